What follows belongs to an exercise in optimizing a design on an open flow for small area and a short achievable clock period; a production flow would make more cautious choices.
At most, simulation tests tie the RTL to the original design; equivalence was not proved.
Order is by start time. A run may have started before the one above it ended, and the first run may already hold edits.
Some runs may be left out. An edit can pass the tests and still lose a function that they never use.
Function not checked in runs 2 to 14, 17 to 20, 23 to 31, 41 to 46, 49 and 52 to 54: the RTL went through the layout flow alone.

==> design.v <==
module    mult_cell
  #(parameter N=4,
    parameter M=4)
 (
      input                     clk,
      input                     rstn,
      input                     en,
      input [M+N-1:0]           mult1,
      input [M-1:0]             mult2,
      input [M+N-1:0]           mult1_acci,
      input                     flag      ,
      output reg [M+N-1:0]      mult1_o,
      output reg [M-1:0]        mult2_shift,  
      output reg [N+M-1:0]      mult1_acco,    
      output reg                rdy,
      output reg                flag_r    
  );
   always @(posedge clk or negedge rstn) begin
      if (!rstn) begin
         rdy            <= 'b0 ;
         mult1_o        <= 'b0 ;
         mult1_acco     <= 'b0 ;
         mult2_shift    <= 'b0 ;
         flag_r         <= 'b0 ;
      end
      else if (en) begin
         rdy            <= 1'b1 ;
         mult2_shift    <= mult2 >> 1 ;
         mult1_o        <= mult1 << 1 ;
         flag_r         <= flag        ;
         if (mult2[0]) begin
            mult1_acco  <= mult1_acci + mult1 ;
         end
         else begin
            mult1_acco  <= mult1_acci ;
         end
      end
      else begin
         rdy            <= 'b0 ;
         mult1_o        <= 'b0 ;
         mult1_acco     <= 'b0 ;
         mult2_shift    <= 'b0 ;
         flag_r         <= 'b0 ;
      end
   end  
endmodule
module    mult_man
  #(parameter N=16,
    parameter M=16)
   (
      input                     clk,
      input                     rstn,
      input                     data_rdy ,
      input [N:0]             mult1_signed,
      input [M:0]             mult2_signed,
      output [N+M-1:0]       res            ,
      output [N+M+1:0]         res_signed     ,
      output                    res_rdy ,
      output [N+M:0]          res_final    
    );
   wire [N-1:0]         mult1           ;
   wire [M-1:0]         mult2           ;
   wire [N+M-1:0]       mult1_t [M-1:0] ;
   wire [M-1:0]         mult2_t [M-1:0] ;
   wire [N+M-1:0]       mult1_acc_t [M-1:0] ;
   wire [M-1:0]         flag_t          ;
   wire [M-1:0]         rdy_t ;
   wire                 flag           ;
   assign flag          =  mult1_signed[N]   +  mult2_signed[M]   ;
   assign mult1   =     (mult1_signed[N]==1'b1)?{~(mult1_signed[N-1:0]-1'b1)} : mult1_signed[N-1:0]  ;
   assign mult2   =     (mult2_signed[M]==1'b1)?{~(mult2_signed[M-1:0]-1'b1)} : mult2_signed[M-1:0]  ;
   mult_cell      #(.N(N), .M(M))
   u_mult_step0
     (
      .clk              (clk),
      .rstn             (rstn),
      .en               (data_rdy),
      .mult1            ({{(M){1'b0}}, mult1}),
      .mult2            (mult2),
      .mult1_acci       ({(N+M){1'b0}}),
      .flag             (flag)         ,
      .mult1_acco       (mult1_acc_t[0]),
      .mult2_shift      (mult2_t[0]),
      .mult1_o          (mult1_t[0]),
      .rdy              (rdy_t[0]),
      .flag_r           (flag_t[0]) 
      );
   genvar               i ;
   generate
      for(i=1; i<=M-1; i=i+1) begin: mult_stepx
         mult_cell      #(.N(N), .M(M))
         u_mult_step
         (
          .clk              (clk),
          .rstn             (rstn),
          .en               (rdy_t[i-1]),
          .mult1            (mult1_t[i-1]),
          .mult2            (mult2_t[i-1]),
          .mult1_acci       (mult1_acc_t[i-1]),
          .flag             (flag_t[i-1])      ,
          .mult1_acco       (mult1_acc_t[i]),
          .mult1_o          (mult1_t[i]),
          .mult2_shift      (mult2_t[i]),
          .rdy              (rdy_t[i]),
          .flag_r           (flag_t[i])   
          );
      end  
   endgenerate
   reg   [N+M+1:0]  res_a                           ;
   always @(*) begin
      if(mult1_acc_t[M-1]==0)begin
         res_a       =     'd0            ;
      end
      else if((mult1_acc_t[M-1]!=0)&&(flag_t[M-1]==1))begin
         res_a       =      {1'b1,(~res_final + 1'b1)} ;
      end
      else begin
         res_a       =     'd0            ;
      end
   end
   assign res_rdy       = rdy_t[M-1];
   assign res           = mult1_acc_t[M-1];
   assign res_final  =  {1'b0,res}  ;
   assign res_signed =  (flag_t[M-1]==1) ? res_a : {1'b0,res_final}   ; 
endmodule
==> run.sh <==
#!/bin/bash
# synth_recipe.tcl (not shown) runs the flow's synth.tcl, then flattens the netlist and writes it again
# the make line also repeats each setting of config.mk as NAME=value (left out here)
make -C /OpenROAD-flow-scripts/flow DESIGN_CONFIG=/design/flow/config.mk WORK_HOME=/design/flow/orfs CLKGATE_MAP_FILE= SYNTH_SCRIPT=/design/flow/synth_recipe.tcl finish
==> config.mk <==
export PLATFORM = sky130hd
export DESIGN_NAME = mult_man
export DESIGN_NICKNAME = mult_man
export VERILOG_FILES = /design/flow/design.v
export SDC_FILE = /design/flow/constraint.sdc
export NUM_CORES = 4
export LEC_CHECK = 0
export CAP_MARGIN = 20
export CORE_MARGIN = 2
export CORE_UTILIZATION = 40
export SLEW_MARGIN = 20
==> constraint.sdc <==
create_clock -name core_clock -period 4.5 [get_ports {clk}]
set_input_delay 0.9000 -clock core_clock [delete_from_list [all_inputs] [get_ports {clk}]]
set_output_delay 0.9000 -clock core_clock [all_outputs]
set_load 0.01 [all_outputs]
==> results of run 1 <==
==> path summary, 6_finish.rpt <==
path | end | slack [ps]
min in group core_clock | mult_stepx[2].u_mult_step.rdy$_DFF_PN0_ | 410
max reg2reg | mult_stepx[15].u_mult_step.mult1_acco[30]$_DFF_PN0_ | 1240
max in group asynchronous | mult_stepx[1].u_mult_step.mult1_o[15]$_DFF_PN0_ | 3030
min | mult_stepx[12].u_mult_step.mult1_o[28]$_DFF_PN0_ | 330
max | res_signed[13] | 130
min reg2reg | mult_stepx[2].u_mult_step.rdy$_DFF_PN0_ | 410
==> per-layer routing <==
layer | up-vias | wire length [um]
met2 | 381 | 43900
met4 | 0 | 2530
met5 | - | 0
li1 | 12511 | -
met3 | 157 | 2050
met1 | 12256 | 29400
==> kinds of logic (layout without fill, tap and decap cells) <==
kind of cell               Yosys count  in the layout  share of synthesized area [%]
xor gates and xnor gates           197            197                           4.52
buffers and inverters              209            381                           2.40
DFF                                783            783                           51.3
adders and majority gates          257            257                           8.71
AOI/OAI and AO/OA                  757            757                           13.0
other                                1              1                        0.00982
muxes                              106            106                           2.81
and+or+nand+nor                   1223           1223                           17.2
==> stage by stage <==
| step | cells | instance area (um2) | hold WS, ps |
|---|---|---|---|
| after floorplan | 3533 | 38200 | 352 |
| after global placement | 4813 | 40800 | 422 |
| after detailed placement | 4813 | 40800 | 416 |
| after CTS | 4966 | 43800 | 365 |
| after global routing | 4970 | 43900 | 395 |
| final | 4970 | 43900 | 334 |
==> final cells by class <==
type                    instances  area share [%]
clock inverters                33            1.10
inverters                      47           0.402
repair buffers                182            4.11
flip-flops and latches        783            44.7
clock buffers                 119            5.67
well taps                    1265            3.61
multi-input cells            2541            40.4
==> repair_timing <==
item,4_1_cts,5_1_grt
pin swaps,1,0
gates resized for setup,9,15
setup endpoints to repair,16,16
hold endpoints to repair,0,0
gates cloned,0,1
buffers inserted,1,3
==> flip-flops by register name, indices dropped and copies added (netlist names), 15 cells and up <==
| signal | cells |
|---|---|
| u_mult_step0.mult2_shift | 15 |
| mult_stepx.u_mult_step.mult1_acco | 375 |
| mult_stepx.u_mult_step.rdy | 15 |
| u_mult_step0.mult1_acco | 16 |
| mult_stepx.u_mult_step.mult2_shift | 105 |
| u_mult_step0.mult1_o | 16 |
| mult_stepx.u_mult_step.flag_r | 15 |
| mult_stepx.u_mult_step.mult1_o | 224 |
==> critical path, delay by kind of cell, from the launching register on <==
kind	cells	cell delay, ps
AND/OR/NAND/NOR	5	1850
flip-flops	1	450
buffers and inverters	1	290
AO/OA/AOI/OAI	2	260
==> layout by cell type (no fill, tap or decap), drive strengths merged, types with 9 or more instances in the layout <==
cell type,instances
a2111o,9
a211o,15
a211oi,65
a21o,85
a21oi,155
a31oi,41
and2,494
and3,22
buf,48
bufinv,9
clkbuf,120
clkdlybuf4s50,130
clkinv,15
dfrtp,783
fa,15
ha,242
inv,51
mux2,9
mux2i,97
nand2,214
nand2b,26
nand3,38
nand4,20
nand4b,15
nor2,223
nor2b,47
nor3,50
nor3b,15
o211ai,21
o21a,59
o21ai,167
o21bai,18
o22ai,18
o31ai,29
o41ai,11
or3,20
or4,12
xnor2,127
xor2,70
==> impl_summary.log, run 1 <==
[metrics] final core area utilization: a little under half
[metrics] total congestion overflow: 0
[metrics] Routed WL per cell: roughly 16 um
[metrics] proportion of synthesized chip area in sequential cells: 51.3%
[metrics] first-pass GRT wire length: between 100000 and 150000 um
[metrics] Initial Util: between 40% and 50%
[metrics] clock slew seen by the registers of the worst setup and hold paths: 60 ps
[metrics] I/O pin total: 137
[metrics] FF+latch count, synth: between 700 and 800
[metrics] number of max-cap violations: 0
[metrics] Reg2Reg Launch Point: mult_stepx[14].u_mult_step.mult1_o[16]$_DFF_PN0_
[metrics] root cell of the clock tree: clkbuf_16
[metrics] Synth warnings: 2
[metrics] die outline width: 313 um
[metrics] count of antenna-violating nets left after detailed routing: 0
[metrics] worst-case clock buffer depth: 3
[metrics] most numerous cell types in the synthesized netlist: 783 x dfrtp_1, 494 x and2_1, 242 x ha_1
[metrics] initial antenna violation count: 0
[metrics] die height: ~310 um
[metrics] detailed-routing iteration count for the pre-antenna-repair pass: 5
[metrics] clock tree from TritonCTS: yes
[metrics] area fraction of the dominant cell type after synthesis: 51.3%
[metrics] final setup violation count: 0
[metrics] Filler cells: approximately 8700
[metrics] number of CTS-inserted buffers: 85
[metrics] final antenna diode count: 0
[metrics] endpoint arrival time on the critical path: about 3500 ps
[metrics] primary flip-flop cell chosen by synthesis mapping: dfrtp_1
[metrics] standard cell with the maximum stage delay on the critical path: or4_4
[metrics] die outline area: about 98000 um2
[metrics] fraction of met3 tracks used by global routing: under 10%
[metrics] cells after synthesis: 3533
[metrics] cell area after synthesis: 38200 um2
[metrics] core footprint: between 90000 and 100000 um2
[metrics] busiest grt layer: met2
[metrics] critical path's most frequent cell: or4_4
[metrics] combined area of the multi-input logic cells: ~18000 um2
[metrics] number of standard-cell rows in the floorplan: roughly 110
[metrics] drt drc: 0
[metrics] share of async-settable or async-resettable flops after synthesis: 100%
[metrics] required time at the endpoint of the critical path: 3600 ps
[metrics] min setup slack post-route: approximately 130 ps
[metrics] first element of the critical path: mult_stepx[15].u_mult_step.mult1_acco[4]$_DFF_PN0_
[metrics] Worst Skew: between 20 and 30 ps
[metrics] list of cells traversed by the critical path: or3_4, or4_4, or4_4, or4_4, o21ai_0, nand2_1, o21ai_0, dlygate4sd2_1
[metrics] leading post-synthesis cells by cell area: dfrtp_1 51%, and2_1 8.1%, ha_1 7.9%
[metrics] Post-Syn Nets: about 3800
[metrics] area used by sequential logic in the layout: between 15000 and 20000 um2
[metrics] met2 track demand over resource: 32.4%
[metrics] combined global-route utilization of all metal layers: around 16%
[metrics] deepest level of the CTS H-tree: 3
[metrics] outcome: finished clean
[metrics] via count of the first global-routing pass: around 26000
[metrics] CP Launch Type: flop
[metrics] pre-CTS worst setup slack: roughly 450 ps
[metrics] kind of critical path: reg -> out
[metrics] DRC violation total after the first TritonRoute iteration: approximately 1100
[metrics] RePlAce Congestion: 0.868
[metrics] HPWL after DPL: 59000 um
[metrics] total detailed-routing wirelength: slightly below 80000 um
[metrics] area overhead of the layout relative to synthesis: 14.9%
[metrics] cell accounting for the most synthesized area: dfrtp_1
[metrics] Rel. slew slack: 32.8%
[metrics] Final Hold Viols: 0
[metrics] post-synthesis area per instance: ~11 um2
[metrics] Nets: around 3900
[metrics] number of port buffers: 135
[metrics] worst slew pin tran: about 1000 ps
[metrics] path category of the worst min-delay check: in -> async
[metrics] maximum fanout encountered on the critical timing path: 6
[metrics] met1 track utilization from global routing: between 10% and 20%
[metrics] Clock Sink Count: just under 800
[metrics] number of hold buffers added after CTS: 0
[metrics] pin count of the biggest net entering global routing: 107
[metrics] number of enable-type register cells in the synthesized netlist: 0
[metrics] biggest cell delay along the critical path: 460 ps
[metrics] number of cells on the worst reg-to-reg path: 8
[metrics] Vias: about 25000
[metrics] Max Slew Vio Count: 0
[metrics] final cycle utilization of the critical path: approximately 97%
[metrics] final critical delay including setup and external delays: 4370 ps
[metrics] top achievable clock speed: 0.229 GHz
[metrics] fraction of layout cells with a size suffix above 1: 6.15%
[metrics] most common cell in the synthesized netlist: dfrtp_1
[metrics] distinct cell type count after synthesis: 73
[metrics] Crit. End Element: primary output
[metrics] final total negative setup slack: 0 ps
[metrics] clock insertion delay at the later pin of the skew report: around 650 ps
[metrics] per-cell via count in the routed design: 5.09
Power of run 1 is not shown: the default activity estimate is doubtful for this run.
## Run 2: large edit since run 1, in outline
design.v: 125 -> 905 lines; modules unchanged: 1
  mult_man: edited, 79 -> 859 lines, shown in part
==> module mult_man as of run 2, first 11 of 859 lines <==
module mult_man (
  input clk, input rstn, input data_rdy,
  input [16:0] mult1_signed, input [16:0] mult2_signed,
  output [31:0] res, output [33:0] res_signed, output res_rdy, output [32:0] res_final);
  wire v0 = data_rdy;
  wire [16:0] ain = {mult1_signed[16],mult1_signed[15],mult1_signed[14],mult1_signed[13],mult1_signed[12],mult1_signed[11],mult1_signed[10],mult1_signed[9],mult1_signed[8],mult1_signed[7],mult1_signed[6],mult1_signed[5],mult1_signed[4],mult1_signed[3],mult1_signed[2],mult1_signed[1],mult1_signed[0]};
  wire [16:0] bin = {mult2_signed[16],mult2_signed[15],mult2_signed[14],mult2_signed[13],mult2_signed[12],mult2_signed[11],mult2_signed[10],mult2_signed[9],mult2_signed[8],mult2_signed[7],mult2_signed[6],mult2_signed[5],mult2_signed[4],mult2_signed[3],mult2_signed[2],mult2_signed[1],mult2_signed[0]};
  wire [15:0] amag = ain[16] ? ~(ain[15:0] - 16'd1) : ain[15:0];
  wire [15:0] bmag = bin[16] ? ~(bin[15:0] - 16'd1) : bin[15:0];
  wire neg0 = (ain[16] ^ bin[16]) & (|ain[15:0]) & (|bin[15:0]);
  wire pp_0_0 = amag[0] & bmag[0];
==> run 2 against run 1 <==
  * Now fails the layout checks on negative setup slack
  * Hold slack gained 92 ps
  * First-iteration DRC count shrank 46%
  * Via count shrank 55%
  * Critical endpoint is now rs_q[30]$_DFF_PN0_
  * Clock-buffer cell count shrank 87
  * Non-clock buffer count grew 157
  * Critical path type is now reg -> reg
  * Die area shrank 59%
  * Synthesized cell count shrank 54%
  * Maximum frequency shrank 3.5%
  * Area after synthesis shrank 60%
==> impl_summary.log, run 2 <==
[metrics] primary flip-flop cell chosen by synthesis mapping: dfxtp_1
[metrics] Final Hold Viols: 0
[metrics] FF+latch count, synth: around 220
[metrics] most common cell in the synthesized netlist: inv_1
[metrics] I/O pin total: ~140
[metrics] required time at the endpoint of the critical path: 4910 ps
[metrics] area fraction in compound gates after synthesis: 7.85%
[metrics] min setup slack post-route: -28.5 ps
[metrics] kind of critical path: reg -> reg
[metrics] final cycle utilization of the critical path: 101%
[metrics] most used cells in the layout excluding fill and tap cells: 310 x inv_1, 225 x nor2_1, 202 x buf_4, 195 x fa_1, 153 x dfxtp_1
[metrics] via count of the first global-routing pass: 12090
[metrics] register bank with the most flops: rs_q
[metrics] worst slew pin tran: 1090 ps
[metrics] most numerous cell types in the synthesized netlist: 315 x inv_1, 226 x nor2_1, 196 x fa_1
[metrics] Filler cells: approximately 3400
[metrics] first-pass GRT wire length: roughly 63000 um
[metrics] Worst Skew: between 15 and 20 ps
[metrics] Synth warnings: 1
[metrics] die outline area: approximately 40000 um2
[metrics] leading post-synthesis cells by cell area: fa_1 25%, dfxtp_1 21%, dfrtp_1 11%
[metrics] core footprint: around 38000 um2
[metrics] drt drc: 0
[metrics] final setup violation count: 2
[metrics] share of async-settable or async-resettable flops after synthesis: between 20 and 30%
[metrics] area used by sequential logic in the layout: between 4000 and 5000 um2
[metrics] top achievable clock speed: 0.221 GHz
[metrics] outcome: failed layout checks
[metrics] die outline width: around 200 um
[metrics] number of port buffers: about 140
[metrics] count of antenna-violating nets left after detailed routing: 0
[metrics] cell total after placement: about 2400
[metrics] number of standard-cell rows in the floorplan: between 70 and 80
[metrics] CP Launch Type: flop
[metrics] per-cell via count in the routed design: 4.69
[metrics] combined global-route utilization of all metal layers: between 10% and 20%
[metrics] Nets: 2198
[metrics] clock slew seen by the registers of the worst setup and hold paths: approximately 60 ps
[metrics] Routed WL per cell: ~16 um
[metrics] HPWL after DPL: between 30000 and 40000 um
[metrics] Post-Synth XOR/XNOR Area: ~5.7%
[metrics] leading cell type in the layout, fill and taps excluded: inv_1
[metrics] number of hold buffers added after CTS: 0
[metrics] cells after synthesis: roughly 1600
[metrics] Top Registers: rs_q x33, r_q x31
[metrics] combined area of the multi-input logic cells: roughly 9600 um2
[metrics] cell area after synthesis: between 15000 and 20000 um2
[metrics] final core area utilization: 52.7%
[metrics] area overhead of the layout relative to synthesis: 29.3%
[metrics] Clock Sink Count: between 200 and 250
[metrics] detailed-routing iteration count for the pre-antenna-repair pass: 5
[metrics] RePlAce Congestion: slightly below 0.9
[metrics] pin count of the biggest net entering global routing: 36
[metrics] flip-flop count of the largest register after layout: 33
[metrics] cell accounting for the most synthesized area: fa_1
[metrics] final cell count without fillers: roughly 2400
[metrics] Post-Syn Nets: about 1900
[metrics] area fraction of the dominant cell type after synthesis: about a quarter
[metrics] maximum fanout encountered on the critical timing path: 6
[metrics] DRC violation total after the first TritonRoute iteration: about 580
[metrics] Max Slew Vio Count: 0
[metrics] pre-CTS worst setup slack: -179 ps
[metrics] post-synthesis adder-cell area fraction: between 20 and 30%
[metrics] first element of the critical path: p1_col5_2$_DFF_P_
[metrics] violated layout checks: negative setup slack
[metrics] portion of netlist area occupied by mux cells: less than 1%
[metrics] number of max-cap violations: 0
[metrics] number of enable-type register cells in the synthesized netlist: 0
[metrics] proportion of synthesized chip area in sequential cells: approximately 31%
[metrics] Rel. slew slack: around a quarter
[metrics] final critical delay including setup and external delays: between 4000 and 5000 ps
-- run 2: cell count changes in the layout (fill, tap and decap cells not counted), sizes merged, moves of 134 or more --
cell / change
buf: +157
dfxtp: +158
inv: +265
dfrtp: -717
fa: +181
and2: -470
o21ai: -134
ha: -193
-- run 2: metal layers --
| layer | track usage, % | wire, um |
|---|---|---|
| met1 | 26.1 | 17400 |
| met2 | 33.1 | 18400 |
| met3 | 3.53 | 2490 |
| met4 | 6.34 | 1100 |
| met5 | 0 | 0 |
-- run 2: area by class of cell --
type / count / share of cell area (%)
Clock buffer: 32 / 3.42
Tap cell: 511 / 3.21
Sequential cell: 224 / 24.2
Antenna cell: 1 / 0.0126
Inverter: 316 / 5.96
Timing Repair Buffer: 339 / 14.6
Clock inverter: 12 / 0.559
Multi-Input combinational cell: 1011 / 48.0
-- run 2: critical path, cell delays in order, from the launching register on --
cell	delay [ps]
dfxtp_2	320
fa_1	480
fa_1	490
inv_1	50
fa_1	470
inv_1	60
ha_4	290
o211a_1	170
a21bo_4	270
a21oi_4	140
nor4_1	80
o211a_1	220
or2_4	250
or3_4	430
nor3_4	190
a41oi_2	160
mux2_4	320
-- run 2: stage by stage --
step	instance area (um2)	TNS (ps)	hold WS, ps
floorplan	15500	0	425
global placement	18500	-1510	448
detailed placement	18500	-2410	451
CTS	19600	-75.5	431
global route	19900	-1780	485
finish	19900	-39.0	426
-- run 2: timing repair --
item / CTS / global route
setup buffers: 8 / 6
hold endpoints to repair: 0 / 0
gates resized for setup: 40 / 64
endpoints found under the setup margin: 15 / 15
pin swaps: 18 / 17
-- run 2: path summary, 6_finish.rpt --
kind,endpoint,slack [ps],cells past startpoint
min reg2reg,rs_q[0]$_DFF_PN0_,460,2
max reg2reg,rs_q[30]$_DFF_PN0_,-30,16
min,r_q[13]$_DFF_PN0_,430,1
max in group asynchronous,rs_q[31]$_DFF_PN0_,3190,2
min in group core_clock,rs_q[0]$_DFF_PN0_,460,2
max,rs_q[30]$_DFF_PN0_,-30,16
Power of run 2 is not shown: default switching activity piles up to over one toggle a cycle in this logic, so the estimate is an artifact.
--- run 3: outline of the changes from run 2 ---
design.v: 905 -> 1046 lines; modules unchanged: 1
  mult_man: edited, 859 -> 1000 lines, shown in part
==> module mult_man as of run 3, first 11 of 1000 lines <==
module mult_man (
  input clk, input rstn, input data_rdy,
  input [16:0] mult1_signed, input [16:0] mult2_signed,
  output [31:0] res, output [33:0] res_signed, output res_rdy, output [32:0] res_final);
  wire v0 = data_rdy;
  wire [16:0] ain = {mult1_signed[16],mult1_signed[15],mult1_signed[14],mult1_signed[13],mult1_signed[12],mult1_signed[11],mult1_signed[10],mult1_signed[9],mult1_signed[8],mult1_signed[7],mult1_signed[6],mult1_signed[5],mult1_signed[4],mult1_signed[3],mult1_signed[2],mult1_signed[1],mult1_signed[0]};
  wire [16:0] bin = {mult2_signed[16],mult2_signed[15],mult2_signed[14],mult2_signed[13],mult2_signed[12],mult2_signed[11],mult2_signed[10],mult2_signed[9],mult2_signed[8],mult2_signed[7],mult2_signed[6],mult2_signed[5],mult2_signed[4],mult2_signed[3],mult2_signed[2],mult2_signed[1],mult2_signed[0]};
  wire [15:0] amag = ain[16] ? ~(ain[15:0] - 16'd1) : ain[15:0];
  wire [15:0] bmag = bin[16] ? ~(bin[15:0] - 16'd1) : bin[15:0];
  wire neg0 = (ain[16] ^ bin[16]) & (|ain[15:0]) & (|bin[15:0]);
  wire pp_0_0 = amag[0] & bmag[0];
==> run 3 against run 2 <==
  * The run now finishes clean
  * Area after synthesis up 12%
  * Clock skew up 2.2 ps
  * Highest routed layer unchanged
  * First-iteration DRC count up 17%
  * Non-clock buffer count down 109
  * Critical path depth down 2
  * Die area up 11%
  * Utilization down 3.3 points
  * Via count down 2.6%
  * Clock-buffer cell count up 23
  * Maximum frequency up 4.0%
  * Routed wire length up 0.88%
==> impl_summary.log, run 3 <==
[metrics] outcome: finished clean
[metrics] hold worst-path end: p2_col29_1$_DFF_P_
[metrics] core footprint: between 40000 and 50000 um2
[metrics] FF+latch count, synth: between 300 and 400
[metrics] final core area utilization: between 40% and 50%
[metrics] number of CTS-inserted buffers: 38
[metrics] Vias: ~11000
[metrics] Post-Syn Nets: ~1800
[metrics] area overhead of the layout relative to synthesis: 21.4%
[metrics] final cycle utilization of the critical path: between 90% and 100%
[metrics] met2 track demand over resource: 29.5%
[metrics] via count of the first global-routing pass: 11653
[metrics] DRC violation total after the first TritonRoute iteration: around 680
[metrics] Max Slew Vio Count: 0
[metrics] drt drc: 0
[metrics] post-synthesis area per instance: 11.1 um2
[metrics] Register-to-Register Setup Slack: ~150 ps
[metrics] list of cells traversed by the critical path: fa_1, ha_1, nand2_1, or3_1, o22ai_1, and3_1, o32ai_1, nor4_1, buf_4, or4bb_4, buf_4, nor3_4, a21oi_2, mux2_1
[metrics] Initial Util: 40.7%
[metrics] Reg2Reg Launch Point: p2_col8_0$_DFF_P_
[metrics] primary flip-flop cell chosen by synthesis mapping: dfxtp_1
[metrics] biggest cell delay along the critical path: around 500 ps
[metrics] number of port buffers: between 100 and 150
[metrics] cells after synthesis: around 1600
[metrics] fraction of met3 tracks used by global routing: under 10%
[metrics] total detailed-routing wirelength: around 40000 um
[metrics] Synth warnings: 1
[metrics] most common cell in the synthesized netlist: dfxtp_1
[metrics] required time at the endpoint of the critical path: roughly 4900 ps
[metrics] cell area after synthesis: between 15000 and 20000 um2
[metrics] critical path's most frequent cell: buf_4
[metrics] path category of the worst min-delay check: reg -> reg
[metrics] initial antenna violation count: 0
[metrics] worst-case clock buffer depth: 3
[metrics] Worst Skew: 20.3 ps
[metrics] register bank with the most flops: rs_q
[metrics] CP Launch Type: flop
[metrics] worst path buffer plus inverter count: 2
[metrics] leading cell type in the layout, fill and taps excluded: dfxtp_1
[metrics] detailed-routing iteration count for the pre-antenna-repair pass: 5
[metrics] I/O pin total: roughly 140
[metrics] Clock Sink Count: roughly 370
[metrics] maximum fanout encountered on the critical timing path: 6
[metrics] root cell of the clock tree: clkbuf_16
[metrics] first-pass GRT wire length: about 63000 um
[metrics] area used by sequential logic in the layout: roughly 7600 um2
[metrics] cell accounting for the most synthesized area: dfxtp_1
[metrics] number of max-cap violations: 0
[metrics] die height: 211 um
[metrics] HPWL after DPL: ~31000 um
[metrics] Routed WL per cell: between 15 and 20 um
[metrics] standard cell with the maximum stage delay on the critical path: or4bb_4
[metrics] final critical delay including setup and external delays: ~4400 ps
[metrics] pin count of the biggest net entering global routing: 68
[metrics] combined global-route utilization of all metal layers: a little under a fifth
[metrics] clock slew seen by the registers of the worst setup and hold paths: about 60 ps
[metrics] final setup violation count: 0
[metrics] total congestion overflow: 0
[metrics] number of hold buffers added after CTS: 0
[metrics] Rel. slew slack: approximately 30%
[metrics] r2r endpoint: rs_q[29]$_DFF_PN0_
[metrics] cell class contributing the biggest share of worst-path delay: simple AND/OR/NAND/NOR gates
[metrics] worst-case hold slack: ~330 ps
[metrics] Nets: 2034
[metrics] Final Hold Viols: 0
[metrics] count of antenna-violating nets left after detailed routing: 0
[metrics] Filler cells: just under 4000
[metrics] number of enable-type register cells in the synthesized netlist: 0
[metrics] die outline area: 44700 um2
[metrics] flip-flop count of the largest register after layout: 33
[metrics] Crit. End Element: flop
-- run 3: per-stage QoR --
step / instance area (um2) / TNS (ps) / worst slack (ps) / cells
floorplan: 17200 / 0 / 36.7 / 1554
global placement: 19400 / -859 / -204 / 2239
detailed placement: 19400 / -870 / -170 / 2239
CTS: 20700 / 0 / 8.46 / 2312
global route: 20900 / -18.8 / -17.8 / 2316
finish: 20900 / 0 / 147 / 2316
-- run 3: what timing repair did --
action,4_1_cts,5_1_grt
cloned,0,0
setup buffers,8,4
gates resized for setup,7,28
pin swaps,3,12
setup endpoints to repair,9,13
-- run 3: worst register-to-register path, delay by kind of cell, from the launching register on --
| kind | cells | cell delay, ps |
|---|---|---|
| buf+inv | 2 | 340 |
| mux | 1 | 310 |
| fa+ha+maj | 2 | 910 |
| flops | 1 | 320 |
| compound gates | 3 | 450 |
| simple gates | 6 | 1920 |
-- run 3: layout make-up --
type	count	area share (%)
Clock buffer	55	5.11
Timing Repair Buffer	230	9.88
Inverter	145	2.61
Multi-Input combinational cell	972	41.8
Tap cell	539	3.23
Clock inverter	10	0.785
Sequential cell	365	36.6
-- run 3: how the worst max path moves through the flow --
stage	from	endpoint	slack [ps]	cells past startpoint
final	p2_col8_0$_DFF_P_	rs_q[29]$_DFF_PN0_	150	14
after global routing	p2_col5_0$_DFF_P_	rs_q[31]$_DFF_PN0_	-20	18
after CTS	p2_col5_0$_DFF_P_	rs_q[28]$_DFF_PN0_	8	15
after detailed placement	p2_col5_0$_DFF_P_	rs_q[31]$_DFF_PN0_	-170	18
after global placement	p2_col5_0$_DFF_P_	rs_q[30]$_DFF_PN0_	-200	17
after floorplan	p2_col5_0$_DFF_P_	rs_q[28]$_DFF_PN0_	40	14
-- run 3: routing by layer --
layer	routed length (um)	vias up
li1	-	5282
met1	18400	5504
met2	18200	323
met3	2090	63
met4	1050	0
met5	0	-
-- run 3: cell families after synthesis --
family                     count (synthesis)  share of synthesized area (%)
AOI/OAI and AO/OA                        156                           6.00
xor gates and xnor gates                 100                           5.09
adders and majority gates                245                           26.4
buffers and inverters                    217                           5.76
DFF                                      365                           44.4
muxes                                      5                          0.335
other                                      1                         0.0218
and+or+nand+nor                          465                           12.0
Power of run 3 is not shown: the default activity estimate is doubtful for this run.
==> run 4: too many edits to list; what changed since run 3 <==
design.v: 1046 -> 896 lines; modules unchanged: 1
  mult_man: edited, 1000 -> 850 lines, shown in part
==> module mult_man, changes in run 4, first 10 of 952 lines <==
@@ -4,6 +4,41 @@
   output [31:0] res, output [33:0] res_signed, output res_rdy, output [32:0] res_final);
   wire v0 = data_rdy;
-  wire [16:0] ain = {mult1_signed[16],mult1_signed[15],mult1_signed[14],mult1_signed[13],mult1_signed[12],mult1_signed[11],mult1_signed[10],mult1_signed[9],mult1_signed[8],mult1_signed[7],mult1_signed[6],mult1_signed[5],mult1_signed[4],mult1_signed[3],mult1_signed[2],mult1_signed[1],mult1_signed[0]};
-  wire [16:0] bin = {mult2_signed[16],mult2_signed[15],mult2_signed[14],mult2_signed[13],mult2_signed[12],mult2_signed[11],mult2_signed[10],mult2_signed[9],mult2_signed[8],mult2_signed[7],mult2_signed[6],mult2_signed[5],mult2_signed[4],mult2_signed[3],mult2_signed[2],mult2_signed[1],mult2_signed[0]};
+  reg p1_a_0; always @(posedge clk) p1_a_0 <= mult1_signed[0];
+  reg p1_a_1; always @(posedge clk) p1_a_1 <= mult1_signed[1];
+  reg p1_a_2; always @(posedge clk) p1_a_2 <= mult1_signed[2];
+  reg p1_a_3; always @(posedge clk) p1_a_3 <= mult1_signed[3];
+  reg p1_a_4; always @(posedge clk) p1_a_4 <= mult1_signed[4];
==> run 4 against run 3 <==
  * Register-to-register slack improved by 20 ps
  * Utilization down 1.2 points
  * Hold slack better by 24 ps
  * Routed wire length down 7.5%
  * Sequential share of layout area down 11 points
  * Worst setup slack improved by 24 ps
  * Final cell count down 1.3%
  * Via count fell by 0.80%
  * Die area decreased by 11%
  * Critical path type unchanged
==> impl_summary.log, run 4 <==
[metrics] outcome: finished clean
[metrics] met2 routed WL: about 16000 um
[metrics] worst-case clock buffer depth: 3
[metrics] clock insertion delay at the later pin of the skew report: 550 ps
[metrics] drt drc: 0
[metrics] number of cells on the worst reg-to-reg path: 17
[metrics] via count of the first global-routing pass: roughly 11000
[metrics] pin count of the biggest net entering global routing: 43
[metrics] share of async-settable or async-resettable flops after synthesis: 31.2%
[metrics] endpoint arrival time on the critical path: about 4800 ps
[metrics] most numerous cell types in the synthesized netlist: 280 x inv_1, 259 x nor2_1, 196 x fa_1
[metrics] busiest grt layer: met2
[metrics] RePlAce Congestion: between 0.8 and 0.9
[metrics] core footprint: 37600 um2
[metrics] Hold Crit Depth: 0
[metrics] number of hold buffers added after CTS: 0
[metrics] per-cell via count in the routed design: 4.85
[metrics] Max Slew Vio Count: 0
[metrics] total detailed-routing wirelength: 36800 um
[metrics] placement-stage cell area: approximately 17000 um2
[metrics] area fraction of the dominant cell type after synthesis: around a quarter
[metrics] number of standard-cell rows in the floorplan: slightly above 70
[metrics] die outline width: 199 um
[metrics] wl on met1: 16300 um
[metrics] number of CTS-inserted buffers: 25
[metrics] path category of the worst min-delay check: reg -> reg
[metrics] area overhead of the layout relative to synthesis: 19.0%
[metrics] standard cell with the maximum stage delay on the critical path: a211oi_1
[metrics] CP Launch Type: flop
[metrics] root cell of the clock tree: clkbuf_16
[metrics] post-synthesis area per instance: 9.39 um2
[metrics] maximum fanout encountered on the critical timing path: 7
[metrics] Vias: 11083
[metrics] detailed-routing iteration count for the pre-antenna-repair pass: 6
[metrics] Crit. End Element: flop
[metrics] number of max-cap violations: 0
[metrics] Nets: 2038
[metrics] Register-to-Register Setup Slack: approximately 170 ps
[metrics] Reg2Reg Launch Point: p2_col7_0$_DFF_P_
[metrics] clock tree from TritonCTS: yes
[metrics] Rel. slew slack: 41.7%
[metrics] count of antenna-violating nets left after detailed routing: 0
[metrics] Worst Skew: ~17 ps
[metrics] cell accounting for the most synthesized area: fa_1
[metrics] most used cells in the layout excluding fill and tap cells: 280 x inv_1, 258 x nor2_1, 196 x fa_1, 148 x dfxtp_1, 134 x clkdlybuf4s50_1
[metrics] fraction of met3 tracks used by global routing: between 2 and 3%
[metrics] cells after synthesis: roughly 1600
[metrics] met1 track utilization from global routing: between 20% and 30%
[metrics] clock slew seen by the registers of the worst setup and hold paths: about 60 ps
[metrics] final cycle utilization of the critical path: between 90% and 100%
[metrics] Clock Sink Count: approximately 220
[metrics] DRC violation total after the first TritonRoute iteration: about 800
[metrics] kind of critical path: reg -> reg
[metrics] worst-case hold slack: 350 ps
[metrics] final core area utilization: between 40% and 50%
[metrics] biggest cell delay along the critical path: 590 ps
[metrics] leading cell type in the layout, fill and taps excluded: inv_1
[metrics] primary flip-flop cell chosen by synthesis mapping: dfxtp_1
[metrics] Final Hold Viols: 0
[metrics] final critical delay including setup and external delays: 4330 ps
[metrics] met3 routed WL: between 2000 and 3000 um
[metrics] first-pass GRT wire length: between 50000 and 60000 um
[metrics] cell area after synthesis: around 15000 um2
[metrics] Post-Syn Nets: 1905
[metrics] uppermost signal routing layer after detailed routing: met4
[metrics] most common cell in the synthesized netlist: inv_1
[metrics] die height: ~200 um
[metrics] FF+latch count, synth: between 200 and 250
[metrics] cell class contributing the biggest share of worst-path delay: adder cells
[metrics] total congestion overflow: 0
[metrics] worst path buffer plus inverter count: 4
==> run 4: changes by cell type after synthesis, moves of 7 or more <==
cell	delta
inv_1	+135
xor2_1	-7
nand3_1	+10
nand2_1	-58
dfxtp_1	-150
nand2b_1	+16
or2_2	+19
clkbuf_1	+17
nor2_1	+54
a211oi_1	+7
xnor2_1	-12
==> run 4: worst max path at each step <==
| stage | from | endpoint | slack (ps) | cells after the start |
|---|---|---|---|---|
| finish | p2_col7_0$_DFF_P_ | rs_q[27]$_DFF_PN0_ | 170 | 17 |
| global route | p2_col7_0$_DFF_P_ | rs_q[27]$_DFF_PN0_ | -40 | 17 |
| CTS | p2_col6_0$_DFF_P_ | rs_q[29]$_DFF_PN0_ | 100 | 15 |
| detailed placement | p2_col4_0$_DFF_P_ | rs_q[31]$_DFF_PN0_ | -9 | 15 |
| global placement | p2_col4_0$_DFF_P_ | rs_q[31]$_DFF_PN0_ | 50 | 15 |
| floorplan | p2_col5_0$_DFF_P_ | rs_q[31]$_DFF_PN0_ | 440 | 16 |
==> run 4: metrics by stage <==
step	instances	TNS, ps
finish	2286	0
global route	2286	-107
CTS	2283	0
detailed placement	2237	-9.47
global placement	2237	0
floorplan	1623	0
==> run 4: logic make-up (layout without fill, tap and decap cells) <==
kind of cell / after synthesis / in the layout / synth area share, %
buffers and inverters: 374 / 526 / 10.4
multiplexers: 8 / 8 / 0.542
adder cells (fa/ha/maj): 245 / 245 / 29.8
flip-flops: 215 / 215 / 30.5
AO/OA/AOI/OAI: 179 / 179 / 8.19
AND/OR/NAND/NOR: 519 / 519 / 15.8
other: 1 / 1 / 0.0246
XOR/XNOR: 82 / 82 / 4.76
==> run 4: area by class of cell <==
type / instances / area, um2 / area share, %
Timing Repair Buffer: 199 / 1830 / 10.1
Inverter: 281 / 1050 / 5.82
Clock buffer: 32 / 662 / 3.65
Tap cell: 511 / 639 / 3.53
Clock inverter: 14 / 160 / 0.884
Multi-Input combinational cell: 1034 / 9140 / 50.4
Sequential cell: 215 / 4640 / 25.6
==> run 4: what timing repair did <==
item | in CTS | in global routing
buffers inserted | 0 | 3
gates resized for setup | 1 | 30
pin swaps | 0 | 4
setup endpoints to repair | 1 | 12
Power of run 4 is left out: the tool's default activity adds up to more than one toggle a clock period on the data nets, which glitch-free logic cannot reach.
==> run 5: too many edits to list; what changed since run 4 <==
design.v: 896 -> 973 lines; modules unchanged: 1
  mult_man: edited, 850 -> 927 lines, shown in part
==> module mult_man as of run 5, first 6 of 927 lines <==
module mult_man (
  input clk, input rstn, input data_rdy,
  input [16:0] mult1_signed, input [16:0] mult2_signed,
  output [31:0] res, output [33:0] res_signed, output res_rdy, output [32:0] res_final);
  wire v0 = data_rdy;
  wire [16:0] ain = {mult1_signed[16],mult1_signed[15],mult1_signed[14],mult1_signed[13],mult1_signed[12],mult1_signed[11],mult1_signed[10],mult1_signed[9],mult1_signed[8],mult1_signed[7],mult1_signed[6],mult1_signed[5],mult1_signed[4],mult1_signed[3],mult1_signed[2],mult1_signed[1],mult1_signed[0]};
--- a/config.mk
+++ b/config.mk
@@ -6,6 +6,8 @@
 export NUM_CORES = 4
 export LEC_CHECK = 0
+export ABC_CLOCK_PERIOD_IN_PS = 2000
 export CAP_MARGIN = 20
 export CORE_MARGIN = 2
 export CORE_UTILIZATION = 40
+export SETUP_SLACK_MARGIN = 2.5
 export SLEW_MARGIN = 20
==> run 5 against run 4 <==
  * Still clean on timing, DRC and antenna
  * Worst setup slack gained 550 ps
  * Die area increased by 7.3%
  * Sequential share of layout area up 5.3 points
  * Critical endpoint is now p3_p_30$_DFF_P_
  * Highest routed layer unchanged
==> impl_summary.log, run 5 <==
[metrics] outcome: finished clean
[metrics] most numerous cell types in the synthesized netlist: 307 x inv_1, 224 x dfxtp_1, 212 x and2_1
[metrics] combined global-route utilization of all metal layers: about 18%
[metrics] worst path buffer plus inverter count: 2
[metrics] fraction of layout cells with a size suffix above 1: approximately a quarter
[metrics] Filler cells: 3685
[metrics] clock insertion delay at the later pin of the skew report: 520 ps
[metrics] RePlAce Congestion: 0.811
[metrics] drt drc: 0
[metrics] first-pass GRT wire length: 60300 um
[metrics] critical path's most frequent cell: fa_1
[metrics] per-cell via count in the routed design: around 4.7
[metrics] path category of the worst min-delay check: in -> async
[metrics] FF+latch count, synth: roughly 290
[metrics] root cell of the clock tree: clkbuf_16
[metrics] die height: 206 um
[metrics] number of CTS-inserted buffers: 35
[metrics] worst slew pin tran: about 740 ps
[metrics] deepest level of the CTS H-tree: 2
[metrics] path length in cells of the critical path: 13
[metrics] list of cells traversed by the critical path: inv_2, fa_1, fa_1, fa_1, inv_2, ha_4, a21oi_2, nor2b_1, a211o_1, a221o_1, o31a_1, a41oi_2, xnor2_1
[metrics] number of max-cap violations: 0
[metrics] Register-to-Register Setup Slack: approximately 720 ps
[metrics] distinct cell type count after synthesis: 61
[metrics] pin count of the biggest net entering global routing: 66
[metrics] number of standard-cell rows in the floorplan: 74
[metrics] cell accounting for the most synthesized area: dfxtp_1
[metrics] Initial Util: between 40% and 50%
[metrics] first element of the critical path: p2_col11_0$_DFF_P_
[metrics] initial antenna violation count: 0
[metrics] Max Slew Vio Count: 0
[metrics] Crit. End Element: flop
[metrics] endpoint arrival time on the critical path: between 4000 and 5000 ps
[metrics] required time at the endpoint of the critical path: between 4000 and 5000 ps
[metrics] number of enable-type register cells in the synthesized netlist: 0
[metrics] Post-Syn Nets: ~1900
[metrics] final setup violation count: 0
[metrics] post-synthesis area per instance: just over 10 um2
[metrics] die outline width: 206 um
[metrics] detailed-routing iteration count for the pre-antenna-repair pass: 4
[metrics] flip-flop count of the largest register after layout: 33
[metrics] count of antenna-violating nets left after detailed routing: 0
[metrics] clock tree from TritonCTS: yes
[metrics] combined area of the multi-input logic cells: 9430 um2
[metrics] most common cell in the synthesized netlist: inv_1
[metrics] area fraction of the dominant cell type after synthesis: 27.4%
[metrics] final critical delay including setup and external delays: between 3000 and 4000 ps
[metrics] standard cell with the maximum stage delay on the critical path: fa_1
[metrics] core footprint: slightly above 40000 um2
[metrics] cell area after synthesis: 16400 um2
[metrics] die outline area: ~43000 um2
[metrics] Clock Sink Count: between 200 and 300
[metrics] maximum fanout encountered on the critical timing path: 5
[metrics] Final Hold Viols: 0
[metrics] total congestion overflow: 0
[metrics] most used cells in the layout excluding fill and tap cells: 294 x inv_1, 197 x and2_1, 182 x dfxtp_1, 180 x fa_1, 132 x nand2_1
[metrics] Reg2Reg Launch Point: p2_col11_0$_DFF_P_
[metrics] area used by sequential logic in the layout: approximately 6300 um2
[metrics] leading cell type in the layout, fill and taps excluded: inv_1
[metrics] cell class contributing the biggest share of worst-path delay: adder cells
[metrics] Nets: about 2000
[metrics] I/O pin total: 137
[metrics] total detailed-routing wirelength: about 38000 um
[metrics] leading post-synthesis cells by cell area: dfxtp_1 27%, fa_1 24%, dfrtp_1 10%
[metrics] r2r endpoint: p3_p_30$_DFF_P_
[metrics] primary flip-flop cell chosen by synthesis mapping: dfxtp_1
[metrics] area overhead of the layout relative to synthesis: 24.5%
[metrics] register bank with the most flops: rs_q
[metrics] DRC violation total after the first TritonRoute iteration: ~560
[metrics] clock slew seen by the registers of the worst setup and hold paths: about 60 ps
[metrics] Routed WL per cell: about 16 um
-- run 5: cell count changes in the layout (fill, tap and decap cells not counted), moves of 41 or more --
cell,change
nor2_1,-240
nand2_1,+42
xor2_1,-41
and2_1,+175
clkdlybuf4s50_1,-110
buf_2,+98
-- run 5: logic make-up (layout without fill, tap and decap cells) --
kind of cell,after synthesis,after routing,share of synthesized area (%)
fa+ha+maj,244,244,27.6
flops,292,292,37.8
buf+inv,393,592,9.94
compound gates,149,149,5.99
xor+xnor,79,79,4.23
mux,2,2,0.130
other cells,1,1,0.0229
simple gates,433,433,14.3
-- run 5: timing repair --
| action | 4_1_cts | 5_1_grt |
|---|---|---|
| gates cloned | 0 | 0 |
| buffers inserted | 64 | 22 |
| pin swaps | 66 | 55 |
| setup endpoints to repair | 215 | 87 |
| gates resized for setup | 536 | 81 |
-- run 5: final cells by class --
cell class	count	share of cell area (%)
flip-flops and latches	292	30.8
clock buffers	45	4.68
clock inverters	16	0.970
inverters	307	5.65
well taps	532	3.27
repair buffers	224	8.32
multi-input cells	908	46.3
-- run 5: layer usage --
metal	global-route usage [%]	vias to the layer above	wire length [um]	part of all wire (%)
met1	24.4	5341	17000	45
met2	30.0	345	17300	46
met5	0	-	0	0
li1	-	5125	-	-
met3	3.44	80	2510	6.6
met4	5.48	0	947	2.5
-- run 5: stage by stage --
step / instance area [um2] / instances / worst slack (ps) / util (%) / hold slack [ps]
floorplan: 16900 / 1593 / 857 / - / 310
global placement: 18400 / 2177 / 678 / 45.2 / 312
detailed placement: 18400 / 2177 / 604 / 45.2 / 316
CTS: 19900 / 2302 / 730 / 49.0 / 309
global route: 20400 / 2324 / 626 / 50.2 / 325
finish: 20400 / 2324 / 717 / 50.2 / 314
Power of run 5 is left out for the same reason.
==> run 6: too many edits to list; what changed since run 5 <==
design.v: 973 -> 895 lines; modules unchanged: 1
  mult_man: edited, 927 -> 849 lines, not shown
--- a/config.mk
+++ b/config.mk
@@ -6,8 +6,8 @@
 export NUM_CORES = 4
 export LEC_CHECK = 0
-export ABC_CLOCK_PERIOD_IN_PS = 2000
+export ABC_CLOCK_PERIOD_IN_PS = 2500
 export CAP_MARGIN = 20
 export CORE_MARGIN = 2
 export CORE_UTILIZATION = 40
-export SETUP_SLACK_MARGIN = 2.5
+export SETUP_SLACK_MARGIN = 2.0
 export SLEW_MARGIN = 20
==> run 6 against run 5 <==
  * The layout now fails its checks (negative setup slack)
  * Utilization grew 3.8 points
  * Critical path type unchanged
  * Area after synthesis shrank 7.1%
  * Critical path depth grew 3
  * Routed wire length shrank 0.65%
  * Non-clock buffer count grew 90
  * Global-route usage grew 1.1 points
==> impl_summary.log, run 6 <==
[metrics] endpoint arrival time on the critical path: between 5000 and 6000 ps
[metrics] Crit. End Element: flop
[metrics] leading cell type in the layout, fill and taps excluded: inv_1
[metrics] final antenna diode count: 0
[metrics] total detailed-routing wirelength: about 38000 um
[metrics] initial antenna violation count: 0
[metrics] final cycle utilization of the critical path: 103%
[metrics] cells after synthesis: around 1600
[metrics] primary flip-flop cell chosen by synthesis mapping: dfxtp_1
[metrics] cell total after placement: about 2200
[metrics] cell accounting for the most synthesized area: fa_1
[metrics] register bank with the most flops: rs_q
[metrics] HPWL after DPL: 26800 um
[metrics] flip-flop count of the largest register after layout: 33
[metrics] die height: 199 um
[metrics] biggest cell delay along the critical path: 600 ps
[metrics] top achievable clock speed: 0.216 GHz
[metrics] CP Launch Type: flop
[metrics] min setup slack post-route: -132 ps
[metrics] fraction of layout cells with a size suffix above 1: between 20% and 30%
[metrics] worst slew pin tran: a little over 900 ps
[metrics] count of antenna-violating nets left after detailed routing: 0
[metrics] violated layout checks: negative setup slack
[metrics] combined global-route utilization of all metal layers: between 10% and 20%
[metrics] FF+latch count, synth: 214
[metrics] clock slew seen by the registers of the worst setup and hold paths: 60 ps
[metrics] design area: 20300 um2
[metrics] area fraction of the dominant cell type after synthesis: between 20% and 30%
[metrics] outcome: failed layout checks
[metrics] final core area utilization: about 54%
[metrics] most common cell in the synthesized netlist: inv_1
[metrics] required time at the endpoint of the critical path: about 4900 ps
[metrics] path category of the worst min-delay check: reg -> reg
[metrics] Max Slew Vio Count: 0
[metrics] maximum fanout encountered on the critical timing path: 4
[metrics] placement-stage cell area: between 15000 and 20000 um2
[metrics] distinct cell type count after synthesis: 80
[metrics] worst-case hold slack: around 350 ps
[metrics] final critical delay including setup and external delays: between 4000 and 5000 ps
[metrics] pre-CTS worst setup slack: -193 ps
[metrics] Post-Syn Nets: 1838
[metrics] Vias: around 11000
[metrics] cell area after synthesis: roughly 15000 um2
[metrics] via count of the first global-routing pass: around 12000
[metrics] die outline area: 39600 um2
[metrics] cell class contributing the biggest share of worst-path delay: simple AND/OR/NAND/NOR gates
[metrics] number of standard-cell rows in the floorplan: between 70 and 80
[metrics] worst path buffer plus inverter count: 3
[metrics] clock tree from TritonCTS: yes
[metrics] Synth warnings: 1
[metrics] DRC violation total after the first TritonRoute iteration: 478
[metrics] most numerous cell types in the synthesized netlist: 280 x inv_1, 226 x and2_1, 196 x fa_1
[metrics] Worst Skew: around 28 ps
[metrics] Nets: approximately 2100
[metrics] die outline width: 199 um
[metrics] deepest level of the CTS H-tree: 1
[metrics] most used cells in the layout excluding fill and tap cells: 251 x inv_1, 199 x and2_1, 176 x fa_1, 134 x clkdlybuf4s50_1
[metrics] standard cell with the maximum stage delay on the critical path: or4b_4
[metrics] I/O pin total: roughly 140
[metrics] number of max-cap violations: 0
[metrics] number of CTS-inserted buffers: 24
[metrics] final setup violation count: 10
[metrics] kind of critical path: reg -> reg
[metrics] area overhead of the layout relative to synthesis: 33.4%
[metrics] number of hold buffers added after CTS: 0
[metrics] core footprint: approximately 38000 um2
[metrics] Rel. slew slack: a little under two fifths
[metrics] Top Registers: rs_q x33, r_q x31
[metrics] RePlAce Congestion: ~0.83
[metrics] list of cells traversed by the critical path: inv_2, fa_2, inv_2, fa_1, ha_4, o211ai_4, a21oi_4, nor2_4, mux4_2, nor3_4, or4b_4, or4b_4, buf_6, o41ai_4, xor2_1, nor2_1
[metrics] final cell count without fillers: roughly 2300
==> run 6: changes by cell type after synthesis, moves of 14 or more <==
cell | previous run | this run
and2_1 | 212 | 226
dfxtp_1 | 224 | 147
inv_1 | 307 | 280
nand2_1 | 140 | 95
nor2_1 | 19 | 70
xnor2_1 | 68 | 48
xor2_1 | 11 | 25
==> run 6: cells by family (layout without fill, tap and decap cells) <==
kind of cell / count (synthesis) / in the layout / share of synthesized area, %
AND/OR/NAND/NOR: 480 / 480 / 17.2
XOR/XNOR: 73 / 73 / 4.20
other: 1 / 1 / 0.0247
multiplexers: 4 / 4 / 0.378
buffers and inverters: 373 / 638 / 10.2
adder cells (fa/ha/maj): 244 / 244 / 29.8
AO/OA/AOI/OAI: 168 / 168 / 7.92
flip-flops: 214 / 214 / 30.4
==> run 6: final cells by class <==
| class | count | area, um2 |
|---|---|---|
| clock buffers | 34 | 753 |
| clock inverters | 10 | 71.3 |
| fillers | 3309 | 17300 |
| inverters | 280 | 1050 |
| multi-input cells | 970 | 10100 |
| flip-flops and latches | 214 | 4730 |
| well taps | 511 | 639 |
| repair buffers | 314 | 2960 |
==> run 6: repair_timing <==
| item | 4_1_cts | 5_1_grt |
|---|---|---|
| pin swaps | 65 | 86 |
| buffers inserted | 60 | 26 |
| gates resized for setup | 168 | 132 |
| endpoints found under the setup margin | 96 | 78 |
==> run 6: worst paths after layout <==
check	slack, ps	start	cells after the start	endpoint
min	350	v1$_DFF_PN0_	0	v2$_DFF_PN0_
max	-130	p2_col5_2$_DFF_P_	16	rs_q[26]$_DFF_PN0_
max reg2reg	-130	p2_col5_2$_DFF_P_	16	rs_q[26]$_DFF_PN0_
min in group asynchronous	420	rstn	1	r_q[2]$_DFF_PN0_
min reg2reg	350	v1$_DFF_PN0_	0	v2$_DFF_PN0_
max in group asynchronous	3210	rstn	2	r_q[14]$_DFF_PN0_
==> run 6: routing by layer <==
layer	up-vias	share of wire [%]	track usage, %	wire (um)
li1	5241	-	-	-
met1	5470	44	25.2	16600
met2	316	47	32.9	17800
met3	75	5.5	3.14	2060
met4	0	2.8	6.33	1050
met5	-	0	0	0
Power of run 6 is left out for the same reason.
## Run 7: large edit since run 6, in outline
design.v: 895 -> 939 lines; modules unchanged: 1
  mult_man: edited, 849 -> 893 lines, shown in part
==> module mult_man as of run 7, first 6 of 893 lines <==
module mult_man (
  input clk, input rstn, input data_rdy,
  input [16:0] mult1_signed, input [16:0] mult2_signed,
  output [31:0] res, output [33:0] res_signed, output res_rdy, output [32:0] res_final);
  wire v0 = data_rdy;
  wire [16:0] ain = {mult1_signed[16],mult1_signed[15],mult1_signed[14],mult1_signed[13],mult1_signed[12],mult1_signed[11],mult1_signed[10],mult1_signed[9],mult1_signed[8],mult1_signed[7],mult1_signed[6],mult1_signed[5],mult1_signed[4],mult1_signed[3],mult1_signed[2],mult1_signed[1],mult1_signed[0]};
--- a/config.mk
+++ b/config.mk
@@ -6,8 +6,8 @@
 export NUM_CORES = 4
 export LEC_CHECK = 0
-export ABC_CLOCK_PERIOD_IN_PS = 2500
+export ABC_CLOCK_PERIOD_IN_PS = 3000
 export CAP_MARGIN = 20
 export CORE_MARGIN = 2
 export CORE_UTILIZATION = 40
-export SETUP_SLACK_MARGIN = 2.0
+export SETUP_SLACK_MARGIN = 1.5
 export SLEW_MARGIN = 20
==> run 7 against run 6 <==
  * The layout still fails its checks (negative setup slack)
  * Global-route usage up 0.052 points
  * Critical endpoint unchanged
  * Final cell count up 5.9%
  * Non-clock buffer count up 10
==> impl_summary.log, run 7 <==
[metrics] post-synthesis adder-cell area fraction: approximately 28%
[metrics] Routed WL per cell: roughly 16 um
[metrics] Crit. End Element: flop
[metrics] Final Hold Viols: 0
[metrics] die height: just over 200 um
[metrics] maximum fanout encountered on the critical timing path: 5
[metrics] total congestion overflow: 0
[metrics] Initial Util: between 40% and 50%
[metrics] main combinational cell family by area after synthesis: adder cells
[metrics] final critical delay including setup and external delays: 4870 ps
[metrics] FF+latch count, synth: 258
[metrics] combined area of the multi-input logic cells: 10300 um2
[metrics] total detailed-routing wirelength: between 30000 and 40000 um
[metrics] most numerous cell types in the synthesized netlist: 314 x inv_1, 196 x fa_1, 191 x dfxtp_1
[metrics] most used cells in the layout excluding fill and tap cells: 299 x inv_1, 195 x fa_1, 182 x dfxtp_1, 167 x and2_1, 147 x nand2_1
[metrics] most common cell in the synthesized netlist: inv_1
[metrics] area fraction in compound gates after synthesis: roughly 7.7%
[metrics] outcome: failed layout checks
[metrics] die outline width: about 200 um
[metrics] final setup violation count: 18
[metrics] area used by sequential logic in the layout: ~5500 um2
[metrics] worst slew pin tran: 951 ps
[metrics] endpoint arrival time on the critical path: between 5000 and 6000 ps
[metrics] number of cells on the worst reg-to-reg path: 16
[metrics] Post-Synth XOR/XNOR Area: about 3.5%
[metrics] core footprint: roughly 40000 um2
[metrics] CP Launch Type: flop
[metrics] RePlAce Congestion: 0.827
[metrics] area overhead of the layout relative to synthesis: 33.2%
[metrics] number of CTS-inserted buffers: 28
[metrics] die outline area: 42100 um2
[metrics] cell accounting for the most synthesized area: fa_1
[metrics] distinct cell type count after synthesis: 79
[metrics] initial antenna violation count: 0
[metrics] pin count of the biggest net entering global routing: 68
[metrics] leading post-synthesis cells by cell area: fa_1 24%, dfxtp_1 24%, dfrtp_1 10%
[metrics] portion of netlist area occupied by mux cells: 0.487%
[metrics] Vias: 11649
[metrics] Worst Skew: 29.1 ps
[metrics] register bank with the most flops: rs_q
[metrics] number of enable-type register cells in the synthesized netlist: 0
[metrics] HPWL after DPL: roughly 29000 um
[metrics] clock insertion delay at the later pin of the skew report: roughly 570 ps
[metrics] kind of critical path: reg -> reg
[metrics] Max Slew Vio Count: 0
[metrics] post-synthesis area per instance: around 9.7 um2
[metrics] final core area utilization: a little over half
[metrics] per-cell via count in the routed design: 4.71
[metrics] min setup slack post-route: -373 ps
[metrics] detailed-routing iteration count for the pre-antenna-repair pass: 5
[metrics] cells after synthesis: approximately 1700
[metrics] Post-Syn Nets: approximately 1900
[metrics] count of buffers added by post-CTS timing repair for setup: 28
[metrics] primary flip-flop cell chosen by synthesis mapping: dfxtp_1
[metrics] number of standard-cell rows in the floorplan: between 70 and 80
[metrics] number of port buffers: between 100 and 150
[metrics] share of async-settable or async-resettable flops after synthesis: between 20 and 30%
[metrics] Rel. slew slack: a little over a third
[metrics] combined global-route utilization of all metal layers: between 10% and 20%
[metrics] Clock Sink Count: 258
[metrics] DRC violation total after the first TritonRoute iteration: 469
[metrics] share of synthesized cell area in and, or, nand and nor gates: 16.2%
[metrics] leading cell type in the layout, fill and taps excluded: inv_1
[metrics] clock tree from TritonCTS: yes
[metrics] flip-flop count of the largest register after layout: 33
[metrics] top achievable clock speed: approximately 0.21 GHz
[metrics] violated layout checks: negative setup slack
[metrics] worst-case clock buffer depth: 3
[metrics] final antenna diode count: 0
[metrics] Nets: around 2200
[metrics] deepest level of the CTS H-tree: 1
[run 7: routing by layer]
| layer | global-route usage, % | share of wire (%) | vias to the layer above |
|---|---|---|---|
| met3 | 2.96 | 5.2 | 54 |
| met5 | 0 | 0 | - |
| met4 | 5.60 | 2.1 | 0 |
| met1 | 25.5 | 45 | 5713 |
| li1 | - | - | 5601 |
| met2 | 33.2 | 48 | 281 |
[run 7: cell type report]
type | instances | share of cell area (%)
clock buffers | 38 | 3.81
clock inverters | 12 | 0.847
inverters | 314 | 5.47
multi-input cells | 1000 | 47.6
flip-flops and latches | 258 | 25.6
well taps | 525 | 3.05
repair buffers | 324 | 13.7
[run 7: cells by family (layout without fill, tap and decap cells)]
family,after synthesis,count (layout)
adders and majority gates,244,244
DFF,258,258
AOI/OAI and AO/OA,177,177
buffers and inverters,402,688
other,1,1
muxes,7,7
and+or+nand+nor,506,506
xor gates and xnor gates,65,65
[run 7: per-stage QoR]
| step | area [um2] | std cells | TNS, ps | worst slack (ps) |
|---|---|---|---|---|
| after floorplan | 16600 | 1660 | -477 | -218 |
| after global placement | 19200 | 2376 | -2520 | -339 |
| after detailed placement | 19200 | 2376 | -3660 | -434 |
| after CTS | 21100 | 2454 | -2240 | -316 |
| after global routing | 21600 | 2471 | -7000 | -536 |
| final | 21600 | 2471 | -3290 | -373 |
[run 7: path summary, 6_finish.rpt]
kind	start	end	slack [ps]
worst max-delay path	p2_col12_0$_DFF_P_	rs_q[26]$_DFF_PN0_	-370
worst min-delay path	v1$_DFF_PN0_	v2$_DFF_PN0_	350
worst max register to register	p2_col12_0$_DFF_P_	rs_q[26]$_DFF_PN0_	-370
worst min register to register	v1$_DFF_PN0_	v2$_DFF_PN0_	350
max in group asynchronous	rstn	rs_q[15]$_DFF_PN0_	3480
min in group asynchronous	rstn	r_q[11]$_DFF_PN0_	510
[run 7: critical path, stage by stage, from the launching register on]
cell and delay (ps):
dfxtp_2 330, inv_2 40, fa_1 550, fa_1 440, fa_1 520, inv_2 50
ha_4 280, buf_6 100, nand4_4 170, buf_4 200, a2111oi_4 310, o211a_1 230
nor3_2 70, or4_4 500, or4_4 460, o21a_1 200, mux2_4 300
Power of run 7 is left out for the same reason.
==> run 8, diff against run 7 <==
--- a/design.v
+++ b/design.v
@@ -924,11 +924,82 @@
   wire s419 = p2_col29_0 ^ p2_col29_1 ^ c364;
   wire c420 = (p2_col29_0 & p2_col29_1) | (p2_col29_0 & c364) | (p2_col29_1 & c364);
-  wire [31:0] cx = {1'b0,p2_col30_0,c418,c416,c414,c412,c410,c408,c406,c404,c402,c400,c398,c396,c394,c392,c390,c388,c386,c384,c382,c380,c378,c376,c374,c372,c370,c368,c366,p2_col2_2,p2_col1_0,p2_col0_0};
-  wire [31:0] cy = {1'b0,c420,s419,s417,s415,s413,s411,s409,s407,s405,s403,s401,s399,s397,s395,s393,s391,s389,s387,s385,s383,s381,s379,s377,s375,s373,s371,s369,s367,s365,p2_col1_1,1'b0};
+  reg p3_col0_0; always @(posedge clk) p3_col0_0 <= p2_col0_0;
+  reg p3_col1_0; always @(posedge clk) p3_col1_0 <= p2_col1_0;
+  reg p3_col1_1; always @(posedge clk) p3_col1_1 <= p2_col1_1;
+  reg p3_col2_0; always @(posedge clk) p3_col2_0 <= p2_col2_2;
+  reg p3_col2_1; always @(posedge clk) p3_col2_1 <= s365;
+  reg p3_col3_0; always @(posedge clk) p3_col3_0 <= c366;
+  reg p3_col3_1; always @(posedge clk) p3_col3_1 <= s367;
+  reg p3_col4_0; always @(posedge clk) p3_col4_0 <= c368;
+  reg p3_col4_1; always @(posedge clk) p3_col4_1 <= s369;
+  reg p3_col5_0; always @(posedge clk) p3_col5_0 <= c370;
+  reg p3_col5_1; always @(posedge clk) p3_col5_1 <= s371;
+  reg p3_col6_0; always @(posedge clk) p3_col6_0 <= c372;
+  reg p3_col6_1; always @(posedge clk) p3_col6_1 <= s373;
+  reg p3_col7_0; always @(posedge clk) p3_col7_0 <= c374;
+  reg p3_col7_1; always @(posedge clk) p3_col7_1 <= s375;
+  reg p3_col8_0; always @(posedge clk) p3_col8_0 <= c376;
+  reg p3_col8_1; always @(posedge clk) p3_col8_1 <= s377;
+  reg p3_col9_0; always @(posedge clk) p3_col9_0 <= c378;
+  reg p3_col9_1; always @(posedge clk) p3_col9_1 <= s379;
+  reg p3_col10_0; always @(posedge clk) p3_col10_0 <= c380;
+  reg p3_col10_1; always @(posedge clk) p3_col10_1 <= s381;
+  reg p3_col11_0; always @(posedge clk) p3_col11_0 <= c382;
+  reg p3_col11_1; always @(posedge clk) p3_col11_1 <= s383;
+  reg p3_col12_0; always @(posedge clk) p3_col12_0 <= c384;
+  reg p3_col12_1; always @(posedge clk) p3_col12_1 <= s385;
+  reg p3_col13_0; always @(posedge clk) p3_col13_0 <= c386;
+  reg p3_col13_1; always @(posedge clk) p3_col13_1 <= s387;
+  reg p3_col14_0; always @(posedge clk) p3_col14_0 <= c388;
+  reg p3_col14_1; always @(posedge clk) p3_col14_1 <= s389;
+  reg p3_col15_0; always @(posedge clk) p3_col15_0 <= c390;
+  reg p3_col15_1; always @(posedge clk) p3_col15_1 <= s391;
+  reg p3_col16_0; always @(posedge clk) p3_col16_0 <= c392;
+  reg p3_col16_1; always @(posedge clk) p3_col16_1 <= s393;
+  reg p3_col17_0; always @(posedge clk) p3_col17_0 <= c394;
+  reg p3_col17_1; always @(posedge clk) p3_col17_1 <= s395;
+  reg p3_col18_0; always @(posedge clk) p3_col18_0 <= c396;
+  reg p3_col18_1; always @(posedge clk) p3_col18_1 <= s397;
+  reg p3_col19_0; always @(posedge clk) p3_col19_0 <= c398;
+  reg p3_col19_1; always @(posedge clk) p3_col19_1 <= s399;
+  reg p3_col20_0; always @(posedge clk) p3_col20_0 <= c400;
+  reg p3_col20_1; always @(posedge clk) p3_col20_1 <= s401;
+  reg p3_col21_0; always @(posedge clk) p3_col21_0 <= c402;
+  reg p3_col21_1; always @(posedge clk) p3_col21_1 <= s403;
+  reg p3_col22_0; always @(posedge clk) p3_col22_0 <= c404;
+  reg p3_col22_1; always @(posedge clk) p3_col22_1 <= s405;
+  reg p3_col23_0; always @(posedge clk) p3_col23_0 <= c406;
+  reg p3_col23_1; always @(posedge clk) p3_col23_1 <= s407;
+  reg p3_col24_0; always @(posedge clk) p3_col24_0 <= c408;
+  reg p3_col24_1; always @(posedge clk) p3_col24_1 <= s409;
+  reg p3_col25_0; always @(posedge clk) p3_col25_0 <= c410;
+  reg p3_col25_1; always @(posedge clk) p3_col25_1 <= s411;
+  reg p3_col26_0; always @(posedge clk) p3_col26_0 <= c412;
+  reg p3_col26_1; always @(posedge clk) p3_col26_1 <= s413;
+  reg p3_col27_0; always @(posedge clk) p3_col27_0 <= c414;
+  reg p3_col27_1; always @(posedge clk) p3_col27_1 <= s415;
+  reg p3_col28_0; always @(posedge clk) p3_col28_0 <= c416;
+  reg p3_col28_1; always @(posedge clk) p3_col28_1 <= s417;
+  reg p3_col29_0; always @(posedge clk) p3_col29_0 <= c418;
+  reg p3_col29_1; always @(posedge clk) p3_col29_1 <= s419;
+  reg p3_col30_0; always @(posedge clk) p3_col30_0 <= p2_col30_0;
+  reg p3_col30_1; always @(posedge clk) p3_col30_1 <= c420;
+  reg p3_n_0; always @(posedge clk) p3_n_0 <= p2_n_0;
+  reg v3; always @(posedge clk or negedge rstn) if (!rstn) v3 <= 1'b0; else v3 <= v2;
+  wire [31:0] cx = {1'b0,p3_col30_0,p3_col29_0,p3_col28_0,p3_col27_0,p3_col26_0,p3_col25_0,p3_col24_0,p3_col23_0,p3_col22_0,p3_col21_0,p3_col20_0,p3_col19_0,p3_col18_0,p3_col17_0,p3_col16_0,p3_col15_0,p3_col14_0,p3_col13_0,p3_col12_0,p3_col11_0,p3_col10_0,p3_col9_0,p3_col8_0,p3_col7_0,p3_col6_0,p3_col5_0,p3_col4_0,p3_col3_0,p3_col2_0,p3_col1_0,p3_col0_0};
+  wire [31:0] cy = {1'b0,p3_col30_1,p3_col29_1,p3_col28_1,p3_col27_1,p3_col26_1,p3_col25_1,p3_col24_1,p3_col23_1,p3_col22_1,p3_col21_1,p3_col20_1,p3_col19_1,p3_col18_1,p3_col17_1,p3_col16_1,p3_col15_1,p3_col14_1,p3_col13_1,p3_col12_1,p3_col11_1,p3_col10_1,p3_col9_1,p3_col8_1,p3_col7_1,p3_col6_1,p3_col5_1,p3_col4_1,p3_col3_1,p3_col2_1,p3_col1_1,1'b0};
   wire [31:0] prod = cx + cy;
   wire [31:0] pf = {prod[31],prod[30],prod[29],prod[28],prod[27],prod[26],prod[25],prod[24],prod[23],prod[22],prod[21],prod[20],prod[19],prod[18],prod[17],prod[16],prod[15],prod[14],prod[13],prod[12],prod[11],prod[10],prod[9],prod[8],prod[7],prod[6],prod[5],prod[4],prod[3],prod[2],prod[1],prod[0]};
-  wire nf = p2_n_0;
-  wire vf = v2;
-  wire [33:0] sgn = nf ? (34'd0 - {2'b00, pf}) : {2'b00, pf};
+  wire nf = p3_n_0;
+  wire vf = v3;
+  wire [31:0] zt = cx ^ cy;
+  wire [31:0] zo = {cx[30:0] | cy[30:0], 1'b0};
+  wire [31:0] ze = ~(zt ^ zo);
+  wire [31:0] nzp;
+  assign nzp[0] = 1'b0;
+  genvar gi; generate for (gi = 1; gi < 32; gi = gi + 1) begin : g_nz
+    assign nzp[gi] = ~&ze[gi-1:0];
+  end endgenerate
+  wire [33:0] sgn = {nf, nf, pf ^ ({32{nf}} & nzp)};
   reg [31:0] r_q; reg [33:0] rs_q; reg rdy_q;
   always @(posedge clk or negedge rstn)
--- a/config.mk
+++ b/config.mk
@@ -6,8 +6,7 @@
 export NUM_CORES = 4
 export LEC_CHECK = 0
-export ABC_CLOCK_PERIOD_IN_PS = 3000
+export ABC_CLOCK_PERIOD_IN_PS = 2000
 export CAP_MARGIN = 20
 export CORE_MARGIN = 2
 export CORE_UTILIZATION = 40
-export SETUP_SLACK_MARGIN = 1.5
 export SLEW_MARGIN = 20
==> run 8 against run 7 <==
  * Now clean on timing, DRC and antenna
  * Die area up 10%
  * Utilization is 7.2 points lower
  * Clock skew fell by 5.4 ps
  * Sequential cell count grew 63
  * Register-to-register slack better by 1700 ps
  * Sequential share of layout area rose by 7.1 points
  * Final cell count shrank 0.53%
  * Hold slack got worse by 37 ps
  * Routed wire length is 1.7% lower
==> impl_summary.log, run 8 <==
[metrics] FF+latch count, synth: around 320
[metrics] Rel. slew slack: a little under two fifths
[metrics] detailed-routing iteration count for the pre-antenna-repair pass: 5
[metrics] Routed WL per cell: between 15 and 20 um
[metrics] Hold Crit Depth: 0
[metrics] final total negative setup slack: 0 ps
[metrics] combined global-route utilization of all metal layers: between 10% and 20%
[metrics] fraction of layout cells with a size suffix above 1: 4.82%
[metrics] total detailed-routing wirelength: roughly 39000 um
[metrics] Resized Gates After CTS: 0
[metrics] leading post-synthesis cells by cell area: dfxtp_1 28%, fa_1 22%, dfrtp_1 9.5%
[metrics] Final Hold Viols: 0
[metrics] Nets: approximately 2100
[metrics] number of max-cap violations: 0
[metrics] die height: 215 um
[metrics] Clock Sink Count: 321
[metrics] DRC violation total after the first TritonRoute iteration: slightly below 600
[metrics] number of standard-cell rows in the floorplan: 77
[metrics] clock slew seen by the registers of the worst setup and hold paths: around 60 ps
[metrics] drt drc: 0
[metrics] die outline width: ~220 um
[metrics] register bank with the most flops: rs_q
[metrics] core footprint: 44100 um2
[metrics] final antenna diode count: 0
[metrics] die outline area: roughly 46000 um2
[metrics] area fraction in compound gates after synthesis: 5.08%
[metrics] I/O pin total: ~140
[metrics] busiest grt layer: met2
[metrics] maximum fanout encountered on the critical timing path: 5
[metrics] CP Launch Type: flop
[metrics] number of port buffers: 135
[metrics] root cell of the clock tree: clkbuf_16
[metrics] number of CTS-inserted buffers: 36
[metrics] cell accounting for the most synthesized area: dfxtp_1
[metrics] most numerous cell types in the synthesized netlist: 341 x inv_1, 253 x dfxtp_1, 196 x fa_1
[metrics] first-pass GRT wire length: 63700 um
[metrics] per-cell via count in the routed design: 4.58
[metrics] Top Registers: rs_q x33, r_q x31
[metrics] clock insertion delay at the later pin of the skew report: 540 ps
[metrics] number of cells on the worst reg-to-reg path: 10
[metrics] area fraction of the dominant cell type after synthesis: ~28%
[metrics] endpoint arrival time on the critical path: roughly 3600 ps
[metrics] number of enable-type register cells in the synthesized netlist: 0
[metrics] Worst Skew: around 24 ps
[metrics] top achievable clock speed: around 0.31 GHz
[metrics] required time at the endpoint of the critical path: 4910 ps
[metrics] flip-flop count of the largest register after layout: 33
[metrics] RePlAce Congestion: 0.804
[metrics] final setup violation count: 0
[metrics] number of hold buffers added after CTS: 0
[metrics] path category of the worst min-delay check: reg -> reg
[metrics] count of antenna-violating nets left after detailed routing: 0
[metrics] pin count of the biggest net entering global routing: 37
[metrics] main combinational cell family by area after synthesis: adder cells
[metrics] Synth warnings: 1
[metrics] r2r endpoint: rs_q[25]$_DFF_PN0_
[metrics] kind of critical path: reg -> reg
[metrics] count of buffers added by post-CTS timing repair for setup: 0
[metrics] most common cell in the synthesized netlist: inv_1
[metrics] met1 track utilization from global routing: between 20% and 30%
[metrics] Vias: between 10000 and 15000
[metrics] proportion of synthesized chip area in sequential cells: between 30 and 40%
[metrics] Initial Util: around two fifths
[metrics] leading cell type in the layout, fill and taps excluded: inv_1
[metrics] Post-Synth XOR/XNOR Area: around 5.3%
[metrics] cell area after synthesis: about 18000 um2
[metrics] met2 track demand over resource: about 28%
[metrics] outcome: finished clean
[metrics] Filler cells: between 4000 and 5000
[metrics] HPWL after DPL: about 28000 um
[metrics] Post-Syn Nets: between 2000 and 2500
==> run 8: worst max-delay path: stages, from the launching register on <==
cell and delay [ps]:
dfxtp_1 330, inv_1 80, ha_1 320, xnor2_1 200, nor4b_4 460, nand3_1 260, nor4b_2 540, nand2_1 190
o41ai_1 440, xor2_1 170, nor2_1 60
==> run 8: final cells by class <==
class / count / area (um2) / area share, %
Clock buffer: 53 / 1100 / 5.30
Clock inverter: 11 / 174 / 0.840
Inverter: 341 / 1280 / 6.18
Multi-Input combinational cell: 999 / 9260 / 44.7
Sequential cell: 321 / 6770 / 32.7
Tap cell: 592 / 741 / 3.58
Timing Repair Buffer: 141 / 1390 / 6.72
==> run 8: kinds of logic (layout without fill, tap and decap cells) <==
kind of cell / Yosys count / in the layout
buf+inv: 438 / 546
mux: 8 / 8
xor+xnor: 104 / 104
fa+ha+maj: 272 / 272
simple gates: 472 / 472
compound gates: 142 / 142
other cells: 1 / 1
flops: 321 / 321
==> run 8: how the worst max path moves through the flow <==
stage	from	end	slack (ps)	depth (start not counted)
2_1_floorplan	p3_col2_0$_DFF_P_	rs_q[23]$_DFF_PN0_	1800	10
3_3_place_gp	mult1_signed[0]	p1_am_14$_DFF_P_	1290	9
3_5_place_dp	mult1_signed[1]	p1_am_14$_DFF_P_	1240	9
4_1_cts	p3_col2_0$_DFF_P_	rs_q[25]$_DFF_PN0_	1350	10
5_1_grt	p3_col2_0$_DFF_P_	rs_q[25]$_DFF_PN0_	1170	10
6_report	p3_col2_0$_DFF_P_	rs_q[25]$_DFF_PN0_	1320	10
==> run 8: layer usage <==
layer | vias to the layer above | routed length, um
met4 | 0 | 1130
met1 | 5466 | 18000
met3 | 72 | 2040
met2 | 315 | 17600
li1 | 5405 | -
met5 | - | 0
==> run 8: stage by stage <==
stage               instance area (um2)  util (%)  cells  hold WS, ps  worst slack, ps
finish                            20700      46.9   2458          312             1320
global route                      20700      46.9   2458          309             1170
CTS                               20700      46.9   2458          306             1350
detailed placement                19400      44.0   2394          312             1240
global placement                  19400      44.0   2394          309             1290
floorplan                         17800         -   1758          310             1800
Power of run 8 is not shown: the default activity estimate is doubtful for this run.
==> run 9, diff against run 8 <==
--- a/design.v
+++ b/design.v
@@ -990,14 +990,45 @@
   wire [31:0] cy = {1'b0,p3_col30_1,p3_col29_1,p3_col28_1,p3_col27_1,p3_col26_1,p3_col25_1,p3_col24_1,p3_col23_1,p3_col22_1,p3_col21_1,p3_col20_1,p3_col19_1,p3_col18_1,p3_col17_1,p3_col16_1,p3_col15_1,p3_col14_1,p3_col13_1,p3_col12_1,p3_col11_1,p3_col10_1,p3_col9_1,p3_col8_1,p3_col7_1,p3_col6_1,p3_col5_1,p3_col4_1,p3_col3_1,p3_col2_1,p3_col1_1,1'b0};
   wire [31:0] prod = cx + cy;
-  wire [31:0] pf = {prod[31],prod[30],prod[29],prod[28],prod[27],prod[26],prod[25],prod[24],prod[23],prod[22],prod[21],prod[20],prod[19],prod[18],prod[17],prod[16],prod[15],prod[14],prod[13],prod[12],prod[11],prod[10],prod[9],prod[8],prod[7],prod[6],prod[5],prod[4],prod[3],prod[2],prod[1],prod[0]};
-  wire nf = p3_n_0;
-  wire vf = v3;
-  wire [31:0] zt = cx ^ cy;
-  wire [31:0] zo = {cx[30:0] | cy[30:0], 1'b0};
-  wire [31:0] ze = ~(zt ^ zo);
+  reg p4_p_0; always @(posedge clk) p4_p_0 <= prod[0];
+  reg p4_p_1; always @(posedge clk) p4_p_1 <= prod[1];
+  reg p4_p_2; always @(posedge clk) p4_p_2 <= prod[2];
+  reg p4_p_3; always @(posedge clk) p4_p_3 <= prod[3];
+  reg p4_p_4; always @(posedge clk) p4_p_4 <= prod[4];
+  reg p4_p_5; always @(posedge clk) p4_p_5 <= prod[5];
+  reg p4_p_6; always @(posedge clk) p4_p_6 <= prod[6];
+  reg p4_p_7; always @(posedge clk) p4_p_7 <= prod[7];
+  reg p4_p_8; always @(posedge clk) p4_p_8 <= prod[8];
+  reg p4_p_9; always @(posedge clk) p4_p_9 <= prod[9];
+  reg p4_p_10; always @(posedge clk) p4_p_10 <= prod[10];
+  reg p4_p_11; always @(posedge clk) p4_p_11 <= prod[11];
+  reg p4_p_12; always @(posedge clk) p4_p_12 <= prod[12];
+  reg p4_p_13; always @(posedge clk) p4_p_13 <= prod[13];
+  reg p4_p_14; always @(posedge clk) p4_p_14 <= prod[14];
+  reg p4_p_15; always @(posedge clk) p4_p_15 <= prod[15];
+  reg p4_p_16; always @(posedge clk) p4_p_16 <= prod[16];
+  reg p4_p_17; always @(posedge clk) p4_p_17 <= prod[17];
+  reg p4_p_18; always @(posedge clk) p4_p_18 <= prod[18];
+  reg p4_p_19; always @(posedge clk) p4_p_19 <= prod[19];
+  reg p4_p_20; always @(posedge clk) p4_p_20 <= prod[20];
+  reg p4_p_21; always @(posedge clk) p4_p_21 <= prod[21];
+  reg p4_p_22; always @(posedge clk) p4_p_22 <= prod[22];
+  reg p4_p_23; always @(posedge clk) p4_p_23 <= prod[23];
+  reg p4_p_24; always @(posedge clk) p4_p_24 <= prod[24];
+  reg p4_p_25; always @(posedge clk) p4_p_25 <= prod[25];
+  reg p4_p_26; always @(posedge clk) p4_p_26 <= prod[26];
+  reg p4_p_27; always @(posedge clk) p4_p_27 <= prod[27];
+  reg p4_p_28; always @(posedge clk) p4_p_28 <= prod[28];
+  reg p4_p_29; always @(posedge clk) p4_p_29 <= prod[29];
+  reg p4_p_30; always @(posedge clk) p4_p_30 <= prod[30];
+  reg p4_p_31; always @(posedge clk) p4_p_31 <= prod[31];
+  reg p4_n_0; always @(posedge clk) p4_n_0 <= p3_n_0;
+  reg v4; always @(posedge clk or negedge rstn) if (!rstn) v4 <= 1'b0; else v4 <= v3;
+  wire [31:0] pf = {p4_p_31,p4_p_30,p4_p_29,p4_p_28,p4_p_27,p4_p_26,p4_p_25,p4_p_24,p4_p_23,p4_p_22,p4_p_21,p4_p_20,p4_p_19,p4_p_18,p4_p_17,p4_p_16,p4_p_15,p4_p_14,p4_p_13,p4_p_12,p4_p_11,p4_p_10,p4_p_9,p4_p_8,p4_p_7,p4_p_6,p4_p_5,p4_p_4,p4_p_3,p4_p_2,p4_p_1,p4_p_0};
+  wire nf = p4_n_0;
+  wire vf = v4;
   wire [31:0] nzp;
   assign nzp[0] = 1'b0;
   genvar gi; generate for (gi = 1; gi < 32; gi = gi + 1) begin : g_nz
-    assign nzp[gi] = ~&ze[gi-1:0];
+    assign nzp[gi] = |pf[gi-1:0];
   end endgenerate
   wire [33:0] sgn = {nf, nf, pf ^ ({32{nf}} & nzp)};
==> run 9 against run 8 <==
  * Area after synthesis shrank 1.7%
  * Clock-buffer cell count up 6
  * First-iteration DRC count rose by 3.1%
  * Highest routed layer unchanged
==> impl_summary.log, run 9 <==
[metrics] outcome: finished clean
[metrics] fraction of layout cells with a size suffix above 1: around 4.2%
[metrics] deepest level of the CTS H-tree: 2
[metrics] standard cell with the maximum stage delay on the critical path: a2111oi_0
[metrics] met2 routed WL: approximately 16000 um
[metrics] Final Hold Viols: 0
[metrics] worst-case clock buffer depth: 3
[metrics] RePlAce Congestion: between 0.8 and 0.9
[metrics] number of cells on the worst reg-to-reg path: 7
[metrics] Reg2Reg Launch Point: p3_col12_0$_DFF_P_
[metrics] pre-CTS worst setup slack: around 1500 ps
[metrics] register bank with the most flops: rs_q
[metrics] final total negative setup slack: 0 ps
[metrics] count of buffers added by post-CTS timing repair for setup: 0
[metrics] final cell count without fillers: about 2400
[metrics] top achievable clock speed: 0.353 GHz
[metrics] met3 routed WL: between 2000 and 2500 um
[metrics] initial antenna violation count: 1
[metrics] number of enable-type register cells in the synthesized netlist: 0
[metrics] min setup slack post-route: ~1700 ps
[metrics] count of antenna-violating nets left after detailed routing: 0
[metrics] Top Registers: rs_q x33, r_q x31
[metrics] detailed-routing iteration count for the pre-antenna-repair pass: 5
[metrics] CP Launch Type: flop
[metrics] Routed WL per cell: 15.3 um
[metrics] flip-flop count of the largest register after layout: 33
[metrics] Hold Crit Depth: 0
[metrics] HPWL after DPL: roughly 26000 um
[metrics] Register-to-Register Setup Slack: 1660 ps
[metrics] most common cell in the synthesized netlist: inv_1
[metrics] number of max-cap violations: 0
[metrics] area fraction of the dominant cell type after synthesis: between 30% and 40%
[metrics] critical path's most frequent cell: a21oi_1
[metrics] share of async-settable or async-resettable flops after synthesis: about a fifth
[metrics] wl on met1: between 15000 and 20000 um
[metrics] final antenna diode count: 0
[metrics] final core area utilization: a little under half
[metrics] cell accounting for the most synthesized area: dfxtp_1
[metrics] most numerous cell types in the synthesized netlist: 312 x inv_1, 286 x dfxtp_1, 198 x nand2_1
[metrics] r2r endpoint: p4_p_22$_DFF_P_
[metrics] worst-case hold slack: between 300 and 400 ps
[metrics] die outline area: 45600 um2
[metrics] clock tree from TritonCTS: yes
[metrics] first-pass GRT wire length: 59900 um
[metrics] cell area after synthesis: 17500 um2
[metrics] most used cells in the layout excluding fill and tap cells: 312 x inv_1, 285 x dfxtp_1, 198 x nand2_1, 196 x fa_1, 149 x and2_1
[metrics] maximum fanout encountered on the critical timing path: 9
[metrics] primary flip-flop cell chosen by synthesis mapping: dfxtp_1
[metrics] proportion of synthesized chip area in sequential cells: 42.5%
[metrics] total congestion overflow: 0
[metrics] distinct cell type count after synthesis: between 50 and 60
[metrics] hold worst-path end: p2_n_0$_DFF_P_
[metrics] root cell of the clock tree: clkbuf_16
[metrics] Max Slew Vio Count: 0
[metrics] placement-stage cell area: approximately 19000 um2
[metrics] clock insertion delay at the later pin of the skew report: 540 ps
[metrics] worst hold path startpoint: p1_n_0$_DFF_P_
[metrics] path category of the worst min-delay check: reg -> reg
[metrics] Synth warnings: 1
[metrics] die outline width: 213 um
[metrics] combined global-route utilization of all metal layers: about 17%
[metrics] number of standard-cell rows in the floorplan: 76
[metrics] Resized Gates After CTS: 0
[metrics] number of port buffers: around 140
[metrics] final setup violation count: 0
[metrics] Crit. End Element: flop
[metrics] pin count of the biggest net entering global routing: 45
[metrics] cells after synthesis: between 1500 and 2000
[metrics] leading post-synthesis cells by cell area: dfxtp_1 33%, fa_1 22%, dfrtp_1 9.8%
[metrics] final critical delay including setup and external delays: 2840 ps
[metrics] Post-Syn Nets: roughly 2000
-- run 9: cell count changes in the layout (fill, tap and decap cells not counted), moves of 25 or more --
| cell | previous run | this run |
|---|---|---|
| nor2_1 | 50 | 17 |
| dfxtp_1 | 253 | 285 |
| inv_1 | 341 | 312 |
| nand2_1 | 170 | 198 |
| ha_1 | 76 | 49 |
| xor2_1 | 51 | 26 |
-- run 9: worst max path at each step --
stage | start | endpoint | slack, ps | cells past startpoint
2_1_floorplan | mult2_signed[9] | p1_bm_14$_DFF_P_ | 2050 | 6
3_3_place_gp | mult2_signed[9] | p1_bm_14$_DFF_P_ | 1500 | 7
3_5_place_dp | mult2_signed[8] | p1_bm_14$_DFF_P_ | 1520 | 7
4_1_cts | p3_col12_0$_DFF_P_ | p4_p_22$_DFF_P_ | 1580 | 7
5_1_grt | p3_col12_0$_DFF_P_ | p4_p_22$_DFF_P_ | 1370 | 7
6_report | p3_col12_0$_DFF_P_ | p4_p_22$_DFF_P_ | 1660 | 7
-- run 9: worst max-delay path, delay by kind of cell (launching register included) --
kind,cells,cell delay (ps)
simple gates,1,140
compound gates,4,1680
xor+xnor,1,160
flops,1,310
fa+ha+maj,1,440
-- run 9: final cells by class --
cell class / count / area, um2
clock buffer: 59 / 1190
clock inverter: 9 / 73.8
fill: 4020 / 22700
inverter: 312 / 1170
multi-input combinational: 915 / 8460
sequential: 355 / 7450
tap: 585 / 732
timing repair buffer: 137 / 1360
-- run 9: cells by family after synthesis --
| group | Yosys count | share of synthesized area (%) |
|---|---|---|
| flip-flops | 355 | 42.5 |
| other | 1 | 0.0214 |
| AND/OR/NAND/NOR | 442 | 12.7 |
| adder cells (fa/ha/maj) | 245 | 25.9 |
| XOR/XNOR | 80 | 3.99 |
| buffers and inverters | 399 | 9.33 |
| AO/OA/AOI/OAI | 147 | 5.58 |
-- run 9: layer usage --
metal / track usage, % / vias up
met1: 22.6 / 5343
met5: 0 / -
li1: - / 5186
met3: 3.66 / 85
met2: 27.1 / 341
met4: 5.10 / 0
Power of run 9 is not shown: the default activity estimate is doubtful for this run.
==> run 10, diff against run 9 <==
==> design.v: back to that of run 8 <==
--- a/config.mk
+++ b/config.mk
@@ -10,3 +10,4 @@
 export CORE_MARGIN = 2
 export CORE_UTILIZATION = 40
+export SETUP_SLACK_MARGIN = 2.4
 export SLEW_MARGIN = 20
==> run 10 against run 9 <==
  * Synthesized cell count grew 5.3%
  * First-iteration DRC count grew 3.2%
  * Design area grew 11%
  * Largest cell class unchanged
  * Still clean on timing, DRC and antenna
  * Critical endpoint is now rs_q[23]$_DFF_PN0_
  * Die area grew 1.7%
  * Clock skew is essentially flat
  * Utilization grew 4.0 points
==> impl_summary.log, run 10 <==
[metrics] outcome: finished clean
[metrics] via count of the first global-routing pass: about 13000
[metrics] leading post-synthesis cells by cell area: dfxtp_1 28%, fa_1 22%, dfrtp_1 9.5%
[metrics] top achievable clock speed: ~0.37 GHz
[metrics] number of standard-cell rows in the floorplan: 77
[metrics] DRC violation total after the first TritonRoute iteration: approximately 620
[metrics] final critical delay including setup and external delays: ~2700 ps
[metrics] most common cell in the synthesized netlist: inv_1
[metrics] Crit. End Element: flop
[metrics] Filler cells: between 3000 and 4000
[metrics] Rel. slew slack: around 51%
[metrics] root cell of the clock tree: clkbuf_16
[metrics] initial antenna violation count: 0
[metrics] met2 routed WL: 18500 um
[metrics] deepest level of the CTS H-tree: 2
[metrics] area fraction of the dominant cell type after synthesis: 28.4%
[metrics] count of antenna-violating nets left after detailed routing: 0
[metrics] share of async-settable or async-resettable flops after synthesis: between 20% and 30%
[metrics] cells after synthesis: around 1800
[metrics] number of port buffers: ~140
[metrics] leading cell type in the layout, fill and taps excluded: inv_1
[metrics] number of enable-type register cells in the synthesized netlist: 0
[metrics] Nets: ~2300
[metrics] wl on met1: 18800 um
[metrics] worst-case clock buffer depth: 3
[metrics] final cell count without fillers: ~2600
[metrics] register bank with the most flops: rs_q
[metrics] maximum fanout encountered on the critical timing path: 6
[metrics] design area: 22600 um2
[metrics] fraction of layout cells with a size suffix above 1: 22.7%
[metrics] Initial Util: 40.4%
[metrics] Max Slew Vio Count: 0
[metrics] Synth warnings: 1
[metrics] final total negative setup slack: 0 ps
[metrics] core footprint: 44100 um2
[metrics] flip-flop count of the largest register after layout: 33
[metrics] most numerous cell types in the synthesized netlist: 341 x inv_1, 253 x dfxtp_1, 196 x fa_1
[metrics] count of buffers added by post-CTS timing repair for setup: 81
[metrics] placement-stage cell area: ~20000 um2
[metrics] Clock Sink Count: 321
[metrics] combined global-route utilization of all metal layers: 17.8%
[metrics] final cycle utilization of the critical path: roughly 60%
[metrics] Routed WL per cell: 15.8 um
[metrics] HPWL after DPL: between 20000 and 30000 um
[metrics] total congestion overflow: 0
[metrics] first-pass GRT wire length: ~66000 um
[metrics] per-cell via count in the routed design: ~4.6
[metrics] cell total after placement: about 2400
[metrics] Vias: between 10000 and 15000
[metrics] die height: roughly 220 um
[metrics] area overhead of the layout relative to synthesis: 26.9%
[metrics] proportion of synthesized chip area in sequential cells: a little under two fifths
[metrics] number of max-cap violations: 0
[metrics] met3 routed WL: slightly below 2000 um
[metrics] Post-Syn Nets: approximately 2100
[metrics] min setup slack post-route: around 1800 ps
[metrics] FF+latch count, synth: about 320
[metrics] uppermost signal routing layer after detailed routing: met4
[metrics] final antenna diode count: 0
[metrics] clock insertion delay at the later pin of the skew report: ~540 ps
[metrics] path category of the worst min-delay check: reg -> reg
[metrics] number of hold buffers added after CTS: 0
[metrics] post-synthesis area per instance: ~10 um2
[metrics] pre-CTS worst setup slack: approximately 1300 ps
[metrics] cell area after synthesis: between 15000 and 20000 um2
[metrics] distinct cell type count after synthesis: 65
[metrics] pin count of the biggest net entering global routing: 37
[metrics] most used cells in the layout excluding fill and tap cells: 329 x inv_1, 209 x dfxtp_1, 194 x fa_1, 167 x and2_1, 161 x nand2_1
[metrics] clock slew seen by the registers of the worst setup and hold paths: 60 ps
[metrics] setup repair after global routing missed its margin: yes
[metrics] Top Registers: rs_q x33, r_q x31
[metrics] drt drc: 0
[metrics] kind of critical path: reg -> reg
[metrics] required time at the endpoint of the critical path: roughly 4900 ps
[metrics] detailed-routing iteration count for the pre-antenna-repair pass: 4
[metrics] endpoint arrival time on the critical path: ~3100 ps
[metrics] cell accounting for the most synthesized area: dfxtp_1
[metrics] number of CTS-inserted buffers: 36
[metrics] clock tree from TritonCTS: yes
[metrics] die outline area: roughly 46000 um2
[metrics] Final Hold Viols: 0
[metrics] worst slew pin tran: roughly 740 ps
[metrics] CP Launch Type: flop
[metrics] die outline width: 215 um
[metrics] total detailed-routing wirelength: between 40000 and 50000 um
[metrics] final setup violation count: 0
[metrics] Resized Gates After CTS: 438
[metrics] primary flip-flop cell chosen by synthesis mapping: dfxtp_1
[metrics] Worst Skew: around 21 ps
[metrics] I/O pin total: 137
[metrics] RePlAce Congestion: between 0.8 and 0.9
==> run 10: worst max-delay path, cell delays in order, from the launching register on <==
cell and delay (ps):
dfxtp_1 360, inv_1 90, ha_4 280, xnor2_1 170, nor3_2 260, nand4_4 200, or2_4 280, or4b_4 580
o21ai_2 170, xor2_1 150, nor2_1 50
==> run 10: per-layer routing <==
| layer | track usage, % | vias to the layer above |
|---|---|---|
| met1 | 24.1 | 5702 |
| met3 | 3.09 | 87 |
| met5 | 0 | - |
| met2 | 28.9 | 282 |
| met4 | 6.41 | 0 |
| li1 | - | 5600 |
==> run 10: kinds of logic (layout without fill, tap and decap cells) <==
logic type	Yosys count	count (layout)	share of synthesized area, %
fa+ha+maj	272	272	27.3
buf+inv	438	651	10.2
flops	321	321	37.9
mux	8	8	0.449
xor+xnor	104	104	5.34
compound gates	142	142	5.08
other cells	1	1	0.0210
simple gates	472	472	13.7
==> run 10: layout make-up <==
class	instances	area, um2	area share (%)
sequential	321	6860	30.3
clock inverter	14	215	0.950
multi-input combinational	999	10400	46.1
timing repair buffer	246	2040	9.00
inverter	341	1310	5.77
clock buffer	50	1040	4.61
tap	592	741	3.27
==> run 10: final timing paths <==
check / start / end / slack [ps] / cells after the start
setup / recovery: p3_col7_0$_DFF_P_ / rs_q[23]$_DFF_PN0_ / 1800 / 10
hold / removal: p2_col30_0$_DFF_P_ / p3_col30_0$_DFF_P_ / 320 / 0
setup reg to reg: p3_col7_0$_DFF_P_ / rs_q[23]$_DFF_PN0_ / 1800 / 10
hold reg to reg: p2_col30_0$_DFF_P_ / p3_col30_0$_DFF_P_ / 320 / 0
max in group asynchronous: rstn / rs_q[29]$_DFF_PN0_ / 3180 / 2
min in group asynchronous: rstn / r_q[3]$_DFF_PN0_ / 410 / 1
==> run 10: metrics by stage <==
stage                     util, %  hold slack (ps)
after global routing         51.3              331
after CTS                    50.5              323
final                        51.3              324
after global placement       45.0              311
after detailed placement     45.0              312
after floorplan                 -              310
Power of run 10 is not shown: the default activity estimate is doubtful for this run.
==> run 11: too many edits to list; what changed since run 10 <==
design.v: 1010 -> 793 lines; modules unchanged: 0
  mult_cell: edited, 46 -> 4 lines
  mult_ha: new, 4 lines
  mult_man: edited, 964 -> 785 lines, shown in part
==> module mult_cell as of run 11 <==
module mult_cell (input a, input b, input ci, output s, output co);
   assign s  = a ^ b ^ ci;
   assign co = (a & b) | (a & ci) | (b & ci);
endmodule
==> module mult_ha as of run 11 <==
module mult_ha (input a, input b, output s, output co);
   assign s  = a ^ b;
   assign co = a & b;
endmodule
==> module mult_man as of run 11, first 6 of 785 lines <==
module mult_man (
  input clk, input rstn, input data_rdy,
  input [16:0] mult1_signed, input [16:0] mult2_signed,
  output [31:0] res, output [33:0] res_signed, output res_rdy, output [32:0] res_final);
  wire v0 = data_rdy;
  wire [16:0] ain = {mult1_signed[16],mult1_signed[15],mult1_signed[14],mult1_signed[13],mult1_signed[12],mult1_signed[11],mult1_signed[10],mult1_signed[9],mult1_signed[8],mult1_signed[7],mult1_signed[6],mult1_signed[5],mult1_signed[4],mult1_signed[3],mult1_signed[2],mult1_signed[1],mult1_signed[0]};
--- a/config.mk
+++ b/config.mk
@@ -10,4 +10,4 @@
 export CORE_MARGIN = 2
 export CORE_UTILIZATION = 40
-export SETUP_SLACK_MARGIN = 2.4
 export SLEW_MARGIN = 20
+export SYNTH_HIERARCHICAL = 1
==> run 11 against run 10 <==
  * Area after synthesis shrank 5.9%
  * Clock skew is 3.6 ps higher
  * Synthesized cell count down 22%
==> impl_summary.log, run 11 <==
[metrics] outcome: finished clean
[metrics] list of cells traversed by the critical path: or4_1, or3_1, or4_4, or3_4, o41ai_4, xnor2_1, and2_1
[metrics] Max Slew Vio Count: 0
[metrics] area overhead of the layout relative to synthesis: 16.4%
[metrics] post-synthesis adder-cell area fraction: approximately 27%
[metrics] area fraction in compound gates after synthesis: 5.70%
[metrics] clock insertion delay at the later pin of the skew report: roughly 540 ps
[metrics] total congestion overflow: 0
[metrics] Post-Syn Nets: 1647
[metrics] most numerous cell types in the synthesized netlist: 321 x and2_1, 286 x dfxtp_1, 196 x fa_1
[metrics] final core area utilization: roughly 47%
[metrics] clock slew seen by the registers of the worst setup and hold paths: about 60 ps
[metrics] Top Registers: rs_q x33, r_q x31
[metrics] fraction of layout cells with a size suffix above 1: ~4.7%
[metrics] cells after synthesis: roughly 1400
[metrics] FF+latch count, synth: about 360
[metrics] die outline width: between 200 and 250 um
[metrics] first-pass GRT wire length: between 50000 and 60000 um
[metrics] number of max-cap violations: 0
[metrics] Vias: roughly 9700
[metrics] deepest level of the CTS H-tree: 2
[metrics] setup repair after global routing missed its margin: no
[metrics] Final Hold Viols: 0
[metrics] cell area after synthesis: ~17000 um2
[metrics] die height: around 210 um
[metrics] main combinational cell family by area after synthesis: adder cells
[metrics] total detailed-routing wirelength: 35200 um
[metrics] drt drc: 0
[metrics] busiest grt layer: met2
[metrics] Post-Synth XOR/XNOR Area: roughly 4.5%
[metrics] number of standard-cell rows in the floorplan: 75
[metrics] most used cells in the layout excluding fill and tap cells: 321 x and2_1, 285 x dfxtp_1, 196 x fa_1, 134 x clkdlybuf4s50_1, 72 x xnor2_1
[metrics] I/O pin total: around 140
[metrics] CP Launch Type: flop
[metrics] Crit. End Element: flop
[metrics] clock tree from TritonCTS: yes
[metrics] final total negative setup slack: 0 ps
[metrics] worst slew pin tran: 837 ps
[metrics] RePlAce Congestion: 0.784
[metrics] worst-case hold slack: around 320 ps
[metrics] initial antenna violation count: 0
[metrics] number of CTS-inserted buffers: 37
[metrics] pre-CTS worst setup slack: 1410 ps
[metrics] number of port buffers: approximately 140
[metrics] die outline area: ~44000 um2
[metrics] portion of netlist area occupied by mux cells: 0%
[metrics] path category of the worst min-delay check: reg -> reg
[metrics] root cell of the clock tree: clkbuf_16
[metrics] primary flip-flop cell chosen by synthesis mapping: dfxtp_1
[metrics] leading cell type in the layout, fill and taps excluded: and2_1
[metrics] biggest cell delay along the critical path: around 660 ps
[metrics] pin count of the biggest net entering global routing: 70
[metrics] fraction of met3 tracks used by global routing: under 10%
[metrics] maximum fanout encountered on the critical timing path: 7
[metrics] endpoint arrival time on the critical path: between 3000 and 4000 ps
[metrics] Resized Gates After CTS: 0
[metrics] distinct cell type count after synthesis: 59
[metrics] per-cell via count in the routed design: between 4 and 5
[metrics] number of hold buffers added after CTS: 0
[metrics] Nets: between 1500 and 2000
[metrics] Routed WL per cell: roughly 17 um
[metrics] most common cell in the synthesized netlist: and2_1
[metrics] final setup violation count: 0
[metrics] Worst Skew: 24.4 ps
[metrics] proportion of synthesized chip area in sequential cells: 44.4%
[metrics] worst-case clock buffer depth: 3
[metrics] Initial Util: between 40% and 50%
[metrics] min setup slack post-route: about 1400 ps
[metrics] via count of the first global-routing pass: around 11000
[metrics] required time at the endpoint of the critical path: between 4000 and 5000 ps
[metrics] cell accounting for the most synthesized area: dfxtp_1
[run 11: path summary, 6_finish.rpt]
path / from / endpoint / slack, ps / cells past startpoint
worst max-delay path: p4_p_1$_DFF_P_ / rs_q[30]$_DFF_PN0_ / 1420 / 7
worst min-delay path: p3_col0_0$_DFF_P_ / p4_p_0$_DFF_P_ / 320 / 0
worst max register to register: p4_p_1$_DFF_P_ / rs_q[30]$_DFF_PN0_ / 1420 / 7
worst min register to register: p3_col0_0$_DFF_P_ / p4_p_0$_DFF_P_ / 320 / 0
max in group asynchronous: rstn / r_q[25]$_DFF_PN0_ / 3400 / 2
min in group asynchronous: rstn / r_q[2]$_DFF_PN0_ / 530 / 2
[run 11: per-stage QoR]
| stage | cells | cell area (um2) |
|---|---|---|
| finish | 2015 | 19600 |
| floorplan | 1365 | 16800 |
| CTS | 2014 | 19600 |
| detailed placement | 1950 | 18400 |
| global placement | 1950 | 18400 |
| global route | 2014 | 19600 |
[run 11: routing by layer]
layer | routed length (um) | share of wire (%)
met5 | 0 | 0
met4 | 802 | 2.3
met3 | 1780 | 5.1
met2 | 16400 | 47
met1 | 16200 | 46
[run 11: logic make-up after synthesis]
logic type      count (synthesis)
simple gates                  431
fa+ha+maj                     245
other cells                     1
xor+xnor                       87
compound gates                144
buf+inv                       102
flops                         355
[run 11: per-module statistics from Yosys (local to each module, per instance)]
module | cell area [um2] | flip-flops and latches | times used
mult_cell | 20.0 | 0 | 195
mult_man | 12700 | 355 | 1
mult_ha | 12.5 | 0 | 15
[run 11: layout make-up]
cell class,count,area (um2)
antenna,1,2.50
clock buffer,53,1110
clock inverter,11,86.3
fill,3803,22100
inverter,11,41.3
multi-input combinational,908,8830
sequential,355,7450
tap,539,674
timing repair buffer,137,1360
[run 11: critical path: cells and delay by family (launching register included)]
family	cells	cell delay [ps]
AO/OA/AOI/OAI	1	220
XOR/XNOR	1	90
flip-flops	1	340
AND/OR/NAND/NOR	5	2310
Power of run 11 is not shown: the default activity estimate is doubtful for this run.
==> run 12, diff against run 11 <==
--- a/config.mk
+++ b/config.mk
@@ -6,8 +6,9 @@
 export NUM_CORES = 4
 export LEC_CHECK = 0
-export ABC_CLOCK_PERIOD_IN_PS = 2000
+export ABC_CLOCK_PERIOD_IN_PS = 1500
 export CAP_MARGIN = 20
 export CORE_MARGIN = 2
 export CORE_UTILIZATION = 40
+export SETUP_SLACK_MARGIN = 2.4
 export SLEW_MARGIN = 20
 export SYNTH_HIERARCHICAL = 1
==> run 12 against run 11 <==
  * Hold slack better by 3.5 ps
  * Sequential share of layout area down 1.8 points
  * Final cell count up 3.2%
  * Largest cell class unchanged
==> impl_summary.log, run 12 <==
[metrics] number of max-cap violations: 0
[metrics] final core area utilization: about half
[metrics] total congestion overflow: 0
[metrics] worst-case hold slack: 326 ps
[metrics] combined global-route utilization of all metal layers: 17.4%
[metrics] drt drc: 0
[metrics] I/O pin total: approximately 140
[metrics] per-cell via count in the routed design: slightly below 5
[metrics] cell total after placement: 1950
[metrics] post-synthesis area per instance: ~12 um2
[metrics] pre-CTS worst setup slack: 1430 ps
[metrics] area fraction of the dominant cell type after synthesis: 34.1%
[metrics] number of hold buffers added after CTS: 0
[metrics] cells after synthesis: between 1000 and 1500
[metrics] final setup violation count: 0
[metrics] worst slew pin tran: between 800 and 900 ps
[metrics] die outline area: 43600 um2
[metrics] root cell of the clock tree: clkbuf_16
[metrics] leading cell type in the layout, fill and taps excluded: and2_1
[metrics] RePlAce Congestion: about 0.77
[metrics] Post-Syn Nets: between 1500 and 2000
[metrics] Routed WL per cell: ~18 um
[metrics] Final Hold Viols: 0
[metrics] number of port buffers: between 100 and 150
[metrics] outcome: finished clean
[metrics] maximum fanout encountered on the critical timing path: 5
[metrics] Hold Crit Depth: 0
[metrics] Max Slew Vio Count: 0
[metrics] clock tree from TritonCTS: yes
[metrics] final cycle utilization of the critical path: slightly above 60%
[metrics] min setup slack post-route: roughly 1800 ps
[metrics] most numerous cell types in the synthesized netlist: 321 x and2_1, 286 x dfxtp_1, 196 x fa_1
[metrics] FF+latch count, synth: between 300 and 400
[metrics] area overhead of the layout relative to synthesis: 23.5%
[metrics] die height: ~210 um
[metrics] area used by sequential logic in the layout: between 7000 and 8000 um2
[metrics] distinct cell type count after synthesis: 59
[metrics] via count of the first global-routing pass: approximately 11000
[metrics] number of CTS-inserted buffers: 39
[metrics] DRC violation total after the first TritonRoute iteration: ~370
[metrics] Register-to-Register Setup Slack: between 1500 and 2000 ps
[metrics] design area: between 20000 and 25000 um2
[metrics] first-pass GRT wire length: a little under 60000 um
[metrics] final total negative setup slack: 0 ps
[metrics] required time at the endpoint of the critical path: a little under 5000 ps
[metrics] worst-case clock buffer depth: 3
[metrics] placement-stage cell area: 18500 um2
[metrics] Rel. slew slack: 45.8%
[metrics] endpoint arrival time on the critical path: around 3200 ps
[metrics] cell area after synthesis: around 17000 um2
[metrics] deepest level of the CTS H-tree: 2
[metrics] count of antenna-violating nets left after detailed routing: 0
[metrics] initial antenna violation count: 1
[metrics] Synth warnings: 7
[metrics] total detailed-routing wirelength: around 37000 um
[metrics] Filler cells: between 3000 and 4000
[metrics] clock slew seen by the registers of the worst setup and hold paths: approximately 60 ps
[metrics] Initial Util: 40.3%
[metrics] most common cell in the synthesized netlist: and2_1
[metrics] Crit. End Element: flop
[metrics] Clock Sink Count: 355
[metrics] fraction of layout cells with a size suffix above 1: 17.9%
[metrics] cell accounting for the most synthesized area: dfxtp_1
[metrics] number of enable-type register cells in the synthesized netlist: 0
[metrics] top achievable clock speed: about 0.37 GHz
[metrics] Vias: around 10000
[metrics] Nets: roughly 1800
[metrics] Worst Skew: 21.0 ps
[metrics] kind of critical path: reg -> reg
[metrics] pin count of the biggest net entering global routing: 53
[metrics] clock insertion delay at the later pin of the skew report: 540 ps
## run 12: cell count changes in the layout (fill, tap and decap cells not counted), moves of 15 or more
cell             change
clkdlybuf4s50_1    -107
clkdlybuf4s15_1     +74
buf_4               +48
dfxtp_1             -37
dfxtp_2             +22
dfxtp_4             +15
## run 12: path summary, 6_finish.rpt
| path | endpoint | start |
|---|---|---|
| worst max-delay path | rs_q[30]$_DFF_PN0_ | p4_p_4$_DFF_P_ |
| worst min-delay path | p2_n_0$_DFF_P_ | p1_n_0$_DFF_P_ |
| worst max register to register | rs_q[30]$_DFF_PN0_ | p4_p_4$_DFF_P_ |
| worst min register to register | p2_n_0$_DFF_P_ | p1_n_0$_DFF_P_ |
| max in group asynchronous | r_q[25]$_DFF_PN0_ | rstn |
| min in group asynchronous | r_q[7]$_DFF_PN0_ | rstn |
## run 12: what timing repair did
item / CTS / global route
gates resized for setup: 295 / 93
pin swaps: 46 / 40
setup endpoints to repair: 175 / 85
buffers inserted: 46 / 11
cloned: 0 / 0
## run 12: cell type report
class	instances	share of cell area [%]
Antenna cell	1	0.0121
Clock buffer	57	5.57
Clock inverter	14	0.802
Inverter	11	0.199
Multi-Input combinational cell	908	45.6
Sequential cell	355	36.3
Tap cell	539	3.25
Timing Repair Buffer	194	8.25
## run 12: critical path: stages (launching register included)
cell	delay [ps]
dfxtp_4	350
or4_4	510
or3_4	400
or4_4	450
or3_4	440
o41ai_4	230
xnor2_1	90
and2_1	150
## run 12: kinds of logic (layout without fill, tap and decap cells)
kind of cell / Yosys count / after routing / synth area share [%]
buf+inv: 102 / 276 / 3.08
xor+xnor: 87 / 87 / 4.54
fa+ha+maj: 245 / 245 / 27.0
compound gates: 144 / 144 / 5.70
simple gates: 431 / 431 / 15.3
flops: 355 / 355 / 44.4
other cells: 1 / 2 / 0.0223
## run 12: per-layer routing
metal	share of wire, %	GRT usage [%]	vias up
met5	0.035	0	-
met4	3.1	6.43	2
met3	5.7	3.65	84
met2	47	28.5	292
met1	44	22.7	5009
li1	-	-	4657
## run 12: modules after synthesis, one instance, submodules excluded
module | flops+latches | copies in the design
mult_cell | 0 | 195
mult_ha | 0 | 15
mult_man | 355 | 1
Power of run 12 is not shown: the default activity estimate is doubtful for this run.
==> run 13: too many edits to list; what changed since run 12 <==
design.v: 793 -> 1645 lines; modules unchanged: 2
  mult_or2: new, 3 lines
  mult_and2: new, 3 lines
  mult_ao21: new, 3 lines
  mult_man: edited, 785 -> 1628 lines, shown in part
==> module mult_or2 as of run 13 <==
module mult_or2 (input a, input b, output y);
   assign y = a | b;
endmodule
==> module mult_and2 as of run 13 <==
module mult_and2 (input a, input b, output y);
   assign y = a & b;
endmodule
==> module mult_ao21 as of run 13 <==
module mult_ao21 (input a, input b, input c, output y);
   assign y = a | (b & c);
endmodule
==> module mult_man, changes in run 13, first 4 of 1812 lines <==
@@ -4,9 +4,167 @@
   output [31:0] res, output [33:0] res_signed, output res_rdy, output [32:0] res_final);
   wire v0 = data_rdy;
-  wire [16:0] ain = {mult1_signed[16],mult1_signed[15],mult1_signed[14],mult1_signed[13],mult1_signed[12],mult1_signed[11],mult1_signed[10],mult1_signed[9],mult1_signed[8],mult1_signed[7],mult1_signed[6],mult1_signed[5],mult1_signed[4],mult1_signed[3],mult1_signed[2],mult1_signed[1],mult1_signed[0]};
--- a/config.mk
+++ b/config.mk
@@ -6,5 +6,5 @@
 export NUM_CORES = 4
 export LEC_CHECK = 0
-export ABC_CLOCK_PERIOD_IN_PS = 1500
+export ABC_CLOCK_PERIOD_IN_PS = 2000
 export CAP_MARGIN = 20
 export CORE_MARGIN = 2
==> run 13 against run 12 <==
  * Still clean
  * Non-clock buffer count up 40
  * Maximum frequency up 18%
  * First-iteration DRC count up 43%
  * Sequential cell count down 61
  * Largest cell class unchanged
==> impl_summary.log, run 13 <==
[metrics] first-pass GRT wire length: around 59000 um
[metrics] Reg2Reg Launch Point: p1_am_2$_DFF_P_
[metrics] root cell of the clock tree: clkbuf_16
[metrics] area fraction of the dominant cell type after synthesis: about 27%
[metrics] main combinational cell family by area after synthesis: adder cells
[metrics] list of cells traversed by the critical path: buf_6, and2_4, fa_2, fa_1, fa_2
[metrics] outcome: finished clean
[metrics] Resized Gates After CTS: 369
[metrics] worst-case clock buffer depth: 3
[metrics] detailed-routing iteration count for the pre-antenna-repair pass: 5
[metrics] clock tree from TritonCTS: yes
[metrics] die height: about 210 um
[metrics] Post-Syn Nets: 1743
[metrics] count of buffers added by post-CTS timing repair for setup: 85
[metrics] die outline width: ~210 um
[metrics] deepest level of the CTS H-tree: 2
[metrics] Nets: a little under 2000
[metrics] critical path's most frequent cell: fa_2
[metrics] path category of the worst min-delay check: reg -> reg
[metrics] register bank with the most flops: rs_q
[metrics] Synth warnings: 7
[metrics] final critical delay including setup and external delays: 2310 ps
[metrics] HPWL after DPL: ~24000 um
[metrics] Crit. End Element: flop
[metrics] combined global-route utilization of all metal layers: between 10% and 20%
[metrics] area overhead of the layout relative to synthesis: 26.9%
[metrics] leading cell type in the layout, fill and taps excluded: and2_1
[metrics] number of hold buffers added after CTS: 0
[metrics] pin count of the biggest net entering global routing: 43
[metrics] standard cell with the maximum stage delay on the critical path: fa_1
[metrics] Max Slew Vio Count: 0
[metrics] drt drc: 0
[metrics] worst slew pin tran: between 700 and 800 ps
[metrics] DRC violation total after the first TritonRoute iteration: between 500 and 600
[metrics] count of antenna-violating nets left after detailed routing: 0
[metrics] Top Registers: rs_q x33, r_q x31
[metrics] final setup violation count: 0
[metrics] top achievable clock speed: 0.432 GHz
[metrics] Register-to-Register Setup Slack: ~2200 ps
[metrics] number of standard-cell rows in the floorplan: 74
[metrics] hold worst-path end: p3_c29_0$_DFF_P_
[metrics] leading post-synthesis cells by cell area: dfxtp_1 27%, fa_1 24%, and2_1 13%
[metrics] cell accounting for the most synthesized area: dfxtp_1
[metrics] die outline area: roughly 43000 um2
[metrics] Hold Crit Depth: 0
[metrics] via count of the first global-routing pass: around 11000
[metrics] kind of critical path: reg -> reg
[metrics] cells after synthesis: around 1400
[metrics] clock insertion delay at the later pin of the skew report: around 520 ps
[metrics] FF+latch count, synth: 294
[metrics] I/O pin total: about 140
[metrics] per-cell via count in the routed design: 4.58
[metrics] required time at the endpoint of the critical path: 4900 ps
[metrics] most common cell in the synthesized netlist: and2_1
[metrics] post-synthesis adder-cell area fraction: between 20% and 30%
[metrics] Initial Util: 40.5%
[metrics] Vias: around 10000
[metrics] share of async-settable or async-resettable flops after synthesis: 23.5%
[metrics] number of max-cap violations: 0
[metrics] total detailed-routing wirelength: approximately 37000 um
[metrics] Final Hold Viols: 0
[metrics] share of synthesized cell area in and, or, nand and nor gates: about 21%
[metrics] Routed WL per cell: 16.7 um
[metrics] most used cells in the layout excluding fill and tap cells: 292 x and2_1, 182 x dfxtp_1, 124 x or2_1, 112 x fa_2, 86 x fa_1
[metrics] initial antenna violation count: 1
[metrics] proportion of synthesized chip area in sequential cells: a little under two fifths
[metrics] final total negative setup slack: 0 ps
[metrics] CP Launch Type: flop
[metrics] flip-flop count of the largest register after layout: 33
[metrics] post-synthesis area per instance: between 10 and 15 um2
[metrics] most numerous cell types in the synthesized netlist: 335 x and2_1, 225 x dfxtp_1, 198 x fa_1
-- run 13: changes by cell type after synthesis, sizes merged, moves of 39 or more --
cell   change
a21o      +56
xnor2     -42
a21oi     -39
inv       +67
or2      +137
dfxtp     -61
-- run 13: final cells by class --
class                   count  area (um2)  share of cell area, %
well taps                 532         666                   3.17
clock inverters            16         236                   1.13
clock buffers              45        1020                   4.85
flip-flops and latches    294        6360                   30.3
multi-input cells         994       10100                   48.1
inverters                  78         293                   1.40
diodes                      1        2.50                 0.0119
repair buffers            234        2310                   11.0
-- run 13: cells by family (layout without fill, tap and decap cells) --
family	after synthesis	after routing
xor gates and xnor gates	60	60
muxes	31	31
buffers and inverters	158	373
other	1	2
AOI/OAI and AO/OA	69	69
DFF	294	294
adders and majority gates	263	263
and+or+nand+nor	567	570
-- run 13: worst reg2reg max path, stage by stage (launching register included) --
cell	delay (ps)
dfxtp_4	420
buf_6	160
and2_4	150
fa_2	450
fa_1	590
fa_2	430
-- run 13: worst max path at each step --
stage | from | end | slack, ps | cells after the start
2_1_floorplan | p1_am_14$_DFF_P_ | p2_c14_3$_DFF_P_ | 2320 | 5
3_3_place_gp | mult2_signed[0] | p1_bm_13$_DFF_P_ | 1830 | 7
3_5_place_dp | mult1_signed[0] | p1_am_9$_DFF_P_ | 1820 | 7
4_1_cts | p1_am_11$_DFF_P_ | p2_c21_2$_DFF_P_ | 2220 | 5
5_1_grt | p1_am_2$_DFF_P_ | p2_c14_3$_DFF_P_ | 2170 | 5
6_report | p1_am_2$_DFF_P_ | p2_c14_3$_DFF_P_ | 2190 | 5
-- run 13: stage by stage --
step	utilization, %	cell area (um2)	hold slack, ps	worst slack (ps)	std cells
3_3_place_gp	44.6	18200	310	1830	2032
4_1_cts	50.6	20700	326	2220	2181
5_1_grt	51.4	21000	329	2170	2193
3_5_place_dp	44.6	18200	312	1820	2032
6_report	51.4	21000	325	2190	2194
2_1_floorplan	-	16700	310	2320	1443
-- run 13: per-layer routing --
metal / GRT usage, % / vias up / routed length [um]
met4: 6.35 / 2 / 1300
met5: 0 / - / 19
li1: - / 4754 / -
met2: 27.8 / 339 / 16400
met1: 23.1 / 4858 / 16300
met3: 3.87 / 97 / 2480
Power of run 13 is not shown: the default activity estimate is doubtful for this run.
==> run 14, diff against run 13 <==
--- a/config.mk
+++ b/config.mk
@@ -10,5 +10,4 @@
 export CORE_MARGIN = 2
 export CORE_UTILIZATION = 40
-export SETUP_SLACK_MARGIN = 2.4
 export SLEW_MARGIN = 20
 export SYNTH_HIERARCHICAL = 1
==> run 14 against run 13 <==
  * Utilization down 4.1 points
  * Routed wire length down 12%
  * Largest cell class unchanged
  * Final cell count down 4.5%
  * Highest routed layer is now met4
  * Global-route usage down 1.8 points
  * First-iteration DRC count down 36%
  * Critical path type unchanged
  * Sequential cell count unchanged
==> impl_summary.log, run 14 <==
[metrics] outcome: finished clean
[metrics] number of enable-type register cells in the synthesized netlist: 0
[metrics] share of async-settable or async-resettable flops after synthesis: between 20% and 30%
[metrics] Final Hold Viols: 0
[metrics] kind of critical path: reg -> reg
[metrics] Filler cells: approximately 3700
[metrics] DRC violation total after the first TritonRoute iteration: approximately 340
[metrics] area fraction of the dominant cell type after synthesis: 27.2%
[metrics] Routed WL per cell: ~15 um
[metrics] via count of the first global-routing pass: around 10000
[metrics] final cycle utilization of the critical path: around three fifths
[metrics] first-pass GRT wire length: 53600 um
[metrics] final total negative setup slack: 0 ps
[metrics] count of antenna-violating nets left after detailed routing: 0
[metrics] pin count of the biggest net entering global routing: 70
[metrics] HPWL after DPL: between 20000 and 25000 um
[metrics] Resized Gates After CTS: 0
[metrics] endpoint arrival time on the critical path: 3030 ps
[metrics] die outline width: 207 um
[metrics] most numerous cell types in the synthesized netlist: 335 x and2_1, 225 x dfxtp_1, 198 x fa_1
[metrics] setup repair after global routing missed its margin: no
[metrics] required time at the endpoint of the critical path: 4880 ps
[metrics] number of standard-cell rows in the floorplan: 74
[metrics] CP Launch Type: flop
[metrics] Crit. End Element: flop
[metrics] primary flip-flop cell chosen by synthesis mapping: dfxtp_1
[metrics] final antenna diode count: 0
[metrics] clock insertion delay at the later pin of the skew report: roughly 510 ps
[metrics] Clock Sink Count: around 290
[metrics] worst-case clock buffer depth: 3
[metrics] combined area of the multi-input logic cells: 9570 um2
[metrics] Post-Syn Nets: 1743
[metrics] number of CTS-inserted buffers: 34
[metrics] total detailed-routing wirelength: between 30000 and 40000 um
[metrics] post-synthesis area per instance: 11.5 um2
[metrics] number of port buffers: 135
[metrics] drt drc: 0
[metrics] register bank with the most flops: rs_q
[metrics] top achievable clock speed: between 0.3 and 0.4 GHz
[metrics] I/O pin total: 137
[metrics] final setup violation count: 0
[metrics] per-cell via count in the routed design: about 4.5
[metrics] Vias: 9428
[metrics] fraction of layout cells with a size suffix above 1: under 10%
[metrics] path category of the worst min-delay check: reg -> reg
[metrics] area used by sequential logic in the layout: just over 6000 um2
[metrics] Top Registers: rs_q x33, r_q x31
[metrics] detailed-routing iteration count for the pre-antenna-repair pass: 4
[metrics] RePlAce Congestion: just over 0.8
[metrics] flip-flop count of the largest register after layout: 33
[metrics] final critical delay including setup and external delays: ~2600 ps
[metrics] number of max-cap violations: 0
[metrics] most used cells in the layout excluding fill and tap cells: 335 x and2_1, 225 x dfxtp_1, 198 x fa_1, 139 x or2_1, 134 x clkdlybuf4s50_1
[metrics] root cell of the clock tree: clkbuf_16
[metrics] initial antenna violation count: 0
[metrics] total congestion overflow: 0
[metrics] Rel. slew slack: about 44%
[metrics] combined global-route utilization of all metal layers: between 10% and 20%
[metrics] worst slew pin tran: 834 ps
[metrics] distinct cell type count after synthesis: 20
[metrics] leading cell type in the layout, fill and taps excluded: and2_1
[metrics] die height: roughly 210 um
[metrics] most common cell in the synthesized netlist: and2_1
[metrics] number of hold buffers added after CTS: 0
[metrics] die outline area: 43000 um2
[metrics] clock slew seen by the registers of the worst setup and hold paths: roughly 60 ps
[metrics] clock tree from TritonCTS: yes
[metrics] cell accounting for the most synthesized area: dfxtp_1
[metrics] core footprint: 40800 um2
[metrics] cell area after synthesis: around 17000 um2
[metrics] area overhead of the layout relative to synthesis: 16.8%
[metrics] Initial Util: about two fifths
[metrics] Nets: 1837
[metrics] cells after synthesis: roughly 1400
[metrics] Synth warnings: 7
[metrics] leading post-synthesis cells by cell area: dfxtp_1 27%, fa_1 24%, and2_1 13%
[metrics] deepest level of the CTS H-tree: 2
[metrics] maximum fanout encountered on the critical timing path: 16
[metrics] FF+latch count, synth: 294
[metrics] count of buffers added by post-CTS timing repair for setup: 0
[metrics] Worst Skew: 13.3 ps
[metrics] Max Slew Vio Count: 0
[metrics] proportion of synthesized chip area in sequential cells: between 30% and 40%
## run 14: cell families after synthesis
kind of cell	synth area share, %
DFF	37.7
AOI/OAI and AO/OA	3.13
buffers and inverters	4.47
muxes	2.11
xor gates and xnor gates	3.18
adders and majority gates	28.9
and+or+nand+nor	20.5
other	0.0227
## run 14: per-module statistics from Yosys (local to each module, per instance)
module,copies in the design,cells inside,area (um2)
mult_ao21,69,1,7.51
mult_man,1,979,10700
mult_ha,12,1,12.5
mult_or2,139,1,6.26
mult_cell,198,1,20.0
mult_and2,46,1,6.26
## run 14: cell type report
class                      instances  area share (%)
clock buffer                      49            5.34
sequential                       294            32.2
inverter                          78            1.52
clock inverter                    13           0.848
multi-input combinational        991            49.5
tap                              532            3.44
timing repair buffer             138            7.08
## run 14: critical path, cell delays in order, from the launching register on
cell,delay (ps)
dfxtp_1,760
and2_1,250
fa_1,450
fa_1,610
fa_1,450
## run 14: final timing paths
path	cells after the start	from	slack (ps)	end
worst max-delay path	4	p1_bm_13$_DFF_P_	1860	p2_c14_3$_DFF_P_
worst min-delay path	0	p2_c29_1$_DFF_P_	320	p3_c29_1$_DFF_P_
max in group asynchronous	2	rstn	3370	r_q[25]$_DFF_PN0_
min in group asynchronous	2	rstn	570	r_q[4]$_DFF_PN0_
worst max register to register	4	p1_bm_13$_DFF_P_	1860	p2_c14_3$_DFF_P_
worst min register to register	0	p2_c29_1$_DFF_P_	320	p3_c29_1$_DFF_P_
## run 14: metal layers
layer	vias up	GRT usage [%]	wire length, um
li1	4555	-	-
met1	4614	21.4	15000
met2	208	24.7	14500
met3	51	3.28	1880
met4	0	4.19	668
met5	-	0	0
## run 14: through the flow
step                area, um2  cells  hold WS, ps  setup slack [ps]  util (%)
floorplan               16500   1443          310              2260         -
global route            19300   2095          327              1790      47.3
detailed placement      18100   2033          312              1660      44.4
CTS                     19300   2095          320              1860      47.3
finish                  19300   2095          325              1860      47.3
global placement        18100   2033          312              1680      44.4
Power of run 14 is not shown: the default activity estimate is doubtful for this run.
==> run 15: too many edits to list; what changed since run 14 <==
design.v: 1645 -> 1649 lines; modules unchanged: 5
  mult_man: edited, 1628 -> 1632 lines, shown in part
==> module mult_man, changes in run 15, first 26 of 742 lines <==
@@ -1119,285 +1119,289 @@
   wire pp838 = p3_c30_0 | p3_c30_1;
   wire hh839 = p3_c30_0 ^ p3_c30_1;
-  wire g840;
-  mult_ao21 u841 (.a(gg768), .b(pp769), .c(gg765), .y(g840));
+  wire n840;
+  mult_and2 u841 (.a(p3_c3_0), .b(p3_c2_0), .y(n840));
   wire n842;
-  mult_and2 u843 (.a(pp769), .b(pp766), .y(n842));
+  mult_and2 u843 (.a(pp763), .b(p3_c4_0), .y(n842));
   wire g844;
-  mult_ao21 u845 (.a(gg774), .b(pp775), .c(gg771), .y(g844));
+  mult_ao21 u845 (.a(gg768), .b(pp769), .c(gg765), .y(g844));
   wire n846;
-  mult_and2 u847 (.a(pp775), .b(pp772), .y(n846));
+  mult_and2 u847 (.a(pp769), .b(pp766), .y(n846));
   wire g848;
-  mult_ao21 u849 (.a(gg780), .b(pp781), .c(gg777), .y(g848));
+  mult_ao21 u849 (.a(gg774), .b(pp775), .c(gg771), .y(g848));
   wire n850;
-  mult_and2 u851 (.a(pp781), .b(pp778), .y(n850));
+  mult_and2 u851 (.a(pp775), .b(pp772), .y(n850));
   wire g852;
-  mult_ao21 u853 (.a(gg786), .b(pp787), .c(gg783), .y(g852));
+  mult_ao21 u853 (.a(gg780), .b(pp781), .c(gg777), .y(g852));
   wire n854;
==> run 15 against run 14 <==
  * Still clean on timing, DRC and antenna
  * Global-route usage fell by 0.22 points
  * Clock-buffer cell count fell by 8
  * First-iteration DRC count fell by 17%
  * Via count fell by 0.74%
  * Die area barely moved
  * Worst setup slack improved by 18 ps
  * Non-clock buffer count fell by 1
  * Clock skew rose by 13 ps
  * Routed wire length fell by 0.99%
  * Utilization fell by 0.53 points
  * Critical path depth did not move
==> impl_summary.log, run 15 <==
[metrics] outcome: finished clean
[metrics] area fraction of the dominant cell type after synthesis: between 20% and 30%
[metrics] cell accounting for the most synthesized area: dfxtp_1
[metrics] count of antenna-violating nets left after detailed routing: 0
[metrics] Reg2Reg Launch Point: p1_am_7$_DFF_P_
[metrics] portion of netlist area occupied by mux cells: roughly 2.1%
[metrics] cell area after synthesis: approximately 17000 um2
[metrics] first-pass GRT wire length: approximately 53000 um
[metrics] distinct cell type count after synthesis: 20
[metrics] clock insertion delay at the later pin of the skew report: about 560 ps
[metrics] most used cells in the layout excluding fill and tap cells: 337 x and2_1, 224 x dfxtp_1, 198 x fa_1, 139 x or2_1, 134 x clkdlybuf4s50_1
[metrics] I/O pin total: 137
[metrics] pin count of the biggest net entering global routing: 70
[metrics] hold worst-path end: p4_s_0$_DFF_P_
[metrics] share of async-settable or async-resettable flops after synthesis: 23.5%
[metrics] min setup slack post-route: roughly 1900 ps
[metrics] post-synthesis adder-cell area fraction: 28.9%
[metrics] die outline area: roughly 43000 um2
[metrics] top achievable clock speed: roughly 0.38 GHz
[metrics] number of max-cap violations: 0
[metrics] clock tree from TritonCTS: yes
[metrics] Post-Syn Nets: approximately 1700
[metrics] number of hold buffers added after CTS: 0
[metrics] cells after synthesis: roughly 1400
[metrics] register bank with the most flops: rs_q
[metrics] Synth warnings: 7
[metrics] worst hold path startpoint: p3_c0_0$_DFF_P_
[metrics] leading post-synthesis cells by cell area: dfxtp_1 27%, fa_1 24%, and2_1 13%
[metrics] number of CTS-inserted buffers: 31
[metrics] core footprint: 40800 um2
[metrics] worst slew pin tran: between 800 and 900 ps
[metrics] total congestion overflow: 0
[metrics] flip-flop count of the largest register after layout: 33
[metrics] post-synthesis area per instance: between 10 and 15 um2
[metrics] maximum fanout encountered on the critical timing path: 16
[metrics] cell total after placement: 2034
[metrics] RePlAce Congestion: 0.820
[metrics] initial antenna violation count: 0
[metrics] number of cells on the worst reg-to-reg path: 4
[metrics] primary flip-flop cell chosen by synthesis mapping: dfxtp_1
[metrics] final antenna diode count: 0
[metrics] Resized Gates After CTS: 0
[metrics] combined global-route utilization of all metal layers: roughly 15%
[metrics] number of enable-type register cells in the synthesized netlist: 0
[metrics] share of synthesized cell area in and, or, nand and nor gates: 20.6%
[metrics] path category of the worst min-delay check: reg -> reg
[metrics] detailed-routing iteration count for the pre-antenna-repair pass: 4
[metrics] Post-Synth XOR/XNOR Area: under 10%
[metrics] endpoint arrival time on the critical path: 3040 ps
[metrics] required time at the endpoint of the critical path: just under 5000 ps
[metrics] Final Hold Viols: 0
[metrics] die height: 207 um
[metrics] area fraction in compound gates after synthesis: approximately 3.1%
[metrics] per-cell via count in the routed design: roughly 4.5
[metrics] r2r endpoint: p2_c19_4$_DFF_P_
[metrics] Nets: roughly 1800
[metrics] Max Slew Vio Count: 0
[metrics] Crit. End Element: flop
[metrics] fraction of layout cells with a size suffix above 1: around 5.5%
[metrics] final cell count without fillers: about 2100
[metrics] clock slew seen by the registers of the worst setup and hold paths: approximately 60 ps
[metrics] number of port buffers: around 140
[metrics] die outline width: roughly 210 um
[metrics] via count of the first global-routing pass: 10141
[metrics] DRC violation total after the first TritonRoute iteration: about 280
[metrics] Routed WL per cell: between 15 and 20 um
[metrics] HPWL after DPL: 23200 um
[metrics] Vias: slightly above 9000
[metrics] main combinational cell family by area after synthesis: adder cells
[metrics] drt drc: 0
[metrics] total detailed-routing wirelength: between 30000 and 40000 um
## run 15: changes by cell type after synthesis
cell    previous run  this run
and2_1           335       337
## run 15: layer usage
layer,up-vias,global-route usage (%),part of all wire [%]
li1,4546,-,-
met1,4532,21.0,47
met2,238,24.4,44
met3,42,3.18,6.7
met4,0,4.58,1.6
met5,-,0,0
## run 15: how the worst max path moves through the flow
stage,cells past startpoint,to,slack (ps),startpoint
after global placement,7,p1_bm_11$_DFF_P_,1730,mult2_signed[0]
after floorplan,5,p2_c14_3$_DFF_P_,2260,p1_am_7$_DFF_P_
after detailed placement,7,p1_bm_13$_DFF_P_,1710,mult2_signed[0]
after CTS,4,p2_c14_3$_DFF_P_,1900,p1_am_2$_DFF_P_
after global routing,4,p2_c14_3$_DFF_P_,1790,p1_bm_13$_DFF_P_
final,4,p2_c19_4$_DFF_P_,1870,p1_am_7$_DFF_P_
## run 15: cell families after synthesis
group	after synthesis
compound gates	69
xor+xnor	60
fa+ha+maj	263
buf+inv	158
flops	294
mux	31
other cells	1
simple gates	569
## run 15: final cells by class
type | instances | area, um2
repair buffers | 137 | 1360
well taps | 532 | 666
flip-flops and latches | 294 | 6230
clock inverters | 15 | 97.6
multi-input cells | 993 | 9580
clock buffers | 41 | 875
fillers | 3765 | 21700
inverters | 78 | 293
## run 15: Yosys stat by module (local to each module, per instance)
module | cell area [um2] | times used | flip-flops and latches | cells
mult_and2 | 6.26 | 48 | 0 | 1
mult_ao21 | 7.51 | 69 | 0 | 1
mult_cell | 20.0 | 198 | 0 | 1
mult_ha | 12.5 | 12 | 0 | 1
mult_man | 10700 | 1 | 294 | 979
mult_or2 | 6.26 | 139 | 0 | 1
## run 15: critical path, cell delays in order, from the launching register on
cell,delay (ps)
dfxtp_1,810
and2_1,250
fa_1,450
fa_1,450
fa_1,520
## run 15: stage by stage
stage	util, %	area, um2	hold slack, ps
after floorplan	-	16600	310
final	46.8	19100	325
after CTS	46.8	19100	326
after global placement	44.4	18100	311
after detailed placement	44.4	18100	312
after global routing	46.8	19100	329
Power of run 15 is not shown: the default activity estimate is doubtful for this run.
==> run 16, diff against run 15 <==
--- a/config.mk
+++ b/config.mk
@@ -10,4 +10,5 @@
 export CORE_MARGIN = 2
 export CORE_UTILIZATION = 40
+export SETUP_SLACK_MARGIN = 2.4
 export SLEW_MARGIN = 20
 export SYNTH_HIERARCHICAL = 1
==> run 16 against run 15 <==
  * Non-clock buffer count grew 62
  * First-iteration DRC count grew 9.9%
  * Register-to-register slack gained 360 ps
  * Critical path depth grew 1
  * Sequential share of layout area shrank 0.71 points
  * Via count grew 4.6%
  * Routed wire length grew 8.6%
  * Clock skew shrank 7.3 ps
  * Worst setup slack gained 360 ps
  * Area after synthesis is the same
  * Utilization grew 2.0 points
  * Synthesized cell count is the same
  * Critical endpoint is now p2_c10_2$_DFF_P_
  * Largest cell class unchanged
==> impl_summary.log, run 16 <==
[metrics] outcome: finished clean
[metrics] setup repair after global routing missed its margin: yes
[metrics] core footprint: approximately 41000 um2
[metrics] hold worst-path end: p3_c1_0$_DFF_P_
[metrics] worst slew pin tran: around 740 ps
[metrics] cell total after placement: slightly above 2000
[metrics] Reg2Reg Launch Point: p1_am_0$_DFF_P_
[metrics] clock tree from TritonCTS: yes
[metrics] path category of the worst min-delay check: reg -> reg
[metrics] final cycle utilization of the critical path: 50.4%
[metrics] area fraction of the dominant cell type after synthesis: 27.2%
[metrics] root cell of the clock tree: clkbuf_16
[metrics] Clock Sink Count: roughly 290
[metrics] number of max-cap violations: 0
[metrics] uppermost signal routing layer after detailed routing: met5
[metrics] first-pass GRT wire length: around 56000 um
[metrics] primary flip-flop cell chosen by synthesis mapping: dfxtp_1
[metrics] die outline width: around 210 um
[metrics] pin count of the biggest net entering global routing: between 60 and 70
[metrics] most numerous cell types in the synthesized netlist: 337 x and2_1, 225 x dfxtp_1, 198 x fa_1
[metrics] most used cells in the layout excluding fill and tap cells: 318 x and2_1, 184 x dfxtp_1, 125 x or2_1, 122 x fa_1, 78 x inv_1
[metrics] DRC violation total after the first TritonRoute iteration: a little over 300
[metrics] Synth warnings: 7
[metrics] Crit. End Element: flop
[metrics] initial antenna violation count: 1
[metrics] Final Hold Viols: 0
[metrics] number of port buffers: around 140
[metrics] leading post-synthesis cells by cell area: dfxtp_1 27%, fa_1 24%, and2_1 13%
[metrics] FF+latch count, synth: ~290
[metrics] pre-CTS worst setup slack: 1770 ps
[metrics] fraction of layout cells with a size suffix above 1: 23.9%
[metrics] die height: between 200 and 250 um
[metrics] endpoint arrival time on the critical path: between 2000 and 3000 ps
[metrics] design area: roughly 20000 um2
[metrics] final setup violation count: 0
[metrics] Register-to-Register Setup Slack: roughly 2200 ps
[metrics] distinct cell type count after synthesis: 20
[metrics] required time at the endpoint of the critical path: roughly 4900 ps
[metrics] total congestion overflow: 0
[metrics] Worst Skew: between 15 and 20 ps
[metrics] per-cell via count in the routed design: approximately 4.5
[metrics] cell accounting for the most synthesized area: dfxtp_1
[metrics] final cell count without fillers: about 2200
[metrics] area overhead of the layout relative to synthesis: 20.4%
[metrics] number of standard-cell rows in the floorplan: 74
[metrics] r2r endpoint: p2_c10_2$_DFF_P_
[metrics] proportion of synthesized chip area in sequential cells: a little under two fifths
[metrics] worst-case hold slack: about 320 ps
[metrics] wl on met1: 15900 um
[metrics] met2 routed WL: approximately 16000 um
[metrics] HPWL after DPL: between 20000 and 25000 um
[metrics] biggest cell delay along the critical path: roughly 530 ps
[metrics] final critical delay including setup and external delays: 2270 ps
[metrics] clock insertion delay at the later pin of the skew report: approximately 570 ps
[metrics] number of hold buffers added after CTS: 0
[metrics] final core area utilization: approximately half
[metrics] maximum fanout encountered on the critical timing path: 6
[metrics] Vias: about 10000
[metrics] most common cell in the synthesized netlist: and2_1
[metrics] Nets: 1900
[metrics] Hold Crit Depth: 0
[metrics] worst hold path startpoint: p2_c1_0$_DFF_P_
[metrics] final antenna diode count: 0
[metrics] final total negative setup slack: 0 ps
[metrics] Routed WL per cell: 16.0 um
[metrics] detailed-routing iteration count for the pre-antenna-repair pass: 4
[metrics] top achievable clock speed: approximately 0.44 GHz
[metrics] I/O pin total: around 140
[metrics] cells after synthesis: 1445
[metrics] die outline area: approximately 43000 um2
[metrics] kind of critical path: reg -> reg
run 16: cell counts after synthesis:
Identical to the previous run, type by type.
run 16: final cells by class:
class	count	area, um2
fill	3703	20900
inverter	78	293
multi-input combinational	996	9960
timing repair buffer	199	1580
sequential	294	6360
clock inverter	14	143
tap	532	666
clock buffer	44	928
run 16: cell families (layout without fill, tap and decap cells):
logic type,count (synthesis),in the layout,share of synthesized area [%]
AOI/OAI and AO/OA,69,69,3.13
adders and majority gates,263,263,28.9
other,1,1,0.0227
DFF,294,294,37.6
buffers and inverters,158,335,4.47
and+or+nand+nor,569,572,20.6
muxes,31,31,2.11
xor gates and xnor gates,60,60,3.18
run 16: layer usage:
layer | GRT usage (%) | vias up
li1 | - | 4681
met1 | 22.1 | 4817
met2 | 26.0 | 233
met3 | 2.66 | 54
met4 | 4.88 | 2
met5 | 0 | -
run 16: Yosys stat by module, one instance, submodules excluded:
module     copies in the design  flops+latches
mult_and2                    48              0
mult_ao21                    69              0
mult_cell                   198              0
mult_ha                      12              0
mult_man                      1            294
mult_or2                    139              0
run 16: worst max path at each step:
| stage | from | slack (ps) | cells after the start | end |
|---|---|---|---|---|
| after detailed placement | mult2_signed[0] | 1770 | 7 | p1_bm_15$_DFF_P_ |
| after global placement | mult2_signed[0] | 1810 | 7 | p1_bm_13$_DFF_P_ |
| after floorplan | p1_am_14$_DFF_P_ | 2320 | 5 | p2_c14_3$_DFF_P_ |
| after global routing | p1_am_3$_DFF_P_ | 2180 | 5 | p2_c7_1$_DFF_P_ |
| final | p1_am_0$_DFF_P_ | 2230 | 5 | p2_c10_2$_DFF_P_ |
| after CTS | p1_am_0$_DFF_P_ | 2240 | 5 | p2_c7_1$_DFF_P_ |
run 16: critical path: cells and delay by family (launching register included):
family	cells	cell delay (ps)
adders and majority gates	3	1430
DFF	1	380
and+or+nand+nor	1	160
buffers and inverters	1	150
run 16: what timing repair did:
action / CTS / global route
hold endpoints to repair: 0 / 0
gates resized for setup: 452 / 104
buffers inserted: 47 / 15
gates cloned: 1 / 2
endpoints found under the setup margin: 206 / 141
pin swaps: 49 / 34
Power of run 16 is not shown: the default activity estimate is doubtful for this run.
==> run 17: too many edits to list; what changed since run 16 <==
design.v: 1649 -> 2323 lines; modules unchanged: 0
  mult_cell: edited, 4 -> 4 lines, not shown
  mult_ha: edited, 4 -> 4 lines, not shown
  mult_han: new, 4 lines, not shown
  mult_inv: new, 3 lines
  mult_nand2: new, 3 lines
  mult_nor2: new, 3 lines
  mult_aoi21: new, 3 lines
  mult_oai21: new, 3 lines, not shown
  mult_man: edited, 1632 -> 2296 lines, shown in part
  removed: mult_or2, mult_and2, mult_ao21
==> module mult_inv as of run 17 <==
module mult_inv (input a, output y);
   assign y = ~a;
endmodule
==> module mult_nand2 as of run 17 <==
module mult_nand2 (input a, input b, output y);
   assign y = ~(a & b);
endmodule
==> module mult_nor2 as of run 17 <==
module mult_nor2 (input a, input b, output y);
   assign y = ~(a | b);
endmodule
==> module mult_aoi21 as of run 17 <==
module mult_aoi21 (input a, input b, input c, output y);
   assign y = ~(a | (b & c));
endmodule
==> module mult_man as of run 17, first 10 of 2296 lines <==
module mult_man (
  input clk, input rstn, input data_rdy,
  input [16:0] mult1_signed, input [16:0] mult2_signed,
  output [31:0] res, output [33:0] res_signed, output res_rdy, output [32:0] res_final);
  wire v0 = data_rdy;
  wire w1;
  mult_nor2 u2 (.y(w1), .a(mult1_signed[1]), .b(mult1_signed[0]));
  wire w3;
  mult_nor2 u4 (.y(w3), .a(mult1_signed[3]), .b(mult1_signed[2]));
  wire w5;
==> run 17 against run 16 <==
  * Critical path depth fell by 1
  * Area after synthesis decreased by 9.9%
  * Critical endpoint is now p2_c18_3$_DFF_P_
  * Clock skew up 2.0 ps
  * Maximum frequency grew 0.12%
  * Routed wire length is 4.9% higher
  * Largest cell class unchanged
==> impl_summary.log, run 17 <==
[metrics] outcome: finished clean
[metrics] Top Registers: rs_q x33, r_q x31
[metrics] Rel. slew slack: 46.2%
[metrics] final setup violation count: 0
[metrics] final total negative setup slack: 0 ps
[metrics] pre-CTS worst setup slack: roughly 1800 ps
[metrics] area overhead of the layout relative to synthesis: 34.4%
[metrics] worst slew pin tran: approximately 810 ps
[metrics] Initial Util: between 40% and 50%
[metrics] clock slew seen by the registers of the worst setup and hold paths: around 60 ps
[metrics] final critical delay including setup and external delays: around 2300 ps
[metrics] Worst Skew: between 20 and 25 ps
[metrics] Crit. End Element: flop
[metrics] number of CTS-inserted buffers: 29
[metrics] flip-flop count of the largest register after layout: 33
[metrics] portion of netlist area occupied by mux cells: 0%
[metrics] number of port buffers: between 100 and 150
[metrics] die outline width: 197 um
[metrics] post-synthesis adder-cell area fraction: 27.6%
[metrics] clock insertion delay at the later pin of the skew report: approximately 570 ps
[metrics] top achievable clock speed: ~0.44 GHz
[metrics] Nets: a little over 2000
[metrics] post-synthesis area per instance: between 9 and 10 um2
[metrics] per-cell via count in the routed design: roughly 4.6
[metrics] I/O pin total: approximately 140
[metrics] final antenna diode count: 0
[metrics] count of antenna-violating nets left after detailed routing: 0
[metrics] root cell of the clock tree: clkbuf_16
[metrics] first-pass GRT wire length: ~57000 um
[metrics] cell class contributing the biggest share of worst-path delay: adder cells
[metrics] final core area utilization: 54.6%
[metrics] RePlAce Congestion: 0.840
[metrics] primary flip-flop cell chosen by synthesis mapping: dfxtp_1
[metrics] share of synthesized cell area in and, or, nand and nor gates: 17.3%
[metrics] die outline area: 38900 um2
[metrics] standard cell with the maximum stage delay on the critical path: fa_1
[metrics] final cycle utilization of the critical path: 50.3%
[metrics] number of max-cap violations: 0
[metrics] list of cells traversed by the critical path: nand2_1, fa_2, fa_1, fa_2
[metrics] area fraction of the dominant cell type after synthesis: roughly a quarter
[metrics] via count of the first global-routing pass: approximately 11000
[metrics] critical path's most frequent cell: fa_2
[metrics] required time at the endpoint of the critical path: ~5000 ps
[metrics] Hold Crit Depth: 0
[metrics] drt drc: 0
[metrics] area fraction in compound gates after synthesis: 3.30%
[metrics] maximum fanout encountered on the critical timing path: 8
[metrics] Register-to-Register Setup Slack: 2240 ps
[metrics] total detailed-routing wirelength: 36100 um
[metrics] path length in cells of the critical path: 4
[metrics] cell accounting for the most synthesized area: fa_1
[metrics] Synth warnings: 7
[metrics] clock tree from TritonCTS: yes
[metrics] fraction of layout cells with a size suffix above 1: between 20% and 30%
[metrics] kind of critical path: reg -> reg
[metrics] most common cell in the synthesized netlist: nand2_1
[metrics] leading cell type in the layout, fill and taps excluded: nand2_1
[metrics] distinct cell type count after synthesis: 21
[metrics] biggest cell delay along the critical path: between 500 and 600 ps
[metrics] Clock Sink Count: 260
[metrics] endpoint arrival time on the critical path: 2690 ps
[metrics] detailed-routing iteration count for the pre-antenna-repair pass: 5
[metrics] CP Launch Type: flop
[metrics] worst path buffer plus inverter count: 0
[metrics] proportion of synthesized chip area in sequential cells: approximately 37%
[metrics] Routed WL per cell: ~16 um
[metrics] number of cells on the worst reg-to-reg path: 4
[metrics] worst-case clock buffer depth: 3
[metrics] Max Slew Vio Count: 0
[metrics] Final Hold Viols: 0
[metrics] register bank with the most flops: rs_q
## run 17: Yosys stat by module, one instance, submodules excluded
module,flops+latches,copies in the design,area (um2)
mult_han,0,12,20.0
mult_aoi21,0,39,8.76
mult_nand2,0,365,3.75
mult_oai21,0,30,5.00
mult_cell,0,198,20.0
mult_man,260,1,7820
mult_inv,0,143,3.75
mult_nor2,0,131,3.75
## run 17: stage by stage
stage / area [um2] / hold WS [ps] / instances
after floorplan: 15000 / 310 / 1532
after global placement: 16600 / 315 / 2091
after detailed placement: 16600 / 312 / 2091
after CTS: 19200 / 325 / 2263
after global routing: 20000 / 339 / 2302
final: 20000 / 325 / 2302
## run 17: final cells by class
class / instances / area [um2]
Clock buffer: 38 / 851
Clock inverter: 16 / 159
Fill cell: 3187 / 16600
Inverter: 168 / 638
Multi-Input combinational cell: 1058 / 9130
Sequential cell: 260 / 5710
Tap cell: 468 / 586
Timing Repair Buffer: 294 / 2980
## run 17: timing repair
action / CTS / global route
cloned: 0 / 1
endpoints found under the setup margin: 195 / 123
pin swaps: 43 / 67
setup buffers: 118 / 38
hold buffers: 0 / 0
resized for setup: 396 / 199
## run 17: worst reg2reg max path, cell delays in order, from the launching register on
cell     delay, ps
dfxtp_4        430
nand2_1        140
fa_2           510
fa_1           590
fa_2           480
## run 17: per-layer routing
layer / part of all wire, % / wire [um] / GRT usage, %
met1: 43 / 15500 / 25.0
met2: 45 / 16200 / 29.6
met3: 8.9 / 3220 / 4.03
met4: 3.4 / 1230 / 6.77
met5: 0 / 0 / 0
## run 17: path summary, 6_finish.rpt
kind / startpoint / endpoint
worst min register to register: p1_n_0$_DFF_P_ / p2_n_0$_DFF_P_
worst min-delay path: p1_n_0$_DFF_P_ / p2_n_0$_DFF_P_
min in group asynchronous: rstn / r_q[1]$_DFF_PN0_
worst max register to register: p1_am_6$_DFF_P_ / p2_c18_3$_DFF_P_
worst max-delay path: p1_am_6$_DFF_P_ / p2_c18_3$_DFF_P_
max in group asynchronous: rstn / v3$_DFF_PN0_
Power of run 17 is not shown: the default activity estimate is doubtful for this run.
==> run 18, diff against run 17 <==
--- a/config.mk
+++ b/config.mk
@@ -10,4 +10,5 @@
 export CORE_MARGIN = 2
 export CORE_UTILIZATION = 40
+export CTS_BUF_LIST = sky130_fd_sc_hd__clkbuf_4 sky130_fd_sc_hd__clkbuf_8
 export SETUP_SLACK_MARGIN = 2.4
 export SLEW_MARGIN = 20
==> run 18 against run 17 <==
  * Non-clock buffer count down 4
  * Global-route usage grew 0.20 points
  * Design area fell by 0.65%
  * Critical path depth is the same
  * Critical path type unchanged
  * Largest cell class unchanged
==> impl_summary.log, run 18 <==
[metrics] most used cells in the layout excluding fill and tap cells: 359 x nand2_1, 163 x inv_1, 150 x nor2_1, 141 x dfxtp_1, 104 x fa_1
[metrics] leading post-synthesis cells by cell area: fa_1 27%, dfxtp_1 26%, dfrtp_1 11%
[metrics] proportion of synthesized chip area in sequential cells: between 30% and 40%
[metrics] outcome: finished clean
[metrics] met3 routed WL: about 3600 um
[metrics] most numerous cell types in the synthesized netlist: 402 x nand2_1, 198 x fa_1, 192 x dfxtp_1
[metrics] cells after synthesis: 1532
[metrics] endpoint arrival time on the critical path: 2800 ps
[metrics] drt drc: 0
[metrics] capture point of the worst path: p2_c18_3$_DFF_P_
[metrics] Top Registers: rs_q x33, r_q x31
[metrics] maximum fanout encountered on the critical timing path: 9
[metrics] setup repair after global routing missed its margin: yes
[metrics] Synth warnings: 7
[metrics] final setup violation count: 0
[metrics] most common cell in the synthesized netlist: nand2_1
[metrics] worst slew pin tran: ~800 ps
[metrics] r2r endpoint: p2_c18_3$_DFF_P_
[metrics] path category of the worst min-delay check: reg -> reg
[metrics] post-synthesis area per instance: 9.74 um2
[metrics] uppermost signal routing layer after detailed routing: met4
[metrics] Vias: 10775
[metrics] die outline area: between 30000 and 40000 um2
[metrics] Reg2Reg Launch Point: p1_bm_5$_DFF_P_
[metrics] kind of critical path: reg -> reg
[metrics] detailed-routing iteration count for the pre-antenna-repair pass: 8
[metrics] DRC violation total after the first TritonRoute iteration: 778
[metrics] core footprint: 36700 um2
[metrics] share of async-settable or async-resettable flops after synthesis: roughly a quarter
[metrics] root cell of the clock tree: clkbuf_8
[metrics] die outline width: 197 um
[metrics] Nets: between 2000 and 2500
[metrics] I/O pin total: roughly 140
[metrics] worst-case clock buffer depth: 3
[metrics] clock slew seen by the registers of the worst setup and hold paths: around 60 ps
[metrics] combined global-route utilization of all metal layers: between 10% and 20%
[metrics] distinct cell type count after synthesis: 21
[metrics] Worst Skew: around 26 ps
[metrics] cell area after synthesis: 14900 um2
[metrics] worst hold path startpoint: p1_n_0$_DFF_P_
[metrics] initial antenna violation count: 1
[metrics] Final Hold Viols: 0
[metrics] pin count of the biggest net entering global routing: 69
[metrics] final critical delay including setup and external delays: around 2400 ps
[metrics] clock insertion delay at the later pin of the skew report: 560 ps
[metrics] flip-flop count of the largest register after layout: 33
[metrics] Clock Sink Count: 260
[metrics] number of port buffers: between 100 and 150
[metrics] register bank with the most flops: rs_q
[metrics] HPWL after DPL: 23000 um
[metrics] primary flip-flop cell chosen by synthesis mapping: dfxtp_1
[metrics] first element of the critical path: p1_bm_5$_DFF_P_
[metrics] number of enable-type register cells in the synthesized netlist: 0
[metrics] fraction of layout cells with a size suffix above 1: between 30 and 40%
[metrics] deepest level of the CTS H-tree: 2
[metrics] Register-to-Register Setup Slack: 2100 ps
[metrics] number of standard-cell rows in the floorplan: 70
[metrics] clock tree from TritonCTS: yes
[metrics] number of CTS-inserted buffers: 43
[metrics] number of hold buffers added after CTS: 0
[metrics] area overhead of the layout relative to synthesis: 33.5%
[metrics] via count of the first global-routing pass: 11181
[metrics] first-pass GRT wire length: just under 60000 um
[metrics] count of antenna-violating nets left after detailed routing: 0
[metrics] Max Slew Vio Count: 0
[metrics] CP Launch Type: flop
[metrics] final cycle utilization of the critical path: a little over half
[metrics] total detailed-routing wirelength: roughly 37000 um
[metrics] Routed WL per cell: ~16 um
[metrics] Crit. End Element: flop
[metrics] leading cell type in the layout, fill and taps excluded: nand2_1
[metrics] final total negative setup slack: 0 ps
[metrics] top achievable clock speed: 0.417 GHz
[metrics] die height: a little under 200 um
[metrics] FF+latch count, synth: 260
[metrics] RePlAce Congestion: approximately 0.84
[metrics] required time at the endpoint of the critical path: between 4000 and 5000 ps
[metrics] wl on met1: around 15000 um
[metrics] per-cell via count in the routed design: between 4 and 5
[metrics] Post-Syn Nets: around 1800
[metrics] number of cells on the worst reg-to-reg path: 4
[metrics] Initial Util: 40.6%
[metrics] Rel. slew slack: between 40% and 50%
[metrics] area fraction of the dominant cell type after synthesis: 26.6%
[metrics] number of max-cap violations: 0
[metrics] met2 routed WL: between 15000 and 20000 um
[metrics] cell accounting for the most synthesized area: fa_1
[metrics] total congestion overflow: 0
## run 18: cell types whose count changed in the layout (fill, tap and decap cells not counted), sizes merged
cell,change
clkdlybuf4s15,-34
diode,+1
clkinv,-4
bufinv,+1
buf,+31
inv,-5
clkbuf,+32
## run 18: cell families after synthesis
kind of cell / after synthesis / share of synthesized area, %
compound gates: 69 / 3.30
xor+xnor: 140 / 8.22
fa+ha+maj: 210 / 27.6
buf+inv: 214 / 6.42
flops: 260 / 37.2
other cells: 1 / 0.0251
simple gates: 638 / 17.3
## run 18: area by class of cell
cell class	count	area [um2]
Timing Repair Buffer	290	2780
Antenna cell	1	2.50
Inverter	168	631
Multi-Input combinational cell	1058	9190
Sequential cell	260	5700
Clock inverter	8	121
Tap cell	468	586
Clock buffer	71	908
Fill cell	3217	16800
## run 18: worst min-delay path by stage
stage | endpoint | cells past startpoint
floorplan | p3_h4_0$_DFF_P_ | 0
global placement | p3_h4_0$_DFF_P_ | 0
detailed placement | p2_n_0$_DFF_P_ | 0
CTS | p2_n_0$_DFF_P_ | 0
global route | p3_h4_0$_DFF_P_ | 0
finish | p2_n_0$_DFF_P_ | 0
## run 18: routing by layer
metal  vias up  global-route usage, %
met1      4974                   25.4
met2       569                   29.3
li1       5100                      -
met3       132                   4.30
met5         -                      0
met4         0                   7.52
## run 18: timing repair
item	CTS	global route
gates resized for setup	440	226
pin swaps	28	98
endpoints found under the setup margin	194	125
gates cloned	0	1
buffers inserted	114	38
## run 18: stage by stage
step	utilization, %	worst slack, ps	instances	instance area (um2)	hold WS (ps)
after global placement	45.3	1880	2091	16600	315
after CTS	51.8	2290	2284	19000	331
after detailed placement	45.3	1850	2091	16600	312
after floorplan	-	2370	1532	15000	310
final	54.3	2100	2324	19900	327
after global routing	54.3	2140	2323	19900	338
## run 18: critical path, cell delays in order (launching register included)
cell,delay (ps)
dfxtp_4,450
nand2_1,140
fa_1,630
fa_1,500
fa_1,520
Power of run 18 is not shown: the default activity estimate is doubtful for this run.
==> run 19, diff against run 18 <==
--- a/config.mk
+++ b/config.mk
@@ -10,6 +10,6 @@
 export CORE_MARGIN = 2
 export CORE_UTILIZATION = 40
-export CTS_BUF_LIST = sky130_fd_sc_hd__clkbuf_4 sky130_fd_sc_hd__clkbuf_8
 export SETUP_SLACK_MARGIN = 2.4
 export SLEW_MARGIN = 20
 export SYNTH_HIERARCHICAL = 1
+export TNS_END_PERCENT = 0
==> run 19 against run 18 <==
  * Die area stayed put
  * Critical endpoint is now p2_c14_3$_DFF_P_
  * Sequential share of layout area is 1.9 points higher
  * Non-clock buffer count is 77 lower
  * Still clean on timing, DRC and antenna
  * First-iteration DRC count is 26% lower
==> impl_summary.log, run 19 <==
[metrics] Final Hold Viols: 0
[metrics] per-cell via count in the routed design: 4.61
[metrics] worst path buffer plus inverter count: 1
[metrics] number of standard-cell rows in the floorplan: 70
[metrics] via count of the first global-routing pass: between 10000 and 15000
[metrics] top achievable clock speed: roughly 0.45 GHz
[metrics] Crit. End Element: flop
[metrics] Initial Util: approximately 40%
[metrics] leading cell type in the layout, fill and taps excluded: nand2_1
[metrics] share of async-settable or async-resettable flops after synthesis: 26.2%
[metrics] Routed WL per cell: between 15 and 20 um
[metrics] biggest cell delay along the critical path: roughly 520 ps
[metrics] clock slew seen by the registers of the worst setup and hold paths: ~60 ps
[metrics] worst slew pin tran: just over 800 ps
[metrics] maximum fanout encountered on the critical timing path: 9
[metrics] setup repair after global routing missed its margin: yes
[metrics] final antenna diode count: 0
[metrics] cell total after placement: roughly 2100
[metrics] total detailed-routing wirelength: approximately 34000 um
[metrics] final cycle utilization of the critical path: 49.9%
[metrics] leading post-synthesis cells by cell area: fa_1 27%, dfxtp_1 26%, dfrtp_1 11%
[metrics] drt drc: 0
[metrics] deepest level of the CTS H-tree: 1
[metrics] Post-Syn Nets: around 1800
[metrics] most used cells in the layout excluding fill and tap cells: 397 x nand2_1, 192 x fa_1, 167 x inv_1, 160 x nor2_1, 154 x dfxtp_1
[metrics] post-synthesis area per instance: approximately 10 um2
[metrics] HPWL after DPL: ~23000 um
[metrics] Top Registers: rs_q x33, r_q x31
[metrics] clock tree from TritonCTS: yes
[metrics] primary flip-flop cell chosen by synthesis mapping: dfxtp_1
[metrics] DRC violation total after the first TritonRoute iteration: around 580
[metrics] cell class contributing the biggest share of worst-path delay: adder cells
[metrics] final setup violation count: 0
[metrics] cells after synthesis: around 1500
[metrics] first-pass GRT wire length: 54800 um
[metrics] critical path's most frequent cell: fa_1
[metrics] RePlAce Congestion: 0.823
[metrics] required time at the endpoint of the critical path: between 4000 and 5000 ps
[metrics] distinct cell type count after synthesis: 21
[metrics] number of port buffers: 135
[metrics] final cell count without fillers: approximately 2200
[metrics] fraction of layout cells with a size suffix above 1: a little over an eighth
[metrics] I/O pin total: about 140
[metrics] CP Launch Type: flop
[metrics] count of antenna-violating nets left after detailed routing: 0
[metrics] total congestion overflow: 0
[metrics] Nets: just under 2000
[metrics] core footprint: about 37000 um2
[metrics] register bank with the most flops: rs_q
[metrics] die outline width: about 200 um
[metrics] most common cell in the synthesized netlist: nand2_1
[metrics] standard cell with the maximum stage delay on the critical path: fa_1
[metrics] outcome: finished clean
[metrics] clock insertion delay at the later pin of the skew report: slightly below 600 ps
[metrics] final total negative setup slack: 0 ps
[metrics] most numerous cell types in the synthesized netlist: 402 x nand2_1, 198 x fa_1, 192 x dfxtp_1
[metrics] number of max-cap violations: 0
[metrics] die outline area: about 39000 um2
[metrics] Worst Skew: 30.5 ps
[metrics] initial antenna violation count: 1
[metrics] endpoint arrival time on the critical path: around 2700 ps
[metrics] number of enable-type register cells in the synthesized netlist: 0
[metrics] path category of the worst min-delay check: reg -> reg
[metrics] final critical delay including setup and external delays: ~2200 ps
[metrics] Max Slew Vio Count: 0
[metrics] worst-case clock buffer depth: 3
[metrics] detailed-routing iteration count for the pre-antenna-repair pass: 6
[metrics] Clock Sink Count: 260
[metrics] area overhead of the layout relative to synthesis: 24.6%
[metrics] flip-flop count of the largest register after layout: 33
[metrics] proportion of synthesized chip area in sequential cells: 37.2%
[metrics] number of hold buffers added after CTS: 0
[metrics] cell accounting for the most synthesized area: fa_1
[metrics] kind of critical path: reg -> reg
[metrics] Synth warnings: 7
[metrics] combined global-route utilization of all metal layers: between 10% and 20%
[metrics] Rel. slew slack: 46.0%
[metrics] area fraction of the dominant cell type after synthesis: 26.6%
[metrics] die height: roughly 200 um
[metrics] Vias: a little over 10000
[metrics] cell area after synthesis: approximately 15000 um2
[metrics] root cell of the clock tree: clkbuf_16
[metrics] list of cells traversed by the critical path: buf_6, nand2_1, fa_1, fa_1, fa_1
[metrics] FF+latch count, synth: 260
[metrics] number of CTS-inserted buffers: 30
[metrics] pin count of the biggest net entering global routing: 69
## run 19: cell counts after synthesis
Identical to the previous run, type by type.
## run 19: metal layers
metal / GRT usage, % / vias up / share of wire (%)
met3: 4.29 / 66 / 9.0
met5: 0 / - / 0
met2: 27.4 / 407 / 43
met4: 5.29 / 0 / 2.5
li1: - / 4921 / -
met1: 24.5 / 4862 / 45
## run 19: per-module statistics from Yosys, one instance, submodules excluded, excerpt
module	copies in the design	area, um2
mult_cell	198	20.0
mult_han	12	20.0
mult_nor2	131	3.75
mult_aoi21	39	8.76
mult_inv	143	3.75
mult_man	1	7820
## run 19: layout make-up
cell class / instances / area (um2)
clock buffer: 38 / 843
sequential: 260 / 5670
clock inverter: 18 / 193
fill: 3396 / 18100
inverter: 168 / 631
timing repair buffer: 213 / 2090
multi-input combinational: 1058 / 8570
tap: 468 / 586
## run 19: repair_timing
action	CTS	global route
endpoints found under the setup margin	198	209
pin swaps	4	2
gates resized for setup	139	39
setup buffers	56	19
## run 19: worst paths after layout
| path | startpoint | slack (ps) | to | depth (start not counted) |
|---|---|---|---|---|
| max | p1_am_8$_DFF_P_ | 2250 | p2_c14_3$_DFF_P_ | 5 |
| min | p1_n_0$_DFF_P_ | 330 | p2_n_0$_DFF_P_ | 0 |
| max reg2reg | p1_am_8$_DFF_P_ | 2250 | p2_c14_3$_DFF_P_ | 5 |
| min reg2reg | p1_n_0$_DFF_P_ | 330 | p2_n_0$_DFF_P_ | 0 |
| max in group asynchronous | rstn | 3440 | r_q[27]$_DFF_PN0_ | 2 |
| min in group asynchronous | rstn | 490 | r_q[7]$_DFF_PN0_ | 2 |
## run 19: cells by family after synthesis
kind of cell,count (synthesis),synth area share (%)
compound gates,69,3.30
flops,260,37.2
fa+ha+maj,210,27.6
simple gates,638,17.3
buf+inv,214,6.42
other cells,1,0.0251
xor+xnor,140,8.22
## run 19: per-stage QoR
stage / area [um2] / hold slack, ps / util, % / setup slack (ps)
global route: 18600 / 330 / 50.6 / 2230
detailed placement: 16600 / 312 / 45.3 / 1840
finish: 18600 / 328 / 50.6 / 2250
CTS: 18200 / 328 / 49.7 / 2270
floorplan: 15000 / 310 / - / 2370
global placement: 16600 / 315 / 45.3 / 1870
Power of run 19 is not shown: the default activity estimate is doubtful for this run.
==> run 20, diff against run 19 <==
--- a/config.mk
+++ b/config.mk
@@ -10,6 +10,6 @@
 export CORE_MARGIN = 2
 export CORE_UTILIZATION = 40
-export SETUP_SLACK_MARGIN = 2.4
+export SETUP_SLACK_MARGIN = 2.3
 export SLEW_MARGIN = 20
 export SYNTH_HIERARCHICAL = 1
-export TNS_END_PERCENT = 0
+export TNS_END_PERCENT = 10
==> run 20 against run 19 <==
  * Still clean
  * Final cell count fell by 2.0%
  * Maximum frequency shrank 4.5%
  * Sequential share of layout area rose by 0.69 points
  * Die area unchanged
  * Critical path type is now reg -> out
  * Critical endpoint is now res[7]
  * Highest routed layer unchanged
==> impl_summary.log, run 20 <==
[metrics] share of async-settable or async-resettable flops after synthesis: 26.2%
[metrics] die height: slightly below 200 um
[metrics] met2 track demand over resource: 27.0%
[metrics] setup repair after global routing missed its margin: yes
[metrics] combined global-route utilization of all metal layers: about 17%
[metrics] pin count of the biggest net entering global routing: 37
[metrics] Final Hold Viols: 0
[metrics] worst hold path startpoint: p2_c3_0$_DFF_P_
[metrics] post-synthesis adder-cell area fraction: 27.6%
[metrics] detailed-routing iteration count for the pre-antenna-repair pass: 5
[metrics] fraction of met3 tracks used by global routing: under 10%
[metrics] core footprint: 36700 um2
[metrics] r2r endpoint: p2_c10_2$_DFF_P_
[metrics] cell area after synthesis: about 15000 um2
[metrics] CP Launch Type: flop
[metrics] combined area of the multi-input logic cells: ~8600 um2
[metrics] number of standard-cell rows in the floorplan: 70
[metrics] clock slew seen by the registers of the worst setup and hold paths: 60 ps
[metrics] Worst Skew: roughly 17 ps
[metrics] cell accounting for the most synthesized area: fa_1
[metrics] hold worst-path end: p3_h3_0$_DFF_P_
[metrics] Synth warnings: 7
[metrics] Hold Crit Depth: 0
[metrics] deepest level of the CTS H-tree: 1
[metrics] area overhead of the layout relative to synthesis: 22.2%
[metrics] Filler cells: approximately 3400
[metrics] placement-stage cell area: ~17000 um2
[metrics] Register-to-Register Setup Slack: about 2300 ps
[metrics] biggest cell delay along the critical path: about 550 ps
[metrics] final cell count without fillers: about 2200
[metrics] I/O pin total: roughly 140
[metrics] first-pass GRT wire length: about 54000 um
[metrics] required time at the endpoint of the critical path: ~3600 ps
[metrics] number of port buffers: roughly 140
[metrics] drt drc: 0
[metrics] cells after synthesis: roughly 1500
[metrics] area fraction in compound gates after synthesis: ~3.3%
[metrics] most common cell in the synthesized netlist: nand2_1
[metrics] final setup violation count: 0
[metrics] Rel. slew slack: about half
[metrics] leading cell type in the layout, fill and taps excluded: nand2_1
[metrics] per-cell via count in the routed design: about 4.6
[metrics] standard cell with the maximum stage delay on the critical path: clkdlybuf4s50_1
[metrics] register bank with the most flops: rs_q
[metrics] die outline area: between 30000 and 40000 um2
[metrics] busiest grt layer: met2
[metrics] number of hold buffers added after CTS: 0
[metrics] outcome: finished clean
[metrics] design area: 18200 um2
[metrics] final critical delay including setup and external delays: between 2000 and 2500 ps
[metrics] area fraction of the dominant cell type after synthesis: 26.6%
[metrics] cell class contributing the biggest share of worst-path delay: buffers and inverters
[metrics] flip-flop count of the largest register after layout: 33
[metrics] FF+latch count, synth: 260
[metrics] post-synthesis area per instance: 9.74 um2
[metrics] distinct cell type count after synthesis: 21
[metrics] Crit. End Element: primary output
[metrics] path category of the worst min-delay check: reg -> reg
[metrics] min setup slack post-route: roughly 2100 ps
[metrics] area used by sequential logic in the layout: roughly 5700 um2
[metrics] leading post-synthesis cells by cell area: fa_1 27%, dfxtp_1 26%, dfrtp_1 11%
[metrics] list of cells traversed by the critical path: clkdlybuf4s50_1
[metrics] root cell of the clock tree: clkbuf_16
[metrics] Nets: between 1500 and 2000
[metrics] Max Slew Vio Count: 0
[metrics] count of antenna-violating nets left after detailed routing: 0
[metrics] kind of critical path: reg -> out
[metrics] endpoint arrival time on the critical path: roughly 1500 ps
[metrics] most numerous cell types in the synthesized netlist: 402 x nand2_1, 198 x fa_1, 192 x dfxtp_1
[metrics] Initial Util: 40.6%
[metrics] top achievable clock speed: about 0.43 GHz
==> run 20: cell counts after synthesis <==
No cell type changed its count.
==> run 20: worst max path at each step <==
stage	start	to	slack (ps)
floorplan	p1_am_0$_DFF_P_	p2_c14_3$_DFF_P_	2260
global placement	p3_h1_0$_DFF_P_	rs_q[19]$_DFF_PN0_	1780
detailed placement	p3_h1_0$_DFF_P_	rs_q[19]$_DFF_PN0_	1730
CTS	r_q[4]$_DFF_PN0_	res_final[4]	2070
global route	r_q[2]$_DFF_PN0_	res_final[2]	2090
finish	r_q[7]$_DFF_PN0_	res[7]	2150
==> run 20: area by class of cell <==
class	instances	area share, %
Multi-Input combinational cell	1058	47.4
Clock inverter	11	0.405
Timing Repair Buffer	176	9.87
Clock buffer	37	4.41
Sequential cell	260	31.2
Inverter	168	3.46
Tap cell	468	3.21
==> run 20: per-module statistics from Yosys, one instance, submodules excluded <==
module	times used	flip-flops and latches
mult_han	12	0
mult_man	1	260
mult_aoi21	39	0
mult_inv	143	0
mult_nor2	131	0
mult_cell	198	0
mult_oai21	30	0
mult_nand2	365	0
==> run 20: kinds of logic after synthesis <==
family                     Yosys count
and+or+nand+nor                    638
DFF                                260
buffers and inverters              214
adders and majority gates          210
xor gates and xnor gates           140
AOI/OAI and AO/OA                   69
other                                1
==> run 20: layer usage <==
layer / vias up / share of wire [%]
met1: 4687 / 45
met5: - / 0
met4: 0 / 2.5
li1: 4827 / -
met3: 73 / 9.4
met2: 445 / 43
==> run 20: what timing repair did <==
action,4_1_cts,5_1_grt
gates resized for setup,76,59
cloned,0,1
endpoints found under the setup margin,194,163
pin swaps,4,18
buffers inserted,27,11
==> run 20: per-stage QoR <==
stage                     utilization (%)  hold WS, ps
after floorplan                         -          310
after global placement               45.1          312
after detailed placement             45.1          314
after CTS                            48.8          329
after global routing                 49.7          329
final                                49.7          327
Power of run 20 is not shown: the default activity estimate is doubtful for this run.
## Run 21: large edit since run 20, in outline
design.v: 2323 -> 2125 lines; modules unchanged: 8
  mult_orpn: new, 3 lines, not shown
  mult_andpn: new, 3 lines, not shown
  mult_man: edited, 2296 -> 2092 lines, not shown
removed: run.sh
==> flow/run.sh (new file) <==
#!/bin/bash
# The standard layout (standard.sh), with one change: the port buffers that buffer_ports
# inserts are sky130_fd_sc_hd__buf_1 cells (later resized as needed) instead of the delay cell
# buffer_ports picks by itself. Every input and output port still gets its buffer.
set -euo pipefail
bash standard.sh 'BUFFER_PORTS_ARGS=-buffer_cell sky130_fd_sc_hd__buf_1' finish > standard_flow.log 2>&1
==> standard.sh (new file) <==
#!/bin/bash
# synth_recipe.tcl (not shown) runs the flow's synth.tcl, then flattens the netlist and writes it again
# the make line also repeats each setting of config.mk as NAME=value (left out here)
make -C /OpenROAD-flow-scripts/flow DESIGN_CONFIG=/design/flow/config.mk WORK_HOME=/design/flow/orfs CLKGATE_MAP_FILE= SYNTH_SCRIPT=/design/flow/synth_recipe.tcl "${@:-finish}"
--- a/config.mk
+++ b/config.mk
@@ -10,6 +10,6 @@
 export CORE_MARGIN = 2
 export CORE_UTILIZATION = 40
-export SETUP_SLACK_MARGIN = 2.3
+export SETUP_SLACK_MARGIN = 2.4
 export SLEW_MARGIN = 20
 export SYNTH_HIERARCHICAL = 1
-export TNS_END_PERCENT = 10
+export TNS_END_PERCENT = 0
==> run 21 against run 20 <==
  * Final cell count is 2.3% higher
  * Routed wire length up 11%
  * Clock-buffer cell count increased by 9
  * Area after synthesis rose by 1.9%
  * Synthesized cell count decreased by 5.7%
  * First-iteration DRC count rose by 25%
  * Utilization grew 0.48 points
==> impl_summary.log, run 21 <==
[metrics] outcome: finished clean
[metrics] leading cell type in the layout, fill and taps excluded: nand2_1
[metrics] distinct cell type count after synthesis: 24
[metrics] Post-Syn Nets: ~1700
[metrics] HPWL after DPL: roughly 23000 um
[metrics] flip-flop count of the largest register after layout: 33
[metrics] DRC violation total after the first TritonRoute iteration: 765
[metrics] final total negative setup slack: 0 ps
[metrics] combined global-route utilization of all metal layers: a little under a fifth
[metrics] maximum fanout encountered on the critical timing path: 7
[metrics] leading post-synthesis cells by cell area: fa_1 26%, dfxtp_1 25%, dfrtp_1 11%
[metrics] number of port buffers: between 100 and 150
[metrics] standard cell with the maximum stage delay on the critical path: fa_1
[metrics] share of async-settable or async-resettable flops after synthesis: 26.2%
[metrics] total detailed-routing wirelength: roughly 36000 um
[metrics] primary flip-flop cell chosen by synthesis mapping: dfxtp_1
[metrics] count of buffers added by post-CTS timing repair for setup: 87
[metrics] most used cells in the layout excluding fill and tap cells: 362 x nand2_1, 189 x fa_1, 149 x dfxtp_1, 134 x buf_1, 110 x nor2_1
[metrics] die height: 199 um
[metrics] worst-case hold slack: around 330 ps
[metrics] area overhead of the layout relative to synthesis: 24.0%
[metrics] via count of the first global-routing pass: 10403
[metrics] Filler cells: around 3400
[metrics] Clock Sink Count: 260
[metrics] required time at the endpoint of the critical path: approximately 4900 ps
[metrics] proportion of synthesized chip area in sequential cells: ~36%
[metrics] clock insertion delay at the later pin of the skew report: 580 ps
[metrics] pin count of the biggest net entering global routing: 69
[metrics] worst hold path startpoint: p2_c3_0$_DFF_P_
[metrics] number of CTS-inserted buffers: 29
[metrics] cell accounting for the most synthesized area: fa_1
[metrics] total congestion overflow: 0
[metrics] CP Launch Type: flop
[metrics] final core area utilization: about half
[metrics] Nets: between 1500 and 2000
[metrics] per-cell via count in the routed design: about 4.6
[metrics] core footprint: roughly 38000 um2
[metrics] setup repair after global routing missed its margin: yes
[metrics] area fraction of the dominant cell type after synthesis: 26.1%
[metrics] min setup slack post-route: roughly 2200 ps
[metrics] Rel. slew slack: ~46%
[metrics] Vias: slightly above 10000
[metrics] most common cell in the synthesized netlist: nand2_1
[metrics] deepest level of the CTS H-tree: 1
[metrics] final cycle utilization of the critical path: 50.7%
[metrics] Max Slew Vio Count: 0
[metrics] Routed WL per cell: between 15 and 20 um
[metrics] number of cells on the worst reg-to-reg path: 5
[metrics] count of antenna-violating nets left after detailed routing: 0
[metrics] placement-stage cell area: 16100 um2
[metrics] Hold Crit Depth: 0
[metrics] cell class contributing the biggest share of worst-path delay: adder cells
[metrics] Resized Gates After CTS: 75
[metrics] die outline area: around 40000 um2
[metrics] hold worst-path end: p3_h3_0$_DFF_P_
[metrics] Synth warnings: 7
[metrics] most numerous cell types in the synthesized netlist: 377 x nand2_1, 198 x fa_1, 192 x dfxtp_1
[metrics] number of standard-cell rows in the floorplan: slightly above 70
[metrics] first-pass GRT wire length: between 50000 and 60000 um
[metrics] number of hold buffers added after CTS: 0
[metrics] Register-to-Register Setup Slack: approximately 2200 ps
[metrics] register bank with the most flops: rs_q
[metrics] Top Registers: rs_q x33, r_q x31
[metrics] detailed-routing iteration count for the pre-antenna-repair pass: 5
[metrics] kind of critical path: reg -> reg
[metrics] clock slew seen by the registers of the worst setup and hold paths: about 60 ps
[metrics] Crit. End Element: flop
[metrics] drt drc: 0
[metrics] list of cells traversed by the critical path: buf_6, nand2_1, fa_1, fa_1, fa_1
[metrics] final critical delay including setup and external delays: around 2300 ps
[metrics] top achievable clock speed: between 0.4 and 0.5 GHz
==> run 21: changes by cell type after synthesis, sizes merged, moves of 4 or more <==
cell    change
nand2b     +21
inv        -85
xor2        +7
o21ai       -7
xnor2       -4
nand2      -25
nor2       -53
a21oi       +7
nor2b      +50
==> run 21: kinds of logic after synthesis <==
group	count (synthesis)	synth area share [%]
adder cells (fa/ha/maj)	210	27.1
AO/OA/AOI/OAI	69	3.41
flip-flops	260	36.5
XOR/XNOR	143	8.24
buffers and inverters	129	4.27
other	1	0.0247
AND/OR/NAND/NOR	632	20.5
==> run 21: layout make-up <==
class / count / area, um2 / share of cell area, %
clock buffers: 46 / 912 / 4.84
repair buffers: 264 / 1990 / 10.6
inverters: 83 / 312 / 1.65
well taps: 511 / 639 / 3.39
flip-flops and latches: 260 / 5680 / 30.1
multi-input cells: 1056 / 9200 / 48.8
clock inverters: 8 / 106 / 0.564
==> run 21: per-layer routing <==
metal / vias up / part of all wire [%] / GRT usage [%]
met5: - / 0 / 0
met4: 0 / 3.4 / 5.83
met3: 92 / 11 / 5.21
met2: 534 / 43 / 28.1
met1: 4866 / 43 / 24.5
li1: 4836 / - / -
==> run 21: per-module statistics from Yosys, one instance, submodules excluded, excerpt <==
module,flip-flops and latches,copies in the design,cells,area [um2]
mult_nor2,0,80,1,3.75
mult_andpn,0,50,1,13.8
mult_oai21,0,23,1,5.00
mult_nand2,0,335,1,3.75
mult_han,0,12,3,20.0
mult_aoi21,0,46,1,8.76
mult_orpn,0,31,1,6.26
mult_inv,0,58,1,3.75
mult_man,260,1,587,7810
==> run 21: worst max path at each step <==
stage,startpoint,endpoint,cells after the start
final,p1_bm_15$_DFF_P_,p2_c20_4$_DFF_P_,5
after global routing,p1_bm_15$_DFF_P_,p2_c20_4$_DFF_P_,5
after CTS,p1_am_0$_DFF_P_,p2_c7_1$_DFF_P_,5
after detailed placement,p3_h2_0$_DFF_P_,rs_q[28]$_DFF_PN0_,10
after global placement,p3_h7_0$_DFF_P_,rs_q[24]$_DFF_PN0_,10
after floorplan,p3_h5_0$_DFF_P_,rs_q[28]$_DFF_PN0_,11
Power of run 21 is not shown: the default activity estimate is doubtful for this run.
==> run 22, diff against run 21 <==
==> run.sh (new file) <==
#!/bin/bash
# synth_recipe.tcl (not shown) runs the flow's synth.tcl, then flattens the netlist and writes it again
# the make line also repeats each setting of config.mk as NAME=value (left out here)
make -C /OpenROAD-flow-scripts/flow DESIGN_CONFIG=/design/flow/config.mk WORK_HOME=/design/flow/orfs CLKGATE_MAP_FILE= SYNTH_SCRIPT=/design/flow/synth_recipe.tcl finish
removed: flow/run.sh
removed: standard.sh
==> run 22 against run 21 <==
  * Sequential share of layout area grew 1.5 points
  * Via count decreased by 6.2%
  * Still clean
  * Synthesized cell count unchanged
  * Largest cell class unchanged
==> impl_summary.log, run 22 <==
[metrics] RePlAce Congestion: slightly above 0.8
[metrics] Clock Sink Count: 260
[metrics] fraction of layout cells with a size suffix above 1: between 10% and 20%
[metrics] Nets: around 1800
[metrics] top achievable clock speed: between 0.4 and 0.5 GHz
[metrics] kind of critical path: reg -> out
[metrics] cells after synthesis: 1444
[metrics] cell area after synthesis: 15200 um2
[metrics] Crit. End Element: primary output
[metrics] count of antenna-violating nets left after detailed routing: 0
[metrics] leading cell type in the layout, fill and taps excluded: nand2_1
[metrics] Worst Skew: between 10 and 15 ps
[metrics] die height: just under 200 um
[metrics] number of port buffers: around 140
[metrics] number of max-cap violations: 0
[metrics] HPWL after DPL: 23100 um
[metrics] met2 track demand over resource: roughly 28%
[metrics] root cell of the clock tree: clkbuf_16
[metrics] via count of the first global-routing pass: 10362
[metrics] most numerous cell types in the synthesized netlist: 377 x nand2_1, 198 x fa_1, 192 x dfxtp_1
[metrics] detailed-routing iteration count for the pre-antenna-repair pass: 6
[metrics] DRC violation total after the first TritonRoute iteration: 597
[metrics] area fraction of the dominant cell type after synthesis: 26.1%
[metrics] combined global-route utilization of all metal layers: approximately 17%
[metrics] Resized Gates After CTS: between 100 and 150
[metrics] path category of the worst min-delay check: reg -> reg
[metrics] setup repair after global routing missed its margin: yes
[metrics] most common cell in the synthesized netlist: nand2_1
[metrics] total detailed-routing wirelength: 32500 um
[metrics] leading post-synthesis cells by cell area: fa_1 26%, dfxtp_1 25%, dfrtp_1 11%
[metrics] worst path buffer plus inverter count: 1
[metrics] final total negative setup slack: 0 ps
[metrics] clock slew seen by the registers of the worst setup and hold paths: around 60 ps
[metrics] list of cells traversed by the critical path: clkdlybuf4s50_1
[metrics] Rel. slew slack: between 40 and 50%
[metrics] Routed WL per cell: roughly 15 um
[metrics] cell class contributing the biggest share of worst-path delay: buffers and inverters
[metrics] fraction of met3 tracks used by global routing: 3.39%
[metrics] biggest cell delay along the critical path: 530 ps
[metrics] outcome: finished clean
[metrics] core footprint: ~38000 um2
[metrics] flip-flop count of the largest register after layout: 33
[metrics] endpoint arrival time on the critical path: approximately 1400 ps
[metrics] register bank with the most flops: rs_q
[metrics] die outline area: ~40000 um2
[metrics] number of enable-type register cells in the synthesized netlist: 0
[metrics] most used cells in the layout excluding fill and tap cells: 374 x nand2_1, 198 x fa_1, 153 x dfxtp_1, 112 x nor2_1, 81 x inv_1
[metrics] Max Slew Vio Count: 0
[metrics] final setup violation count: 0
[metrics] number of hold buffers added after CTS: 0
[metrics] primary flip-flop cell chosen by synthesis mapping: dfxtp_1
[metrics] area overhead of the layout relative to synthesis: 18.0%
[metrics] total congestion overflow: 0
[metrics] cell accounting for the most synthesized area: fa_1
[metrics] final critical delay including setup and external delays: ~2300 ps
[metrics] busiest grt layer: met2
[metrics] per-cell via count in the routed design: 4.60
[metrics] Synth warnings: 7
[metrics] share of async-settable or async-resettable flops after synthesis: 26.2%
[metrics] number of standard-cell rows in the floorplan: 71
[metrics] distinct cell type count after synthesis: 24
[metrics] die outline width: between 150 and 200 um
[metrics] FF+latch count, synth: 260
[metrics] proportion of synthesized chip area in sequential cells: 36.5%
[metrics] clock tree from TritonCTS: yes
[metrics] maximum fanout encountered on the critical timing path: 2
[metrics] drt drc: 0
[metrics] first-pass GRT wire length: about 54000 um
[metrics] worst-case clock buffer depth: 3
[metrics] Final Hold Viols: 0
[metrics] pin count of the biggest net entering global routing: 40
==> run 22: cell counts after synthesis <==
No cell type changed its count.
==> run 22: routing by layer <==
metal | vias to the layer above | routed length [um]
li1 | 4588 | -
met1 | 4664 | 14400
met2 | 372 | 14700
met3 | 61 | 2570
met4 | 0 | 720
met5 | - | 0
==> run 22: per-module statistics from Yosys (local to each module, per instance) <==
module / cell area (um2) / times used
mult_man: 7810 / 1
mult_han: 20.0 / 12
mult_nor2: 3.75 / 80
mult_orpn: 6.26 / 31
mult_oai21: 5.00 / 23
mult_andpn: 13.8 / 50
mult_inv: 3.75 / 58
mult_nand2: 3.75 / 335
mult_aoi21: 8.76 / 46
mult_cell: 20.0 / 198
==> run 22: final timing paths <==
path | start | endpoint | cells past startpoint
worst max-delay path | r_q[3]$_DFF_PN0_ | res[3] | 1
worst min-delay path | p2_c3_0$_DFF_P_ | p3_h3_0$_DFF_P_ | 0
worst max register to register | p1_bm_8$_DFF_P_ | p2_c14_3$_DFF_P_ | 4
worst min register to register | p2_c3_0$_DFF_P_ | p3_h3_0$_DFF_P_ | 0
max in group asynchronous | rstn | rs_q[28]$_DFF_PN0_ | 2
min in group asynchronous | rstn | r_q[9]$_DFF_PN0_ | 1
==> run 22: cells by family after synthesis <==
logic type / Yosys count / synth area share, %
and+or+nand+nor: 632 / 20.5
DFF: 260 / 36.5
adders and majority gates: 210 / 27.1
xor gates and xnor gates: 143 / 8.24
buffers and inverters: 129 / 4.27
AOI/OAI and AO/OA: 69 / 3.41
other: 1 / 0.0247
==> run 22: cell type report <==
class,instances,area [um2]
Inverter,83,312
Tap cell,511,639
Clock inverter,11,62.6
Timing Repair Buffer,146,1350
Sequential cell,260,5660
Multi-Input combinational cell,1055,9090
Clock buffer,40,797
Fill cell,3493,19700
==> run 22: through the flow <==
step / hold WS, ps / instance area (um2) / std cells / setup slack (ps) / util (%)
floorplan: 310 / 15300 / 1444 / 2350 / -
global placement: 315 / 16900 / 2046 / 1890 / 45.1
detailed placement: 317 / 16900 / 2046 / 1890 / 45.1
CTS: 334 / 17900 / 2105 / 2180 / 47.5
global route: 345 / 17900 / 2106 / 2140 / 47.7
finish: 329 / 17900 / 2106 / 2210 / 47.7
Power of run 22 is not shown: the default activity estimate is doubtful for this run.
==> run 23: too many edits to list; what changed since run 22 <==
design.v: 2125 -> 2105 lines; modules unchanged: 10
  mult_aoi21b: new, 3 lines
  mult_oai21b: new, 3 lines
  mult_man: edited, 2092 -> 2066 lines, not shown
==> module mult_aoi21b as of run 23 <==
module mult_aoi21b (input a, input b, input c, output y);    
   assign y = ~(~a | (b & c));
endmodule
==> module mult_oai21b as of run 23 <==
module mult_oai21b (input a, input b, input c, output y);    
   assign y = ~(~a & (b | c));
endmodule
==> run 23 against run 22 <==
  * Still clean on timing, DRC and antenna
  * Non-clock buffer count rose by 3
  * Synthesized cell count fell by 0.90%
  * Register-to-register slack got worse by 20 ps
  * Critical endpoint is now p2_c18_3$_DFF_P_
==> impl_summary.log, run 23 <==
[metrics] outcome: finished clean
[metrics] first-pass GRT wire length: 53100 um
[metrics] standard cell with the maximum stage delay on the critical path: fa_1
[metrics] setup repair after global routing missed its margin: yes
[metrics] fraction of layout cells with a size suffix above 1: between 10 and 15%
[metrics] number of port buffers: between 100 and 150
[metrics] Routed WL per cell: approximately 15 um
[metrics] clock tree from TritonCTS: yes
[metrics] Nets: ~1800
[metrics] Clock Sink Count: 260
[metrics] Crit. End Element: flop
[metrics] list of cells traversed by the critical path: nand2_1, fa_1, fa_1, fa_1
[metrics] biggest cell delay along the critical path: 580 ps
[metrics] clock slew seen by the registers of the worst setup and hold paths: approximately 60 ps
[metrics] final critical delay including setup and external delays: between 2000 and 2500 ps
[metrics] number of standard-cell rows in the floorplan: 71
[metrics] final antenna diode count: 0
[metrics] Rel. slew slack: roughly 45%
[metrics] cells after synthesis: 1431
[metrics] maximum fanout encountered on the critical timing path: 16
[metrics] Max Slew Vio Count: 0
[metrics] primary flip-flop cell chosen by synthesis mapping: dfxtp_1
[metrics] distinct cell type count after synthesis: 26
[metrics] register bank with the most flops: rs_q
[metrics] required time at the endpoint of the critical path: roughly 4900 ps
[metrics] core footprint: 37500 um2
[metrics] first element of the critical path: p1_am_6$_DFF_P_
[metrics] detailed-routing iteration count for the pre-antenna-repair pass: 5
[metrics] top achievable clock speed: 0.434 GHz
[metrics] Vias: between 9000 and 10000
[metrics] path category of the worst min-delay check: reg -> reg
[metrics] HPWL after DPL: between 20000 and 25000 um
[metrics] number of CTS-inserted buffers: 29
[metrics] flip-flop count of the largest register after layout: 33
[metrics] die outline width: 199 um
[metrics] number of max-cap violations: 0
[metrics] area overhead of the layout relative to synthesis: 19.1%
[metrics] count of antenna-violating nets left after detailed routing: 0
[metrics] clock insertion delay at the later pin of the skew report: between 500 and 600 ps
[metrics] final total negative setup slack: 0 ps
[metrics] min setup slack post-route: 2200 ps
[metrics] Reg2Reg Launch Point: p1_am_6$_DFF_P_
[metrics] via count of the first global-routing pass: approximately 10000
[metrics] leading post-synthesis cells by cell area: fa_1 26%, dfxtp_1 25%, dfrtp_1 11%
[metrics] root cell of the clock tree: clkbuf_16
[metrics] final core area utilization: around half
[metrics] Top Registers: rs_q x33, r_q x31
[metrics] cell area after synthesis: about 15000 um2
[metrics] I/O pin total: 137
[metrics] Synth warnings: 7
[metrics] RePlAce Congestion: ~0.82
[metrics] pre-CTS worst setup slack: 1860 ps
[metrics] Post-Syn Nets: approximately 1700
[metrics] pin count of the biggest net entering global routing: 69
[metrics] total congestion overflow: 0
[metrics] drt drc: 0
[metrics] most used cells in the layout excluding fill and tap cells: 373 x nand2_1, 198 x fa_1, 153 x dfxtp_1, 112 x nor2_1, 81 x dlygate4sd2_1
[metrics] DRC violation total after the first TritonRoute iteration: roughly 500
[metrics] final cycle utilization of the critical path: about half
[metrics] kind of critical path: reg -> reg
[metrics] worst-case clock buffer depth: 3
[metrics] leading cell type in the layout, fill and taps excluded: nand2_1
[metrics] area fraction of the dominant cell type after synthesis: a little over a quarter
[metrics] critical path's most frequent cell: fa_1
[metrics] combined global-route utilization of all metal layers: 17.0%
[metrics] die height: 199 um
[metrics] worst slew pin tran: 823 ps
[metrics] share of async-settable or async-resettable flops after synthesis: between 20% and 30%
[metrics] CP Launch Type: flop
[metrics] worst hold path startpoint: p2_c4_0$_DFF_P_
[metrics] die outline area: between 30000 and 40000 um2
run 23: changes by cell type in the layout (fill, tap and decap cells not counted), sizes merged, moves of 4 or more:
cell	change
a21boi	+11
a21oi	-11
clkdlybuf4s50	-9
clkinv	-4
dlygate4sd2	+9
inv	-12
run 23: cell type report:
class                      instances  share of cell area (%)
timing repair buffer             149                    7.55
tap                              511                    3.54
inverter                          70                    1.45
multi-input combinational       1056                    50.6
clock buffer                      43                    4.87
clock inverter                     9                   0.616
sequential                       260                    31.3
run 23: what timing repair did:
item,4_1_cts,5_1_grt
buffers inserted,9,3
gates resized for setup,119,14
pin swaps,2,2
gates cloned,0,1
setup endpoints to repair,199,213
hold buffers,0,0
run 23: final timing paths:
check / to / slack, ps / cells after the start
setup / recovery: p2_c18_3$_DFF_P_ / 2200 / 4
hold / removal: p3_h4_0$_DFF_P_ / 330 / 0
setup reg to reg: p2_c18_3$_DFF_P_ / 2200 / 4
hold reg to reg: p3_h4_0$_DFF_P_ / 330 / 0
max in group asynchronous: rs_q[28]$_DFF_PN0_ / 3420 / 2
min in group asynchronous: r_q[11]$_DFF_PN0_ / 530 / 2
run 23: modules after synthesis, one instance, submodules excluded, a selection:
module,cells inside,flops+latches,cell area [um2],copies in the design
mult_nand2,1,0,3.75,335
mult_han,3,0,20.0,12
mult_aoi21,1,0,8.76,35
mult_oai21b,1,0,7.51,2
mult_man,587,260,7810,1
mult_nor2,1,0,3.75,80
mult_cell,1,0,20.0,198
run 23: per-stage QoR:
step	std cells	hold WS [ps]
floorplan	1431	310
global placement	2033	314
detailed placement	2033	315
CTS	2094	329
global route	2098	336
finish	2098	327
run 23: logic make-up after synthesis:
family | count (synthesis) | synth area share, %
DFF | 260 | 36.5
AOI/OAI and AO/OA | 69 | 3.63
adders and majority gates | 210 | 27.1
and+or+nand+nor | 632 | 20.5
other | 1 | 0.0247
buffers and inverters | 116 | 3.95
xor gates and xnor gates | 143 | 8.25
run 23: metal layers:
metal	GRT usage [%]	up-vias	part of all wire, %
li1	-	4570	-
met1	23.3	4645	45
met2	27.2	354	45
met3	3.15	75	7.7
met4	5.39	0	2.9
met5	0	-	0
Power of run 23 is not shown: the default activity estimate is doubtful for this run.
==> run 24, diff against run 23 <==
--- a/config.mk
+++ b/config.mk
@@ -10,4 +10,6 @@
 export CORE_MARGIN = 2
 export CORE_UTILIZATION = 40
+export CTS_CLUSTER_DIAMETER = 60
+export CTS_CLUSTER_SIZE = 30
 export SETUP_SLACK_MARGIN = 2.4
 export SLEW_MARGIN = 20
==> run 24 against run 23 <==
  * Die area unchanged
  * Clock skew rose by 12 ps
  * Utilization shrank 0.65 points
  * Still clean
  * Critical endpoint unchanged
  * Design area fell by 1.4%
  * Critical path type unchanged
  * Sequential share of layout area increased by 0.42 points
  * Worst setup slack got worse by 20 ps
  * Global-route usage shrank 0.16 points
  * Sequential cell count is the same
  * Hold slack improved by 10 ps
  * First-iteration DRC count rose by 0.20%
  * Non-clock buffer count down 2
==> impl_summary.log, run 24 <==
[metrics] total congestion overflow: 0
[metrics] pin count of the biggest net entering global routing: a little under 70
[metrics] met2 routed WL: approximately 14000 um
[metrics] most common cell in the synthesized netlist: nand2_1
[metrics] final core area utilization: between 40% and 50%
[metrics] critical path's most frequent cell: fa_1
[metrics] CP Launch Type: flop
[metrics] share of synthesized cell area in and, or, nand and nor gates: 20.5%
[metrics] final critical delay including setup and external delays: 2320 ps
[metrics] path category of the worst min-delay check: reg -> reg
[metrics] list of cells traversed by the critical path: nand2_1, fa_1, fa_1, fa_1
[metrics] design area: 17800 um2
[metrics] share of async-settable or async-resettable flops after synthesis: 26.2%
[metrics] outcome: finished clean
[metrics] flip-flop count of the largest register after layout: 33
[metrics] top achievable clock speed: about 0.43 GHz
[metrics] Clock Sink Count: between 200 and 300
[metrics] detailed-routing iteration count for the pre-antenna-repair pass: 5
[metrics] count of antenna-violating nets left after detailed routing: 0
[metrics] primary flip-flop cell chosen by synthesis mapping: dfxtp_1
[metrics] uppermost signal routing layer after detailed routing: met4
[metrics] fraction of layout cells with a size suffix above 1: 12.9%
[metrics] post-synthesis adder-cell area fraction: 27.1%
[metrics] number of hold buffers added after CTS: 0
[metrics] number of standard-cell rows in the floorplan: 71
[metrics] die outline width: approximately 200 um
[metrics] Post-Syn Nets: ~1700
[metrics] number of enable-type register cells in the synthesized netlist: 0
[metrics] distinct cell type count after synthesis: 26
[metrics] via count of the first global-routing pass: between 10000 and 15000
[metrics] clock insertion delay at the later pin of the skew report: ~530 ps
[metrics] register bank with the most flops: rs_q
[metrics] main combinational cell family by area after synthesis: adder cells
[metrics] Synth warnings: 7
[metrics] wl on met1: 14400 um
[metrics] die outline area: about 40000 um2
[metrics] I/O pin total: between 100 and 150
[metrics] HPWL after DPL: between 20000 and 25000 um
[metrics] drt drc: 0
[metrics] number of max-cap violations: 0
[metrics] core footprint: ~37000 um2
[metrics] DRC violation total after the first TritonRoute iteration: between 400 and 500
[metrics] placement-stage cell area: approximately 17000 um2
[metrics] worst slew pin tran: a little over 800 ps
[metrics] most numerous cell types in the synthesized netlist: 377 x nand2_1, 198 x fa_1, 192 x dfxtp_1
[metrics] portion of netlist area occupied by mux cells: 0%
[metrics] biggest cell delay along the critical path: slightly below 600 ps
[metrics] maximum fanout encountered on the critical timing path: 16
[metrics] Nets: 1803
[metrics] most used cells in the layout excluding fill and tap cells: 374 x nand2_1, 198 x fa_1, 154 x dfxtp_1, 112 x nor2_1, 77 x clkdlybuf4s50_1
[metrics] root cell of the clock tree: clkbuf_16
[metrics] Vias: just under 10000
[metrics] endpoint arrival time on the critical path: ~2700 ps
[metrics] leading cell type in the layout, fill and taps excluded: nand2_1
[metrics] Routed WL per cell: around 16 um
[metrics] worst-case clock buffer depth: 3
[metrics] per-cell via count in the routed design: 4.62
[metrics] standard cell with the maximum stage delay on the critical path: fa_1
[metrics] post-synthesis area per instance: 10.6 um2
[metrics] area fraction of the dominant cell type after synthesis: between 20% and 30%
[metrics] FF+latch count, synth: 260
[metrics] combined global-route utilization of all metal layers: 16.8%
[metrics] leading post-synthesis cells by cell area: fa_1 26%, dfxtp_1 25%, dfrtp_1 11%
[metrics] area overhead of the layout relative to synthesis: 17.5%
[metrics] initial antenna violation count: 0
[metrics] area fraction in compound gates after synthesis: about 3.6%
[metrics] proportion of synthesized chip area in sequential cells: between 30% and 40%
[metrics] first-pass GRT wire length: about 53000 um
[metrics] Rel. slew slack: around 45%
[metrics] cells after synthesis: 1431
[metrics] Top Registers: rs_q x33, r_q x31
run 24: cell counts after synthesis:
Identical to the previous run, type by type.
run 24: worst max-delay path, delay by kind of cell, from the launching register on:
kind	cells	cell delay, ps
adder cells (fa/ha/maj)	3	1550
flip-flops	1	510
AND/OR/NAND/NOR	1	140
run 24: path summary, 6_finish.rpt:
path	start	to	slack, ps	depth (start not counted)
max in group asynchronous	rstn	rs_q[0]$_DFF_PN0_	3410	2
min in group asynchronous	rstn	r_q[11]$_DFF_PN0_	550	2
min reg2reg	p2_c2_0$_DFF_P_	p3_h2_0$_DFF_P_	340	0
max	p1_am_6$_DFF_P_	p2_c18_3$_DFF_P_	2180	4
max reg2reg	p1_am_6$_DFF_P_	p2_c18_3$_DFF_P_	2180	4
min	p2_c2_0$_DFF_P_	p3_h2_0$_DFF_P_	340	0
run 24: repair_timing:
action | in CTS | in global routing
endpoints found under the setup margin | 199 | 217
gates resized for setup | 91 | 13
setup buffers | 10 | 0
hold endpoints to repair | 0 | 0
cloned | 0 | 1
pin swaps | 3 | 1
run 24: layout make-up:
| type | count | area [um2] |
|---|---|---|
| fillers | 3517 | 19700 |
| inverters | 70 | 263 |
| clock buffers | 22 | 529 |
| well taps | 511 | 639 |
| multi-input cells | 1056 | 9140 |
| repair buffers | 147 | 1380 |
| clock inverters | 15 | 221 |
| flip-flops and latches | 260 | 5660 |
run 24: per-layer routing:
metal	GRT usage, %	vias to the layer above
li1	-	4544
met1	23.2	4645
met2	26.6	356
met3	3.17	77
met4	5.78	0
met5	0	-
run 24: per-module statistics from Yosys, one instance, submodules excluded, excerpt:
module       copies in the design  flops+latches  cell area [um2]  cells inside
mult_han                       12              0             20.0             3
mult_orpn                      31              0             6.26             1
mult_aoi21                     35              0             8.76             1
mult_inv                       45              0             3.75             1
mult_oai21                     21              0             5.00             1
mult_man                        1            260             7810           587
mult_oai21b                     2              0             7.51             1
run 24: per-stage QoR:
stage / hold WS, ps / worst slack (ps) / cells
finish: 337 / 2180 / 2081
CTS: 341 / 2180 / 2080
global route: 346 / 2140 / 2081
global placement: 314 / 1890 / 2033
floorplan: 310 / 2350 / 1431
detailed placement: 315 / 1860 / 2033
Power of run 24 is not shown: the default activity estimate is doubtful for this run.
==> run 25, diff against run 24 <==
--- a/config.mk
+++ b/config.mk
@@ -10,7 +10,5 @@
 export CORE_MARGIN = 2
 export CORE_UTILIZATION = 40
-export CTS_CLUSTER_DIAMETER = 60
-export CTS_CLUSTER_SIZE = 30
-export SETUP_SLACK_MARGIN = 2.4
+export SETUP_SLACK_MARGIN = 2.2
 export SLEW_MARGIN = 20
 export SYNTH_HIERARCHICAL = 1
==> run 25 against run 24 <==
  * Still clean
  * Register-to-register slack worse by 40 ps
  * First-iteration DRC count fell by 2.0%
  * Routed wire length is 1.4% lower
  * Area after synthesis unchanged
  * Maximum frequency fell by 1.8%
  * Global-route usage shrank 0.15 points
  * Via count about the same
  * Critical path depth is the same
  * Design area increased by 1.2%
  * Worst setup slack lost 42 ps
  * Highest routed layer unchanged
==> impl_summary.log, run 25 <==
[metrics] outcome: finished clean
[metrics] leading post-synthesis cells by cell area: fa_1 26%, dfxtp_1 25%, dfrtp_1 11%
[metrics] clock slew seen by the registers of the worst setup and hold paths: approximately 60 ps
[metrics] final total negative setup slack: 0 ps
[metrics] number of CTS-inserted buffers: 29
[metrics] multi-input logic portion of the cell area: approximately half
[metrics] Final Hold Viols: 0
[metrics] Vias: 9630
[metrics] Filler cells: 3471
[metrics] HPWL after DPL: around 23000 um
[metrics] count of clock buffers in the final design: 37
[metrics] clock tree cell share of total cell area: 5.48%
[metrics] hold worst-path end: p2_n_0$_DFF_P_
[metrics] Worst Skew: roughly 12 ps
[metrics] kind of critical path: reg -> reg
[metrics] Nets: around 1800
[metrics] worst slew pin tran: 847 ps
[metrics] Clock Sink Count: 260
[metrics] area used by sequential logic in the layout: 5600 um2
[metrics] setup repair after global routing missed its margin: yes
[metrics] total detailed-routing wirelength: roughly 32000 um
[metrics] worst hold path startpoint: p1_n_0$_DFF_P_
[metrics] area fraction of the dominant cell type after synthesis: 26.1%
[metrics] number of max-cap violations: 0
[metrics] number of tap cells added at floorplan: ~500
[metrics] number of enable-type register cells in the synthesized netlist: 0
[metrics] most common cell in the synthesized netlist: nand2_1
[metrics] register bank with the most flops: rs_q
[metrics] area overhead of the layout relative to synthesis: 19.0%
[metrics] final critical delay including setup and external delays: around 2400 ps
[metrics] pin count of the biggest net entering global routing: 69
[metrics] per-cell via count in the routed design: 4.60
[metrics] combined area of the multi-input logic cells: 9100 um2
[metrics] I/O pin total: about 140
[metrics] number of hold buffers added after CTS: 0
[metrics] Hold Crit Depth: 0
[metrics] combined global-route utilization of all metal layers: around 17%
[metrics] deepest level of the CTS H-tree: 1
[metrics] Top Registers: rs_q x33, r_q x31
[metrics] path category of the worst min-delay check: reg -> reg
[metrics] clock tree from TritonCTS: yes
[metrics] non-clock inverter total of the final layout: 70
[metrics] cell accounting for the most synthesized area: fa_1
[metrics] number of port buffers: approximately 140
[metrics] initial antenna violation count: 1
[metrics] worst-case clock buffer depth: 3
[metrics] final setup violation count: 0
[metrics] top achievable clock speed: approximately 0.42 GHz
[metrics] first element of the critical path: p1_bm_12$_DFF_P_
[metrics] Post-Syn Nets: between 1500 and 2000
[metrics] required time at the endpoint of the critical path: slightly below 5000 ps
[metrics] busiest grt layer: met2
[metrics] number of combinational gates with multiple inputs: approximately 1100
[metrics] Max Slew Vio Count: 0
[metrics] Initial Util: about 40%
[metrics] DRC violation total after the first TritonRoute iteration: between 400 and 500
[metrics] Routed WL per cell: ~15 um
[metrics] post-synthesis area per instance: 10.6 um2
[metrics] top cell category: multi-input combinational cells
[metrics] flip-flop count of the largest register after layout: 33
[metrics] FF+latch count, synth: 260
[metrics] endpoint arrival time on the critical path: 2780 ps
[metrics] fraction of area in registers: ~31%
[metrics] final core area utilization: 48.2%
[metrics] most used cells in the layout excluding fill and tap cells: 374 x nand2_1, 198 x fa_1, 159 x dfxtp_1, 132 x clkdlybuf4s50_1, 113 x nor2_1
[metrics] core footprint: approximately 37000 um2
[metrics] most numerous cell types in the synthesized netlist: 377 x nand2_1, 198 x fa_1, 192 x dfxtp_1
[metrics] capture point of the worst path: p2_c21_1$_DFF_P_
[metrics] CP Launch Type: flop
[metrics] proportion of synthesized chip area in sequential cells: about 37%
[metrics] share of async-settable or async-resettable flops after synthesis: about a quarter
run 25: cell counts after synthesis:
No cell type changed its count.
run 25: critical path, cell delays in order (launching register included):
cell	delay, ps
dfxtp_2	580
nand2_1	180
fa_1	560
fa_1	480
fa_1	440
run 25: per-module statistics from Yosys (local to each module, per instance):
| module | cells inside | flops+latches | times used | area [um2] |
|---|---|---|---|---|
| mult_oai21 | 1 | 0 | 21 | 5.00 |
| mult_man | 587 | 260 | 1 | 7810 |
| mult_aoi21 | 1 | 0 | 35 | 8.76 |
| mult_inv | 1 | 0 | 45 | 3.75 |
| mult_andpn | 1 | 0 | 50 | 13.8 |
| mult_cell | 1 | 0 | 198 | 20.0 |
| mult_oai21b | 1 | 0 | 2 | 7.51 |
| mult_nor2 | 1 | 0 | 80 | 3.75 |
| mult_orpn | 1 | 0 | 31 | 6.26 |
| mult_aoi21b | 1 | 0 | 11 | 11.3 |
| mult_nand2 | 1 | 0 | 335 | 3.75 |
| mult_han | 3 | 0 | 12 | 20.0 |
run 25: stage by stage:
step / hold WS, ps / setup slack [ps] / cells / area (um2)
final: 328 / 2140 / 2095 / 18100
after global routing: 334 / 2080 / 2095 / 18100
after CTS: 327 / 2110 / 2095 / 18000
after detailed placement: 312 / 1750 / 2033 / 16900
after global placement: 312 / 1780 / 2033 / 16900
after floorplan: 310 / 2210 / 1431 / 15200
run 25: cell families (layout without fill, tap and decap cells):
| logic type | after synthesis | count (layout) | synth area share [%] |
|---|---|---|---|
| AO/OA/AOI/OAI | 69 | 69 | 3.63 |
| adder cells (fa/ha/maj) | 210 | 210 | 27.1 |
| buffers and inverters | 116 | 269 | 3.95 |
| XOR/XNOR | 143 | 143 | 8.25 |
| flip-flops | 260 | 260 | 36.5 |
| other | 1 | 1 | 0.0247 |
| AND/OR/NAND/NOR | 632 | 632 | 20.5 |
run 25: metal layers:
metal | vias up | part of all wire (%)
li1 | 4565 | -
met1 | 4651 | 44
met2 | 377 | 45
met3 | 37 | 9.5
met4 | 0 | 1.6
met5 | - | 0
run 25: timing repair:
item	in CTS	in global routing
setup endpoints to repair	193	178
pin swaps	3	0
hold endpoints to repair	0	0
resized for setup	36	17
buffers inserted	9	0
Power of run 25 is not shown: the default activity estimate is doubtful for this run.
==> run 26, diff against run 25 <==
--- a/config.mk
+++ b/config.mk
@@ -9,6 +9,7 @@
 export CAP_MARGIN = 20
 export CORE_MARGIN = 2
-export CORE_UTILIZATION = 40
-export SETUP_SLACK_MARGIN = 2.2
+export CORE_UTILIZATION = 60
+export PLACE_DENSITY = 0.75
+export SETUP_SLACK_MARGIN = 2.4
 export SLEW_MARGIN = 20
 export SYNTH_HIERARCHICAL = 1
==> run 26 against run 25 <==
  * Synthesized cell count is the same
  * Still clean
  * Routed wire length shrank 3.1%
  * Register-to-register slack gained 20 ps
  * Critical path type unchanged
  * Design area shrank 1.6%
  * Clock-buffer cell count shrank 2
  * Clock skew shrank 3.9 ps
==> impl_summary.log, run 26 <==
[metrics] leading post-synthesis cells by cell area: fa_1 26%, dfxtp_1 25%, dfrtp_1 11%
[metrics] flip-flop count of the largest register after layout: 33
[metrics] number of max-cap violations: 0
[metrics] number of hold buffers added after CTS: 0
[metrics] combined global-route utilization of all metal layers: a little under a quarter
[metrics] required time at the endpoint of the critical path: 4910 ps
[metrics] proportion of synthesized chip area in sequential cells: 36.5%
[metrics] Routed WL per cell: roughly 16 um
[metrics] most used cells in the layout excluding fill and tap cells: 374 x nand2_1, 198 x fa_1, 155 x dfxtp_1, 113 x nor2_1, 84 x clkdlybuf4s50_1
[metrics] top achievable clock speed: 0.427 GHz
[metrics] final cycle utilization of the critical path: a little over half
[metrics] register bank with the most flops: rs_q
[metrics] HPWL after DPL: about 21000 um
[metrics] distinct cell type count after synthesis: 26
[metrics] Nets: roughly 1800
[metrics] post-synthesis area per instance: ~11 um2
[metrics] share of async-settable or async-resettable flops after synthesis: a little over a quarter
[metrics] biggest cell delay along the critical path: 600 ps
[metrics] final setup violation count: 0
[metrics] worst-case hold slack: 327 ps
[metrics] primary flip-flop cell chosen by synthesis mapping: dfxtp_1
[metrics] final antenna diode count: 0
[metrics] placement-stage cell area: between 15000 and 20000 um2
[metrics] number of enable-type register cells in the synthesized netlist: 0
[metrics] RePlAce Congestion: ~0.84
[metrics] pre-CTS worst setup slack: 1900 ps
[metrics] leading cell type in the layout, fill and taps excluded: nand2_1
[metrics] Crit. End Element: flop
[metrics] Rel. slew slack: between 30% and 40%
[metrics] path category of the worst min-delay check: reg -> reg
[metrics] Top Registers: rs_q x33, r_q x31
[metrics] Vias: between 9000 and 10000
[metrics] FF+latch count, synth: 260
[metrics] final core area utilization: 71.0%
[metrics] first-pass GRT wire length: about 50000 um
[metrics] area fraction of the dominant cell type after synthesis: between 20% and 30%
[metrics] detailed-routing iteration count for the pre-antenna-repair pass: 5
[metrics] list of cells traversed by the critical path: nand2_1, fa_1, fa_1, fa_1
[metrics] most common cell in the synthesized netlist: nand2_1
[metrics] area overhead of the layout relative to synthesis: 17.1%
[metrics] die outline area: about 27000 um2
[metrics] final critical delay including setup and external delays: about 2300 ps
[metrics] design area: approximately 18000 um2
[metrics] worst path buffer plus inverter count: 0
[metrics] cells after synthesis: 1431
[metrics] drt drc: 0
[metrics] DRC violation total after the first TritonRoute iteration: between 700 and 800
[metrics] Final Hold Viols: 0
[metrics] Synth warnings: 7
[metrics] most numerous cell types in the synthesized netlist: 377 x nand2_1, 198 x fa_1, 192 x dfxtp_1
[metrics] fraction of layout cells with a size suffix above 1: between 10% and 20%
[metrics] cell area after synthesis: 15200 um2
[metrics] clock tree from TritonCTS: yes
[metrics] cell accounting for the most synthesized area: fa_1
[metrics] maximum fanout encountered on the critical timing path: 16
[metrics] initial antenna violation count: 0
[metrics] number of CTS-inserted buffers: 27
[metrics] clock insertion delay at the later pin of the skew report: around 530 ps
[metrics] Post-Syn Nets: roughly 1700
[metrics] per-cell via count in the routed design: between 5 and 6
[metrics] worst slew pin tran: about 1000 ps
[metrics] critical path's most frequent cell: fa_1
[metrics] CP Launch Type: flop
[metrics] root cell of the clock tree: clkbuf_16
[metrics] count of antenna-violating nets left after detailed routing: 0
[metrics] core footprint: between 20000 and 30000 um2
[metrics] deepest level of the CTS H-tree: 1
[metrics] outcome: finished clean
[metrics] die height: between 150 and 200 um
[metrics] kind of critical path: reg -> reg
[metrics] endpoint arrival time on the critical path: approximately 2800 ps
run 26: cell count changes in the layout (fill, tap and decap cells not counted), moves of 5 or more:
cell,delta
dfxtp_4,+17
clkbuf_1,+5
dfxtp_2,-13
clkdlybuf4s50_1,-48
dlygate4sd2_1,+48
run 26: cell type report:
type	instances	area [um2]
multi-input combinational	1056	9140
fill	1845	7260
sequential	260	5650
timing repair buffer	144	1400
clock buffer	35	726
tap	330	413
inverter	70	263
clock inverter	14	180
run 26: what timing repair did:
action                     in CTS  in global routing
setup endpoints to repair     196                212
gates resized for setup        75                 18
buffers inserted                6                  1
pin swaps                       2                  2
cloned                          0                  1
run 26: modules after synthesis (local to each module, per instance):
module	flip-flops and latches	cell area (um2)
mult_inv	0	3.75
mult_nand2	0	3.75
mult_aoi21	0	8.76
mult_andpn	0	13.8
mult_han	0	20.0
mult_man	260	7810
mult_nor2	0	3.75
mult_cell	0	20.0
mult_orpn	0	6.26
mult_aoi21b	0	11.3
mult_oai21b	0	7.51
mult_oai21	0	5.00
run 26: logic make-up after synthesis:
| kind of cell | Yosys count | share of synthesized area [%] |
|---|---|---|
| XOR/XNOR | 143 | 8.25 |
| buffers and inverters | 116 | 3.95 |
| flip-flops | 260 | 36.5 |
| AND/OR/NAND/NOR | 632 | 20.5 |
| other | 1 | 0.0247 |
| AO/OA/AOI/OAI | 69 | 3.63 |
| adder cells (fa/ha/maj) | 210 | 27.1 |
run 26: per-layer routing:
layer	global-route usage (%)	share of wire, %
met5	0	0
met4	7.04	2.5
met3	4.90	8.6
met2	39.9	47
met1	31.9	42
run 26: path summary, 6_finish.rpt:
kind	startpoint	to	slack (ps)	cells past startpoint
hold / removal	p2_c3_0$_DFF_P_	p3_h3_0$_DFF_P_	330	0
setup / recovery	p1_am_11$_DFF_P_	p2_c21_2$_DFF_P_	2160	4
max in group asynchronous	rstn	r_q[30]$_DFF_PN0_	3230	2
setup reg to reg	p1_am_11$_DFF_P_	p2_c21_2$_DFF_P_	2160	4
hold reg to reg	p2_c3_0$_DFF_P_	p3_h3_0$_DFF_P_	330	0
min in group asynchronous	rstn	rs_q[11]$_DFF_PN0_	380	1
Power of run 26 is not shown: the default activity estimate is doubtful for this run.
==> run 27, diff against run 26 <==
--- a/config.mk
+++ b/config.mk
@@ -9,6 +9,6 @@
 export CAP_MARGIN = 20
 export CORE_MARGIN = 2
-export CORE_UTILIZATION = 60
-export PLACE_DENSITY = 0.75
+export CORE_UTILIZATION = 40
+export GPL_TIMING_DRIVEN = 1
 export SETUP_SLACK_MARGIN = 2.4
 export SLEW_MARGIN = 20
==> run 27 against run 26 <==
  * Still clean on timing, DRC and antenna
  * Non-clock buffer count increased by 5
  * Final cell count rose by 9.9%
  * Clock-buffer cell count is 8 higher
  * Sequential share of layout area shrank 0.47 points
  * First-iteration DRC count is 33% lower
  * Clock skew rose by 6.3 ps
  * Synthesized cell count is the same
  * Utilization decreased by 23 points
  * Sequential cell count stayed put
  * Via count fell by 1.6%
  * Maximum frequency is 1.7% higher
==> impl_summary.log, run 27 <==
[metrics] outcome: finished clean
[metrics] final critical delay including setup and external delays: roughly 2300 ps
[metrics] count of antenna-violating nets left after detailed routing: 0
[metrics] I/O pin total: around 140
[metrics] clock insertion delay at the later pin of the skew report: 540 ps
[metrics] met2 routed WL: about 15000 um
[metrics] Final Hold Viols: 0
[metrics] worst slew pin tran: 823 ps
[metrics] number of hold buffers added after CTS: 0
[metrics] cell accounting for the most synthesized area: fa_1
[metrics] register bank with the most flops: rs_q
[metrics] initial antenna violation count: 0
[metrics] FF+latch count, synth: 260
[metrics] die height: between 150 and 200 um
[metrics] fraction of met3 tracks used by global routing: about 3.2%
[metrics] final setup violation count: 0
[metrics] via count of the first global-routing pass: roughly 10000
[metrics] Clock Sink Count: 260
[metrics] final core area utilization: roughly half
[metrics] distinct cell type count after synthesis: 26
[metrics] biggest cell delay along the critical path: roughly 580 ps
[metrics] setup repair after global routing missed its margin: yes
[metrics] Register-to-Register Setup Slack: between 2000 and 2500 ps
[metrics] HPWL after DPL: around 23000 um
[metrics] total detailed-routing wirelength: between 30000 and 40000 um
[metrics] list of cells traversed by the critical path: nand2_1, fa_1, fa_1, fa_1
[metrics] combined global-route utilization of all metal layers: between 10% and 20%
[metrics] worst path buffer plus inverter count: 0
[metrics] endpoint arrival time on the critical path: between 2000 and 3000 ps
[metrics] core footprint: about 37000 um2
[metrics] number of standard-cell rows in the floorplan: 71
[metrics] worst-case clock buffer depth: 3
[metrics] path length in cells of the critical path: 4
[metrics] CP Launch Type: flop
[metrics] flip-flop count of the largest register after layout: 33
[metrics] Nets: approximately 1800
[metrics] deepest level of the CTS H-tree: 1
[metrics] primary flip-flop cell chosen by synthesis mapping: dfxtp_1
[metrics] root cell of the clock tree: clkbuf_16
[metrics] die outline width: approximately 200 um
[metrics] r2r endpoint: p2_c18_3$_DFF_P_
[metrics] Resized Gates After CTS: about 120
[metrics] most common cell in the synthesized netlist: nand2_1
[metrics] pre-CTS worst setup slack: 1860 ps
[metrics] die outline area: between 30000 and 40000 um2
[metrics] design area: roughly 18000 um2
[metrics] number of max-cap violations: 0
[metrics] Routed WL per cell: 15.5 um
[metrics] final antenna diode count: 0
[metrics] busiest grt layer: met2
[metrics] met3 routed WL: roughly 2500 um
[metrics] clock tree from TritonCTS: yes
[metrics] final total negative setup slack: 0 ps
[metrics] Post-Syn Nets: 1678
[metrics] placement-stage cell area: about 17000 um2
[metrics] top achievable clock speed: approximately 0.43 GHz
[metrics] required time at the endpoint of the critical path: just under 5000 ps
[metrics] share of async-settable or async-resettable flops after synthesis: about a quarter
[metrics] Synth warnings: 7
[metrics] RePlAce Congestion: ~0.8
[metrics] Rel. slew slack: 45.1%
[metrics] kind of critical path: reg -> reg
[metrics] proportion of synthesized chip area in sequential cells: 36.5%
[metrics] met2 track demand over resource: 27.2%
[metrics] cells after synthesis: 1431
[metrics] final cycle utilization of the critical path: around half
[metrics] uppermost signal routing layer after detailed routing: met4
[metrics] DRC violation total after the first TritonRoute iteration: around 500
[metrics] maximum fanout encountered on the critical timing path: 16
[metrics] number of port buffers: between 100 and 150
[metrics] drt drc: 0
==> run 27: changes by cell type in the layout (fill, tap and decap cells not counted), sizes merged <==
cell	delta
buf	+5
clkdlybuf4s50	-32
clkbuf	+8
bufinv	-2
clkinv	-4
dlygate4sd2	+32
clkinvlp	+1
==> run 27: final cells by class <==
cell class / instances / area (um2)
inverters: 70 / 263
multi-input cells: 1056 / 9160
clock inverters: 9 / 111
flip-flops and latches: 260 / 5660
repair buffers: 149 / 1370
fillers: 3518 / 19400
well taps: 511 / 639
clock buffers: 43 / 880
==> run 27: cell families (layout without fill, tap and decap cells) <==
| family | Yosys count | count (layout) | share of synthesized area (%) |
|---|---|---|---|
| buffers and inverters | 116 | 271 | 3.95 |
| other | 1 | 1 | 0.0247 |
| adder cells (fa/ha/maj) | 210 | 210 | 27.1 |
| AND/OR/NAND/NOR | 632 | 633 | 20.5 |
| AO/OA/AOI/OAI | 69 | 69 | 3.63 |
| XOR/XNOR | 143 | 143 | 8.25 |
| flip-flops | 260 | 260 | 36.5 |
==> run 27: worst min-delay path by stage <==
| stage | slack [ps] | end | startpoint | cells after the start |
|---|---|---|---|---|
| global route | 340 | p3_h2_0$_DFF_P_ | p2_c2_0$_DFF_P_ | 0 |
| global placement | 310 | p2_n_0$_DFF_P_ | p1_n_0$_DFF_P_ | 0 |
| CTS | 330 | p2_n_0$_DFF_P_ | p1_n_0$_DFF_P_ | 0 |
| detailed placement | 320 | p2_n_0$_DFF_P_ | p1_n_0$_DFF_P_ | 0 |
| floorplan | 310 | p3_h4_0$_DFF_P_ | p2_c4_0$_DFF_P_ | 0 |
| finish | 330 | p3_h4_0$_DFF_P_ | p2_c4_0$_DFF_P_ | 0 |
==> run 27: per-module statistics from Yosys (local to each module, per instance), a selection <==
module,cell area [um2],cells,copies in the design
mult_cell,20.0,1,198
mult_han,20.0,3,12
mult_andpn,13.8,1,50
mult_aoi21b,11.3,1,11
mult_aoi21,8.76,1,35
mult_oai21b,7.51,1,2
mult_orpn,6.26,1,31
mult_oai21,5.00,1,21
mult_inv,3.75,1,45
mult_nor2,3.75,1,80
Power of run 27 is not shown: the default activity estimate is doubtful for this run.
==> run 28, diff against run 27 <==
==> flow/run.sh (new file) <==
#!/bin/bash
# The standard layout (standard.sh), with one change: the port buffers that buffer_ports
# inserts are sky130_fd_sc_hd__buf_2 cells (later resized as needed) instead of the delay cell
# buffer_ports picks by itself. Every input and output port still gets its buffer.
set -euo pipefail
bash standard.sh 'BUFFER_PORTS_ARGS=-buffer_cell sky130_fd_sc_hd__buf_2' finish > standard_flow.log 2>&1
==> standard.sh (new file) <==
#!/bin/bash
# synth_recipe.tcl (not shown) runs the flow's synth.tcl, then flattens the netlist and writes it again
# the make line also repeats each setting of config.mk as NAME=value (left out here)
make -C /OpenROAD-flow-scripts/flow DESIGN_CONFIG=/design/flow/config.mk WORK_HOME=/design/flow/orfs CLKGATE_MAP_FILE= SYNTH_SCRIPT=/design/flow/synth_recipe.tcl "${@:-finish}"
--- a/config.mk
+++ b/config.mk
@@ -10,5 +10,4 @@
 export CORE_MARGIN = 2
 export CORE_UTILIZATION = 40
-export GPL_TIMING_DRIVEN = 1
 export SETUP_SLACK_MARGIN = 2.4
 export SLEW_MARGIN = 20
removed: run.sh
==> run 28 against run 27 <==
  * Global-route usage increased by 1.5 points
  * Sequential share of layout area decreased by 1.4 points
  * Final cell count increased by 5.1%
  * Critical endpoint is now p2_c16_4$_DFF_P_
  * Register-to-register slack improved by 80 ps
  * Design area increased by 4.9%
  * Clock-buffer cell count decreased by 8
  * Maximum frequency increased by 3.8%
  * Synthesized cell count unchanged
  * Utilization increased by 2.4 points
  * Die area unchanged
  * Routed wire length increased by 9.3%
  * Still clean on timing, DRC and antenna
==> impl_summary.log, run 28 <==
[metrics] biggest cell delay along the critical path: ~570 ps
[metrics] fraction of layout cells with a size suffix above 1: 29.1%
[metrics] count of antenna-violating nets left after detailed routing: 0
[metrics] number of cells on the worst reg-to-reg path: 6
[metrics] pin count of the biggest net entering global routing: 46
[metrics] drt drc: 0
[metrics] kind of critical path: reg -> reg
[metrics] die height: 199 um
[metrics] placement-stage cell area: ~16000 um2
[metrics] leading post-synthesis cells by cell area: fa_1 26%, dfxtp_1 25%, dfrtp_1 11%
[metrics] cell total after placement: slightly above 2000
[metrics] Top Registers: rs_q x33, r_q x31
[metrics] RePlAce Congestion: 0.828
[metrics] primary flip-flop cell chosen by synthesis mapping: dfxtp_1
[metrics] number of max-cap violations: 0
[metrics] portion of netlist area occupied by mux cells: 0%
[metrics] most numerous cell types in the synthesized netlist: 377 x nand2_1, 198 x fa_1, 192 x dfxtp_1
[metrics] core footprint: about 37000 um2
[metrics] DRC violation total after the first TritonRoute iteration: around 770
[metrics] leading cell type in the layout, fill and taps excluded: nand2_1
[metrics] cell area after synthesis: 15200 um2
[metrics] Initial Util: between 40% and 50%
[metrics] flip-flop count of the largest register after layout: 33
[metrics] Routed WL per cell: ~16 um
[metrics] initial antenna violation count: 0
[metrics] hold worst-path end: p3_n_0$_DFF_P_
[metrics] worst-case hold slack: 325 ps
[metrics] final cell count without fillers: roughly 2200
[metrics] root cell of the clock tree: clkbuf_16
[metrics] Crit. End Element: flop
[metrics] final setup violation count: 0
[metrics] number of port buffers: about 140
[metrics] endpoint arrival time on the critical path: 2630 ps
[metrics] final critical delay including setup and external delays: 2220 ps
[metrics] Reg2Reg Launch Point: p1_bm_4$_DFF_P_
[metrics] FF+latch count, synth: 260
[metrics] register bank with the most flops: rs_q
[metrics] Nets: 1920
[metrics] detailed-routing iteration count for the pre-antenna-repair pass: 5
[metrics] cells after synthesis: approximately 1400
[metrics] total detailed-routing wirelength: 35500 um
[metrics] Post-Synth XOR/XNOR Area: 8.25%
[metrics] clock slew seen by the registers of the worst setup and hold paths: ~60 ps
[metrics] final cycle utilization of the critical path: just under 50%
[metrics] die outline area: approximately 40000 um2
[metrics] per-cell via count in the routed design: 4.66
[metrics] first-pass GRT wire length: 56600 um
[metrics] outcome: finished clean
[metrics] list of cells traversed by the critical path: buf_4, buf_4, nand2_1, fa_1, fa_1, fa_1
[metrics] clock insertion delay at the later pin of the skew report: ~530 ps
[metrics] Hold Crit Depth: 0
[metrics] proportion of synthesized chip area in sequential cells: between 30% and 40%
[metrics] area overhead of the layout relative to synthesis: 25.0%
[metrics] I/O pin total: about 140
[metrics] share of async-settable or async-resettable flops after synthesis: a little over a quarter
[metrics] Rel. slew slack: between 30% and 40%
[metrics] worst hold path startpoint: p2_n_0$_DFF_P_
[metrics] deepest level of the CTS H-tree: 1
[metrics] HPWL after DPL: 23000 um
[metrics] Vias: about 10000
[metrics] required time at the endpoint of the critical path: approximately 4900 ps
[metrics] worst-case clock buffer depth: 3
[metrics] die outline width: between 150 and 200 um
[metrics] number of CTS-inserted buffers: 27
[metrics] most used cells in the layout excluding fill and tap cells: 366 x nand2_1, 177 x fa_1, 152 x dfxtp_1, 135 x buf_2, 111 x nor2_1
[metrics] Worst Skew: ~9.0 ps
[metrics] Max Slew Vio Count: 0
[metrics] number of standard-cell rows in the floorplan: approximately 70
[metrics] design area: ~19000 um2
[metrics] via count of the first global-routing pass: between 10000 and 15000
[metrics] Clock Sink Count: 260
[run 28: routing by layer]
metal  vias to the layer above  share of wire (%)  global-route usage, %
li1                       4794                  -                      -
met4                         0                3.0                   5.67
met1                      4912                 43                   25.7
met5                         -                  0                      0
met2                       484                 44                   28.6
met3                        84                9.5                   4.07
[run 28: worst register-to-register path, stage by stage, from the launching register on]
cell and delay [ps]:
dfxtp_4 370, buf_4 140, buf_4 130, nand2_1 70
fa_1 400, fa_1 570, fa_1 410
[run 28: worst max-delay path by stage]
stage	depth (start not counted)	slack (ps)	from	to
after global placement	9	2020	p3_h1_0$_DFF_P_	rs_q[24]$_DFF_PN0_
after floorplan	11	2350	p3_h5_0$_DFF_P_	rs_q[28]$_DFF_PN0_
after detailed placement	10	1950	p3_h2_0$_DFF_P_	rs_q[28]$_DFF_PN0_
after CTS	5	2320	p1_am_1$_DFF_P_	p2_c10_2$_DFF_P_
after global routing	10	2220	p3_h10_0$_DFF_P_	rs_q[25]$_DFF_PN0_
final	6	2280	p1_bm_4$_DFF_P_	p2_c16_4$_DFF_P_
[run 28: per-module statistics from Yosys, one instance, submodules excluded]
module,times used,flops+latches
mult_han,12,0
mult_nor2,80,0
mult_oai21b,2,0
mult_cell,198,0
mult_man,1,260
mult_nand2,335,0
mult_aoi21,35,0
mult_andpn,50,0
mult_inv,45,0
mult_aoi21b,11,0
mult_oai21,21,0
mult_orpn,31,0
[run 28: cell families after synthesis]
family,Yosys count
buf+inv,116
flops,260
fa+ha+maj,210
other cells,1
compound gates,69
xor+xnor,143
simple gates,632
[run 28: area by class of cell]
| type | instances | area [um2] |
|---|---|---|
| fill | 3344 | 18500 |
| clock inverter | 14 | 184 |
| multi-input combinational | 1056 | 9250 |
| inverter | 70 | 263 |
| tap | 511 | 639 |
| timing repair buffer | 258 | 2170 |
| sequential | 260 | 5680 |
| clock buffer | 35 | 787 |
[run 28: timing repair]
action                     CTS  global route
setup endpoints to repair   97            86
buffers inserted           110            10
cloned                       1             0
pin swaps                   21            11
resized for setup           95            19
Power of run 28 is not shown: the default activity estimate is doubtful for this run.
==> run 29, diff against run 28 <==
==> flow/run.sh (replaced) <==
#!/bin/bash
# The standard layout (standard.sh), with one change: the port buffers that buffer_ports
# inserts are sky130_fd_sc_hd__buf_4 cells (later resized as needed) instead of the delay cell
# buffer_ports picks by itself. Every input and output port still gets its buffer.
set -euo pipefail
bash standard.sh 'BUFFER_PORTS_ARGS=-buffer_cell sky130_fd_sc_hd__buf_4' finish > standard_flow.log 2>&1
==> run 29 against run 28 <==
  * Still clean on timing, DRC and antenna
  * Sequential share of layout area fell by 0.15 points
  * Non-clock buffer count fell by 24
  * Sequential cell count did not move
  * Routed wire length fell by 1.9%
  * Die area did not move
  * Clock-buffer cell count rose by 6
==> impl_summary.log, run 29 <==
[metrics] outcome: finished clean
[metrics] final setup violation count: 0
[metrics] final core area utilization: ~51%
[metrics] Filler cells: roughly 3400
[metrics] cell total after placement: a little over 2000
[metrics] clock insertion delay at the later pin of the skew report: 550 ps
[metrics] worst-case clock buffer depth: 3
[metrics] first-pass GRT wire length: approximately 57000 um
[metrics] cells after synthesis: around 1400
[metrics] Clock Sink Count: 260
[metrics] number of cells on the worst reg-to-reg path: 4
[metrics] cell class contributing the biggest share of worst-path delay: adder cells
[metrics] CP Launch Type: flop
[metrics] worst path buffer plus inverter count: 0
[metrics] proportion of synthesized chip area in sequential cells: 36.5%
[metrics] Final Hold Viols: 0
[metrics] clock tree from TritonCTS: yes
[metrics] Routed WL per cell: about 16 um
[metrics] Register-to-Register Setup Slack: approximately 2300 ps
[metrics] number of enable-type register cells in the synthesized netlist: 0
[metrics] area fraction of the dominant cell type after synthesis: 26.1%
[metrics] core footprint: 37500 um2
[metrics] RePlAce Congestion: roughly 0.83
[metrics] number of max-cap violations: 0
[metrics] number of standard-cell rows in the floorplan: 71
[metrics] Post-Syn Nets: 1678
[metrics] count of antenna-violating nets left after detailed routing: 0
[metrics] Reg2Reg Launch Point: p1_am_8$_DFF_P_
[metrics] met2 routed WL: about 15000 um
[metrics] Hold Crit Depth: 0
[metrics] per-cell via count in the routed design: between 4 and 5
[metrics] total congestion overflow: 0
[metrics] worst hold path startpoint: p2_n_0$_DFF_P_
[metrics] flip-flop count of the largest register after layout: 33
[metrics] leading cell type in the layout, fill and taps excluded: nand2_1
[metrics] I/O pin total: 137
[metrics] final cycle utilization of the critical path: 49.6%
[metrics] worst slew pin tran: between 800 and 900 ps
[metrics] share of async-settable or async-resettable flops after synthesis: between 20% and 30%
[metrics] combined global-route utilization of all metal layers: around 18%
[metrics] final cell count without fillers: approximately 2200
[metrics] die height: between 150 and 200 um
[metrics] total detailed-routing wirelength: between 30000 and 40000 um
[metrics] number of port buffers: around 140
[metrics] DRC violation total after the first TritonRoute iteration: about 620
[metrics] top achievable clock speed: 0.448 GHz
[metrics] clock slew seen by the registers of the worst setup and hold paths: 60 ps
[metrics] setup repair after global routing missed its margin: yes
[metrics] biggest cell delay along the critical path: ~580 ps
[metrics] fraction of layout cells with a size suffix above 1: 28.5%
[metrics] post-synthesis area per instance: 10.6 um2
[metrics] Worst Skew: 17.9 ps
[metrics] initial antenna violation count: 0
[metrics] maximum fanout encountered on the critical timing path: 12
[metrics] Nets: approximately 1900
[metrics] area overhead of the layout relative to synthesis: 25.8%
[metrics] Max Slew Vio Count: 0
[metrics] hold worst-path end: p3_n_0$_DFF_P_
[metrics] endpoint arrival time on the critical path: 2650 ps
[metrics] detailed-routing iteration count for the pre-antenna-repair pass: 7
[metrics] final antenna diode count: 0
[metrics] cell area after synthesis: between 15000 and 20000 um2
[metrics] final critical delay including setup and external delays: roughly 2200 ps
[metrics] number of hold buffers added after CTS: 0
[metrics] required time at the endpoint of the critical path: between 4000 and 5000 ps
[metrics] drt drc: 0
[metrics] distinct cell type count after synthesis: 26
[metrics] FF+latch count, synth: 260
[metrics] kind of critical path: reg -> reg
[metrics] most numerous cell types in the synthesized netlist: 377 x nand2_1, 198 x fa_1, 192 x dfxtp_1
[metrics] r2r endpoint: p2_c18_3$_DFF_P_
run 29: cell counts after synthesis:
No cell type changed its count.
run 29: metal layers:
layer | up-vias | GRT usage (%)
met5 | - | 0
met4 | 0 | 6.85
met1 | 4828 | 25.2
li1 | 4744 | -
met3 | 83 | 3.71
met2 | 445 | 28.7
run 29: worst max path at each step:
stage                     start                 end  slack, ps  cells after the start
2_1_floorplan   p3_h5_0$_DFF_P_  rs_q[28]$_DFF_PN0_       2350                     11
3_3_place_gp    p3_g1_0$_DFF_P_  rs_q[24]$_DFF_PN0_       1980                     10
3_5_place_dp    p3_h2_0$_DFF_P_  rs_q[28]$_DFF_PN0_       1940                     10
4_1_cts        p1_bm_13$_DFF_P_    p2_c25_1$_DFF_P_       2320                      5
5_1_grt        p3_h10_0$_DFF_P_  rs_q[25]$_DFF_PN0_       2240                     10
6_report        p1_am_8$_DFF_P_    p2_c18_3$_DFF_P_       2270                      4
run 29: area by class of cell:
type / count / area, um2 / share of cell area (%)
clock inverters: 13 / 129 / 0.675
flip-flops and latches: 260 / 5680 / 29.8
inverters: 70 / 263 / 1.38
well taps: 511 / 639 / 3.35
multi-input cells: 1055 / 9260 / 48.5
clock buffers: 41 / 851 / 4.46
repair buffers: 234 / 2260 / 11.8
run 29: stage by stage:
step,area (um2),setup WS [ps]
6_report,19100,2270
5_1_grt,19100,2240
4_1_cts,19000,2320
3_5_place_dp,16600,1940
3_3_place_gp,16600,1980
2_1_floorplan,15300,2350
run 29: logic make-up (layout without fill, tap and decap cells):
group | after synthesis | in the layout | share of synthesized area [%]
AO/OA/AOI/OAI | 69 | 69 | 3.63
XOR/XNOR | 143 | 143 | 8.25
adder cells (fa/ha/maj) | 210 | 210 | 27.1
buffers and inverters | 116 | 358 | 3.95
flip-flops | 260 | 260 | 36.5
other | 1 | 1 | 0.0247
AND/OR/NAND/NOR | 632 | 632 | 20.5
run 29: repair_timing:
item                                    4_1_cts  5_1_grt
buffers inserted                             99        0
endpoints found under the setup margin       97       83
resized for setup                            88       25
pin swaps                                    16        6
Power of run 29 is not shown: the default activity estimate is doubtful for this run.
==> run 30, diff against run 29 <==
==> flow/run.sh (replaced) <==
#!/bin/bash
# The standard layout (standard.sh), with one change: the port buffers that buffer_ports
# inserts are sky130_fd_sc_hd__buf_2 cells (later resized as needed) instead of the delay cell
# buffer_ports picks by itself. Every input and output port still gets its buffer.
set -euo pipefail
bash standard.sh 'BUFFER_PORTS_ARGS=-buffer_cell sky130_fd_sc_hd__buf_2' finish > standard_flow.log 2>&1
--- a/config.mk
+++ b/config.mk
@@ -10,5 +10,5 @@
 export CORE_MARGIN = 2
 export CORE_UTILIZATION = 40
-export SETUP_SLACK_MARGIN = 2.4
+export SETUP_SLACK_MARGIN = 2.3
 export SLEW_MARGIN = 20
 export SYNTH_HIERARCHICAL = 1
==> run 30 against run 29 <==
  * Final cell count decreased by 3.7%
  * Clock skew decreased by 2.5 ps
  * Sequential share of layout area increased by 2.4 points
  * First-iteration DRC count decreased by 8.8%
  * Synthesized cell count unchanged
  * Maximum frequency decreased by 0.62%
  * Register-to-register slack about the same
  * Highest routed layer unchanged
==> impl_summary.log, run 30 <==
[metrics] number of cells on the worst reg-to-reg path: 4
[metrics] hold worst-path end: p3_h4_0$_DFF_P_
[metrics] core footprint: about 37000 um2
[metrics] Reg2Reg Launch Point: p1_bm_14$_DFF_P_
[metrics] die outline area: about 40000 um2
[metrics] final critical delay including setup and external delays: roughly 2200 ps
[metrics] Clock Sink Count: between 200 and 300
[metrics] number of hold buffers added after CTS: 0
[metrics] most used cells in the layout excluding fill and tap cells: 373 x nand2_1, 197 x fa_1, 157 x dfxtp_1, 135 x buf_2, 112 x nor2_1
[metrics] pre-CTS worst setup slack: 1710 ps
[metrics] Post-Syn Nets: approximately 1700
[metrics] flip-flop count of the largest register after layout: 33
[metrics] drt drc: 0
[metrics] kind of critical path: reg -> reg
[metrics] Top Registers: rs_q x33, r_q x31
[metrics] via count of the first global-routing pass: roughly 10000
[metrics] HPWL after DPL: 23600 um
[metrics] Hold Crit Depth: 0
[metrics] maximum fanout encountered on the critical timing path: 16
[metrics] path category of the worst min-delay check: reg -> reg
[metrics] clock slew seen by the registers of the worst setup and hold paths: approximately 70 ps
[metrics] r2r endpoint: p2_c14_3$_DFF_P_
[metrics] final total negative setup slack: 0 ps
[metrics] number of enable-type register cells in the synthesized netlist: 0
[metrics] I/O pin total: 137
[metrics] endpoint arrival time on the critical path: between 2000 and 3000 ps
[metrics] design area: around 18000 um2
[metrics] leading post-synthesis cells by cell area: fa_1 26%, dfxtp_1 25%, dfrtp_1 11%
[metrics] area overhead of the layout relative to synthesis: 16.1%
[metrics] count of antenna-violating nets left after detailed routing: 0
[metrics] Initial Util: roughly two fifths
[metrics] number of port buffers: ~140
[metrics] clock insertion delay at the later pin of the skew report: roughly 550 ps
[metrics] cell accounting for the most synthesized area: fa_1
[metrics] Nets: between 1500 and 2000
[metrics] final setup violation count: 0
[metrics] CP Launch Type: flop
[metrics] deepest level of the CTS H-tree: 1
[metrics] FF+latch count, synth: 260
[metrics] cells after synthesis: ~1400
[metrics] pin count of the biggest net entering global routing: 40
[metrics] final antenna diode count: 0
[metrics] number of max-cap violations: 0
[metrics] Register-to-Register Setup Slack: 2250 ps
[metrics] primary flip-flop cell chosen by synthesis mapping: dfxtp_1
[metrics] final core area utilization: a little under half
[metrics] fraction of layout cells with a size suffix above 1: 22.3%
[metrics] setup repair after global routing missed its margin: yes
[metrics] initial antenna violation count: 0
[metrics] total congestion overflow: 0
[metrics] first-pass GRT wire length: around 53000 um
[metrics] worst-case hold slack: ~330 ps
[metrics] worst slew pin tran: between 800 and 900 ps
[metrics] top achievable clock speed: around 0.45 GHz
[metrics] Routed WL per cell: approximately 15 um
[metrics] register bank with the most flops: rs_q
[metrics] die outline width: ~200 um
[metrics] Vias: approximately 9700
[metrics] worst hold path startpoint: p2_c4_0$_DFF_P_
[metrics] most numerous cell types in the synthesized netlist: 377 x nand2_1, 198 x fa_1, 192 x dfxtp_1
[metrics] most common cell in the synthesized netlist: nand2_1
[metrics] DRC violation total after the first TritonRoute iteration: between 500 and 600
[metrics] area used by sequential logic in the layout: between 5000 and 6000 um2
[metrics] share of async-settable or async-resettable flops after synthesis: 26.2%
[metrics] combined area of the multi-input logic cells: between 9000 and 10000 um2
[metrics] Rel. slew slack: between 40% and 50%
[metrics] Worst Skew: 15.4 ps
[metrics] root cell of the clock tree: clkbuf_16
[metrics] RePlAce Congestion: 0.830
[metrics] clock tree from TritonCTS: yes
[metrics] outcome: finished clean
run 30: cell counts after synthesis:
No cell type changed its count.
run 30: worst max-delay path, cell delays in order (launching register included):
cell,delay [ps]
dfxtp_4,500
nand2_1,130
fa_1,600
fa_1,450
fa_1,450
run 30: Yosys stat by module, one instance, submodules excluded, excerpt:
module / flip-flops and latches / cells / area, um2
mult_nor2: 0 / 1 / 3.75
mult_aoi21b: 0 / 1 / 11.3
mult_cell: 0 / 1 / 20.0
mult_oai21: 0 / 1 / 5.00
mult_orpn: 0 / 1 / 6.26
mult_aoi21: 0 / 1 / 8.76
run 30: cell families (layout without fill, tap and decap cells):
logic type	Yosys count	in the layout	share of synthesized area [%]
AND/OR/NAND/NOR	632	632	20.5
other	1	1	0.0247
adder cells (fa/ha/maj)	210	210	27.1
buffers and inverters	116	277	3.95
flip-flops	260	260	36.5
AO/OA/AOI/OAI	69	69	3.63
XOR/XNOR	143	143	8.25
run 30: layout make-up:
cell class	count	area share [%]
repair buffers	155	5.06
flip-flops and latches	260	32.1
multi-input cells	1055	51.7
clock inverters	20	1.51
inverters	70	1.49
well taps	511	3.63
clock buffers	32	4.48
run 30: routing by layer:
layer	global-route usage [%]	routed length, um	vias up	part of all wire (%)
met2	26.4	14000	391	43
met4	4.28	680	0	2.1
met1	23.6	14600	4642	45
met3	3.56	2930	55	9.1
met5	0	0	-	0
li1	-	-	4593	-
run 30: what timing repair did:
action	in CTS	in global routing
resized for setup	77	3
setup buffers	18	0
setup endpoints to repair	102	52
pin swaps	3	0
hold endpoints to repair	0	0
run 30: worst max-delay path by stage:
stage	from	endpoint	slack, ps	cells after the start
floorplan	p3_h4_0$_DFF_P_	rs_q[28]$_DFF_PN0_	2230	11
global placement	p3_h4_0$_DFF_P_	rs_q[30]$_DFF_PN0_	1740	11
detailed placement	p3_h4_0$_DFF_P_	rs_q[30]$_DFF_PN0_	1710	11
CTS	p1_bm_11$_DFF_P_	p2_c13_2$_DFF_P_	2280	4
global route	p3_h6_0$_DFF_P_	rs_q[18]$_DFF_PN0_	2130	12
finish	p1_bm_14$_DFF_P_	p2_c14_3$_DFF_P_	2250	4
Power of run 30 is not shown: the default activity estimate is doubtful for this run.
--- run 31: outline of the changes from run 30 ---
design.v: 2105 -> 2204 lines; modules unchanged: 12
  mult_buf: new, 3 lines
  mult_man: edited, 2066 -> 2162 lines, shown in part
==> module mult_buf as of run 31 <==
module mult_buf (input a, output y);
   assign y = a;
endmodule
==> module mult_man, changes in run 31, first 14 of 3408 lines <==
@@ -163,4 +163,68 @@
   wire m158 = mult2_signed[15] ^ (mult2_signed[16] & w140);
   wire neg0 = (mult1_signed[16] ^ mult2_signed[16]) & w63 & w142;
+  wire d159;
+  mult_buf u160 (.a(mult1_signed[0]), .y(d159));
+  wire d161;
+  mult_buf u162 (.a(m65), .y(d161));
+  wire d163;
+  mult_buf u164 (.a(m66), .y(d163));
+  wire d165;
+  mult_buf u166 (.a(m67), .y(d165));
+  wire d167;
+  mult_buf u168 (.a(m68), .y(d167));
+  wire d169;
removed: flow/run.sh
removed: standard.sh
==> run.sh (new file) <==
#!/bin/bash
# synth_recipe.tcl (not shown) runs the flow's synth.tcl, then flattens the netlist and writes it again
# the make line also repeats each setting of config.mk as NAME=value (left out here)
make -C /OpenROAD-flow-scripts/flow DESIGN_CONFIG=/design/flow/config.mk WORK_HOME=/design/flow/orfs CLKGATE_MAP_FILE= SYNTH_SCRIPT=/design/flow/synth_recipe.tcl finish
--- a/config.mk
+++ b/config.mk
@@ -10,5 +10,5 @@
 export CORE_MARGIN = 2
 export CORE_UTILIZATION = 40
-export SETUP_SLACK_MARGIN = 2.3
+export SETUP_SLACK_MARGIN = 2.4
 export SLEW_MARGIN = 20
 export SYNTH_HIERARCHICAL = 1
==> run 31 against run 30 <==
  * Sequential cell count increased by 32
  * Synthesized cell count increased by 4.5%
  * Critical path depth unchanged
  * Clock-buffer cell count increased by 9
  * Via count decreased by 0.89%
==> impl_summary.log, run 31 <==
[metrics] core footprint: 39600 um2
[metrics] cell class contributing the biggest share of worst-path delay: adder cells
[metrics] fraction of layout cells with a size suffix above 1: 16.5%
[metrics] die outline area: 41800 um2
[metrics] cells after synthesis: ~1500
[metrics] required time at the endpoint of the critical path: just under 5000 ps
[metrics] clock insertion delay at the later pin of the skew report: 560 ps
[metrics] DRC violation total after the first TritonRoute iteration: 462
[metrics] cell area after synthesis: roughly 16000 um2
[metrics] total congestion overflow: 0
[metrics] number of CTS-inserted buffers: 30
[metrics] Post-Syn Nets: about 1700
[metrics] per-cell via count in the routed design: approximately 4.5
[metrics] Reg2Reg Launch Point: p1_am_9$_DFF_P_
[metrics] die outline width: between 200 and 250 um
[metrics] worst-case clock buffer depth: 3
[metrics] standard cell with the maximum stage delay on the critical path: fa_1
[metrics] Max Slew Vio Count: 0
[metrics] FF+latch count, synth: approximately 300
[metrics] drt drc: 0
[metrics] top achievable clock speed: roughly 0.46 GHz
[metrics] Synth warnings: 7
[metrics] kind of critical path: reg -> reg
[metrics] leading cell type in the layout, fill and taps excluded: nand2_1
[metrics] path category of the worst min-delay check: reg -> reg
[metrics] Vias: 9595
[metrics] min setup slack post-route: between 2000 and 2500 ps
[metrics] Filler cells: approximately 3700
[metrics] most common cell in the synthesized netlist: nand2_1
[metrics] Routed WL per cell: approximately 15 um
[metrics] Worst Skew: about 11 ps
[metrics] r2r endpoint: p2_c14_3$_DFF_P_
[metrics] RePlAce Congestion: 0.876
[metrics] placement-stage cell area: between 15000 and 20000 um2
[metrics] Rel. slew slack: a little under three fifths
[metrics] root cell of the clock tree: clkbuf_16
[metrics] leading post-synthesis cells by cell area: dfxtp_1 28%, fa_1 25%, dfrtp_1 11%
[metrics] outcome: finished clean
[metrics] Initial Util: around two fifths
[metrics] I/O pin total: around 140
[metrics] most used cells in the layout excluding fill and tap cells: 372 x nand2_1, 195 x fa_1, 151 x dfxtp_1, 109 x nor2_1, 71 x xor2_1
[metrics] maximum fanout encountered on the critical timing path: 8
[metrics] final critical delay including setup and external delays: 2170 ps
[metrics] initial antenna violation count: 0
[metrics] final cell count without fillers: ~2200
[metrics] clock slew seen by the registers of the worst setup and hold paths: ~60 ps
[metrics] portion of netlist area occupied by mux cells: 0%
[metrics] area fraction of the dominant cell type after synthesis: 27.9%
[metrics] area overhead of the layout relative to synthesis: 17.9%
[metrics] first-pass GRT wire length: ~53000 um
[metrics] critical path's most frequent cell: fa_1
[metrics] distinct cell type count after synthesis: 26
[metrics] cell total after placement: roughly 2100
[metrics] final antenna diode count: 0
[metrics] pin count of the biggest net entering global routing: 38
[metrics] endpoint arrival time on the critical path: 2600 ps
[metrics] most numerous cell types in the synthesized netlist: 377 x nand2_1, 224 x dfxtp_1, 198 x fa_1
[metrics] number of cells on the worst reg-to-reg path: 4
[metrics] count of antenna-violating nets left after detailed routing: 0
[metrics] list of cells traversed by the critical path: nand2_1, fa_1, fa_1, fa_1
[metrics] number of hold buffers added after CTS: 0
[metrics] detailed-routing iteration count for the pre-antenna-repair pass: 7
[metrics] capture point of the worst path: p2_c14_3$_DFF_P_
[metrics] cell accounting for the most synthesized area: dfxtp_1
[metrics] number of standard-cell rows in the floorplan: between 70 and 80
[metrics] final cycle utilization of the critical path: 48.3%
[metrics] combined global-route utilization of all metal layers: ~16%
[metrics] register bank with the most flops: rs_q
[metrics] Nets: approximately 1900
[metrics] Post-Synth XOR/XNOR Area: between 7 and 8%
[metrics] Clock Sink Count: 292
==> run 31: cell types whose count changed after synthesis, sizes merged <==
cell	previous run	this run
dfxtp	192	224
buf	43	75
==> run 31: worst min path at each step <==
stage,to,depth (start not counted),start
6_report,p3_h3_0$_DFF_P_,0,p2_c3_0$_DFF_P_
5_1_grt,p3_n_0$_DFF_P_,0,p2_n_0$_DFF_P_
4_1_cts,p3_h2_0$_DFF_P_,0,p2_c2_0$_DFF_P_
3_5_place_dp,p3_h3_0$_DFF_P_,0,p2_c3_0$_DFF_P_
3_3_place_gp,p3_h3_0$_DFF_P_,0,p2_c3_0$_DFF_P_
2_1_floorplan,p3_h4_0$_DFF_P_,0,p2_c4_0$_DFF_P_
==> run 31: kinds of logic after synthesis <==
group | Yosys count
buf+inv | 148
fa+ha+maj | 210
other cells | 1
xor+xnor | 143
compound gates | 69
simple gates | 632
flops | 292
==> run 31: per-layer routing <==
metal  up-vias  wire length (um)  GRT usage (%)
met1      4595             15600           22.8
met2       278             13800           24.6
met4         0               510           4.22
met5         -                 0              0
met3        39              2080           2.90
li1       4683                 -              -
==> run 31: what timing repair did <==
action / in CTS / in global routing
resized for setup: 254 / 12
hold endpoints to repair: 0 / 0
buffers inserted: 13 / 6
pin swaps: 8 / 5
endpoints found under the setup margin: 213 / 198
==> run 31: final cells by class <==
cell class                 count  area [um2]  area share (%)
tap                          525         657            3.47
clock inverter                14         158           0.833
inverter                      70         263            1.39
multi-input combinational   1055        9180            48.5
sequential                   292        6360            33.6
timing repair buffer         157        1450            7.64
clock buffer                  41         863            4.56
==> run 31: Yosys stat by module (local to each module, per instance), excerpt <==
module	cell area (um2)	cells inside
mult_man	8450	619
mult_han	20.0	3
mult_andpn	13.8	1
mult_aoi21b	11.3	1
mult_aoi21	8.76	1
mult_buf	7.51	1
mult_oai21b	7.51	1
mult_orpn	6.26	1
mult_oai21	5.00	1
mult_nand2	3.75	1
mult_nor2	3.75	1
==> run 31: stage by stage <==
stage | util [%] | hold slack (ps)
after global placement | 44.3 | 314
after floorplan | - | 310
after global routing | 47.8 | 335
after detailed placement | 44.3 | 315
final | 47.8 | 331
after CTS | 47.5 | 332
Power of run 31 is not shown: the default activity estimate is doubtful for this run.
## Run 32: large edit since run 31, in outline
design.v: 2204 -> 2108 lines; modules unchanged: 13
  mult_man: edited, 2162 -> 2066 lines, shown in part
==> module mult_man as of run 32, first 6 of 2066 lines <==
module mult_man (
  input clk, input rstn, input data_rdy,
  input [16:0] mult1_signed, input [16:0] mult2_signed,
  output [31:0] res, output [33:0] res_signed, output res_rdy, output [32:0] res_final);
  wire v0 = data_rdy;
  wire w1;
removed: run.sh
==> flow/run.sh (new file) <==
#!/bin/bash
# The standard layout (standard.sh), with one change: the port buffers that buffer_ports
# inserts are sky130_fd_sc_hd__buf_2 cells (later resized as needed) instead of the delay cell
# buffer_ports picks by itself. Every input and output port still gets its buffer.
set -euo pipefail
bash standard.sh 'BUFFER_PORTS_ARGS=-buffer_cell sky130_fd_sc_hd__buf_2' finish > standard_flow.log 2>&1
==> standard.sh (new file) <==
#!/bin/bash
# synth_recipe.tcl (not shown) runs the flow's synth.tcl, then flattens the netlist and writes it again
# the make line also repeats each setting of config.mk as NAME=value (left out here)
make -C /OpenROAD-flow-scripts/flow DESIGN_CONFIG=/design/flow/config.mk WORK_HOME=/design/flow/orfs CLKGATE_MAP_FILE= SYNTH_SCRIPT=/design/flow/synth_recipe.tcl "${@:-finish}"
--- a/config.mk
+++ b/config.mk
@@ -10,5 +10,5 @@
 export CORE_MARGIN = 2
 export CORE_UTILIZATION = 40
-export SETUP_SLACK_MARGIN = 2.4
+export SETUP_SLACK_MARGIN = 2.3
 export SLEW_MARGIN = 20
 export SYNTH_HIERARCHICAL = 1
==> run 32 against run 31 <==
  * First-iteration DRC count up 22%
  * Maximum frequency down 3.3%
  * Global-route usage up 0.93 points
  * Routed wire length up 0.90%
  * Critical endpoint unchanged
  * Largest cell class unchanged
==> impl_summary.log, run 32 <==
[metrics] leading cell type in the layout, fill and taps excluded: nand2_1
[metrics] most used cells in the layout excluding fill and tap cells: 373 x nand2_1, 197 x fa_1, 157 x dfxtp_1, 135 x buf_2, 112 x nor2_1
[metrics] detailed-routing iteration count for the pre-antenna-repair pass: 5
[metrics] final cycle utilization of the critical path: approximately 50%
[metrics] combined area of the multi-input logic cells: roughly 9100 um2
[metrics] I/O pin total: approximately 140
[metrics] final setup violation count: 0
[metrics] cell accounting for the most synthesized area: fa_1
[metrics] first-pass GRT wire length: 52600 um
[metrics] non-clock inverter total of the final layout: 70
[metrics] Synth warnings: 7
[metrics] number of enable-type register cells in the synthesized netlist: 0
[metrics] combined global-route utilization of all metal layers: between 10% and 20%
[metrics] final critical delay including setup and external delays: between 2000 and 2500 ps
[metrics] Clock Sink Count: 260
[metrics] Vias: roughly 9700
[metrics] number of non-clock buffers in the layout: roughly 160
[metrics] endpoint arrival time on the critical path: 2680 ps
[metrics] Crit. End Element: flop
[metrics] multi-input logic portion of the cell area: between 50% and 60%
[metrics] distinct cell type count after synthesis: 26
[metrics] final antenna diode count: 0
[metrics] pin count of the biggest net entering global routing: 40
[metrics] Routed WL per cell: 15.3 um
[metrics] root cell of the clock tree: clkbuf_16
[metrics] via count of the first global-routing pass: slightly above 10000
[metrics] register bank with the most flops: rs_q
[metrics] area overhead of the layout relative to synthesis: 16.1%
[metrics] Max Slew Vio Count: 0
[metrics] count of flip-flops and latches: 260
[metrics] per-cell via count in the routed design: 4.60
[metrics] Nets: roughly 1800
[metrics] maximum fanout encountered on the critical timing path: 16
[metrics] area used by sequential logic in the layout: around 5700 um2
[metrics] clock tree from TritonCTS: yes
[metrics] clock tree cell share of total cell area: 5.99%
[metrics] post-synthesis area per instance: ~11 um2
[metrics] cells after synthesis: 1431
[metrics] number of CTS-inserted buffers: 28
[metrics] top achievable clock speed: between 0.4 and 0.5 GHz
[metrics] die outline width: 199 um
[metrics] outcome: finished clean
[metrics] Top Registers: rs_q x33, r_q x31
[metrics] DRC violation total after the first TritonRoute iteration: ~560
[metrics] total detailed-routing wirelength: ~32000 um
[metrics] most numerous cell types in the synthesized netlist: 377 x nand2_1, 198 x fa_1, 192 x dfxtp_1
[metrics] drt drc: 0
[metrics] cell area after synthesis: 15200 um2
[metrics] clock insertion delay at the later pin of the skew report: 550 ps
[metrics] HPWL after DPL: ~24000 um
[metrics] fraction of area in registers: roughly 32%
[metrics] number of standard-cell rows in the floorplan: 71
[metrics] required time at the endpoint of the critical path: ~5000 ps
[metrics] most common cell in the synthesized netlist: nand2_1
[metrics] core footprint: ~37000 um2
[metrics] worst slew pin tran: about 810 ps
[metrics] Rel. slew slack: a little under half
[metrics] setup repair after global routing missed its margin: yes
[metrics] CP Launch Type: flop
[metrics] RePlAce Congestion: between 0.8 and 0.9
[metrics] count of antenna-violating nets left after detailed routing: 0
[metrics] path category of the worst min-delay check: reg -> reg
[metrics] die outline area: around 40000 um2
[metrics] Initial Util: about 40%
[metrics] total congestion overflow: 0
[metrics] flip-flop count of the largest register after layout: 33
[metrics] initial antenna violation count: 0
[metrics] leading post-synthesis cells by cell area: fa_1 26%, dfxtp_1 25%, dfrtp_1 11%
[metrics] clock slew seen by the registers of the worst setup and hold paths: 70 ps
[metrics] Post-Syn Nets: around 1700
[metrics] number of combinational gates with multiple inputs: between 1000 and 1500
[metrics] Worst Skew: between 15 and 20 ps
[metrics] share of async-settable or async-resettable flops after synthesis: about a quarter
[metrics] number of tap cells added at floorplan: 511
[metrics] count of clock buffers in the final design: 32
[metrics] top cell category: multi-input combinational cells
[metrics] FF+latch count, synth: 260
[metrics] area fraction of the dominant cell type after synthesis: between 20% and 30%
[metrics] number of max-cap violations: 0
[metrics] primary flip-flop cell chosen by synthesis mapping: dfxtp_1
[metrics] worst-case clock buffer depth: 3
[metrics] deepest level of the CTS H-tree: 1
[metrics] fraction of layout cells with a size suffix above 1: about 22%
[metrics] Final Hold Viols: 0
[metrics] kind of critical path: reg -> reg
[metrics] die height: 199 um
[metrics] number of port buffers: around 140
[metrics] proportion of synthesized chip area in sequential cells: 36.5%
[metrics] non-clk buf share: between 5 and 6%
[metrics] final total negative setup slack: 0 ps
[metrics] Filler cells: between 3000 and 4000
[run 32: cell types whose count changed after synthesis, sizes merged]
cell and change:
dfxtp -32, buf -32
[run 32: repair_timing]
action,in CTS,in global routing
pin swaps,3,0
endpoints found under the setup margin,102,52
gates cloned,0,0
setup buffers,18,0
gates resized for setup,77,3
hold buffers,0,0
[run 32: layer usage]
layer  GRT usage (%)  share of wire, %  vias up
met4            4.28               2.1        0
met1            23.6                45     4642
li1                -                 -     4593
met5               0                 0        -
met2            26.4                43      391
met3            3.56               9.1       55
[run 32: worst paths after layout]
kind                                   from                 end  slack (ps)  depth (start not counted)
max in group asynchronous              rstn        v3$_DFF_PN0_        3160                          2
min reg2reg                 p2_c4_0$_DFF_P_     p3_h4_0$_DFF_P_         330                          0
min in group asynchronous              rstn  rs_q[11]$_DFF_PN0_         440                          1
max reg2reg                p1_bm_14$_DFF_P_    p2_c14_3$_DFF_P_        2250                          4
min                         p2_c4_0$_DFF_P_     p3_h4_0$_DFF_P_         330                          0
max                        p1_bm_14$_DFF_P_    p2_c14_3$_DFF_P_        2250                          4
[run 32: through the flow]
| step | area, um2 | cells | utilization, % | hold slack [ps] | setup slack (ps) |
|---|---|---|---|---|---|
| after global routing | 17600 | 2103 | 47.0 | 331 | 2130 |
| after CTS | 17600 | 2103 | 47.0 | 328 | 2280 |
| final | 17600 | 2103 | 47.0 | 328 | 2250 |
| after global placement | 16200 | 2033 | 43.2 | 312 | 1740 |
| after floorplan | 15200 | 1431 | - | 310 | 2230 |
| after detailed placement | 16200 | 2033 | 43.2 | 312 | 1710 |
[run 32: worst max-delay path: stages (launching register included)]
cell     delay, ps
dfxtp_4        500
nand2_1        130
fa_1           600
fa_1           450
fa_1           450
[run 32: kinds of logic after synthesis]
group / after synthesis / share of synthesized area [%]
and+or+nand+nor: 632 / 20.5
xor gates and xnor gates: 143 / 8.25
DFF: 260 / 36.5
adders and majority gates: 210 / 27.1
other: 1 / 0.0247
buffers and inverters: 116 / 3.95
AOI/OAI and AO/OA: 69 / 3.63
Power of run 32 is not shown: the default activity estimate is doubtful for this run.
==> run 33, diff against run 32 <==
--- a/design.v
+++ b/design.v
@@ -7,8 +7,4 @@
    assign co = a & b;
 endmodule
-module mult_han (input a, input b, output s, output co);              
-   assign s  = a ^ b;
-   assign co = ~(a | b);
-endmodule
 module mult_buf (input a, output y);
    assign y = a;
@@ -1167,19 +1163,25 @@
   reg v2; always @(posedge clk or negedge rstn) if (!rstn) v2 <= 1'b0; else v2 <= v1;
   wire s1142, c1143;
-  mult_han u1144 (.a(p2_c11_0), .b(p2_c11_1), .s(s1142), .co(c1143));
+  assign s1142 = p2_c11_0 ^ p2_c11_1;
+  mult_nor2 u1144 (.a(p2_c11_0), .b(p2_c11_1), .y(c1143));
   wire s1145, c1146;
-  mult_han u1147 (.a(p2_c12_0), .b(p2_c12_1), .s(s1145), .co(c1146));
+  assign s1145 = p2_c12_0 ^ p2_c12_1;
+  mult_nor2 u1147 (.a(p2_c12_0), .b(p2_c12_1), .y(c1146));
   wire s1148, c1149;
-  mult_han u1150 (.a(p2_c13_0), .b(p2_c13_1), .s(s1148), .co(c1149));
+  assign s1148 = p2_c13_0 ^ p2_c13_1;
+  mult_nor2 u1150 (.a(p2_c13_0), .b(p2_c13_1), .y(c1149));
   wire s1151, c1152;
-  mult_han u1153 (.a(p2_c14_0), .b(p2_c14_1), .s(s1151), .co(c1152));
+  assign s1151 = p2_c14_0 ^ p2_c14_1;
+  mult_nor2 u1153 (.a(p2_c14_0), .b(p2_c14_1), .y(c1152));
   wire s1154, c1155;
   mult_cell u1156 (.a(p2_c15_0), .b(p2_c15_1), .ci(p2_c15_2), .s(s1154), .co(c1155));
   wire s1157, c1158;
-  mult_han u1159 (.a(p2_c15_3), .b(p2_c15_4), .s(s1157), .co(c1158));
+  assign s1157 = p2_c15_3 ^ p2_c15_4;
+  mult_nor2 u1159 (.a(p2_c15_3), .b(p2_c15_4), .y(c1158));
   wire s1160, c1161;
   mult_cell u1162 (.a(p2_c16_0), .b(p2_c16_1), .ci(p2_c16_2), .s(s1160), .co(c1161));
   wire s1163, c1164;
-  mult_han u1165 (.a(p2_c16_3), .b(p2_c16_4), .s(s1163), .co(c1164));
+  assign s1163 = p2_c16_3 ^ p2_c16_4;
+  mult_nor2 u1165 (.a(p2_c16_3), .b(p2_c16_4), .y(c1164));
   wire s1166, c1167;
   mult_cell u1168 (.a(p2_c17_0), .b(p2_c17_1), .ci(p2_c17_2), .s(s1166), .co(c1167));
@@ -1193,9 +1195,12 @@
   mult_cell u1180 (.a(p2_c20_0), .b(p2_c20_1), .ci(p2_c20_2), .s(s1178), .co(c1179));
   wire s1181, c1182;
-  mult_han u1183 (.a(p2_c8_0), .b(p2_c8_1), .s(s1181), .co(c1182));
+  assign s1181 = p2_c8_0 ^ p2_c8_1;
+  mult_nor2 u1183 (.a(p2_c8_0), .b(p2_c8_1), .y(c1182));
   wire s1184, c1185;
-  mult_han u1186 (.a(p2_c9_0), .b(p2_c9_1), .s(s1184), .co(c1185));
+  assign s1184 = p2_c9_0 ^ p2_c9_1;
+  mult_nor2 u1186 (.a(p2_c9_0), .b(p2_c9_1), .y(c1185));
   wire s1187, c1188;
-  mult_han u1189 (.a(p2_c10_0), .b(p2_c10_1), .s(s1187), .co(c1188));
+  assign s1187 = p2_c10_0 ^ p2_c10_1;
+  mult_nor2 u1189 (.a(p2_c10_0), .b(p2_c10_1), .y(c1188));
   wire s1190, c1191;
   mult_cell u1192 (.a(p2_c11_2), .b(p2_c11_3), .ci(p2_c11_4), .s(s1190), .co(c1191));
@@ -1237,9 +1242,12 @@
   mult_cell u1241 (.a(p2_c24_0), .b(p2_c24_1), .ci(p2_c24_2), .s(s1239), .co(c1240));
   wire s1242, c1243;
-  mult_han u1244 (.a(p2_c5_0), .b(p2_c5_1), .s(s1242), .co(c1243));
+  assign s1242 = p2_c5_0 ^ p2_c5_1;
+  mult_nor2 u1244 (.a(p2_c5_0), .b(p2_c5_1), .y(c1243));
   wire s1245, c1246;
-  mult_han u1247 (.a(p2_c6_0), .b(p2_c6_1), .s(s1245), .co(c1246));
+  assign s1245 = p2_c6_0 ^ p2_c6_1;
+  mult_nor2 u1247 (.a(p2_c6_0), .b(p2_c6_1), .y(c1246));
   wire s1248, c1249;
-  mult_han u1250 (.a(p2_c7_0), .b(p2_c7_1), .s(s1248), .co(c1249));
+  assign s1248 = p2_c7_0 ^ p2_c7_1;
+  mult_nor2 u1250 (.a(p2_c7_0), .b(p2_c7_1), .y(c1249));
   wire i1251;
   mult_inv u1252 (.a(s1181), .y(i1251));
--- a/config.mk
+++ b/config.mk
@@ -6,4 +6,5 @@
 export NUM_CORES = 4
 export LEC_CHECK = 0
+export ABC_AREA = 1
 export ABC_CLOCK_PERIOD_IN_PS = 2000
 export CAP_MARGIN = 20
==> run 33 against run 32 <==
  * Final cell count increased by 17%
  * Hold slack worse by 1.4 ps
  * Via count increased by 16%
  * Utilization is 1.5 points higher
  * Largest cell class unchanged
  * First-iteration DRC count rose by 20%
  * Sequential share of layout area decreased by 1.8 points
  * Clock skew barely moved
  * Critical path depth unchanged
  * Sequential cell count did not move
  * Clock-buffer cell count grew 5
  * Critical path type unchanged
  * Synthesized cell count rose by 21%
  * Routed wire length rose by 12%
==> impl_summary.log, run 33 <==
[metrics] setup repair after global routing missed its margin: yes
[metrics] total congestion overflow: 0
[metrics] via count of the first global-routing pass: about 11000
[metrics] count of antenna-violating nets left after detailed routing: 0
[metrics] Rel. slew slack: roughly 33%
[metrics] worst slew pin tran: around 1000 ps
[metrics] Clock Sink Count: 260
[metrics] Worst Skew: approximately 15 ps
[metrics] most used cells in the layout excluding fill and tap cells: 535 x nand2_1, 225 x inv_1, 171 x fa_1, 156 x nor2_1, 155 x dfxtp_1
[metrics] core footprint: approximately 38000 um2
[metrics] post-synthesis area per instance: approximately 9 um2
[metrics] final critical delay including setup and external delays: between 2000 and 2500 ps
[metrics] number of enable-type register cells in the synthesized netlist: 0
[metrics] Initial Util: 40.3%
[metrics] clock slew seen by the registers of the worst setup and hold paths: roughly 60 ps
[metrics] CP Launch Type: flop
[metrics] HPWL after DPL: around 26000 um
[metrics] most numerous cell types in the synthesized netlist: 542 x nand2_1, 226 x inv_1, 198 x fa_1
[metrics] share of async-settable or async-resettable flops after synthesis: a little over a quarter
[metrics] deepest level of the CTS H-tree: 1
[metrics] path length in cells of the critical path: 4
[metrics] combined global-route utilization of all metal layers: about 17%
[metrics] leading post-synthesis cells by cell area: fa_1 26%, dfxtp_1 25%, nand2_1 13%
[metrics] proportion of synthesized chip area in sequential cells: a little over a third
[metrics] die height: ~200 um
[metrics] DRC violation total after the first TritonRoute iteration: about 680
[metrics] most common cell in the synthesized netlist: nand2_1
[metrics] first-pass GRT wire length: ~57000 um
[metrics] Max Slew Vio Count: 0
[metrics] fraction of layout cells with a size suffix above 1: about a quarter
[metrics] met2 routed WL: about 15000 um
[metrics] per-cell via count in the routed design: approximately 4.6
[metrics] number of CTS-inserted buffers: 28
[metrics] primary flip-flop cell chosen by synthesis mapping: dfxtp_1
[metrics] number of cells on the worst reg-to-reg path: 4
[metrics] worst path buffer plus inverter count: 0
[metrics] clock insertion delay at the later pin of the skew report: 560 ps
[metrics] detailed-routing iteration count for the pre-antenna-repair pass: 5
[metrics] hold worst-path end: p3_h0_0$_DFF_P_
[metrics] Final Hold Viols: 0
[metrics] endpoint arrival time on the critical path: 2700 ps
[metrics] clock tree from TritonCTS: yes
[metrics] cells after synthesis: around 1700
[metrics] first element of the critical path: p1_bm_7$_DFF_P_
[metrics] wl on met1: 16300 um
[metrics] pin count of the biggest net entering global routing: 44
[metrics] maximum fanout encountered on the critical timing path: 13
[metrics] Nets: between 2000 and 2500
[metrics] die outline area: 40400 um2
[metrics] register bank with the most flops: rs_q
[metrics] number of hold buffers added after CTS: 0
[metrics] path category of the worst min-delay check: reg -> reg
[metrics] leading cell type in the layout, fill and taps excluded: nand2_1
[metrics] Crit. End Element: flop
[metrics] root cell of the clock tree: clkbuf_16
[metrics] met3 routed WL: between 3000 and 4000 um
[metrics] area overhead of the layout relative to synthesis: 20.4%
[metrics] list of cells traversed by the critical path: nand2_1, fa_1, fa_1, fa_1
[metrics] Synth warnings: 7
[metrics] worst-case clock buffer depth: 3
[metrics] Routed WL per cell: approximately 15 um
[metrics] top achievable clock speed: between 0.4 and 0.5 GHz
[metrics] drt drc: 0
[metrics] final total negative setup slack: 0 ps
[metrics] Hold Crit Depth: 0
[metrics] FF+latch count, synth: 260
[metrics] required time at the endpoint of the critical path: approximately 4900 ps
[metrics] cell accounting for the most synthesized area: fa_1
[metrics] Vias: about 11000
[metrics] r2r endpoint: p2_c14_3$_DFF_P_
[metrics] outcome: finished clean
## run 33: cell count changes after synthesis, sizes merged, moves of 21 or more
cell / before / now
a21oi: 35 / 75
and2: 26 / 0
nor2: 118 / 222
xnor2: 69 / 45
inv: 70 / 227
nand2: 377 / 542
xor2: 74 / 53
nand2b: 44 / 0
nor2b: 50 / 0
nand3: 0 / 30
## run 33: routing by layer
| metal | global-route usage, % | up-vias |
|---|---|---|
| met3 | 4.27 | 73 |
| met1 | 24.0 | 5244 |
| met2 | 26.7 | 454 |
| li1 | - | 5479 |
| met5 | 0 | - |
| met4 | 5.40 | 0 |
## run 33: area by class of cell
type / count / area (um2) / area share [%]
clock buffer: 37 / 850 / 4.55
sequential: 260 / 5670 / 30.4
clock inverter: 15 / 185 / 0.991
multi-input combinational: 1192 / 8900 / 47.7
inverter: 227 / 860 / 4.60
tap: 518 / 648 / 3.47
timing repair buffer: 212 / 1560 / 8.35
## run 33: repair_timing
item,4_1_cts,5_1_grt
pin swaps,3,9
setup endpoints to repair,101,62
buffers inserted,15,60
resized for setup,64,80
hold endpoints to repair,0,0
cloned,0,0
## run 33: per-module statistics from Yosys, one instance, submodules excluded, a selection
module / copies in the design / cell area [um2]
mult_aoi21b: 11 / 12.5
mult_nor2: 92 / 3.75
mult_inv: 45 / 3.75
mult_oai21: 21 / 5.00
mult_andpn: 50 / 10.0
mult_man: 1 / 8470
## run 33: stage by stage
step                cells  setup WS (ps)  hold slack (ps)  area (um2)  util [%]
floorplan            1727           2230              310       15500         -
global route         2461           2210              343       18700      48.6
detailed placement   2334           1710              313       16500      42.9
global placement     2334           1820              312       16500      42.9
CTS                  2401           2260              326       17800      46.3
finish               2461           2230              327       18700      48.6
## run 33: cell families after synthesis
logic type	Yosys count	share of synthesized area, %
flops	260	35.7
xor+xnor	98	5.53
simple gates	796	20.8
other cells	1	0.0242
compound gates	99	4.35
fa+ha+maj	198	25.5
buf+inv	275	7.98
Power of run 33 is not shown: the default activity estimate is doubtful for this run.
==> run 34, diff against run 33 <==
--- a/config.mk
+++ b/config.mk
@@ -6,5 +6,4 @@
 export NUM_CORES = 4
 export LEC_CHECK = 0
-export ABC_AREA = 1
 export ABC_CLOCK_PERIOD_IN_PS = 2000
 export CAP_MARGIN = 20
==> run 34 against run 33 <==
  * Still clean on timing, DRC and antenna
  * Register-to-register slack barely moved
  * Non-clock buffer count is 26 lower
  * Utilization shrank 0.79 points
  * Global-route usage fell by 0.51 points
  * Critical path depth stayed put
  * Sequential cell count unchanged
  * Highest routed layer unchanged
==> impl_summary.log, run 34 <==
[metrics] share of async-settable or async-resettable flops after synthesis: a little over a quarter
[metrics] Reg2Reg Launch Point: p1_bm_5$_DFF_P_
[metrics] CP Launch Type: flop
[metrics] number of max-cap violations: 0
[metrics] setup repair after global routing missed its margin: yes
[metrics] via count of the first global-routing pass: ~10000
[metrics] clock insertion delay at the later pin of the skew report: 550 ps
[metrics] Synth warnings: 7
[metrics] worst slew pin tran: roughly 920 ps
[metrics] area overhead of the layout relative to synthesis: 18.4%
[metrics] combined global-route utilization of all metal layers: roughly 17%
[metrics] I/O pin total: 137
[metrics] path category of the worst min-delay check: reg -> reg
[metrics] wl on met1: 14600 um
[metrics] Crit. End Element: flop
[metrics] outcome: finished clean
[metrics] Rel. slew slack: between 30% and 40%
[metrics] Routed WL per cell: between 15 and 20 um
[metrics] distinct cell type count after synthesis: 25
[metrics] biggest cell delay along the critical path: roughly 550 ps
[metrics] standard cell with the maximum stage delay on the critical path: fa_1
[metrics] Clock Sink Count: 260
[metrics] number of enable-type register cells in the synthesized netlist: 0
[metrics] maximum fanout encountered on the critical timing path: 16
[metrics] cell area after synthesis: ~15000 um2
[metrics] Nets: 1824
[metrics] clock slew seen by the registers of the worst setup and hold paths: 70 ps
[metrics] first element of the critical path: p1_bm_5$_DFF_P_
[metrics] fraction of layout cells with a size suffix above 1: between 20 and 25%
[metrics] primary flip-flop cell chosen by synthesis mapping: dfxtp_1
[metrics] proportion of synthesized chip area in sequential cells: about 37%
[metrics] required time at the endpoint of the critical path: around 4900 ps
[metrics] final antenna diode count: 0
[metrics] final total negative setup slack: 0 ps
[metrics] Max Slew Vio Count: 0
[metrics] pin count of the biggest net entering global routing: 46
[metrics] core footprint: 37400 um2
[metrics] first-pass GRT wire length: approximately 52000 um
[metrics] list of cells traversed by the critical path: nand2_1, fa_1, fa_1, fa_1
[metrics] detailed-routing iteration count for the pre-antenna-repair pass: 5
[metrics] Vias: between 9000 and 10000
[metrics] Top Registers: rs_q x33, r_q x31
[metrics] post-synthesis area per instance: around 11 um2
[metrics] Worst Skew: 25.8 ps
[metrics] register bank with the most flops: rs_q
[metrics] root cell of the clock tree: clkbuf_16
[metrics] Final Hold Viols: 0
[metrics] total congestion overflow: 0
[metrics] worst path buffer plus inverter count: 0
[metrics] worst-case clock buffer depth: 3
[metrics] RePlAce Congestion: ~0.85
[metrics] uppermost signal routing layer after detailed routing: met4
[metrics] final critical delay including setup and external delays: around 2300 ps
[metrics] final setup violation count: 0
[metrics] most used cells in the layout excluding fill and tap cells: 373 x nand2_1, 192 x fa_1, 150 x dfxtp_1, 135 x buf_2, 122 x nor2_1
[metrics] die outline width: between 150 and 200 um
[metrics] per-cell via count in the routed design: between 4 and 5
[metrics] met3 routed WL: between 3000 and 4000 um
[metrics] initial antenna violation count: 0
[metrics] die outline area: 39300 um2
[metrics] kind of critical path: reg -> reg
[metrics] number of CTS-inserted buffers: 28
[metrics] worst hold path startpoint: p2_n_0$_DFF_P_
[metrics] top achievable clock speed: around 0.44 GHz
[metrics] HPWL after DPL: around 23000 um
[metrics] cell class contributing the biggest share of worst-path delay: adder cells
[metrics] most numerous cell types in the synthesized netlist: 377 x nand2_1, 198 x fa_1, 192 x dfxtp_1
[metrics] area fraction of the dominant cell type after synthesis: approximately a quarter
[metrics] leading post-synthesis cells by cell area: fa_1 26%, dfxtp_1 25%, dfrtp_1 11%
[metrics] flip-flop count of the largest register after layout: 33
[metrics] clock tree from TritonCTS: yes
-- run 34: cells by family (layout without fill, tap and decap cells) --
family          after synthesis  after routing  synth area share, %
other cells                   1              1               0.0249
xor+xnor                    155            155                 9.00
simple gates                644            644                 20.9
fa+ha+maj                   198            198                 26.3
compound gates               69             69                 3.65
buf+inv                      92            284                 3.38
flops                       260            260                 36.8
-- run 34: area by class of cell --
type	count	area, um2
fillers	3454	19500
multi-input cells	1067	9190
flip-flops and latches	260	5670
repair buffers	186	1230
clock buffers	42	867
well taps	511	639
inverters	46	173
clock inverters	10	87.6
-- run 34: worst reg2reg max path, delay by kind of cell, from the launching register on --
family | cells | cell delay [ps]
fa+ha+maj | 3 | 1470
flops | 1 | 510
simple gates | 1 | 140
-- run 34: repair_timing --
action,CTS,global route
gates resized for setup,72,51
endpoints found under the setup margin,101,59
pin swaps,3,10
hold endpoints to repair,0,0
setup buffers,9,40
hold buffers,0,0
-- run 34: path summary, 6_finish.rpt --
path,cells after the start,endpoint
setup / recovery,4,p2_c14_3$_DFF_P_
hold reg to reg,0,p3_n_0$_DFF_P_
setup reg to reg,4,p2_c14_3$_DFF_P_
max in group asynchronous,2,r_q[31]$_DFF_PN0_
hold / removal,0,p3_n_0$_DFF_P_
min in group asynchronous,1,r_q[10]$_DFF_PN0_
-- run 34: Yosys stat by module (local to each module, per instance), a selection --
module / flip-flops and latches / area [um2]
mult_man: 260 / 7920
mult_cell: 0 / 20.0
mult_aoi21: 0 / 8.76
mult_oai21: 0 / 5.00
mult_nand2: 0 / 3.75
mult_nor2: 0 / 3.75
-- run 34: routing by layer --
layer | up-vias | global-route usage [%]
met5 | - | 0
met4 | 0 | 4.48
met3 | 68 | 4.48
met2 | 416 | 26.2
met1 | 4694 | 23.1
li1 | 4621 | -
-- run 34: per-stage QoR --
step                      hold WS (ps)  cell area, um2  instances
after global routing               328           17900       2122
after floorplan                    310           15100       1419
after detailed placement           312           16100       2021
after global placement             311           16100       2021
final                              324           17900       2122
after CTS                          326           17300       2082
Power of run 34 is not shown: the default activity estimate is doubtful for this run.
==> run 35, diff against run 34 <==
--- a/config.mk
+++ b/config.mk
@@ -6,5 +6,4 @@
 export NUM_CORES = 4
 export LEC_CHECK = 0
-export ABC_CLOCK_PERIOD_IN_PS = 2000
 export CAP_MARGIN = 20
 export CORE_MARGIN = 2
==> run 35 against run 34 <==
  * Clock-buffer cell count is the same
  * Maximum frequency stayed put
  * Non-clock buffer count is the same
  * Die area unchanged
  * Clock skew stayed put
  * Utilization is the same
  * Final cell count is the same
  * Worst setup slack did not move
  * Hold slack did not move
  * Via count stayed put
  * Routed wire length unchanged
  * Critical endpoint unchanged
==> impl_summary.log, run 35 <==
[metrics] cell accounting for the most synthesized area: fa_1
[metrics] list of cells traversed by the critical path: nand2_1, fa_1, fa_1, fa_1
[metrics] Hold Crit Depth: 0
[metrics] met3 routed WL: ~3300 um
[metrics] total congestion overflow: 0
[metrics] clock insertion delay at the later pin of the skew report: around 550 ps
[metrics] min setup slack post-route: between 2000 and 2500 ps
[metrics] cell class contributing the biggest share of worst-path delay: adder cells
[metrics] via count of the first global-routing pass: ~10000
[metrics] final antenna diode count: 0
[metrics] pre-CTS worst setup slack: 1770 ps
[metrics] cells after synthesis: ~1400
[metrics] most numerous cell types in the synthesized netlist: 377 x nand2_1, 198 x fa_1, 192 x dfxtp_1
[metrics] met2 routed WL: between 10000 and 15000 um
[metrics] Rel. slew slack: 38.5%
[metrics] HPWL after DPL: between 20000 and 25000 um
[metrics] uppermost signal routing layer after detailed routing: met4
[metrics] drt drc: 0
[metrics] met2 track demand over resource: between 20% and 30%
[metrics] path category of the worst min-delay check: reg -> reg
[metrics] register bank with the most flops: rs_q
[metrics] die height: 198 um
[metrics] root cell of the clock tree: clkbuf_16
[metrics] most used cells in the layout excluding fill and tap cells: 373 x nand2_1, 192 x fa_1, 150 x dfxtp_1, 135 x buf_2, 122 x nor2_1
[metrics] DRC violation total after the first TritonRoute iteration: approximately 600
[metrics] biggest cell delay along the critical path: 550 ps
[metrics] cell area after synthesis: ~15000 um2
[metrics] path length in cells of the critical path: 4
[metrics] Register-to-Register Setup Slack: 2250 ps
[metrics] standard cell with the maximum stage delay on the critical path: fa_1
[metrics] number of cells on the worst reg-to-reg path: 4
[metrics] share of async-settable or async-resettable flops after synthesis: 26.2%
[metrics] final cycle utilization of the critical path: around half
[metrics] per-cell via count in the routed design: between 4 and 5
[metrics] CP Launch Type: flop
[metrics] worst-case clock buffer depth: 3
[metrics] met1 track utilization from global routing: between 20% and 30%
[metrics] placement-stage cell area: about 16000 um2
[metrics] clock slew seen by the registers of the worst setup and hold paths: approximately 70 ps
[metrics] Post-Syn Nets: roughly 1700
[metrics] I/O pin total: 137
[metrics] clock tree from TritonCTS: yes
[metrics] die outline area: 39300 um2
[metrics] total detailed-routing wirelength: ~33000 um
[metrics] post-synthesis area per instance: around 11 um2
[metrics] outcome: finished clean
[metrics] Routed WL per cell: approximately 16 um
[metrics] number of max-cap violations: 0
[metrics] required time at the endpoint of the critical path: ~4900 ps
[metrics] critical path's most frequent cell: fa_1
[metrics] wl on met1: around 15000 um
[metrics] initial antenna violation count: 0
[metrics] flip-flop count of the largest register after layout: 33
[metrics] area fraction in compound gates after synthesis: 3.65%
[metrics] top achievable clock speed: between 0.4 and 0.5 GHz
[metrics] Post-Synth XOR/XNOR Area: around 9.0%
[metrics] share of synthesized cell area in and, or, nand and nor gates: 20.9%
[metrics] area fraction of the dominant cell type after synthesis: a little over a quarter
[metrics] Worst Skew: approximately 26 ps
[metrics] most common cell in the synthesized netlist: nand2_1
[metrics] number of port buffers: approximately 140
[metrics] busiest grt layer: met2
[metrics] combined global-route utilization of all metal layers: 16.8%
[metrics] Synth warnings: 7
[metrics] Nets: around 1800
[metrics] number of enable-type register cells in the synthesized netlist: 0
[metrics] Vias: between 9000 and 10000
[metrics] first-pass GRT wire length: about 52000 um
[metrics] pin count of the biggest net entering global routing: 46
[metrics] leading cell type in the layout, fill and taps excluded: nand2_1
[metrics] cell total after placement: between 2000 and 2500
## run 35: cell counts in the layout (fill, tap and decap cells not counted)
Identical to the previous run, type by type.
## run 35: cell families after synthesis
kind of cell             after synthesis
AO/OA/AOI/OAI                         69
adder cells (fa/ha/maj)              198
AND/OR/NAND/NOR                      644
other                                  1
XOR/XNOR                             155
flip-flops                           260
buffers and inverters                 92
## run 35: per-module statistics from Yosys, one instance, submodules excluded
module       cells inside  flip-flops and latches  copies in the design  cell area (um2)
mult_andpn              1                       0                    50             13.8
mult_aoi21              1                       0                    35             8.76
mult_aoi21b             1                       0                    11             11.3
mult_cell               1                       0                   198             20.0
mult_inv                1                       0                    45             3.75
mult_man              599                     260                     1             7920
mult_nand2              1                       0                   335             3.75
mult_nor2               1                       0                    92             3.75
mult_oai21              1                       0                    21             5.00
mult_oai21b             1                       0                     2             7.51
mult_orpn               1                       0                    31             6.26
## run 35: final timing paths
path | startpoint | endpoint
worst max register to register | p1_bm_5$_DFF_P_ | p2_c14_3$_DFF_P_
worst min register to register | p2_n_0$_DFF_P_ | p3_n_0$_DFF_P_
min in group asynchronous | rstn | r_q[10]$_DFF_PN0_
worst min-delay path | p2_n_0$_DFF_P_ | p3_n_0$_DFF_P_
max in group asynchronous | rstn | r_q[31]$_DFF_PN0_
worst max-delay path | p1_bm_5$_DFF_P_ | p2_c14_3$_DFF_P_
## run 35: timing repair
item,CTS,global route
hold buffers,0,0
pin swaps,3,10
endpoints found under the setup margin,101,59
setup buffers,9,40
gates resized for setup,72,51
## run 35: area by class of cell
type | count | area, um2
Sequential cell | 260 | 5670
Timing Repair Buffer | 186 | 1230
Inverter | 46 | 173
Tap cell | 511 | 639
Multi-Input combinational cell | 1067 | 9190
Clock inverter | 10 | 87.6
Fill cell | 3454 | 19500
Clock buffer | 42 | 867
## run 35: worst reg2reg max path, cell delays in order, from the launching register on
cell     delay (ps)
dfxtp_4         510
nand2_1         140
fa_1            510
fa_1            550
fa_1            410
Power of run 35 is not shown: the default activity estimate is doubtful for this run.
==> run 36, diff against run 35 <==
==> flow/run.sh (replaced) <==
#!/bin/bash
# The standard layout (standard.sh) with two changes:
# - the port buffers that buffer_ports inserts are sky130_fd_sc_hd__buf_2 cells (resized later as
#   needed) instead of the delay cell buffer_ports picks by itself; every port still gets one;
# - ABC maps the design's small gate modules for a 1 fF load instead of 5 fF, so that it does
#   not pick x2/x4 drive strengths for single gates (the resizer upsizes where timing needs it).
set -euo pipefail
bash standard.sh 'BUFFER_PORTS_ARGS=-buffer_cell sky130_fd_sc_hd__buf_2' ABC_LOAD_IN_FF=1 finish > standard_flow.log 2>&1
--- a/config.mk
+++ b/config.mk
@@ -6,4 +6,5 @@
 export NUM_CORES = 4
 export LEC_CHECK = 0
+export ABC_CLOCK_PERIOD_IN_PS = 2000
 export CAP_MARGIN = 20
 export CORE_MARGIN = 2
==> run 36 against run 35 <==
  * Area after synthesis decreased by 3.6%
  * Final cell count decreased by 0.19%
  * Design area decreased by 0.25%
  * Utilization increased by 2.2 points
  * Maximum frequency decreased by 0.62%
==> impl_summary.log, run 36 <==
[metrics] biggest cell delay along the critical path: 480 ps
[metrics] die outline width: around 200 um
[metrics] die outline area: 37900 um2
[metrics] Nets: between 1500 and 2000
[metrics] final cycle utilization of the critical path: about half
[metrics] final setup violation count: 0
[metrics] met1 track utilization from global routing: 23.8%
[metrics] worst hold path startpoint: p2_c0_0$_DFF_P_
[metrics] initial antenna violation count: 0
[metrics] maximum fanout encountered on the critical timing path: 9
[metrics] CP Launch Type: flop
[metrics] count of antenna-violating nets left after detailed routing: 0
[metrics] per-cell via count in the routed design: ~4.7
[metrics] Register-to-Register Setup Slack: ~2200 ps
[metrics] total detailed-routing wirelength: between 30000 and 40000 um
[metrics] FF+latch count, synth: 260
[metrics] cells after synthesis: 1419
[metrics] clock tree from TritonCTS: yes
[metrics] distinct cell type count after synthesis: 24
[metrics] outcome: finished clean
[metrics] total congestion overflow: 0
[metrics] die height: a little under 200 um
[metrics] HPWL after DPL: 22100 um
[metrics] pin count of the biggest net entering global routing: 37
[metrics] fraction of layout cells with a size suffix above 1: between 20% and 30%
[metrics] core footprint: around 36000 um2
[metrics] number of standard-cell rows in the floorplan: 69
[metrics] final critical delay including setup and external delays: around 2300 ps
[metrics] area fraction of the dominant cell type after synthesis: between 20% and 30%
[metrics] number of CTS-inserted buffers: 28
[metrics] via count of the first global-routing pass: between 9000 and 10000
[metrics] area overhead of the layout relative to synthesis: 22.6%
[metrics] wl on met1: 14700 um
[metrics] standard cell with the maximum stage delay on the critical path: fa_1
[metrics] number of enable-type register cells in the synthesized netlist: 0
[metrics] Synth warnings: 7
[metrics] Reg2Reg Launch Point: p1_bm_10$_DFF_P_
[metrics] Initial Util: 40.8%
[metrics] kind of critical path: reg -> reg
[metrics] critical path's most frequent cell: fa_1
[metrics] Vias: 9946
[metrics] endpoint arrival time on the critical path: between 2000 and 3000 ps
[metrics] top achievable clock speed: approximately 0.44 GHz
[metrics] most numerous cell types in the synthesized netlist: 377 x nand2_1, 198 x fa_1, 192 x dfxtp_1
[metrics] RePlAce Congestion: 0.831
[metrics] proportion of synthesized chip area in sequential cells: 38.1%
[metrics] primary flip-flop cell chosen by synthesis mapping: dfxtp_1
[metrics] path length in cells of the critical path: 5
[metrics] post-synthesis area per instance: approximately 10 um2
[metrics] cell area after synthesis: between 10000 and 15000 um2
[metrics] combined global-route utilization of all metal layers: about 17%
[metrics] final total negative setup slack: 0 ps
[metrics] DRC violation total after the first TritonRoute iteration: ~660
[metrics] Crit. End Element: flop
[metrics] Rel. slew slack: a little over a third
[metrics] worst-case clock buffer depth: 3
[metrics] hold worst-path end: p3_h0_0$_DFF_P_
[metrics] number of cells on the worst reg-to-reg path: 5
[metrics] met2 track demand over resource: between 20% and 30%
[metrics] share of async-settable or async-resettable flops after synthesis: between 20% and 30%
[metrics] first element of the critical path: p1_bm_10$_DFF_P_
[metrics] cell class contributing the biggest share of worst-path delay: adder cells
[metrics] Routed WL per cell: between 15 and 20 um
[metrics] root cell of the clock tree: clkbuf_16
[metrics] capture point of the worst path: p2_c16_4$_DFF_P_
[metrics] most used cells in the layout excluding fill and tap cells: 376 x nand2_1, 191 x fa_1, 152 x dfxtp_1, 135 x buf_2, 125 x nor2_1
[metrics] setup repair after global routing missed its margin: yes
[metrics] Clock Sink Count: 260
[metrics] number of max-cap violations: 0
[metrics] most common cell in the synthesized netlist: nand2_1
[metrics] busiest grt layer: met2
[run 36: cell count changes after synthesis, moves of 11 or more]
cell | before | now
a21boi_1 | 0 | 11
a21boi_2 | 11 | 0
a21oi_1 | 0 | 35
a21oi_2 | 35 | 0
and2_0 | 0 | 26
and2_1 | 26 | 0
nor2b_1 | 0 | 54
nor2b_4 | 50 | 0
[run 36: modules after synthesis, one instance, submodules excluded]
module | area (um2) | flip-flops and latches | cells | times used
mult_oai21b | 7.51 | 0 | 1 | 2
mult_nand2 | 3.75 | 0 | 1 | 335
mult_nor2 | 3.75 | 0 | 1 | 92
mult_aoi21 | 5.00 | 0 | 1 | 35
mult_oai21 | 5.00 | 0 | 1 | 21
mult_andpn | 6.26 | 0 | 1 | 50
mult_aoi21b | 7.51 | 0 | 1 | 11
mult_orpn | 6.26 | 0 | 1 | 31
mult_man | 7920 | 260 | 599 | 1
mult_cell | 20.0 | 0 | 1 | 198
mult_inv | 3.75 | 0 | 1 | 45
[run 36: timing repair]
item	4_1_cts	5_1_grt
setup buffers	4	91
resized for setup	67	65
pin swaps	3	5
endpoints found under the setup margin	102	73
[run 36: layout make-up]
class	instances	area, um2	share of cell area, %
clock buffer	36	802	4.50
clock inverter	16	206	1.16
inverter	46	173	0.969
multi-input combinational	1067	8610	48.3
sequential	260	5680	31.8
tap	461	577	3.24
timing repair buffer	232	1770	9.94
[run 36: kinds of logic (layout without fill, tap and decap cells)]
group,after synthesis,after routing,synth area share (%)
adders and majority gates,198,198,27.3
xor gates and xnor gates,155,155,9.39
buffers and inverters,92,330,3.48
AOI/OAI and AO/OA,69,69,2.60
DFF,260,260,38.1
other,1,1,0.0258
and+or+nand+nor,644,644,19.1
[run 36: through the flow]
step | cells | hold slack, ps | util (%) | instance area, um2
2_1_floorplan | 1419 | 310 | - | 14600
3_3_place_gp | 1970 | 311 | 43.4 | 15500
3_5_place_dp | 1971 | 312 | 43.5 | 15500
4_1_cts | 2027 | 328 | 46.8 | 16700
5_1_grt | 2118 | 330 | 50.0 | 17800
6_report | 2118 | 327 | 50.0 | 17800
Power of run 36 is not shown: the default activity estimate is doubtful for this run.
==> run 37, diff against run 36 <==
--- a/config.mk
+++ b/config.mk
@@ -6,9 +6,8 @@
 export NUM_CORES = 4
 export LEC_CHECK = 0
-export ABC_CLOCK_PERIOD_IN_PS = 2000
 export CAP_MARGIN = 20
 export CORE_MARGIN = 2
 export CORE_UTILIZATION = 40
-export SETUP_SLACK_MARGIN = 2.3
+export SETUP_SLACK_MARGIN = 2.15
 export SLEW_MARGIN = 20
 export SYNTH_HIERARCHICAL = 1
==> run 37 against run 36 <==
  * First-iteration DRC count decreased by 15%
  * Synthesized cell count unchanged
  * Die area unchanged
  * Critical endpoint is now p2_c20_4$_DFF_P_
  * Clock skew is 7.9 ps lower
  * Sequential cell count is the same
  * Worst setup slack got worse by 59 ps
  * Non-clock buffer count fell by 90
  * Still clean
  * Area after synthesis is the same
  * Clock-buffer cell count rose by 7
==> impl_summary.log, run 37 <==
[metrics] worst-case clock buffer depth: 3
[metrics] core footprint: between 30000 and 40000 um2
[metrics] worst-case hold slack: around 330 ps
[metrics] non-clk buf share: approximately 4.5%
[metrics] drt drc: 0
[metrics] top achievable clock speed: ~0.43 GHz
[metrics] Initial Util: a little over 40%
[metrics] deepest level of the CTS H-tree: 1
[metrics] final cell count without fillers: 2026
[metrics] via count of the first global-routing pass: between 9000 and 10000
[metrics] number of tap cells added at floorplan: 461
[metrics] r2r endpoint: p2_c20_4$_DFF_P_
[metrics] number of port buffers: approximately 140
[metrics] clock tree cell share of total cell area: 5.69%
[metrics] proportion of synthesized chip area in sequential cells: a little under two fifths
[metrics] clock tree from TritonCTS: yes
[metrics] number of max-cap violations: 0
[metrics] Nets: ~1800
[metrics] Crit. End Element: flop
[metrics] cell accounting for the most synthesized area: fa_1
[metrics] standard cell with the maximum stage delay on the critical path: dfxtp_2
[metrics] kind of critical path: reg -> reg
[metrics] outcome: finished clean
[metrics] top cell category: multi-input combinational cells
[metrics] cells after synthesis: roughly 1400
[metrics] combined area of the multi-input logic cells: about 8500 um2
[metrics] combined global-route utilization of all metal layers: 16.5%
[metrics] final core area utilization: a little under half
[metrics] final antenna diode count: 0
[metrics] DRC violation total after the first TritonRoute iteration: roughly 560
[metrics] Worst Skew: approximately 16 ps
[metrics] pre-CTS worst setup slack: about 1600 ps
[metrics] leading post-synthesis cells by cell area: fa_1 27%, dfxtp_1 26%, dfrtp_1 12%
[metrics] biggest cell delay along the critical path: 610 ps
[metrics] Rel. slew slack: roughly a third
[metrics] clock insertion delay at the later pin of the skew report: ~540 ps
[metrics] number of cells on the worst reg-to-reg path: 4
[metrics] primary flip-flop cell chosen by synthesis mapping: dfxtp_1
[metrics] register bank with the most flops: rs_q
[metrics] pin count of the biggest net entering global routing: 41
[metrics] min setup slack post-route: roughly 2200 ps
[metrics] required time at the endpoint of the critical path: between 4000 and 5000 ps
[metrics] flip-flop count of the largest register after layout: 33
[metrics] Register-to-Register Setup Slack: approximately 2200 ps
[metrics] Routed WL per cell: about 15 um
[metrics] area used by sequential logic in the layout: ~5700 um2
[metrics] Final Hold Viols: 0
[metrics] initial antenna violation count: 0
[metrics] distinct cell type count after synthesis: 24
[metrics] post-synthesis area per instance: 10.2 um2
[metrics] Post-Syn Nets: ~1700
[metrics] Filler cells: about 3300
[metrics] multi-input logic portion of the cell area: around half
[metrics] maximum fanout encountered on the critical timing path: 16
[metrics] Reg2Reg Launch Point: p1_am_14$_DFF_P_
[metrics] share of async-settable or async-resettable flops after synthesis: around a quarter
[metrics] cell area after synthesis: 14500 um2
[metrics] count of clock buffers in the final design: 43
[metrics] first element of the critical path: p1_am_14$_DFF_P_
[metrics] list of cells traversed by the critical path: nand2_1, fa_1, fa_1, fa_1
[metrics] die height: about 200 um
[metrics] Top Registers: rs_q x33, r_q x31
[metrics] fraction of area in registers: about a third
[metrics] final total negative setup slack: 0 ps
[metrics] final cycle utilization of the critical path: between 50% and 60%
[metrics] die outline area: around 38000 um2
[metrics] detailed-routing iteration count for the pre-antenna-repair pass: 5
[metrics] first-pass GRT wire length: approximately 51000 um
[metrics] number of CTS-inserted buffers: 28
[metrics] area fraction of the dominant cell type after synthesis: a little over a quarter
[metrics] worst slew pin tran: 1000 ps
run 37: changes by cell type in the layout (fill, tap and decap cells not counted), moves of 3 or more:
cell | previous run | this run
buf_4 | 56 | 6
buf_12 | 23 | 1
buf_6 | 16 | 0
dfxtp_1 | 152 | 159
fa_1 | 191 | 198
fa_2 | 7 | 0
clkbuf_1 | 2 | 7
clkinv_2 | 5 | 1
dfxtp_4 | 32 | 28
dfxtp_2 | 8 | 5
nor2_4 | 4 | 1
nor2b_1 | 50 | 53
run 37: cells by family (layout without fill, tap and decap cells):
logic type / Yosys count / after routing / synth area share, %
AND/OR/NAND/NOR: 644 / 644 / 19.1
flip-flops: 260 / 260 / 38.1
XOR/XNOR: 155 / 155 / 9.39
other: 1 / 1 / 0.0258
buffers and inverters: 92 / 238 / 3.48
AO/OA/AOI/OAI: 69 / 69 / 2.60
adder cells (fa/ha/maj): 198 / 198 / 27.3
run 37: worst max-delay path, delay by kind of cell, from the launching register on:
kind                       cells  cell delay (ps)
adders and majority gates      3             1420
DFF                            1              610
and+or+nand+nor                1              150
run 37: per-layer routing:
metal	GRT usage (%)	wire (um)	vias up
li1	-	-	4530
met3	4.41	2840	56
met4	4.25	591	0
met2	25.7	13300	383
met5	0	0	-
met1	23.0	14200	4478
run 37: repair_timing:
item	CTS	global route
endpoints found under the setup margin	96	53
pin swaps	2	2
setup buffers	4	1
resized for setup	42	31
hold buffers	0	0
run 37: how the worst min path moves through the flow:
| stage | from | endpoint | slack, ps | cells after the start |
|---|---|---|---|---|
| floorplan | p1_n_0$_DFF_P_ | p2_n_0$_DFF_P_ | 310 | 0 |
| global placement | p2_n_0$_DFF_P_ | p3_n_0$_DFF_P_ | 310 | 0 |
| detailed placement | p2_c2_0$_DFF_P_ | p3_h2_0$_DFF_P_ | 310 | 0 |
| CTS | p2_c2_0$_DFF_P_ | p3_h2_0$_DFF_P_ | 330 | 0 |
| global route | p2_c2_0$_DFF_P_ | p3_h2_0$_DFF_P_ | 330 | 0 |
| finish | p2_c2_0$_DFF_P_ | p3_h2_0$_DFF_P_ | 330 | 0 |
Power of run 37 is not shown: the default activity estimate is doubtful for this run.
==> run 38, diff against run 37 <==
--- a/config.mk
+++ b/config.mk
@@ -9,5 +9,5 @@
 export CORE_MARGIN = 2
 export CORE_UTILIZATION = 40
-export SETUP_SLACK_MARGIN = 2.15
+export SETUP_SLACK_MARGIN = 2.25
 export SLEW_MARGIN = 20
 export SYNTH_HIERARCHICAL = 1
==> run 38 against run 37 <==
  * Critical endpoint is now p2_c14_3$_DFF_P_
  * Die area did not move
  * Sequential cell count did not move
  * First-iteration DRC count fell by 3.2%
  * Critical path type unchanged
  * Sequential share of layout area fell by 1.1 points
  * Clock-buffer cell count fell by 7
  * Via count rose by 2.3%
  * Highest routed layer unchanged
  * Final cell count rose by 2.3%
==> impl_summary.log, run 38 <==
[metrics] initial antenna violation count: 0
[metrics] capture point of the worst path: p2_c14_3$_DFF_P_
[metrics] outcome: finished clean
[metrics] Top Registers: rs_q x33, r_q x31
[metrics] cell class contributing the biggest share of worst-path delay: adder cells
[metrics] clock slew seen by the registers of the worst setup and hold paths: 60 ps
[metrics] Clock Sink Count: 260
[metrics] pin count of the biggest net entering global routing: 37
[metrics] clock insertion delay at the later pin of the skew report: about 560 ps
[metrics] register bank with the most flops: rs_q
[metrics] per-cell via count in the routed design: ~4.7
[metrics] area overhead of the layout relative to synthesis: 18.6%
[metrics] Routed WL per cell: around 15 um
[metrics] endpoint arrival time on the critical path: approximately 2700 ps
[metrics] Final Hold Viols: 0
[metrics] proportion of synthesized chip area in sequential cells: about two fifths
[metrics] critical path's most frequent cell: fa_1
[metrics] worst slew pin tran: about 960 ps
[metrics] detailed-routing iteration count for the pre-antenna-repair pass: 5
[metrics] RePlAce Congestion: approximately 0.83
[metrics] number of port buffers: 135
[metrics] number of standard-cell rows in the floorplan: between 60 and 70
[metrics] share of async-settable or async-resettable flops after synthesis: 26.2%
[metrics] die height: 195 um
[metrics] core footprint: around 36000 um2
[metrics] standard cell with the maximum stage delay on the critical path: fa_1
[metrics] Post-Syn Nets: approximately 1700
[metrics] deepest level of the CTS H-tree: 1
[metrics] worst hold path startpoint: p2_c0_0$_DFF_P_
[metrics] FF+latch count, synth: 260
[metrics] min setup slack post-route: around 2200 ps
[metrics] first element of the critical path: p1_bm_14$_DFF_P_
[metrics] number of CTS-inserted buffers: 28
[metrics] total detailed-routing wirelength: 31500 um
[metrics] final cycle utilization of the critical path: between 50% and 60%
[metrics] die outline width: approximately 200 um
[metrics] number of cells on the worst reg-to-reg path: 4
[metrics] final core area utilization: between 40% and 50%
[metrics] HPWL after DPL: about 22000 um
[metrics] top achievable clock speed: around 0.44 GHz
[metrics] primary flip-flop cell chosen by synthesis mapping: dfxtp_1
[metrics] Initial Util: approximately two fifths
[metrics] Max Slew Vio Count: 0
[metrics] cell area after synthesis: around 15000 um2
[metrics] final total negative setup slack: 0 ps
[metrics] drt drc: 0
[metrics] first-pass GRT wire length: 50700 um
[metrics] Register-to-Register Setup Slack: approximately 2200 ps
[metrics] CP Launch Type: flop
[metrics] via count of the first global-routing pass: approximately 10000
[metrics] root cell of the clock tree: clkbuf_16
[metrics] Rel. slew slack: roughly 36%
[metrics] clock tree from TritonCTS: yes
[metrics] biggest cell delay along the critical path: 590 ps
[metrics] cell accounting for the most synthesized area: fa_1
[metrics] distinct cell type count after synthesis: 24
[metrics] Worst Skew: between 20 and 30 ps
[metrics] count of antenna-violating nets left after detailed routing: 0
[metrics] worst path buffer plus inverter count: 0
[metrics] setup repair after global routing missed its margin: yes
[metrics] post-synthesis area per instance: between 10 and 15 um2
[metrics] most common cell in the synthesized netlist: nand2_1
[metrics] path category of the worst min-delay check: reg -> reg
[metrics] number of enable-type register cells in the synthesized netlist: 0
[metrics] area fraction of the dominant cell type after synthesis: 27.3%
[metrics] maximum fanout encountered on the critical timing path: 16
[metrics] Reg2Reg Launch Point: p1_bm_14$_DFF_P_
[metrics] Nets: ~1800
[metrics] Crit. End Element: flop
[metrics] list of cells traversed by the critical path: nand2_1, fa_1, fa_1, fa_1
[metrics] most used cells in the layout excluding fill and tap cells: 376 x nand2_1, 194 x fa_1, 153 x dfxtp_1, 135 x buf_2, 125 x nor2_1
==> run 38: changes by cell type in the layout (fill, tap and decap cells not counted), sizes merged <==
cell / change
inv: +1
clkinv: +4
bufinv: +2
clkbuf: -7
buf: +45
clkinvlp: +2
==> run 38: timing repair <==
action	in CTS	in global routing
setup endpoints to repair	95	44
gates resized for setup	66	37
buffers inserted	4	46
pin swaps	3	4
==> run 38: through the flow <==
stage               instances  hold slack, ps  cell area (um2)
floorplan                1419             310            14600
global placement         1970             311            15500
detailed placement       1971             312            15500
CTS                      2027             328            16700
global route             2073             330            17200
finish                   2073             327            17200
==> run 38: final cells by class <==
type | count | area (um2)
Clock inverter | 16 | 206
Inverter | 46 | 173
Multi-Input combinational cell | 1067 | 8590
Fill cell | 3325 | 18400
Timing Repair Buffer | 187 | 1230
Sequential cell | 260 | 5670
Clock buffer | 36 | 802
Tap cell | 461 | 577
==> run 38: kinds of logic after synthesis <==
family                   count (synthesis)  synth area share [%]
adder cells (fa/ha/maj)                198                  27.3
other                                    1                0.0258
XOR/XNOR                               155                  9.39
AND/OR/NAND/NOR                        644                  19.1
flip-flops                             260                  38.1
AO/OA/AOI/OAI                           69                  2.60
buffers and inverters                   92                  3.48
==> run 38: modules after synthesis, one instance, submodules excluded <==
module | flops+latches | copies in the design | cell area, um2 | cells
mult_aoi21b | 0 | 11 | 7.51 | 1
mult_orpn | 0 | 31 | 6.26 | 1
mult_andpn | 0 | 50 | 6.26 | 1
mult_nor2 | 0 | 92 | 3.75 | 1
mult_oai21 | 0 | 21 | 5.00 | 1
mult_aoi21 | 0 | 35 | 5.00 | 1
mult_inv | 0 | 45 | 3.75 | 1
mult_man | 260 | 1 | 7920 | 599
mult_oai21b | 0 | 2 | 7.51 | 1
mult_nand2 | 0 | 335 | 3.75 | 1
mult_cell | 0 | 198 | 20.0 | 1
==> run 38: routing by layer <==
metal | track usage [%] | vias up | share of wire (%) | wire length [um]
met5 | 0 | - | 0 | 0
met4 | 3.96 | 0 | 1.8 | 570
met3 | 3.96 | 44 | 9.1 | 2870
met2 | 25.4 | 417 | 44 | 13800
met1 | 23.8 | 4580 | 45 | 14300
li1 | - | 4621 | - | -
Power of run 38 is not shown: the default activity estimate is doubtful for this run.
==> run 39, diff against run 38 <==
--- a/config.mk
+++ b/config.mk
@@ -9,5 +9,5 @@
 export CORE_MARGIN = 2
 export CORE_UTILIZATION = 40
-export SETUP_SLACK_MARGIN = 2.25
+export SETUP_SLACK_MARGIN = 2.2
 export SLEW_MARGIN = 20
 export SYNTH_HIERARCHICAL = 1
==> run 39 against run 38 <==
  * Largest cell class unchanged
  * Synthesized cell count stayed put
  * Design area is 2.5% lower
  * Global-route usage is 0.15 points higher
  * Routed wire length is 1.9% lower
  * Highest routed layer unchanged
  * Clock-buffer cell count is 3 higher
  * Area after synthesis stayed put
  * Worst setup slack better by 20 ps
==> impl_summary.log, run 39 <==
[metrics] outcome: finished clean
[metrics] met1 track utilization from global routing: between 20% and 30%
[metrics] clock slew seen by the registers of the worst setup and hold paths: 60 ps
[metrics] combined global-route utilization of all metal layers: between 10% and 20%
[metrics] Filler cells: 3283
[metrics] Max Slew Vio Count: 0
[metrics] number of max-cap violations: 0
[metrics] endpoint arrival time on the critical path: 2670 ps
[metrics] drt drc: 0
[metrics] kind of critical path: reg -> reg
[metrics] I/O pin total: around 140
[metrics] die outline area: 37900 um2
[metrics] Final Hold Viols: 0
[metrics] area overhead of the layout relative to synthesis: 15.6%
[metrics] CP Launch Type: flop
[metrics] first-pass GRT wire length: roughly 50000 um
[metrics] final antenna diode count: 0
[metrics] cells after synthesis: about 1400
[metrics] proportion of synthesized chip area in sequential cells: 38.1%
[metrics] fraction of layout cells with a size suffix above 1: between 10% and 20%
[metrics] core footprint: roughly 36000 um2
[metrics] total congestion overflow: 0
[metrics] register bank with the most flops: rs_q
[metrics] RePlAce Congestion: 0.835
[metrics] FF+latch count, synth: 260
[metrics] area fraction of the dominant cell type after synthesis: between 20 and 30%
[metrics] final total negative setup slack: 0 ps
[metrics] Top Registers: rs_q x33, r_q x31
[metrics] final cell count without fillers: between 2000 and 2500
[metrics] final cycle utilization of the critical path: between 40% and 50%
[metrics] final critical delay including setup and external delays: about 2200 ps
[metrics] maximum fanout encountered on the critical timing path: 16
[metrics] die height: between 150 and 200 um
[metrics] path category of the worst min-delay check: reg -> reg
[metrics] met2 track demand over resource: 25.8%
[metrics] DRC violation total after the first TritonRoute iteration: 545
[metrics] Initial Util: 40.8%
[metrics] HPWL after DPL: roughly 23000 um
[metrics] final setup violation count: 0
[metrics] number of enable-type register cells in the synthesized netlist: 0
[metrics] cell accounting for the most synthesized area: fa_1
[metrics] pin count of the biggest net entering global routing: 40
[metrics] number of CTS-inserted buffers: 29
[metrics] most used cells in the layout excluding fill and tap cells: 375 x nand2_1, 198 x fa_1, 158 x dfxtp_1, 135 x buf_2, 125 x nor2_1
[metrics] Vias: 9483
[metrics] flip-flop count of the largest register after layout: 33
[metrics] cell area after synthesis: approximately 15000 um2
[metrics] clock insertion delay at the later pin of the skew report: roughly 550 ps
[metrics] deepest level of the CTS H-tree: 1
[metrics] Register-to-Register Setup Slack: ~2300 ps
[metrics] clock tree from TritonCTS: yes
[metrics] primary flip-flop cell chosen by synthesis mapping: dfxtp_1
[metrics] cell total after placement: 1971
[metrics] number of port buffers: about 140
[metrics] distinct cell type count after synthesis: 24
[metrics] Nets: ~1800
[metrics] most numerous cell types in the synthesized netlist: 377 x nand2_1, 198 x fa_1, 192 x dfxtp_1
[metrics] Worst Skew: about 16 ps
[metrics] Routed WL per cell: 15.2 um
[metrics] required time at the endpoint of the critical path: 4930 ps
[metrics] worst slew pin tran: about 970 ps
[metrics] total detailed-routing wirelength: around 31000 um
[metrics] share of async-settable or async-resettable flops after synthesis: 26.2%
[metrics] post-synthesis area per instance: 10.2 um2
[metrics] fraction of met3 tracks used by global routing: 4.42%
[metrics] pre-CTS worst setup slack: about 1700 ps
[metrics] number of hold buffers added after CTS: 0
[metrics] Clock Sink Count: 260
[metrics] Crit. End Element: flop
[metrics] Synth warnings: 7
[metrics] min setup slack post-route: 2260 ps
[metrics] top achievable clock speed: roughly 0.45 GHz
[metrics] per-cell via count in the routed design: approximately 4.7
[metrics] leading cell type in the layout, fill and taps excluded: nand2_1
[metrics] most common cell in the synthesized netlist: nand2_1
[metrics] busiest grt layer: met2
[metrics] Post-Syn Nets: around 1700
[metrics] root cell of the clock tree: clkbuf_16
[metrics] setup repair after global routing missed its margin: yes
[metrics] worst-case clock buffer depth: 3
[metrics] via count of the first global-routing pass: 9994
[metrics] leading post-synthesis cells by cell area: fa_1 27%, dfxtp_1 26%, dfrtp_1 12%
[metrics] Rel. slew slack: between 30% and 40%
[metrics] count of antenna-violating nets left after detailed routing: 0
[metrics] number of standard-cell rows in the floorplan: approximately 70
[metrics] detailed-routing iteration count for the pre-antenna-repair pass: 5
[metrics] die outline width: between 150 and 200 um
[metrics] initial antenna violation count: 0
## run 39: cell count changes in the layout (fill, tap and decap cells not counted), sizes merged
cell      previous run  this run
nor2               130       131
clkbuf              36        39
clkinvlp             4         1
clkinv               6         4
inv                 48        51
buf                187       147
## run 39: cell type report
cell class | count | area (um2) | area share [%]
clock buffers | 39 | 836 | 4.97
clock inverters | 14 | 193 | 1.15
inverters | 46 | 173 | 1.03
multi-input cells | 1068 | 8560 | 50.9
flip-flops and latches | 260 | 5660 | 33.7
well taps | 461 | 577 | 3.43
repair buffers | 147 | 803 | 4.78
## run 39: cell families (layout without fill, tap and decap cells)
logic type,after synthesis,count (layout),share of synthesized area (%)
xor+xnor,155,155,9.39
fa+ha+maj,198,198,27.3
buf+inv,92,246,3.48
simple gates,644,645,19.1
flops,260,260,38.1
other cells,1,1,0.0258
compound gates,69,69,2.60
## run 39: layer usage
metal,share of wire [%],wire (um)
met4,1.7,523
met2,43,13400
met5,0,0
met1,46,14200
met3,9.1,2820
## run 39: what timing repair did
action | in CTS | in global routing
setup endpoints to repair | 96 | 71
gates resized for setup | 39 | 43
setup buffers | 1 | 9
cloned | 0 | 1
pin swaps | 1 | 3
## run 39: worst paths after layout
kind | to | from | cells after the start
min reg2reg | p3_n_0$_DFF_P_ | p2_n_0$_DFF_P_ | 0
max reg2reg | p2_c14_3$_DFF_P_ | p1_bm_13$_DFF_P_ | 4
max in group asynchronous | r_q[28]$_DFF_PN0_ | rstn | 2
max | p2_c14_3$_DFF_P_ | p1_bm_13$_DFF_P_ | 4
min | p3_n_0$_DFF_P_ | p2_n_0$_DFF_P_ | 0
min in group asynchronous | r_q[11]$_DFF_PN0_ | rstn | 1
## run 39: metrics by stage
stage	instance area, um2	hold slack (ps)	utilization [%]
finish	16800	325	47.1
floorplan	14500	310	-
detailed placement	15500	312	43.4
global route	16800	331	47.1
CTS	16600	326	46.5
global placement	15500	314	43.4
## run 39: worst max-delay path, cell delays in order (launching register included)
cell     delay [ps]
dfxtp_4         490
nand2_1         120
fa_1            470
fa_1            570
fa_1            490
Power of run 39 is not shown: the default activity estimate is doubtful for this run.
==> run 40, diff against run 39 <==
--- a/config.mk
+++ b/config.mk
@@ -9,4 +9,6 @@
 export CORE_MARGIN = 2
 export CORE_UTILIZATION = 40
+export CTS_BUF_LIST = sky130_fd_sc_hd__clkbuf_4 sky130_fd_sc_hd__clkbuf_8
+export CTS_CLUSTER_SIZE = 30
 export SETUP_SLACK_MARGIN = 2.2
 export SLEW_MARGIN = 20
==> run 40 against run 39 <==
  * Largest cell class unchanged
  * Final cell count rose by 1.2%
  * Hold slack got worse by 1.0 ps
  * Clock skew rose by 5.6 ps
  * Non-clock buffer count fell by 2
  * Still clean on timing, DRC and antenna
  * Synthesized cell count did not move
  * Worst setup slack barely moved
==> impl_summary.log, run 40 <==
[metrics] outcome: finished clean
[metrics] cell accounting for the most synthesized area: fa_1
[metrics] via count of the first global-routing pass: roughly 10000
[metrics] final setup violation count: 0
[metrics] final core area utilization: a little under half
[metrics] final cycle utilization of the critical path: about 50%
[metrics] worst slew pin tran: ~970 ps
[metrics] count of buffers added by post-CTS timing repair for setup: 3
[metrics] count of antenna-violating nets left after detailed routing: 0
[metrics] primary flip-flop cell chosen by synthesis mapping: dfxtp_1
[metrics] setup repair after global routing missed its margin: yes
[metrics] number of hold buffers added after CTS: 0
[metrics] Reg2Reg Launch Point: p1_am_0$_DFF_P_
[metrics] DRC violation total after the first TritonRoute iteration: approximately 570
[metrics] kind of critical path: reg -> reg
[metrics] I/O pin total: approximately 140
[metrics] HPWL after DPL: between 20000 and 25000 um
[metrics] Final Hold Viols: 0
[metrics] required time at the endpoint of the critical path: 4940 ps
[metrics] total congestion overflow: 0
[metrics] hold worst-path end: p3_h3_0$_DFF_P_
[metrics] drt drc: 0
[metrics] Max Slew Vio Count: 0
[metrics] deepest level of the CTS H-tree: 2
[metrics] clock slew seen by the registers of the worst setup and hold paths: about 60 ps
[metrics] cell area after synthesis: 14500 um2
[metrics] cells after synthesis: between 1000 and 1500
[metrics] total detailed-routing wirelength: ~31000 um
[metrics] leading post-synthesis cells by cell area: fa_1 27%, dfxtp_1 26%, dfrtp_1 12%
[metrics] Register-to-Register Setup Slack: about 2300 ps
[metrics] Top Registers: rs_q x33, r_q x31
[metrics] share of async-settable or async-resettable flops after synthesis: between 20% and 30%
[metrics] number of max-cap violations: 0
[metrics] Routed WL per cell: between 15 and 20 um
[metrics] endpoint arrival time on the critical path: between 2000 and 3000 ps
[metrics] first-pass GRT wire length: 51600 um
[metrics] combined global-route utilization of all metal layers: approximately 17%
[metrics] FF+latch count, synth: between 200 and 300
[metrics] Nets: between 1500 and 2000
[metrics] RePlAce Congestion: roughly 0.84
[metrics] most common cell in the synthesized netlist: nand2_1
[metrics] Clock Sink Count: 260
[metrics] distinct cell type count after synthesis: 24
[metrics] number of cells on the worst reg-to-reg path: 4
[metrics] register bank with the most flops: rs_q
[metrics] clock tree from TritonCTS: yes
[metrics] most numerous cell types in the synthesized netlist: 377 x nand2_1, 198 x fa_1, 192 x dfxtp_1
[metrics] Synth warnings: 7
[metrics] worst hold path startpoint: p2_c3_0$_DFF_P_
[metrics] number of CTS-inserted buffers: between 40 and 50
[metrics] Rel. slew slack: a little over a third
[metrics] Vias: between 9000 and 10000
[metrics] clock insertion delay at the later pin of the skew report: between 500 and 600 ps
[metrics] list of cells traversed by the critical path: nand2_1, fa_1, fa_1, fa_1
[metrics] top achievable clock speed: between 0.4 and 0.5 GHz
[metrics] area overhead of the layout relative to synthesis: 15.7%
[metrics] worst-case hold slack: about 320 ps
[metrics] fraction of layout cells with a size suffix above 1: approximately 17%
[metrics] die height: between 150 and 200 um
[metrics] r2r endpoint: p2_c14_3$_DFF_P_
[metrics] path category of the worst min-delay check: reg -> reg
[metrics] per-cell via count in the routed design: 4.64
[metrics] maximum fanout encountered on the critical timing path: 16
[metrics] leading cell type in the layout, fill and taps excluded: nand2_1
[metrics] Filler cells: 3306
[metrics] final critical delay including setup and external delays: around 2200 ps
[metrics] detailed-routing iteration count for the pre-antenna-repair pass: 6
[metrics] number of standard-cell rows in the floorplan: 69
[metrics] Post-Syn Nets: about 1700
[metrics] Worst Skew: 22.0 ps
[metrics] most used cells in the layout excluding fill and tap cells: 376 x nand2_1, 198 x fa_1, 157 x dfxtp_1, 135 x buf_2, 126 x nor2_1
## run 40: cell count changes in the layout (fill, tap and decap cells not counted), sizes merged
cell      previous run  this run
inv                 51        46
nor2               131       130
bufinv               4         6
clkinv               4         6
clkbuf              39        66
clkinvlp             1         3
buf                147       145
## run 40: final cells by class
type                    count  area (um2)  area share, %
repair buffers            145         776           4.61
clock buffers              66         840           4.99
flip-flops and latches    260        5660           33.7
clock inverters            15         236           1.41
multi-input cells        1067        8550           50.9
inverters                  46         173           1.03
well taps                 461         577           3.43
## run 40: per-stage QoR
step / setup slack [ps] / std cells / instance area [um2]
after global placement: 1760 / 1971 / 15500
after global routing: 2160 / 2060 / 16800
after detailed placement: 1690 / 1971 / 15500
after floorplan: 2250 / 1419 / 14500
final: 2260 / 2060 / 16800
after CTS: 2140 / 2055 / 16700
## run 40: logic make-up after synthesis
| family | after synthesis | synth area share (%) |
|---|---|---|
| buffers and inverters | 92 | 3.48 |
| adders and majority gates | 198 | 27.3 |
| other | 1 | 0.0258 |
| and+or+nand+nor | 644 | 19.1 |
| AOI/OAI and AO/OA | 69 | 2.60 |
| xor gates and xnor gates | 155 | 9.39 |
| DFF | 260 | 38.1 |
## run 40: critical path: cells and delay by family, from the launching register on
kind,cells,cell delay (ps)
AND/OR/NAND/NOR,1,120
flip-flops,1,490
adder cells (fa/ha/maj),3,1510
## run 40: worst max path at each step
stage | from | endpoint | slack, ps | depth (start not counted)
CTS | p1_bm_12$_DFF_P_ | p2_c18_3$_DFF_P_ | 2140 | 4
global route | p3_h9_0$_DFF_P_ | rs_q[24]$_DFF_PN0_ | 2160 | 10
finish | p1_am_0$_DFF_P_ | p2_c14_3$_DFF_P_ | 2260 | 4
global placement | p3_h4_0$_DFF_P_ | rs_q[28]$_DFF_PN0_ | 1760 | 11
detailed placement | p3_h4_0$_DFF_P_ | rs_q[18]$_DFF_PN0_ | 1690 | 10
floorplan | p3_h4_0$_DFF_P_ | rs_q[28]$_DFF_PN0_ | 2250 | 11
## run 40: layer usage
layer  GRT usage [%]  share of wire, %  vias up
met5               0                 0        -
met4            5.53               2.5        0
met3            4.79               8.8       73
met2            25.9                43      381
met1            23.3                46     4534
li1                -                 -     4580
Power of run 40 is not shown: the default activity estimate is doubtful for this run.
==> run 41, diff against run 40 <==
--- a/design.v
+++ b/design.v
@@ -1691,203 +1691,203 @@
   wire w1650;
   mult_nand2 u1651 (.y(w1650), .a(w1580), .b(w1564));
-  wire i1652;
-  mult_inv u1653 (.a(w1562), .y(i1652));
+  wire w1652;
+  mult_oai21 u1653 (.y(w1652), .a(w1582), .b(w1584), .c(i1642));
   wire w1654;
-  mult_oai21 u1655 (.y(w1654), .a(w1582), .b(w1584), .c(i1652));
-  wire w1656;
-  mult_andpn u1657 (.y(w1656), .a(w1564), .b(w1584));
-  wire i1658;
-  mult_inv u1659 (.a(w1600), .y(i1658));
+  mult_andpn u1655 (.y(w1654), .a(w1564), .b(w1584));
+  wire i1656;
+  mult_inv u1657 (.a(w1600), .y(i1656));
+  wire w1658;
+  mult_aoi21 u1659 (.y(w1658), .a(p3_g24_0), .b(p3_h24_0), .c(i1656));
   wire w1660;
-  mult_aoi21 u1661 (.y(w1660), .a(p3_g24_0), .b(p3_h24_0), .c(i1658));
+  mult_nand2 u1661 (.y(w1660), .a(p3_h24_0), .b(w1602));
   wire w1662;
-  mult_nand2 u1663 (.y(w1662), .a(p3_h24_0), .b(w1602));
+  mult_oai21 u1663 (.y(w1662), .a(w1460), .b(w1462), .c(w1600));
   wire w1664;
-  mult_oai21 u1665 (.y(w1664), .a(w1460), .b(w1462), .c(w1600));
-  wire w1666;
-  mult_andpn u1667 (.y(w1666), .a(w1602), .b(w1462));
-  wire i1668;
-  mult_inv u1669 (.a(w1534), .y(i1668));
+  mult_andpn u1665 (.y(w1664), .a(w1602), .b(w1462));
+  wire i1666;
+  mult_inv u1667 (.a(w1534), .y(i1666));
+  wire w1668;
+  mult_oai21 u1669 (.y(w1668), .a(w1532), .b(i1666), .c(w1600));
   wire w1670;
-  mult_oai21 u1671 (.y(w1670), .a(w1532), .b(i1668), .c(w1600));
+  mult_nand2 u1671 (.y(w1670), .a(w1534), .b(w1602));
   wire w1672;
-  mult_nand2 u1673 (.y(w1672), .a(w1534), .b(w1602));
-  wire i1674;
-  mult_inv u1675 (.a(w1600), .y(i1674));
+  mult_aoi21 u1673 (.y(w1672), .a(w1536), .b(w1538), .c(i1656));
+  wire w1674;
+  mult_nand2 u1675 (.y(w1674), .a(w1538), .b(w1602));
   wire w1676;
-  mult_aoi21 u1677 (.y(w1676), .a(w1536), .b(w1538), .c(i1674));
+  mult_oai21 u1677 (.y(w1676), .a(w1604), .b(w1606), .c(w1600));
   wire w1678;
-  mult_nand2 u1679 (.y(w1678), .a(w1538), .b(w1602));
+  mult_andpn u1679 (.y(w1678), .a(w1602), .b(w1606));
   wire w1680;
-  mult_oai21 u1681 (.y(w1680), .a(w1604), .b(w1606), .c(w1600));
+  mult_aoi21 u1681 (.y(w1680), .a(w1610), .b(w1612), .c(i1656));
   wire w1682;
-  mult_andpn u1683 (.y(w1682), .a(w1602), .b(w1606));
-  wire i1684;
-  mult_inv u1685 (.a(w1600), .y(i1684));
+  mult_nand2 u1683 (.y(w1682), .a(w1612), .b(w1602));
+  wire w1684;
+  mult_oai21 u1685 (.y(w1684), .a(w1614), .b(w1616), .c(w1600));
   wire w1686;
-  mult_aoi21 u1687 (.y(w1686), .a(w1610), .b(w1612), .c(i1684));
-  wire w1688;
-  mult_nand2 u1689 (.y(w1688), .a(w1612), .b(w1602));
+  mult_andpn u1687 (.y(w1686), .a(w1602), .b(w1616));
+  wire i1688;
+  mult_inv u1689 (.a(p3_h16_0), .y(i1688));
   wire w1690;
-  mult_oai21 u1691 (.y(w1690), .a(w1614), .b(w1616), .c(w1600));
+  mult_aoi21 u1691 (.y(w1690), .a(p3_g16_0), .b(i1688), .c(w1652));
   wire w1692;
-  mult_andpn u1693 (.y(w1692), .a(w1602), .b(w1616));
-  wire i1694;
-  mult_inv u1695 (.a(p3_h16_0), .y(i1694));
+  mult_andpn u1693 (.y(w1692), .a(w1654), .b(p3_h16_0));
+  wire w1694;
+  mult_aoi21b u1695 (.y(w1694), .a(w1444), .b(w1446), .c(w1652));
   wire w1696;
-  mult_aoi21 u1697 (.y(w1696), .a(p3_g16_0), .b(i1694), .c(w1654));
+  mult_nand2 u1697 (.y(w1696), .a(w1446), .b(w1654));
   wire w1698;
-  mult_andpn u1699 (.y(w1698), .a(w1656), .b(p3_h16_0));
+  mult_aoi21 u1699 (.y(w1698), .a(w1510), .b(w1512), .c(w1652));
   wire w1700;
-  mult_aoi21b u1701 (.y(w1700), .a(w1444), .b(w1446), .c(w1654));
-  wire w1702;
-  mult_nand2 u1703 (.y(w1702), .a(w1446), .b(w1656));
+  mult_nand2 u1701 (.y(w1700), .a(w1512), .b(w1654));
+  wire i1702;
+  mult_inv u1703 (.a(w1518), .y(i1702));
   wire w1704;
-  mult_aoi21 u1705 (.y(w1704), .a(w1510), .b(w1512), .c(w1654));
+  mult_aoi21 u1705 (.y(w1704), .a(w1516), .b(i1702), .c(w1652));
   wire w1706;
-  mult_nand2 u1707 (.y(w1706), .a(w1512), .b(w1656));
-  wire i1708;
-  mult_inv u1709 (.a(w1518), .y(i1708));
+  mult_andpn u1707 (.y(w1706), .a(w1654), .b(w1518));
+  wire w1708;
+  mult_aoi21b u1709 (.y(w1708), .a(w1586), .b(w1588), .c(w1652));
   wire w1710;
-  mult_aoi21 u1711 (.y(w1710), .a(w1516), .b(i1708), .c(w1654));
+  mult_nand2 u1711 (.y(w1710), .a(w1588), .b(w1654));
   wire w1712;
-  mult_andpn u1713 (.y(w1712), .a(w1656), .b(w1518));
+  mult_aoi21 u1713 (.y(w1712), .a(w1592), .b(w1594), .c(w1652));
   wire w1714;
-  mult_aoi21b u1715 (.y(w1714), .a(w1586), .b(w1588), .c(w1654));
+  mult_nand2 u1715 (.y(w1714), .a(w1594), .b(w1654));
   wire w1716;
-  mult_nand2 u1717 (.y(w1716), .a(w1588), .b(w1656));
+  mult_aoi21b u1717 (.y(w1716), .a(w1596), .b(w1598), .c(w1652));
   wire w1718;
-  mult_aoi21 u1719 (.y(w1718), .a(w1592), .b(w1594), .c(w1654));
+  mult_nand2 u1719 (.y(w1718), .a(w1598), .b(w1654));
   wire w1720;
-  mult_nand2 u1721 (.y(w1720), .a(w1594), .b(w1656));
+  mult_aoi21b u1721 (.y(w1720), .a(w1600), .b(w1602), .c(w1652));
   wire w1722;
-  mult_aoi21b u1723 (.y(w1722), .a(w1596), .b(w1598), .c(w1654));
-  wire w1724;
-  mult_nand2 u1725 (.y(w1724), .a(w1598), .b(w1656));
+  mult_nand2 u1723 (.y(w1722), .a(w1602), .b(w1654));
+  wire i1724;
+  mult_inv u1725 (.a(w1652), .y(i1724));
   wire w1726;
-  mult_aoi21b u1727 (.y(w1726), .a(w1600), .b(w1602), .c(w1654));
+  mult_oai21 u1727 (.y(w1726), .a(w1658), .b(w1660), .c(i1724));
   wire w1728;
-  mult_nand2 u1729 (.y(w1728), .a(w1602), .b(w1656));
-  wire i1730;
-  mult_inv u1731 (.a(w1654), .y(i1730));
+  mult_andpn u1729 (.y(w1728), .a(w1654), .b(w1660));
+  wire w1730;
+  mult_aoi21 u1731 (.y(w1730), .a(w1662), .b(w1664), .c(w1652));
   wire w1732;
-  mult_oai21 u1733 (.y(w1732), .a(w1660), .b(w1662), .c(i1730));
-  wire w1734;
-  mult_andpn u1735 (.y(w1734), .a(w1656), .b(w1662));
+  mult_nand2 u1733 (.y(w1732), .a(w1664), .b(w1654));
+  wire i1734;
+  mult_inv u1735 (.a(w1670), .y(i1734));
   wire w1736;
-  mult_aoi21 u1737 (.y(w1736), .a(w1664), .b(w1666), .c(w1654));
+  mult_aoi21 u1737 (.y(w1736), .a(w1668), .b(i1734), .c(w1652));
   wire w1738;
-  mult_nand2 u1739 (.y(w1738), .a(w1666), .b(w1656));
-  wire i1740;
-  mult_inv u1741 (.a(w1672), .y(i1740));
+  mult_andpn u1739 (.y(w1738), .a(w1654), .b(w1670));
+  wire w1740;
+  mult_oai21 u1741 (.y(w1740), .a(w1672), .b(w1674), .c(i1724));
   wire w1742;
-  mult_aoi21 u1743 (.y(w1742), .a(w1670), .b(i1740), .c(w1654));
+  mult_andpn u1743 (.y(w1742), .a(w1654), .b(w1674));
   wire w1744;
-  mult_andpn u1745 (.y(w1744), .a(w1656), .b(w1672));
-  wire i1746;
-  mult_inv u1747 (.a(w1654), .y(i1746));
+  mult_aoi21 u1745 (.y(w1744), .a(w1676), .b(w1678), .c(w1652));
+  wire w1746;
+  mult_nand2 u1747 (.y(w1746), .a(w1678), .b(w1654));
   wire w1748;
-  mult_oai21 u1749 (.y(w1748), .a(w1676), .b(w1678), .c(i1746));
+  mult_oai21 u1749 (.y(w1748), .a(w1680), .b(w1682), .c(i1724));
   wire w1750;
-  mult_andpn u1751 (.y(w1750), .a(w1656), .b(w1678));
+  mult_andpn u1751 (.y(w1750), .a(w1654), .b(w1682));
   wire w1752;
-  mult_aoi21 u1753 (.y(w1752), .a(w1680), .b(w1682), .c(w1654));
+  mult_aoi21 u1753 (.y(w1752), .a(w1684), .b(w1686), .c(w1652));
   wire w1754;
-  mult_nand2 u1755 (.y(w1754), .a(w1682), .b(w1656));
-  wire i1756;
-  mult_inv u1757 (.a(w1654), .y(i1756));
+  mult_nand2 u1755 (.y(w1754), .a(w1686), .b(w1654));
+  wire w1756;
+  mult_nor2 u1757 (.y(w1756), .a(p3_h1_0), .b(p3_g1_0));
   wire w1758;
-  mult_oai21 u1759 (.y(w1758), .a(w1686), .b(w1688), .c(i1756));
+  mult_orpn u1759 (.y(w1758), .a(p3_g5_0), .b(p3_h5_0));
   wire w1760;
-  mult_andpn u1761 (.y(w1760), .a(w1656), .b(w1688));
+  mult_orpn u1761 (.y(w1760), .a(p3_h6_0), .b(p3_g6_0));
   wire w1762;
-  mult_aoi21 u1763 (.y(w1762), .a(w1690), .b(w1692), .c(w1654));
+  mult_orpn u1763 (.y(w1762), .a(p3_h7_0), .b(p3_g7_0));
   wire w1764;
-  mult_nand2 u1765 (.y(w1764), .a(w1692), .b(w1656));
+  mult_orpn u1765 (.y(w1764), .a(p3_g8_0), .b(p3_h8_0));
   wire w1766;
-  mult_nor2 u1767 (.y(w1766), .a(p3_h1_0), .b(p3_g1_0));
+  mult_orpn u1767 (.y(w1766), .a(p3_g9_0), .b(p3_h9_0));
   wire w1768;
-  mult_orpn u1769 (.y(w1768), .a(p3_g5_0), .b(p3_h5_0));
+  mult_orpn u1769 (.y(w1768), .a(p3_h10_0), .b(p3_g10_0));
   wire w1770;
-  mult_orpn u1771 (.y(w1770), .a(p3_h6_0), .b(p3_g6_0));
+  mult_orpn u1771 (.y(w1770), .a(p3_h11_0), .b(p3_g11_0));
   wire w1772;
-  mult_orpn u1773 (.y(w1772), .a(p3_h7_0), .b(p3_g7_0));
+  mult_orpn u1773 (.y(w1772), .a(p3_g12_0), .b(p3_h12_0));
   wire w1774;
-  mult_orpn u1775 (.y(w1774), .a(p3_g8_0), .b(p3_h8_0));
+  mult_nor2 u1775 (.y(w1774), .a(p3_h13_0), .b(p3_g13_0));
   wire w1776;
-  mult_orpn u1777 (.y(w1776), .a(p3_g9_0), .b(p3_h9_0));
+  mult_nor2 u1777 (.y(w1776), .a(p3_h14_0), .b(p3_g14_0));
   wire w1778;
-  mult_orpn u1779 (.y(w1778), .a(p3_h10_0), .b(p3_g10_0));
+  mult_nor2 u1779 (.y(w1778), .a(p3_h15_0), .b(p3_g15_0));
   wire w1780;
-  mult_orpn u1781 (.y(w1780), .a(p3_h11_0), .b(p3_g11_0));
+  mult_orpn u1781 (.y(w1780), .a(p3_g16_0), .b(p3_h16_0));
   wire w1782;
-  mult_orpn u1783 (.y(w1782), .a(p3_g12_0), .b(p3_h12_0));
+  mult_orpn u1783 (.y(w1782), .a(p3_h17_0), .b(p3_g17_0));
   wire w1784;
-  mult_nor2 u1785 (.y(w1784), .a(p3_h13_0), .b(p3_g13_0));
+  mult_orpn u1785 (.y(w1784), .a(p3_g18_0), .b(p3_h18_0));
   wire w1786;
-  mult_nor2 u1787 (.y(w1786), .a(p3_h14_0), .b(p3_g14_0));
+  mult_nor2 u1787 (.y(w1786), .a(p3_h19_0), .b(p3_g19_0));
   wire w1788;
-  mult_nor2 u1789 (.y(w1788), .a(p3_h15_0), .b(p3_g15_0));
+  mult_nor2 u1789 (.y(w1788), .a(p3_h20_0), .b(p3_g20_0));
   wire w1790;
-  mult_orpn u1791 (.y(w1790), .a(p3_g16_0), .b(p3_h16_0));
+  mult_nor2 u1791 (.y(w1790), .a(p3_h21_0), .b(p3_g21_0));
   wire w1792;
-  mult_orpn u1793 (.y(w1792), .a(p3_h17_0), .b(p3_g17_0));
+  mult_nor2 u1793 (.y(w1792), .a(p3_h22_0), .b(p3_g22_0));
   wire w1794;
-  mult_orpn u1795 (.y(w1794), .a(p3_g18_0), .b(p3_h18_0));
+  mult_nor2 u1795 (.y(w1794), .a(p3_h23_0), .b(p3_g23_0));
   wire w1796;
-  mult_nor2 u1797 (.y(w1796), .a(p3_h19_0), .b(p3_g19_0));
+  mult_nor2 u1797 (.y(w1796), .a(p3_h24_0), .b(p3_g24_0));
   wire w1798;
-  mult_nor2 u1799 (.y(w1798), .a(p3_h20_0), .b(p3_g20_0));
+  mult_nor2 u1799 (.y(w1798), .a(p3_h25_0), .b(p3_g25_0));
   wire w1800;
-  mult_nor2 u1801 (.y(w1800), .a(p3_h21_0), .b(p3_g21_0));
+  mult_nor2 u1801 (.y(w1800), .a(p3_h26_0), .b(p3_g26_0));
   wire w1802;
-  mult_nor2 u1803 (.y(w1802), .a(p3_h22_0), .b(p3_g22_0));
+  mult_nor2 u1803 (.y(w1802), .a(p3_h27_0), .b(p3_g27_0));
   wire w1804;
-  mult_nor2 u1805 (.y(w1804), .a(p3_h23_0), .b(p3_g23_0));
+  mult_nor2 u1805 (.y(w1804), .a(p3_h28_0), .b(p3_g28_0));
   wire w1806;
-  mult_nor2 u1807 (.y(w1806), .a(p3_h24_0), .b(p3_g24_0));
+  mult_nor2 u1807 (.y(w1806), .a(p3_h29_0), .b(p3_g29_0));
   wire w1808;
-  mult_nor2 u1809 (.y(w1808), .a(p3_h25_0), .b(p3_g25_0));
-  wire w1810;
-  mult_nor2 u1811 (.y(w1810), .a(p3_h26_0), .b(p3_g26_0));
-  wire w1812;
-  mult_nor2 u1813 (.y(w1812), .a(p3_h27_0), .b(p3_g27_0));
-  wire w1814;
-  mult_nor2 u1815 (.y(w1814), .a(p3_h28_0), .b(p3_g28_0));
-  wire w1816;
-  mult_nor2 u1817 (.y(w1816), .a(p3_h29_0), .b(p3_g29_0));
-  wire w1818;
-  mult_nor2 u1819 (.y(w1818), .a(p3_h30_0), .b(p3_g30_0));
-  wire e1820 = ~(~p3_h0_0 ^ 1'b0);
-  wire e1821 = ~(p3_h1_0 ^ ~p3_h0_0);
-  wire e1822 = ~(~p3_h2_0 ^ ~w1766);
-  wire e1823 = ~(~p3_h3_0 ^ ~p3_h2_0);
-  wire e1824 = ~(~p3_h4_0 ^ ~p3_h3_0);
-  wire e1825 = ~(~p3_h5_0 ^ ~p3_h4_0);
-  wire e1826 = ~(p3_h6_0 ^ w1768);
-  wire e1827 = ~(p3_h7_0 ^ w1770);
-  wire e1828 = ~(~p3_h8_0 ^ w1772);
-  wire e1829 = ~(~p3_h9_0 ^ w1774);
-  wire e1830 = ~(p3_h10_0 ^ w1776);
-  wire e1831 = ~(p3_h11_0 ^ w1778);
-  wire e1832 = ~(~p3_h12_0 ^ w1780);
-  wire e1833 = ~(p3_h13_0 ^ w1782);
-  wire e1834 = ~(p3_h14_0 ^ ~w1784);
-  wire e1835 = ~(p3_h15_0 ^ ~w1786);
-  wire e1836 = ~(~p3_h16_0 ^ ~w1788);
-  wire e1837 = ~(p3_h17_0 ^ w1790);
-  wire e1838 = ~(~p3_h18_0 ^ w1792);
-  wire e1839 = ~(p3_h19_0 ^ w1794);
-  wire e1840 = ~(p3_h20_0 ^ ~w1796);
-  wire e1841 = ~(p3_h21_0 ^ ~w1798);
-  wire e1842 = ~(p3_h22_0 ^ ~w1800);
-  wire e1843 = ~(p3_h23_0 ^ ~w1802);
-  wire e1844 = ~(p3_h24_0 ^ ~w1804);
-  wire e1845 = ~(p3_h25_0 ^ ~w1806);
-  wire e1846 = ~(p3_h26_0 ^ ~w1808);
-  wire e1847 = ~(p3_h27_0 ^ ~w1810);
-  wire e1848 = ~(p3_h28_0 ^ ~w1812);
-  wire e1849 = ~(p3_h29_0 ^ ~w1814);
-  wire e1850 = ~(p3_h30_0 ^ ~w1816);
+  mult_nor2 u1809 (.y(w1808), .a(p3_h30_0), .b(p3_g30_0));
+  wire e1810 = ~(~p3_h0_0 ^ 1'b0);
+  wire e1811 = ~(p3_h1_0 ^ ~p3_h0_0);
+  wire e1812 = ~(~p3_h2_0 ^ ~w1756);
+  wire e1813 = ~(~p3_h3_0 ^ ~p3_h2_0);
+  wire e1814 = ~(~p3_h4_0 ^ ~p3_h3_0);
+  wire e1815 = ~(~p3_h5_0 ^ ~p3_h4_0);
+  wire e1816 = ~(p3_h6_0 ^ w1758);
+  wire e1817 = ~(p3_h7_0 ^ w1760);
+  wire e1818 = ~(~p3_h8_0 ^ w1762);
+  wire e1819 = ~(~p3_h9_0 ^ w1764);
+  wire e1820 = ~(p3_h10_0 ^ w1766);
+  wire e1821 = ~(p3_h11_0 ^ w1768);
+  wire e1822 = ~(~p3_h12_0 ^ w1770);
+  wire e1823 = ~(p3_h13_0 ^ w1772);
+  wire e1824 = ~(p3_h14_0 ^ ~w1774);
+  wire e1825 = ~(p3_h15_0 ^ ~w1776);
+  wire e1826 = ~(~p3_h16_0 ^ ~w1778);
+  wire e1827 = ~(p3_h17_0 ^ w1780);
+  wire e1828 = ~(~p3_h18_0 ^ w1782);
+  wire e1829 = ~(p3_h19_0 ^ w1784);
+  wire e1830 = ~(p3_h20_0 ^ ~w1786);
+  wire e1831 = ~(p3_h21_0 ^ ~w1788);
+  wire e1832 = ~(p3_h22_0 ^ ~w1790);
+  wire e1833 = ~(p3_h23_0 ^ ~w1792);
+  wire e1834 = ~(p3_h24_0 ^ ~w1794);
+  wire e1835 = ~(p3_h25_0 ^ ~w1796);
+  wire e1836 = ~(p3_h26_0 ^ ~w1798);
+  wire e1837 = ~(p3_h27_0 ^ ~w1800);
+  wire e1838 = ~(p3_h28_0 ^ ~w1802);
+  wire e1839 = ~(p3_h29_0 ^ ~w1804);
+  wire e1840 = ~(p3_h30_0 ^ ~w1806);
+  wire w1841;
+  mult_nand2 u1842 (.y(w1841), .a(e1811), .b(e1810));
+  wire w1843;
+  mult_nand2 u1844 (.y(w1843), .a(e1813), .b(e1812));
+  wire w1845;
+  mult_nand2 u1846 (.y(w1845), .a(e1815), .b(e1814));
+  wire w1847;
+  mult_nand2 u1848 (.y(w1847), .a(e1817), .b(e1816));
+  wire w1849;
+  mult_nand2 u1850 (.y(w1849), .a(e1819), .b(e1818));
   wire w1851;
   mult_nand2 u1852 (.y(w1851), .a(e1821), .b(e1820));
@@ -1911,133 +1911,123 @@
   mult_nand2 u1870 (.y(w1869), .a(e1839), .b(e1838));
   wire w1871;
-  mult_nand2 u1872 (.y(w1871), .a(e1841), .b(e1840));
+  mult_andpn u1872 (.y(w1871), .a(e1812), .b(w1841));
   wire w1873;
-  mult_nand2 u1874 (.y(w1873), .a(e1843), .b(e1842));
+  mult_nor2 u1874 (.y(w1873), .a(w1843), .b(w1841));
   wire w1875;
-  mult_nand2 u1876 (.y(w1875), .a(e1845), .b(e1844));
+  mult_andpn u1876 (.y(w1875), .a(e1816), .b(w1845));
   wire w1877;
-  mult_nand2 u1878 (.y(w1877), .a(e1847), .b(e1846));
+  mult_nor2 u1878 (.y(w1877), .a(w1847), .b(w1845));
   wire w1879;
-  mult_nand2 u1880 (.y(w1879), .a(e1849), .b(e1848));
+  mult_andpn u1880 (.y(w1879), .a(e1820), .b(w1849));
   wire w1881;
-  mult_andpn u1882 (.y(w1881), .a(e1822), .b(w1851));
+  mult_nor2 u1882 (.y(w1881), .a(w1851), .b(w1849));
   wire w1883;
-  mult_nor2 u1884 (.y(w1883), .a(w1853), .b(w1851));
+  mult_andpn u1884 (.y(w1883), .a(e1824), .b(w1853));
   wire w1885;
-  mult_andpn u1886 (.y(w1885), .a(e1826), .b(w1855));
+  mult_nor2 u1886 (.y(w1885), .a(w1855), .b(w1853));
   wire w1887;
-  mult_nor2 u1888 (.y(w1887), .a(w1857), .b(w1855));
+  mult_andpn u1888 (.y(w1887), .a(e1828), .b(w1857));
   wire w1889;
-  mult_andpn u1890 (.y(w1889), .a(e1830), .b(w1859));
+  mult_nor2 u1890 (.y(w1889), .a(w1859), .b(w1857));
   wire w1891;
-  mult_nor2 u1892 (.y(w1891), .a(w1861), .b(w1859));
+  mult_andpn u1892 (.y(w1891), .a(e1832), .b(w1861));
   wire w1893;
-  mult_andpn u1894 (.y(w1893), .a(e1834), .b(w1863));
+  mult_nor2 u1894 (.y(w1893), .a(w1863), .b(w1861));
   wire w1895;
-  mult_nor2 u1896 (.y(w1895), .a(w1865), .b(w1863));
+  mult_andpn u1896 (.y(w1895), .a(e1836), .b(w1865));
   wire w1897;
-  mult_andpn u1898 (.y(w1897), .a(e1838), .b(w1867));
+  mult_nor2 u1898 (.y(w1897), .a(w1867), .b(w1865));
   wire w1899;
-  mult_nor2 u1900 (.y(w1899), .a(w1869), .b(w1867));
+  mult_andpn u1900 (.y(w1899), .a(e1840), .b(w1869));
   wire w1901;
-  mult_andpn u1902 (.y(w1901), .a(e1842), .b(w1871));
+  mult_nand2 u1902 (.y(w1901), .a(e1814), .b(w1873));
   wire w1903;
-  mult_nor2 u1904 (.y(w1903), .a(w1873), .b(w1871));
+  mult_andpn u1904 (.y(w1903), .a(w1873), .b(w1845));
   wire w1905;
-  mult_andpn u1906 (.y(w1905), .a(e1846), .b(w1875));
+  mult_nand2 u1906 (.y(w1905), .a(w1875), .b(w1873));
   wire w1907;
-  mult_nor2 u1908 (.y(w1907), .a(w1877), .b(w1875));
+  mult_nand2 u1908 (.y(w1907), .a(w1877), .b(w1873));
   wire w1909;
-  mult_andpn u1910 (.y(w1909), .a(e1850), .b(w1879));
+  mult_nand2 u1910 (.y(w1909), .a(e1822), .b(w1881));
   wire w1911;
-  mult_nand2 u1912 (.y(w1911), .a(e1824), .b(w1883));
+  mult_andpn u1912 (.y(w1911), .a(w1881), .b(w1853));
   wire w1913;
-  mult_andpn u1914 (.y(w1913), .a(w1883), .b(w1855));
+  mult_nand2 u1914 (.y(w1913), .a(w1883), .b(w1881));
   wire w1915;
-  mult_nand2 u1916 (.y(w1915), .a(w1885), .b(w1883));
+  mult_nand2 u1916 (.y(w1915), .a(w1885), .b(w1881));
   wire w1917;
-  mult_nand2 u1918 (.y(w1917), .a(w1887), .b(w1883));
+  mult_nand2 u1918 (.y(w1917), .a(e1830), .b(w1889));
   wire w1919;
-  mult_nand2 u1920 (.y(w1919), .a(e1832), .b(w1891));
+  mult_andpn u1920 (.y(w1919), .a(w1889), .b(w1861));
   wire w1921;
-  mult_andpn u1922 (.y(w1921), .a(w1891), .b(w1863));
+  mult_nand2 u1922 (.y(w1921), .a(w1891), .b(w1889));
   wire w1923;
-  mult_nand2 u1924 (.y(w1923), .a(w1893), .b(w1891));
+  mult_nand2 u1924 (.y(w1923), .a(w1893), .b(w1889));
   wire w1925;
-  mult_nand2 u1926 (.y(w1925), .a(w1895), .b(w1891));
+  mult_nand2 u1926 (.y(w1925), .a(e1838), .b(w1897));
   wire w1927;
-  mult_nand2 u1928 (.y(w1927), .a(e1840), .b(w1899));
+  mult_andpn u1928 (.y(w1927), .a(w1897), .b(w1869));
   wire w1929;
-  mult_andpn u1930 (.y(w1929), .a(w1899), .b(w1871));
+  mult_nand2 u1930 (.y(w1929), .a(w1899), .b(w1897));
   wire w1931;
-  mult_nand2 u1932 (.y(w1931), .a(w1901), .b(w1899));
+  mult_andpn u1932 (.y(w1931), .a(e1818), .b(w1907));
   wire w1933;
-  mult_nand2 u1934 (.y(w1933), .a(w1903), .b(w1899));
+  mult_nor2 u1934 (.y(w1933), .a(w1849), .b(w1907));
   wire w1935;
-  mult_nand2 u1936 (.y(w1935), .a(e1848), .b(w1907));
+  mult_andpn u1936 (.y(w1935), .a(w1879), .b(w1907));
   wire w1937;
-  mult_andpn u1938 (.y(w1937), .a(w1907), .b(w1879));
+  mult_andpn u1938 (.y(w1937), .a(w1881), .b(w1907));
   wire w1939;
-  mult_nand2 u1940 (.y(w1939), .a(w1909), .b(w1907));
+  mult_nor2 u1940 (.y(w1939), .a(w1909), .b(w1907));
   wire w1941;
-  mult_andpn u1942 (.y(w1941), .a(e1828), .b(w1917));
+  mult_andpn u1942 (.y(w1941), .a(w1911), .b(w1907));
   wire w1943;
-  mult_nor2 u1944 (.y(w1943), .a(w1859), .b(w1917));
+  mult_nor2 u1944 (.y(w1943), .a(w1913), .b(w1907));
   wire w1945;
-  mult_andpn u1946 (.y(w1945), .a(w1889), .b(w1917));
+  mult_nor2 u1946 (.y(w1945), .a(w1915), .b(w1907));
   wire w1947;
-  mult_andpn u1948 (.y(w1947), .a(w1891), .b(w1917));
+  mult_andpn u1948 (.y(w1947), .a(e1834), .b(w1923));
   wire w1949;
-  mult_nor2 u1950 (.y(w1949), .a(w1919), .b(w1917));
+  mult_nor2 u1950 (.y(w1949), .a(w1865), .b(w1923));
   wire w1951;
-  mult_andpn u1952 (.y(w1951), .a(w1921), .b(w1917));
+  mult_andpn u1952 (.y(w1951), .a(w1895), .b(w1923));
   wire w1953;
-  mult_nor2 u1954 (.y(w1953), .a(w1923), .b(w1917));
+  mult_andpn u1954 (.y(w1953), .a(w1897), .b(w1923));
   wire w1955;
-  mult_nor2 u1956 (.y(w1955), .a(w1925), .b(w1917));
+  mult_nor2 u1956 (.y(w1955), .a(w1925), .b(w1923));
   wire w1957;
-  mult_andpn u1958 (.y(w1957), .a(e1844), .b(w1933));
+  mult_andpn u1958 (.y(w1957), .a(w1927), .b(w1923));
   wire w1959;
-  mult_nor2 u1960 (.y(w1959), .a(w1875), .b(w1933));
+  mult_nor2 u1960 (.y(w1959), .a(w1929), .b(w1923));
   wire w1961;
-  mult_andpn u1962 (.y(w1961), .a(w1905), .b(w1933));
+  mult_nand2 u1962 (.y(w1961), .a(e1826), .b(w1945));
   wire w1963;
-  mult_andpn u1964 (.y(w1963), .a(w1907), .b(w1933));
+  mult_andpn u1964 (.y(w1963), .a(w1945), .b(w1857));
   wire w1965;
-  mult_nor2 u1966 (.y(w1965), .a(w1935), .b(w1933));
+  mult_nand2 u1966 (.y(w1965), .a(w1887), .b(w1945));
   wire w1967;
-  mult_andpn u1968 (.y(w1967), .a(w1937), .b(w1933));
+  mult_nand2 u1968 (.y(w1967), .a(w1889), .b(w1945));
   wire w1969;
-  mult_nor2 u1970 (.y(w1969), .a(w1939), .b(w1933));
+  mult_andpn u1970 (.y(w1969), .a(w1945), .b(w1917));
   wire w1971;
-  mult_nand2 u1972 (.y(w1971), .a(e1836), .b(w1955));
+  mult_nand2 u1972 (.y(w1971), .a(w1919), .b(w1945));
   wire w1973;
-  mult_andpn u1974 (.y(w1973), .a(w1955), .b(w1867));
+  mult_andpn u1974 (.y(w1973), .a(w1945), .b(w1921));
   wire w1975;
-  mult_nand2 u1976 (.y(w1975), .a(w1897), .b(w1955));
+  mult_andpn u1976 (.y(w1975), .a(w1945), .b(w1923));
   wire w1977;
-  mult_nand2 u1978 (.y(w1977), .a(w1899), .b(w1955));
+  mult_nand2 u1978 (.y(w1977), .a(w1947), .b(w1945));
   wire w1979;
-  mult_andpn u1980 (.y(w1979), .a(w1955), .b(w1927));
+  mult_nand2 u1980 (.y(w1979), .a(w1949), .b(w1945));
   wire w1981;
-  mult_nand2 u1982 (.y(w1981), .a(w1929), .b(w1955));
+  mult_nand2 u1982 (.y(w1981), .a(w1951), .b(w1945));
   wire w1983;
-  mult_andpn u1984 (.y(w1983), .a(w1955), .b(w1931));
+  mult_nand2 u1984 (.y(w1983), .a(w1953), .b(w1945));
   wire w1985;
-  mult_andpn u1986 (.y(w1985), .a(w1955), .b(w1933));
+  mult_nand2 u1986 (.y(w1985), .a(w1955), .b(w1945));
   wire w1987;
-  mult_nand2 u1988 (.y(w1987), .a(w1957), .b(w1955));
+  mult_nand2 u1988 (.y(w1987), .a(w1957), .b(w1945));
   wire w1989;
-  mult_nand2 u1990 (.y(w1989), .a(w1959), .b(w1955));
-  wire w1991;
-  mult_nand2 u1992 (.y(w1991), .a(w1961), .b(w1955));
-  wire w1993;
-  mult_nand2 u1994 (.y(w1993), .a(w1963), .b(w1955));
-  wire w1995;
-  mult_nand2 u1996 (.y(w1995), .a(w1965), .b(w1955));
-  wire w1997;
-  mult_nand2 u1998 (.y(w1997), .a(w1967), .b(w1955));
-  wire w1999;
-  mult_nand2 u2000 (.y(w1999), .a(w1969), .b(w1955));
+  mult_nand2 u1990 (.y(w1989), .a(w1959), .b(w1945));
   wire [31:0] pf;
   wire [31:0] sg;
@@ -2045,65 +2035,65 @@
   assign sg[0] = ~p3_h0_0 ^ 1'b0 ^ (p3_n_0 & 1'b0);
   assign pf[1] = p3_h1_0 ^ 1'b0;
-  assign sg[1] = p3_h1_0 ^ 1'b0 ^ (p3_n_0 & ~e1820);
+  assign sg[1] = p3_h1_0 ^ 1'b0 ^ (p3_n_0 & ~e1810);
   assign pf[2] = ~p3_h2_0 ^ p3_g1_0;
-  assign sg[2] = ~p3_h2_0 ^ p3_g1_0 ^ (p3_n_0 & ~~w1851);
+  assign sg[2] = ~p3_h2_0 ^ p3_g1_0 ^ (p3_n_0 & ~~w1841);
   assign pf[3] = ~p3_h3_0 ^ w1472;
-  assign sg[3] = ~p3_h3_0 ^ w1472 ^ (p3_n_0 & ~w1881);
+  assign sg[3] = ~p3_h3_0 ^ w1472 ^ (p3_n_0 & ~w1871);
   assign pf[4] = ~p3_h4_0 ^ ~w1476;
-  assign sg[4] = ~p3_h4_0 ^ ~w1476 ^ (p3_n_0 & ~w1883);
+  assign sg[4] = ~p3_h4_0 ^ ~w1476 ^ (p3_n_0 & ~w1873);
   assign pf[5] = ~p3_h5_0 ^ w1546;
-  assign sg[5] = ~p3_h5_0 ^ w1546 ^ (p3_n_0 & ~~w1911);
+  assign sg[5] = ~p3_h5_0 ^ w1546 ^ (p3_n_0 & ~~w1901);
   assign pf[6] = p3_h6_0 ^ ~w1552;
-  assign sg[6] = p3_h6_0 ^ ~w1552 ^ (p3_n_0 & ~w1913);
+  assign sg[6] = p3_h6_0 ^ ~w1552 ^ (p3_n_0 & ~w1903);
   assign pf[7] = p3_h7_0 ^ w1556;
-  assign sg[7] = p3_h7_0 ^ w1556 ^ (p3_n_0 & ~~w1915);
+  assign sg[7] = p3_h7_0 ^ w1556 ^ (p3_n_0 & ~~w1905);
   assign pf[8] = ~p3_h8_0 ^ w1562;
-  assign sg[8] = ~p3_h8_0 ^ w1562 ^ (p3_n_0 & ~~w1917);
+  assign sg[8] = ~p3_h8_0 ^ w1562 ^ (p3_n_0 & ~~w1907);
   assign pf[9] = ~p3_h9_0 ^ ~w1620;
-  assign sg[9] = ~p3_h9_0 ^ ~w1620 ^ (p3_n_0 & ~w1941);
+  assign sg[9] = ~p3_h9_0 ^ ~w1620 ^ (p3_n_0 & ~w1931);
   assign pf[10] = p3_h10_0 ^ ~w1624;
-  assign sg[10] = p3_h10_0 ^ ~w1624 ^ (p3_n_0 & ~w1943);
+  assign sg[10] = p3_h10_0 ^ ~w1624 ^ (p3_n_0 & ~w1933);
   assign pf[11] = p3_h11_0 ^ ~w1630;
-  assign sg[11] = p3_h11_0 ^ ~w1630 ^ (p3_n_0 & ~w1945);
+  assign sg[11] = p3_h11_0 ^ ~w1630 ^ (p3_n_0 & ~w1935);
   assign pf[12] = ~p3_h12_0 ^ ~w1634;
-  assign sg[12] = ~p3_h12_0 ^ ~w1634 ^ (p3_n_0 & ~w1947);
+  assign sg[12] = ~p3_h12_0 ^ ~w1634 ^ (p3_n_0 & ~w1937);
   assign pf[13] = p3_h13_0 ^ ~w1638;
-  assign sg[13] = p3_h13_0 ^ ~w1638 ^ (p3_n_0 & ~w1949);
+  assign sg[13] = p3_h13_0 ^ ~w1638 ^ (p3_n_0 & ~w1939);
   assign pf[14] = p3_h14_0 ^ w1644;
-  assign sg[14] = p3_h14_0 ^ w1644 ^ (p3_n_0 & ~w1951);
+  assign sg[14] = p3_h14_0 ^ w1644 ^ (p3_n_0 & ~w1941);
   assign pf[15] = p3_h15_0 ^ ~w1648;
-  assign sg[15] = p3_h15_0 ^ ~w1648 ^ (p3_n_0 & ~w1953);
-  assign pf[16] = ~p3_h16_0 ^ w1654;
-  assign sg[16] = ~p3_h16_0 ^ w1654 ^ (p3_n_0 & ~w1955);
-  assign pf[17] = p3_h17_0 ^ ~w1696;
-  assign sg[17] = p3_h17_0 ^ ~w1696 ^ (p3_n_0 & ~~w1971);
-  assign pf[18] = ~p3_h18_0 ^ ~w1700;
-  assign sg[18] = ~p3_h18_0 ^ ~w1700 ^ (p3_n_0 & ~w1973);
-  assign pf[19] = p3_h19_0 ^ ~w1704;
-  assign sg[19] = p3_h19_0 ^ ~w1704 ^ (p3_n_0 & ~~w1975);
-  assign pf[20] = p3_h20_0 ^ ~w1710;
-  assign sg[20] = p3_h20_0 ^ ~w1710 ^ (p3_n_0 & ~~w1977);
-  assign pf[21] = p3_h21_0 ^ ~w1714;
-  assign sg[21] = p3_h21_0 ^ ~w1714 ^ (p3_n_0 & ~w1979);
-  assign pf[22] = p3_h22_0 ^ ~w1718;
-  assign sg[22] = p3_h22_0 ^ ~w1718 ^ (p3_n_0 & ~~w1981);
-  assign pf[23] = p3_h23_0 ^ ~w1722;
-  assign sg[23] = p3_h23_0 ^ ~w1722 ^ (p3_n_0 & ~w1983);
-  assign pf[24] = p3_h24_0 ^ ~w1726;
-  assign sg[24] = p3_h24_0 ^ ~w1726 ^ (p3_n_0 & ~w1985);
-  assign pf[25] = p3_h25_0 ^ w1732;
-  assign sg[25] = p3_h25_0 ^ w1732 ^ (p3_n_0 & ~~w1987);
-  assign pf[26] = p3_h26_0 ^ ~w1736;
-  assign sg[26] = p3_h26_0 ^ ~w1736 ^ (p3_n_0 & ~~w1989);
-  assign pf[27] = p3_h27_0 ^ ~w1742;
-  assign sg[27] = p3_h27_0 ^ ~w1742 ^ (p3_n_0 & ~~w1991);
-  assign pf[28] = p3_h28_0 ^ w1748;
-  assign sg[28] = p3_h28_0 ^ w1748 ^ (p3_n_0 & ~~w1993);
-  assign pf[29] = p3_h29_0 ^ ~w1752;
-  assign sg[29] = p3_h29_0 ^ ~w1752 ^ (p3_n_0 & ~~w1995);
-  assign pf[30] = p3_h30_0 ^ w1758;
-  assign sg[30] = p3_h30_0 ^ w1758 ^ (p3_n_0 & ~~w1997);
-  assign pf[31] = 1'b0 ^ ~w1762;
-  assign sg[31] = 1'b0 ^ ~w1762 ^ (p3_n_0 & ~~w1999);
+  assign sg[15] = p3_h15_0 ^ ~w1648 ^ (p3_n_0 & ~w1943);
+  assign pf[16] = ~p3_h16_0 ^ w1652;
+  assign sg[16] = ~p3_h16_0 ^ w1652 ^ (p3_n_0 & ~w1945);
+  assign pf[17] = p3_h17_0 ^ ~w1690;
+  assign sg[17] = p3_h17_0 ^ ~w1690 ^ (p3_n_0 & ~~w1961);
+  assign pf[18] = ~p3_h18_0 ^ ~w1694;
+  assign sg[18] = ~p3_h18_0 ^ ~w1694 ^ (p3_n_0 & ~w1963);
+  assign pf[19] = p3_h19_0 ^ ~w1698;
+  assign sg[19] = p3_h19_0 ^ ~w1698 ^ (p3_n_0 & ~~w1965);
+  assign pf[20] = p3_h20_0 ^ ~w1704;
+  assign sg[20] = p3_h20_0 ^ ~w1704 ^ (p3_n_0 & ~~w1967);
+  assign pf[21] = p3_h21_0 ^ ~w1708;
+  assign sg[21] = p3_h21_0 ^ ~w1708 ^ (p3_n_0 & ~w1969);
+  assign pf[22] = p3_h22_0 ^ ~w1712;
+  assign sg[22] = p3_h22_0 ^ ~w1712 ^ (p3_n_0 & ~~w1971);
+  assign pf[23] = p3_h23_0 ^ ~w1716;
+  assign sg[23] = p3_h23_0 ^ ~w1716 ^ (p3_n_0 & ~w1973);
+  assign pf[24] = p3_h24_0 ^ ~w1720;
+  assign sg[24] = p3_h24_0 ^ ~w1720 ^ (p3_n_0 & ~w1975);
+  assign pf[25] = p3_h25_0 ^ w1726;
+  assign sg[25] = p3_h25_0 ^ w1726 ^ (p3_n_0 & ~~w1977);
+  assign pf[26] = p3_h26_0 ^ ~w1730;
+  assign sg[26] = p3_h26_0 ^ ~w1730 ^ (p3_n_0 & ~~w1979);
+  assign pf[27] = p3_h27_0 ^ ~w1736;
+  assign sg[27] = p3_h27_0 ^ ~w1736 ^ (p3_n_0 & ~~w1981);
+  assign pf[28] = p3_h28_0 ^ w1740;
+  assign sg[28] = p3_h28_0 ^ w1740 ^ (p3_n_0 & ~~w1983);
+  assign pf[29] = p3_h29_0 ^ ~w1744;
+  assign sg[29] = p3_h29_0 ^ ~w1744 ^ (p3_n_0 & ~~w1985);
+  assign pf[30] = p3_h30_0 ^ w1748;
+  assign sg[30] = p3_h30_0 ^ w1748 ^ (p3_n_0 & ~~w1987);
+  assign pf[31] = 1'b0 ^ ~w1752;
+  assign sg[31] = 1'b0 ^ ~w1752 ^ (p3_n_0 & ~~w1989);
   wire vf = v3;
   wire nf = p3_n_0;
--- a/config.mk
+++ b/config.mk
@@ -9,5 +9,6 @@
 export CORE_MARGIN = 2
 export CORE_UTILIZATION = 40
-export CTS_BUF_LIST = sky130_fd_sc_hd__clkbuf_4 sky130_fd_sc_hd__clkbuf_8
+export CTS_BUF_LIST = sky130_fd_sc_hd__clkbuf_16
+export CTS_CLUSTER_DIAMETER = 80
 export CTS_CLUSTER_SIZE = 30
 export SETUP_SLACK_MARGIN = 2.2
==> run 41 against run 40 <==
  * Still clean
  * Hold slack improved by 4.7 ps
  * Maximum frequency fell by 2.8%
  * Sequential share of layout area rose by 1.0 points
  * Register-to-register slack got worse by 60 ps
  * First-iteration DRC count fell by 3.0%
  * Final cell count fell by 2.3%
  * Routed wire length fell by 1.1%
  * Clock-buffer cell count fell by 51
  * Global-route usage fell by 0.47 points
  * Design area fell by 2.9%
  * Utilization fell by 1.4 points
  * Via count fell by 1.2%
  * Critical path type unchanged
==> impl_summary.log, run 41 <==
[metrics] Crit. End Element: flop
[metrics] path category of the worst min-delay check: in -> async
[metrics] fraction of area in registers: 34.7%
[metrics] worst-case clock buffer depth: 3
[metrics] final cell count without fillers: about 2000
[metrics] area overhead of the layout relative to synthesis: 12.4%
[metrics] Nets: approximately 1800
[metrics] combined area of the multi-input logic cells: roughly 8600 um2
[metrics] Resized Gates After CTS: 35
[metrics] cells after synthesis: 1414
[metrics] non-clock inverter total of the final layout: around 40
[metrics] Max Slew Vio Count: 0
[metrics] setup repair after global routing missed its margin: yes
[metrics] non-clk buf share: approximately 5.4%
[metrics] leading cell type in the layout, fill and taps excluded: nand2_1
[metrics] proportion of synthesized chip area in sequential cells: about two fifths
[metrics] FF+latch count, synth: 260
[metrics] worst slew pin tran: between 800 and 900 ps
[metrics] Routed WL per cell: between 15 and 20 um
[metrics] first-pass GRT wire length: 50700 um
[metrics] final total negative setup slack: 0 ps
[metrics] kind of critical path: reg -> reg
[metrics] number of max-cap violations: 0
[metrics] most common cell in the synthesized netlist: nand2_1
[metrics] required time at the endpoint of the critical path: between 4000 and 5000 ps
[metrics] Post-Syn Nets: about 1600
[metrics] leading post-synthesis cells by cell area: fa_1 27%, dfxtp_1 26%, dfrtp_1 12%
[metrics] biggest cell delay along the critical path: slightly below 600 ps
[metrics] register bank with the most flops: rs_q
[metrics] count of buffers added by post-CTS timing repair for setup: 5
[metrics] RePlAce Congestion: 0.821
[metrics] clock tree from TritonCTS: yes
[metrics] most numerous cell types in the synthesized netlist: 377 x nand2_1, 198 x fa_1, 192 x dfxtp_1
[metrics] Vias: roughly 9500
[metrics] Initial Util: between 40% and 50%
[metrics] cell total after placement: between 1500 and 2000
[metrics] die outline width: 195 um
[metrics] Rel. slew slack: roughly 41%
[metrics] root cell of the clock tree: clkbuf_16
[metrics] critical path's most frequent cell: fa_1
[metrics] count of flip-flops and latches: 260
[metrics] endpoint arrival time on the critical path: about 2700 ps
[metrics] number of combinational gates with multiple inputs: roughly 1100
[metrics] number of port buffers: 135
[metrics] multi-input logic portion of the cell area: 52.5%
[metrics] number of enable-type register cells in the synthesized netlist: 0
[metrics] list of cells traversed by the critical path: nand2_1, fa_1, fa_1, fa_1
[metrics] pin count of the biggest net entering global routing: 48
[metrics] final setup violation count: 0
[metrics] I/O pin total: between 100 and 150
[metrics] CP Launch Type: flop
[metrics] number of standard-cell rows in the floorplan: roughly 70
[metrics] top achievable clock speed: 0.434 GHz
[metrics] drt drc: 0
[metrics] outcome: finished clean
[metrics] standard cell with the maximum stage delay on the critical path: dfxtp_2
[metrics] clock slew seen by the registers of the worst setup and hold paths: around 90 ps
[metrics] detailed-routing iteration count for the pre-antenna-repair pass: 5
[metrics] area fraction of the dominant cell type after synthesis: 27.3%
[metrics] Top Registers: rs_q x33, r_q x31
[metrics] initial antenna violation count: 0
[metrics] core footprint: 35700 um2
[metrics] final core area utilization: between 40% and 50%
[metrics] total detailed-routing wirelength: 30700 um
[metrics] cell area after synthesis: 14500 um2
[metrics] clock tree cell share of total cell area: 2.87%
[metrics] per-cell via count in the routed design: 4.70
[metrics] die height: slightly below 200 um
[metrics] count of antenna-violating nets left after detailed routing: 0
[metrics] Filler cells: roughly 3400
[metrics] worst-case hold slack: between 300 and 400 ps
[run 41: changes by cell type in the layout (fill, tap and decap cells not counted), sizes merged]
cell,previous run,this run
clkinvlp,3,0
bufinv,6,0
buf,145,158
clkbuf,66,15
nor2,130,131
clkinv,6,5
[run 41: per-stage QoR]
stage	cell area [um2]	worst slack (ps)
floorplan	14500	2240
global placement	15500	1740
detailed placement	15500	1670
CTS	16000	2080
global route	16300	2180
finish	16300	2190
[run 41: routing by layer]
layer	GRT usage [%]	share of wire (%)	vias to the layer above
li1	-	-	4510
met1	23.5	46	4535
met2	25.5	44	371
met3	3.77	7.8	39
met4	4.05	2.2	0
met5	0	0	-
[run 41: cells by family after synthesis]
kind of cell / Yosys count / synth area share (%)
simple gates: 644 / 19.1
flops: 260 / 38.2
fa+ha+maj: 198 / 27.3
xor+xnor: 155 / 9.40
buf+inv: 87 / 3.35
compound gates: 69 / 2.60
other cells: 1 / 0.0258
[run 41: final timing paths]
path,start,end,slack (ps),cells past startpoint
worst min-delay path,rstn,rs_q[10]$_DFF_PN0_,330,1
worst max register to register,p1_bm_4$_DFF_P_,p2_c18_3$_DFF_P_,2190,4
worst min register to register,p2_c0_0$_DFF_P_,p3_h0_0$_DFF_P_,330,0
min in group core_clock,p2_c0_0$_DFF_P_,p3_h0_0$_DFF_P_,330,0
worst max-delay path,p1_bm_4$_DFF_P_,p2_c18_3$_DFF_P_,2190,4
max in group asynchronous,rstn,r_q[27]$_DFF_PN0_,3260,2
[run 41: modules after synthesis, one instance, submodules excluded]
module	cells	times used	cell area, um2	flip-flops and latches
mult_andpn	1	50	6.26	0
mult_aoi21	1	35	5.00	0
mult_inv	1	40	3.75	0
mult_cell	1	198	20.0	0
mult_man	599	1	7920	260
mult_aoi21b	1	11	7.51	0
mult_nand2	1	335	3.75	0
mult_oai21b	1	2	7.51	0
mult_nor2	1	92	3.75	0
mult_orpn	1	31	6.26	0
mult_oai21	1	21	5.00	0
[run 41: worst max-delay path, delay by kind of cell, from the launching register on]
kind	cells	cell delay, ps
flip-flops	1	590
adder cells (fa/ha/maj)	3	1440
AND/OR/NAND/NOR	1	150
Power of run 41 is not shown: the default activity estimate is doubtful for this run.
==> run 42, diff against run 41 <==
--- a/config.mk
+++ b/config.mk
@@ -9,7 +9,7 @@
 export CORE_MARGIN = 2
 export CORE_UTILIZATION = 40
-export CTS_BUF_LIST = sky130_fd_sc_hd__clkbuf_16
-export CTS_CLUSTER_DIAMETER = 80
-export CTS_CLUSTER_SIZE = 30
+export CTS_BUF_LIST = sky130_fd_sc_hd__clkbuf_8 sky130_fd_sc_hd__clkbuf_16
+export CTS_CLUSTER_DIAMETER = 60
+export CTS_CLUSTER_SIZE = 20
 export SETUP_SLACK_MARGIN = 2.2
 export SLEW_MARGIN = 20
==> run 42 against run 41 <==
  * Critical path depth stayed put
  * Hold slack lost 11 ps
  * Worst setup slack got worse by 14 ps
  * Final cell count up 0.40%
  * Area after synthesis did not move
  * Critical endpoint unchanged
==> impl_summary.log, run 42 <==
[metrics] outcome: finished clean
[metrics] worst slew pin tran: roughly 900 ps
[metrics] required time at the endpoint of the critical path: between 4000 and 5000 ps
[metrics] clock insertion delay at the later pin of the skew report: 530 ps
[metrics] Nets: roughly 1800
[metrics] combined global-route utilization of all metal layers: around 17%
[metrics] Worst Skew: approximately 18 ps
[metrics] endpoint arrival time on the critical path: 2710 ps
[metrics] Rel. slew slack: between 40% and 50%
[metrics] number of cells on the worst reg-to-reg path: 4
[metrics] final antenna diode count: 0
[metrics] Vias: 9518
[metrics] proportion of synthesized chip area in sequential cells: 38.2%
[metrics] first-pass GRT wire length: between 50000 and 60000 um
[metrics] final critical delay including setup and external delays: around 2300 ps
[metrics] Register-to-Register Setup Slack: ~2200 ps
[metrics] Max Slew Vio Count: 0
[metrics] r2r endpoint: p2_c18_3$_DFF_P_
[metrics] most numerous cell types in the synthesized netlist: 377 x nand2_1, 198 x fa_1, 192 x dfxtp_1
[metrics] top achievable clock speed: 0.431 GHz
[metrics] I/O pin total: approximately 140
[metrics] RePlAce Congestion: approximately 0.82
[metrics] path category of the worst min-delay check: in -> async
[metrics] Clock Sink Count: 260
[metrics] cells after synthesis: 1414
[metrics] share of async-settable or async-resettable flops after synthesis: about a quarter
[metrics] number of port buffers: ~140
[metrics] kind of critical path: reg -> reg
[metrics] Post-Syn Nets: roughly 1600
[metrics] Crit. End Element: flop
[metrics] CP Launch Type: flop
[metrics] deepest level of the CTS H-tree: 1
[metrics] Final Hold Viols: 0
[metrics] DRC violation total after the first TritonRoute iteration: 543
[metrics] distinct cell type count after synthesis: 24
[metrics] via count of the first global-routing pass: between 9000 and 10000
[metrics] Reg2Reg Launch Point: p1_am_14$_DFF_P_
[metrics] Top Registers: rs_q x33, r_q x31
[metrics] number of standard-cell rows in the floorplan: slightly below 70
[metrics] die height: just under 200 um
[metrics] most used cells in the layout excluding fill and tap cells: 376 x nand2_1, 198 x fa_1, 155 x dfxtp_1, 135 x buf_2, 126 x nor2_1
[metrics] setup repair after global routing missed its margin: yes
[metrics] primary flip-flop cell chosen by synthesis mapping: dfxtp_1
[metrics] drt drc: 0
[metrics] pin count of the biggest net entering global routing: 48
[metrics] number of enable-type register cells in the synthesized netlist: 0
[metrics] Initial Util: ~40%
[metrics] number of hold buffers added after CTS: 0
[metrics] die outline area: 37800 um2
[metrics] Resized Gates After CTS: 36
[metrics] area fraction of the dominant cell type after synthesis: roughly 27%
[metrics] cell area after synthesis: about 15000 um2
[metrics] cell accounting for the most synthesized area: fa_1
[metrics] clock tree from TritonCTS: yes
[metrics] final cycle utilization of the critical path: about 50%
[metrics] number of max-cap violations: 0
[metrics] number of CTS-inserted buffers: 23
[metrics] final total negative setup slack: 0 ps
[metrics] Synth warnings: 7
[metrics] final cell count without fillers: approximately 2000
[metrics] area overhead of the layout relative to synthesis: 14.0%
[metrics] per-cell via count in the routed design: around 4.7
[metrics] cell total after placement: 1965
[metrics] register bank with the most flops: rs_q
[metrics] count of buffers added by post-CTS timing repair for setup: 5
[metrics] root cell of the clock tree: clkbuf_16
[metrics] final setup violation count: 0
[metrics] post-synthesis area per instance: 10.3 um2
[metrics] initial antenna violation count: 0
[metrics] worst-case clock buffer depth: 3
[metrics] total congestion overflow: 0
[metrics] core footprint: 35700 um2
[metrics] fraction of layout cells with a size suffix above 1: around 16%
[metrics] FF+latch count, synth: 260
[metrics] HPWL after DPL: 22500 um
[metrics] leading post-synthesis cells by cell area: fa_1 27%, dfxtp_1 26%, dfrtp_1 12%
[metrics] Routed WL per cell: between 15 and 20 um
[metrics] leading cell type in the layout, fill and taps excluded: nand2_1
[metrics] detailed-routing iteration count for the pre-antenna-repair pass: 8
[metrics] die outline width: about 190 um
[metrics] most common cell in the synthesized netlist: nand2_1
[metrics] flip-flop count of the largest register after layout: 33
[metrics] total detailed-routing wirelength: just over 30000 um
[metrics] maximum fanout encountered on the critical timing path: 16
[metrics] clock slew seen by the registers of the worst setup and hold paths: roughly 70 ps
[metrics] count of antenna-violating nets left after detailed routing: 0
## run 42: worst max-delay path by stage
stage	from	to	slack [ps]	cells past startpoint
2_1_floorplan	p3_h4_0$_DFF_P_	rs_q[28]$_DFF_PN0_	2240	11
3_3_place_gp	p3_h4_0$_DFF_P_	rs_q[30]$_DFF_PN0_	1740	11
3_5_place_dp	p3_h4_0$_DFF_P_	rs_q[30]$_DFF_PN0_	1670	11
4_1_cts	p1_am_2$_DFF_P_	p2_c18_3$_DFF_P_	2100	4
5_1_grt	p3_h9_0$_DFF_P_	rs_q[23]$_DFF_PN0_	2150	11
6_report	p1_am_14$_DFF_P_	p2_c18_3$_DFF_P_	2180	4
## run 42: final cells by class
| class | instances | area, um2 |
|---|---|---|
| fillers | 3367 | 19100 |
| multi-input cells | 1067 | 8550 |
| flip-flops and latches | 260 | 5660 |
| repair buffers | 153 | 836 |
| well taps | 461 | 577 |
| clock buffers | 23 | 576 |
| clock inverters | 16 | 199 |
| inverters | 41 | 154 |
## run 42: kinds of logic (layout without fill, tap and decap cells)
family / Yosys count / after routing / synth area share, %
adders and majority gates: 198 / 198 / 27.3
buffers and inverters: 87 / 233 / 3.35
DFF: 260 / 260 / 38.2
and+or+nand+nor: 644 / 644 / 19.1
AOI/OAI and AO/OA: 69 / 69 / 2.60
other: 1 / 1 / 0.0258
xor gates and xnor gates: 155 / 155 / 9.40
## run 42: through the flow
step / area, um2 / worst slack (ps) / utilization [%] / hold slack, ps
2_1_floorplan: 14500 / 2240 / - / 310
3_3_place_gp: 15500 / 1740 / 43.3 / 314
3_5_place_dp: 15500 / 1670 / 43.3 / 318
4_1_cts: 16300 / 2100 / 45.8 / 314
5_1_grt: 16600 / 2150 / 46.4 / 339
6_report: 16600 / 2180 / 46.4 / 318
## run 42: per-layer routing
metal  GRT usage, %  part of all wire, %  up-vias
met1           23.6                   46     4587
met4           3.79                  1.5        0
met5              0                    0        -
met3           3.90                  8.5       34
met2           25.9                   44      378
li1               -                    -     4519
## run 42: critical path, stage by stage (launching register included)
cell and delay (ps):
dfxtp_2 590, nand2_1 150, fa_1 540, fa_1 440, fa_1 470
Power of run 42 is not shown: the default activity estimate is doubtful for this run.
==> run 43, diff against run 42 <==
--- a/config.mk
+++ b/config.mk
@@ -9,7 +9,4 @@
 export CORE_MARGIN = 2
 export CORE_UTILIZATION = 40
-export CTS_BUF_LIST = sky130_fd_sc_hd__clkbuf_8 sky130_fd_sc_hd__clkbuf_16
-export CTS_CLUSTER_DIAMETER = 60
-export CTS_CLUSTER_SIZE = 20
 export SETUP_SLACK_MARGIN = 2.2
 export SLEW_MARGIN = 20
==> run 43 against run 42 <==
  * Non-clock buffer count fell by 7
  * Still clean
  * Routed wire length grew 0.75%
  * Synthesized cell count stayed put
  * Clock-buffer cell count is 11 higher
  * Register-to-register slack improved by 30 ps
  * Design area rose by 0.98%
  * Area after synthesis did not move
  * Critical path type unchanged
  * Critical path depth stayed put
==> impl_summary.log, run 43 <==
[metrics] outcome: finished clean
[metrics] Nets: about 1800
[metrics] root cell of the clock tree: clkbuf_16
[metrics] number of hold buffers added after CTS: 0
[metrics] uppermost signal routing layer after detailed routing: met5
[metrics] number of standard-cell rows in the floorplan: around 70
[metrics] pre-CTS worst setup slack: about 1700 ps
[metrics] post-synthesis area per instance: about 10 um2
[metrics] Max Slew Vio Count: 0
[metrics] worst-case clock buffer depth: 3
[metrics] path category of the worst min-delay check: in -> async
[metrics] cell total after placement: 1965
[metrics] RePlAce Congestion: roughly 0.82
[metrics] standard cell with the maximum stage delay on the critical path: dfxtp_2
[metrics] Final Hold Viols: 0
[metrics] cell area after synthesis: about 15000 um2
[metrics] area overhead of the layout relative to synthesis: 15.1%
[metrics] most used cells in the layout excluding fill and tap cells: 376 x nand2_1, 198 x fa_1, 158 x dfxtp_1, 135 x buf_2, 127 x nor2_1
[metrics] fraction of layout cells with a size suffix above 1: between 15 and 20%
[metrics] drt drc: 0
[metrics] maximum fanout encountered on the critical timing path: 16
[metrics] combined global-route utilization of all metal layers: approximately 17%
[metrics] combined area of the multi-input logic cells: 8540 um2
[metrics] final antenna diode count: 0
[metrics] total detailed-routing wirelength: about 31000 um
[metrics] biggest cell delay along the critical path: around 570 ps
[metrics] count of antenna-violating nets left after detailed routing: 0
[metrics] met2 routed WL: ~13000 um
[metrics] die height: between 150 and 200 um
[metrics] HPWL after DPL: 22500 um
[metrics] detailed-routing iteration count for the pre-antenna-repair pass: 5
[metrics] met2 track demand over resource: 26.1%
[metrics] list of cells traversed by the critical path: nand2_1, fa_1, fa_1, fa_1
[metrics] most common cell in the synthesized netlist: nand2_1
[metrics] fraction of met3 tracks used by global routing: 4.37%
[metrics] number of CTS-inserted buffers: 28
[metrics] met1 track utilization from global routing: a little under a quarter
[metrics] register bank with the most flops: rs_q
[metrics] Routed WL per cell: roughly 15 um
[metrics] first-pass GRT wire length: around 52000 um
[metrics] Initial Util: 40.7%
[metrics] kind of critical path: reg -> reg
[metrics] FF+latch count, synth: 260
[metrics] primary flip-flop cell chosen by synthesis mapping: dfxtp_1
[metrics] CP Launch Type: flop
[metrics] pin count of the biggest net entering global routing: between 40 and 50
[metrics] final cycle utilization of the critical path: about half
[metrics] number of max-cap violations: 0
[metrics] number of port buffers: around 140
[metrics] per-cell via count in the routed design: between 4 and 5
[metrics] Rel. slew slack: between 30% and 40%
[metrics] Vias: 9583
[metrics] worst slew pin tran: 908 ps
[metrics] final critical delay including setup and external delays: about 2300 ps
[metrics] clock tree from TritonCTS: yes
[metrics] Top Registers: rs_q x33, r_q x31
[metrics] cell accounting for the most synthesized area: fa_1
[metrics] core footprint: 35700 um2
[metrics] Clock Sink Count: 260
[metrics] proportion of synthesized chip area in sequential cells: between 30% and 40%
[metrics] total congestion overflow: 0
[metrics] required time at the endpoint of the critical path: 4930 ps
[metrics] Post-Syn Nets: between 1500 and 2000
[metrics] via count of the first global-routing pass: ~10000
[metrics] die outline width: just under 200 um
[metrics] Crit. End Element: flop
[metrics] clock insertion delay at the later pin of the skew report: roughly 560 ps
[metrics] leading cell type in the layout, fill and taps excluded: nand2_1
[metrics] cells after synthesis: roughly 1400
[metrics] flip-flop count of the largest register after layout: 33
[metrics] number of enable-type register cells in the synthesized netlist: 0
## run 43: cell type report
| cell class | count | share of cell area [%] |
|---|---|---|
| Multi-Input combinational cell | 1067 | 51.1 |
| Clock buffer | 34 | 4.83 |
| Clock inverter | 18 | 1.24 |
| Sequential cell | 260 | 33.8 |
| Tap cell | 461 | 3.45 |
| Inverter | 41 | 0.921 |
| Timing Repair Buffer | 146 | 4.61 |
## run 43: timing repair
action,4_1_cts,5_1_grt
endpoints found under the hold margin,0,0
resized for setup,57,17
setup buffers,8,2
setup endpoints to repair,96,60
pin swaps,2,1
## run 43: cells by family (layout without fill, tap and decap cells)
kind of cell	after synthesis	count (layout)	share of synthesized area (%)
xor gates and xnor gates	155	155	9.40
other	1	1	0.0258
buffers and inverters	87	239	3.35
AOI/OAI and AO/OA	69	69	2.60
and+or+nand+nor	644	644	19.1
DFF	260	260	38.2
adders and majority gates	198	198	27.3
## run 43: final timing paths
| path | end | cells past startpoint | startpoint | slack (ps) |
|---|---|---|---|---|
| min in group core_clock | p3_h4_0$_DFF_P_ | 0 | p2_c4_0$_DFF_P_ | 330 |
| min reg2reg | p3_h4_0$_DFF_P_ | 0 | p2_c4_0$_DFF_P_ | 330 |
| max reg2reg | p2_c14_3$_DFF_P_ | 4 | p1_bm_4$_DFF_P_ | 2210 |
| max | p2_c14_3$_DFF_P_ | 4 | p1_bm_4$_DFF_P_ | 2210 |
| max in group asynchronous | r_q[27]$_DFF_PN0_ | 2 | rstn | 3270 |
| min | r_q[11]$_DFF_PN0_ | 1 | rstn | 280 |
## run 43: through the flow
step                      area (um2)  utilization, %  hold slack (ps)
final                          16700            46.9              281
after global routing           16700            46.9              317
after CTS                      16700            46.7              273
after detailed placement       15500            43.3              318
after global placement         15500            43.3              314
after floorplan                14500               -              310
## run 43: worst max-delay path: cells and delay by family, from the launching register on
| kind | cells | cell delay, ps |
|---|---|---|
| fa+ha+maj | 3 | 1450 |
| flops | 1 | 570 |
| simple gates | 1 | 140 |
Power of run 43 is not shown: the default activity estimate is doubtful for this run.
==> run 44, diff against run 43 <==
--- a/config.mk
+++ b/config.mk
@@ -8,5 +8,6 @@
 export CAP_MARGIN = 20
 export CORE_MARGIN = 2
-export CORE_UTILIZATION = 40
+export CORE_UTILIZATION = 55
+export PLACE_DENSITY = 0.7
 export SETUP_SLACK_MARGIN = 2.2
 export SLEW_MARGIN = 20
==> run 44 against run 43 <==
  * Still clean
  * First-iteration DRC count up 30%
  * Hold slack better by 32 ps
  * Global-route usage up 4.5 points
  * Synthesized cell count unchanged
  * Area after synthesis unchanged
  * Largest cell class unchanged
  * Highest routed layer is now met4
==> impl_summary.log, run 44 <==
[metrics] clock slew seen by the registers of the worst setup and hold paths: about 60 ps
[metrics] cell area after synthesis: around 15000 um2
[metrics] fraction of layout cells with a size suffix above 1: roughly 15%
[metrics] root cell of the clock tree: clkbuf_16
[metrics] Max Slew Vio Count: 0
[metrics] number of hold buffers added after CTS: 0
[metrics] distinct cell type count after synthesis: 24
[metrics] clock tree cell share of total cell area: between 4 and 5%
[metrics] core footprint: roughly 26000 um2
[metrics] register bank with the most flops: rs_q
[metrics] count of flip-flops and latches: 260
[metrics] total congestion overflow: 0
[metrics] die height: 166 um
[metrics] Routed WL per cell: 15.3 um
[metrics] number of combinational gates with multiple inputs: 1067
[metrics] Reg2Reg Launch Point: p1_am_15$_DFF_P_
[metrics] RePlAce Congestion: 0.902
[metrics] number of tap cells added at floorplan: between 300 and 400
[metrics] first-pass GRT wire length: ~48000 um
[metrics] Vias: approximately 9600
[metrics] Final Hold Viols: 0
[metrics] HPWL after DPL: 20900 um
[metrics] post-synthesis area per instance: about 10 um2
[metrics] endpoint arrival time on the critical path: ~2600 ps
[metrics] Top Registers: rs_q x33, r_q x31
[metrics] top cell category: multi-input combinational cells
[metrics] required time at the endpoint of the critical path: approximately 4900 ps
[metrics] number of non-clock buffers in the layout: 149
[metrics] maximum fanout encountered on the critical timing path: 16
[metrics] leading post-synthesis cells by cell area: fa_1 27%, dfxtp_1 26%, dfrtp_1 12%
[metrics] Crit. End Element: flop
[metrics] worst-case hold slack: approximately 310 ps
[metrics] flip-flop count of the largest register after layout: 33
[metrics] worst slew pin tran: between 900 and 1000 ps
[metrics] non-clk buf share: under 10%
[metrics] number of CTS-inserted buffers: 26
[metrics] multi-input logic portion of the cell area: 52.1%
[metrics] top achievable clock speed: 0.441 GHz
[metrics] outcome: finished clean
[metrics] number of cells on the worst reg-to-reg path: 4
[metrics] I/O pin total: 137
[metrics] initial antenna violation count: 1
[metrics] min setup slack post-route: 2230 ps
[metrics] primary flip-flop cell chosen by synthesis mapping: dfxtp_1
[metrics] Clock Sink Count: 260
[metrics] placement-stage cell area: ~15000 um2
[metrics] area fraction of the dominant cell type after synthesis: a little over a quarter
[metrics] total detailed-routing wirelength: about 29000 um
[metrics] hold worst-path end: p3_h0_0$_DFF_P_
[metrics] die outline width: around 170 um
[metrics] via count of the first global-routing pass: roughly 9700
[metrics] detailed-routing iteration count for the pre-antenna-repair pass: 5
[metrics] pin count of the biggest net entering global routing: 45
[metrics] final antenna diode count: 0
[metrics] drt drc: 0
[metrics] most numerous cell types in the synthesized netlist: 377 x nand2_1, 198 x fa_1, 192 x dfxtp_1
[metrics] Rel. slew slack: 39.6%
[metrics] number of standard-cell rows in the floorplan: slightly below 60
[metrics] die outline area: about 28000 um2
[metrics] non-clock inverter total of the final layout: 41
[metrics] most used cells in the layout excluding fill and tap cells: 376 x nand2_1, 198 x fa_1, 156 x dfxtp_1, 135 x buf_2, 126 x nor2_1
[metrics] cells after synthesis: ~1400
[metrics] number of max-cap violations: 0
[metrics] area used by sequential logic in the layout: around 5700 um2
[metrics] Worst Skew: 23.7 ps
[metrics] leading cell type in the layout, fill and taps excluded: nand2_1
[metrics] cell accounting for the most synthesized area: fa_1
[metrics] setup repair after global routing missed its margin: yes
[metrics] design area: 16400 um2
[metrics] Hold Crit Depth: 0
[metrics] Post-Syn Nets: about 1600
==> run 44: Yosys stat by module (local to each module, per instance), excerpt <==
module,area (um2),cells,flip-flops and latches
mult_andpn,6.26,1,0
mult_man,7920,599,260
mult_inv,3.75,1,0
mult_cell,20.0,1,0
mult_aoi21,5.00,1,0
mult_orpn,6.26,1,0
==> run 44: worst max-delay path by stage <==
stage,end,startpoint,slack (ps),cells past startpoint
global route,rs_q[25]$_DFF_PN0_,p3_h8_0$_DFF_P_,2140,10
floorplan,rs_q[28]$_DFF_PN0_,p3_h4_0$_DFF_P_,2240,11
global placement,rs_q[25]$_DFF_PN0_,p3_h4_0$_DFF_P_,1840,11
detailed placement,rs_q[25]$_DFF_PN0_,p3_h4_0$_DFF_P_,1790,11
finish,p2_c18_2$_DFF_P_,p1_am_15$_DFF_P_,2230,4
CTS,p2_c18_3$_DFF_P_,p1_bm_12$_DFF_P_,2170,4
==> run 44: logic make-up after synthesis <==
family	Yosys count	synth area share [%]
and+or+nand+nor	644	19.1
DFF	260	38.2
adders and majority gates	198	27.3
xor gates and xnor gates	155	9.40
buffers and inverters	87	3.35
AOI/OAI and AO/OA	69	2.60
other	1	0.0258
==> run 44: metrics by stage <==
step                instances  utilization [%]
floorplan                1414                -
global placement         1839             58.9
detailed placement       1839             58.9
CTS                      1888             62.5
global route             1897             63.2
finish                   1897             63.2
==> run 44: what timing repair did <==
item / 4_1_cts / 5_1_grt
pin swaps: 2 / 6
endpoints found under the setup margin: 95 / 59
setup buffers: 4 / 9
gates resized for setup: 47 / 35
==> run 44: metal layers <==
layer  global-route usage, %  vias up  wire [um]
met1                    29.7     4505      12700
met3                    4.49       63       2780
met5                       0        -          0
met4                    6.56        0        696
li1                        -     4524          -
met2                    33.9      465      12900
==> run 44: critical path, stage by stage (launching register included) <==
cell     delay, ps
dfxtp_2        570
nand2_1        140
fa_1           460
fa_1           460
fa_1           480
Power of run 44 is not shown: the default activity estimate is doubtful for this run.
==> run 45, diff against run 44 <==
--- a/config.mk
+++ b/config.mk
@@ -8,6 +8,6 @@
 export CAP_MARGIN = 20
 export CORE_MARGIN = 2
-export CORE_UTILIZATION = 55
-export PLACE_DENSITY = 0.7
+export CORE_UTILIZATION = 40
+export PLACE_DENSITY = 0.8
 export SETUP_SLACK_MARGIN = 2.2
 export SLEW_MARGIN = 20
==> run 45 against run 44 <==
  * Sequential share of layout area shrank 0.60 points
  * Critical path type unchanged
  * Still clean on timing, DRC and antenna
  * Maximum frequency shrank 0.25%
  * Hold slack gained 15 ps
  * Critical endpoint is now p2_c21_0$_DFF_P_
==> impl_summary.log, run 45 <==
[metrics] outcome: finished clean
[metrics] distinct cell type count after synthesis: 24
[metrics] number of standard-cell rows in the floorplan: slightly below 70
[metrics] core footprint: roughly 36000 um2
[metrics] Max Slew Vio Count: 0
[metrics] proportion of synthesized chip area in sequential cells: a little under two fifths
[metrics] share of async-settable or async-resettable flops after synthesis: 26.2%
[metrics] area overhead of the layout relative to synthesis: 15.0%
[metrics] final cell count without fillers: between 2000 and 2500
[metrics] worst hold path startpoint: p2_c3_0$_DFF_P_
[metrics] leading cell type in the layout, fill and taps excluded: nand2_1
[metrics] number of CTS-inserted buffers: 25
[metrics] Rel. slew slack: between 30% and 40%
[metrics] first-pass GRT wire length: about 52000 um
[metrics] final cycle utilization of the critical path: around 51%
[metrics] total detailed-routing wirelength: about 32000 um
[metrics] flip-flop count of the largest register after layout: 33
[metrics] Final Hold Viols: 0
[metrics] HPWL after DPL: 22600 um
[metrics] FF+latch count, synth: 260
[metrics] area used by sequential logic in the layout: between 5000 and 6000 um2
[metrics] cell accounting for the most synthesized area: fa_1
[metrics] count of antenna-violating nets left after detailed routing: 0
[metrics] Worst Skew: around 30 ps
[metrics] Clock Sink Count: 260
[metrics] pin count of the biggest net entering global routing: between 40 and 50
[metrics] final antenna diode count: 0
[metrics] Routed WL per cell: 15.9 um
[metrics] CP Launch Type: flop
[metrics] post-synthesis area per instance: just over 10 um2
[metrics] initial antenna violation count: 0
[metrics] Reg2Reg Launch Point: p1_am_4$_DFF_P_
[metrics] area fraction of the dominant cell type after synthesis: between 20% and 30%
[metrics] clock insertion delay at the later pin of the skew report: 540 ps
[metrics] Post-Syn Nets: 1649
[metrics] die outline width: 195 um
[metrics] total congestion overflow: 0
[metrics] maximum fanout encountered on the critical timing path: 16
[metrics] number of max-cap violations: 0
[metrics] Top Registers: rs_q x33, r_q x31
[metrics] top achievable clock speed: between 0.4 and 0.5 GHz
[metrics] most numerous cell types in the synthesized netlist: 377 x nand2_1, 198 x fa_1, 192 x dfxtp_1
[metrics] final setup violation count: 0
[metrics] Vias: ~9900
[metrics] number of enable-type register cells in the synthesized netlist: 0
[metrics] drt drc: 0
[metrics] clock tree from TritonCTS: yes
[metrics] clock slew seen by the registers of the worst setup and hold paths: ~60 ps
[metrics] endpoint arrival time on the critical path: about 2600 ps
[metrics] detailed-routing iteration count for the pre-antenna-repair pass: 5
[metrics] most common cell in the synthesized netlist: nand2_1
[metrics] pre-CTS worst setup slack: about 1700 ps
[metrics] leading post-synthesis cells by cell area: fa_1 27%, dfxtp_1 26%, dfrtp_1 12%
[metrics] root cell of the clock tree: clkbuf_16
[metrics] register bank with the most flops: rs_q
[metrics] first element of the critical path: p1_am_4$_DFF_P_
[metrics] worst-case clock buffer depth: 3
[metrics] via count of the first global-routing pass: 10612
[metrics] placement-stage cell area: ~15000 um2
[metrics] number of port buffers: ~140
[metrics] path category of the worst min-delay check: reg -> reg
[metrics] Crit. End Element: flop
[metrics] Nets: between 1500 and 2000
[metrics] cell total after placement: 1966
[metrics] primary flip-flop cell chosen by synthesis mapping: dfxtp_1
[metrics] cell area after synthesis: roughly 15000 um2
[metrics] Synth warnings: 7
[metrics] combined area of the multi-input logic cells: around 8600 um2
[metrics] design area: about 17000 um2
[metrics] I/O pin total: about 140
[metrics] deepest level of the CTS H-tree: 1
## run 45: metrics by stage
step                util (%)  hold slack [ps]
floorplan                  -              310
global placement        43.3              313
detailed placement      43.4              313
CTS                     46.3              328
global route            46.8              336
finish                  46.8              328
## run 45: per-layer routing
layer,share of wire [%],wire [um],track usage [%]
met1,40,12800,21.4
met2,47,15100,28.1
met3,11,3510,4.81
met4,2.4,782,5.75
met5,0,0,0
## run 45: cell families after synthesis
kind of cell               synth area share [%]
AOI/OAI and AO/OA                          2.60
xor gates and xnor gates                   9.40
adders and majority gates                  27.3
buffers and inverters                      3.35
DFF                                        38.2
other                                    0.0258
and+or+nand+nor                            19.1
## run 45: timing repair
action,CTS,global route
pin swaps,2,2
resized for setup,44,45
buffers inserted,6,7
endpoints found under the setup margin,96,75
cloned,0,1
hold buffers,0,0
## run 45: Yosys stat by module, one instance, submodules excluded, excerpt
module | cells | times used | cell area [um2] | flip-flops and latches
mult_inv | 1 | 40 | 3.75 | 0
mult_nand2 | 1 | 335 | 3.75 | 0
mult_orpn | 1 | 31 | 6.26 | 0
mult_nor2 | 1 | 92 | 3.75 | 0
mult_andpn | 1 | 50 | 6.26 | 0
mult_aoi21b | 1 | 11 | 7.51 | 0
mult_oai21b | 1 | 2 | 7.51 | 0
mult_oai21 | 1 | 21 | 5.00 | 0
mult_cell | 1 | 198 | 20.0 | 0
## run 45: final cells by class
class / count / area share [%]
Multi-Input combinational cell: 1068 / 51.4
Sequential cell: 260 / 33.9
Timing Repair Buffer: 150 / 4.94
Clock buffer: 35 / 4.34
Tap cell: 461 / 3.46
Clock inverter: 11 / 1.02
Inverter: 41 / 0.922
## run 45: path summary, 6_finish.rpt
check,end,slack [ps],cells past startpoint
worst max-delay path,p2_c21_0$_DFF_P_,2220,4
worst min-delay path,p3_h3_0$_DFF_P_,330,0
worst max register to register,p2_c21_0$_DFF_P_,2220,4
worst min register to register,p3_h3_0$_DFF_P_,330,0
max in group asynchronous,r_q[31]$_DFF_PN0_,3120,2
min in group asynchronous,r_q[11]$_DFF_PN0_,510,1
## run 45: worst max-delay path: stages (launching register included)
cell	delay [ps]
dfxtp_4	500
nand2_1	150
fa_1	520
fa_1	450
fa_1	490
Power of run 45 is not shown: the default activity estimate is doubtful for this run.
==> run 46, diff against run 45 <==
--- a/config.mk
+++ b/config.mk
@@ -8,6 +8,6 @@
 export CAP_MARGIN = 20
 export CORE_MARGIN = 2
-export CORE_UTILIZATION = 40
-export PLACE_DENSITY = 0.8
+export CORE_UTILIZATION = 70
+export PLACE_DENSITY = 0.85
 export SETUP_SLACK_MARGIN = 2.2
 export SLEW_MARGIN = 20
==> run 46 against run 45 <==
  * Via count rose by 2.3%
  * Highest routed layer unchanged
  * Design area fell by 2.3%
  * Still clean
  * Synthesized cell count did not move
  * Critical path depth did not move
  * Critical path type unchanged
  * Area after synthesis did not move
  * Sequential share of layout area rose by 0.59 points
  * Clock-buffer cell count did not move
  * Routed wire length fell by 1.7%
==> impl_summary.log, run 46 <==
[metrics] list of cells traversed by the critical path: nand2_1, fa_1, fa_1, fa_1
[metrics] worst slew pin tran: 894 ps
[metrics] required time at the endpoint of the critical path: 4890 ps
[metrics] number of standard-cell rows in the floorplan: 52
[metrics] deepest level of the CTS H-tree: 1
[metrics] flip-flop count of the largest register after layout: 33
[metrics] Post-Syn Nets: ~1600
[metrics] area fraction in compound gates after synthesis: around 2.6%
[metrics] cells after synthesis: roughly 1400
[metrics] Crit. End Element: flop
[metrics] share of async-settable or async-resettable flops after synthesis: approximately a quarter
[metrics] Worst Skew: about 12 ps
[metrics] Final Hold Viols: 0
[metrics] top achievable clock speed: between 0.4 and 0.5 GHz
[metrics] most numerous cell types in the synthesized netlist: 377 x nand2_1, 198 x fa_1, 192 x dfxtp_1
[metrics] post-synthesis area per instance: 10.3 um2
[metrics] CP Launch Type: flop
[metrics] clock insertion delay at the later pin of the skew report: approximately 520 ps
[metrics] Reg2Reg Launch Point: p1_bm_4$_DFF_P_
[metrics] proportion of synthesized chip area in sequential cells: about two fifths
[metrics] most common cell in the synthesized netlist: nand2_1
[metrics] Vias: between 10000 and 15000
[metrics] root cell of the clock tree: clkbuf_16
[metrics] RePlAce Congestion: roughly 0.90
[metrics] post-synthesis adder-cell area fraction: 27.3%
[metrics] HPWL after DPL: approximately 21000 um
[metrics] number of enable-type register cells in the synthesized netlist: 0
[metrics] die outline width: around 150 um
[metrics] primary flip-flop cell chosen by synthesis mapping: dfxtp_1
[metrics] number of cells on the worst reg-to-reg path: 4
[metrics] I/O pin total: about 140
[metrics] die outline area: approximately 22000 um2
[metrics] count of antenna-violating nets left after detailed routing: 0
[metrics] outcome: finished clean
[metrics] first-pass GRT wire length: approximately 50000 um
[metrics] DRC violation total after the first TritonRoute iteration: between 900 and 1000
[metrics] clock tree from TritonCTS: yes
[metrics] pin count of the biggest net entering global routing: 39
[metrics] number of max-cap violations: 0
[metrics] kind of critical path: reg -> reg
[metrics] maximum fanout encountered on the critical timing path: 16
[metrics] number of port buffers: approximately 140
[metrics] hold worst-path end: p3_n_0$_DFF_P_
[metrics] area fraction of the dominant cell type after synthesis: 27.3%
[metrics] drt drc: 0
[metrics] Post-Synth XOR/XNOR Area: a little under a tenth
[metrics] distinct cell type count after synthesis: 24
[metrics] main combinational cell family by area after synthesis: adder cells
[metrics] Routed WL per cell: approximately 17 um
[metrics] Max Slew Vio Count: 0
[metrics] capture point of the worst path: p2_c18_3$_DFF_P_
[metrics] combined global-route utilization of all metal layers: between 20 and 30%
[metrics] core footprint: approximately 20000 um2
[metrics] Clock Sink Count: 260
[metrics] cell accounting for the most synthesized area: fa_1
[metrics] die height: approximately 150 um
[metrics] total congestion overflow: 0
[metrics] leading cell type in the layout, fill and taps excluded: nand2_1
[metrics] worst-case clock buffer depth: 3
[metrics] Top Registers: rs_q x33, r_q x31
[metrics] per-cell via count in the routed design: about 5.5
[metrics] fraction of layout cells with a size suffix above 1: approximately 15%
[metrics] share of synthesized cell area in and, or, nand and nor gates: between 10% and 20%
[metrics] Initial Util: about 72%
[metrics] leading post-synthesis cells by cell area: fa_1 27%, dfxtp_1 26%, dfrtp_1 12%
[metrics] Filler cells: approximately 1200
[metrics] number of CTS-inserted buffers: 26
[metrics] Register-to-Register Setup Slack: 2130 ps
[metrics] most used cells in the layout excluding fill and tap cells: 377 x nand2_1, 198 x fa_1, 159 x dfxtp_1, 135 x buf_2, 128 x nor2_1
[metrics] final setup violation count: 0
[metrics] clock slew seen by the registers of the worst setup and hold paths: roughly 60 ps
-- run 46: timing repair --
action | in CTS | in global routing
setup endpoints to repair | 95 | 78
gates resized for setup | 55 | 6
buffers inserted | 4 | 4
hold endpoints to repair | 0 | 0
cloned | 0 | 1
pin swaps | 1 | 2
-- run 46: metal layers --
| layer | wire length, um | up-vias | track usage, % |
|---|---|---|---|
| li1 | - | 4528 | - |
| met1 | 11900 | 4809 | 37.1 |
| met2 | 15600 | 630 | 50.8 |
| met3 | 3120 | 112 | 6.39 |
| met4 | 1030 | 0 | 11.0 |
| met5 | 0 | - | 0 |
-- run 46: cell type report --
cell class | instances | area [um2] | share of cell area, %
multi-input cells | 1067 | 8540 | 52.3
repair inverters | 1 | 5.00 | 0.0307
inverters | 41 | 158 | 0.966
clock buffers | 35 | 768 | 4.71
repair buffers | 144 | 756 | 4.63
clock inverters | 13 | 119 | 0.729
diodes | 1 | 2.50 | 0.0153
well taps | 270 | 338 | 2.07
flip-flops and latches | 260 | 5630 | 34.5
-- run 46: cells by family (layout without fill, tap and decap cells) --
family | after synthesis | in the layout
compound gates | 69 | 69
xor+xnor | 155 | 155
fa+ha+maj | 198 | 198
buf+inv | 87 | 234
flops | 260 | 260
other cells | 1 | 2
simple gates | 644 | 644
-- run 46: Yosys stat by module (local to each module, per instance), a selection --
module       cells inside  times used  area (um2)
mult_oai21b             1           2        7.51
mult_man              599           1        7920
mult_orpn               1          31        6.26
mult_nand2              1         335        3.75
mult_andpn              1          50        6.26
mult_aoi21b             1          11        7.51
-- run 46: per-stage QoR --
stage / setup WS, ps / util [%] / hold WS [ps] / std cells / area, um2
after floorplan: 2240 / - / 310 / 1414 / 14500
after global placement: 1870 / 75.0 / 312 / 1774 / 15200
after detailed placement: 1750 / 75.0 / 313 / 1774 / 15200
after CTS: 2170 / 80.1 / 328 / 1826 / 16300
after global routing: 2050 / 80.4 / 334 / 1831 / 16300
final: 2130 / 80.4 / 328 / 1832 / 16300
-- run 46: worst max-delay path: cells and delay by family, from the launching register on --
family / cells / cell delay (ps)
adder cells (fa/ha/maj): 3 / 1510
flip-flops: 1 / 580
AND/OR/NAND/NOR: 1 / 150
Power of run 46 is not shown: the default activity estimate is doubtful for this run.
--- run 47: outline of the changes from run 46 ---
design.v: 2106 -> 1702 lines; modules unchanged: 12
  mult_man: edited, 2068 -> 1664 lines, shown in part
==> module mult_man, changes in run 47, first 18 of 3343 lines <==
@@ -163,4 +163,28 @@
   wire m158 = mult2_signed[15] ^ (mult2_signed[16] & w140);
   wire neg0 = (mult1_signed[16] ^ mult2_signed[16]) & w63 & w142;
+  wire one159 = mult2_signed[0] ^ 1'b0;
+  wire two160 = (m144 & ~mult2_signed[0] & ~1'b0) | (~m144 & mult2_signed[0] & 1'b0);
+  wire neg161 = m144;
+  wire one162 = m145 ^ m144;
+  wire two163 = (m146 & ~m145 & ~m144) | (~m146 & m145 & m144);
+  wire neg164 = m146;
+  wire one165 = m147 ^ m146;
+  wire two166 = (m148 & ~m147 & ~m146) | (~m148 & m147 & m146);
+  wire neg167 = m148;
+  wire one168 = m149 ^ m148;
+  wire two169 = (m150 & ~m149 & ~m148) | (~m150 & m149 & m148);
+  wire neg170 = m150;
+  wire one171 = m151 ^ m150;
+  wire two172 = (m152 & ~m151 & ~m150) | (~m152 & m151 & m150);
+  wire neg173 = m152;
--- a/config.mk
+++ b/config.mk
@@ -8,7 +8,6 @@
 export CAP_MARGIN = 20
 export CORE_MARGIN = 2
-export CORE_UTILIZATION = 70
-export PLACE_DENSITY = 0.85
-export SETUP_SLACK_MARGIN = 2.2
+export CORE_UTILIZATION = 40
+export SETUP_SLACK_MARGIN = 2.3
 export SLEW_MARGIN = 20
 export SYNTH_HIERARCHICAL = 1
==> run 47 against run 46 <==
  * Utilization down 35 points
  * First-iteration DRC count down 35%
  * Clock-buffer cell count up 8
  * Synthesized cell count up 7.4%
  * Register-to-register slack better by 170 ps
  * Non-clock buffer count up 4
  * Sequential share of layout area down 0.92 points
  * Area after synthesis up 3.8%
  * Hold slack worse by 24 ps
  * Via count down 2.3%
==> impl_summary.log, run 47 <==
[metrics] outcome: finished clean
[metrics] most numerous cell types in the synthesized netlist: 219 x xnor2_1, 196 x dfxtp_1, 167 x nand2_1
[metrics] required time at the endpoint of the critical path: between 4000 and 5000 ps
[metrics] busiest grt layer: met2
[metrics] first-pass GRT wire length: between 50000 and 60000 um
[metrics] capture point of the worst path: p2_c19_3$_DFF_P_
[metrics] Routed WL per cell: 15.0 um
[metrics] share of async-settable or async-resettable flops after synthesis: between 20 and 30%
[metrics] number of CTS-inserted buffers: 28
[metrics] Top Registers: rs_q x33, r_q x31
[metrics] combined global-route utilization of all metal layers: between 10% and 20%
[metrics] number of cells on the worst reg-to-reg path: 4
[metrics] I/O pin total: 137
[metrics] final total negative setup slack: 0 ps
[metrics] clock tree from TritonCTS: yes
[metrics] deepest level of the CTS H-tree: 1
[metrics] min setup slack post-route: approximately 2300 ps
[metrics] post-synthesis area per instance: between 9 and 10 um2
[metrics] most used cells in the layout excluding fill and tap cells: 219 x xnor2_1, 165 x nand2_1, 159 x dfxtp_1, 135 x buf_2, 120 x a22oi_1
[metrics] final cycle utilization of the critical path: approximately half
[metrics] drt drc: 0
[metrics] distinct cell type count after synthesis: 30
[metrics] clock insertion delay at the later pin of the skew report: about 550 ps
[metrics] clock slew seen by the registers of the worst setup and hold paths: about 60 ps
[metrics] proportion of synthesized chip area in sequential cells: approximately 37%
[metrics] combined area of the multi-input logic cells: approximately 8600 um2
[metrics] Crit. End Element: flop
[metrics] final critical delay including setup and external delays: ~2200 ps
[metrics] met2 track demand over resource: between 20 and 30%
[metrics] fraction of met3 tracks used by global routing: 2.55%
[metrics] portion of netlist area occupied by mux cells: 0%
[metrics] DRC violation total after the first TritonRoute iteration: between 600 and 700
[metrics] main combinational cell family by area after synthesis: XOR/XNOR gates
[metrics] worst-case clock buffer depth: 3
[metrics] most common cell in the synthesized netlist: xnor2_1
[metrics] area overhead of the layout relative to synthesis: 12.5%
[metrics] cell area after synthesis: roughly 15000 um2
[metrics] count of antenna-violating nets left after detailed routing: 0
[metrics] post-synthesis adder-cell area fraction: around 16%
[metrics] worst slew pin tran: between 700 and 800 ps
[metrics] area fraction in compound gates after synthesis: a little under a tenth
[metrics] Worst Skew: 21.4 ps
[metrics] primary flip-flop cell chosen by synthesis mapping: dfxtp_1
[metrics] Reg2Reg Launch Point: p1_two4_0$_DFF_P_
[metrics] Post-Synth XOR/XNOR Area: ~18%
[metrics] initial antenna violation count: 0
[metrics] Filler cells: roughly 3600
[metrics] per-cell via count in the routed design: ~4.7
[metrics] Rel. slew slack: a little over half
[metrics] die outline width: 198 um
[metrics] number of port buffers: about 140
[metrics] endpoint arrival time on the critical path: 2620 ps
[metrics] share of synthesized cell area in and, or, nand and nor gates: 14.1%
[metrics] design area: between 15000 and 20000 um2
[metrics] final antenna diode count: 0
[metrics] core footprint: 37400 um2
[metrics] Synth warnings: 7
[metrics] HPWL after DPL: ~22000 um
[metrics] kind of critical path: reg -> reg
[metrics] met1 track utilization from global routing: a little under a quarter
[metrics] Final Hold Viols: 0
[metrics] number of standard-cell rows in the floorplan: slightly above 70
[metrics] area fraction of the dominant cell type after synthesis: between 20% and 30%
[metrics] total detailed-routing wirelength: 31400 um
[metrics] die height: approximately 200 um
[metrics] cells after synthesis: between 1500 and 2000
[metrics] detailed-routing iteration count for the pre-antenna-repair pass: 5
[metrics] first element of the critical path: p1_two4_0$_DFF_P_
[metrics] RePlAce Congestion: ~0.86
[metrics] root cell of the clock tree: clkbuf_16
[metrics] Initial Util: around two fifths
==> run 47: cell types whose count changed in the layout (fill, tap and decap cells not counted), sizes merged, moves of 27 or more <==
| cell | delta |
|---|---|
| nand2 | -210 |
| xnor2 | +159 |
| a22oi | +120 |
| fa | -90 |
| nor2 | -29 |
| inv | +27 |
==> run 47: final cells by class <==
class	instances	share of cell area, %
sequential	264	33.6
timing repair buffer	148	4.75
inverter	67	1.48
clock buffer	43	5.13
multi-input combinational	1060	50.5
clock inverter	8	0.738
tap	511	3.77
==> run 47: stage by stage <==
step                instances  utilization (%)  hold WS (ps)
detailed placement       2047             42.2           313
finish                   2101             45.3           305
global placement         2046             42.2           316
global route             2101             45.3           327
floorplan                1518                -           310
CTS                      2099             45.1           280
==> run 47: per-layer routing <==
layer  wire, um  up-vias
met3       2370       59
li1           -     4845
met2      13300      363
met4        824        0
met5          0        -
met1      14900     4580
==> run 47: Yosys stat by module, one instance, submodules excluded, excerpt <==
module	copies in the design	cells	flops+latches
mult_nor2	61	1	0
mult_nand2	104	1	0
mult_orpn	47	1	0
mult_inv	63	1	0
mult_andpn	40	1	0
mult_aoi21	17	1	0
mult_aoi21b	23	1	0
mult_man	1	1010	264
==> run 47: logic make-up (layout without fill, tap and decap cells) <==
family / after synthesis / in the layout
XOR/XNOR: 297 / 297
AND/OR/NAND/NOR: 442 / 442
adder cells (fa/ha/maj): 122 / 122
AO/OA/AOI/OAI: 198 / 198
flip-flops: 264 / 264
other: 1 / 1
buffers and inverters: 194 / 266
==> run 47: critical path, cell delays in order, from the launching register on <==
cell     delay [ps]
dfxtp_2         610
a22oi_1         150
xnor2_1         180
fa_1            670
fa_1            460
==> run 47: timing repair <==
item | 4_1_cts | 5_1_grt
hold buffers | 0 | 0
gates resized for setup | 37 | 23
pin swaps | 1 | 2
setup buffers | 1 | 2
endpoints found under the hold margin | 0 | 0
setup endpoints to repair | 105 | 72
Power of run 47 is not shown: the default activity estimate is doubtful for this run.
==> run 48, diff against run 47 <==
--- a/config.mk
+++ b/config.mk
@@ -9,5 +9,5 @@
 export CORE_MARGIN = 2
 export CORE_UTILIZATION = 40
-export SETUP_SLACK_MARGIN = 2.3
+export SETUP_SLACK_MARGIN = 2.45
 export SLEW_MARGIN = 20
 export SYNTH_HIERARCHICAL = 1
==> run 48 against run 47 <==
  * Clock-buffer cell count grew 2
  * Sequential cell count unchanged
  * Via count rose by 0.50%
  * Clock skew is 0.57 ps higher
  * Register-to-register slack better by 140 ps
  * Still clean
  * Area after synthesis stayed put
  * Highest routed layer is now met5
  * Largest cell class unchanged
  * Utilization is 0.77 points higher
  * Sequential share of layout area fell by 0.12 points
  * Design area is 1.7% higher
  * Hold slack better by 24 ps
  * Critical endpoint is now p2_c18_3$_DFF_P_
  * Synthesized cell count did not move
==> impl_summary.log, run 48 <==
[metrics] number of tap cells added at floorplan: a little over 500
[metrics] min setup slack post-route: approximately 2400 ps
[metrics] worst slew pin tran: around 950 ps
[metrics] number of non-clock buffers in the layout: around 160
[metrics] combined global-route utilization of all metal layers: roughly 16%
[metrics] distinct cell type count after synthesis: 30
[metrics] top cell category: multi-input combinational cells
[metrics] Resized Gates After CTS: approximately 70
[metrics] most numerous cell types in the synthesized netlist: 219 x xnor2_1, 196 x dfxtp_1, 167 x nand2_1
[metrics] Hold Crit Depth: 0
[metrics] primary flip-flop cell chosen by synthesis mapping: dfxtp_1
[metrics] RePlAce Congestion: around 0.85
[metrics] setup repair after global routing missed its margin: yes
[metrics] clock slew seen by the registers of the worst setup and hold paths: around 60 ps
[metrics] required time at the endpoint of the critical path: approximately 4900 ps
[metrics] root cell of the clock tree: clkbuf_16
[metrics] biggest cell delay along the critical path: 500 ps
[metrics] HPWL after DPL: about 23000 um
[metrics] Clock Sink Count: ~260
[metrics] total congestion overflow: 0
[metrics] count of buffers added by post-CTS timing repair for setup: 5
[metrics] hold worst-path end: p3_h2_0$_DFF_P_
[metrics] per-cell via count in the routed design: ~4.7
[metrics] worst path buffer plus inverter count: 0
[metrics] Register-to-Register Setup Slack: ~2400 ps
[metrics] most used cells in the layout excluding fill and tap cells: 206 x xnor2_1, 162 x nand2_1, 150 x dfxtp_1, 135 x buf_2, 120 x a22oi_1
[metrics] die outline area: roughly 40000 um2
[metrics] worst-case clock buffer depth: 3
[metrics] number of combinational gates with multiple inputs: 1060
[metrics] FF+latch count, synth: approximately 260
[metrics] area fraction of the dominant cell type after synthesis: 26.0%
[metrics] number of CTS-inserted buffers: 28
[metrics] deepest level of the CTS H-tree: 1
[metrics] non-clock inverter total of the final layout: 67
[metrics] final core area utilization: ~46%
[metrics] cells after synthesis: 1518
[metrics] standard cell with the maximum stage delay on the critical path: fa_1
[metrics] via count of the first global-routing pass: 9966
[metrics] Filler cells: 3526
[metrics] number of max-cap violations: 0
[metrics] worst-case hold slack: ~330 ps
[metrics] pin count of the biggest net entering global routing: approximately 70
[metrics] combined area of the multi-input logic cells: about 9000 um2
[metrics] number of hold buffers added after CTS: 0
[metrics] initial antenna violation count: 2
[metrics] critical path's most frequent cell: fa_1
[metrics] Nets: approximately 1700
[metrics] count of flip-flops and latches: around 260
[metrics] Rel. slew slack: 36.5%
[metrics] first-pass GRT wire length: ~52000 um
[metrics] top achievable clock speed: 0.485 GHz
[metrics] worst hold path startpoint: p2_c2_0$_DFF_P_
[metrics] number of standard-cell rows in the floorplan: 71
[metrics] Reg2Reg Launch Point: p1_am_4$_DFF_P_
[metrics] final antenna diode count: 0
[metrics] endpoint arrival time on the critical path: about 2500 ps
[metrics] die height: between 150 and 200 um
[metrics] outcome: finished clean
[metrics] Max Slew Vio Count: 0
[metrics] final total negative setup slack: 0 ps
[metrics] list of cells traversed by the critical path: a22oi_1, xnor2_1, fa_1, fa_1
[metrics] Final Hold Viols: 0
[metrics] Crit. End Element: flop
[metrics] maximum fanout encountered on the critical timing path: 17
[metrics] final setup violation count: 0
[metrics] core footprint: ~37000 um2
[metrics] CP Launch Type: flop
[metrics] fraction of layout cells with a size suffix above 1: 18.5%
[metrics] number of enable-type register cells in the synthesized netlist: 0
[metrics] clock tree cell share of total cell area: around 5.6%
[metrics] leading cell type in the layout, fill and taps excluded: xnor2_1
==> run 48: cell counts after synthesis <==
Identical to the previous run, type by type.
==> run 48: metal layers <==
layer / routed length [um] / vias up / track usage [%]
li1: - / 4863 / -
met1: 15200 / 4612 / 23.1
met2: 13700 / 358 / 25.4
met3: 2600 / 61 / 3.12
met4: 751 / 2 / 5.40
met5: 8 / - / 0
==> run 48: stage by stage <==
| stage | cells | cell area (um2) |
|---|---|---|
| after global placement | 2045 | 15800 |
| after CTS | 2102 | 17000 |
| after floorplan | 1518 | 15100 |
| final | 2110 | 17200 |
| after global routing | 2110 | 17200 |
| after detailed placement | 2045 | 15800 |
==> run 48: modules after synthesis (local to each module, per instance), excerpt <==
module / flip-flops and latches / times used
mult_man: 264 / 1
mult_cell: 0 / 108
mult_ha: 0 / 14
mult_aoi21b: 0 / 23
mult_orpn: 0 / 47
mult_aoi21: 0 / 17
mult_inv: 0 / 63
mult_nand2: 0 / 104
==> run 48: worst max-delay path by stage <==
| stage | from | end | slack, ps | cells past startpoint |
|---|---|---|---|---|
| 2_1_floorplan | p1_neg0_0$_DFF_P_ | p2_c8_1$_DFF_P_ | 2400 | 5 |
| 3_3_place_gp | p1_neg6_0$_DFF_P_ | p2_c27_1$_DFF_P_ | 2010 | 4 |
| 3_5_place_dp | p1_neg0_0$_DFF_P_ | p2_c16_2$_DFF_P_ | 1930 | 3 |
| 4_1_cts | p3_h7_0$_DFF_P_ | rs_q[18]$_DFF_PN0_ | 2410 | 11 |
| 5_1_grt | p3_h9_0$_DFF_P_ | rs_q[20]$_DFF_PN0_ | 2370 | 10 |
| 6_report | p1_am_4$_DFF_P_ | p2_c18_3$_DFF_P_ | 2440 | 4 |
==> run 48: cell families (layout without fill, tap and decap cells) <==
| group | count (synthesis) | after routing | synth area share, % |
|---|---|---|---|
| and+or+nand+nor | 442 | 442 | 14.1 |
| buffers and inverters | 194 | 275 | 6.25 |
| adders and majority gates | 122 | 122 | 15.5 |
| xor gates and xnor gates | 297 | 297 | 17.7 |
| AOI/OAI and AO/OA | 198 | 198 | 9.07 |
| DFF | 264 | 264 | 37.3 |
| other | 1 | 1 | 0.0249 |
Power of run 48 is not shown: the default activity estimate is doubtful for this run.
==> run 49: too many edits to list; what changed since run 48 <==
design.v: 1702 -> 1357 lines; modules unchanged: 12
  mult_man: edited, 1664 -> 1319 lines, not shown
==> run 49 against run 48 <==
  * Final cell count fell by 2.0%
  * Via count rose by 2.0%
  * Synthesized cell count fell by 2.4%
  * Design area fell by 1.5%
  * Hold slack improved by 1.6 ps
  * Clock skew fell by 3.5 ps
  * Area after synthesis barely moved
  * Global-route usage rose by 0.88 points
  * Critical path depth rose by 6
  * Maximum frequency fell by 20%
  * Utilization fell by 0.69 points
  * Critical endpoint is now rs_q[29]$_DFF_PN0_
  * Largest cell class unchanged
  * Highest routed layer is now met4
==> impl_summary.log, run 49 <==
[metrics] kind of critical path: reg -> reg
[metrics] primary flip-flop cell chosen by synthesis mapping: dfxtp_1
[metrics] Final Hold Viols: 0
[metrics] worst hold path startpoint: p2_n_0$_DFF_P_
[metrics] leading post-synthesis cells by cell area: dfxtp_1 26%, fa_1 14%, dfrtp_1 11%
[metrics] cell total after placement: between 2000 and 2500
[metrics] Synth warnings: 7
[metrics] Nets: 1700
[metrics] deepest level of the CTS H-tree: 1
[metrics] final cycle utilization of the critical path: between 50% and 60%
[metrics] worst-case clock buffer depth: 3
[metrics] Max Slew Vio Count: 0
[metrics] met3 routed WL: ~2300 um
[metrics] fraction of layout cells with a size suffix above 1: between 10% and 20%
[metrics] HPWL after DPL: 23800 um
[metrics] area overhead of the layout relative to synthesis: 12.8%
[metrics] via count of the first global-routing pass: just over 10000
[metrics] path category of the worst min-delay check: reg -> reg
[metrics] Reg2Reg Launch Point: p3_h1_0$_DFF_P_
[metrics] drt drc: 0
[metrics] clock slew seen by the registers of the worst setup and hold paths: 60 ps
[metrics] Vias: 10089
[metrics] DRC violation total after the first TritonRoute iteration: 583
[metrics] cells after synthesis: between 1000 and 1500
[metrics] RePlAce Congestion: approximately 0.9
[metrics] Initial Util: between 40% and 50%
[metrics] cell accounting for the most synthesized area: dfxtp_1
[metrics] combined global-route utilization of all metal layers: between 10% and 20%
[metrics] clock tree from TritonCTS: yes
[metrics] endpoint arrival time on the critical path: between 2000 and 3000 ps
[metrics] FF+latch count, synth: between 200 and 300
[metrics] met2 routed WL: 14000 um
[metrics] I/O pin total: 137
[metrics] Routed WL per cell: around 16 um
[metrics] share of async-settable or async-resettable flops after synthesis: 25.8%
[metrics] initial antenna violation count: 0
[metrics] register bank with the most flops: rs_q
[metrics] total congestion overflow: 0
[metrics] Register-to-Register Setup Slack: just under 2000 ps
[metrics] leading cell type in the layout, fill and taps excluded: xnor2_1
[metrics] Rel. slew slack: 27.8%
[metrics] number of CTS-inserted buffers: 27
[metrics] r2r endpoint: rs_q[29]$_DFF_PN0_
[metrics] clock insertion delay at the later pin of the skew report: around 560 ps
[metrics] cell area after synthesis: between 15000 and 20000 um2
[metrics] Hold Crit Depth: 0
[metrics] root cell of the clock tree: clkbuf_16
[metrics] number of port buffers: between 100 and 150
[metrics] uppermost signal routing layer after detailed routing: met4
[metrics] Post-Syn Nets: 1647
[metrics] top achievable clock speed: 0.390 GHz
[metrics] distinct cell type count after synthesis: 75
[metrics] final cell count without fillers: roughly 2100
[metrics] outcome: finished clean
[metrics] min setup slack post-route: about 1900 ps
[metrics] maximum fanout encountered on the critical timing path: 7
[metrics] most numerous cell types in the synthesized netlist: 196 x dfxtp_1, 191 x xnor2_1, 120 x a22oi_1
[metrics] post-synthesis area per instance: 10.2 um2
[metrics] Top Registers: rs_q x33, r_q x31
[metrics] final critical delay including setup and external delays: about 2600 ps
[metrics] number of enable-type register cells in the synthesized netlist: 0
[metrics] most common cell in the synthesized netlist: dfxtp_1
[metrics] flip-flop count of the largest register after layout: 33
[metrics] total detailed-routing wirelength: ~33000 um
[metrics] die height: between 150 and 200 um
[metrics] number of standard-cell rows in the floorplan: 71
[metrics] core footprint: approximately 37000 um2
[metrics] Filler cells: between 3000 and 4000
[metrics] number of hold buffers added after CTS: 0
[metrics] setup repair after global routing missed its margin: yes
[metrics] count of antenna-violating nets left after detailed routing: 0
## run 49: timing repair
| item | CTS | global route |
|---|---|---|
| pin swaps | 16 | 12 |
| setup endpoints to repair | 110 | 125 |
| gates resized for setup | 24 | 11 |
| buffers inserted | 11 | 3 |
## run 49: cells by family after synthesis
kind of cell,synth area share [%]
DFF,37.4
xor gates and xnor gates,15.7
muxes,0.407
AOI/OAI and AO/OA,11.4
adders and majority gates,16.0
and+or+nand+nor,13.8
other,0.0249
buffers and inverters,5.28
## run 49: worst max-delay path by stage
stage,from,end,slack (ps),depth (start not counted)
detailed placement,p3_h3_0$_DFF_P_,rs_q[24]$_DFF_PN0_,1650,9
finish,p3_h1_0$_DFF_P_,rs_q[29]$_DFF_PN0_,1930,10
global placement,p3_h1_0$_DFF_P_,rs_q[21]$_DFF_PN0_,1710,9
CTS,p3_h2_0$_DFF_P_,rs_q[26]$_DFF_PN0_,1940,10
floorplan,p3_h11_0$_DFF_P_,rs_q[30]$_DFF_PN0_,2120,9
global route,p3_g0_0$_DFF_P_,rs_q[28]$_DFF_PN0_,1780,11
## run 49: through the flow
| stage | cell area, um2 | hold WS, ps | util [%] |
|---|---|---|---|
| 2_1_floorplan | 15100 | 310 | - |
| 3_3_place_gp | 15800 | 316 | 42.3 |
| 6_report | 17000 | 330 | 45.4 |
| 3_5_place_dp | 15800 | 313 | 42.3 |
| 4_1_cts | 16900 | 329 | 45.2 |
| 5_1_grt | 17000 | 332 | 45.4 |
## run 49: layout make-up
type	instances	area, um2	area share [%]
Tap cell	511	639	3.77
Multi-Input combinational cell	1042	8750	51.6
Clock buffer	39	751	4.42
Clock inverter	11	171	1.01
Timing Repair Buffer	161	875	5.15
Sequential cell	264	5640	33.2
Inverter	39	146	0.862
## run 49: metal layers
metal,global-route usage (%),vias up
li1,-,4965
met4,5.21,0
met3,3.08,44
met1,24.7,4757
met2,26.7,323
met5,0,-
## run 49: worst max-delay path, cell delays in order, from the launching register on
cell	delay (ps)
dfxtp_4	360
or3b_1	370
a211o_1	310
a211o_4	330
a21oi_4	160
buf_4	130
nand3_2	150
buf_4	190
o21ai_0	200
or2_2	150
mux2i_1	60
Power of run 49 is not shown: the default activity estimate is doubtful for this run.
==> run 50, diff against run 49 <==
==> design.v: back to that of run 47 <==
--- a/config.mk
+++ b/config.mk
@@ -9,5 +9,5 @@
 export CORE_MARGIN = 2
 export CORE_UTILIZATION = 40
-export SETUP_SLACK_MARGIN = 2.45
+export SETUP_SLACK_MARGIN = 2.55
 export SLEW_MARGIN = 20
 export SYNTH_HIERARCHICAL = 1
==> run 50 against run 49 <==
  * First-iteration DRC count rose by 27%
  * Global-route usage shrank 0.24 points
  * Routed wire length rose by 1.9%
  * Still clean
  * Synthesized cell count is 2.4% higher
  * Design area increased by 5.8%
==> impl_summary.log, run 50 <==
[metrics] final setup violation count: 0
[metrics] placement-stage cell area: between 15000 and 20000 um2
[metrics] met3 routed WL: roughly 2600 um
[metrics] final antenna diode count: 0
[metrics] design area: ~18000 um2
[metrics] outcome: finished clean
[metrics] setup repair after global routing missed its margin: yes
[metrics] final cycle utilization of the critical path: between 40% and 50%
[metrics] uppermost signal routing layer after detailed routing: met4
[metrics] first element of the critical path: p1_am_11$_DFF_P_
[metrics] number of enable-type register cells in the synthesized netlist: 0
[metrics] area overhead of the layout relative to synthesis: 19.2%
[metrics] Worst Skew: approximately 16 ps
[metrics] worst slew pin tran: roughly 1000 ps
[metrics] wl on met1: about 15000 um
[metrics] worst-case clock buffer depth: 3
[metrics] first-pass GRT wire length: 53500 um
[metrics] capture point of the worst path: p2_c11_2$_DFF_P_
[metrics] area fraction of the dominant cell type after synthesis: a little over a quarter
[metrics] Crit. End Element: flop
[metrics] via count of the first global-routing pass: between 10000 and 15000
[metrics] Top Registers: rs_q x33, r_q x31
[metrics] busiest grt layer: met2
[metrics] number of max-cap violations: 0
[metrics] clock insertion delay at the later pin of the skew report: 560 ps
[metrics] Clock Sink Count: between 200 and 300
[metrics] post-synthesis area per instance: ~9.9 um2
[metrics] number of hold buffers added after CTS: 0
[metrics] flip-flop count of the largest register after layout: 33
[metrics] Register-to-Register Setup Slack: between 2000 and 2500 ps
[metrics] most used cells in the layout excluding fill and tap cells: 204 x xnor2_1, 154 x nand2_1, 135 x buf_2, 133 x dfxtp_1, 116 x a22oi_1
[metrics] min setup slack post-route: between 2000 and 2500 ps
[metrics] Post-Syn Nets: about 1700
[metrics] I/O pin total: ~140
[metrics] final core area utilization: 48.0%
[metrics] RePlAce Congestion: 0.869
[metrics] register bank with the most flops: rs_q
[metrics] primary flip-flop cell chosen by synthesis mapping: dfxtp_1
[metrics] FF+latch count, synth: between 200 and 300
[metrics] die height: between 150 and 200 um
[metrics] met2 routed WL: approximately 15000 um
[metrics] deepest level of the CTS H-tree: 1
[metrics] Reg2Reg Launch Point: p1_am_11$_DFF_P_
[metrics] Vias: between 10000 and 15000
[metrics] met2 track demand over resource: ~27%
[metrics] clock slew seen by the registers of the worst setup and hold paths: ~60 ps
[metrics] fraction of layout cells with a size suffix above 1: 24.2%
[metrics] kind of critical path: reg -> reg
[metrics] required time at the endpoint of the critical path: roughly 4900 ps
[metrics] Rel. slew slack: 30.2%
[metrics] endpoint arrival time on the critical path: ~2500 ps
[metrics] HPWL after DPL: roughly 23000 um
[metrics] number of standard-cell rows in the floorplan: 71
[metrics] leading cell type in the layout, fill and taps excluded: xnor2_1
[metrics] root cell of the clock tree: clkbuf_16
[metrics] proportion of synthesized chip area in sequential cells: between 30% and 40%
[metrics] most numerous cell types in the synthesized netlist: 219 x xnor2_1, 196 x dfxtp_1, 167 x nand2_1
[metrics] pre-CTS worst setup slack: slightly below 2000 ps
[metrics] detailed-routing iteration count for the pre-antenna-repair pass: 6
[metrics] die outline width: a little under 200 um
[metrics] r2r endpoint: p2_c11_2$_DFF_P_
[metrics] distinct cell type count after synthesis: 30
[metrics] Nets: approximately 1800
[metrics] met1 track utilization from global routing: 23.7%
[metrics] Final Hold Viols: 0
[metrics] core footprint: between 30000 and 40000 um2
[metrics] Initial Util: approximately 40%
[metrics] number of CTS-inserted buffers: 29
[metrics] number of cells on the worst reg-to-reg path: 5
[metrics] DRC violation total after the first TritonRoute iteration: 743
[metrics] per-cell via count in the routed design: approximately 4.7
## run 50: modules after synthesis, one instance, submodules excluded
module / flops+latches / times used / cells
mult_oai21: 0 / 24 / 1
mult_man: 264 / 1 / 1010
mult_nand2: 0 / 104 / 1
mult_cell: 0 / 108 / 1
mult_andpn: 0 / 40 / 1
mult_oai21b: 0 / 7 / 1
mult_inv: 0 / 63 / 1
mult_aoi21: 0 / 17 / 1
mult_orpn: 0 / 47 / 1
mult_ha: 0 / 14 / 1
mult_aoi21b: 0 / 23 / 1
mult_nor2: 0 / 61 / 1
## run 50: worst min-delay path by stage
stage                                from               to  slack (ps)  depth (start not counted)
after global placement    p2_c1_0$_DFF_P_  p3_h1_0$_DFF_P_         310                          0
after global routing       p2_n_0$_DFF_P_   p3_n_0$_DFF_P_         340                          0
after floorplan            p1_n_0$_DFF_P_   p2_n_0$_DFF_P_         310                          0
after CTS                  p2_n_0$_DFF_P_   p3_n_0$_DFF_P_         330                          0
final                      p2_n_0$_DFF_P_   p3_n_0$_DFF_P_         330                          0
after detailed placement   p2_n_0$_DFF_P_   p3_n_0$_DFF_P_         310                          0
## run 50: what timing repair did
action                                  4_1_cts  5_1_grt
resized for setup                            89      108
gates cloned                                  0        2
pin swaps                                     6       41
buffers inserted                              7       48
endpoints found under the setup margin      209      187
hold endpoints to repair                      0        0
## run 50: per-stage QoR
step / hold slack (ps) / instances
after floorplan: 310 / 1518
after global placement: 313 / 2043
after detailed placement: 312 / 2043
after CTS: 326 / 2104
after global routing: 336 / 2154
final: 326 / 2154
## run 50: cell type report
class	instances	area, um2
tap	511	639
fill	3465	19400
clock buffer	37	786
multi-input combinational	1060	8970
timing repair buffer	198	1270
clock inverter	17	225
sequential	264	5820
inverter	67	251
## run 50: critical path, cell delays in order (launching register included)
cell,delay (ps)
dfxtp_4,420
buf_6,180
a22oi_1,110
xnor2_1,160
fa_1,600
fa_1,430
## run 50: cell families after synthesis
family / synth area share, %
buf+inv: 6.25
xor+xnor: 17.7
flops: 37.3
compound gates: 9.07
other cells: 0.0249
fa+ha+maj: 15.5
simple gates: 14.1
Power of run 50 is not shown: the default activity estimate is doubtful for this run.
==> run 51, diff against run 50 <==
--- a/config.mk
+++ b/config.mk
@@ -9,5 +9,8 @@
 export CORE_MARGIN = 2
 export CORE_UTILIZATION = 40
-export SETUP_SLACK_MARGIN = 2.55
+export CTS_BUF_LIST = sky130_fd_sc_hd__clkbuf_16
+export CTS_CLUSTER_DIAMETER = 80
+export CTS_CLUSTER_SIZE = 30
+export SETUP_SLACK_MARGIN = 2.45
 export SLEW_MARGIN = 20
 export SYNTH_HIERARCHICAL = 1
==> run 51 against run 50 <==
  * Hold slack improved by 12 ps
  * Design area decreased by 6.7%
  * Via count decreased by 3.6%
  * Critical path type unchanged
  * Utilization decreased by 3.2 points
  * Maximum frequency decreased by 2.2%
  * Routed wire length decreased by 6.1%
  * Still clean
==> impl_summary.log, run 51 <==
[metrics] drt drc: 0
[metrics] critical path's most frequent cell: fa_1
[metrics] combined area of the multi-input logic cells: around 8700 um2
[metrics] standard cell with the maximum stage delay on the critical path: dfxtp_4
[metrics] detailed-routing iteration count for the pre-antenna-repair pass: 6
[metrics] Crit. End Element: flop
[metrics] Register-to-Register Setup Slack: ~2400 ps
[metrics] proportion of synthesized chip area in sequential cells: a little under two fifths
[metrics] hold worst-path end: p3_h1_0$_DFF_P_
[metrics] number of enable-type register cells in the synthesized netlist: 0
[metrics] Reg2Reg Launch Point: p1_neg5_0$_DFF_P_
[metrics] first-pass GRT wire length: 51300 um
[metrics] die outline area: roughly 40000 um2
[metrics] RePlAce Congestion: roughly 0.85
[metrics] core footprint: 37400 um2
[metrics] I/O pin total: 137
[metrics] final cycle utilization of the critical path: between 40% and 50%
[metrics] most used cells in the layout excluding fill and tap cells: 208 x xnor2_1, 162 x nand2_1, 146 x dfxtp_1, 135 x buf_2, 120 x a22oi_1
[metrics] clock insertion delay at the later pin of the skew report: 520 ps
[metrics] DRC violation total after the first TritonRoute iteration: between 600 and 700
[metrics] cell accounting for the most synthesized area: dfxtp_1
[metrics] post-synthesis area per instance: between 9 and 10 um2
[metrics] final setup violation count: 0
[metrics] fraction of layout cells with a size suffix above 1: 17.7%
[metrics] final total negative setup slack: 0 ps
[metrics] Clock Sink Count: around 260
[metrics] leading post-synthesis cells by cell area: dfxtp_1 26%, fa_1 14%, xnor2_1 13%
[metrics] worst slew pin tran: between 900 and 1000 ps
[metrics] first element of the critical path: p1_neg5_0$_DFF_P_
[metrics] Routed WL per cell: between 15 and 20 um
[metrics] most numerous cell types in the synthesized netlist: 219 x xnor2_1, 196 x dfxtp_1, 167 x nand2_1
[metrics] Nets: roughly 1700
[metrics] Final Hold Viols: 0
[metrics] post-synthesis adder-cell area fraction: 15.5%
[metrics] number of standard-cell rows in the floorplan: 71
[metrics] area fraction in compound gates after synthesis: just over 9%
[metrics] combined global-route utilization of all metal layers: between 15 and 20%
[metrics] die outline width: slightly below 200 um
[metrics] Worst Skew: roughly 27 ps
[metrics] final critical delay including setup and external delays: about 2100 ps
[metrics] Post-Synth XOR/XNOR Area: between 10% and 20%
[metrics] Max Slew Vio Count: 0
[metrics] total congestion overflow: 0
[metrics] deepest level of the CTS H-tree: 1
[metrics] outcome: finished clean
[metrics] share of async-settable or async-resettable flops after synthesis: 25.8%
[metrics] Rel. slew slack: between 30% and 40%
[metrics] Post-Syn Nets: around 1700
[metrics] per-cell via count in the routed design: roughly 4.7
[metrics] cell area after synthesis: between 15000 and 20000 um2
[metrics] Synth warnings: 7
[metrics] top achievable clock speed: between 0.4 and 0.5 GHz
[metrics] maximum fanout encountered on the critical timing path: 14
[metrics] most common cell in the synthesized netlist: xnor2_1
[metrics] Vias: 9726
[metrics] CP Launch Type: flop
[metrics] Hold Crit Depth: 0
[metrics] number of max-cap violations: 0
[metrics] area used by sequential logic in the layout: ~5800 um2
[metrics] required time at the endpoint of the critical path: 4910 ps
[metrics] initial antenna violation count: 1
[metrics] Filler cells: between 3000 and 4000
[metrics] worst-case clock buffer depth: 3
[metrics] biggest cell delay along the critical path: 530 ps
[metrics] area overhead of the layout relative to synthesis: 11.2%
[metrics] number of CTS-inserted buffers: 15
[metrics] Top Registers: rs_q x33, r_q x31
[metrics] die height: just under 200 um
[metrics] worst hold path startpoint: p2_c1_0$_DFF_P_
[metrics] main combinational cell family by area after synthesis: XOR/XNOR gates
[metrics] number of cells on the worst reg-to-reg path: 4
-- run 51: cell counts after synthesis --
No cell type changed its count.
-- run 51: worst max-delay path by stage --
stage | to | slack (ps) | cells past startpoint
floorplan | p2_c8_1$_DFF_P_ | 2400 | 5
CTS | p2_c17_3$_DFF_P_ | 2410 | 4
finish | p2_c19_3$_DFF_P_ | 2420 | 4
global route | rs_q[20]$_DFF_PN0_ | 2370 | 10
global placement | p2_c27_1$_DFF_P_ | 2010 | 4
detailed placement | p2_c16_2$_DFF_P_ | 1930 | 3
-- run 51: routing by layer --
metal,part of all wire (%),up-vias,GRT usage (%),wire [um]
li1,-,4819,-,-
met1,48,4574,23.5,15300
met2,43,297,25.5,13700
met3,7.0,36,2.37,2230
met4,1.5,0,3.73,479
met5,0,-,0,0
-- run 51: critical path: cells and delay by family, from the launching register on --
family / cells / cell delay, ps
fa+ha+maj: 2 / 1010
flops: 1 / 530
buf+inv: 1 / 240
xor+xnor: 1 / 180
-- run 51: final cells by class --
cell class / count / share of cell area, %
inverters: 67 / 1.50
multi-input cells: 1060 / 52.0
well taps: 511 / 3.82
clock inverters: 10 / 0.926
clock buffers: 15 / 2.24
repair buffers: 153 / 5.03
flip-flops and latches: 264 / 34.4
-- run 51: repair_timing --
action                                 in CTS  in global routing
gates cloned                                0                  0
pin swaps                                   4                  7
setup buffers                               5                  5
setup endpoints to repair                 109                 74
endpoints found under the hold margin       0                  0
gates resized for setup                    69                 56
-- run 51: logic make-up after synthesis --
logic type | Yosys count
XOR/XNOR | 297
AO/OA/AOI/OAI | 198
other | 1
AND/OR/NAND/NOR | 442
adder cells (fa/ha/maj) | 122
buffers and inverters | 194
flip-flops | 264
-- run 51: metrics by stage --
| step | setup slack, ps | hold WS (ps) | util (%) | instance area, um2 | cells |
|---|---|---|---|---|---|
| after detailed placement | 1930 | 313 | 42.2 | 15800 | 2045 |
| final | 2420 | 337 | 44.8 | 16800 | 2080 |
| after floorplan | 2400 | 310 | - | 15100 | 1518 |
| after CTS | 2410 | 339 | 44.1 | 16500 | 2075 |
| after global routing | 2370 | 345 | 44.8 | 16800 | 2080 |
| after global placement | 2010 | 313 | 42.2 | 15800 | 2045 |
Power of run 51 is not shown: the default activity estimate is doubtful for this run.
==> run 52: too many edits to list; what changed since run 51 <==
design.v: 1702 -> 1750 lines; modules unchanged: 12
  mult_man: edited, 1664 -> 1712 lines, shown in part
==> module mult_man, changes in run 52, first 37 of 2656 lines <==
@@ -187,4 +187,36 @@
   wire two181 = (m158 & ~m157 & ~m156) | (~m158 & m157 & m156);
   wire neg182 = m158;
+  wire d183;
+  mult_buf u184 (.a(mult1_signed[0]), .y(d183));
+  wire d185;
+  mult_buf u186 (.a(m65), .y(d185));
+  wire d187;
+  mult_buf u188 (.a(m66), .y(d187));
+  wire d189;
+  mult_buf u190 (.a(m67), .y(d189));
+  wire d191;
+  mult_buf u192 (.a(m68), .y(d191));
+  wire d193;
+  mult_buf u194 (.a(m69), .y(d193));
+  wire d195;
+  mult_buf u196 (.a(m70), .y(d195));
+  wire d197;
+  mult_buf u198 (.a(m71), .y(d197));
+  wire d199;
+  mult_buf u200 (.a(m72), .y(d199));
+  wire d201;
+  mult_buf u202 (.a(m73), .y(d201));
+  wire d203;
+  mult_buf u204 (.a(m74), .y(d203));
+  wire d205;
+  mult_buf u206 (.a(m75), .y(d205));
+  wire d207;
+  mult_buf u208 (.a(m76), .y(d207));
+  wire d209;
+  mult_buf u210 (.a(m77), .y(d209));
+  wire d211;
+  mult_buf u212 (.a(m78), .y(d211));
+  wire d213;
+  mult_buf u214 (.a(m79), .y(d213));
   reg p1_am_0; always @(posedge clk) p1_am_0 <= mult1_signed[0];
   reg p1_am_1; always @(posedge clk) p1_am_1 <= m65;
==> run 52 against run 51 <==
  * Global-route usage is 0.13 points lower
  * Hold slack got worse by 8.4 ps
  * Utilization is 0.38 points lower
  * Area after synthesis is 2.9% higher
  * First-iteration DRC count down 1.4%
  * Critical path depth did not move
  * Final cell count rose by 1.4%
  * Die area increased by 2.8%
  * Clock-buffer cell count up 4
  * Largest cell class unchanged
==> impl_summary.log, run 52 <==
[metrics] cell area after synthesis: about 15000 um2
[metrics] die outline area: between 40000 and 50000 um2
[metrics] busiest grt layer: met2
[metrics] number of enable-type register cells in the synthesized netlist: 0
[metrics] Nets: 1740
[metrics] first-pass GRT wire length: ~53000 um
[metrics] worst-case clock buffer depth: 3
[metrics] Final Hold Viols: 0
[metrics] HPWL after DPL: roughly 24000 um
[metrics] final critical delay including setup and external delays: about 2100 ps
[metrics] endpoint arrival time on the critical path: between 2000 and 3000 ps
[metrics] Crit. End Element: flop
[metrics] maximum fanout encountered on the critical timing path: 9
[metrics] die outline width: about 200 um
[metrics] Clock Sink Count: 280
[metrics] Reg2Reg Launch Point: p1_am2_6$_DFF_P_
[metrics] portion of netlist area occupied by mux cells: 0%
[metrics] Register-to-Register Setup Slack: roughly 2400 ps
[metrics] required time at the endpoint of the critical path: 4910 ps
[metrics] number of CTS-inserted buffers: 18
[metrics] total detailed-routing wirelength: ~32000 um
[metrics] post-synthesis area per instance: around 10 um2
[metrics] area fraction in compound gates after synthesis: 8.82%
[metrics] most common cell in the synthesized netlist: xnor2_1
[metrics] I/O pin total: roughly 140
[metrics] final total negative setup slack: 0 ps
[metrics] top achievable clock speed: 0.472 GHz
[metrics] leading post-synthesis cells by cell area: dfxtp_1 27%, fa_1 14%, xnor2_1 12%
[metrics] path category of the worst min-delay check: reg -> reg
[metrics] Max Slew Vio Count: 0
[metrics] share of async-settable or async-resettable flops after synthesis: between 20% and 30%
[metrics] uppermost signal routing layer after detailed routing: met4
[metrics] CP Launch Type: flop
[metrics] area overhead of the layout relative to synthesis: 10.3%
[metrics] Top Registers: rs_q x33, r_q x31
[metrics] setup repair after global routing missed its margin: yes
[metrics] r2r endpoint: p2_c16_3$_DFF_P_
[metrics] number of cells on the worst reg-to-reg path: 4
[metrics] main combinational cell family by area after synthesis: XOR/XNOR gates
[metrics] Vias: between 9000 and 10000
[metrics] outcome: finished clean
[metrics] per-cell via count in the routed design: ~4.7
[metrics] initial antenna violation count: 0
[metrics] register bank with the most flops: rs_q
[metrics] via count of the first global-routing pass: between 10000 and 15000
[metrics] clock tree from TritonCTS: yes
[metrics] hold worst-path end: p3_h3_0$_DFF_P_
[metrics] clock slew seen by the registers of the worst setup and hold paths: approximately 100 ps
[metrics] share of synthesized cell area in and, or, nand and nor gates: between 10% and 20%
[metrics] kind of critical path: reg -> reg
[metrics] detailed-routing iteration count for the pre-antenna-repair pass: 6
[metrics] count of buffers added by post-CTS timing repair for setup: 3
[metrics] root cell of the clock tree: clkbuf_16
[metrics] Hold Crit Depth: 0
[metrics] most used cells in the layout excluding fill and tap cells: 216 x xnor2_1, 173 x dfxtp_1, 164 x nand2_1, 135 x buf_2, 120 x a22oi_1
[metrics] fraction of layout cells with a size suffix above 1: between 10% and 20%
[metrics] DRC violation total after the first TritonRoute iteration: roughly 630
[metrics] proportion of synthesized chip area in sequential cells: around two fifths
[metrics] die height: 201 um
[metrics] wl on met1: 15200 um
[metrics] number of hold buffers added after CTS: 0
[metrics] fraction of met3 tracks used by global routing: under 10%
[metrics] Resized Gates After CTS: 28
[metrics] count of antenna-violating nets left after detailed routing: 0
[metrics] pin count of the biggest net entering global routing: 41
[metrics] Synth warnings: 7
[metrics] final cycle utilization of the critical path: 47.1%
[metrics] total congestion overflow: 0
[metrics] core footprint: approximately 38000 um2
[metrics] leading cell type in the layout, fill and taps excluded: xnor2_1
[metrics] FF+latch count, synth: 280
==> run 52: how the worst max path moves through the flow <==
stage / slack [ps] / depth (start not counted) / endpoint / startpoint
floorplan: 2400 / 5 / p2_c8_1$_DFF_P_ / p1_neg0_0$_DFF_P_
global placement: 2060 / 4 / p2_c10_2$_DFF_P_ / p1_neg0_0$_DFF_P_
detailed placement: 2030 / 4 / p2_c10_2$_DFF_P_ / p1_neg0_0$_DFF_P_
CTS: 2350 / 4 / p2_c24_2$_DFF_P_ / p1_one5_0$_DFF_P_
global route: 2320 / 10 / rs_q[24]$_DFF_PN0_ / p3_h5_0$_DFF_P_
finish: 2380 / 4 / p2_c16_3$_DFF_P_ / p1_am2_6$_DFF_P_
==> run 52: worst max-delay path: stages (launching register included) <==
cell,delay (ps)
dfxtp_1,610
a22oi_1,190
xnor2_1,180
fa_1,610
fa_1,430
==> run 52: stage by stage <==
stage | hold WS [ps] | worst slack [ps] | utilization [%] | std cells | cell area (um2)
after detailed placement | 313 | 2030 | 41.9 | 2069 | 16100
final | 329 | 2380 | 44.4 | 2110 | 17100
after global placement | 315 | 2060 | 41.9 | 2069 | 16100
after CTS | 331 | 2350 | 43.9 | 2103 | 16900
after global routing | 335 | 2320 | 44.4 | 2110 | 17100
after floorplan | 310 | 2400 | - | 1550 | 15500
==> run 52: modules after synthesis (local to each module, per instance), a selection <==
module,flops+latches,cell area (um2),cells,times used
mult_buf,0,7.51,1,16
mult_man,280,11200,1026,1
mult_oai21,0,5.00,1,24
mult_cell,0,20.0,1,108
mult_orpn,0,6.26,1,47
mult_aoi21,0,5.00,1,17
mult_aoi21b,0,7.51,1,23
mult_inv,0,3.75,1,63
mult_oai21b,0,7.51,1,7
mult_nor2,0,3.75,1,61
mult_ha,0,12.5,1,14
mult_andpn,0,6.26,1,40
==> run 52: final cells by class <==
cell class | instances | area [um2]
clock inverter | 12 | 200
clock buffer | 19 | 475
sequential | 280 | 6030
tap | 518 | 648
inverter | 67 | 251
fill | 3658 | 21400
timing repair buffer | 154 | 855
multi-input combinational | 1060 | 8630
Power of run 52 is not shown: the default activity estimate is doubtful for this run.
--- run 53: outline of the changes from run 52 ---
design.v: 1750 -> 1869 lines; modules unchanged: 12
  mult_man: edited, 1712 -> 1831 lines, shown in part
==> module mult_man, changes in run 53, first 26 of 2935 lines <==
@@ -165,58 +165,26 @@
   wire one159 = mult2_signed[0] ^ 1'b0;
   wire two160 = (m144 & ~mult2_signed[0] & ~1'b0) | (~m144 & mult2_signed[0] & 1'b0);
-  wire neg161 = m144;
+  wire neg161 = m144 & ~(mult2_signed[0] & 1'b0);
   wire one162 = m145 ^ m144;
   wire two163 = (m146 & ~m145 & ~m144) | (~m146 & m145 & m144);
-  wire neg164 = m146;
+  wire neg164 = m146 & ~(m145 & m144);
   wire one165 = m147 ^ m146;
   wire two166 = (m148 & ~m147 & ~m146) | (~m148 & m147 & m146);
-  wire neg167 = m148;
+  wire neg167 = m148 & ~(m147 & m146);
   wire one168 = m149 ^ m148;
   wire two169 = (m150 & ~m149 & ~m148) | (~m150 & m149 & m148);
-  wire neg170 = m150;
+  wire neg170 = m150 & ~(m149 & m148);
   wire one171 = m151 ^ m150;
   wire two172 = (m152 & ~m151 & ~m150) | (~m152 & m151 & m150);
-  wire neg173 = m152;
+  wire neg173 = m152 & ~(m151 & m150);
   wire one174 = m153 ^ m152;
   wire two175 = (m154 & ~m153 & ~m152) | (~m154 & m153 & m152);
-  wire neg176 = m154;
+  wire neg176 = m154 & ~(m153 & m152);
   wire one177 = m155 ^ m154;
==> run 53 against run 52 <==
  * Clock skew is 6.3 ps higher
  * Area after synthesis up 0.76%
  * Register-to-register slack improved by 30 ps
  * Critical endpoint is now p2_c18_2$_DFF_P_
  * Utilization grew 1.5 points
  * Non-clock buffer count is 18 higher
  * Maximum frequency up 1.3%
  * Critical path type unchanged
  * Die area grew 0.74%
  * First-iteration DRC count decreased by 10%
==> impl_summary.log, run 53 <==
[metrics] RePlAce Congestion: 0.906
[metrics] Final Hold Viols: 0
[metrics] count of antenna-violating nets left after detailed routing: 0
[metrics] per-cell via count in the routed design: between 4 and 5
[metrics] number of cells on the worst reg-to-reg path: 5
[metrics] proportion of synthesized chip area in sequential cells: a little over a third
[metrics] design area: about 18000 um2
[metrics] flip-flop count of the largest register after layout: 33
[metrics] Hold Crit Depth: 0
[metrics] worst-case clock buffer depth: 3
[metrics] number of CTS-inserted buffers: 18
[metrics] Worst Skew: 37.1 ps
[metrics] Reg2Reg Launch Point: p1_two1_0$_DFF_P_
[metrics] Rel. slew slack: 33.9%
[metrics] Top Registers: rs_q x33, r_q x31
[metrics] die outline width: approximately 200 um
[metrics] Crit. End Element: flop
[metrics] total detailed-routing wirelength: approximately 32000 um
[metrics] Nets: around 1800
[metrics] Initial Util: 40.5%
[metrics] min setup slack post-route: 2410 ps
[metrics] distinct cell type count after synthesis: 56
[metrics] Routed WL per cell: 14.2 um
[metrics] clock insertion delay at the later pin of the skew report: about 520 ps
[metrics] leading cell type in the layout, fill and taps excluded: xor2_1
[metrics] area overhead of the layout relative to synthesis: 13.4%
[metrics] final core area utilization: 45.9%
[metrics] combined global-route utilization of all metal layers: roughly 15%
[metrics] number of max-cap violations: 0
[metrics] area fraction of the dominant cell type after synthesis: 25.3%
[metrics] FF+latch count, synth: roughly 270
[metrics] maximum fanout encountered on the critical timing path: 18
[metrics] most used cells in the layout excluding fill and tap cells: 228 x xor2_1, 143 x dfxtp_1, 136 x nor2_1, 131 x buf_2, 128 x a22oi_1
[metrics] Clock Sink Count: around 270
[metrics] placement-stage cell area: roughly 16000 um2
[metrics] final setup violation count: 0
[metrics] share of async-settable or async-resettable flops after synthesis: between 20% and 30%
[metrics] pre-CTS worst setup slack: about 1600 ps
[metrics] top achievable clock speed: ~0.48 GHz
[metrics] via count of the first global-routing pass: approximately 10000
[metrics] die height: about 200 um
[metrics] DRC violation total after the first TritonRoute iteration: 569
[metrics] worst-case hold slack: ~340 ps
[metrics] outcome: finished clean
[metrics] worst hold path startpoint: p2_c1_0$_DFF_P_
[metrics] final cell count without fillers: around 2200
[metrics] number of enable-type register cells in the synthesized netlist: 0
[metrics] final total negative setup slack: 0 ps
[metrics] path category of the worst min-delay check: reg -> reg
[metrics] leading post-synthesis cells by cell area: dfxtp_1 25%, fa_1 14%, xor2_1 13%
[metrics] die outline area: between 40000 and 50000 um2
[metrics] setup repair after global routing missed its margin: yes
[metrics] detailed-routing iteration count for the pre-antenna-repair pass: 6
[metrics] kind of critical path: reg -> reg
[metrics] drt drc: 0
[metrics] Register-to-Register Setup Slack: between 2000 and 2500 ps
[metrics] Synth warnings: 7
[metrics] cell accounting for the most synthesized area: dfxtp_1
[metrics] register bank with the most flops: rs_q
[metrics] I/O pin total: 137
[metrics] most common cell in the synthesized netlist: xor2_1
[metrics] final critical delay including setup and external delays: 2090 ps
[metrics] final cycle utilization of the critical path: between 40% and 50%
[metrics] root cell of the clock tree: clkbuf_16
[metrics] cell total after placement: about 2200
[metrics] Vias: about 10000
[metrics] final antenna diode count: 0
[metrics] clock slew seen by the registers of the worst setup and hold paths: approximately 100 ps
[metrics] required time at the endpoint of the critical path: 4890 ps
[metrics] r2r endpoint: p2_c18_2$_DFF_P_
[metrics] first element of the critical path: p1_two1_0$_DFF_P_
## run 53: changes by cell type after synthesis, moves of 17 or more
| cell | before | now |
|---|---|---|
| a21boi_1 | 23 | 6 |
| a21oi_1 | 17 | 36 |
| buf_4 | 53 | 35 |
| inv_1 | 67 | 84 |
| nand2_1 | 167 | 129 |
| nor2_1 | 101 | 148 |
| nor2b_1 | 49 | 77 |
| xnor2_1 | 219 | 67 |
| xor2_1 | 69 | 231 |
## run 53: layout make-up
| type | instances | area [um2] |
|---|---|---|
| fillers | 3741 | 20800 |
| inverters | 85 | 319 |
| multi-input cells | 1151 | 9310 |
| clock buffers | 19 | 475 |
| flip-flops and latches | 265 | 5750 |
| clock inverters | 13 | 130 |
| repair buffers | 172 | 1080 |
| well taps | 518 | 648 |
## run 53: cells by family after synthesis
| group | share of synthesized area (%) |
|---|---|
| AOI/OAI and AO/OA | 10.7 |
| xor gates and xnor gates | 17.4 |
| adders and majority gates | 14.1 |
| buffers and inverters | 6.34 |
| DFF | 36.2 |
| muxes | 0.160 |
| other | 0.0240 |
| and+or+nand+nor | 15.1 |
## run 53: timing repair
action / in CTS / in global routing
pin swaps: 12 / 14
setup endpoints to repair: 123 / 86
buffers inserted: 18 / 15
gates resized for setup: 73 / 66
## run 53: worst max-delay path by stage
stage	depth (start not counted)	to	slack, ps
final	5	p2_c18_2$_DFF_P_	2410
after global routing	10	rs_q[21]$_DFF_PN0_	2330
after CTS	5	p2_c17_3$_DFF_P_	2390
after global placement	10	p1_two5_0$_DFF_P_	1700
after floorplan	9	p1_two5_0$_DFF_P_	2210
after detailed placement	10	p1_two6_0$_DFF_P_	1630
## run 53: per-layer routing
metal / global-route usage, % / vias to the layer above / share of wire [%]
met5: 0 / - / 0
met3: 1.81 / 46 / 4.6
li1: - / 5290 / -
met2: 23.7 / 262 / 43
met1: 22.6 / 4870 / 50
met4: 4.07 / 0 / 2.3
## run 53: worst max-delay path, cell delays in order (launching register included)
cell	delay (ps)
dfxtp_2	570
nor2b_1	170
o21ai_0	80
o21a_1	140
fa_1	560
fa_1	460
Power of run 53 is not shown: the default activity estimate is doubtful for this run.
==> run 54, diff against run 53 <==
--- a/config.mk
+++ b/config.mk
@@ -9,7 +9,4 @@
 export CORE_MARGIN = 2
 export CORE_UTILIZATION = 40
-export CTS_BUF_LIST = sky130_fd_sc_hd__clkbuf_16
-export CTS_CLUSTER_DIAMETER = 80
-export CTS_CLUSTER_SIZE = 30
 export SETUP_SLACK_MARGIN = 2.45
 export SLEW_MARGIN = 20
==> run 54 against run 53 <==
  * Global-route usage is 0.13 points lower
  * Critical path type is now in -> reg
  * Register-to-register slack worse by 20 ps
  * Via count is 1.2% higher
  * Hold slack lost 14 ps
==> impl_summary.log, run 54 <==
[metrics] Top Registers: rs_q x33, r_q x31
[metrics] number of CTS-inserted buffers: 28
[metrics] distinct cell type count after synthesis: 56
[metrics] Worst Skew: about 9.2 ps
[metrics] primary flip-flop cell chosen by synthesis mapping: dfxtp_1
[metrics] worst slew pin tran: a little under 1000 ps
[metrics] Synth warnings: 7
[metrics] most common cell in the synthesized netlist: xor2_1
[metrics] top achievable clock speed: between 0.4 and 0.5 GHz
[metrics] share of async-settable or async-resettable flops after synthesis: between 20% and 30%
[metrics] setup repair after global routing missed its margin: yes
[metrics] CP Launch Type: input pin
[metrics] final total negative setup slack: 0 ps
[metrics] number of port buffers: 135
[metrics] area overhead of the layout relative to synthesis: 16.2%
[metrics] Final Hold Viols: 0
[metrics] Clock Sink Count: around 270
[metrics] final antenna diode count: 0
[metrics] design area: 18100 um2
[metrics] Rel. slew slack: approximately a third
[metrics] DRC violation total after the first TritonRoute iteration: roughly 570
[metrics] worst-case hold slack: around 320 ps
[metrics] die height: between 200 and 250 um
[metrics] leading cell type in the layout, fill and taps excluded: xor2_1
[metrics] drt drc: 0
[metrics] cell total after placement: roughly 2200
[metrics] RePlAce Congestion: 0.906
[metrics] register bank with the most flops: rs_q
[metrics] min setup slack post-route: approximately 2400 ps
[metrics] root cell of the clock tree: clkbuf_16
[metrics] number of hold buffers added after CTS: 0
[metrics] I/O pin total: approximately 140
[metrics] Vias: about 11000
[metrics] clock slew seen by the registers of the worst setup and hold paths: about 60 ps
[metrics] via count of the first global-routing pass: 10212
[metrics] endpoint arrival time on the critical path: roughly 2600 ps
[metrics] most used cells in the layout excluding fill and tap cells: 229 x xor2_1, 148 x dfxtp_1, 135 x nor2_1, 130 x buf_2, 128 x a22oi_1
[metrics] number of standard-cell rows in the floorplan: 72
[metrics] Routed WL per cell: approximately 14 um
[metrics] area fraction of the dominant cell type after synthesis: 25.3%
[metrics] number of enable-type register cells in the synthesized netlist: 0
[metrics] kind of critical path: in -> reg
[metrics] core footprint: ~39000 um2
[metrics] final critical delay including setup and external delays: approximately 2100 ps
[metrics] HPWL after DPL: ~25000 um
[metrics] capture point of the worst path: p1_two5_0$_DFF_P_
[metrics] total detailed-routing wirelength: roughly 32000 um
[metrics] clock tree from TritonCTS: yes
[metrics] first-pass GRT wire length: between 50000 and 60000 um
[metrics] cells after synthesis: 1623
[metrics] pin count of the biggest net entering global routing: 40
[metrics] final cycle utilization of the critical path: about 48%
[metrics] maximum fanout encountered on the critical timing path: 8
[metrics] die outline width: ~200 um
[metrics] number of cells on the worst reg-to-reg path: 5
[metrics] leading post-synthesis cells by cell area: dfxtp_1 25%, fa_1 14%, xor2_1 13%
[metrics] total congestion overflow: 0
[metrics] final setup violation count: 0
[metrics] FF+latch count, synth: ~270
[metrics] first element of the critical path: mult2_signed[0]
[metrics] count of antenna-violating nets left after detailed routing: 0
[metrics] initial antenna violation count: 1
[metrics] Register-to-Register Setup Slack: 2390 ps
[metrics] proportion of synthesized chip area in sequential cells: 36.2%
[metrics] die outline area: ~41000 um2
[metrics] Crit. End Element: flop
[metrics] combined global-route utilization of all metal layers: 15.2%
[metrics] path category of the worst min-delay check: reg -> reg
[metrics] deepest level of the CTS H-tree: 1
[metrics] final cell count without fillers: roughly 2300
[metrics] most numerous cell types in the synthesized netlist: 231 x xor2_1, 197 x dfxtp_1, 148 x nor2_1
[metrics] outcome: finished clean
[metrics] flip-flop count of the largest register after layout: 33
[metrics] Initial Util: between 40% and 50%
[metrics] placement-stage cell area: 16300 um2
[metrics] Post-Syn Nets: 1771
[metrics] detailed-routing iteration count for the pre-antenna-repair pass: 5
[metrics] pre-CTS worst setup slack: roughly 1600 ps
[metrics] post-synthesis area per instance: just under 10 um2
[metrics] Nets: roughly 1900
[metrics] final core area utilization: a little under half
[metrics] r2r endpoint: p2_c14_2$_DFF_P_
[metrics] fraction of layout cells with a size suffix above 1: 19.5%
[metrics] cell accounting for the most synthesized area: dfxtp_1
[metrics] worst-case clock buffer depth: 3
[metrics] clock insertion delay at the later pin of the skew report: roughly 540 ps
[metrics] required time at the endpoint of the critical path: ~4900 ps
[metrics] Max Slew Vio Count: 0
[metrics] number of max-cap violations: 0
[metrics] cell area after synthesis: 15600 um2
[metrics] per-cell via count in the routed design: approximately 4.7
[metrics] Reg2Reg Launch Point: p1_neg3_0$_DFF_P_
## run 54: area by class of cell
class                   instances  area, um2
clock buffers                  42        855
clock inverters                10       83.8
fillers                      3693      20400
inverters                      85        319
multi-input cells            1152       9260
flip-flops and latches        265       5740
well taps                     518        648
repair buffers                188       1240
## run 54: timing repair
| action | CTS | global route |
|---|---|---|
| hold endpoints to repair | 0 | 0 |
| gates cloned | 0 | 1 |
| setup buffers | 7 | 42 |
| resized for setup | 53 | 74 |
| pin swaps | 7 | 17 |
| setup endpoints to repair | 122 | 99 |
## run 54: worst max-delay path: stages
cell	delay (ps)
buf_8	100
nor2_4	130
nand2_4	110
nor2_4	230
nand2b_1	130
nand2_4	90
xor2_4	210
buf_12	140
mux2i_1	60
a221oi_1	320
o2bb2ai_1	120
## run 54: worst min-delay path by stage
stage,to,startpoint,slack [ps],depth (start not counted)
global placement,p3_h1_0$_DFF_P_,p2_c1_0$_DFF_P_,320,0
CTS,p3_h1_0$_DFF_P_,p2_c1_0$_DFF_P_,330,0
global route,p3_h1_0$_DFF_P_,p2_c1_0$_DFF_P_,330,0
floorplan,p2_n_0$_DFF_P_,p1_n_0$_DFF_P_,310,0
detailed placement,p3_h1_0$_DFF_P_,p2_c1_0$_DFF_P_,320,0
finish,p3_h1_0$_DFF_P_,p2_c1_0$_DFF_P_,320,0
## run 54: logic make-up (layout without fill, tap and decap cells)
group / count (synthesis) / count (layout) / share of synthesized area, %
simple gates: 486 / 486 / 15.1
xor+xnor: 303 / 304 / 17.4
flops: 265 / 265 / 36.2
compound gates: 248 / 248 / 10.7
buf+inv: 207 / 325 / 6.34
fa+ha+maj: 111 / 111 / 14.1
mux: 2 / 2 / 0.160
other cells: 1 / 1 / 0.0240
## run 54: routing by layer
metal | share of wire, % | global-route usage (%) | up-vias
li1 | - | - | 5354
met2 | 43 | 23.4 | 263
met1 | 50 | 22.3 | 4927
met3 | 5.0 | 1.90 | 53
met5 | 0 | 0 | -
met4 | 2.2 | 4.18 | 0
Power of run 54 is not shown: the default activity estimate is doubtful for this run.
==> run 55, diff against run 54 <==
==> design.v: back to that of run 47 <==
--- a/config.mk
+++ b/config.mk
@@ -9,5 +9,8 @@
 export CORE_MARGIN = 2
 export CORE_UTILIZATION = 40
-export SETUP_SLACK_MARGIN = 2.45
+export CTS_BUF_LIST = sky130_fd_sc_hd__clkbuf_16
+export CTS_CLUSTER_DIAMETER = 80
+export CTS_CLUSTER_SIZE = 30
+export SETUP_SLACK_MARGIN = 2.4
 export SLEW_MARGIN = 20
 export SYNTH_HIERARCHICAL = 1
==> run 55 against run 54 <==
  * Still clean on timing, DRC and antenna
  * Worst setup slack gained 50 ps
  * Design area is 8.7% lower
  * First-iteration DRC count grew 11%
  * Hold slack better by 6.9 ps
  * Clock skew increased by 24 ps
  * Die area down 3.5%
  * Non-clock buffer count fell by 38
  * Via count is 7.9% lower
  * Area after synthesis fell by 3.5%
  * Utilization shrank 2.8 points
  * Global-route usage increased by 0.80 points
==> impl_summary.log, run 55 <==
[metrics] Final Hold Viols: 0
[metrics] cell accounting for the most synthesized area: dfxtp_1
[metrics] CP Launch Type: flop
[metrics] number of hold buffers added after CTS: 0
[metrics] leading post-synthesis cells by cell area: dfxtp_1 26%, fa_1 14%, xnor2_1 13%
[metrics] die outline width: around 200 um
[metrics] core footprint: around 37000 um2
[metrics] leading cell type in the layout, fill and taps excluded: xnor2_1
[metrics] drt drc: 0
[metrics] number of CTS-inserted buffers: 15
[metrics] required time at the endpoint of the critical path: between 4000 and 5000 ps
[metrics] biggest cell delay along the critical path: 520 ps
[metrics] FF+latch count, synth: 264
[metrics] outcome: finished clean
[metrics] final core area utilization: 44.3%
[metrics] Filler cells: between 3000 and 4000
[metrics] Initial Util: between 40% and 50%
[metrics] Clock Sink Count: 264
[metrics] combined global-route utilization of all metal layers: between 15 and 20%
[metrics] count of antenna-violating nets left after detailed routing: 0
[metrics] first-pass GRT wire length: 50600 um
[metrics] Synth warnings: 7
[metrics] number of enable-type register cells in the synthesized netlist: 0
[metrics] final critical delay including setup and external delays: 2090 ps
[metrics] proportion of synthesized chip area in sequential cells: between 30% and 40%
[metrics] final antenna diode count: 0
[metrics] area used by sequential logic in the layout: approximately 5700 um2
[metrics] RePlAce Congestion: 0.846
[metrics] Resized Gates After CTS: 53
[metrics] HPWL after DPL: between 20000 and 25000 um
[metrics] number of standard-cell rows in the floorplan: between 70 and 80
[metrics] detailed-routing iteration count for the pre-antenna-repair pass: 6
[metrics] distinct cell type count after synthesis: 30
[metrics] fraction of layout cells with a size suffix above 1: between 15 and 20%
[metrics] I/O pin total: about 140
[metrics] Worst Skew: between 30 and 40 ps
[metrics] post-synthesis area per instance: just under 10 um2
[metrics] combined area of the multi-input logic cells: between 8000 and 9000 um2
[metrics] Crit. End Element: flop
[metrics] worst-case hold slack: between 300 and 400 ps
[metrics] final cycle utilization of the critical path: roughly 46%
[metrics] die outline area: just under 40000 um2
[metrics] setup repair after global routing missed its margin: yes
[metrics] most used cells in the layout excluding fill and tap cells: 217 x xnor2_1, 165 x nand2_1, 151 x dfxtp_1, 135 x buf_2, 120 x a22oi_1
[metrics] area fraction of the dominant cell type after synthesis: 26.0%
[metrics] number of max-cap violations: 0
[metrics] flip-flop count of the largest register after layout: 33
[metrics] register bank with the most flops: rs_q
[metrics] number of port buffers: around 140
[metrics] Rel. slew slack: 36.2%
[metrics] total congestion overflow: 0
[metrics] Nets: 1717
[metrics] primary flip-flop cell chosen by synthesis mapping: dfxtp_1
[metrics] final setup violation count: 0
[metrics] maximum fanout encountered on the critical timing path: 28
[metrics] clock insertion delay at the later pin of the skew report: about 520 ps
[metrics] clock tree from TritonCTS: yes
[metrics] standard cell with the maximum stage delay on the critical path: dfxtp_2
[metrics] endpoint arrival time on the critical path: about 2500 ps
[metrics] deepest level of the CTS H-tree: 1
[metrics] clock slew seen by the registers of the worst setup and hold paths: about 100 ps
[metrics] initial antenna violation count: 0
[metrics] Vias: approximately 10000
[metrics] most numerous cell types in the synthesized netlist: 219 x xnor2_1, 196 x dfxtp_1, 167 x nand2_1
[metrics] most common cell in the synthesized netlist: xnor2_1
[metrics] per-cell via count in the routed design: approximately 4.7
[metrics] cell area after synthesis: 15100 um2
[metrics] cells after synthesis: between 1500 and 2000
[metrics] Routed WL per cell: between 10 and 15 um
[metrics] worst slew pin tran: approximately 960 ps
[metrics] final total negative setup slack: 0 ps
==> run 55: metrics by stage <==
step	cells	setup WS (ps)	cell area (um2)
detailed placement	2048	1740	15800
floorplan	1518	2340	15100
global placement	2047	1810	15800
finish	2077	2410	16600
CTS	2075	2370	16400
global route	2077	2340	16600
==> run 55: cells by family after synthesis <==
group | count (synthesis) | synth area share (%)
flops | 264 | 37.3
xor+xnor | 297 | 17.7
other cells | 1 | 0.0249
compound gates | 198 | 9.07
buf+inv | 194 | 6.25
simple gates | 442 | 14.1
fa+ha+maj | 122 | 15.5
==> run 55: final cells by class <==
cell class              instances  share of cell area [%]
multi-input cells            1060                    52.0
well taps                     511                    3.86
inverters                      67                    1.52
repair buffers                150                    5.08
flip-flops and latches        264                    34.7
clock buffers                  15                    2.27
clock inverters                10                   0.582
==> run 55: modules after synthesis, one instance, submodules excluded, excerpt <==
module       cells inside  cell area (um2)  flops+latches
mult_andpn              1             6.26              0
mult_man             1010            10900            264
mult_inv                1             3.75              0
mult_cell               1             20.0              0
mult_oai21b             1             7.51              0
mult_orpn               1             6.26              0
mult_nand2              1             3.75              0
mult_aoi21              1             5.00              0
==> run 55: final timing paths <==
kind                                   from  depth (start not counted)  slack (ps)           endpoint
max reg2reg                p1_top_0$_DFF_P_                          6        2410   p2_c19_3$_DFF_P_
min                         p2_c1_0$_DFF_P_                          0         330    p3_h1_0$_DFF_P_
min reg2reg                 p2_c1_0$_DFF_P_                          0         330    p3_h1_0$_DFF_P_
min in group asynchronous              rstn                          1         400  rs_q[9]$_DFF_PN0_
max in group asynchronous              rstn                          2        3190       v3$_DFF_PN0_
max                        p1_top_0$_DFF_P_                          6        2410   p2_c19_3$_DFF_P_
==> run 55: metal layers <==
metal  track usage [%]  wire length (um)  share of wire, %
met5                 0                 0                 0
met4              3.87               702               2.3
met3              3.65              2510               8.1
met2              24.6             12900                42
met1              22.7             14800                48
==> run 55: critical path, delay by kind of cell (launching register included) <==
family	cells	cell delay (ps)
fa+ha+maj	2	910
flops	1	520
buf+inv	3	390
xor+xnor	1	160
Power of run 55 is not shown: the default activity estimate is doubtful for this run.
==> run 56, diff against run 55 <==
--- a/config.mk
+++ b/config.mk
@@ -12,5 +12,5 @@
 export CTS_CLUSTER_DIAMETER = 80
 export CTS_CLUSTER_SIZE = 30
-export SETUP_SLACK_MARGIN = 2.4
+export SETUP_SLACK_MARGIN = 2.5
 export SLEW_MARGIN = 20
 export SYNTH_HIERARCHICAL = 1
==> run 56 against run 55 <==
  * Design area is 1.9% higher
  * Highest routed layer unchanged
  * Area after synthesis unchanged
  * Still clean on timing, DRC and antenna
  * Global-route usage is 0.059 points higher
==> impl_summary.log, run 56 <==
[metrics] most used cells in the layout excluding fill and tap cells: 209 x xnor2_1, 158 x nand2_1, 136 x dfxtp_1, 135 x buf_2, 119 x a22oi_1
[metrics] share of synthesized cell area in and, or, nand and nor gates: between 10% and 20%
[metrics] post-synthesis adder-cell area fraction: between 10% and 20%
[metrics] pin count of the biggest net entering global routing: roughly 70
[metrics] portion of netlist area occupied by mux cells: 0%
[metrics] top achievable clock speed: around 0.50 GHz
[metrics] die height: between 150 and 200 um
[metrics] total congestion overflow: 0
[metrics] number of enable-type register cells in the synthesized netlist: 0
[metrics] number of cells on the worst reg-to-reg path: 4
[metrics] list of cells traversed by the critical path: a22oi_1, xnor2_1, fa_1, fa_1
[metrics] share of async-settable or async-resettable flops after synthesis: 25.8%
[metrics] area overhead of the layout relative to synthesis: 12.0%
[metrics] capture point of the worst path: p2_c16_3$_DFF_P_
[metrics] r2r endpoint: p2_c16_3$_DFF_P_
[metrics] HPWL after DPL: 22400 um
[metrics] leading cell type in the layout, fill and taps excluded: xnor2_1
[metrics] proportion of synthesized chip area in sequential cells: between 30 and 40%
[metrics] Post-Syn Nets: ~1700
[metrics] endpoint arrival time on the critical path: approximately 2400 ps
[metrics] final total negative setup slack: 0 ps
[metrics] Top Registers: rs_q x33, r_q x31
[metrics] primary flip-flop cell chosen by synthesis mapping: dfxtp_1
[metrics] cell class contributing the biggest share of worst-path delay: adder cells
[metrics] Worst Skew: about 23 ps
[metrics] Hold Crit Depth: 0
[metrics] number of max-cap violations: 0
[metrics] cell accounting for the most synthesized area: dfxtp_1
[metrics] clock slew seen by the registers of the worst setup and hold paths: about 100 ps
[metrics] post-synthesis area per instance: 9.92 um2
[metrics] Final Hold Viols: 0
[metrics] design area: around 17000 um2
[metrics] Nets: roughly 1700
[metrics] worst-case clock buffer depth: 3
[metrics] Crit. End Element: flop
[metrics] total detailed-routing wirelength: around 31000 um
[metrics] Initial Util: roughly two fifths
[metrics] cells after synthesis: about 1500
[metrics] core footprint: 37400 um2
[metrics] main combinational cell family by area after synthesis: XOR/XNOR gates
[metrics] cell area after synthesis: between 15000 and 20000 um2
[metrics] min setup slack post-route: between 2000 and 2500 ps
[metrics] number of standard-cell rows in the floorplan: 71
[metrics] area fraction of the dominant cell type after synthesis: about a quarter
[metrics] combined global-route utilization of all metal layers: between 15 and 20%
[metrics] most common cell in the synthesized netlist: xnor2_1
[metrics] kind of critical path: reg -> reg
[metrics] most numerous cell types in the synthesized netlist: 219 x xnor2_1, 196 x dfxtp_1, 167 x nand2_1
[metrics] first-pass GRT wire length: between 50000 and 60000 um
[metrics] flip-flop count of the largest register after layout: 33
[metrics] maximum fanout encountered on the critical timing path: 17
[metrics] final critical delay including setup and external delays: just over 2000 ps
[metrics] outcome: finished clean
[metrics] pre-CTS worst setup slack: a little under 2000 ps
[metrics] final cycle utilization of the critical path: between 40 and 50%
[metrics] distinct cell type count after synthesis: 30
[metrics] placement-stage cell area: roughly 16000 um2
[metrics] Synth warnings: 7
[metrics] Max Slew Vio Count: 0
[metrics] path length in cells of the critical path: 4
[metrics] drt drc: 0
[metrics] root cell of the clock tree: clkbuf_16
[metrics] final setup violation count: 0
[metrics] die outline width: 198 um
[metrics] required time at the endpoint of the critical path: 4900 ps
[metrics] hold worst-path end: p3_h1_0$_DFF_P_
[metrics] Register-to-Register Setup Slack: around 2500 ps
[metrics] register bank with the most flops: rs_q
[metrics] setup repair after global routing missed its margin: yes
[metrics] final cell count without fillers: between 2000 and 2500
[metrics] biggest cell delay along the critical path: around 600 ps
==> run 56: cell types whose count changed in the layout (fill, tap and decap cells not counted), moves of 7 or more <==
| cell | delta |
|---|---|
| dfxtp_1 | -15 |
| dfxtp_4 | +14 |
| xnor2_1 | -8 |
| xnor2_2 | +8 |
| nand2_1 | -7 |
| buf_4 | +8 |
==> run 56: final cells by class <==
type | instances | area share [%]
Inverter | 67 | 1.49
Timing Repair Buffer | 160 | 5.45
Tap cell | 511 | 3.79
Multi-Input combinational cell | 1060 | 52.0
Clock inverter | 10 | 0.690
Sequential cell | 264 | 34.4
Clock buffer | 15 | 2.22
==> run 56: modules after synthesis (local to each module, per instance), a selection <==
| module | copies in the design | cells inside | flip-flops and latches | area [um2] |
|---|---|---|---|---|
| mult_man | 1 | 1010 | 264 | 10900 |
| mult_cell | 108 | 1 | 0 | 20.0 |
| mult_ha | 14 | 1 | 0 | 12.5 |
| mult_aoi21b | 23 | 1 | 0 | 7.51 |
| mult_andpn | 40 | 1 | 0 | 6.26 |
| mult_oai21 | 24 | 1 | 0 | 5.00 |
| mult_nor2 | 61 | 1 | 0 | 3.75 |
==> run 56: layer usage <==
| layer | part of all wire, % | global-route usage [%] |
|---|---|---|
| met5 | 0 | 0 |
| met3 | 7.9 | 3.20 |
| met1 | 47 | 22.7 |
| met2 | 44 | 25.2 |
| met4 | 1.5 | 3.87 |
==> run 56: kinds of logic after synthesis <==
group,Yosys count
and+or+nand+nor,442
xor gates and xnor gates,297
DFF,264
AOI/OAI and AO/OA,198
buffers and inverters,194
adders and majority gates,122
other,1
==> run 56: repair_timing <==
action / CTS / global route
pin swaps: 6 / 15
buffers inserted: 7 / 12
resized for setup: 85 / 69
endpoints found under the setup margin: 109 / 70
==> run 56: worst register-to-register path, cell delays in order, from the launching register on <==
cell and delay [ps]:
dfxtp_2 600, a22oi_1 160, xnor2_1 230, fa_1 500
fa_1 430
Power of run 56 is not shown: the default activity estimate is doubtful for this run.
==> run 57, diff against run 56 <==
--- a/config.mk
+++ b/config.mk
@@ -12,5 +12,5 @@
 export CTS_CLUSTER_DIAMETER = 80
 export CTS_CLUSTER_SIZE = 30
-export SETUP_SLACK_MARGIN = 2.5
+export SETUP_SLACK_MARGIN = 2.55
 export SLEW_MARGIN = 20
 export SYNTH_HIERARCHICAL = 1
==> run 57 against run 56 <==
  * Via count rose by 1.6%
  * Still clean
  * Sequential share of layout area fell by 0.42 points
  * Routed wire length rose by 5.0%
  * Synthesized cell count did not move
==> impl_summary.log, run 57 <==
[metrics] outcome: finished clean
[metrics] worst-case clock buffer depth: 3
[metrics] Initial Util: about 40%
[metrics] Synth warnings: 7
[metrics] biggest cell delay along the critical path: about 460 ps
[metrics] flip-flop count of the largest register after layout: 33
[metrics] Resized Gates After CTS: 97
[metrics] required time at the endpoint of the critical path: 4900 ps
[metrics] HPWL after DPL: 22600 um
[metrics] leading post-synthesis cells by cell area: dfxtp_1 26%, fa_1 14%, xnor2_1 13%
[metrics] worst slew pin tran: 1030 ps
[metrics] root cell of the clock tree: clkbuf_16
[metrics] most used cells in the layout excluding fill and tap cells: 210 x xnor2_1, 157 x nand2_1, 137 x dfxtp_1, 135 x buf_2, 115 x a22oi_1
[metrics] min setup slack post-route: ~2500 ps
[metrics] final antenna diode count: 0
[metrics] standard cell with the maximum stage delay on the critical path: fa_1
[metrics] fraction of layout cells with a size suffix above 1: 21.0%
[metrics] Routed WL per cell: about 16 um
[metrics] Top Registers: rs_q x33, r_q x31
[metrics] number of max-cap violations: 0
[metrics] number of port buffers: around 140
[metrics] combined global-route utilization of all metal layers: 16.8%
[metrics] drt drc: 0
[metrics] post-synthesis area per instance: 9.92 um2
[metrics] endpoint arrival time on the critical path: about 2400 ps
[metrics] detailed-routing iteration count for the pre-antenna-repair pass: 5
[metrics] Vias: a little under 10000
[metrics] cells after synthesis: 1518
[metrics] Rel. slew slack: 31.0%
[metrics] placement-stage cell area: approximately 16000 um2
[metrics] first-pass GRT wire length: roughly 53000 um
[metrics] path category of the worst min-delay check: reg -> reg
[metrics] clock slew seen by the registers of the worst setup and hold paths: around 100 ps
[metrics] combined area of the multi-input logic cells: just under 9000 um2
[metrics] most numerous cell types in the synthesized netlist: 219 x xnor2_1, 196 x dfxtp_1, 167 x nand2_1
[metrics] setup repair after global routing missed its margin: yes
[metrics] clock insertion delay at the later pin of the skew report: roughly 520 ps
[metrics] number of hold buffers added after CTS: 0
[metrics] maximum fanout encountered on the critical timing path: 9
[metrics] critical path's most frequent cell: fa_1
[metrics] total congestion overflow: 0
[metrics] most common cell in the synthesized netlist: xnor2_1
[metrics] per-cell via count in the routed design: ~4.7
[metrics] FF+latch count, synth: ~260
[metrics] cell accounting for the most synthesized area: dfxtp_1
[metrics] die height: 198 um
[metrics] distinct cell type count after synthesis: 30
[metrics] Final Hold Viols: 0
[metrics] kind of critical path: reg -> reg
[metrics] Clock Sink Count: 264
[metrics] design area: between 15000 and 20000 um2
[metrics] final cycle utilization of the critical path: between 40% and 50%
[metrics] list of cells traversed by the critical path: buf_4, a22oi_2, xnor2_1, fa_1, fa_1
[metrics] primary flip-flop cell chosen by synthesis mapping: dfxtp_1
[metrics] Nets: between 1500 and 2000
[metrics] pin count of the biggest net entering global routing: between 40 and 50
[metrics] cell area after synthesis: approximately 15000 um2
[metrics] number of CTS-inserted buffers: 15
[metrics] Worst Skew: a little under 30 ps
[metrics] via count of the first global-routing pass: slightly below 10000
[metrics] CP Launch Type: flop
[metrics] clock tree from TritonCTS: yes
[metrics] number of standard-cell rows in the floorplan: ~70
[metrics] count of buffers added by post-CTS timing repair for setup: 8
[metrics] register bank with the most flops: rs_q
[metrics] Crit. End Element: flop
[metrics] die outline width: between 150 and 200 um
[metrics] area overhead of the layout relative to synthesis: 13.5%
[metrics] final critical delay including setup and external delays: approximately 2000 ps
[metrics] Filler cells: between 3000 and 4000
[metrics] proportion of synthesized chip area in sequential cells: 37.3%
[run 57: final cells by class]
class	instances	share of cell area [%]
multi-input combinational	1060	51.7
sequential	264	34.0
timing repair buffer	179	6.29
tap	511	3.74
clock buffer	15	2.19
inverter	67	1.47
clock inverter	10	0.688
[run 57: metal layers]
layer  wire length, um  GRT usage [%]  up-vias
met5                 0              0        -
met3              2450           2.57       40
met1             15500           24.0     4663
li1                  -              -     4871
met4               457           3.79        0
met2             14400           26.8      359
[run 57: final timing paths]
kind,startpoint,endpoint,slack (ps),depth (start not counted)
min,p2_c2_0$_DFF_P_,p3_h2_0$_DFF_P_,340,0
max in group asynchronous,rstn,rs_q[30]$_DFF_PN0_,3140,2
min reg2reg,p2_c2_0$_DFF_P_,p3_h2_0$_DFF_P_,340,0
max,p1_one4_0$_DFF_P_,p2_c12_2$_DFF_P_,2480,5
min in group asynchronous,rstn,r_q[8]$_DFF_PN0_,430,1
max reg2reg,p1_one4_0$_DFF_P_,p2_c12_2$_DFF_P_,2480,5
[run 57: through the flow]
step	hold slack [ps]	util, %	cells
4_1_cts	337	44.4	2076
3_5_place_dp	312	42.2	2043
5_1_grt	347	45.7	2106
3_3_place_gp	313	42.2	2043
2_1_floorplan	310	-	1518
6_report	335	45.7	2106
[run 57: per-module statistics from Yosys (local to each module, per instance), excerpt]
module | cells inside | flops+latches | times used
mult_man | 1010 | 264 | 1
mult_cell | 1 | 0 | 108
mult_aoi21b | 1 | 0 | 23
mult_aoi21 | 1 | 0 | 17
mult_nor2 | 1 | 0 | 61
mult_nand2 | 1 | 0 | 104
[run 57: critical path: cells and delay by family (launching register included)]
kind | cells | cell delay [ps]
fa+ha+maj | 2 | 910
compound gates | 1 | 110
buf+inv | 1 | 230
xor+xnor | 1 | 220
flops | 1 | 450
[run 57: logic make-up (layout without fill, tap and decap cells)]
group,after synthesis,in the layout,share of synthesized area (%)
xor gates and xnor gates,297,297,17.7
adders and majority gates,122,122,15.5
buffers and inverters,194,271,6.25
other,1,1,0.0249
AOI/OAI and AO/OA,198,198,9.07
DFF,264,264,37.3
and+or+nand+nor,442,442,14.1
Power of run 57 is not shown: the default activity estimate is doubtful for this run.
==> run 58, diff against run 57 <==
--- a/config.mk
+++ b/config.mk
@@ -12,5 +12,5 @@
 export CTS_CLUSTER_DIAMETER = 80
 export CTS_CLUSTER_SIZE = 30
-export SETUP_SLACK_MARGIN = 2.55
+export SETUP_SLACK_MARGIN = 2.6
 export SLEW_MARGIN = 20
 export SYNTH_HIERARCHICAL = 1
==> run 58 against run 57 <==
  * Hold slack worse by 3.3 ps
  * Synthesized cell count unchanged
  * Non-clock buffer count up 45
  * Utilization up 2.3 points
  * Maximum frequency up 0.73%
  * Worst setup slack better by 15 ps
  * Area after synthesis unchanged
==> impl_summary.log, run 58 <==
[metrics] outcome: finished clean
[metrics] Routed WL per cell: 15.7 um
[metrics] fraction of layout cells with a size suffix above 1: 27.2%
[metrics] pin count of the biggest net entering global routing: 40
[metrics] via count of the first global-routing pass: between 10000 and 15000
[metrics] portion of netlist area occupied by mux cells: 0%
[metrics] leading post-synthesis cells by cell area: dfxtp_1 26%, fa_1 14%, xnor2_1 13%
[metrics] main combinational cell family by area after synthesis: XOR/XNOR gates
[metrics] Top Registers: rs_q x33, r_q x31
[metrics] final total negative setup slack: 0 ps
[metrics] Hold Crit Depth: 0
[metrics] Vias: 10050
[metrics] cells after synthesis: between 1500 and 2000
[metrics] top achievable clock speed: ~0.5 GHz
[metrics] worst slew pin tran: just over 1000 ps
[metrics] total congestion overflow: 0
[metrics] Max Slew Vio Count: 0
[metrics] die outline width: 198 um
[metrics] total detailed-routing wirelength: about 34000 um
[metrics] endpoint arrival time on the critical path: between 2000 and 2500 ps
[metrics] number of port buffers: 135
[metrics] cell area after synthesis: around 15000 um2
[metrics] primary flip-flop cell chosen by synthesis mapping: dfxtp_1
[metrics] post-synthesis adder-cell area fraction: around 16%
[metrics] number of standard-cell rows in the floorplan: a little over 70
[metrics] cell accounting for the most synthesized area: dfxtp_1
[metrics] most common cell in the synthesized netlist: xnor2_1
[metrics] area fraction of the dominant cell type after synthesis: 26.0%
[metrics] standard cell with the maximum stage delay on the critical path: fa_1
[metrics] detailed-routing iteration count for the pre-antenna-repair pass: 5
[metrics] most used cells in the layout excluding fill and tap cells: 200 x xnor2_1, 156 x nand2_1, 135 x buf_2, 134 x dfxtp_1, 105 x fa_1
[metrics] Register-to-Register Setup Slack: ~2500 ps
[metrics] RePlAce Congestion: ~0.86
[metrics] CP Launch Type: flop
[metrics] combined global-route utilization of all metal layers: between 10% and 20%
[metrics] leading cell type in the layout, fill and taps excluded: xnor2_1
[metrics] final setup violation count: 0
[metrics] r2r endpoint: p2_c21_2$_DFF_P_
[metrics] core footprint: ~37000 um2
[metrics] share of async-settable or async-resettable flops after synthesis: between 20% and 30%
[metrics] Final Hold Viols: 0
[metrics] uppermost signal routing layer after detailed routing: met4
[metrics] worst path buffer plus inverter count: 1
[metrics] clock tree from TritonCTS: yes
[metrics] Initial Util: approximately 40%
[metrics] number of cells on the worst reg-to-reg path: 5
[metrics] Post-Syn Nets: approximately 1700
[metrics] share of synthesized cell area in and, or, nand and nor gates: 14.1%
[metrics] Crit. End Element: flop
[metrics] clock slew seen by the registers of the worst setup and hold paths: approximately 100 ps
[metrics] clock insertion delay at the later pin of the skew report: ~500 ps
[metrics] count of antenna-violating nets left after detailed routing: 0
[metrics] proportion of synthesized chip area in sequential cells: between 30% and 40%
[metrics] post-synthesis area per instance: approximately 9.9 um2
[metrics] number of CTS-inserted buffers: 15
[metrics] final antenna diode count: 0
[metrics] per-cell via count in the routed design: 4.67
[metrics] Worst Skew: 19.8 ps
[metrics] deepest level of the CTS H-tree: 1
[metrics] die height: 198 um
[metrics] Filler cells: 3487
[metrics] DRC violation total after the first TritonRoute iteration: between 500 and 600
[metrics] final critical delay including setup and external delays: between 2000 and 2500 ps
[metrics] Synth warnings: 7
[metrics] first-pass GRT wire length: roughly 54000 um
[metrics] I/O pin total: between 100 and 150
[metrics] met3 routed WL: around 2300 um
[metrics] drt drc: 0
[metrics] maximum fanout encountered on the critical timing path: 8
[metrics] wl on met1: 15700 um
[metrics] Post-Synth XOR/XNOR Area: between 10% and 20%
[run 58: cell types whose count changed in the layout (fill, tap and decap cells not counted), moves of 10 or more]
cell     change
xnor2_2     +11
xnor2_1     -10
buf_4       +30
buf_12      +10
a22oi_1     -38
a22oi_2     +38
[run 58: final cells by class]
class	instances	area [um2]	share of cell area, %
clock inverters	9	88.8	0.495
clock buffers	15	375	2.09
repair buffers	224	1580	8.82
multi-input cells	1060	9180	51.2
flip-flops and latches	264	5820	32.5
well taps	511	639	3.56
inverters	67	251	1.40
[run 58: worst max-delay path by stage]
stage	start	endpoint	slack, ps	cells after the start
2_1_floorplan	p1_one7_0$_DFF_P_	p2_c19_3$_DFF_P_	2560	8
5_1_grt	p3_h7_0$_DFF_P_	rs_q[24]$_DFF_PN0_	2430	11
6_report	p1_one3_0$_DFF_P_	p2_c21_2$_DFF_P_	2500	5
3_3_place_gp	p1_neg5_0$_DFF_P_	p2_c21_3$_DFF_P_	1950	4
3_5_place_dp	p1_one2_0$_DFF_P_	p2_c18_3$_DFF_P_	1970	4
4_1_cts	p1_one3_0$_DFF_P_	p2_c22_0$_DFF_P_	2530	5
[run 58: stage by stage]
stage	instance area (um2)	utilization (%)	instances	hold slack [ps]	worst slack (ps)
floorplan	15600	-	1518	310	2560
global placement	16000	42.7	2042	314	1950
detailed placement	16000	42.8	2043	313	1970
CTS	17300	46.2	2123	336	2530
global route	17900	48.0	2150	341	2430
finish	17900	48.0	2150	332	2500
[run 58: logic make-up (layout without fill, tap and decap cells)]
group / Yosys count / in the layout
other cells: 1 / 1
xor+xnor: 297 / 297
compound gates: 198 / 198
fa+ha+maj: 122 / 122
buf+inv: 194 / 315
simple gates: 442 / 442
flops: 264 / 264
[run 58: worst register-to-register path: stages, from the launching register on]
cell	delay (ps)
dfxtp_4	470
buf_8	180
a22oi_2	100
xnor2_2	170
fa_1	560
fa_2	420
[run 58: what timing repair did]
action	in CTS	in global routing
cloned	0	2
pin swaps	10	34
setup buffers	56	25
setup endpoints to repair	214	195
gates resized for setup	102	99
hold buffers	0	0
[run 58: routing by layer]
metal,up-vias,track usage (%)
li1,4954,-
met1,4679,24.3
met4,0,5.26
met3,71,3.15
met2,346,26.9
met5,-,0
Power of run 58 is not shown: the default activity estimate is doubtful for this run.

[static timing again, ports no longer ideal]
Ports are ideal in the flow. The routed layouts listed here were re-timed in OpenROAD. Step 1 sets driving cells, clkbuf_16 on the clock port and buf_2 on the other inputs (assumed; they add their load-dependent delay and slew). Step 2 moves the port delays by t, midway between the first and last clock arrival at a register: inputs arrive t later, outputs are due t later. That takes back most of the time a late clock gives input paths. a / b / c = ideal / step 1 / step 2; a / b = the first two.
run	t (ns)	setup slack, ns	worst setup path after step 2	worst register clock-pin slew, ns
run 1	0.699	0.131 / 0.066 / 0.764	register to output	0.07 / 0.07
run 2	0.584	-0.029 / -0.029 / -0.199	input to register	0.06 / 0.06
run 3	0.575	0.147 / 0.147 / 0.042	input to register	0.06 / 0.06
run 4	0.593	0.170 / 0.170 / 0.170	register to register	0.07 / 0.07
run 5	0.554	0.717 / 0.717 / 0.717	register to register	0.06 / 0.06
run 6	0.566	-0.132 / -0.132 / -0.132	register to register	0.07 / 0.07
run 7	0.607	-0.373 / -0.373 / -0.373	register to register	0.06 / 0.06
run 8	0.583	1.324 / 1.324 / 1.229	input to register	0.07 / 0.07
run 9	0.575	1.664 / 1.664 / 1.508	input to register	0.06 / 0.06
run 10	0.583	1.798 / 1.798 / 1.787	input to register	0.06 / 0.06
run 11	0.578	1.418 / 1.418 / 1.418	register to register	0.06 / 0.06
run 12	0.577	1.762 / 1.762 / 1.762	register to register	0.06 / 0.06
run 13	0.566	2.187 / 2.187 / 1.915	input to register	0.06 / 0.06
run 14	0.554	1.857 / 1.857 / 1.691	input to register	0.06 / 0.06
run 15	0.597	1.875 / 1.875 / 1.689	input to register	0.07 / 0.07
run 16	0.617	2.233 / 2.233 / 1.818	input to register	0.07 / 0.07
run 17	0.606	2.235 / 2.235 / 2.035	input to register	0.07 / 0.07
run 18	0.592	2.105 / 2.105 / 2.048	input to register	0.07 / 0.07
run 19	0.609	2.254 / 2.254 / 1.956	input to register	0.07 / 0.07
run 20	0.586	2.147 / 2.100 / 1.835	input to register	0.07 / 0.07
run 21	0.613	2.218 / 2.218 / 2.218	register to register	0.07 / 0.07
run 22	0.581	2.210 / 2.160 / 1.909	input to register	0.06 / 0.06
run 23	0.583	2.198 / 2.161 / 1.965	input to register	0.06 / 0.06
run 24	0.566	2.178 / 2.153 / 1.960	input to register	0.10 / 0.10
run 25	0.583	2.136 / 2.099 / 1.882	input to register	0.06 / 0.06
run 26	0.573	2.159 / 2.150 / 1.990	input to register	0.06 / 0.06
run 27	0.583	2.198 / 2.161 / 1.965	input to register	0.06 / 0.06
run 28	0.576	2.282 / 2.282 / 2.259	input to register	0.07 / 0.07
run 29	0.593	2.268 / 2.268 / 2.268	register to register	0.06 / 0.06
run 30	0.598	2.254 / 2.254 / 2.254	register to register	0.07 / 0.07
run 31	0.599	2.329 / 2.329 / 1.958	input to register	0.06 / 0.06
run 32	0.598	2.254 / 2.254 / 2.254	register to register	0.07 / 0.07
run 33	0.603	2.231 / 2.231 / 2.231	register to register	0.06 / 0.06
run 34	0.589	2.245 / 2.245 / 2.245	register to register	0.07 / 0.07
run 35	0.589	2.245 / 2.245 / 2.245	register to register	0.07 / 0.07
run 36	0.594	2.231 / 2.231 / 2.231	register to register	0.07 / 0.07
run 37	0.585	2.172 / 2.172 / 2.172	register to register	0.06 / 0.06
run 38	0.595	2.240 / 2.240 / 2.240	register to register	0.07 / 0.07
run 39	0.596	2.260 / 2.260 / 2.260	register to register	0.06 / 0.06
run 40	0.597	2.259 / 2.259 / 2.259	register to register	0.07 / 0.07
run 41	0.545	2.195 / 2.195 / 2.195	register to register	0.11 / 0.11
run 42	0.576	2.181 / 2.181 / 2.181	register to register	0.08 / 0.08
run 43	0.595	2.210 / 2.210 / 2.210	register to register	0.07 / 0.07
run 44	0.561	2.230 / 2.230 / 2.230	register to register	0.06 / 0.06
run 45	0.573	2.224 / 2.224 / 2.224	register to register	0.07 / 0.07
run 46	0.564	2.129 / 2.129 / 2.129	register to register	0.07 / 0.07
run 47	0.593	2.300 / 2.300 / 2.028	input to register	0.06 / 0.06
run 48	0.596	2.438 / 2.438 / 2.108	input to register	0.07 / 0.07
run 49	0.597	1.935 / 1.935 / 1.924	input to register	0.06 / 0.06
run 50	0.607	2.470 / 2.461 / 2.192	input to register	0.06 / 0.06
run 51	0.556	2.424 / 2.424 / 2.120	input to register	0.11 / 0.11
run 52	0.562	2.382 / 2.382 / 2.086	input to register	0.10 / 0.10
run 53	0.555	2.409 / 2.409 / 1.934	input to register	0.10 / 0.10
run 54	0.587	2.360 / 2.372 / 1.785	input to register	0.06 / 0.06
run 55	0.548	2.409 / 2.409 / 2.103	input to register	0.11 / 0.11
run 56	0.545	2.485 / 2.485 / 2.175	input to register	0.11 / 0.11
run 57	0.550	2.484 / 2.484 / 2.206	input to register	0.11 / 0.11
run 58	0.528	2.499 / 2.499 / 2.290	input to register	0.11 / 0.11
For run 54, which loses most, drivers alone change the setup slack by +0.012 ns; drivers and shift together by -0.575 ns.
